From an optimization exercise on the open Yosys and OpenROAD flow, aimed at small area and a short achievable clock period; shortcuts taken in it are not production practice. At most, simulation tests tie the RTL to the original design; equivalence was not proved. Runs are listed by start time; runs that overlapped did not see each other's results, and the first one shown may already differ from the original design. Some runs may be left out. An edit can pass the tests and still lose a function that they never use. The RTL of runs 2 to 10, 14, 15, 18, 24 to 31, 47, 49, 50, 56, 63, 64, 78 and 79 was laid out without a check of its function. Power and IR drop assume default switching activity.

**flow/config.mk**
```make
export PLATFORM = sky130hd
export DESIGN_NAME = shifter_io_wrapper
export DESIGN_NICKNAME = shifter_io_wrapper
export VERILOG_FILES = /design/flow/design.v
export SDC_FILE = /design/flow/constraint.sdc
export NUM_CORES = 4
export LEC_CHECK = 0
export CAP_MARGIN = 20
export CORE_MARGIN = 2
export CORE_UTILIZATION = 40
export SLEW_MARGIN = 20
```
**flow/constraint.sdc**
```tcl
create_clock -name core_clock -period 2.5 [get_ports {clk}]
set_input_delay 0.5000 -clock core_clock [delete_from_list [all_inputs] [get_ports {clk}]]
set_output_delay 0.5000 -clock core_clock [all_outputs]
set_load 0.01 [all_outputs]
```
**flow/design.v**
```verilog
module comb_bit_reverser #(parameter WIDTH = 32) (
    input  wire [WIDTH-1:0] in_data,
    output wire [WIDTH-1:0] out_data
);
    genvar i;
    generate
        for (i = 0; i < WIDTH; i = i + 1) begin : gen_rev
            assign out_data[i] = in_data[WIDTH-1-i];
        end
    endgenerate
endmodule
module comb_block_mux #(
    parameter integer WIDTH = 32,
    parameter integer BLOCK = 16,
    parameter integer BLOCK_OFFSET = 0,
    parameter integer SHIFT_AMT = 1
)(
    input  wire [WIDTH-1:0] in_full,
    input  wire             do_shift,
    input  wire             fill_bit,
    output wire [BLOCK-1:0] out_block
);
    genvar j;
    generate
        for (j = 0; j < BLOCK; j = j + 1) begin : bit_logic
            localparam integer my_idx = BLOCK_OFFSET + j;
            localparam integer src_idx = my_idx + SHIFT_AMT;
            if (src_idx < WIDTH) begin
                assign out_block[j] = do_shift ? in_full[src_idx] : in_full[my_idx];
            end else begin
                assign out_block[j] = do_shift ? fill_bit : in_full[my_idx];
            end
        end
    endgenerate
endmodule
module pipelined_shifter_core #(
    parameter integer WIDTH = 32,  
    parameter integer BLOCK = 16    
)(
    input  wire             clk,
    input  wire [1:0]       opcode,
    input  wire [$clog2(WIDTH)-1:0] shamt, 
    input  wire             v_in,
    input  wire [WIDTH-1:0] din,
    output reg  [WIDTH-1:0] dout,
    output reg              v_out
);
    function integer clog2;
        input integer value;
        begin
            value = value - 1;
            for (clog2 = 0; value > 0; clog2 = clog2 + 1)
                value = value >> 1;
        end
    endfunction
    localparam integer STAGES = clog2(WIDTH);  
    reg [WIDTH-1:0] pipe_data  [STAGES:0]; 
    reg [STAGES-1:0] pipe_shamt [STAGES:0];  
    reg             pipe_fill  [STAGES:0];
    reg             pipe_rev   [STAGES:0];
    reg             pipe_valid [STAGES:0];
    wire [WIDTH-1:0] din_reversed;
    comb_bit_reverser #(.WIDTH(WIDTH)) rev_in (.in_data(din), .out_data(din_reversed));
    wire is_left  = (opcode == 2'b00);
    wire is_arith = (opcode == 2'b10);
    always @(posedge clk) begin
        pipe_data[STAGES]  <= is_left ? din_reversed : din;
        pipe_fill[STAGES]  <= is_arith ? din[WIDTH-1] : 1'b0;
        pipe_rev[STAGES]   <= is_left;
        pipe_shamt[STAGES] <= shamt;
        pipe_valid[STAGES] <= v_in;
    end
    genvar i, b;
    generate
        for (i = STAGES - 1; i >= 0; i = i - 1) begin : gen_stages
            localparam integer SHIFT_AMT = 1 << i;
            wire [WIDTH-1:0] stage_comb_res;
            for (b = 0; b < WIDTH/BLOCK; b = b + 1) begin : gen_blocks
                comb_block_mux #(
                    .WIDTH(WIDTH), 
                    .BLOCK(BLOCK), 
                    .BLOCK_OFFSET(b*BLOCK), 
                    .SHIFT_AMT(SHIFT_AMT)
                ) u_blk (
                    .in_full(pipe_data[i+1]), 
                    .do_shift(pipe_shamt[i+1][i]), 
                    .fill_bit(pipe_fill[i+1]),
                    .out_block(stage_comb_res[b*BLOCK +: BLOCK])
                );
            end
            always @(posedge clk) begin
                pipe_data[i]  <= stage_comb_res;
                pipe_shamt[i] <= pipe_shamt[i+1];  
                pipe_fill[i]  <= pipe_fill[i+1];
                pipe_rev[i]   <= pipe_rev[i+1];
                pipe_valid[i] <= pipe_valid[i+1];
            end
        end
    endgenerate
    wire [WIDTH-1:0] data_final_reversed;
    comb_bit_reverser #(.WIDTH(WIDTH)) rev_out (.in_data(pipe_data[0]), .out_data(data_final_reversed));
    always @(posedge clk) begin
        dout  <= pipe_rev[0] ? data_final_reversed : pipe_data[0];
        v_out <= pipe_valid[0];
    end
endmodule
module shifter_io_wrapper #(
    parameter integer WIDTH = 32,
    parameter integer BLOCK = 16
)(
    input  wire             clk,
    input  wire             v_in,
    input  wire [1:0]       opcode,
    input  wire [$clog2(WIDTH)-1:0] shamt, 
    input  wire [WIDTH-1:0] din,
    output wire [WIDTH-1:0] dout,
    output wire             v_out
);
    function integer clog2;
        input integer value;
        begin
            value = value - 1;
            for (clog2 = 0; value > 0; clog2 = clog2 + 1)
                value = value >> 1;
        end
    endfunction
    localparam SHAMT_W = clog2(WIDTH);
    (* IOB = "true" *) reg [WIDTH-1:0] din_iob;
    (* IOB = "true" *) reg [1:0]       opcode_iob;
    (* IOB = "true" *) reg [SHAMT_W-1:0] shamt_iob;
    (* IOB = "true" *) reg             v_iob;
    always @(posedge clk) begin
        din_iob    <= din;
        opcode_iob <= opcode;
        shamt_iob  <= shamt;
        v_iob      <= v_in;
    end
    wire [WIDTH-1:0] core_out;
    wire             core_vout;
    pipelined_shifter_core #(
        .WIDTH(WIDTH),
        .BLOCK(BLOCK)
    ) u_core (
        .clk   (clk),
        .opcode(opcode_iob),
        .shamt (shamt_iob),
        .v_in  (v_iob),
        .din   (din_iob),
        .dout  (core_out),
        .v_out (core_vout)
    );
    (* IOB = "true" *) reg [WIDTH-1:0] dout_iob;
    (* IOB = "true" *) reg             v_out_iob;
    always @(posedge clk) begin
        dout_iob  <= core_out;
        v_out_iob <= core_vout;
    end
    assign dout  = dout_iob;
    assign v_out = v_out_iob;
endmodule
```
**flow/run.sh**
```bash
#!/bin/bash
# synth_recipe.tcl (not shown) runs the flow's synth.tcl, then flattens the netlist and writes it again
# the make line also repeats each setting of config.mk as NAME=value (left out here)
make -C /OpenROAD-flow-scripts/flow DESIGN_CONFIG=/design/flow/config.mk WORK_HOME=/design/flow/orfs CLKGATE_MAP_FILE= SYNTH_SCRIPT=/design/flow/synth_recipe.tcl finish
```
==> qor.txt, run 1 <==
PLACEMENT
--------------------------------------------------------------------------------------------
Worst setup slack after placement .............................................     0.945 ns
Last weighted congestion value of the routability-driven placer ...............        0.766
HPWL reported at the end of detailed placement ................................      8.07 mm
Number of input and output port buffers inserted ..............................           73
Post-DP Area ..................................................................   10,300 µm²
Total instance count after detailed placement .................................          982

GLOBAL ROUTING
--------------------------------------------------------------------------------------------
GR Overflow Total .............................................................            0
Number of global-route vias before repair .....................................        4,350
Antenna violations before repair ..............................................            0
Global-route wire length before repair ........................................      20.8 mm
Combined global-route utilization of all metal layers .........................        0.102
Largest net degree at the start of global routing .............................           34

YOSYS
--------------------------------------------------------------------------------------------
Synthesized area ..............................................................     9350 µm²
Post-Syn Instances ............................................................          618
Basic-gate share of the synthesized area counting and, or, nand and nor cells .      0.00388
Flip-flop and latch count after synthesis .....................................          330
Dominant combinational cell family by area after synthesis .................... multiplexers
Synth warn ....................................................................           12
Average cell area after synthesis .............................................     15.1 µm²
Share of the synthesized area in compound gates (AO/OA/AOI/OAI) ...............       0.0161
Xor-xnor portion of the synthesized cell area .................................            0
Adder and majority cell fraction of the synthesized area ......................            0
Proportion of synthesized area in mux cells ...................................        0.234
Number of distinct library cells after synthesis ..............................           15
Syn nets ......................................................................          659
Sequential cell area fraction in the yosys report .............................        0.707

WORST SETUP PATH
--------------------------------------------------------------------------------------------
Buffers & Inverters on Critical Path ..........................................            1
Data required, critical path ..................................................      2.00 ns
Crit path kind ................................................................ flip-flop to primary output
Crit-path leading delay family ................................................ buffers and inverters
Kind of launch point of the worst setup path ..................................    flip-flop
Slowest cell on crit path ..................................................... sky130_fd_sc_hd__clkdlybuf4s50_1
Highest cell delay on the worst timing path ...................................      0.53 ns
Cells along the critical path ................................................. clkdlybuf4s50_1
Arrival time of the worst setup path ..........................................      1.36 ns
Largest fanout on the critical path ...........................................            1
Kind of end point of the critical path ........................................ primary output

TIMING
--------------------------------------------------------------------------------------------
Setup tns final ...............................................................         0 ns
Final Slew Violations .........................................................            0
Max-slew headroom at the worst pin ............................................        0.443
Final-layout worst hold slack .................................................     0.323 ns
Max frequency .................................................................    0.537 GHz
Least setup slack across all paths after layout ...............................     0.637 ns
Setup Viol. Count Final .......................................................            0
Fin crit period ...............................................................      1.86 ns
Unrepaired setup endpoints after global routing ...............................           no
Final Hold Fails ..............................................................            0
Clk_skew ......................................................................   0.00557 ns
Measured slew at the worst slew-check pin .....................................     0.834 ns
Post-route clock period utilization ...........................................        0.745

DIE
--------------------------------------------------------------------------------------------
Site Rows .....................................................................           55
Ports placed on the boundary ..................................................           74
Die outline width .............................................................       157 µm
Area of the die ...............................................................   24,600 µm²
Area inside the core boundary .................................................   22,800 µm²
Die height ....................................................................       157 µm
Initial standard-cell utilization of the core .................................        0.410

CTS
--------------------------------------------------------------------------------------------
Number of sinks handled by clock tree synthesis ...............................          330
Clock latency of the later-clocked register in the worst-skew pair ............      0.53 ns
CTS clock-pin slew for the worst setup and hold paths .........................      0.06 ns
CTS tree ......................................................................         done
Post CTS Setup Buffer Count ...................................................            0
Number of hold buffers added after cts ........................................            0
CTS HTree Levels ..............................................................            1
CTS root buf .................................................................. sky130_fd_sc_hd__clkbuf_16
Buffers from clock root to sink, at most ......................................            3
Number of buffers added by the clock tree synthesis step ......................           31
# resized after CTS ...........................................................            0

ROUTE
--------------------------------------------------------------------------------------------
Drt via density ...............................................................         4.08
1st-iter DRT viols ............................................................           92
Total wirelength of the detailed-routed design ................................      12.2 mm
DR vias .......................................................................        4,233
Number of DRC violations after detailed routing ...............................            0
DR pass1 iterations ...........................................................            4
Remaining antenna violation count .............................................            0
Average wire per cell in the routed design ....................................      11.7 µm

LAYOUT
--------------------------------------------------------------------------------------------
Number of cells in the finished layout apart from fillers .....................        1,038
Layout cells sized above 1 ....................................................        0.341
Number of fill cells ..........................................................        1,945
Commonest cells after routing, fill and taps aside ............................ sky130_fd_sc_hd__dfxtp_1 (330), sky130_fd_sc_hd__mux2_2 (189), sky130_fd_sc_hd__clkdlybuf4s50_1 (73)
Number of diodes added for antenna fixing .....................................            0
Layout Cell Area excl Fill ....................................................   11,300 µm²
Post-layout net count .........................................................          743
Synth-to-Final Area Change ....................................................        21.1%
Utilization after layout ......................................................        0.497
Most common cell after layout, fill and taps aside ............................ sky130_fd_sc_hd__dfxtp_1

RUN
--------------------------------------------------------------------------------------------
Maximum capacitance violations ................................................            0

PWR
--------------------------------------------------------------------------------------------
Leak Pwr ......................................................................      4.62 nW
Power density normalized to cell area .........................................  1030 nW/µm²
Peak VDD IR ...................................................................     0.538 mV
Total power ...................................................................      11.6 mW

WORST HOLD PATH
--------------------------------------------------------------------------------------------
Hold crit path type ........................................................... flip-flop to flip-flop

OUTCOME
--------------------------------------------------------------------------------------------
Run status .................................................................... finished clean

==> flip-flops by register name, indices dropped and copies added, names as in the netlist <==
| register | cells |
|---|---|
| din_iob | 32 |
| dout_iob | 32 |
| opcode_iob | 2 |
| shamt_iob | 5 |
| u_core.dout | 32 |
| u_core.pipe_data | 192 |
| u_core.pipe_fill | 5 |
| u_core.pipe_rev | 6 |
| u_core.pipe_shamt | 15 |
| u_core.pipe_valid | 6 |
| u_core.v_out | 1 |
| v_iob | 1 |
| v_out_iob | 1 |
==> Yosys cell counts <==
library cell | n | share of area
sky130_fd_sc_hd__nor2_4 | 1 | 0.0012
sky130_fd_sc_hd__buf_2 | 6 | 0.0032
sky130_fd_sc_hd__buf_4 | 1 | 0.00080
sky130_fd_sc_hd__clkbuf_2 | 2 | 0.0011
sky130_fd_sc_hd__o21ai_0 | 30 | 0.016
sky130_fd_sc_hd__and3b_2 | 1 | 0.0011
sky130_fd_sc_hd__mux2_1 | 4 | 0.0048
sky130_fd_sc_hd__inv_1 | 30 | 0.012
sky130_fd_sc_hd__mux2_4 | 1 | 0.0016
sky130_fd_sc_hd__dfxtp_1 | 330 | 0.71
sky130_fd_sc_hd__clkbuf_8 | 2 | 0.0029
sky130_fd_sc_hd__mux2_2 | 189 | 0.23
sky130_fd_sc_hd__buf_6 | 15 | 0.018
sky130_fd_sc_hd__nand2_1 | 4 | 0.0016
sky130_fd_sc_hd__clkbuf_1 | 2 | 0.00080
==> where the power goes <==
| group | internal [mW] | switching [mW] |
|---|---|---|
| logic | 0.565 | 0.269 |
| clock network | 2.89 | 1.79 |
| registers | 5.89 | 0.230 |
| total | 9.34 | 2.29 |
==> final cells by class <==
type                       instances  area [µm²]  share of cell area
clock inverter                    11         160              0.0141
inverter                          30         113             0.00995
multi-input combinational        230        2370               0.210
clock buffer                      45         898              0.0794
timing repair buffer              79         776              0.0685
sequential                       330        6610               0.584
tap                              313         392              0.0346
==> logic make-up (layout without fill, tap and decap cells) <==
kind of cell / count (synthesis) / after routing
DFF: 330 / 330
and+or+nand+nor: 6 / 6
buffers and inverters: 58 / 165
muxes: 194 / 194
AOI/OAI and AO/OA: 30 / 30
==> metal layers <==
| metal | part of all wire | global-route usage |
|---|---|---|
| met1 | 0.47 | 0.130 |
| met2 | 0.45 | 0.170 |
| met3 | 0.051 | 0.0252 |
| met4 | 0.028 | 0.0345 |
| met5 | 0 | 0 |
==> path summary, 6_finish.rpt <==
| path | start | end | slack (ns) | cells past startpoint |
|---|---|---|---|---|
| setup / recovery | dout_iob[14] | dout[14] | 0.64 | 1 |
| hold / removal | shamt_iob[0] | u_core.pipe_shamt[5][0] | 0.32 | 0 |
| setup reg to reg | opcode_iob[1] | u_core.pipe_data[5][25] | 0.97 | 2 |
| hold reg to reg | shamt_iob[0] | u_core.pipe_shamt[5][0] | 0.32 | 0 |
==> inputs of run 2 (changes only) <==
--- a/flow/design.v
+++ b/flow/design.v
@@ -113,48 +113,33 @@
     input  wire [1:0]       opcode,
-    input  wire [$clog2(WIDTH)-1:0] shamt, 
-    input  wire [WIDTH-1:0] din,
-    output wire [WIDTH-1:0] dout,
-    output wire             v_out
+    input  wire [4:0]       shamt,
+    input  wire [31:0]      din,
+    output reg  [31:0]      dout,
+    output reg              v_out
 );
-    function integer clog2;
-        input integer value;
-        begin
-            value = value - 1;
-            for (clog2 = 0; value > 0; clog2 = clog2 + 1)
-                value = value >> 1;
-        end
-    endfunction
-    localparam SHAMT_W = clog2(WIDTH);
-    (* IOB = "true" *) reg [WIDTH-1:0] din_iob;
-    (* IOB = "true" *) reg [1:0]       opcode_iob;
-    (* IOB = "true" *) reg [SHAMT_W-1:0] shamt_iob;
-    (* IOB = "true" *) reg             v_iob;
+    integer i;
+    wire is_left = (opcode == 2'b00);
+    wire fill    = (opcode == 2'b10) & din[31];
+    reg [31:0] a0;
+    always @* for (i = 0; i < 32; i = i + 1) a0[i] = is_left ? din[31-i] : din[i];
+    wire [31:0] a1 = shamt[4] ? {{16{fill}}, a0[31:16]} : a0;
+    wire [31:0] a2 = shamt[3] ? {{8{fill}},  a1[31:8]}  : a1;
+    wire [31:0] a3 = shamt[2] ? {{4{fill}},  a2[31:4]}  : a2;
+    reg [31:0] m_data;
+    reg [1:0]  m_sh;
+    reg        m_fill, m_left, m_v;
     always @(posedge clk) begin
-        din_iob    <= din;
-        opcode_iob <= opcode;
-        shamt_iob  <= shamt;
-        v_iob      <= v_in;
+        m_data <= a3;
+        m_sh   <= shamt[1:0];
+        m_fill <= fill;
+        m_left <= is_left;
+        m_v    <= v_in;
     end
-    wire [WIDTH-1:0] core_out;
-    wire             core_vout;
-    pipelined_shifter_core #(
-        .WIDTH(WIDTH),
-        .BLOCK(BLOCK)
-    ) u_core (
-        .clk   (clk),
-        .opcode(opcode_iob),
-        .shamt (shamt_iob),
-        .v_in  (v_iob),
-        .din   (din_iob),
-        .dout  (core_out),
-        .v_out (core_vout)
-    );
-    (* IOB = "true" *) reg [WIDTH-1:0] dout_iob;
-    (* IOB = "true" *) reg             v_out_iob;
+    wire [31:0] b1 = m_sh[1] ? {{2{m_fill}}, m_data[31:2]} : m_data;
+    wire [31:0] b2 = m_sh[0] ? {m_fill, b1[31:1]} : b1;
+    reg [31:0] b3;
+    always @* for (i = 0; i < 32; i = i + 1) b3[i] = m_left ? b2[31-i] : b2[i];
     always @(posedge clk) begin
-        dout_iob  <= core_out;
-        v_out_iob <= core_vout;
+        dout  <= b3;
+        v_out <= m_v;
     end
-    assign dout  = dout_iob;
-    assign v_out = v_out_iob;
 endmodule
==> run 2 against run 1 <==
Compared with the run above:
- synthesized area down 56%
- design area down 52%
- wire length down 2.7%
- combinational power up 12%
- critical endpoint is now m_data[2]
- clock skew up 0.0057 ns
- largest power group unchanged
==> qor.txt, run 2 <==
WORST SETUP PATH
--------------------------------------------------------------------------------------------
Buffers & Inverters on Critical Path ..........................................            3
Highest cell delay on the worst timing path ...................................      0.49 ns
Slowest cell on crit path ..................................................... sky130_fd_sc_hd__mux4_2
Kind of launch point of the worst setup path ..................................   input port
Crit path kind ................................................................ input port to flip-flop

YOSYS
--------------------------------------------------------------------------------------------
Basic-gate share of the synthesized area counting and, or, nand and nor cells .        0.158
Share of the synthesized area in compound gates (AO/OA/AOI/OAI) ...............        0.129
Xor-xnor portion of the synthesized cell area .................................            0
Number of distinct library cells after synthesis ..............................           45
Largest area contributor in the netlist ....................................... sky130_fd_sc_hd__dfxtp_1
Post-synth top area share .....................................................        0.340
Async set-or-reset flop fraction in the synthesized netlist ...................            0
Dominant combinational cell family by area after synthesis .................... multiplexers

GLOBAL ROUTING
--------------------------------------------------------------------------------------------
Met3 track utilization from global routing ....................................       0.0322
Met2 track demand over resource ...............................................        0.350
GR Overflow Total .............................................................            0

CTS
--------------------------------------------------------------------------------------------
Post CTS Setup Buffer Count ...................................................            0
Number of sinks handled by clock tree synthesis ...............................           70

DIE
--------------------------------------------------------------------------------------------
Die outline width .............................................................       106 µm
Initial standard-cell utilization of the core .................................        0.405

ROUTE
--------------------------------------------------------------------------------------------
Drt via density ...............................................................         5.51
Wire length on met3 ...........................................................       623 µm
1st-iter DRT viols ............................................................          196
Wl on met1 ....................................................................      5.10 mm

WORST HOLD PATH
--------------------------------------------------------------------------------------------
Critical hold path startpoint .................................................          m_v

PWR
--------------------------------------------------------------------------------------------
Power of the clock network ....................................................     0.964 mW
Comb pwr share ................................................................        0.288
Logic power comb ..............................................................     0.936 mW
Biggest power consumer among the groups ....................................... sequential cells

TIMING
--------------------------------------------------------------------------------------------
Max-slew headroom at the worst pin ............................................        0.424
Fin crit period ...............................................................      2.12 ns
Max frequency .................................................................    0.471 GHz

LAYOUT
--------------------------------------------------------------------------------------------
Layout cells sized above 1 ....................................................        0.231

OUTCOME
--------------------------------------------------------------------------------------------
Run status .................................................................... finished clean

## run 2: changes by cell type in the layout (fill, tap and decap cells not counted), moves of 23 or more
cell | before | now
sky130_fd_sc_hd__nor2_1 | 0 | 23
sky130_fd_sc_hd__mux2_2 | 189 | 16
sky130_fd_sc_hd__buf_4 | 6 | 41
sky130_fd_sc_hd__nand2_1 | 4 | 92
sky130_fd_sc_hd__mux4_2 | 0 | 38
sky130_fd_sc_hd__mux2i_1 | 0 | 29
sky130_fd_sc_hd__clkbuf_16 | 31 | 0
sky130_fd_sc_hd__inv_1 | 30 | 6
sky130_fd_sc_hd__dfxtp_1 | 330 | 69
## run 2: final cells by class
class | instances | area, µm² | share of cell area
Multi-Input combinational cell | 307 | 2510 | 0.463
Sequential cell | 70 | 1400 | 0.259
Timing Repair Buffer | 117 | 1100 | 0.203
Tap cell | 136 | 170 | 0.0314
Clock buffer | 10 | 138 | 0.0254
Clock inverter | 4 | 72.6 | 0.0134
Inverter | 7 | 26.3 | 0.00485
## run 2: stage by stage
step           hold WS [ns]   util
2_1_floorplan         0.310      -
3_3_place_gp          0.312  0.511
3_5_place_dp          0.326  0.511
4_1_cts               0.344  0.532
5_1_grt               0.353  0.532
6_report              0.339  0.532
## run 2: logic make-up (layout without fill, tap and decap cells)
family          after synthesis  count (layout)
buf+inv                      44             138
compound gates               78              78
mux                          83              83
simple gates                146             146
flops                        70              70
==> inputs of run 3 (changes only) <==
--- a/flow/config.mk
+++ b/flow/config.mk
@@ -10,2 +10,3 @@
 export CORE_UTILIZATION = 40
+export SETUP_SLACK_MARGIN = 1.0
 export SLEW_MARGIN = 20
==> run 3 against run 2 <==
Compared with the run above:
- combinational power up about 10%
- utilization rose by 7.9 points
- critical endpoint is now m_data[18]
- sequential power hardly changed
- critical path type unchanged
- total power rose by 2.4%
- still clean
- setup slack better by 0.43 ns
- wire length grew 3.3%
- largest power group unchanged
==> qor.txt, run 3 <==
PWR
---------------------------------------------------------------------------------
Comb pwr share .....................................................        0.310
Sequential power ...................................................      1.34 mW
Clock power frac ...................................................        0.288
Logic power comb ...................................................      1.03 mW
Leak Pwr ...........................................................      2.68 nW

YOSYS
---------------------------------------------------------------------------------
Top post-synthesis cells by count .................................. sky130_fd_sc_hd__nand2_1 (92), sky130_fd_sc_hd__dfxtp_1 (70), sky130_fd_sc_hd__mux4_2 (38)
Sequential cell area fraction in the yosys report ..................        0.340
Library cell with the highest instance count after synthesis ....... sky130_fd_sc_hd__nand2_1
Async set-or-reset flop fraction in the synthesized netlist ........            0
Average cell area after synthesis ..................................     9.79 µm²

WORST HOLD PATH
---------------------------------------------------------------------------------
Critical hold path startpoint ......................................          m_v

TIMING
---------------------------------------------------------------------------------
Measured slew at the worst slew-check pin ..........................     0.844 ns
Setup Viol. Count Final ............................................            0
Clk_skew ...........................................................    0.0145 ns
Final Slew Violations ..............................................            0

ROUTE
---------------------------------------------------------------------------------
Wl on met1 .........................................................      5.05 mm

WORST SETUP PATH
---------------------------------------------------------------------------------
Largest fanout on the critical path ................................           14
Slowest cell on crit path .......................................... sky130_fd_sc_hd__a222oi_1

DIE
---------------------------------------------------------------------------------
Area of the die ....................................................   11,100 µm²
Die outline width ..................................................       106 µm

GLOBAL ROUTING
---------------------------------------------------------------------------------
Global-route wire length before repair .............................      19.5 mm
Antenna violations before repair ...................................            0
Met2 track demand over resource ....................................        0.392
GR Overflow Total ..................................................            0
Largest net degree at the start of global routing ..................           34

OUTCOME
---------------------------------------------------------------------------------
Run status ......................................................... finished clean

CTS
---------------------------------------------------------------------------------
CTS tree ...........................................................         done
Number of sinks handled by clock tree synthesis ....................           70
Buffers from clock root to sink, at most ...........................            2
Clock latency of the later-clocked register in the worst-skew pair .      0.35 ns

LAYOUT
---------------------------------------------------------------------------------
Layout cells sized above 1 .........................................        0.391
Number of cells in the finished layout apart from fillers ..........          689
Number of diodes added for antenna fixing ..........................            0

PLACEMENT
---------------------------------------------------------------------------------
Last weighted congestion value of the routability-driven placer ....        0.926

==> run 3: kinds of logic (layout without fill, tap and decap cells) <==
| kind of cell | count (synthesis) | count (layout) | share of synthesized area |
|---|---|---|---|
| AOI/OAI and AO/OA | 78 | 78 | 0.129 |
| buffers and inverters | 44 | 175 | 0.0510 |
| DFF | 70 | 70 | 0.340 |
| muxes | 83 | 83 | 0.322 |
| and+or+nand+nor | 146 | 147 | 0.158 |
==> run 3: what timing repair did <==
item                                    in CTS  in global routing
pin swaps                                   29                 30
gates resized for setup                    135                 53
hold endpoints to repair                     0                  0
setup buffers                               20                 13
endpoints found under the setup margin      93                 31
cloned                                       2                  0
==> run 3: through the flow <==
step	hold slack, ns	setup slack (ns)	util	TNS [ns]	power (mW)
4_1_cts	0.332	0.813	0.578	0	3.28
2_1_floorplan	0.310	0.637	-	0	1.90
3_5_place_dp	0.317	-0.0975	0.520	-0.167	2.31
5_1_grt	0.348	0.751	0.611	0	3.51
6_report	0.330	0.808	0.611	0	3.33
3_3_place_gp	0.314	-0.0688	0.520	-0.0892	2.30
==> run 3: area by class of cell <==
type | count | area [µm²]
clock inverters | 6 | 86.3
fillers | 874 | 3970
well taps | 136 | 170
multi-input cells | 308 | 2930
repair buffers | 152 | 1460
flip-flops and latches | 70 | 1410
clock buffers | 10 | 128
inverters | 7 | 36.3
==> inputs of run 4 (changes only) <==
--- a/flow/config.mk
+++ b/flow/config.mk
@@ -10,3 +10,3 @@
 export CORE_UTILIZATION = 40
-export SETUP_SLACK_MARGIN = 1.0
+export SETUP_SLACK_MARGIN = 0.5
 export SLEW_MARGIN = 20
==> run 4 against run 3 <==
Compared with the run above:
- die area is the same
- non-clock buffer count shrank 29
- critical path depth shrank 2
- synthesized area is the same
- via count shrank 3.0%
- clock power grew 0.8%
- register-to-register slack lost 0.35 ns
- largest cell class unchanged
- final cell count shrank 4.6%
- total power shrank 1.5%
==> qor.txt, run 4 <==
OUTCOME
------------------------------------------------------------------------------
Run status ...................................................... finished clean

LAYOUT
------------------------------------------------------------------------------
Layout Cell Area excl Fill ......................................     5550 µm²
Most common cell after layout, fill and taps aside .............. sky130_fd_sc_hd__nand2_1
Top class by area ............................................... multi-input gates
Final-layout clock-cell area share ..............................       0.0379
Layout cells sized above 1 ......................................        0.251
FF+latch area ...................................................     1400 µm²
Post-layout net count ...........................................          559
Proportion of cell area occupied by multi-input gates ...........        0.457
Top Registers ................................................... dout: 32 flops, m_data: 32 flops, m_sh: 2 flops
Utilization after layout ........................................        0.545

ROUTE
------------------------------------------------------------------------------
Average wire per cell in the routed design ......................      18.4 µm
Wl on met1 ......................................................      5.21 mm
DR pass1 iterations .............................................            5
Remaining antenna violation count ...............................            0

CTS
------------------------------------------------------------------------------
CTS root buf .................................................... sky130_fd_sc_hd__clkbuf_8
Buffers from clock root to sink, at most ........................            2
CTS tree ........................................................         done
Number of sinks handled by clock tree synthesis .................           70

WORST SETUP PATH
------------------------------------------------------------------------------
Path depth of the worst reg2reg path ............................            4
Arrival time of the worst setup path ............................      2.22 ns
Kind of end point of the critical path ..........................    flip-flop
Startpoint of the worst register-to-register path ...............      m_sh[0]
Highest cell delay on the worst timing path .....................      0.55 ns
Setup slack of the most critical reg-to-reg path ................      0.76 ns
Data required, critical path ....................................      2.74 ns

PLACEMENT
------------------------------------------------------------------------------
Total instance count after detailed placement ...................          637
Last weighted congestion value of the routability-driven placer .        0.943
Number of input and output port buffers inserted ................           73

TIMING
------------------------------------------------------------------------------
Least setup slack across all paths after layout .................     0.525 ns
Setup tns final .................................................         0 ns
Max-slew headroom at the worst pin ..............................        0.427
Unrepaired setup endpoints after global routing .................           no
Final-layout worst hold slack ...................................     0.339 ns

YOSYS
------------------------------------------------------------------------------
Synthesized area ................................................     4120 µm²
Post-Syn Instances ..............................................          421
Library cell with the highest instance count after synthesis .... sky130_fd_sc_hd__nand2_1
Post-synth top area share .......................................        0.340
Sequential cell area fraction in the yosys report ...............        0.340
Syn nets ........................................................          462

PWR
------------------------------------------------------------------------------
Clock power frac ................................................        0.295
Net switching power of the design ...............................     0.899 mW
Biggest power consumer among the groups ......................... sequential cells

WORST HOLD PATH
------------------------------------------------------------------------------
Critical hold path startpoint ...................................          m_v
Number of cells on the worst hold path ..........................            0

GLOBAL ROUTING
------------------------------------------------------------------------------
Global-route wire length before repair ..........................      19.1 mm
GR Overflow Total ...............................................            0
Layer with the highest usage ....................................         met2
Met3 track utilization from global routing ......................       0.0315

==> run 4: worst max-delay path by stage <==
stage	start	to	slack, ns	cells past startpoint
2_1_floorplan	opcode[0]	m_data[0]	0.51	7
3_3_place_gp	opcode[1]	m_data[2]	0.07	7
3_5_place_dp	opcode[1]	m_data[2]	0.03	7
4_1_cts	opcode[0]	m_data[2]	0.49	7
5_1_grt	shamt[2]	m_data[4]	0.52	6
6_report	shamt[2]	m_data[4]	0.52	6
==> run 4: cell families (layout without fill, tap and decap cells) <==
logic type      count (synthesis)  after routing  synth area share
compound gates                 78             78             0.129
buf+inv                        44            144            0.0510
flops                          70             70             0.340
mux                            83             83             0.322
simple gates                  146            146             0.158
==> run 4: worst register-to-register path, stage by stage (launching register included) <==
cell,delay [ns]
sky130_fd_sc_hd__dfxtp_2,0.64
sky130_fd_sc_hd__buf_4,0.30
sky130_fd_sc_hd__mux4_2,0.54
sky130_fd_sc_hd__nand2_1,0.09
sky130_fd_sc_hd__nand2_1,0.07
==> run 4: repair_timing <==
| action | in CTS | in global routing |
|---|---|---|
| cloned | 1 | 1 |
| hold buffers | 0 | 0 |
| pin swaps | 3 | 3 |
| setup endpoints to repair | 14 | 12 |
| gates resized for setup | 4 | 10 |
| setup buffers | 3 | 1 |
==> inputs of run 5 (changes only) <==
--- a/flow/config.mk
+++ b/flow/config.mk
@@ -7,2 +7,3 @@
 export LEC_CHECK = 0
+export ABC_AREA = 1
 export CAP_MARGIN = 20
@@ -10,3 +11,2 @@
 export CORE_UTILIZATION = 40
-export SETUP_SLACK_MARGIN = 0.5
 export SLEW_MARGIN = 20
==> run 5 against run 4 <==
Compared with the run above:
- setup slack better by 0.12 ns
- register-to-register slack about the same
- clock power down about 20%
- clock skew decreased by 0.0023 ns
- critical endpoint is now m_data[24]
- largest cell class unchanged
- largest power group unchanged
- highest routed layer unchanged
==> qor.txt, run 5 <==
OUTCOME
------------------------------------------------------------------------------
Run status ...................................................... finished clean

PLACEMENT
------------------------------------------------------------------------------
Number of input and output port buffers inserted ................           73
Post-DP Area ....................................................     4810 µm²
Total instance count after detailed placement ...................          798

ROUTE
------------------------------------------------------------------------------
1st-iter DRT viols ..............................................          283
Number of DRC violations after detailed routing .................            0
Drt via density .................................................         5.19
Total wirelength of the detailed-routed design ..................      11.0 mm

CTS
------------------------------------------------------------------------------
Number of buffers added by the clock tree synthesis step ........            9
CTS clock-pin slew for the worst setup and hold paths ...........      0.07 ns
Post CTS Setup Buffer Count .....................................            0
CTS HTree Levels ................................................            3
Number of hold buffers added after cts ..........................            0
Number of sinks handled by clock tree synthesis .................           70

YOSYS
------------------------------------------------------------------------------
Synth warn ......................................................            1
Share of the synthesized area in compound gates (AO/OA/AOI/OAI) .       0.0646
Adder and majority cell fraction of the synthesized area ........            0
Leading post-synthesis cells by cell area ....................... sky130_fd_sc_hd__dfxtp_1 (34%), sky130_fd_sc_hd__nand3_1 (21%), sky130_fd_sc_hd__nand2_1 (19%)
Post-Syn Instances ..............................................          623
Xor-xnor portion of the synthesized cell area ...................            0
Top post-synthesis cells by count ............................... sky130_fd_sc_hd__nand2_1 (202), sky130_fd_sc_hd__nand3_1 (171), sky130_fd_sc_hd__dfxtp_1 (70)

WORST SETUP PATH
------------------------------------------------------------------------------
Crit path kind .................................................. input port to flip-flop
Kind of end point of the critical path ..........................    flip-flop

GLOBAL ROUTING
------------------------------------------------------------------------------
Largest net degree at the start of global routing ...............           35
Combined global-route utilization of all metal layers ...........        0.205
GR Overflow Total ...............................................            0
Number of global-route vias before repair .......................        3,844

PWR
------------------------------------------------------------------------------
Sequential power ................................................      1.31 mW

RUN
------------------------------------------------------------------------------
Maximum capacitance violations ..................................            0

LAYOUT
------------------------------------------------------------------------------
Post-layout net count ...........................................          717

TIMING
------------------------------------------------------------------------------
Unrepaired setup endpoints after global routing .................           no
Final Hold Fails ................................................            0

DIE
------------------------------------------------------------------------------
Area inside the core boundary ...................................     9820 µm²
Site Rows .......................................................           36

[run 5: worst max-delay path, cell delays in order]
cell	delay (ns)
sky130_fd_sc_hd__clkdlybuf4s50_1	0.57
sky130_fd_sc_hd__inv_2	0.08
sky130_fd_sc_hd__nand2_4	0.33
sky130_fd_sc_hd__nand2_1	0.14
sky130_fd_sc_hd__nand3_1	0.13
sky130_fd_sc_hd__nand2_1	0.07
sky130_fd_sc_hd__nand2_1	0.06
sky130_fd_sc_hd__nand2_1	0.06
sky130_fd_sc_hd__nand2_1	0.06
sky130_fd_sc_hd__nand2_1	0.05
[run 5: metal layers]
layer,up-vias,GRT usage,share of wire
met5,-,0,0
met2,136,0.350,0.48
met1,1910,0.257,0.44
met4,0,0.0857,0.028
li1,2153,-,-
met3,24,0.0293,0.053
[run 5: path summary, 6_finish.rpt]
path / start / to / slack [ns]
setup reg to reg: m_sh[1] / dout[30] / 0.76
setup / recovery: opcode[0] / m_data[24] / 0.65
hold / removal: m_v / v_out / 0.33
hold reg to reg: m_v / v_out / 0.33
[run 5: area by class of cell]
class	count	area [µm²]	share of cell area
Sequential cell	70	1400	0.282
Antenna cell	1	2.50	0.000503
Clock buffer	9	124	0.0249
Tap cell	133	166	0.0334
Timing Repair Buffer	85	833	0.167
Clock inverter	6	38.8	0.00779
Inverter	41	154	0.0309
Multi-Input combinational cell	469	2260	0.453
==> inputs of run 6 (changes only) <==
==> flow/flow/run.sh (new file) <==
#!/bin/bash
# Standard ORFS layout; only the cell used for the port buffers differs.
set -euo pipefail
bash standard.sh "BUFFER_PORTS_ARGS=-buffer_cell sky130_fd_sc_hd__buf_2" finish > standard_flow.log 2>&1
==> flow/standard.sh (new file) <==
#!/bin/bash
# synth_recipe.tcl (not shown) runs the flow's synth.tcl, then flattens the netlist and writes it again
# the make line also repeats each setting of config.mk as NAME=value (left out here)
make -C /OpenROAD-flow-scripts/flow DESIGN_CONFIG=/design/flow/config.mk WORK_HOME=/design/flow/orfs CLKGATE_MAP_FILE= SYNTH_SCRIPT=/design/flow/synth_recipe.tcl "${@:-finish}"
removed: flow/run.sh
==> run 6 against run 5 <==
Compared with the run above:
- still clean on timing, DRC and antenna
- sequential power hardly changed
- utilization is 3.6 points lower
- combinational power is 13% lower
- die area stayed put
- design area is 7.1% lower
- wire length is 4.3% lower
- final cell count is 0.37% lower
- sequential share of layout area is 2.1 points higher
- critical endpoint is now dout[31]
- largest cell class unchanged
==> qor.txt, run 6 <==
OUTCOME
---------------------------------------------------------------------------------
Run status ......................................................... finished clean

CTS
---------------------------------------------------------------------------------
# resized after CTS ................................................            0
Clock latency of the later-clocked register in the worst-skew pair .      0.34 ns
Number of hold buffers added after cts .............................            0

WORST SETUP PATH
---------------------------------------------------------------------------------
Most frequent cell on the critical path ............................ sky130_fd_sc_hd__o21ai_0
Kind of end point of the critical path .............................    flip-flop

LAYOUT
---------------------------------------------------------------------------------
Layout non-clock buf frac ..........................................       0.0963
Number of fill cells ...............................................        1,057
FF+latch area ......................................................     1400 µm²
Top Registers ...................................................... dout: 32 flops, m_data: 32 flops, m_sh: 2 flops
Fraction of area in registers ......................................        0.303
Multi-input combinational cell count ...............................          469
Proportion of cell area occupied by multi-input gates ..............        0.488
Number of ordinary and repair buffers in the finished layout .......           82
Number of diodes added for antenna fixing ..........................            0
CLK BUF ............................................................           12

WORST HOLD PATH
---------------------------------------------------------------------------------
Hold crit path type ................................................ input port to flip-flop

YOSYS
---------------------------------------------------------------------------------
Largest area contributor in the netlist ............................ sky130_fd_sc_hd__dfxtp_1
Flip-flop and latch count after synthesis ..........................           70
Post-Syn Instances .................................................          623
Top post-synthesis cells by count .................................. sky130_fd_sc_hd__nand2_1 (202), sky130_fd_sc_hd__nand3_1 (171), sky130_fd_sc_hd__dfxtp_1 (70)
Post-synth top area share ..........................................        0.345

PWR
---------------------------------------------------------------------------------
Comb pwr share .....................................................        0.236
Sequential power ...................................................      1.30 mW
Internal power consumption .........................................      2.01 mW

TIMING
---------------------------------------------------------------------------------
Max frequency ......................................................    0.576 GHz
Final Slew Violations ..............................................            0
Post-route clock period utilization ................................        0.694

DIE
---------------------------------------------------------------------------------
Die height .........................................................       105 µm
Area inside the core boundary ......................................     9820 µm²

GLOBAL ROUTING
---------------------------------------------------------------------------------
Global-route wire length before repair .............................      17.7 mm
Combined global-route utilization of all metal layers ..............        0.198

PLACEMENT
---------------------------------------------------------------------------------
Last weighted congestion value of the routability-driven placer ....        0.950

ROUTE
---------------------------------------------------------------------------------
1st-iter DRT viols .................................................          368

==> run 6: cell counts after synthesis <==
Identical to the previous run, type by type.
==> run 6: final timing paths <==
| kind | startpoint | to | slack, ns | cells past startpoint |
|---|---|---|---|---|
| setup / recovery | m_sh[1] | dout[31] | 0.76 | 5 |
| hold / removal | v_in | m_v | 0.26 | 1 |
| setup reg to reg | m_sh[1] | dout[31] | 0.76 | 5 |
| hold reg to reg | m_v | v_out | 0.33 | 0 |
==> run 6: logic make-up after synthesis <==
kind of cell	Yosys count	synth area share
compound gates	52	0.0646
flops	70	0.345
mux	14	0.0344
buf+inv	84	0.101
simple gates	403	0.456
==> run 6: per-stage QoR <==
| stage | instance area (µm²) | hold slack (ns) |
|---|---|---|
| floorplan | 4070 | 0.310 |
| global placement | 4420 | 0.310 |
| detailed placement | 4420 | 0.317 |
| CTS | 4620 | 0.245 |
| global route | 4620 | 0.239 |
| finish | 4620 | 0.261 |
==> run 6: metal layers <==
metal / routed length [µm] / vias up / share of wire / GRT usage
li1: - / 2147 / - / -
met1: 4710 / 1880 / 0.45 / 0.248
met2: 5030 / 137 / 0.48 / 0.337
met3: 521 / 23 / 0.049 / 0.0312
met4: 276 / 0 / 0.026 / 0.0800
met5: 0 / - / 0 / 0
==> inputs of run 7 (changes only) <==
==> flow/flow/run.sh (replaced) <==
#!/bin/bash
# Standard ORFS layout; only the cell used for the port buffers differs.
set -euo pipefail
bash standard.sh "BUFFER_PORTS_ARGS=-buffer_cell sky130_fd_sc_hd__buf_1" finish > standard_flow.log 2>&1
==> run 7 against run 6 <==
Compared with the run above:
- register-to-register slack hardly changed
- non-clock buffer count is 1 lower
- hold slack worse by 0.020 ns
- first-iteration DRC count is 43% lower
- total power is 5.8% higher
- via count is 1.5% lower
- sequential share of layout area is 0.42 points higher
- fmax is 0.86% higher
- critical endpoint is now dout[30]
- die area stayed put
- critical path type unchanged
- global-route usage hardly changed
- combinational power is 5.1% lower
==> qor.txt, run 7 <==
LAYOUT
-----------------------------------------------------------------------
Number of diodes added for antenna fixing ................            0
Layout cells sized above 1 ...............................       0.0812
Post-layout net count ....................................          713

WORST SETUP PATH
-----------------------------------------------------------------------
Startpoint of the worst register-to-register path ........      m_sh[0]
Setup slack of the most critical reg-to-reg path .........      0.78 ns
Highest cell delay on the worst timing path ..............      0.61 ns
Crit-path leading delay family ...........................   flip-flops
Slowest cell on crit path ................................ sky130_fd_sc_hd__dfxtp_1
Kind of launch point of the worst setup path .............    flip-flop

GLOBAL ROUTING
-----------------------------------------------------------------------
Met3 track utilization from global routing ...............       0.0331
Global-route wire length before repair ...................      17.5 mm
Largest net degree at the start of global routing ........           35
Number of global-route vias before repair ................        3,868

ROUTE
-----------------------------------------------------------------------
Highest layer used for signal routing ....................         met4
Detailed-routed wire length on met2 ......................      4.88 mm
DR pass1 iterations ......................................            4
Number of DRC violations after detailed routing ..........            0

OUTCOME
-----------------------------------------------------------------------
Run status ............................................... finished clean

TIMING
-----------------------------------------------------------------------
Measured slew at the worst slew-check pin ................      1.02 ns
Setup Viol. Count Final ..................................            0
Final Hold Fails .........................................            0
Fin crit period ..........................................      1.72 ns

PWR
-----------------------------------------------------------------------
Power density normalized to cell area ....................   673 nW/µm²
Logic power comb .........................................     0.650 mW
Internal power consumption ...............................      2.16 mW
Net switching share of the total power ...................        0.295
Peak VDD IR ..............................................     0.320 mV
Comb pwr share ...........................................        0.212

CTS
-----------------------------------------------------------------------
Number of buffers added by the clock tree synthesis step .            9
# resized after CTS ......................................            0

PLACEMENT
-----------------------------------------------------------------------
Total instance count after detailed placement ............          794
Number of input and output port buffers inserted .........           73

WORST HOLD PATH
-----------------------------------------------------------------------
Worst Hold End ...........................................          m_v

YOSYS
-----------------------------------------------------------------------
Leading post-synthesis cells by cell area ................ sky130_fd_sc_hd__dfxtp_1 (34%), sky130_fd_sc_hd__nand3_1 (21%), sky130_fd_sc_hd__nand2_1 (19%)

[run 7: cell types whose count changed in the layout (fill, tap and decap cells not counted)]
cell	before	now
sky130_fd_sc_hd__buf_1	0	73
sky130_fd_sc_hd__buf_2	73	0
sky130_fd_sc_hd__clkinv_2	3	0
sky130_fd_sc_hd__bufinv_16	1	3
sky130_fd_sc_hd__buf_12	1	0
sky130_fd_sc_hd__clkbuf_8	11	10
sky130_fd_sc_hd__clkinv_4	0	1
sky130_fd_sc_hd__clkinvlp_4	0	1
[run 7: kinds of logic after synthesis]
logic type | after synthesis
and+or+nand+nor | 403
muxes | 14
buffers and inverters | 84
AOI/OAI and AO/OA | 52
DFF | 70
[run 7: worst register-to-register path, cell delays in order, from the launching register on]
cell and delay [ns]:
sky130_fd_sc_hd__dfxtp_1 0.61, sky130_fd_sc_hd__inv_2 0.34, sky130_fd_sc_hd__o21ai_0 0.52, sky130_fd_sc_hd__nand2_1 0.09
sky130_fd_sc_hd__o21ai_0 0.09
[run 7: final cells by class]
type	instances	area, µm²
fillers	1056	5260
multi-input cells	469	2260
flip-flops and latches	70	1400
repair buffers	81	334
well taps	133	166
inverters	41	154
clock buffers	11	141
clock inverters	5	106
[run 7: metrics by stage]
step | power (mW) | cell area (µm²)
after CTS | 3.09 | 4560
after detailed placement | 1.99 | 4310
final | 3.07 | 4560
after global routing | 3.25 | 4560
after floorplan | 1.80 | 4070
after global placement | 1.98 | 4310
==> inputs of run 8 (changes only) <==
--- a/flow/config.mk
+++ b/flow/config.mk
@@ -11,2 +11,3 @@
 export CORE_UTILIZATION = 40
+export SETUP_SLACK_MARGIN = 0.8
 export SLEW_MARGIN = 20
==> run 8 against run 7 <==
Compared with the run above:
- synthesized area is the same
- still clean on timing, DRC and antenna
- non-clock buffer count did not move
- critical endpoint is now dout[31]
- largest power group unchanged
- clock power about the same
- sequential cell count unchanged
- die area unchanged
- design area is 0.30% higher
- critical path depth increased by 2
==> qor.txt, run 8 <==
OUTCOME
------------------------------------------------------------------------------
Run status ...................................................... finished clean

ROUTE
------------------------------------------------------------------------------
Total wirelength of the detailed-routed design ..................      10.6 mm
Drt via density .................................................         5.10
Wl on met1 ......................................................      4.83 mm

TIMING
------------------------------------------------------------------------------
Post-route clock period utilization .............................        0.632
Max frequency ...................................................    0.632 GHz
Fin crit period .................................................      1.58 ns

YOSYS
------------------------------------------------------------------------------
Flip-flop and latch count after synthesis .......................           70
Count of flip-flops with a built-in enable after synthesis ......            0
Synthesized area ................................................     4070 µm²
Async set-or-reset flop fraction in the synthesized netlist .....            0
Average cell area after synthesis ...............................     6.53 µm²

PWR
------------------------------------------------------------------------------
Clock power frac ................................................        0.360
Power density normalized to cell area ...........................   672 nW/µm²

CTS
------------------------------------------------------------------------------
CTS HTree Levels ................................................            3
Number of sinks handled by clock tree synthesis .................           70
Buffers from clock root to sink, at most ........................            2

GLOBAL ROUTING
------------------------------------------------------------------------------
Met3 track utilization from global routing ......................       0.0331
Layer with the highest usage ....................................         met2

LAYOUT
------------------------------------------------------------------------------
Number of diodes added for antenna fixing .......................            0
Synth-to-Final Area Change ......................................        12.4%
Layout cells sized above 1 ......................................       0.0842
Top Registers ................................................... dout: 32 flops, m_data: 32 flops, m_sh: 2 flops

WORST SETUP PATH
------------------------------------------------------------------------------
Kind of end point of the critical path ..........................    flip-flop
Setup slack of the most critical reg-to-reg path ................      0.92 ns
Largest fanout on the critical path .............................           29
R2R Path End ....................................................     dout[31]
Arrival time of the worst setup path ............................      1.85 ns

DIE
------------------------------------------------------------------------------
Area inside the core boundary ...................................     9820 µm²

RUN
------------------------------------------------------------------------------
Maximum capacitance violations ..................................            0

PLACEMENT
------------------------------------------------------------------------------
Total instance count after detailed placement ...................          794
Last weighted congestion value of the routability-driven placer .        0.916

WORST HOLD PATH
------------------------------------------------------------------------------
Hold crit path type ............................................. input port to flip-flop
Number of cells on the worst hold path ..........................            1

run 8: per-stage QoR:
step           power [mW]  cell area [µm²]
2_1_floorplan        1.80             4070
3_3_place_gp         1.98             4310
3_5_place_dp         1.99             4310
4_1_cts              3.09             4560
5_1_grt              3.26             4570
6_report             3.07             4570
run 8: worst max-delay path, cell delays in order, from the launching register on:
cell,delay (ns)
sky130_fd_sc_hd__dfxtp_1,0.38
sky130_fd_sc_hd__buf_4,0.35
sky130_fd_sc_hd__nand2_1,0.11
sky130_fd_sc_hd__a21boi_0,0.16
sky130_fd_sc_hd__o21ai_1,0.32
sky130_fd_sc_hd__nand2_1,0.08
sky130_fd_sc_hd__o21ai_0,0.09
run 8: area by class of cell:
type / instances / area, µm² / area share
Clock inverter: 5 / 106 / 0.0233
Tap cell: 133 / 166 / 0.0364
Timing Repair Buffer: 81 / 334 / 0.0731
Multi-Input combinational cell: 469 / 2260 / 0.495
Sequential cell: 70 / 1400 / 0.307
Inverter: 41 / 158 / 0.0345
Clock buffer: 11 / 141 / 0.0309
run 8: kinds of logic (layout without fill, tap and decap cells):
group	Yosys count	count (layout)	share of synthesized area
DFF	70	70	0.345
buffers and inverters	84	138	0.101
AOI/OAI and AO/OA	52	52	0.0646
muxes	14	14	0.0344
and+or+nand+nor	403	403	0.456
run 8: what timing repair did:
action	in CTS	in global routing
hold buffers	0	0
endpoints found under the setup margin	2	37
resized for setup	1	4
==> inputs of run 9 (changes only) <==
--- a/flow/design.v
+++ b/flow/design.v
@@ -120,22 +120,46 @@
     wire is_left = (opcode == 2'b00);
-    wire fill    = (opcode == 2'b10) & din[31];
-    reg [31:0] a0;
-    always @* for (i = 0; i < 32; i = i + 1) a0[i] = is_left ? din[31-i] : din[i];
-    wire [31:0] a1 = shamt[4] ? {{16{fill}}, a0[31:16]} : a0;
-    wire [31:0] a2 = shamt[3] ? {{8{fill}},  a1[31:8]}  : a1;
-    wire [31:0] a3 = shamt[2] ? {{4{fill}},  a2[31:4]}  : a2;
+    reg [31:0] x0;
+    always @* for (i = 0; i < 32; i = i + 1) x0[i] = is_left ? din[31-i] : din[i];
+    reg [31:0] p_data;
+    reg [4:0]  p_sh, p_shn;
+    reg        p_fill, p_left, p_leftn, p_v;
+    always @(posedge clk) begin
+        p_data  <= x0;
+        p_sh    <= shamt;
+        p_shn   <= ~shamt;
+        p_fill  <= (opcode == 2'b10) & din[31];
+        p_left  <= is_left;
+        p_leftn <= ~is_left;
+        p_v     <= v_in;
+    end
+    reg [31:0] a1, a2, a3;
+    always @* begin
+        for (i = 0; i < 32; i = i + 1)
+            a1[i] = (p_sh[4] & (i + 16 < 32 ? p_data[(i + 16) % 32] : p_fill)) | (p_shn[4] & p_data[i]);
+        for (i = 0; i < 32; i = i + 1)
+            a2[i] = (p_sh[3] & (i + 8 < 32 ? a1[(i + 8) % 32] : p_fill)) | (p_shn[3] & a1[i]);
+        for (i = 0; i < 32; i = i + 1)
+            a3[i] = (p_sh[2] & (i + 4 < 32 ? a2[(i + 4) % 32] : p_fill)) | (p_shn[2] & a2[i]);
+    end
     reg [31:0] m_data;
-    reg [1:0]  m_sh;
-    reg        m_fill, m_left, m_v;
+    reg [1:0]  m_sh, m_shn;
+    reg        m_fill, m_left, m_leftn, m_v;
     always @(posedge clk) begin
-        m_data <= a3;
-        m_sh   <= shamt[1:0];
-        m_fill <= fill;
-        m_left <= is_left;
-        m_v    <= v_in;
+        m_data  <= a3;
+        m_sh    <= p_sh[1:0];
+        m_shn   <= p_shn[1:0];
+        m_fill  <= p_fill;
+        m_left  <= p_left;
+        m_leftn <= p_leftn;
+        m_v     <= p_v;
     end
-    wire [31:0] b1 = m_sh[1] ? {{2{m_fill}}, m_data[31:2]} : m_data;
-    wire [31:0] b2 = m_sh[0] ? {m_fill, b1[31:1]} : b1;
-    reg [31:0] b3;
-    always @* for (i = 0; i < 32; i = i + 1) b3[i] = m_left ? b2[31-i] : b2[i];
+    reg [31:0] b1, b2, b3;
+    always @* begin
+        for (i = 0; i < 32; i = i + 1)
+            b1[i] = (m_sh[1] & (i + 2 < 32 ? m_data[(i + 2) % 32] : m_fill)) | (m_shn[1] & m_data[i]);
+        for (i = 0; i < 32; i = i + 1)
+            b2[i] = (m_sh[0] & (i + 1 < 32 ? b1[(i + 1) % 32] : m_fill)) | (m_shn[0] & b1[i]);
+        for (i = 0; i < 32; i = i + 1)
+            b3[i] = (m_left & b2[31-i]) | (m_leftn & b2[i]);
+    end
     always @(posedge clk) begin
==> run 9 against run 8 <==
Compared with the run above:
- synthesized cell count is 28% higher
- design area up 30%
- sequential cell count is 49 higher
- fmax rose by 17%
- global-route usage fell by 2.5 points
- setup slack improved by 0.22 ns
- combinational power fell by 9.8%
- first-iteration DRC count grew 63%
- clock skew fell by 0.0026 ns
- synthesized area grew 26%
- total power up 60%
- largest cell class unchanged
- highest routed layer unchanged
==> qor.txt, run 9 <==
OUTCOME
---------------------------------------------------------------------------
Run status ................................................... finished clean

TIMING
---------------------------------------------------------------------------
Fin crit period ..............................................      1.36 ns
Measured slew at the worst slew-check pin ....................     0.989 ns
Max frequency ................................................    0.737 GHz
Final Slew Violations ........................................            0
Post-route clock period utilization ..........................        0.543

YOSYS
---------------------------------------------------------------------------
Sequential cell area fraction in the yosys report ............        0.464
Number of distinct library cells after synthesis .............           16
Flip-flop and latch count after synthesis ....................          119
Post-Syn Instances ...........................................          800
Post-synth top area share ....................................        0.464
Library cell with the highest instance count after synthesis . sky130_fd_sc_hd__nand2_1
Most common flop cell mapped by yosys ........................ sky130_fd_sc_hd__dfxtp_1
Async set-or-reset flop fraction in the synthesized netlist ..            0

LAYOUT
---------------------------------------------------------------------------
Layout Cell Area excl Fill ...................................     5970 µm²
FF+latch area ................................................     2380 µm²
Top class by area ............................................ multi-input gates

ROUTE
---------------------------------------------------------------------------
Number of DRC violations after detailed routing ..............            0
1st-iter DRT viols ...........................................          317

PWR
---------------------------------------------------------------------------
Sequential group share of total power ........................        0.445
Logic power comb .............................................     0.588 mW
Power of the clock network ...................................      2.13 mW
Biggest power consumer among the groups ...................... sequential cells
Net switching share of the total power .......................        0.254

CTS
---------------------------------------------------------------------------
CTS clock-pin slew for the worst setup and hold paths ........      0.05 ns
Post CTS Setup Buffer Count ..................................            0

DIE
---------------------------------------------------------------------------
Initial standard-cell utilization of the core ................        0.408
Area inside the core boundary ................................   12,600 µm²
Die height ...................................................       117 µm

WORST SETUP PATH
---------------------------------------------------------------------------
Startpoint of the worst register-to-register path ............     p_shn[2]
Crit path kind ............................................... flip-flop to primary output
Origin of the worst setup path ...............................     dout[22]
Data required, critical path .................................      2.00 ns
Path depth of the worst reg2reg path .........................            3

## run 9: cell types whose count changed in the layout (fill, tap and decap cells not counted), moves of 3 or more
cell and change:
sky130_fd_sc_hd__nand2_1 +367, sky130_fd_sc_hd__dfxtp_1 +49, sky130_fd_sc_hd__inv_2 -3, sky130_fd_sc_hd__o21ai_0 -16, sky130_fd_sc_hd__mux2i_1 -14, sky130_fd_sc_hd__inv_1 -15
sky130_fd_sc_hd__bufinv_16 -3, sky130_fd_sc_hd__nand3_2 -9, sky130_fd_sc_hd__nand3_1 -171, sky130_fd_sc_hd__clkbuf_8 -5, sky130_fd_sc_hd__clkbuf_16 +17, sky130_fd_sc_hd__buf_4 +3
sky130_fd_sc_hd__clkinv_2 +4
## run 9: logic make-up (layout without fill, tap and decap cells)
family	Yosys count	after routing	synth area share
simple gates	585	585	0.437
compound gates	32	32	0.0312
flops	119	119	0.464
buf+inv	64	135	0.0675
## run 9: metal layers
| metal | vias to the layer above | share of wire | GRT usage | wire (µm) |
|---|---|---|---|---|
| li1 | 2504 | - | - | - |
| met1 | 1810 | 0.50 | 0.228 | 5310 |
| met2 | 87 | 0.43 | 0.263 | 4480 |
| met3 | 19 | 0.045 | 0.0530 | 474 |
| met4 | 0 | 0.023 | 0.0698 | 243 |
| met5 | - | 0 | 0 | 0 |
==> inputs of run 10 (changes only) <==
--- a/flow/design.v
+++ b/flow/design.v
@@ -120,25 +120,8 @@
     wire is_left = (opcode == 2'b00);
-    reg [31:0] x0;
-    always @* for (i = 0; i < 32; i = i + 1) x0[i] = is_left ? din[31-i] : din[i];
-    reg [31:0] p_data;
-    reg [4:0]  p_sh, p_shn;
-    reg        p_fill, p_left, p_leftn, p_v;
-    always @(posedge clk) begin
-        p_data  <= x0;
-        p_sh    <= shamt;
-        p_shn   <= ~shamt;
-        p_fill  <= (opcode == 2'b10) & din[31];
-        p_left  <= is_left;
-        p_leftn <= ~is_left;
-        p_v     <= v_in;
-    end
-    reg [31:0] a1, a2, a3;
-    always @* begin
-        for (i = 0; i < 32; i = i + 1)
-            a1[i] = (p_sh[4] & (i + 16 < 32 ? p_data[(i + 16) % 32] : p_fill)) | (p_shn[4] & p_data[i]);
-        for (i = 0; i < 32; i = i + 1)
-            a2[i] = (p_sh[3] & (i + 8 < 32 ? a1[(i + 8) % 32] : p_fill)) | (p_shn[3] & a1[i]);
-        for (i = 0; i < 32; i = i + 1)
-            a3[i] = (p_sh[2] & (i + 4 < 32 ? a2[(i + 4) % 32] : p_fill)) | (p_shn[2] & a2[i]);
-    end
+    wire fill    = (opcode == 2'b10) & din[31];
+    reg [31:0] a0;
+    always @* for (i = 0; i < 32; i = i + 1) a0[i] = is_left ? din[31-i] : din[i];
+    wire [31:0] a1 = shamt[4] ? {{16{fill}}, a0[31:16]} : a0;
+    wire [31:0] a2 = shamt[3] ? {{8{fill}},  a1[31:8]}  : a1;
+    wire [31:0] a3 = shamt[2] ? {{4{fill}},  a2[31:4]}  : a2;
     reg [31:0] m_data;
@@ -148,8 +131,8 @@
         m_data  <= a3;
-        m_sh    <= p_sh[1:0];
-        m_shn   <= p_shn[1:0];
-        m_fill  <= p_fill;
-        m_left  <= p_left;
-        m_leftn <= p_leftn;
-        m_v     <= p_v;
+        m_sh    <= shamt[1:0];
+        m_shn   <= ~shamt[1:0];
+        m_fill  <= fill;
+        m_left  <= is_left;
+        m_leftn <= ~is_left;
+        m_v     <= v_in;
     end
==> run 10 against run 9 <==
Compared with the run above:
- still clean on timing, DRC and antenna
- total power is 41% lower
- fmax down 16%
- count of clock-buffer cells in the layout down 15
- hold slack better by 0.065 ns
- critical path type is now input port to flip-flop
- critical endpoint is now m_data[2]
- largest power group unchanged
==> qor.txt, run 10 <==
OUTCOME
---------------------------------------------------------------------------
Run status ................................................... finished clean

PLACEMENT
---------------------------------------------------------------------------
Number of input and output port buffers inserted .............           73
Worst setup slack after placement ............................     0.476 ns
Total instance count after detailed placement ................          871

LAYOUT
---------------------------------------------------------------------------
Non-clock inverter count .....................................           74
Post-layout net count ........................................          789
CLK BUF ......................................................           10
Layout cells sized above 1 ...................................       0.0531
Multi-input logic area .......................................     2200 µm²
Fraction of area in registers ................................        0.315
FF+latch area ................................................     1460 µm²
Commonest cells after routing, fill and taps aside ........... sky130_fd_sc_hd__nand2_1 (327), sky130_fd_sc_hd__nand3_1 (140), sky130_fd_sc_hd__dfxtp_1 (73), sky130_fd_sc_hd__buf_1 (73), sky130_fd_sc_hd__inv_1 (67)
Layout non-clock buf frac ....................................       0.0735
Top class by area ............................................ multi-input gates
Number of ordinary and repair buffers in the finished layout .           82
Final-layout clock-cell area share ...........................       0.0385

PWR
---------------------------------------------------------------------------
Sequential power .............................................      1.35 mW
Total power ..................................................      2.87 mW
Leak Pwr .....................................................      2.46 nW

DIE
---------------------------------------------------------------------------
Area of the die ..............................................   11,100 µm²
Tap cell count ...............................................          136

CTS
---------------------------------------------------------------------------
CTS HTree Levels .............................................            3
Number of buffers added by the clock tree synthesis step .....            9
Number of sinks handled by clock tree synthesis ..............           73

TIMING
---------------------------------------------------------------------------
Final Slew Violations ........................................            0
Setup tns final ..............................................         0 ns
Final-layout worst hold slack ................................     0.242 ns
Final Hold Fails .............................................            0
Post-route clock period utilization ..........................        0.645
Fin crit period ..............................................      1.61 ns
Max frequency ................................................    0.620 GHz
Setup Viol. Count Final ......................................            0
Clk_skew .....................................................    0.0101 ns
Measured slew at the worst slew-check pin ....................      1.02 ns
Unrepaired setup endpoints after global routing ..............          yes

WORST SETUP PATH
---------------------------------------------------------------------------
Crit path kind ............................................... input port to flip-flop
Arrival time of the worst setup path .........................      1.83 ns
Largest fanout on the critical path ..........................           32

ROUTE
---------------------------------------------------------------------------
DR pass1 iterations ..........................................            5
Remaining antenna violation count ............................            0
Average wire per cell in the routed design ...................      12.4 µm
Drt via density ..............................................         4.92
DR vias ......................................................        4,373

GLOBAL ROUTING
---------------------------------------------------------------------------
Number of global-route vias before repair ....................        4,006
GR Overflow Total ............................................            0
Largest net degree at the start of global routing ............           34
Global-route wire length before repair .......................      17.9 mm

YOSYS
---------------------------------------------------------------------------
Largest area contributor in the netlist ...................... sky130_fd_sc_hd__dfxtp_1
Most common flop cell mapped by yosys ........................ sky130_fd_sc_hd__dfxtp_1

run 10: changes by cell type in the layout (fill, tap and decap cells not counted), sizes merged, moves of 8 or more:
cell      change
nand2       -250
nand3       +140
inv          +48
dfxtp        -46
o21ai        -30
o22ai        +30
clkbuf       -15
clkinvlp      +8
run 10: logic make-up (layout without fill, tap and decap cells):
logic type      count (synthesis)  after routing  share of synthesized area
buf+inv                       116            172                      0.114
flops                          73             73                      0.354
simple gates                  476            476                      0.483
compound gates                 32             32                     0.0479
run 10: final timing paths:
| path | startpoint | to | slack [ns] | cells after the start |
|---|---|---|---|---|
| setup / recovery | shamt[4] | m_data[2] | 0.89 | 6 |
| hold / removal | v_in | m_v | 0.24 | 1 |
| hold reg to reg | m_v | v_out | 0.34 | 0 |
| setup reg to reg | m_shn[1] | dout[13] | 0.99 | 6 |
run 10: critical path: stages:
cell                         delay [ns]
sky130_fd_sc_hd__buf_1             0.15
sky130_fd_sc_hd__clkinvlp_4        0.48
sky130_fd_sc_hd__nand3_1           0.28
sky130_fd_sc_hd__nand3_1           0.18
sky130_fd_sc_hd__nand3_1           0.13
sky130_fd_sc_hd__nand2_1           0.10
run 10: metal layers:
metal / vias up / global-route usage / routed length, µm
li1: 2295 / - / -
met1: 1945 / 0.252 / 5170
met2: 116 / 0.335 / 5100
met3: 17 / 0.0414 / 538
met4: 0 / 0.0648 / 237
met5: - / 0 / 0
==> inputs of run 11 (changes only) <==
==> flow/design.v (replaced) <==
module mux_inv (
    input  wire a,
    input  wire b,
    input  wire s,
    input  wire sn,
    output wire y
);
    assign y = ~((a | s) & (b | sn));
endmodule
module mux_buf (
    input  wire a,
    input  wire b,
    input  wire s,
    input  wire sn,
    output wire y
);
    assign y = (a | s) & (b | sn);
endmodule
module shifter_io_wrapper #(
    parameter integer WIDTH = 32,
    parameter integer BLOCK = 16
)(
    input  wire             clk,
    input  wire             v_in,
    input  wire [1:0]       opcode,
    input  wire [4:0]       shamt,
    input  wire [31:0]      din,
    output reg  [31:0]      dout,
    output reg              v_out
);
    genvar i;
    wire is_left  = (opcode == 2'b00);
    wire is_leftn = ~is_left;
    wire fill     = (opcode == 2'b10) & din[31];
    wire filln    = ~fill;
    wire [4:2] shn = ~shamt[4:2];
    wire [31:0] d1;    
    wire [31:0] d2;    
    wire [31:0] d3;    
    wire [31:0] d4;    
    generate
        for (i = 0; i < 32; i = i + 1) begin : g_s1
            mux_inv u_rev (.a(din[i]), .b(din[31-i]), .s(is_left), .sn(is_leftn), .y(d1[i]));
            mux_inv u_16 (.a(d1[i]), .b(i + 16 < 32 ? d1[(i + 16) % 32] : filln),
                          .s(shamt[4]), .sn(shn[4]), .y(d2[i]));
            mux_inv u_8  (.a(d2[i]), .b(i + 8 < 32 ? d2[(i + 8) % 32] : fill),
                          .s(shamt[3]), .sn(shn[3]), .y(d3[i]));
            mux_inv u_4  (.a(d3[i]), .b(i + 4 < 32 ? d3[(i + 4) % 32] : filln),
                          .s(shamt[2]), .sn(shn[2]), .y(d4[i]));
        end
    endgenerate
    reg [31:0] m_data;
    reg [1:0]  m_sh;
    reg        m_fill, m_left, m_v;
    always @(posedge clk) begin
        m_data <= d4;
        m_sh   <= shamt[1:0];
        m_fill <= fill;
        m_left <= is_left;
        m_v    <= v_in;
    end
    wire [1:0] m_shn   = ~m_sh;
    wire       m_filln = ~m_fill;
    wire       m_leftn = ~m_left;
    wire [31:0] e1;    
    wire [31:0] e2;    
    wire [31:0] e3;    
    generate
        for (i = 0; i < 32; i = i + 1) begin : g_s2
            mux_inv u_2   (.a(m_data[i]), .b(i + 2 < 32 ? m_data[(i + 2) % 32] : m_fill),
                           .s(m_sh[1]), .sn(m_shn[1]), .y(e1[i]));
            mux_inv u_1   (.a(e1[i]), .b(i + 1 < 32 ? e1[(i + 1) % 32] : m_filln),
                           .s(m_sh[0]), .sn(m_shn[0]), .y(e2[i]));
            mux_buf u_rev (.a(e2[i]), .b(e2[31-i]), .s(m_left), .sn(m_leftn), .y(e3[i]));
        end
    endgenerate
    always @(posedge clk) begin
        dout  <= e3;
        v_out <= m_v;
    end
endmodule
--- a/flow/config.mk
+++ b/flow/config.mk
@@ -13 +13,2 @@
 export SLEW_MARGIN = 20
+export SYNTH_HIERARCHICAL = 1
==> run 11 against run 10 <==
Compared with the run above:
- clock skew is 0.00085 ns higher
- global-route usage fell by 3.7 points
- design area up 69%
- hold slack better by 0.0082 ns
- setup slack improved by 0.13 ns
- synthesized area rose by 66%
- die area grew 64%
- count of clock-buffer cells in the layout increased by 1
- sequential cell count decreased by 3
- critical endpoint is now m_data[23]
- non-clock buffer count increased by 3
- clock power up 57%
- fmax is 9.0% higher
==> qor.txt, run 11 <==
OUTCOME
--------------------------------------------------------------------------------------------
Run status .................................................................... finished clean

YOSYS
--------------------------------------------------------------------------------------------
Count of flip-flops with a built-in enable after synthesis ....................            0
Dominant combinational cell family by area after synthesis .................... buffers and inverters
Basic-gate share of the synthesized area counting and, or, nand and nor cells .        0.371
Xor-xnor portion of the synthesized cell area .................................            0
Synthesized area ..............................................................     6860 µm²
Post-Syn Instances ............................................................        1,523
Leading post-synthesis cells by cell area ..................................... sky130_fd_sc_hd__inv_1 (43%), sky130_fd_sc_hd__nand2_1 (32%), sky130_fd_sc_hd__dfxtp_1 (20%)

ROUTE
--------------------------------------------------------------------------------------------
Drt via density ...............................................................         3.58
Total wirelength of the detailed-routed design ................................      13.8 mm
Average wire per cell in the routed design ....................................      7.49 µm

WORST HOLD PATH
--------------------------------------------------------------------------------------------
Hold crit path type ........................................................... input port to flip-flop

CTS
--------------------------------------------------------------------------------------------
Buffers from clock root to sink, at most ......................................            2
CTS clock-pin slew for the worst setup and hold paths .........................      0.06 ns
CTS HTree Levels ..............................................................            3
Number of sinks handled by clock tree synthesis ...............................           70
Number of buffers added by the clock tree synthesis step ......................            9

WORST SETUP PATH
--------------------------------------------------------------------------------------------
Path depth of the worst reg2reg path ..........................................            9
Origin of the worst setup path ................................................    opcode[1]
Data required, critical path ..................................................      2.72 ns
Kind of launch point of the worst setup path ..................................   input port
Crit path to ..................................................................   m_data[23]
Slowest cell on crit path ..................................................... sky130_fd_sc_hd__buf_8
Setup slack of the most critical reg-to-reg path ..............................      1.03 ns
Kind of end point of the critical path ........................................    flip-flop

GLOBAL ROUTING
--------------------------------------------------------------------------------------------
Antenna violations before repair ..............................................            0
Largest net degree at the start of global routing .............................           34

TIMING
--------------------------------------------------------------------------------------------
Final Hold Fails ..............................................................            0
Fin crit period ...............................................................      1.48 ns
Least setup slack across all paths after layout ...............................      1.02 ns
Post-route clock period utilization ...........................................        0.592

PWR
--------------------------------------------------------------------------------------------
Power density normalized to cell area .........................................   471 nW/µm²

LAYOUT
--------------------------------------------------------------------------------------------
Number of fill cells ..........................................................        1,951
Top class by area .............................................................    inverters

run 11: metal layers:
metal,track usage,vias up,routed length [µm]
met2,0.277,68,6060
met3,0.0199,10,418
met1,0.211,2522,7210
met4,0.0486,0,133
li1,-,3997,-
met5,0,-,0
run 11: worst min path at each step:
| stage | startpoint | end | depth (start not counted) |
|---|---|---|---|
| after CTS | shamt[1] | m_sh[1] | 1 |
| after global placement | m_v | v_out | 0 |
| final | shamt[1] | m_sh[1] | 1 |
| after floorplan | m_v | v_out | 0 |
| after detailed placement | m_v | v_out | 0 |
| after global routing | shamt[1] | m_sh[1] | 1 |
run 11: report_power, final:
| part | switching (mW) | internal, mW |
|---|---|---|
| Combinational | 0.676 | 0.362 |
| Sequential | 0.0605 | 1.26 |
| Clock | 0.470 | 0.875 |
| Total | 1.21 | 2.49 |
run 11: per-module statistics from Yosys, one instance, submodules excluded:
| module | area, µm² | cells |
|---|---|---|
| mux_buf | 11.3 | 3 |
| shifter_io_wrapper | 1460 | 83 |
| mux_inv | 26.3 | 7 |
run 11: stage by stage:
stage / power (mW) / instance area [µm²]
2_1_floorplan: 2.11 / 6880
3_3_place_gp: 2.38 / 7520
3_5_place_dp: 2.39 / 7520
4_1_cts: 3.76 / 7830
5_1_grt: 4.03 / 7850
6_report: 3.70 / 7850
==> inputs of run 12 (changes only) <==
--- a/flow/config.mk
+++ b/flow/config.mk
@@ -8,2 +8,3 @@
 export ABC_AREA = 1
+export ABC_CLOCK_PERIOD_IN_PS = 2500
 export CAP_MARGIN = 20
==> run 12 against run 11 <==
Compared with the run above:
- critical path depth did not move
- sequential power is essentially flat
- count of clock-buffer cells in the layout is the same
- clock power hardly changed
- utilization unchanged
- wire length did not move
- critical endpoint unchanged
- clock skew unchanged
- first-iteration DRC count unchanged
- synthesized area unchanged
- design area stayed put
==> qor.txt, run 12 <==
OUTCOME
---------------------------------------------------------------------------------
Run status ......................................................... finished clean

TIMING
---------------------------------------------------------------------------------
Post-route clock period utilization ................................        0.592

ROUTE
---------------------------------------------------------------------------------
Total wirelength of the detailed-routed design .....................      13.8 mm
DR pass1 iterations ................................................            4
DR vias ............................................................        6,597
Average wire per cell in the routed design .........................      7.49 µm

CTS
---------------------------------------------------------------------------------
Number of hold buffers added after cts .............................            0
CTS tree ...........................................................         done
Clock latency of the later-clocked register in the worst-skew pair .      0.34 ns

WORST SETUP PATH
---------------------------------------------------------------------------------
Cells along the critical path ...................................... buf_1 > nor2_4 > inv_1 > buf_8 > inv_1 > nand2_1 > nand2_1 > inv_1 > nand2_1 > nand2_1 > inv_1 > nand2_1 > nand2_1 > inv_1 > nand2_1 > nand2_1
Buffers & Inverters on Critical Path ...............................            7
Slowest cell on crit path .......................................... sky130_fd_sc_hd__buf_8
Kind of end point of the critical path .............................    flip-flop
Crit-path leading delay family ..................................... simple AND/OR/NAND/NOR gates
Setup slack of the most critical reg-to-reg path ...................      1.03 ns
Largest fanout on the critical path ................................           32

PLACEMENT
---------------------------------------------------------------------------------
HPWL reported at the end of detailed placement .....................      10.5 mm
Total instance count after detailed placement ......................        1,828

LAYOUT
---------------------------------------------------------------------------------
Commonest cells after routing, fill and taps aside ................. sky130_fd_sc_hd__inv_1 (775), sky130_fd_sc_hd__nand2_1 (577), sky130_fd_sc_hd__nor2_1 (96)
Number of cells in the finished layout apart from fillers ..........        1,845
Layout cells sized above 1 .........................................       0.0203
Top Registers ...................................................... dout: 32 flops, m_data: 32 flops, m_sh: 2 flops

WORST HOLD PATH
---------------------------------------------------------------------------------
Critical hold path startpoint ......................................     shamt[1]

PWR
---------------------------------------------------------------------------------
Comb pwr share .....................................................        0.281
Power of the clock network .........................................      1.34 mW
Total power ........................................................      3.70 mW
Logic power comb ...................................................      1.04 mW
Clock power frac ...................................................        0.363

YOSYS
---------------------------------------------------------------------------------
Largest area contributor in the netlist ............................ sky130_fd_sc_hd__inv_1
Leading post-synthesis cells by cell area .......................... sky130_fd_sc_hd__inv_1 (43%), sky130_fd_sc_hd__nand2_1 (32%), sky130_fd_sc_hd__dfxtp_1 (20%)
Post-synth top area share ..........................................        0.425
Synth warn .........................................................            7

GLOBAL ROUTING
---------------------------------------------------------------------------------
GR Overflow Total ..................................................            0
Number of global-route vias before repair ..........................        5,673

## run 12: cell counts in the layout (fill, tap and decap cells not counted)
Identical to the previous run, type by type.
## run 12: path summary, 6_finish.rpt
kind,to,cells after the start
setup reg to reg,dout[0],9
setup / recovery,m_data[23],16
hold / removal,m_sh[1],1
hold reg to reg,v_out,0
## run 12: layout make-up
type	count	area (µm²)	share of cell area
timing repair buffer	85	375	0.0478
timing repair inverter	1	7.51	0.000956
clock buffer	11	233	0.0296
clock inverter	5	83.8	0.0107
multi-input combinational	676	2550	0.325
tap	220	275	0.0351
inverter	777	2920	0.372
sequential	70	1400	0.179
## run 12: per-stage QoR
| step | hold WS [ns] | util | setup slack, ns |
|---|---|---|---|
| final | 0.251 | 0.470 | 1.02 |
| after floorplan | 0.310 | - | 0.403 |
| after detailed placement | 0.319 | 0.450 | 0.582 |
| after CTS | 0.239 | 0.469 | 0.895 |
| after global placement | 0.311 | 0.450 | 0.612 |
| after global routing | 0.238 | 0.470 | 0.807 |
## run 12: kinds of logic after synthesis
family        synth area share
simple gates             0.371
flops                    0.204
buf+inv                  0.425
## run 12: timing repair
item | CTS | global route
setup endpoints to repair | 0 | 55
buffers inserted | 0 | 0
gates resized for setup | 0 | 4
hold endpoints to repair | 0 | 0
## run 12: metal layers
layer  wire length (µm)  global-route usage
met4                133              0.0486
met2               6060               0.277
met1               7210               0.211
met5                  0                   0
met3                418              0.0199
==> inputs of run 13 (changes only) <==
--- a/flow/config.mk
+++ b/flow/config.mk
@@ -8,3 +8,3 @@
 export ABC_AREA = 1
-export ABC_CLOCK_PERIOD_IN_PS = 2500
+export ABC_CLOCK_PERIOD_IN_PS = 100000
 export CAP_MARGIN = 20
==> run 13 against run 12 <==
Compared with the run above:
- still clean on timing, DRC and antenna
- fmax stayed put
- synthesized area stayed put
- via count stayed put
- count of clock-buffer cells in the layout stayed put
- design area stayed put
- wire length stayed put
- critical endpoint unchanged
- final cell count stayed put
- largest cell class unchanged
- clock power hardly changed
- sequential cell count stayed put
- non-clock buffer count stayed put
- global-route usage stayed put
- die area stayed put
==> qor.txt, run 13 <==
OUTCOME
--------------------------------------------------------------------------------------------
Run status .................................................................... finished clean

ROUTE
--------------------------------------------------------------------------------------------
Wire length on met3 ...........................................................       418 µm
Highest layer used for signal routing .........................................         met4
Detailed-routed wire length on met2 ...........................................      6.06 mm

PLACEMENT
--------------------------------------------------------------------------------------------
Post-DP Area ..................................................................     7520 µm²
HPWL reported at the end of detailed placement ................................      10.5 mm
Number of input and output port buffers inserted ..............................           73
Last weighted congestion value of the routability-driven placer ...............        0.827

YOSYS
--------------------------------------------------------------------------------------------
Post-synth top area share .....................................................        0.425
Adder and majority cell fraction of the synthesized area ......................            0
Library cell with the highest instance count after synthesis .................. sky130_fd_sc_hd__inv_1
Dominant combinational cell family by area after synthesis .................... buffers and inverters
Largest area contributor in the netlist ....................................... sky130_fd_sc_hd__inv_1
Average cell area after synthesis .............................................     4.51 µm²
Basic-gate share of the synthesized area counting and, or, nand and nor cells .        0.371

TIMING
--------------------------------------------------------------------------------------------
Max-slew headroom at the worst pin ............................................        0.360
Max frequency .................................................................    0.676 GHz
Setup Viol. Count Final .......................................................            0

LAYOUT
--------------------------------------------------------------------------------------------
Layout non-clock buf frac .....................................................       0.0478
Number of ordinary and repair buffers in the finished layout ..................           85
Top Registers ................................................................. dout: 32 flops, m_data: 32 flops, m_sh: 2 flops
Synth-to-Final Area Change ....................................................        14.4%
FFs & Latches .................................................................           70

RUN
--------------------------------------------------------------------------------------------
Maximum capacitance violations ................................................            0

WORST SETUP PATH
--------------------------------------------------------------------------------------------
Highest cell delay on the worst timing path ...................................      0.17 ns
Buffers & Inverters on Critical Path ..........................................            7
Path depth of the worst reg2reg path ..........................................            9
Most frequent cell on the critical path ....................................... sky130_fd_sc_hd__nand2_1
Crit-path leading delay family ................................................ simple AND/OR/NAND/NOR gates

CTS
--------------------------------------------------------------------------------------------
# resized after CTS ...........................................................            0
Number of hold buffers added after cts ........................................            0

PWR
--------------------------------------------------------------------------------------------
Internal power consumption ....................................................      2.49 mW

GLOBAL ROUTING
--------------------------------------------------------------------------------------------
Layer with the highest usage ..................................................         met2

DIE
--------------------------------------------------------------------------------------------
Area of the die ...............................................................   18,200 µm²

==> run 13: stage by stage <==
stage	instances	power, mW	utilization	hold slack (ns)
3_3_place_gp	1828	2.38	0.450	0.311
5_1_grt	1845	4.03	0.470	0.238
6_report	1845	3.70	0.470	0.251
2_1_floorplan	1523	2.11	-	0.310
4_1_cts	1844	3.76	0.469	0.239
3_5_place_dp	1828	2.39	0.450	0.319
==> run 13: Yosys stat by module (local to each module, per instance) <==
module / flip-flops and latches / cell area (µm²) / cells / times used
mux_buf: 0 / 11.3 / 3 / 32
mux_inv: 0 / 26.3 / 7 / 192
shifter_io_wrapper: 70 / 1460 / 83 / 1
==> run 13: worst register-to-register path, cell delays in order (launching register included) <==
cell and delay (ns):
sky130_fd_sc_hd__dfxtp_2 0.41, sky130_fd_sc_hd__clkinvlp_4 0.32, sky130_fd_sc_hd__inv_1 0.15, sky130_fd_sc_hd__nand2_1 0.08, sky130_fd_sc_hd__nand2_1 0.09, sky130_fd_sc_hd__inv_1 0.05, sky130_fd_sc_hd__nand2_1 0.06, sky130_fd_sc_hd__nand2_1 0.06
sky130_fd_sc_hd__nor2_1 0.09, sky130_fd_sc_hd__nor2_1 0.05
==> run 13: cell families (layout without fill, tap and decap cells) <==
family                 after synthesis  after routing
AND/OR/NAND/NOR                    676            676
flip-flops                          70             70
buffers and inverters              777            879
==> inputs of run 14 (changes only) <==
==> flow/design.v: back to that of run 2 <==
--- a/flow/config.mk
+++ b/flow/config.mk
@@ -8,3 +8,3 @@
 export ABC_AREA = 1
-export ABC_CLOCK_PERIOD_IN_PS = 100000
+export ABC_CLOCK_PERIOD_IN_PS = 2500
 export CAP_MARGIN = 20
@@ -14,2 +14 @@
 export SLEW_MARGIN = 20
-export SYNTH_HIERARCHICAL = 1
==> run 14 against run 13 <==
Compared with the run above:
- sequential share of layout area rose by 13 points
- clock power shrank 17%
- sequential power about the same
- critical path depth is 10 lower
- die area is 40% lower
- fmax is 6.5% lower
- count of clock-buffer cells in the layout unchanged
- design area decreased by 42%
- utilization is 0.44 points lower
- global-route usage increased by 3.6 points
- final cell count is 56% lower
- register-to-register slack worse by 0.11 ns
==> qor.txt, run 14 <==
GLOBAL ROUTING
-------------------------------------------------------------------------
Number of global-route vias before repair ..................        3,868
Layer with the highest usage ...............................         met2
Antenna violations before repair ...........................            0
Global-route wire length before repair .....................      17.5 mm

LAYOUT
-------------------------------------------------------------------------
Most common cell after layout, fill and taps aside ......... sky130_fd_sc_hd__nand2_1
Non-clock inverter count ...................................           41
Commonest cells after routing, fill and taps aside ......... sky130_fd_sc_hd__nand2_1 (202), sky130_fd_sc_hd__nand3_1 (171), sky130_fd_sc_hd__buf_1 (73)
Proportion of cell area occupied by multi-input gates ......        0.495

OUTCOME
-------------------------------------------------------------------------
Run status ................................................. finished clean

YOSYS
-------------------------------------------------------------------------
Average cell area after synthesis ..........................     6.53 µm²
Adder and majority cell fraction of the synthesized area ...            0
Syn nets ...................................................          664
Count of flip-flops with a built-in enable after synthesis .            0
Xor-xnor portion of the synthesized cell area ..............            0
Synthesized area ...........................................     4070 µm²
Flip-flop and latch count after synthesis ..................           70

TIMING
-------------------------------------------------------------------------
Least setup slack across all paths after layout ............     0.919 ns
Max frequency ..............................................    0.632 GHz
Fin crit period ............................................      1.58 ns
Final Slew Violations ......................................            0
Unrepaired setup endpoints after global routing ............          yes

WORST SETUP PATH
-------------------------------------------------------------------------
Kind of end point of the critical path .....................    flip-flop
Startpoint of the worst register-to-register path ..........      m_sh[1]
Path depth of the worst reg2reg path .......................            6
R2R Path End ...............................................     dout[31]
Setup slack of the most critical reg-to-reg path ...........      0.92 ns
Data required, critical path ...............................      2.77 ns

ROUTE
-------------------------------------------------------------------------
Wl on met1 .................................................      4.83 mm
Remaining antenna violation count ..........................            0

CTS
-------------------------------------------------------------------------
Buffers from clock root to sink, at most ...................            2
CTS root buf ............................................... sky130_fd_sc_hd__clkbuf_8

PWR
-------------------------------------------------------------------------
Leak Pwr ...................................................      2.22 nW

RUN
-------------------------------------------------------------------------
Maximum capacitance violations .............................            0

DIE
-------------------------------------------------------------------------
Ports placed on the boundary ...............................           74

==> run 14: worst min-delay path by stage <==
stage / startpoint / endpoint / slack (ns) / cells after the start
detailed placement: m_v / v_out / 0.32 / 0
global route: shamt[0] / m_sh[0] / 0.23 / 1
floorplan: m_v / v_out / 0.31 / 0
global placement: m_v / v_out / 0.31 / 0
CTS: v_in / m_v / 0.23 / 1
finish: v_in / m_v / 0.24 / 1
==> run 14: through the flow <==
step | total power [mW] | hold WS, ns | std cells | util | cell area [µm²]
after floorplan | 1.80 | 0.310 | 623 | - | 4070
after global placement | 1.98 | 0.311 | 794 | 0.439 | 4310
after detailed placement | 1.99 | 0.319 | 794 | 0.439 | 4310
after CTS | 3.09 | 0.231 | 810 | 0.464 | 4560
after global routing | 3.26 | 0.230 | 810 | 0.466 | 4570
final | 3.07 | 0.237 | 810 | 0.466 | 4570
==> run 14: worst max-delay path, delay by kind of cell (launching register included) <==
| family | cells | cell delay (ns) |
|---|---|---|
| AOI/OAI and AO/OA | 3 | 0.57 |
| buffers and inverters | 1 | 0.35 |
| DFF | 1 | 0.38 |
| and+or+nand+nor | 2 | 0.19 |
==> run 14: what timing repair did <==
action,CTS,global route
hold endpoints to repair,0,0
endpoints found under the setup margin,2,37
gates resized for setup,1,4
==> run 14: power by group <==
part | switching (mW) | internal, mW
Clock | 0.415 | 0.692
Sequential | 0.0595 | 1.25
Combinational | 0.433 | 0.220
==> inputs of run 15 (changes only) <==
--- a/flow/config.mk
+++ b/flow/config.mk
@@ -8,3 +8,3 @@
 export ABC_AREA = 1
-export ABC_CLOCK_PERIOD_IN_PS = 2500
+export ABC_CLOCK_PERIOD_IN_PS = 100000
 export CAP_MARGIN = 20
==> run 15 against run 14 <==
Compared with the run above:
- largest power group unchanged
- hold slack is the same
- count of clock-buffer cells in the layout did not move
- die area unchanged
- wire length did not move
==> qor.txt, run 15 <==
CTS
--------------------------------------------------------------------------
CTS root buf ................................................ sky130_fd_sc_hd__clkbuf_8
Number of hold buffers added after cts ......................            0

GLOBAL ROUTING
--------------------------------------------------------------------------
Combined global-route utilization of all metal layers .......        0.197
Global-route wire length before repair ......................      17.5 mm
Largest net degree at the start of global routing ...........           35

WORST SETUP PATH
--------------------------------------------------------------------------
Crit path kind .............................................. flip-flop to flip-flop
R2R Path End ................................................     dout[31]
Count of cell instances traversed by the critical path ......            6
Highest cell delay on the worst timing path .................      0.38 ns
Path depth of the worst reg2reg path ........................            6
Data required, critical path ................................      2.77 ns
Crit-path leading delay family .............................. compound AO/OA/AOI/OAI gates
Largest fanout on the critical path .........................           29
Setup slack of the most critical reg-to-reg path ............      0.92 ns
Kind of launch point of the worst setup path ................    flip-flop
Kind of end point of the critical path ......................    flip-flop

ROUTE
--------------------------------------------------------------------------
Number of DRC violations after detailed routing .............            0
Total wirelength of the detailed-routed design ..............      10.6 mm
DR vias .....................................................        4,131

WORST HOLD PATH
--------------------------------------------------------------------------
Number of cells on the worst hold path ......................            1
Hold crit path type ......................................... input port to flip-flop

TIMING
--------------------------------------------------------------------------
Unrepaired setup endpoints after global routing .............          yes
Setup Viol. Count Final .....................................            0
Fin crit period .............................................      1.58 ns
Max-slew headroom at the worst pin ..........................        0.341
Final Slew Violations .......................................            0
Final-layout worst hold slack ...............................     0.237 ns
Clk_skew ....................................................   0.00895 ns

PWR
--------------------------------------------------------------------------
Biggest power consumer among the groups ..................... sequential cells
Comb pwr share ..............................................        0.212
Total power .................................................      3.07 mW
Power of the clock network ..................................      1.11 mW

LAYOUT
--------------------------------------------------------------------------
Number of cells in the finished layout apart from fillers ...          810
Utilization after layout ....................................        0.466
Top Registers ............................................... dout: 32 flops, m_data: 32 flops, m_sh: 2 flops
Layout Cell Area excl Fill ..................................     4570 µm²
Number of fill cells ........................................        1,056

PLACEMENT
--------------------------------------------------------------------------
Worst setup slack after placement ...........................     0.512 ns
Number of input and output port buffers inserted ............           73
Total instance count after detailed placement ...............          794

YOSYS
--------------------------------------------------------------------------
Post-synth top area share ...................................        0.345
Async set-or-reset flop fraction in the synthesized netlist .            0
Average cell area after synthesis ...........................     6.53 µm²
Largest area contributor in the netlist ..................... sky130_fd_sc_hd__dfxtp_1

DIE
--------------------------------------------------------------------------
Site Rows ...................................................           36
Initial standard-cell utilization of the core ...............        0.414
Area inside the core boundary ...............................     9820 µm²

RUN
--------------------------------------------------------------------------
Maximum capacitance violations ..............................            0

OUTCOME
--------------------------------------------------------------------------
Run status .................................................. finished clean

[run 15: cell counts in the layout (fill, tap and decap cells not counted)]
Identical to the previous run, type by type.
[run 15: cells by family after synthesis]
| kind of cell | synth area share |
|---|---|
| flops | 0.345 |
| simple gates | 0.456 |
| mux | 0.0344 |
| buf+inv | 0.101 |
| compound gates | 0.0646 |
[run 15: area by class of cell]
cell class                 count  area [µm²]  area share
inverter                      41         158      0.0345
tap                          133         166      0.0364
clock buffer                  11         141      0.0309
timing repair buffer          81         334      0.0731
multi-input combinational    469        2260       0.495
clock inverter                 5         106      0.0233
sequential                    70        1400       0.307
[run 15: how the worst max path moves through the flow]
stage | start | slack, ns | to
final | m_sh[1] | 0.92 | dout[31]
after global routing | m_sh[1] | 0.78 | dout[31]
after CTS | m_sh[1] | 0.81 | dout[31]
after detailed placement | opcode[1] | 0.51 | m_data[4]
after global placement | opcode[1] | 0.53 | m_data[4]
after floorplan | shamt[3] | 1.12 | m_data[16]
[run 15: what timing repair did]
item	in CTS	in global routing
gates resized for setup	1	4
gates cloned	0	0
setup endpoints to repair	2	37
[run 15: metal layers]
metal,vias to the layer above,share of wire,global-route usage
met2,134,0.46,0.329
met4,0,0.033,0.100
met3,29,0.051,0.0331
met1,1825,0.45,0.245
met5,-,0,0
li1,2143,-,-
==> inputs of run 16 (changes only) <==
==> flow/design.v: back to that of run 11 <==
--- a/flow/config.mk
+++ b/flow/config.mk
@@ -7,4 +7,2 @@
 export LEC_CHECK = 0
-export ABC_AREA = 1
-export ABC_CLOCK_PERIOD_IN_PS = 100000
 export CAP_MARGIN = 20
@@ -14 +12,2 @@
 export SLEW_MARGIN = 20
+export SYNTH_HIERARCHICAL = 1
==> run 16 against run 15 <==
Compared with the run above:
- still clean
- utilization grew 5.2 points
- combinational power shrank 3.5%
- sequential share of layout area grew 7.2 points
- fmax grew 0.52%
- global-route usage grew 0.24 points
- total power shrank 4.5%
- critical path depth grew 1
==> qor.txt, run 16 <==
PLACEMENT
---------------------------------------------------------------------------------
Worst setup slack after placement ..................................     0.535 ns

YOSYS
---------------------------------------------------------------------------------
Flip-flop and latch count after synthesis ..........................           70
Dominant combinational cell family by area after synthesis ......... compound AO/OA/AOI/OAI gates
Proportion of synthesized area in mux cells ........................            0
Average cell area after synthesis ..................................     9.62 µm²
Adder and majority cell fraction of the synthesized area ...........            0
Most common flop cell mapped by yosys .............................. sky130_fd_sc_hd__dfxtp_1
Async set-or-reset flop fraction in the synthesized netlist ........            0
Sequential cell area fraction in the yosys report ..................        0.477
Largest area contributor in the netlist ............................ sky130_fd_sc_hd__dfxtp_1

WORST SETUP PATH
---------------------------------------------------------------------------------
Startpoint of the worst register-to-register path ..................      m_sh[1]
Kind of end point of the critical path .............................    flip-flop
Highest cell delay on the worst timing path ........................      0.29 ns

CTS
---------------------------------------------------------------------------------
CTS root buf ....................................................... sky130_fd_sc_hd__clkbuf_8
Clock latency of the later-clocked register in the worst-skew pair .      0.34 ns

TIMING
---------------------------------------------------------------------------------
Setup tns final ....................................................         0 ns
Post-route clock period utilization ................................        0.629
Least setup slack across all paths after layout ....................     0.927 ns
Final Slew Violations ..............................................            0

PWR
---------------------------------------------------------------------------------
Clock power frac ...................................................        0.336
Net switching power of the design ..................................     0.828 mW

ROUTE
---------------------------------------------------------------------------------
Total wirelength of the detailed-routed design .....................      8.14 mm
Number of DRC violations after detailed routing ....................            0

GLOBAL ROUTING
---------------------------------------------------------------------------------
Antenna violations before repair ...................................            0
Global-route wire length before repair .............................      12.6 mm
Largest net degree at the start of global routing ..................           35

DIE
---------------------------------------------------------------------------------
Site Rows ..........................................................           31
Area inside the core boundary ......................................     7180 µm²
Area of the die ....................................................     8040 µm²

LAYOUT
---------------------------------------------------------------------------------
Commonest cells after routing, fill and taps aside ................. sky130_fd_sc_hd__o22ai_1 (191), sky130_fd_sc_hd__buf_1 (71), sky130_fd_sc_hd__dfxtp_1 (67)
Number of diodes added for antenna fixing ..........................            0
Synth-to-Final Area Change .........................................        26.6%
Post-layout net count ..............................................          446

OUTCOME
---------------------------------------------------------------------------------
Run status ......................................................... finished clean

run 16: cell count changes after synthesis, sizes merged, moves of 32 or more:
cell,previous run,this run
nand2,217,0
o22ai,0,192
nand3,180,0
o21ai,50,0
inv,41,7
o22a,0,32
run 16: worst max path at each step:
stage | cells past startpoint | to | startpoint | slack, ns
after floorplan | 5 | m_data[28] | opcode[1] | 0.86
after global placement | 6 | m_data[30] | opcode[1] | 0.56
after detailed placement | 6 | m_data[26] | opcode[1] | 0.54
after CTS | 4 | dout[4] | m_sh[1] | 0.82
after global routing | 7 | m_data[23] | opcode[1] | 0.84
final | 7 | m_data[1] | opcode[1] | 0.93
run 16: routing by layer:
metal / wire [µm] / share of wire / global-route usage / vias up
met1: 3810 / 0.47 / 0.277 / 1441
met2: 3650 / 0.45 / 0.291 / 132
met4: 214 / 0.026 / 0.126 / 0
li1: - / - / - / 1582
met3: 468 / 0.057 / 0.0274 / 18
met5: 0 / 0 / 0 / -
run 16: cell type report:
type / count / area [µm²]
fillers: 683 / 3460
multi-input cells: 229 / 1530
flip-flops and latches: 70 / 1410
repair buffers: 87 / 385
clock buffers: 10 / 138
well taps: 99 / 124
clock inverters: 6 / 85.1
inverters: 7 / 37.5
repair inverters: 1 / 7.51
run 16: Yosys stat by module, one instance, submodules excluded:
module | cells | copies in the design | area [µm²]
mux_buf | 1 | 32 | 8.76
mux_inv | 1 | 192 | 6.26
shifter_io_wrapper | 81 | 1 | 1450
==> inputs of run 17 (changes only) <==
--- a/flow/config.mk
+++ b/flow/config.mk
@@ -10,3 +10,2 @@
 export CORE_UTILIZATION = 40
-export SETUP_SLACK_MARGIN = 0.8
 export SLEW_MARGIN = 20
==> run 17 against run 16 <==
Compared with the run above:
- register-to-register slack got worse by 0.19 ns
- fmax fell by 25%
- global-route usage grew 0.33 points
- highest routed layer unchanged
- sequential power barely moved
- clock power fell by about 10%
- first-iteration DRC count decreased by 18%
- combinational power shrank 2%
- largest power group unchanged
- non-clock buffer count fell by 3
- wire length down 3.0%
- critical endpoint is now m_data[22]
- setup slack lost 0.53 ns
- hold slack worse by 0.0048 ns
- synthesized area unchanged
==> qor.txt, run 17 <==
YOSYS
------------------------------------------------------------------------
Synthesized area ..........................................     2940 µm²
Largest area contributor in the netlist ................... sky130_fd_sc_hd__dfxtp_1

LAYOUT
------------------------------------------------------------------------
Number of cells in the finished layout apart from fillers .          504

WORST HOLD PATH
------------------------------------------------------------------------
Number of cells on the worst hold path ....................            1

CTS
------------------------------------------------------------------------
Number of buffers added by the clock tree synthesis step ..            9
Post CTS Setup Buffer Count ...............................            0

OUTCOME
------------------------------------------------------------------------
Run status ................................................ finished clean

DIE
------------------------------------------------------------------------
Die height ................................................      89.7 µm
Ports placed on the boundary ..............................           74
Area of the die ...........................................     8040 µm²

PLACEMENT
------------------------------------------------------------------------
Worst setup slack after placement .........................    0.0953 ns
Post-DP Area ..............................................     3420 µm²
Number of input and output port buffers inserted ..........           73

ROUTE
------------------------------------------------------------------------
Drt via density ...........................................         6.22
DR vias ...................................................        3,135

GLOBAL ROUTING
------------------------------------------------------------------------
Antenna violations before repair ..........................            0
Global-route wire length before repair ....................      12.8 mm

PWR
------------------------------------------------------------------------
Power density normalized to cell area .....................   779 nW/µm²
Total power ...............................................      2.82 mW

WORST SETUP PATH
------------------------------------------------------------------------
Largest fanout on the critical path .......................           32
Crit-path leading delay family ............................ compound AO/OA/AOI/OAI gates

TIMING
------------------------------------------------------------------------
Setup Viol. Count Final ...................................            0

RUN
------------------------------------------------------------------------
Maximum capacitance violations ............................            0

-- run 17: how the worst min path moves through the flow --
stage                     start    end  slack, ns
after floorplan             m_v  v_out       0.31
after global placement      m_v  v_out       0.31
after detailed placement    m_v  v_out       0.32
after CTS                  v_in    m_v       0.23
after global routing       v_in    m_v       0.25
final                      v_in    m_v       0.24
-- run 17: cell families (layout without fill, tap and decap cells) --
| family | count (synthesis) | count (layout) | share of synthesized area |
|---|---|---|---|
| compound gates | 224 | 224 | 0.505 |
| buf+inv | 7 | 107 | 0.00895 |
| flops | 70 | 70 | 0.477 |
| simple gates | 4 | 4 | 0.00895 |
-- run 17: power groups by stage --
stage,sequential (mW),combinational (mW),clock (mW)
2_1_floorplan,1.38,0.361,0
3_3_place_gp,1.34,0.607,0
3_5_place_dp,1.34,0.607,0
4_1_cts,1.31,0.614,0.913
5_1_grt,1.33,0.694,0.951
6_report,1.31,0.619,0.888
-- run 17: final cells by class --
type,count,area [µm²]
inverter,7,26.3
clock inverter,5,58.8
tap,99,124
multi-input combinational,228,1510
sequential,70,1400
timing repair buffer,84,357
clock buffer,11,141
fill,725,3560
-- run 17: layer usage --
layer | part of all wire | global-route usage | vias up
met2 | 0.45 | 0.313 | 121
met1 | 0.46 | 0.277 | 1432
li1 | - | - | 1568
met4 | 0.024 | 0.0923 | 0
met5 | 0 | 0 | -
met3 | 0.056 | 0.0366 | 14
==> inputs of run 18 (changes only) <==
==> flow/design.v (replaced) <==
module mux_inv (
    input  wire a,
    input  wire b,
    input  wire s,
    input  wire sn,
    output wire y
);
    assign y = ~((a | s) & (b | sn));
endmodule
module mask_bit (
    input  wire an,
    input  wire m,
    input  wire g,
    output wire y
);
    assign y = ~((an & m) | g);
endmodule
module shifter_io_wrapper #(
    parameter integer WIDTH = 32,
    parameter integer BLOCK = 16
)(
    input  wire             clk,
    input  wire             v_in,
    input  wire [1:0]       opcode,
    input  wire [4:0]       shamt,
    input  wire [31:0]      din,
    output reg  [31:0]      dout,
    output reg              v_out
);
    genvar i;
    wire is_left = (opcode == 2'b00);
    wire fill    = (opcode == 2'b10) & din[31];
    wire [4:0] rot = is_left ? (5'd0 - shamt) : shamt;
    wire [4:0] rotn = ~rot;
    wire [31:0] d1;    
    wire [31:0] d2;    
    wire [31:0] d3;    
    generate
        for (i = 0; i < 32; i = i + 1) begin : g_s1
            mux_inv u_1 (.a(din[i]), .b(din[(i + 1) % 32]), .s(rot[0]), .sn(rotn[0]), .y(d1[i]));
            mux_inv u_2 (.a(d1[i]),  .b(d1[(i + 2) % 32]),  .s(rot[1]), .sn(rotn[1]), .y(d2[i]));
            mux_inv u_4 (.a(d2[i]),  .b(d2[(i + 4) % 32]),  .s(rot[2]), .sn(rotn[2]), .y(d3[i]));
        end
    endgenerate
    reg [31:0] m_data;    
    reg [4:3]  m_rot;
    reg [4:0]  m_sh;
    reg        m_left, m_fill, m_v;
    always @(posedge clk) begin
        m_data <= d3;
        m_rot  <= rot[4:3];
        m_sh   <= shamt;
        m_left <= is_left;
        m_fill <= fill;
        m_v    <= v_in;
    end
    wire [4:3] m_rotn = ~m_rot;
    wire [31:0] e1;    
    wire [31:0] e2;    
    generate
        for (i = 0; i < 32; i = i + 1) begin : g_s2
            mux_inv u_8  (.a(m_data[i]), .b(m_data[(i + 8) % 32]), .s(m_rot[3]), .sn(m_rotn[3]), .y(e1[i]));
            mux_inv u_16 (.a(e1[i]),     .b(e1[(i + 16) % 32]),    .s(m_rot[4]), .sn(m_rotn[4]), .y(e2[i]));
        end
    endgenerate
    reg [31:0] keep;
    integer k;
    always @* begin
        for (k = 0; k < 32; k = k + 1)
            keep[k] = m_left ? (k >= m_sh) : (k + m_sh <= 31);
    end
    wire [31:0] fillg = ~(keep | {32{m_fill}});    
    wire [31:0] res;
    generate
        for (i = 0; i < 32; i = i + 1) begin : g_out
            mask_bit u_m (.an(e2[i]), .m(keep[i]), .g(fillg[i]), .y(res[i]));
        end
    endgenerate
    always @(posedge clk) begin
        dout  <= res;
        v_out <= m_v;
    end
endmodule
--- a/flow/config.mk
+++ b/flow/config.mk
@@ -10,2 +10,3 @@
 export CORE_UTILIZATION = 40
+export SETUP_SLACK_MARGIN = 0.8
 export SLEW_MARGIN = 20
==> run 18 against run 17 <==
Compared with the run above:
- register-to-register slack better by 0.02 ns
- sequential power up 14%
- utilization up 3.0 points
- sequential cell count up 5
- total power up 28%
- wire length up 53%
- global-route usage up 0.39 points
- clock skew down 0.0048 ns
- final cell count up 36%
==> qor.txt, run 18 <==
YOSYS
--------------------------------------------------------------------------------------------
Async set-or-reset flop fraction in the synthesized netlist ...................            0
Average cell area after synthesis .............................................     8.87 µm²
Count of flip-flops with a built-in enable after synthesis ....................            0
Share of the synthesized area in compound gates (AO/OA/AOI/OAI) ...............        0.483
Synth warn ....................................................................            7
Number of distinct library cells after synthesis ..............................           60
Post-synth top area share .....................................................        0.367
Proportion of synthesized area in mux cells ...................................      0.00245
Basic-gate share of the synthesized area counting and, or, nand and nor cells .       0.0710

PWR
--------------------------------------------------------------------------------------------
Power of the clock network ....................................................     0.915 mW
Net switching share of the total power ........................................        0.338
Total power ...................................................................      3.61 mW
Sequential power ..............................................................      1.49 mW
Leak Pwr ......................................................................      1.80 nW
Sequential group share of total power .........................................        0.411

LAYOUT
--------------------------------------------------------------------------------------------
Multi-input logic area ........................................................     2800 µm²
Synth-to-Final Area Change ....................................................        28.9%
Top Registers ................................................................. dout: 32 flops, m_data: 32 flops, m_sh: 5 flops
Number of cells in the finished layout apart from fillers .....................          686
Final-layout clock-cell area share ............................................       0.0368
CLK BUF .......................................................................           13
Number of fill cells ..........................................................          902
FF+latch area .................................................................     1520 µm²
Layout cells sized above 1 ....................................................        0.260
Layout non-clock buf frac .....................................................        0.100

RUN
--------------------------------------------------------------------------------------------
Maximum capacitance violations ................................................            0

ROUTE
--------------------------------------------------------------------------------------------
Number of DRC violations after detailed routing ...............................            0
Wire length on met3 ...........................................................       729 µm
Average wire per cell in the routed design ....................................      17.7 µm
Highest layer used for signal routing .........................................         met4
Total wirelength of the detailed-routed design ................................      12.1 mm

DIE
--------------------------------------------------------------------------------------------
Ports placed on the boundary ..................................................           74
Initial standard-cell utilization of the core .................................        0.415
Area of the die ...............................................................   11,000 µm²

OUTCOME
--------------------------------------------------------------------------------------------
Run status .................................................................... finished clean

WORST SETUP PATH
--------------------------------------------------------------------------------------------
Kind of launch point of the worst setup path ..................................   input port
R2R Path End ..................................................................     dout[18]
Origin of the worst setup path ................................................     shamt[0]
Setup slack of the most critical reg-to-reg path ..............................      0.84 ns
Largest fanout on the critical path ...........................................            8

CTS
--------------------------------------------------------------------------------------------
Clock latency of the later-clocked register in the worst-skew pair ............      0.34 ns

TIMING
--------------------------------------------------------------------------------------------
Setup Viol. Count Final .......................................................            0
Measured slew at the worst slew-check pin .....................................     0.572 ns

PLACEMENT
--------------------------------------------------------------------------------------------
Number of input and output port buffers inserted ..............................           73
HPWL reported at the end of detailed placement ................................      8.80 mm
Post-DP Area ..................................................................     4610 µm²

GLOBAL ROUTING
--------------------------------------------------------------------------------------------
Number of global-route vias before repair .....................................        3,652
Layer with the highest usage ..................................................         met2
GR Overflow Total .............................................................            0

==> run 18: per-stage QoR <==
stage,hold slack (ns),setup WS (ns)
6_report,0.271,0.774
5_1_grt,0.264,0.736
4_1_cts,0.262,0.757
3_5_place_dp,0.335,0.355
3_3_place_gp,0.310,0.388
2_1_floorplan,0.310,-0.429
==> run 18: repair_timing <==
action,4_1_cts,5_1_grt
hold buffers,0,0
pin swaps,2,6
cloned,0,3
endpoints found under the setup margin,51,47
buffers inserted,0,1
gates resized for setup,34,47
==> run 18: modules after synthesis (local to each module, per instance) <==
| module | cell area [µm²] | flip-flops and latches | cells | copies in the design |
|---|---|---|---|---|
| mask_bit | 8.76 | 0 | 1 | 32 |
| shifter_io_wrapper | 2810 | 75 | 269 | 1 |
| mux_inv | 6.26 | 0 | 1 | 160 |
==> run 18: critical path: stages <==
cell	delay, ns
sky130_fd_sc_hd__buf_6	0.08
sky130_fd_sc_hd__clkinvlp_4	0.11
sky130_fd_sc_hd__ha_4	0.26
sky130_fd_sc_hd__mux2i_4	0.18
sky130_fd_sc_hd__clkinvlp_4	0.23
sky130_fd_sc_hd__clkbuf_16	0.25
sky130_fd_sc_hd__o22ai_4	0.21
sky130_fd_sc_hd__o22ai_1	0.12
==> inputs of run 19 (changes only) <==
==> flow/design.v: back to that of run 11 <==
--- a/flow/config.mk
+++ b/flow/config.mk
@@ -10,3 +10,3 @@
 export CORE_UTILIZATION = 40
-export SETUP_SLACK_MARGIN = 0.8
+export SETUP_SLACK_MARGIN = 1.2
 export SLEW_MARGIN = 20
==> run 19 against run 18 <==
Compared with the run above:
- clock skew is 0.00052 ns lower
- clock power is 9.1% higher
- critical path depth stayed put
- global-route usage is 5.4 points higher
- design area is 0.55% higher
- register-to-register slack better by 0.23 ns
- sequential cell count is 5 lower
- largest cell class unchanged
- sequential power is 7% lower
- largest power group unchanged
- sequential share of layout area is 2.0 points lower
- hold slack worse by 0.028 ns
- synthesized cell count is 34% lower
==> qor.txt, run 19 <==
OUTCOME
--------------------------------------------------------------------------
Run status .................................................. finished clean

CTS
--------------------------------------------------------------------------
CTS clock-pin slew for the worst setup and hold paths .......      0.07 ns
CTS tree ....................................................         done
Number of sinks handled by clock tree synthesis .............           70
CTS root buf ................................................ sky130_fd_sc_hd__clkbuf_8

ROUTE
--------------------------------------------------------------------------
Drt via density .............................................         6.84
Total wirelength of the detailed-routed design ..............      11.6 mm
Remaining antenna violation count ...........................            0
DR vias .....................................................        3,603

WORST SETUP PATH
--------------------------------------------------------------------------
Kind of end point of the critical path ......................    flip-flop
Largest fanout on the critical path .........................            8

LAYOUT
--------------------------------------------------------------------------
Non-clock inverter count ....................................           10
Multi-input logic area ......................................     2680 µm²
Layout non-clock buf frac ...................................        0.150
Top Registers ............................................... dout: 32 flops, m_data: 32 flops, m_sh: 2 flops
Fraction of area in registers ...............................        0.267
FFs & Latches ...............................................           70
Post-layout net count .......................................          464

YOSYS
--------------------------------------------------------------------------
Syn nets ....................................................          346
Async set-or-reset flop fraction in the synthesized netlist .            0

TIMING
--------------------------------------------------------------------------
Clk_skew ....................................................   0.00542 ns
Post-route clock period utilization .........................        0.599
Fin crit period .............................................      1.50 ns

PWR
--------------------------------------------------------------------------
Comb pwr share ..............................................        0.307
Total power .................................................      3.44 mW
Leak Pwr ....................................................      1.84 nW
Power of the clock network ..................................     0.998 mW
Clock power frac ............................................        0.290
Net switching share of the total power ......................        0.313

DIE
--------------------------------------------------------------------------
Area inside the core boundary ...............................     7180 µm²
Die height ..................................................      89.7 µm

PLACEMENT
--------------------------------------------------------------------------
HPWL reported at the end of detailed placement ..............      5.45 mm
Total instance count after detailed placement ...............          485

GLOBAL ROUTING
--------------------------------------------------------------------------
Number of global-route vias before repair ...................        3,171

-- run 19: final timing paths --
| kind | cells past startpoint | endpoint | from | slack (ns) |
|---|---|---|---|---|
| setup / recovery | 8 | m_data[2] | opcode[0] | 1.00 |
| hold / removal | 1 | m_v | v_in | 0.24 |
| setup reg to reg | 6 | dout[10] | m_sh[1] | 1.07 |
| hold reg to reg | 0 | v_out | m_v | 0.33 |
-- run 19: what timing repair did --
action	4_1_cts	5_1_grt
pin swaps	43	21
buffers inserted	14	3
setup endpoints to repair	76	90
gates cloned	9	0
gates resized for setup	161	106
-- run 19: kinds of logic (layout without fill, tap and decap cells) --
kind of cell,count (synthesis),after routing,synth area share
AND/OR/NAND/NOR,4,7,0.00895
AO/OA/AOI/OAI,224,224,0.505
flip-flops,70,70,0.477
buffers and inverters,7,127,0.00895
-- run 19: per-layer routing --
| layer | vias to the layer above | share of wire | GRT usage |
|---|---|---|---|
| li1 | 1632 | - | - |
| met1 | 1728 | 0.41 | 0.321 |
| met2 | 202 | 0.50 | 0.437 |
| met3 | 41 | 0.061 | 0.0466 |
| met4 | 0 | 0.035 | 0.132 |
| met5 | - | 0 | 0 |
-- run 19: Yosys stat by module (local to each module, per instance) --
module	cells	flip-flops and latches	times used
mux_buf	1	0	32
shifter_io_wrapper	81	70	1
mux_inv	1	0	192
==> inputs of run 20 (changes only) <==
--- a/flow/config.mk
+++ b/flow/config.mk
@@ -9,4 +9,4 @@
 export CORE_MARGIN = 2
-export CORE_UTILIZATION = 40
-export SETUP_SLACK_MARGIN = 1.2
+export CORE_UTILIZATION = 60
+export SETUP_SLACK_MARGIN = 0.8
 export SLEW_MARGIN = 20
==> run 20 against run 19 <==
Compared with the run above:
- still clean
- fmax decreased by 6.9%
- combinational power decreased by about 40%
- global-route usage increased by 3.2 points
- synthesized cell count unchanged
- via count decreased by 7.0%
- hold slack got worse by 0.0038 ns
- sequential share of layout area increased by 12 points
- clock power decreased by 8.5%
- highest routed layer unchanged
==> qor.txt, run 20 <==
OUTCOME
---------------------------------------------------------------------------------
Run status ......................................................... finished clean

LAYOUT
---------------------------------------------------------------------------------
Layout cells sized above 1 .........................................       0.0954
Post-layout net count ..............................................          445
Utilization after layout ...........................................        0.771
Number of diodes added for antenna fixing ..........................            0

PLACEMENT
---------------------------------------------------------------------------------
Last weighted congestion value of the routability-driven placer ....        0.928
Total instance count after detailed placement ......................          453
Worst setup slack after placement ..................................     0.586 ns

TIMING
---------------------------------------------------------------------------------
Max-slew headroom at the worst pin .................................        0.432
Final-layout worst hold slack ......................................     0.239 ns
Setup Viol. Count Final ............................................            0

DIE
---------------------------------------------------------------------------------
Die outline width ..................................................      73.9 µm
Die height .........................................................      73.9 µm
Initial standard-cell utilization of the core ......................        0.621
Area inside the core boundary ......................................     4720 µm²

ROUTE
---------------------------------------------------------------------------------
DR vias ............................................................        3,349
Wire length on met3 ................................................       749 µm
Remaining antenna violation count ..................................            0
Wl on met1 .........................................................      3.42 mm

GLOBAL ROUTING
---------------------------------------------------------------------------------
Global-route wire length before repair .............................      12.4 mm
GR Overflow Total ..................................................            0
Number of global-route vias before repair ..........................        2,572

WORST HOLD PATH
---------------------------------------------------------------------------------
Number of cells on the worst hold path .............................            1

WORST SETUP PATH
---------------------------------------------------------------------------------
Crit path to .......................................................     dout[25]
R2R Path End .......................................................     dout[25]

PWR
---------------------------------------------------------------------------------
Total power ........................................................      2.87 mW
Power density normalized to cell area ..............................   788 nW/µm²

YOSYS
---------------------------------------------------------------------------------
Syn nets ...........................................................          346
Number of distinct library cells after synthesis ...................            8
Top post-synthesis cells by count .................................. sky130_fd_sc_hd__o22ai_1 (192), sky130_fd_sc_hd__dfxtp_1 (70), sky130_fd_sc_hd__o22a_1 (32)
Post-Syn Instances .................................................          305
Async set-or-reset flop fraction in the synthesized netlist ........            0

CTS
---------------------------------------------------------------------------------
Clock latency of the later-clocked register in the worst-skew pair .      0.35 ns
CTS root buf ....................................................... sky130_fd_sc_hd__clkbuf_8

[run 20: cell counts after synthesis]
No cell type changed its count.
[run 20: per-module statistics from Yosys (local to each module, per instance)]
| module | times used | cells inside |
|---|---|---|
| mux_buf | 32 | 1 |
| shifter_io_wrapper | 1 | 81 |
| mux_inv | 192 | 1 |
[run 20: cell families (layout without fill, tap and decap cells)]
kind of cell / count (synthesis) / in the layout / share of synthesized area
and+or+nand+nor: 4 / 5 / 0.00895
AOI/OAI and AO/OA: 224 / 224 / 0.505
buffers and inverters: 7 / 110 / 0.00895
DFF: 70 / 70 / 0.477
[run 20: layout make-up]
class	count	area, µm²	share of cell area
Timing Repair inverter	2	15.0	0.00412
Clock buffer	12	155	0.0426
Timing Repair Buffer	85	369	0.101
Inverter	7	37.5	0.0103
Tap cell	67	83.8	0.0230
Clock inverter	4	45.0	0.0124
Multi-Input combinational cell	229	1530	0.419
Sequential cell	70	1410	0.387
[run 20: power by group]
part	leakage, nW	switching (mW)	internal (mW)
sequential	0.590	0.0759	1.25
combinational	0.526	0.362	0.263
clock	0.106	0.402	0.510
total	1.22	0.840	2.03
[run 20: repair_timing]
item / in CTS / in global routing
setup buffers: 0 / 4
hold buffers: 0 / 0
gates cloned: 2 / 1
gates resized for setup: 3 / 2
setup endpoints to repair: 32 / 34
pin swaps: 0 / 1
==> inputs of run 21 (changes only) <==
--- a/flow/config.mk
+++ b/flow/config.mk
@@ -9,4 +9,4 @@
 export CORE_MARGIN = 2
-export CORE_UTILIZATION = 60
-export SETUP_SLACK_MARGIN = 0.8
+export CORE_UTILIZATION = 40
+export SETUP_SLACK_MARGIN = 1.0
 export SLEW_MARGIN = 20
==> run 21 against run 20 <==
Compared with the run above:
- sequential cell count unchanged
- utilization down 21 points
- design area is 10% higher
- count of clock-buffer cells in the layout stayed put
- critical path type is now input port to flip-flop
- critical endpoint is now m_data[6]
==> qor.txt, run 21 <==
LAYOUT
---------------------------------------------------------------------------------
Commonest cells after routing, fill and taps aside ................. sky130_fd_sc_hd__o22ai_1 (150), sky130_fd_sc_hd__buf_1 (70), sky130_fd_sc_hd__dfxtp_1 (67)
Number of cells in the finished layout apart from fillers ..........          513
Layout Cell Area excl Fill .........................................     4020 µm²
Utilization after layout ...........................................        0.561

PWR
---------------------------------------------------------------------------------
Leak Pwr ...........................................................      1.37 nW

TIMING
---------------------------------------------------------------------------------
Final Slew Violations ..............................................            0
Clk_skew ...........................................................   0.00587 ns
Setup tns final ....................................................         0 ns
Measured slew at the worst slew-check pin ..........................     0.913 ns
Fin crit period ....................................................      1.51 ns
Final-layout worst hold slack ......................................     0.250 ns

YOSYS
---------------------------------------------------------------------------------
Count of flip-flops with a built-in enable after synthesis .........            0
Syn nets ...........................................................          346
Share of the synthesized area in compound gates (AO/OA/AOI/OAI) ....        0.505
Synthesized area ...................................................     2940 µm²
Average cell area after synthesis ..................................     9.62 µm²
Flip-flop and latch count after synthesis ..........................           70
Post-Syn Instances .................................................          305

DIE
---------------------------------------------------------------------------------
Area of the die ....................................................     8040 µm²
Initial standard-cell utilization of the core ......................        0.409

ROUTE
---------------------------------------------------------------------------------
1st-iter DRT viols .................................................          212
Remaining antenna violation count ..................................            0

GLOBAL ROUTING
---------------------------------------------------------------------------------
Met2 track demand over resource ....................................        0.337
Antenna violations before repair ...................................            0
GR Overflow Total ..................................................            0
Layer with the highest usage .......................................         met2
Number of global-route vias before repair ..........................        2,746
Largest net degree at the start of global routing ..................           34

CTS
---------------------------------------------------------------------------------
Number of hold buffers added after cts .............................            0
CTS HTree Levels ...................................................            3
Clock latency of the later-clocked register in the worst-skew pair .      0.34 ns
CTS clock-pin slew for the worst setup and hold paths ..............      0.07 ns

WORST SETUP PATH
---------------------------------------------------------------------------------
Startpoint of the worst register-to-register path ..................      m_sh[1]

OUTCOME
---------------------------------------------------------------------------------
Run status ......................................................... finished clean

==> run 21: final timing paths <==
check	slack (ns)	depth (start not counted)	endpoint
hold reg to reg	0.33	0	v_out
setup reg to reg	1.10	5	dout[0]
setup / recovery	0.99	6	m_data[6]
hold / removal	0.25	1	m_v
==> run 21: layout make-up <==
cell class / instances / area share
clock buffers: 12 / 0.0361
inverters: 7 / 0.0103
repair inverters: 2 / 0.00373
repair buffers: 89 / 0.105
flip-flops and latches: 70 / 0.350
multi-input cells: 230 / 0.447
clock inverters: 4 / 0.0174
well taps: 99 / 0.0308
==> run 21: critical path, cell delays in order <==
cell	delay (ns)
sky130_fd_sc_hd__buf_2	0.15
sky130_fd_sc_hd__or2_4	0.34
sky130_fd_sc_hd__o22ai_1	0.20
sky130_fd_sc_hd__o22ai_2	0.11
sky130_fd_sc_hd__o22ai_1	0.23
sky130_fd_sc_hd__o22ai_1	0.13
==> run 21: logic make-up after synthesis <==
logic type	Yosys count
and+or+nand+nor	4
buffers and inverters	7
AOI/OAI and AO/OA	224
DFF	70
==> run 21: power by group <==
part / internal, mW / switching, mW
Combinational: 0.302 / 0.398
Clock: 0.587 / 0.395
Sequential: 1.26 / 0.0636
==> run 21: timing repair <==
action	4_1_cts	5_1_grt
endpoints found under the setup margin	63	33
pin swaps	3	1
setup buffers	7	1
gates resized for setup	8	42
gates cloned	3	1
==> inputs of run 22 (changes only) <==
--- a/flow/config.mk
+++ b/flow/config.mk
@@ -10,3 +10,3 @@
 export CORE_UTILIZATION = 40
-export SETUP_SLACK_MARGIN = 1.0
+export SETUP_SLACK_MARGIN = 0.6
 export SLEW_MARGIN = 20
==> run 22 against run 21 <==
Compared with the run above:
- global-route usage fell by 1.2 points
- clock skew is 0.00086 ns lower
- synthesized cell count unchanged
- count of clock-buffer cells in the layout is 1 higher
- non-clock buffer count decreased by 4
- first-iteration DRC count is 12% lower
- wire length down 8.3%
- critical path type unchanged
- critical endpoint is now m_data[29]
- largest cell class unchanged
==> qor.txt, run 22 <==
YOSYS
------------------------------------------------------------------------------
Top post-synthesis cells by count ............................... sky130_fd_sc_hd__o22ai_1 (192), sky130_fd_sc_hd__dfxtp_1 (70), sky130_fd_sc_hd__o22a_1 (32)
Count of flip-flops with a built-in enable after synthesis ......            0
Leading post-synthesis cells by cell area ....................... sky130_fd_sc_hd__dfxtp_1 (48%), sky130_fd_sc_hd__o22ai_1 (41%), sky130_fd_sc_hd__o22a_1 (9.5%)
Sequential cell area fraction in the yosys report ...............        0.477
Largest area contributor in the netlist ......................... sky130_fd_sc_hd__dfxtp_1

GLOBAL ROUTING
------------------------------------------------------------------------------
Number of global-route vias before repair .......................        2,679
GR Overflow Total ...............................................            0
Combined global-route utilization of all metal layers ...........        0.199

PWR
------------------------------------------------------------------------------
Comb pwr share ..................................................        0.227
Power of the clock network ......................................     0.801 mW
Leak Pwr ........................................................      1.20 nW
Internal power consumption ......................................      1.94 mW
Clock power frac ................................................        0.293

ROUTE
------------------------------------------------------------------------------
DR vias .........................................................        3,153
1st-iter DRT viols ..............................................          187

TIMING
------------------------------------------------------------------------------
Unrepaired setup endpoints after global routing .................           no
Final Slew Violations ...........................................            0

DIE
------------------------------------------------------------------------------
Die height ......................................................      89.7 µm
Die outline width ...............................................      89.7 µm

PLACEMENT
------------------------------------------------------------------------------
Worst setup slack after placement ...............................     0.401 ns
Last weighted congestion value of the routability-driven placer .        0.897
HPWL reported at the end of detailed placement ..................      5.50 mm

LAYOUT
------------------------------------------------------------------------------
Most common cell after layout, fill and taps aside .............. sky130_fd_sc_hd__o22ai_1
Top Registers ................................................... dout: 32 flops, m_data: 32 flops, m_sh: 2 flops
Layout Cell Area excl Fill ......................................     3610 µm²
Utilization after layout ........................................        0.503
Post-layout net count ...........................................          442

OUTCOME
------------------------------------------------------------------------------
Run status ...................................................... finished clean

WORST HOLD PATH
------------------------------------------------------------------------------
Critical hold path startpoint ...................................         v_in
Worst Hold End ..................................................          m_v

WORST SETUP PATH
------------------------------------------------------------------------------
Setup slack of the most critical reg-to-reg path ................      0.85 ns
Data required, critical path ....................................      2.66 ns

CTS
------------------------------------------------------------------------------
Number of sinks handled by clock tree synthesis .................           70

RUN
------------------------------------------------------------------------------
Maximum capacitance violations ..................................            0

## run 22: cell counts after synthesis
Identical to the previous run, type by type.
## run 22: cell families after synthesis
logic type,share of synthesized area
AO/OA/AOI/OAI,0.505
flip-flops,0.477
buffers and inverters,0.00895
AND/OR/NAND/NOR,0.00895
## run 22: worst max-delay path by stage
stage | to | slack, ns
finish | m_data[29] | 0.74
global placement | m_data[29] | 0.42
detailed placement | m_data[29] | 0.40
CTS | m_data[29] | 0.75
global route | m_data[9] | 0.61
floorplan | m_data[28] | 0.64
## run 22: routing by layer
layer / share of wire / up-vias / track usage
met5: 0 / - / 0
met4: 0.012 / 0 / 0.0706
met3: 0.072 / 11 / 0.0366
met2: 0.44 / 148 / 0.301
met1: 0.47 / 1422 / 0.285
li1: - / 1572 / -
## run 22: cell type report
type                       count  area [µm²]  share of cell area
clock inverter                 1        5.00             0.00139
tap                           99         124              0.0343
inverter                       7        30.0             0.00832
clock buffer                  13         169              0.0468
multi-input combinational    228        1520               0.420
sequential                    70        1400               0.389
timing repair buffer          85         364               0.101
## run 22: worst max-delay path, stage by stage
cell                      delay, ns
sky130_fd_sc_hd__buf_1         0.12
sky130_fd_sc_hd__or2_1         0.30
sky130_fd_sc_hd__buf_4         0.24
sky130_fd_sc_hd__o22ai_1       0.20
sky130_fd_sc_hd__o22ai_1       0.13
sky130_fd_sc_hd__o22ai_1       0.29
sky130_fd_sc_hd__o22ai_1       0.13
==> inputs of run 23 (changes only) <==
--- a/flow/config.mk
+++ b/flow/config.mk
@@ -9,4 +9,4 @@
 export CORE_MARGIN = 2
-export CORE_UTILIZATION = 40
-export SETUP_SLACK_MARGIN = 0.6
+export CORE_UTILIZATION = 60
+export SETUP_SLACK_MARGIN = 1.0
 export SLEW_MARGIN = 20
==> run 23 against run 22 <==
Compared with the run above:
- clock power shrank 3.6%
- critical path depth is the same
- via count grew 8.4%
- clock skew shrank 0.00095 ns
- sequential power is essentially flat
- hold slack lost 0.0077 ns
- fmax grew 16%
- critical endpoint is now m_data[19]
- sequential share of layout area shrank 1.8 points
- non-clock buffer count grew 8
- global-route usage grew 11 points
- sequential cell count is the same
==> qor.txt, run 23 <==
OUTCOME
--------------------------------------------------------------------------
Run status .................................................. finished clean

PWR
--------------------------------------------------------------------------
Comb pwr share ..............................................        0.242
Sequential group share of total power .......................        0.480
Total power .................................................      2.77 mW
Net switching share of the total power ......................        0.296
Internal power consumption ..................................      1.95 mW

LAYOUT
--------------------------------------------------------------------------
Utilization after layout ....................................        0.804
Commonest cells after routing, fill and taps aside .......... sky130_fd_sc_hd__o22ai_1 (176), sky130_fd_sc_hd__buf_1 (70), sky130_fd_sc_hd__dfxtp_1 (67)
Number of diodes added for antenna fixing ...................            0

YOSYS
--------------------------------------------------------------------------
Number of distinct library cells after synthesis ............            8
Async set-or-reset flop fraction in the synthesized netlist .            0
Synthesized area ............................................     2940 µm²
Leading post-synthesis cells by cell area ................... sky130_fd_sc_hd__dfxtp_1 (48%), sky130_fd_sc_hd__o22ai_1 (41%), sky130_fd_sc_hd__o22a_1 (9.5%)
Post-Syn Instances ..........................................          305

TIMING
--------------------------------------------------------------------------
Clk_skew ....................................................   0.00406 ns
Final Slew Violations .......................................            0
Max frequency ...............................................    0.658 GHz
Final-layout worst hold slack ...............................     0.247 ns
Fin crit period .............................................      1.52 ns
Least setup slack across all paths after layout .............     0.980 ns

ROUTE
--------------------------------------------------------------------------
Drt via density .............................................         7.06
DR vias .....................................................        3,418

WORST SETUP PATH
--------------------------------------------------------------------------
Largest fanout on the critical path .........................           33
Highest cell delay on the worst timing path .................      0.25 ns
Kind of end point of the critical path ......................    flip-flop
Kind of launch point of the worst setup path ................   input port

DIE
--------------------------------------------------------------------------
Area inside the core boundary ...............................     4720 µm²
Area of the die .............................................     5470 µm²
Die outline width ...........................................      73.9 µm

CTS
--------------------------------------------------------------------------
Number of hold buffers added after cts ......................            0
Post CTS Setup Buffer Count .................................            5

PLACEMENT
--------------------------------------------------------------------------
HPWL reported at the end of detailed placement ..............      5.19 mm
Post-DP Area ................................................     3420 µm²

GLOBAL ROUTING
--------------------------------------------------------------------------
Met3 track utilization from global routing ..................       0.0759

[run 23: cell counts after synthesis]
No cell type changed its count.
[run 23: cell families after synthesis]
group,after synthesis
DFF,70
and+or+nand+nor,4
buffers and inverters,7
AOI/OAI and AO/OA,224
[run 23: final timing paths]
kind | end | slack, ns | depth (start not counted)
worst min-delay path | m_v | 0.25 | 1
worst max register to register | dout[24] | 1.01 | 5
worst max-delay path | m_data[19] | 0.98 | 7
worst min register to register | v_out | 0.33 | 0
[run 23: Yosys stat by module (local to each module, per instance)]
module	area, µm²	cells inside	times used	flip-flops and latches
mux_buf	8.76	1	32	0
mux_inv	6.26	1	192	0
shifter_io_wrapper	1450	81	1	70
[run 23: layer usage]
layer	part of all wire	vias up
li1	-	1600
met1	0.42	1558
met2	0.47	224
met3	0.079	36
met4	0.032	0
met5	0	-
[run 23: layout make-up]
class | instances | area (µm²) | area share
timing repair buffer | 93 | 448 | 0.118
timing repair inverter | 2 | 15.0 | 0.00395
clock inverter | 1 | 5.00 | 0.00132
clock buffer | 14 | 163 | 0.0428
sequential | 70 | 1410 | 0.371
tap | 67 | 83.8 | 0.0221
multi-input combinational | 230 | 1640 | 0.431
inverter | 7 | 41.3 | 0.0109
[run 23: critical path, delay by kind of cell]
family	cells	cell delay (ns)
simple gates	1	0.13
compound gates	4	0.78
buf+inv	2	0.33
==> inputs of run 24 (changes only) <==
==> flow/design.v (replaced) <==
module mux_inv (
    input  wire a,
    input  wire b,
    input  wire s,
    input  wire sn,
    output wire y
);
    assign y = ~((a | s) & (b | sn));
endmodule
module oai21 (
    input  wire a,
    input  wire b,
    input  wire c,
    output wire y
);
    assign y = ~((a | b) & c);
endmodule
module nand2 (
    input  wire a,
    input  wire b,
    output wire y
);
    assign y = ~(a & b);
endmodule
module shifter_io_wrapper #(
    parameter integer WIDTH = 32,
    parameter integer BLOCK = 16
)(
    input  wire             clk,
    input  wire             v_in,
    input  wire [1:0]       opcode,
    input  wire [4:0]       shamt,
    input  wire [31:0]      din,
    output reg  [31:0]      dout,
    output reg              v_out
);
    genvar i, j;
    wire is_left = (opcode == 2'b00);
    wire fill    = (opcode == 2'b10) & din[31];
    wire [4:0] rot  = is_left ? (5'd0 - shamt) : shamt;
    wire [4:0] rotn = ~rot;
    wire [31:0] d1;    
    wire [31:0] d2;    
    wire [31:0] d3;    
    generate
        for (i = 0; i < 32; i = i + 1) begin : g_s1
            mux_inv u_1 (.a(din[i]), .b(din[(i + 1) % 32]), .s(rot[0]), .sn(rotn[0]), .y(d1[i]));
            mux_inv u_2 (.a(d1[i]),  .b(d1[(i + 2) % 32]),  .s(rot[1]), .sn(rotn[1]), .y(d2[i]));
            mux_inv u_4 (.a(d2[i]),  .b(d2[(i + 4) % 32]),  .s(rot[2]), .sn(rotn[2]), .y(d3[i]));
        end
    endgenerate
    reg [31:0] m_data;    
    reg [4:3]  m_rot, m_rotn;
    reg [4:0]  m_sh;
    reg        m_left, m_fill, m_v;
    always @(posedge clk) begin
        m_data <= d3;
        m_rot  <= rot[4:3];
        m_rotn <= rotn[4:3];
        m_sh   <= shamt;
        m_left <= is_left;
        m_fill <= fill;
        m_v    <= v_in;
    end
    wire [31:0] e1;    
    wire [31:0] e2;    
    generate
        for (i = 0; i < 32; i = i + 1) begin : g_s2
            mux_inv u_8  (.a(m_data[i]), .b(m_data[(i + 8) % 32]), .s(m_rot[3]), .sn(m_rotn[3]), .y(e1[i]));
            mux_inv u_16 (.a(e1[i]),     .b(e1[(i + 16) % 32]),    .s(m_rot[4]), .sn(m_rotn[4]), .y(e2[i]));
        end
    endgenerate
    wire [4:0] nb = ~m_sh;
    wire [4:0] up_x  = {5{m_left}} & nb;      
    wire [4:0] up_y  = {5{m_left}} | nb;
    wire [4:0] lo_x  = {5{~m_left}} & nb;     
    wire [4:0] lo_y  = {5{~m_left}} | nb;
    wire [1:0]  k1n = ~{up_y[0], lo_y[0]};    
    wire [3:0]  k2;                           
    wire [7:0]  k3n;                          
    wire [15:0] k4;                           
    wire [31:0] keepn;                        
    generate
        for (j = 0; j < 2; j = j + 1) begin : g_k2
            oai21 u_lo (.a(~lo_y[1]), .b(k1n[j]), .c(~lo_x[1]), .y(k2[j]));
            oai21 u_up (.a(~up_y[1]), .b(k1n[j]), .c(~up_x[1]), .y(k2[j + 2]));
        end
        for (j = 0; j < 4; j = j + 1) begin : g_k3
            oai21 u_lo (.a(lo_x[2]), .b(k2[j]), .c(lo_y[2]), .y(k3n[j]));
            oai21 u_up (.a(up_x[2]), .b(k2[j]), .c(up_y[2]), .y(k3n[j + 4]));
        end
        for (j = 0; j < 8; j = j + 1) begin : g_k4
            oai21 u_lo (.a(~lo_y[3]), .b(k3n[j]), .c(~lo_x[3]), .y(k4[j]));
            oai21 u_up (.a(~up_y[3]), .b(k3n[j]), .c(~up_x[3]), .y(k4[j + 8]));
        end
        for (j = 0; j < 16; j = j + 1) begin : g_k5
            oai21 u_lo (.a(lo_x[4]), .b(k4[j]), .c(lo_y[4]), .y(keepn[j]));
            oai21 u_up (.a(up_x[4]), .b(k4[j]), .c(up_y[4]), .y(keepn[j + 16]));
        end
    endgenerate
    wire [31:0] res;
    wire [31:0] h;
    generate
        for (i = 0; i < 32; i = i + 1) begin : g_out
            nand2 u_h (.a(keepn[i]), .b(m_fill), .y(h[i]));
            oai21 u_r (.a(e2[i]), .b(keepn[i]), .c(h[i]), .y(res[i]));
        end
    endgenerate
    always @(posedge clk) begin
        dout  <= res;
        v_out <= m_v;
    end
endmodule
--- a/flow/config.mk
+++ b/flow/config.mk
@@ -9,4 +9,4 @@
 export CORE_MARGIN = 2
-export CORE_UTILIZATION = 60
-export SETUP_SLACK_MARGIN = 1.0
+export CORE_UTILIZATION = 40
+export SETUP_SLACK_MARGIN = 0.8
 export SLEW_MARGIN = 20
==> run 24 against run 23 <==
Compared with the run above:
- combinational power rose by 38%
- register-to-register slack worse by 0.06 ns
- die area increased by 70%
- final cell count rose by 26%
- sequential share of layout area shrank 0.94 points
- clock skew grew 0.0084 ns
- critical path depth shrank 1
- clock power up 12%
- hold slack got worse by 0.0072 ns
- largest cell class unchanged
- utilization shrank 28 points
- via count grew 6.8%
- critical endpoint is now m_data[6]
==> qor.txt, run 24 <==
PWR
-------------------------------------------------------------------------
Sequential group share of total power ......................        0.460
Power of the clock network .................................     0.861 mW
Comb pwr share .............................................        0.280
Peak VDD IR ................................................     0.264 mV

LAYOUT
-------------------------------------------------------------------------
Utilization after layout ...................................        0.521
CLK BUF ....................................................            9
Top class by area .......................................... multi-input gates
Layout non-clock buf frac ..................................       0.0974
Post-layout net count ......................................          541

YOSYS
-------------------------------------------------------------------------
Syn nets ...................................................          444
Synth warn .................................................            7
Most common flop cell mapped by yosys ...................... sky130_fd_sc_hd__dfxtp_1
Count of flip-flops with a built-in enable after synthesis .            0

PLACEMENT
-------------------------------------------------------------------------
HPWL reported at the end of detailed placement .............      7.05 mm
Number of input and output port buffers inserted ...........           73

CTS
-------------------------------------------------------------------------
CTS tree ...................................................         done
CTS clock-pin slew for the worst setup and hold paths ......      0.08 ns
Number of sinks handled by clock tree synthesis ............           77

GLOBAL ROUTING
-------------------------------------------------------------------------
Met2 track demand over resource ............................        0.321
Largest net degree at the start of global routing ..........           36

TIMING
-------------------------------------------------------------------------
Measured slew at the worst slew-check pin ..................     0.987 ns
Setup Viol. Count Final ....................................            0
Setup tns final ............................................         0 ns
Least setup slack across all paths after layout ............     0.834 ns

WORST SETUP PATH
-------------------------------------------------------------------------
Data required, critical path ...............................      2.73 ns
Crit-path leading delay family ............................. compound AO/OA/AOI/OAI gates
Startpoint of the worst register-to-register path ..........       m_left

RUN
-------------------------------------------------------------------------
Maximum capacitance violations .............................            0

ROUTE
-------------------------------------------------------------------------
DR pass1 iterations ........................................            4

OUTCOME
-------------------------------------------------------------------------
Run status ................................................. finished clean

WORST HOLD PATH
-------------------------------------------------------------------------
Critical hold path startpoint ..............................         v_in

DIE
-------------------------------------------------------------------------
Site Rows ..................................................           33
Ports placed on the boundary ...............................           74
Initial standard-cell utilization of the core ..............        0.414

-- run 24: cell count changes after synthesis, moves of 3 or more --
cell | previous run | this run
sky130_fd_sc_hd__and2_1 | 0 | 3
sky130_fd_sc_hd__nand2b_1 | 0 | 4
sky130_fd_sc_hd__o22ai_1 | 192 | 160
sky130_fd_sc_hd__nand2_1 | 0 | 34
sky130_fd_sc_hd__dfxtp_1 | 70 | 77
sky130_fd_sc_hd__o22a_1 | 32 | 0
sky130_fd_sc_hd__inv_1 | 7 | 2
sky130_fd_sc_hd__o21ai_1 | 0 | 92
sky130_fd_sc_hd__nor2b_1 | 0 | 5
-- run 24: kinds of logic after synthesis --
family                     count (synthesis)  share of synthesized area
buffers and inverters                      3                    0.00331
and+or+nand+nor                           59                     0.0867
AOI/OAI and AO/OA                        258                      0.442
adders and majority gates                  1                    0.00367
DFF                                       77                      0.453
xor gates and xnor gates                   2                    0.00514
muxes                                      2                    0.00625
-- run 24: how the worst max path moves through the flow --
stage / start / cells past startpoint / slack (ns) / endpoint
2_1_floorplan: shamt[0] / 5 / 0.19 / m_data[0]
3_3_place_gp: shamt[0] / 6 / 0.38 / m_data[25]
3_5_place_dp: shamt[0] / 6 / 0.35 / m_data[25]
4_1_cts: opcode[1] / 7 / 0.82 / m_data[27]
5_1_grt: shamt[0] / 6 / 0.76 / m_data[19]
6_report: shamt[0] / 6 / 0.83 / m_data[6]
==> inputs of run 25 (changes only) <==
--- a/flow/config.mk
+++ b/flow/config.mk
@@ -9,4 +9,4 @@
 export CORE_MARGIN = 2
-export CORE_UTILIZATION = 40
-export SETUP_SLACK_MARGIN = 0.8
+export CORE_UTILIZATION = 60
+export SETUP_SLACK_MARGIN = 1.0
 export SLEW_MARGIN = 20
==> run 25 against run 24 <==
Compared with the run above:
- utilization is 41 points higher
- sequential cell count stayed put
- fmax is 5.0% lower
- non-clock buffer count is 12 higher
- setup slack worse by 0.088 ns
- critical endpoint is now dout[10]
- total power is 22% higher
- synthesized area stayed put
- still clean on timing, DRC and antenna
- die area is 32% lower
- sequential share of layout area is 5.8 points lower
- count of clock-buffer cells in the layout is 2 higher
- clock power is 38% higher
- wire length is 69% higher
==> qor.txt, run 25 <==
PWR
---------------------------------------------------------------------------------
Clock power frac ...................................................        0.293
Leak Pwr ...........................................................      1.76 nW
Net switching power of the design ..................................      1.39 mW
Sequential group share of total power ..............................        0.381

WORST SETUP PATH
---------------------------------------------------------------------------------
Origin of the worst setup path .....................................      m_sh[4]
Startpoint of the worst register-to-register path ..................      m_sh[4]

CTS
---------------------------------------------------------------------------------
Clock latency of the later-clocked register in the worst-skew pair .      0.35 ns
Number of buffers added by the clock tree synthesis step ...........            9

OUTCOME
---------------------------------------------------------------------------------
Run status ......................................................... finished clean

YOSYS
---------------------------------------------------------------------------------
Synth warn .........................................................            7
Leading post-synthesis cells by cell area .......................... sky130_fd_sc_hd__dfxtp_1 (45%), sky130_fd_sc_hd__o22ai_1 (29%), sky130_fd_sc_hd__o21ai_1 (14%)
Largest area contributor in the netlist ............................ sky130_fd_sc_hd__dfxtp_1
Count of flip-flops with a built-in enable after synthesis .........            0
Async set-or-reset flop fraction in the synthesized netlist ........            0

TIMING
---------------------------------------------------------------------------------
Final-layout worst hold slack ......................................     0.239 ns
Max-slew headroom at the worst pin .................................        0.255
Setup Viol. Count Final ............................................            0
Measured slew at the worst slew-check pin ..........................      1.12 ns

ROUTE
---------------------------------------------------------------------------------
Total wirelength of the detailed-routed design .....................      16.0 mm
Detailed-routed wire length on met2 ................................      6.80 mm
Wl on met1 .........................................................      5.26 mm
DR vias ............................................................        4,835

DIE
---------------------------------------------------------------------------------
Die height .........................................................      79.3 µm
Area of the die ....................................................     6290 µm²

PLACEMENT
---------------------------------------------------------------------------------
Total instance count after detailed placement ......................          556
Last weighted congestion value of the routability-driven placer ....        0.977
Post-DP Area .......................................................     3930 µm²

GLOBAL ROUTING
---------------------------------------------------------------------------------
Combined global-route utilization of all metal layers ..............        0.364
Global-route wire length before repair .............................      18.1 mm
GR Overflow Total ..................................................            0

LAYOUT
---------------------------------------------------------------------------------
Utilization after layout ...........................................        0.927
Top Registers ...................................................... dout: 32 flops, m_data: 32 flops, m_sh: 5 flops
Synth-to-Final Area Change .........................................        49.9%

WORST HOLD PATH
---------------------------------------------------------------------------------
Hold crit path type ................................................ input port to flip-flop

run 25: cell counts after synthesis:
Identical to the previous run, type by type.
run 25: cell families (layout without fill, tap and decap cells):
family                     Yosys count  after routing  synth area share
AOI/OAI and AO/OA                  258            258             0.442
DFF                                 77             77             0.453
and+or+nand+nor                     59             59            0.0867
xor gates and xnor gates             2              2           0.00514
adders and majority gates            1              1           0.00367
buffers and inverters                3            117           0.00331
muxes                                2              5           0.00625
run 25: repair_timing:
| item | in CTS | in global routing |
|---|---|---|
| hold endpoints to repair | 0 | 0 |
| buffers inserted | 9 | 4 |
| cloned | 3 | 3 |
| gates resized for setup | 65 | 82 |
| endpoints found under the setup margin | 64 | 63 |
| pin swaps | 24 | 45 |
run 25: area by class of cell:
class / count / area, µm²
multi-input cells: 325 / 2580
repair buffers: 99 / 619
clock inverters: 5 / 106
clock buffers: 11 / 151
fillers: 179 / 400
flip-flops and latches: 77 / 1550
well taps: 72 / 90.1
inverters: 2 / 11.3
run 25: power by group through the flow:
stage                     combinational (mW)  clock (mW)  sequential (mW)
after global routing                    1.36        1.23             1.55
after CTS                               1.00        1.16             1.52
after floorplan                        0.515           0             1.61
after global placement                 0.845           0             1.54
final                                   1.32        1.19             1.54
after detailed placement               0.860           0             1.55
==> inputs of run 26 (changes only) <==
==> flow/design.v (replaced) <==
module mux_inv (
    input  wire a,
    input  wire b,
    input  wire s,
    input  wire sn,
    output wire y
);
    assign y = ~((a | s) & (b | sn));
endmodule
module mux_buf (
    input  wire a,
    input  wire b,
    input  wire s,
    input  wire sn,
    output wire y
);
    assign y = (a | s) & (b | sn);
endmodule
module shifter_io_wrapper #(
    parameter integer WIDTH = 32,
    parameter integer BLOCK = 16
)(
    input  wire             clk,
    input  wire             v_in,
    input  wire [1:0]       opcode,
    input  wire [4:0]       shamt,
    input  wire [31:0]      din,
    output reg  [31:0]      dout,
    output reg              v_out
);
    genvar i;
    wire is_left  = (opcode == 2'b00);
    wire is_leftn = ~is_left;
    wire fill     = (opcode == 2'b10) & din[31];
    wire filln    = ~fill;
    wire [4:3] shn = ~shamt[4:3];
    wire [31:0] d1;    
    wire [31:0] d2;    
    wire [31:0] d3;    
    generate
        for (i = 0; i < 32; i = i + 1) begin : g_s1
            mux_inv u_rev (.a(din[i]), .b(din[31-i]), .s(is_left), .sn(is_leftn), .y(d1[i]));
            mux_inv u_16 (.a(d1[i]), .b(i + 16 < 32 ? d1[(i + 16) % 32] : filln),
                          .s(shamt[4]), .sn(shn[4]), .y(d2[i]));
            mux_inv u_8  (.a(d2[i]), .b(i + 8 < 32 ? d2[(i + 8) % 32] : fill),
                          .s(shamt[3]), .sn(shn[3]), .y(d3[i]));
        end
    endgenerate
    reg [31:0] m_datan;             
    reg [2:0]  m_sh, m_shn;
    reg        m_left, m_leftn;
    reg        m_fill, m_v;
    always @(posedge clk) begin
        m_datan <= d3;
        m_sh    <= shamt[2:0];
        m_shn   <= ~shamt[2:0];
        m_left  <= is_left;
        m_leftn <= is_leftn;
        m_fill  <= fill;
        m_v     <= v_in;
    end
    wire m_filln = ~m_fill;
    wire [31:0] e1;    
    wire [31:0] e2;    
    wire [31:0] e3;    
    wire [31:0] e4;    
    generate
        for (i = 0; i < 32; i = i + 1) begin : g_s2
            mux_inv u_4   (.a(m_datan[i]), .b(i + 4 < 32 ? m_datan[(i + 4) % 32] : m_filln),
                           .s(m_sh[2]), .sn(m_shn[2]), .y(e1[i]));
            mux_inv u_2   (.a(e1[i]), .b(i + 2 < 32 ? e1[(i + 2) % 32] : m_fill),
                           .s(m_sh[1]), .sn(m_shn[1]), .y(e2[i]));
            mux_inv u_1   (.a(e2[i]), .b(i + 1 < 32 ? e2[(i + 1) % 32] : m_filln),
                           .s(m_sh[0]), .sn(m_shn[0]), .y(e3[i]));
            mux_buf u_rev (.a(e3[i]), .b(e3[31-i]), .s(m_left), .sn(m_leftn), .y(e4[i]));
        end
    endgenerate
    always @(posedge clk) begin
        dout  <= e4;
        v_out <= m_v;
    end
endmodule
==> run 26 against run 25 <==
Compared with the run above:
- non-clock buffer count shrank 9
- final cell count decreased by 18%
- design area down 26%
- combinational power down 52%
- total power decreased by 28%
- sequential power fell by 8%
- register-to-register slack improved by 0.29 ns
- synthesized area fell by 11%
- still clean on timing, DRC and antenna
- utilization shrank 14 points
- sequential cell count decreased by 2
- clock skew down 0.0074 ns
- critical endpoint is now m_datan[23]
- critical path type is now input port to flip-flop
==> qor.txt, run 26 <==
YOSYS
-------------------------------------------------------------------------
Top post-synthesis cells by count .......................... sky130_fd_sc_hd__o22ai_1 (192), sky130_fd_sc_hd__dfxtp_1 (75), sky130_fd_sc_hd__o22a_1 (32)
Synth warn .................................................            7
Xor-xnor portion of the synthesized cell area ..............            0
Sequential cell area fraction in the yosys report ..........        0.495
Most common flop cell mapped by yosys ...................... sky130_fd_sc_hd__dfxtp_1
Count of flip-flops with a built-in enable after synthesis .            0

LAYOUT
-------------------------------------------------------------------------
Layout Cell Area excl Fill .................................     3780 µm²
Number of fill cells .......................................          351
Layout cells sized above 1 .................................       0.0935
Commonest cells after routing, fill and taps aside ......... sky130_fd_sc_hd__o22ai_1 (190), sky130_fd_sc_hd__dfxtp_1 (73), sky130_fd_sc_hd__buf_1 (72)
Number of cells in the finished layout apart from fillers ..          484

TIMING
-------------------------------------------------------------------------
Post-route clock period utilization ........................        0.602
Max-slew headroom at the worst pin .........................        0.313
Clk_skew ...................................................    0.0105 ns
Final-layout worst hold slack ..............................     0.259 ns
Measured slew at the worst slew-check pin ..................      1.03 ns
Setup tns final ............................................         0 ns
Unrepaired setup endpoints after global routing ............          yes

WORST SETUP PATH
-------------------------------------------------------------------------
Cells along the critical path .............................. buf_1 > or2_4 > o22ai_1 > o22ai_1 > o22ai_1

OUTCOME
-------------------------------------------------------------------------
Run status ................................................. finished clean

GLOBAL ROUTING
-------------------------------------------------------------------------
GR Overflow Total ..........................................            0
Combined global-route utilization of all metal layers ......        0.284
Global-route wire length before repair .....................      12.4 mm
Layer with the highest usage ...............................         met2
Largest net degree at the start of global routing ..........           34

PLACEMENT
-------------------------------------------------------------------------
Worst setup slack after placement ..........................     0.556 ns
HPWL reported at the end of detailed placement .............      5.12 mm

PWR
-------------------------------------------------------------------------
Clock power frac ...........................................        0.298
Power density normalized to cell area ......................   770 nW/µm²
Sequential power ...........................................      1.41 mW
Comb pwr share .............................................        0.219

CTS
-------------------------------------------------------------------------
Number of sinks handled by clock tree synthesis ............           75
Post CTS Setup Buffer Count ................................            1

RUN
-------------------------------------------------------------------------
Maximum capacitance violations .............................            0

==> run 26: cell count changes in the layout (fill, tap and decap cells not counted), moves of 15 or more <==
cell / previous run / this run
sky130_fd_sc_hd__o21ai_1: 62 / 0
sky130_fd_sc_hd__o22ai_4: 15 / 0
sky130_fd_sc_hd__o22a_1: 0 / 32
sky130_fd_sc_hd__o21ai_2: 30 / 0
sky130_fd_sc_hd__o22ai_1: 111 / 190
sky130_fd_sc_hd__nand2_1: 34 / 0
sky130_fd_sc_hd__o22ai_2: 34 / 2
==> run 26: layout make-up <==
| type | count | area (µm²) | area share |
|---|---|---|---|
| Inverter | 6 | 26.3 | 0.00694 |
| Timing Repair Buffer | 90 | 427 | 0.113 |
| Clock inverter | 2 | 35.0 | 0.00926 |
| Clock buffer | 14 | 153 | 0.0403 |
| Multi-Input combinational cell | 230 | 1550 | 0.410 |
| Sequential cell | 75 | 1510 | 0.399 |
| Tap cell | 67 | 83.8 | 0.0222 |
==> run 26: final timing paths <==
path                            startpoint  depth (start not counted)           to  slack [ns]
worst min register to register         m_v                          0        v_out        0.33
worst min-delay path                  v_in                          1          m_v        0.26
worst max register to register     m_sh[2]                          5     dout[13]        1.04
worst max-delay path             opcode[0]                          5  m_datan[23]         1.0
==> run 26: metal layers <==
layer	routed length, µm	share of wire	vias to the layer above
li1	-	-	1604
met1	3430	0.42	1497
met2	3870	0.47	224
met3	735	0.090	23
met4	127	0.016	0
met5	0	0	-
==> inputs of run 27 (changes only) <==
--- a/flow/config.mk
+++ b/flow/config.mk
@@ -9,4 +9,4 @@
 export CORE_MARGIN = 2
-export CORE_UTILIZATION = 60
-export SETUP_SLACK_MARGIN = 1.0
+export CORE_UTILIZATION = 40
+export SETUP_SLACK_MARGIN = 0.8
 export SLEW_MARGIN = 20
==> run 27 against run 26 <==
Compared with the run above:
- sequential share of layout area up 0.56 points
- sequential cell count is the same
- global-route usage decreased by 9.0 points
- utilization fell by 28 points
- hold slack got worse by 0.013 ns
- clock power fell by 9.1%
- setup slack lost 0.026 ns
- first-iteration DRC count down 57%
- register-to-register slack got worse by 0.07 ns
- non-clock buffer count decreased by 3
- die area rose by 47%
- critical path type is now flip-flop to flip-flop
- total power down 3.6%
==> qor.txt, run 27 <==
OUTCOME
--------------------------------------------------------------------------------------------
Run status .................................................................... finished clean

TIMING
--------------------------------------------------------------------------------------------
Setup tns final ...............................................................         0 ns
Final Slew Violations .........................................................            0
Final-layout worst hold slack .................................................     0.247 ns
Unrepaired setup endpoints after global routing ...............................           no
Max-slew headroom at the worst pin ............................................        0.321
Final Hold Fails ..............................................................            0
Fin crit period ...............................................................      1.53 ns

LAYOUT
--------------------------------------------------------------------------------------------
Commonest cells after routing, fill and taps aside ............................ sky130_fd_sc_hd__o22ai_1 (192), sky130_fd_sc_hd__dfxtp_1 (75), sky130_fd_sc_hd__buf_1 (73)
Number of diodes added for antenna fixing .....................................            0

WORST SETUP PATH
--------------------------------------------------------------------------------------------
R2R Path End ..................................................................      dout[3]
Path depth of the worst reg2reg path ..........................................            5
Origin of the worst setup path ................................................     m_shn[2]

CTS
--------------------------------------------------------------------------------------------
Buffers from clock root to sink, at most ......................................            2
CTS tree ......................................................................         done
Number of sinks handled by clock tree synthesis ...............................           75

YOSYS
--------------------------------------------------------------------------------------------
Largest area contributor in the netlist ....................................... sky130_fd_sc_hd__dfxtp_1
Count of flip-flops with a built-in enable after synthesis ....................            0
Basic-gate share of the synthesized area counting and, or, nand and nor cells .      0.00867
Library cell with the highest instance count after synthesis .................. sky130_fd_sc_hd__o22ai_1
Post-synth top area share .....................................................        0.495
Average cell area after synthesis .............................................     9.81 µm²
Most common flop cell mapped by yosys ......................................... sky130_fd_sc_hd__dfxtp_1

GLOBAL ROUTING
--------------------------------------------------------------------------------------------
Antenna violations before repair ..............................................            0
GR Overflow Total .............................................................            0
Combined global-route utilization of all metal layers .........................        0.194

PWR
--------------------------------------------------------------------------------------------
Total power ...................................................................      2.81 mW

WORST HOLD PATH
--------------------------------------------------------------------------------------------
Worst Hold End ................................................................          m_v

ROUTE
--------------------------------------------------------------------------------------------
Average wire per cell in the routed design ....................................      15.8 µm
DR pass1 iterations ...........................................................            4
DR vias .......................................................................        3,150
Number of DRC violations after detailed routing ...............................            0

DIE
--------------------------------------------------------------------------------------------
Area of the die ...............................................................     8290 µm²
Die outline width .............................................................      91.1 µm

[run 27: cell counts after synthesis]
Identical to the previous run, type by type.
[run 27: where the power goes]
group / internal (mW) / switching [mW] / leakage, nW
clock: 0.401 / 0.388 / 0.0843
combinational: 0.262 / 0.356 / 0.537
sequential: 1.33 / 0.0656 / 0.632
total: 2.00 / 0.809 / 1.25
[run 27: cell type report]
class                   count  area [µm²]
fillers                   767        3580
multi-input cells         228        1520
flip-flops and latches     75        1500
repair buffers             87         379
clock buffers              12         155
well taps                  99         124
inverters                   6        22.5
clock inverters             2        12.5
[run 27: how the worst max path moves through the flow]
stage | cells after the start | end | slack, ns
floorplan | 4 | dout[10] | 0.84
global placement | 5 | m_datan[29] | 0.52
finish | 5 | dout[3] | 0.97
CTS | 5 | m_datan[29] | 0.85
detailed placement | 5 | m_datan[29] | 0.47
global route | 5 | dout[20] | 0.87
[run 27: stage by stage]
| step | worst slack (ns) | cell area, µm² | std cells | utilization |
|---|---|---|---|---|
| after global routing | 0.868 | 3710 | 509 | 0.509 |
| final | 0.969 | 3710 | 509 | 0.509 |
| after global placement | 0.518 | 3510 | 491 | 0.482 |
| after floorplan | 0.837 | 3040 | 309 | - |
| after CTS | 0.846 | 3680 | 505 | 0.505 |
| after detailed placement | 0.472 | 3510 | 491 | 0.482 |
[run 27: timing repair]
item	4_1_cts	5_1_grt
buffers inserted	0	4
resized for setup	0	1
setup endpoints to repair	0	32
==> inputs of run 28 (changes only) <==
--- a/flow/config.mk
+++ b/flow/config.mk
@@ -10,3 +10,3 @@
 export CORE_UTILIZATION = 40
-export SETUP_SLACK_MARGIN = 0.8
+export SETUP_SLACK_MARGIN = 1.0
 export SLEW_MARGIN = 20
==> run 28 against run 27 <==
Compared with the run above:
- synthesized cell count unchanged
- clock power rose by 16%
- die area unchanged
- count of clock-buffer cells in the layout is 3 lower
- first-iteration DRC count grew 21%
- global-route usage rose by 0.74 points
- still clean
- largest cell class unchanged
- largest power group unchanged
- register-to-register slack better by 0.09 ns
- hold slack worse by 0.0015 ns
==> qor.txt, run 28 <==
LAYOUT
---------------------------------------------------------------------------
FFs & Latches ................................................           75
Layout non-clock buf frac ....................................        0.120
Number of diodes added for antenna fixing ....................            0
Number of fill cells .........................................          727
Top Registers ................................................ dout: 32 flops, m_datan: 32 flops
FF+latch area ................................................     1510 µm²
Synth-to-Final Area Change ...................................        26.8%
Most common cell after layout, fill and taps aside ........... sky130_fd_sc_hd__o22ai_1
Final-layout clock-cell area share ...........................       0.0527
Number of ordinary and repair buffers in the finished layout .           93

TIMING
---------------------------------------------------------------------------
Setup Viol. Count Final ......................................            0
Final-layout worst hold slack ................................     0.245 ns

RUN
---------------------------------------------------------------------------
Maximum capacitance violations ...............................            0

ROUTE
---------------------------------------------------------------------------
Wire length on met3 ..........................................       659 µm
Average wire per cell in the routed design ...................      16.4 µm
Wl on met1 ...................................................      3.93 mm
Number of DRC violations after detailed routing ..............            0

YOSYS
---------------------------------------------------------------------------
Largest area contributor in the netlist ...................... sky130_fd_sc_hd__dfxtp_1
Syn nets .....................................................          350
Library cell with the highest instance count after synthesis . sky130_fd_sc_hd__o22ai_1
Most common flop cell mapped by yosys ........................ sky130_fd_sc_hd__dfxtp_1
Flip-flop and latch count after synthesis ....................           75
Top post-synthesis cells by count ............................ sky130_fd_sc_hd__o22ai_1 (192), sky130_fd_sc_hd__dfxtp_1 (75), sky130_fd_sc_hd__o22a_1 (32)

PLACEMENT
---------------------------------------------------------------------------
Worst setup slack after placement ............................     0.583 ns

PWR
---------------------------------------------------------------------------
Total power ..................................................      2.95 mW
Sequential group share of total power ........................        0.474

CTS
---------------------------------------------------------------------------
Buffers from clock root to sink, at most .....................            2

OUTCOME
---------------------------------------------------------------------------
Run status ................................................... finished clean

DIE
---------------------------------------------------------------------------
Area inside the core boundary ................................     7290 µm²
Die height ...................................................      91.1 µm
Area of the die ..............................................     8290 µm²

WORST SETUP PATH
---------------------------------------------------------------------------
Startpoint of the worst register-to-register path ............      m_sh[2]
Buffers & Inverters on Critical Path .........................            1
Kind of end point of the critical path .......................    flip-flop

-- run 28: cell types whose count changed in the layout (fill, tap and decap cells not counted), moves of 2 or more --
cell                       delta
sky130_fd_sc_hd__buf_4        +2
sky130_fd_sc_hd__clkbuf_8     -2
sky130_fd_sc_hd__dfxtp_4      +2
sky130_fd_sc_hd__dfxtp_1      -3
sky130_fd_sc_hd__clkinv_4     +5
sky130_fd_sc_hd__buf_12       +2
-- run 28: worst min-delay path by stage --
stage | startpoint | endpoint | slack, ns | depth (start not counted)
after floorplan | m_v | v_out | 0.31 | 0
after global placement | m_v | v_out | 0.32 | 0
final | v_in | m_v | 0.25 | 1
after detailed placement | m_v | v_out | 0.31 | 0
after global routing | v_in | m_v | 0.24 | 1
after CTS | v_in | m_v | 0.23 | 1
-- run 28: modules after synthesis (local to each module, per instance) --
module	times used	cells
shifter_io_wrapper	1	85
mux_buf	32	1
mux_inv	192	1
-- run 28: logic make-up after synthesis --
logic type / synth area share
AND/OR/NAND/NOR: 0.00867
AO/OA/AOI/OAI: 0.489
buffers and inverters: 0.00743
flip-flops: 0.495
-- run 28: timing repair --
action                                  in CTS  in global routing
endpoints found under the setup margin      37                 55
buffers inserted                             1                  9
pin swaps                                    1                  2
gates resized for setup                      2                  2
-- run 28: per-stage QoR --
step,area (µm²),cells
finish,3840,517
global route,3840,517
CTS,3730,508
detailed placement,3520,491
global placement,3520,491
floorplan,3040,309
==> inputs of run 29 (changes only) <==
--- a/flow/config.mk
+++ b/flow/config.mk
@@ -9,3 +9,3 @@
 export CORE_MARGIN = 2
-export CORE_UTILIZATION = 40
+export CORE_UTILIZATION = 50
 export SETUP_SLACK_MARGIN = 1.0
==> run 29 against run 28 <==
Compared with the run above:
- clock power is 22% higher
- combinational power up 0.6%
- global-route usage grew 3.4 points
- sequential share of layout area fell by 0.49 points
==> qor.txt, run 29 <==
PWR
--------------------------------------------------------------------------
Power density normalized to cell area .......................   812 nW/µm²
Peak VDD IR .................................................     0.595 mV
Net switching share of the total power ......................        0.271
Sequential group share of total power .......................        0.445
Internal power consumption ..................................      2.30 mW

WORST SETUP PATH
--------------------------------------------------------------------------
Kind of launch point of the worst setup path ................    flip-flop
Origin of the worst setup path ..............................      m_sh[2]
Startpoint of the worst register-to-register path ...........      m_sh[2]
Setup slack of the most critical reg-to-reg path ............      1.03 ns
Cells along the critical path ............................... buf_12 > o22ai_1 > o22ai_1 > o22ai_1 > o22a_1
Data required, critical path ................................      2.79 ns
Crit path kind .............................................. flip-flop to flip-flop
Crit-path leading delay family .............................. compound AO/OA/AOI/OAI gates

ROUTE
--------------------------------------------------------------------------
Highest layer used for signal routing .......................         met4
Remaining antenna violation count ...........................            0
DR vias .....................................................        3,297

YOSYS
--------------------------------------------------------------------------
Post-synth top area share ...................................        0.495
Count of flip-flops with a built-in enable after synthesis ..            0
Flip-flop and latch count after synthesis ...................           75
Async set-or-reset flop fraction in the synthesized netlist .            0
Synthesized area ............................................     3030 µm²

OUTCOME
--------------------------------------------------------------------------
Run status .................................................. finished clean

PLACEMENT
--------------------------------------------------------------------------
HPWL reported at the end of detailed placement ..............      5.32 mm
Post-DP Area ................................................     3460 µm²
Number of input and output port buffers inserted ............           73

TIMING
--------------------------------------------------------------------------
Max-slew headroom at the worst pin ..........................        0.305
Fin crit period .............................................      1.47 ns
Unrepaired setup endpoints after global routing .............           no

CTS
--------------------------------------------------------------------------
Post CTS Setup Buffer Count .................................            0
CTS tree ....................................................         done
CTS root buf ................................................ sky130_fd_sc_hd__clkbuf_8

LAYOUT
--------------------------------------------------------------------------
Layout cells sized above 1 ..................................        0.112
Number of diodes added for antenna fixing ...................            0

GLOBAL ROUTING
--------------------------------------------------------------------------
Met2 track demand over resource .............................        0.372

==> run 29: cell count changes in the layout (fill, tap and decap cells not counted), moves of 2 or more <==
cell	previous run	this run
sky130_fd_sc_hd__bufinv_16	1	3
sky130_fd_sc_hd__clkinv_4	5	2
sky130_fd_sc_hd__o22ai_1	191	187
sky130_fd_sc_hd__buf_4	16	14
sky130_fd_sc_hd__clkbuf_2	0	2
sky130_fd_sc_hd__o22ai_2	1	5
sky130_fd_sc_hd__buf_1	73	71
==> run 29: area by class of cell <==
cell class	count	share of cell area
multi-input combinational	230	0.403
sequential	75	0.388
tap	75	0.0241
clock inverter	6	0.0290
inverter	6	0.00579
clock buffer	10	0.0354
timing repair buffer	91	0.114
==> run 29: metrics by stage <==
stage          power, mW  setup slack, ns
5_1_grt             3.30            0.958
3_5_place_dp        2.02            0.543
4_1_cts             3.14            0.982
3_3_place_gp        2.02            0.572
6_report            3.16             1.03
2_1_floorplan       1.83            0.988
==> run 29: kinds of logic (layout without fill, tap and decap cells) <==
logic type             count (synthesis)  after routing  synth area share
and+or+nand+nor                        4              6           0.00867
DFF                                   75             75             0.495
AOI/OAI and AO/OA                    224            224             0.489
buffers and inverters                  6            113           0.00743
==> run 29: modules after synthesis, one instance, submodules excluded <==
module,cells inside,copies in the design
mux_inv,1,192
mux_buf,1,32
shifter_io_wrapper,85,1
==> inputs of run 30 (changes only) <==
--- a/flow/config.mk
+++ b/flow/config.mk
@@ -9,4 +9,4 @@
 export CORE_MARGIN = 2
-export CORE_UTILIZATION = 50
-export SETUP_SLACK_MARGIN = 1.0
+export CORE_UTILIZATION = 40
+export SETUP_SLACK_MARGIN = 1.2
 export SLEW_MARGIN = 20
==> run 30 against run 29 <==
Compared with the run above:
- total power grew 8.9%
- global-route usage is 2.6 points lower
- fmax rose by 1.6%
- wire length rose by 15%
- setup slack improved by 0.023 ns
- largest power group unchanged
- critical endpoint is now dout[25]
- via count up 2.6%
- count of clock-buffer cells in the layout increased by 1
- highest routed layer unchanged
- still clean on timing, DRC and antenna
- final cell count is 4.7% higher
- non-clock buffer count fell by 3
- synthesized cell count unchanged
- hold slack got worse by 0.0025 ns
==> qor.txt, run 30 <==
OUTCOME
---------------------------------------------------------------------------------
Run status ......................................................... finished clean

TIMING
---------------------------------------------------------------------------------
Final Hold Fails ...................................................            0
Clk_skew ...........................................................    0.0121 ns
Setup tns final ....................................................         0 ns

CTS
---------------------------------------------------------------------------------
Post CTS Setup Buffer Count ........................................           10
Number of sinks handled by clock tree synthesis ....................           75
Number of hold buffers added after cts .............................            0
# resized after CTS ................................................           61
Clock latency of the later-clocked register in the worst-skew pair .      0.36 ns

ROUTE
---------------------------------------------------------------------------------
Drt via density ....................................................         6.55
Total wirelength of the detailed-routed design .....................      9.47 mm
Highest layer used for signal routing ..............................         met4
1st-iter DRT viols .................................................          258
Number of DRC violations after detailed routing ....................            0
Detailed-routed wire length on met2 ................................      4.43 mm
Average wire per cell in the routed design .........................      18.3 µm

DIE
---------------------------------------------------------------------------------
Die outline width ..................................................      91.1 µm
Area of the die ....................................................     8290 µm²
Area inside the core boundary ......................................     7290 µm²

LAYOUT
---------------------------------------------------------------------------------
Top Registers ...................................................... dout: 32 flops, m_datan: 32 flops
Layout cells sized above 1 .........................................        0.420
Utilization after layout ...........................................        0.636
Commonest cells after routing, fill and taps aside ................. sky130_fd_sc_hd__o22ai_1 (103), sky130_fd_sc_hd__o22ai_2 (85), sky130_fd_sc_hd__dfxtp_1 (64)
Number of cells in the finished layout apart from fillers ..........          516

WORST SETUP PATH
---------------------------------------------------------------------------------
Kind of end point of the critical path .............................    flip-flop
Arrival time of the worst setup path ...............................      1.74 ns

WORST HOLD PATH
---------------------------------------------------------------------------------
Hold crit path type ................................................ input port to flip-flop

PWR
---------------------------------------------------------------------------------
Power density normalized to cell area ..............................   741 nW/µm²

YOSYS
---------------------------------------------------------------------------------
Sequential cell area fraction in the yosys report ..................        0.495
Proportion of synthesized area in mux cells ........................            0
Share of the synthesized area in compound gates (AO/OA/AOI/OAI) ....        0.489

PLACEMENT
---------------------------------------------------------------------------------
Total instance count after detailed placement ......................          484

GLOBAL ROUTING
---------------------------------------------------------------------------------
GR Overflow Total ..................................................            0
Number of global-route vias before repair ..........................        2,936

run 30: cell counts after synthesis:
Identical to the previous run, type by type.
run 30: worst paths after layout:
kind / slack [ns] / cells past startpoint / startpoint / to
worst min register to register: 0.35 / 0 / m_v / v_out
worst max-delay path: 1.06 / 5 / m_sh[2] / dout[25]
worst max register to register: 1.06 / 5 / m_sh[2] / dout[25]
worst min-delay path: 0.24 / 1 / v_in / m_v
run 30: power breakdown:
part | internal, mW | leakage [nW] | total [mW] | switching [mW]
registers | 1.33 | 0.634 | 1.46 | 0.127
clock network | 0.752 | 0.131 | 1.19 | 0.441
logic | 0.388 | 0.923 | 0.783 | 0.395
run 30: cell type report:
| class | count | area, µm² |
|---|---|---|
| timing repair buffer | 88 | 547 |
| tap | 99 | 124 |
| clock buffer | 11 | 163 |
| sequential | 75 | 1530 |
| fill | 610 | 2660 |
| multi-input combinational | 232 | 2140 |
| clock inverter | 5 | 106 |
| inverter | 6 | 26.3 |
run 30: worst register-to-register path: cells and delay by family, from the launching register on:
kind            cells  cell delay [ns]
compound gates      4             0.86
flops               1             0.36
buf+inv             1             0.15
run 30: modules after synthesis (local to each module, per instance):
module / flops+latches / cells / times used
mux_inv: 0 / 1 / 192
mux_buf: 0 / 1 / 32
shifter_io_wrapper: 75 / 85 / 1
run 30: kinds of logic after synthesis:
group                  Yosys count
AOI/OAI and AO/OA              224
buffers and inverters            6
DFF                             75
and+or+nand+nor                  4
==> inputs of run 31 (changes only) <==
--- a/flow/config.mk
+++ b/flow/config.mk
@@ -9,4 +9,4 @@
 export CORE_MARGIN = 2
-export CORE_UTILIZATION = 40
-export SETUP_SLACK_MARGIN = 1.2
+export CORE_UTILIZATION = 60
+export SETUP_SLACK_MARGIN = 0.9
 export SLEW_MARGIN = 20
==> run 31 against run 30 <==
Compared with the run above:
- still clean on timing, DRC and antenna
- non-clock buffer count decreased by 7
- wire length decreased by 21%
- critical path depth decreased by 1
- register-to-register slack got worse by 0.06 ns
- sequential share of layout area increased by 8.2 points
- first-iteration DRC count increased by 50%
- die area decreased by 32%
- via count decreased by 4.2%
- synthesized cell count unchanged
- total power decreased by 18%
- fmax decreased by 4.3%
- highest routed layer unchanged
==> qor.txt, run 31 <==
WORST HOLD PATH
---------------------------------------------------------------------------
Number of cells on the worst hold path .......................            1

TIMING
---------------------------------------------------------------------------
Unrepaired setup endpoints after global routing ..............          yes
Final Slew Violations ........................................            0
Setup Viol. Count Final ......................................            0

WORST SETUP PATH
---------------------------------------------------------------------------
Setup slack of the most critical reg-to-reg path .............      0.99 ns
Kind of end point of the critical path .......................    flip-flop
Largest fanout on the critical path ..........................           32
Count of cell instances traversed by the critical path .......            4

YOSYS
---------------------------------------------------------------------------
Syn nets .....................................................          350
Post-synth top area share ....................................        0.495
Largest area contributor in the netlist ...................... sky130_fd_sc_hd__dfxtp_1
Library cell with the highest instance count after synthesis . sky130_fd_sc_hd__o22ai_1
Average cell area after synthesis ............................     9.81 µm²
Leading post-synthesis cells by cell area .................... sky130_fd_sc_hd__dfxtp_1 (50%), sky130_fd_sc_hd__o22ai_1 (40%), sky130_fd_sc_hd__o22a_1 (9.2%)

DIE
---------------------------------------------------------------------------
Area of the die ..............................................     5640 µm²

ROUTE
---------------------------------------------------------------------------
1st-iter DRT viols ...........................................          388
Average wire per cell in the routed design ...................      15.8 µm

PWR
---------------------------------------------------------------------------
Net switching power of the design ............................     0.797 mW
Logic power comb .............................................     0.601 mW
Comb pwr share ...............................................        0.213
Leak Pwr .....................................................      1.24 nW
Clock power frac .............................................        0.287
Sequential group share of total power ........................        0.500
Internal power consumption ...................................      2.02 mW
Power density normalized to cell area ........................   770 nW/µm²

LAYOUT
---------------------------------------------------------------------------
Number of fill cells .........................................          381
Number of cells in the finished layout apart from fillers ....          474
Number of diodes added for antenna fixing ....................            0
Layout cells sized above 1 ...................................       0.0688

OUTCOME
---------------------------------------------------------------------------
Run status ................................................... finished clean

CTS
---------------------------------------------------------------------------
CTS root buf ................................................. sky130_fd_sc_hd__clkbuf_8
Post CTS Setup Buffer Count ..................................            0
Number of hold buffers added after cts .......................            0

RUN
---------------------------------------------------------------------------
Maximum capacitance violations ...............................            0

[run 31: cell counts after synthesis]
No cell type changed its count.
[run 31: metrics by stage]
stage | power, mW | setup WS [ns] | cell area [µm²] | hold WS [ns] | utilization
after floorplan | 1.82 | 0.966 | 3040 | 0.310 | -
after global placement | 2.01 | 0.620 | 3450 | 0.311 | 0.721
after detailed placement | 2.01 | 0.525 | 3450 | 0.315 | 0.721
after CTS | 2.82 | 0.900 | 3640 | 0.240 | 0.761
after global routing | 2.97 | 0.851 | 3660 | 0.251 | 0.765
final | 2.82 | 0.993 | 3660 | 0.254 | 0.765
[run 31: kinds of logic after synthesis]
family,share of synthesized area
AOI/OAI and AO/OA,0.489
buffers and inverters,0.00743
DFF,0.495
and+or+nand+nor,0.00867
[run 31: layout make-up]
| cell class | count | area (µm²) | area share |
|---|---|---|---|
| Multi-Input combinational cell | 230 | 1540 | 0.419 |
| Sequential cell | 75 | 1510 | 0.412 |
| Tap cell | 67 | 83.8 | 0.0229 |
| Inverter | 6 | 22.5 | 0.00615 |
| Timing Repair Buffer | 81 | 334 | 0.0912 |
| Clock inverter | 2 | 10.0 | 0.00273 |
| Clock buffer | 13 | 169 | 0.0461 |
[run 31: layer usage]
metal	track usage	routed length, µm	up-vias
met5	0	0	-
met4	0.149	170	0
met3	0.0402	595	27
met2	0.412	3320	194
met1	0.377	3410	1437
li1	-	-	1583
==> inputs of run 32 (changes only) <==
--- a/flow/design.v
+++ b/flow/design.v
@@ -18,2 +18,22 @@
 endmodule
+module nor2_cell (
+    input  wire a,
+    input  wire b,
+    output wire y
+);
+    assign y = ~(a | b);
+endmodule
+module or2_cell (
+    input  wire a,
+    input  wire b,
+    output wire y
+);
+    assign y = a | b;
+endmodule
+module inv_cell (
+    input  wire a,
+    output wire y
+);
+    assign y = ~a;
+endmodule
 module shifter_io_wrapper #(
@@ -31,4 +51,7 @@
     genvar i;
-    wire is_left  = (opcode == 2'b00);
-    wire is_leftn = ~is_left;
+    wire [1:0] is_left, is_leftn;
+    nor2_cell u_l0  (.a(opcode[1]), .b(opcode[0]), .y(is_left[0]));
+    nor2_cell u_l1  (.a(opcode[1]), .b(opcode[0]), .y(is_left[1]));
+    or2_cell  u_ln0 (.a(opcode[1]), .b(opcode[0]), .y(is_leftn[0]));
+    or2_cell  u_ln1 (.a(opcode[1]), .b(opcode[0]), .y(is_leftn[1]));
     wire fill     = (opcode == 2'b10) & din[31];
@@ -41,3 +64,3 @@
         for (i = 0; i < 32; i = i + 1) begin : g_s1
-            mux_inv u_rev (.a(din[i]), .b(din[31-i]), .s(is_left), .sn(is_leftn), .y(d1[i]));
+            mux_inv u_rev (.a(din[i]), .b(din[31-i]), .s(is_left[i / 16]), .sn(is_leftn[i / 16]), .y(d1[i]));
             mux_inv u_16 (.a(d1[i]), .b(i + 16 < 32 ? d1[(i + 16) % 32] : filln),
@@ -48,4 +71,8 @@
     endgenerate
+    wire shn2b, sh2b;
+    inv_cell u_shn2b (.a(shamt[2]), .y(shn2b));
+    inv_cell u_sh2b  (.a(shn2b), .y(sh2b));
     reg [31:0] m_datan;             
     reg [2:0]  m_sh, m_shn;
+    reg        m_sh2b, m_shn2b;     
     reg        m_left, m_leftn;
@@ -56,4 +83,6 @@
         m_shn   <= ~shamt[2:0];
-        m_left  <= is_left;
-        m_leftn <= is_leftn;
+        m_sh2b  <= sh2b;
+        m_shn2b <= shn2b;
+        m_left  <= is_left[0];
+        m_leftn <= is_leftn[0];
         m_fill  <= fill;
@@ -69,3 +98,3 @@
             mux_inv u_4   (.a(m_datan[i]), .b(i + 4 < 32 ? m_datan[(i + 4) % 32] : m_filln),
-                           .s(m_sh[2]), .sn(m_shn[2]), .y(e1[i]));
+                           .s(i < 16 ? m_sh[2] : m_sh2b), .sn(i < 16 ? m_shn[2] : m_shn2b), .y(e1[i]));
             mux_inv u_2   (.a(e1[i]), .b(i + 2 < 32 ? e1[(i + 2) % 32] : m_fill),
--- a/flow/config.mk
+++ b/flow/config.mk
@@ -9,4 +9,4 @@
 export CORE_MARGIN = 2
-export CORE_UTILIZATION = 60
-export SETUP_SLACK_MARGIN = 0.9
+export CORE_UTILIZATION = 40
+export SETUP_SLACK_MARGIN = 1.0
 export SLEW_MARGIN = 20
==> run 32 against run 31 <==
Compared with the run above:
- still clean on timing, DRC and antenna
- critical path depth is the same
- fmax increased by 5.1%
- sequential cell count increased by 2
- register-to-register slack better by 0.07 ns
- final cell count grew 8.6%
- global-route usage is 7.6 points lower
- clock power grew 36%
- total power is 12% higher
- die area increased by 50%
- wire length rose by 11%
- sequential share of layout area is 0.67 points lower
- utilization is 26 points lower
==> qor.txt, run 32 <==
WORST SETUP PATH
--------------------------------------------------------------------------------------------
Largest fanout on the critical path ...........................................           16
Arrival time of the worst setup path ..........................................      1.67 ns
Most frequent cell on the critical path ....................................... sky130_fd_sc_hd__o22ai_1
Slowest cell on crit path ..................................................... sky130_fd_sc_hd__dfxtp_2

PLACEMENT
--------------------------------------------------------------------------------------------
Number of input and output port buffers inserted ..............................           73
HPWL reported at the end of detailed placement ................................      6.03 mm

LAYOUT
--------------------------------------------------------------------------------------------
Multi-input logic area ........................................................     1540 µm²
CLK BUF .......................................................................           10
Proportion of cell area occupied by multi-input gates .........................        0.402
Layout Cell Area excl Fill ....................................................     3830 µm²
Commonest cells after routing, fill and taps aside ............................ sky130_fd_sc_hd__o22ai_1 (192), sky130_fd_sc_hd__buf_1 (73), sky130_fd_sc_hd__dfxtp_1 (72)

TIMING
--------------------------------------------------------------------------------------------
Unrepaired setup endpoints after global routing ...............................           no
Max frequency .................................................................    0.697 GHz
Clk_skew ......................................................................   0.00935 ns
Setup Viol. Count Final .......................................................            0
Fin crit period ...............................................................      1.43 ns

CTS
--------------------------------------------------------------------------------------------
CTS root buf .................................................................. sky130_fd_sc_hd__clkbuf_8
Clock latency of the later-clocked register in the worst-skew pair ............      0.35 ns

GLOBAL ROUTING
--------------------------------------------------------------------------------------------
Largest net degree at the start of global routing .............................           34
Antenna violations before repair ..............................................            0
GR Overflow Total .............................................................            0

DIE
--------------------------------------------------------------------------------------------
Die outline width .............................................................      91.9 µm
Area of the die ...............................................................     8440 µm²

YOSYS
--------------------------------------------------------------------------------------------
Async set-or-reset flop fraction in the synthesized netlist ...................            0
Average cell area after synthesis .............................................     9.81 µm²
Largest area contributor in the netlist ....................................... sky130_fd_sc_hd__dfxtp_1
Flip-flop and latch count after synthesis .....................................           77
Adder and majority cell fraction of the synthesized area ......................            0
Count of flip-flops with a built-in enable after synthesis ....................            0
Basic-gate share of the synthesized area counting and, or, nand and nor cells .       0.0117

ROUTE
--------------------------------------------------------------------------------------------
Remaining antenna violation count .............................................            0
Total wirelength of the detailed-routed design ................................      8.33 mm

PWR
--------------------------------------------------------------------------------------------
Leak Pwr ......................................................................      1.30 nW

OUTCOME
--------------------------------------------------------------------------------------------
Run status .................................................................... finished clean

run 32: cell count changes in the layout (fill, tap and decap cells not counted), sizes merged:
| cell | previous run | this run |
|---|---|---|
| buf | 81 | 82 |
| clkinvlp | 0 | 1 |
| bufinv | 0 | 3 |
| inv | 6 | 8 |
| dfxtp | 75 | 77 |
| clkbuf | 13 | 10 |
run 32: where the power goes:
group	switching, mW	internal, mW	leakage, nW
Clock	0.440	0.663	0.116
Combinational	0.346	0.258	0.530
Sequential	0.0787	1.37	0.650
Total	0.865	2.29	1.30
run 32: per-module statistics from Yosys (local to each module, per instance):
module	cells inside	flip-flops and latches	cell area, µm²	times used
mux_buf	1	0	8.76	32
inv_cell	1	0	3.75	2
nor2_cell	1	0	3.75	2
or2_cell	1	0	6.26	2
shifter_io_wrapper	85	77	1580	1
mux_inv	1	0	6.26	192
run 32: final timing paths:
path	from	end	slack, ns	depth (start not counted)
setup reg to reg	m_sh[2]	dout[13]	1.07	4
hold / removal	v_in	m_v	0.24	1
hold reg to reg	m_v	v_out	0.33	0
setup / recovery	m_sh[2]	dout[13]	1.07	4
run 32: what timing repair did:
action / CTS / global route
cloned: 0 / 0
endpoints found under the setup margin: 48 / 36
setup buffers: 0 / 1
gates resized for setup: 5 / 6
pin swaps: 0 / 1
==> inputs of run 33 (changes only) <==
--- a/flow/config.mk
+++ b/flow/config.mk
@@ -10,3 +10,3 @@
 export CORE_UTILIZATION = 40
-export SETUP_SLACK_MARGIN = 1.0
+export SETUP_SLACK_MARGIN = 0.8
 export SLEW_MARGIN = 20
==> run 33 against run 32 <==
Compared with the run above:
- sequential power hardly changed
- total power is 10% lower
- design area is 2.5% lower
- critical path depth stayed put
- sequential share of layout area is 0.85 points higher
- wire length is 2.7% lower
- first-iteration DRC count is 4.6% lower
- sequential cell count stayed put
- via count is 1.4% lower
- non-clock buffer count stayed put
- clock power is 28% lower
- largest cell class unchanged
- highest routed layer unchanged
==> qor.txt, run 33 <==
GLOBAL ROUTING
--------------------------------------------------------------------------------------------
GR Overflow Total .............................................................            0
Global-route wire length before repair ........................................      13.0 mm
Combined global-route utilization of all metal layers .........................        0.189

PWR
--------------------------------------------------------------------------------------------
Sequential power ..............................................................      1.45 mW
Peak VDD IR ...................................................................     0.212 mV
Sequential group share of total power .........................................        0.511

ROUTE
--------------------------------------------------------------------------------------------
Number of DRC violations after detailed routing ...............................            0
Average wire per cell in the routed design ....................................      15.7 µm

YOSYS
--------------------------------------------------------------------------------------------
Post-Syn Instances ............................................................          315
Synth warn ....................................................................            7
Syn nets ......................................................................          356
Basic-gate share of the synthesized area counting and, or, nand and nor cells .       0.0117
Sequential cell area fraction in the yosys report .............................        0.499
Largest area contributor in the netlist ....................................... sky130_fd_sc_hd__dfxtp_1

DIE
--------------------------------------------------------------------------------------------
Area of the die ...............................................................     8440 µm²
Ports placed on the boundary ..................................................           74
Area inside the core boundary .................................................     7610 µm²
Die height ....................................................................      91.9 µm

WORST SETUP PATH
--------------------------------------------------------------------------------------------
Largest fanout on the critical path ...........................................           16
Crit path to ..................................................................     dout[21]
Path depth of the worst reg2reg path ..........................................            4
Setup slack of the most critical reg-to-reg path ..............................      0.94 ns
Startpoint of the worst register-to-register path .............................      m_shn2b

TIMING
--------------------------------------------------------------------------------------------
Measured slew at the worst slew-check pin .....................................      1.01 ns
Setup Viol. Count Final .......................................................            0
Max-slew headroom at the worst pin ............................................        0.327

CTS
--------------------------------------------------------------------------------------------
CTS HTree Levels ..............................................................            3
Number of hold buffers added after cts ........................................            0
Clock latency of the later-clocked register in the worst-skew pair ............      0.35 ns
# resized after CTS ...........................................................            0

PLACEMENT
--------------------------------------------------------------------------------------------
Total instance count after detailed placement .................................          499
Number of input and output port buffers inserted ..............................           73

LAYOUT
--------------------------------------------------------------------------------------------
Top Registers ................................................................. dout: 32 flops, m_datan: 32 flops

OUTCOME
--------------------------------------------------------------------------------------------
Run status .................................................................... finished clean

==> run 33: cell counts after synthesis <==
No cell type changed its count.
==> run 33: cells by family (layout without fill, tap and decap cells) <==
logic type / after synthesis / after routing
flops: 77 / 77
buf+inv: 8 / 106
compound gates: 224 / 224
simple gates: 6 / 6
==> run 33: metal layers <==
layer	share of wire	routed length (µm)	vias to the layer above	global-route usage
li1	-	-	1596	-
met1	0.48	3900	1433	0.253
met2	0.45	3640	98	0.301
met3	0.054	440	9	0.0362
met4	0.015	122	0	0.0759
met5	0	0	-	0
==> run 33: cell type report <==
type                            instances  area, µm²
Multi-Input combinational cell        230       1520
Timing Repair Buffer                   82        342
Fill cell                             811       3870
Sequential cell                        77       1540
Clock buffer                           11        131
Tap cell                              102        128
Inverter                                8       30.0
Clock inverter                          5       37.5
==> run 33: per-stage QoR <==
| step | power (mW) | util |
|---|---|---|
| 2_1_floorplan | 1.86 | - |
| 3_3_place_gp | 2.06 | 0.468 |
| 3_5_place_dp | 2.06 | 0.468 |
| 4_1_cts | 2.85 | 0.490 |
| 5_1_grt | 2.99 | 0.491 |
| 6_report | 2.84 | 0.491 |
==> run 33: critical path, stage by stage, from the launching register on <==
cell and delay [ns]:
sky130_fd_sc_hd__dfxtp_1 0.62, sky130_fd_sc_hd__o22ai_1 0.22, sky130_fd_sc_hd__o22ai_1 0.25, sky130_fd_sc_hd__o22ai_1 0.13
sky130_fd_sc_hd__o22a_1 0.21
==> inputs of run 34 (changes only) <==
--- a/flow/config.mk
+++ b/flow/config.mk
@@ -10,3 +10,4 @@
 export CORE_UTILIZATION = 40
-export SETUP_SLACK_MARGIN = 0.8
+export CTS_BUF_LIST = sky130_fd_sc_hd__clkbuf_4
+export SETUP_SLACK_MARGIN = 1.0
 export SLEW_MARGIN = 20
==> run 34 against run 33 <==
Compared with the run above:
- count of clock-buffer cells in the layout decreased by 1
- still clean on timing, DRC and antenna
- first-iteration DRC count decreased by 3.4%
- total power increased by 5.4%
- final cell count unchanged
- wire length increased by 2.8%
- combinational power increased by 0.7%
- sequential power about the same
- sequential cell count unchanged
- clock skew increased by 0.0074 ns
- largest cell class unchanged
- design area increased by 0.97%
- global-route usage increased by 0.88 points
- setup slack improved by 0.12 ns
==> qor.txt, run 34 <==
ROUTE
--------------------------------------------------------------------------------------------
DR pass1 iterations ...........................................................            5
Total wirelength of the detailed-routed design ................................      8.33 mm

GLOBAL ROUTING
--------------------------------------------------------------------------------------------
Combined global-route utilization of all metal layers .........................        0.198
Number of global-route vias before repair .....................................        2,806

YOSYS
--------------------------------------------------------------------------------------------
Library cell with the highest instance count after synthesis .................. sky130_fd_sc_hd__o22ai_1
Post-Syn Instances ............................................................          315
Top post-synthesis cells by count ............................................. sky130_fd_sc_hd__o22ai_1 (192), sky130_fd_sc_hd__dfxtp_1 (77), sky130_fd_sc_hd__o22a_1 (32)
Basic-gate share of the synthesized area counting and, or, nand and nor cells .       0.0117
Sequential cell area fraction in the yosys report .............................        0.499
Largest area contributor in the netlist ....................................... sky130_fd_sc_hd__dfxtp_1
Async set-or-reset flop fraction in the synthesized netlist ...................            0

OUTCOME
--------------------------------------------------------------------------------------------
Run status .................................................................... finished clean

DIE
--------------------------------------------------------------------------------------------
Site Rows .....................................................................           32
Area of the die ...............................................................     8440 µm²

CTS
--------------------------------------------------------------------------------------------
Number of sinks handled by clock tree synthesis ...............................           77
CTS HTree Levels ..............................................................            3
Number of buffers added by the clock tree synthesis step ......................            9

WORST SETUP PATH
--------------------------------------------------------------------------------------------
Slowest cell on crit path ..................................................... sky130_fd_sc_hd__or2_2
Count of cell instances traversed by the critical path ........................            5
R2R Path End ..................................................................     dout[13]
Crit path kind ................................................................ input port to flip-flop

TIMING
--------------------------------------------------------------------------------------------
Final Slew Violations .........................................................            0
Fin crit period ...............................................................      1.44 ns
Final-layout worst hold slack .................................................     0.160 ns
Least setup slack across all paths after layout ...............................      1.06 ns
Setup tns final ...............................................................         0 ns

LAYOUT
--------------------------------------------------------------------------------------------
Layout non-clock buf frac .....................................................       0.0906
Number of cells in the finished layout apart from fillers .....................          515
Top class by area ............................................................. sequential cells
FF+latch area .................................................................     1550 µm²
Number of diodes added for antenna fixing .....................................            0

WORST HOLD PATH
--------------------------------------------------------------------------------------------
Worst Hold End ................................................................          m_v

PLACEMENT
--------------------------------------------------------------------------------------------
Total instance count after detailed placement .................................          498
Worst setup slack after placement .............................................     0.577 ns

-- run 34: cell count changes in the layout (fill, tap and decap cells not counted), moves of 2 or more --
| cell | before | now |
|---|---|---|
| sky130_fd_sc_hd__bufinv_16 | 0 | 3 |
| sky130_fd_sc_hd__clkbuf_1 | 2 | 0 |
| sky130_fd_sc_hd__clkbuf_4 | 0 | 10 |
| sky130_fd_sc_hd__clkbuf_8 | 9 | 0 |
| sky130_fd_sc_hd__clkinvlp_4 | 5 | 1 |
| sky130_fd_sc_hd__dfxtp_1 | 75 | 72 |
| sky130_fd_sc_hd__dfxtp_2 | 2 | 4 |
| sky130_fd_sc_hd__nor2_4 | 0 | 2 |
-- run 34: routing by layer --
layer  global-route usage  vias to the layer above  share of wire
met3               0.0386                       14          0.059
met5                    0                        -              0
met1                0.259                     1460           0.47
met2                0.314                      132           0.45
met4               0.0945                        0          0.023
li1                     -                     1598              -
-- run 34: power by group --
group / leakage [nW] / internal, mW / switching (mW)
clock network: 0.0966 / 0.517 / 0.421
logic: 0.528 / 0.257 / 0.346
registers: 0.650 / 1.37 / 0.0782
total: 1.27 / 2.14 / 0.845
-- run 34: repair_timing --
| action | 4_1_cts | 5_1_grt |
|---|---|---|
| pin swaps | 0 | 1 |
| endpoints found under the setup margin | 32 | 38 |
| resized for setup | 4 | 6 |
| buffers inserted | 0 | 1 |
| endpoints found under the hold margin | 0 | 0 |
==> inputs of run 35 (changes only) <==
--- a/flow/config.mk
+++ b/flow/config.mk
@@ -10,3 +10,4 @@
 export CORE_UTILIZATION = 40
-export CTS_BUF_LIST = sky130_fd_sc_hd__clkbuf_4
+export CTS_CLUSTER_DIAMETER = 100
+export CTS_CLUSTER_SIZE = 40
 export SETUP_SLACK_MARGIN = 1.0
==> run 35 against run 34 <==
Compared with the run above:
- first-iteration DRC count rose by 8.5%
- die area unchanged
- critical path depth is 1 lower
- non-clock buffer count is the same
- highest routed layer unchanged
- global-route usage is essentially flat
- still clean
- combinational power about the same
- register-to-register slack worse by 0.02 ns
- clock skew shrank 0.0054 ns
- hold slack better by 0.085 ns
- largest cell class unchanged
- clock power is 17% higher
- design area up 1.5%
==> qor.txt, run 35 <==
PWR
-------------------------------------------------------------------------
Power density normalized to cell area ......................   824 nW/µm²
Internal power consumption .................................      2.29 mW
Peak VDD IR ................................................     0.319 mV
Biggest power consumer among the groups .................... sequential cells
Power of the clock network .................................      1.10 mW

ROUTE
-------------------------------------------------------------------------
1st-iter DRT viols .........................................          153
Wl on met1 .................................................      3.88 mm

LAYOUT
-------------------------------------------------------------------------
Post-layout net count ......................................          449
Number of diodes added for antenna fixing ..................            0
Most common cell after layout, fill and taps aside ......... sky130_fd_sc_hd__o22ai_1

CTS
-------------------------------------------------------------------------
Number of sinks handled by clock tree synthesis ............           77
CTS root buf ............................................... sky130_fd_sc_hd__clkbuf_8
Buffers from clock root to sink, at most ...................            2
Number of buffers added by the clock tree synthesis step ...            9

TIMING
-------------------------------------------------------------------------
Clk_skew ...................................................   0.00935 ns
Fin crit period ............................................      1.43 ns
Setup Viol. Count Final ....................................            0
Measured slew at the worst slew-check pin ..................     0.999 ns

WORST SETUP PATH
-------------------------------------------------------------------------
Arrival time of the worst setup path .......................      1.67 ns
Buffers & Inverters on Critical Path .......................            0
Most frequent cell on the critical path .................... sky130_fd_sc_hd__o22ai_1
R2R Path End ...............................................     dout[13]
Kind of launch point of the worst setup path ...............    flip-flop
Crit path kind ............................................. flip-flop to flip-flop
Startpoint of the worst register-to-register path ..........      m_sh[2]
Largest fanout on the critical path ........................           16

WORST HOLD PATH
-------------------------------------------------------------------------
Number of cells on the worst hold path .....................            1
Critical hold path startpoint ..............................         v_in

YOSYS
-------------------------------------------------------------------------
Count of flip-flops with a built-in enable after synthesis .            0
Largest area contributor in the netlist .................... sky130_fd_sc_hd__dfxtp_1
Most common flop cell mapped by yosys ...................... sky130_fd_sc_hd__dfxtp_1

OUTCOME
-------------------------------------------------------------------------
Run status ................................................. finished clean

GLOBAL ROUTING
-------------------------------------------------------------------------
Layer with the highest usage ...............................         met2
Antenna violations before repair ...........................            0

==> run 35: cell counts after synthesis <==
No cell type changed its count.
==> run 35: timing repair <==
action | in CTS | in global routing
gates resized for setup | 5 | 6
buffers inserted | 0 | 1
pin swaps | 0 | 1
setup endpoints to repair | 48 | 36
==> run 35: final cells by class <==
type	count	area, µm²
fill	759	3780
sequential	77	1550
multi-input combinational	230	1540
timing repair buffer	82	342
clock buffer	10	128
tap	102	128
clock inverter	6	111
inverter	8	30.0
==> run 35: worst max path at each step <==
stage	start	end	cells after the start
after CTS	opcode[0]	m_datan[30]	5
after floorplan	opcode[0]	m_datan[16]	4
final	m_sh[2]	dout[13]	4
after detailed placement	opcode[1]	m_datan[30]	5
after global placement	opcode[1]	m_datan[25]	5
after global routing	shamt[4]	m_datan[30]	5
==> run 35: stage by stage <==
step	worst slack [ns]	hold slack [ns]	std cells	power [mW]
2_1_floorplan	1.04	0.310	315	1.86
3_3_place_gp	0.580	0.314	498	2.06
3_5_place_dp	0.577	0.315	498	2.06
4_1_cts	0.979	0.231	514	3.16
5_1_grt	1.00	0.237	515	3.31
6_report	1.07	0.245	515	3.15
==> run 35: cell families (layout without fill, tap and decap cells) <==
logic type,Yosys count,after routing,synth area share
compound gates,224,224,0.480
buf+inv,8,106,0.00972
flops,77,77,0.499
simple gates,6,6,0.0117
==> inputs of run 36 (changes only) <==
--- a/flow/config.mk
+++ b/flow/config.mk
@@ -10,4 +10,3 @@
 export CORE_UTILIZATION = 40
-export CTS_CLUSTER_DIAMETER = 100
-export CTS_CLUSTER_SIZE = 40
+export PLACE_DENSITY = 0.8
 export SETUP_SLACK_MARGIN = 1.0
==> run 36 against run 35 <==
Compared with the run above:
- global-route usage shrank 0.67 points
- die area unchanged
- wire length is 1.6% lower
- clock skew shrank 0.0042 ns
- setup slack improved by 0.012 ns
- highest routed layer unchanged
==> qor.txt, run 36 <==
CTS
---------------------------------------------------------------------------
CTS clock-pin slew for the worst setup and hold paths ........      0.08 ns
CTS root buf ................................................. sky130_fd_sc_hd__clkbuf_8
Number of hold buffers added after cts .......................            0
CTS HTree Levels .............................................            3
CTS tree .....................................................         done
Number of buffers added by the clock tree synthesis step .....            9

YOSYS
---------------------------------------------------------------------------
Post-Syn Instances ...........................................          315
Top post-synthesis cells by count ............................ sky130_fd_sc_hd__o22ai_1 (192), sky130_fd_sc_hd__dfxtp_1 (77), sky130_fd_sc_hd__o22a_1 (32)
Library cell with the highest instance count after synthesis . sky130_fd_sc_hd__o22ai_1
Xor-xnor portion of the synthesized cell area ................            0
Syn nets .....................................................          356
Proportion of synthesized area in mux cells ..................            0
Async set-or-reset flop fraction in the synthesized netlist ..            0
Post-synth top area share ....................................        0.499

GLOBAL ROUTING
---------------------------------------------------------------------------
Global-route wire length before repair .......................      13.4 mm
Largest net degree at the start of global routing ............           34
Antenna violations before repair .............................            0

PWR
---------------------------------------------------------------------------
Power density normalized to cell area ........................   830 nW/µm²

WORST SETUP PATH
---------------------------------------------------------------------------
Arrival time of the worst setup path .........................      1.64 ns
Largest fanout on the critical path ..........................           16
Crit-path leading delay family ............................... compound AO/OA/AOI/OAI gates

TIMING
---------------------------------------------------------------------------
Final-layout worst hold slack ................................     0.252 ns
Measured slew at the worst slew-check pin ....................      1.01 ns
Fin crit period ..............................................      1.42 ns

OUTCOME
---------------------------------------------------------------------------
Run status ................................................... finished clean

LAYOUT
---------------------------------------------------------------------------
Top Registers ................................................ dout: 32 flops, m_datan: 32 flops
Number of cells in the finished layout apart from fillers ....          514
FF+latch area ................................................     1550 µm²
Layout Cell Area excl Fill ...................................     3830 µm²

ROUTE
---------------------------------------------------------------------------
DR pass1 iterations ..........................................            5
Total wirelength of the detailed-routed design ...............      8.19 mm
DR vias ......................................................        3,268

WORST HOLD PATH
---------------------------------------------------------------------------
Hold crit path type .......................................... input port to flip-flop

PLACEMENT
---------------------------------------------------------------------------
Post-DP Area .................................................     3560 µm²

run 36: cell counts after synthesis:
Identical to the previous run, type by type.
run 36: final cells by class:
class / instances / area share
timing repair buffer: 82 / 0.0895
clock buffer: 10 / 0.0359
tap: 102 / 0.0333
clock inverter: 5 / 0.0281
sequential: 77 / 0.404
inverter: 8 / 0.00784
multi-input combinational: 230 / 0.402
run 36: final timing paths:
path	from	end	slack, ns	depth (start not counted)
worst min-delay path	v_in	m_v	0.25	1
worst max register to register	m_shn[2]	dout[6]	1.09	4
worst min register to register	m_v	v_out	0.34	0
worst max-delay path	opcode[1]	m_datan[22]	1.08	5
run 36: what timing repair did:
action | in CTS | in global routing
setup buffers | 1 | 0
setup endpoints to repair | 54 | 27
resized for setup | 8 | 3
pin swaps | 1 | 0
hold endpoints to repair | 0 | 0
run 36: per-module statistics from Yosys (local to each module, per instance):
module              flops+latches  cells inside  area, µm²
nor2_cell                       0             1       3.75
inv_cell                        0             1       3.75
or2_cell                        0             1       6.26
mux_buf                         0             1       8.76
mux_inv                         0             1       6.26
shifter_io_wrapper             77            85       1580
run 36: report_power, final:
group / internal (mW) / switching [mW]
Clock: 0.690 / 0.440
Combinational: 0.259 / 0.345
Sequential: 1.37 / 0.0796
run 36: layer usage:
metal  global-route usage  wire [µm]
met1                0.259       3780
met2                0.300       3790
met3               0.0386        550
met4               0.0746         77
met5                    0          0
==> inputs of run 37 (changes only) <==
--- a/flow/config.mk
+++ b/flow/config.mk
@@ -10,4 +10,3 @@
 export CORE_UTILIZATION = 40
-export PLACE_DENSITY = 0.8
-export SETUP_SLACK_MARGIN = 1.0
+export SETUP_SLACK_MARGIN = 1.15
 export SLEW_MARGIN = 20
==> run 37 against run 36 <==
Compared with the run above:
- non-clock buffer count is 3 higher
- clock skew is 0.0062 ns higher
- critical path type is now flip-flop to flip-flop
- still clean on timing, DRC and antenna
- sequential cell count unchanged
- highest routed layer unchanged
- wire length grew 4.2%
- count of clock-buffer cells in the layout grew 2
- clock power is 13% lower
- utilization increased by 2.3 points
==> qor.txt, run 37 <==
GLOBAL ROUTING
--------------------------------------------------------------------------
Number of global-route vias before repair ...................        2,876
GR Overflow Total ...........................................            0

LAYOUT
--------------------------------------------------------------------------
Non-clock inverter count ....................................            9
Final-layout clock-cell area share ..........................       0.0550
Post-layout net count .......................................          453
Multi-input logic area ......................................     1640 µm²
Most common cell after layout, fill and taps aside .......... sky130_fd_sc_hd__o22ai_1
Fraction of area in registers ...............................        0.391
FF+latch area ...............................................     1570 µm²
Synth-to-Final Area Change ..................................        29.6%
Number of fill cells ........................................          728
Layout non-clock buf frac ...................................        0.100
Top class by area ........................................... multi-input gates

YOSYS
--------------------------------------------------------------------------
Async set-or-reset flop fraction in the synthesized netlist .            0
Number of distinct library cells after synthesis ............            8
Post-Syn Instances ..........................................          315
Flip-flop and latch count after synthesis ...................           77
Synth warn ..................................................            7
Count of flip-flops with a built-in enable after synthesis ..            0

DIE
--------------------------------------------------------------------------
Die outline width ...........................................      91.9 µm
Area inside the core boundary ...............................     7610 µm²

WORST SETUP PATH
--------------------------------------------------------------------------
Largest fanout on the critical path .........................           16
Startpoint of the worst register-to-register path ...........      m_sh[2]
R2R Path End ................................................     dout[14]
Crit path kind .............................................. flip-flop to flip-flop
Crit-path leading delay family .............................. compound AO/OA/AOI/OAI gates
Buffers & Inverters on Critical Path ........................            0
Cells along the critical path ............................... o22ai_1 > o22ai_1 > o22ai_1 > o22a_1
Count of cell instances traversed by the critical path ......            4
Data required, critical path ................................      2.75 ns

ROUTE
--------------------------------------------------------------------------
DR pass1 iterations .........................................            5
Total wirelength of the detailed-routed design ..............      8.53 mm
DR vias .....................................................        3,289

PWR
--------------------------------------------------------------------------
Sequential power ............................................      1.47 mW
Internal power consumption ..................................      2.19 mW
Comb pwr share ..............................................        0.205
Biggest power consumer among the groups ..................... sequential cells

CTS
--------------------------------------------------------------------------
Number of buffers added by the clock tree synthesis step ....            9
CTS root buf ................................................ sky130_fd_sc_hd__clkbuf_8
Buffers from clock root to sink, at most ....................            2

PLACEMENT
--------------------------------------------------------------------------
Number of input and output port buffers inserted ............           73
HPWL reported at the end of detailed placement ..............      5.91 mm

WORST HOLD PATH
--------------------------------------------------------------------------
Worst Hold End ..............................................          m_v
Hold crit path type ......................................... input port to flip-flop

TIMING
--------------------------------------------------------------------------
Final Hold Fails ............................................            0
Setup tns final .............................................         0 ns
Post-route clock period utilization .........................        0.539
Final Slew Violations .......................................            0

OUTCOME
--------------------------------------------------------------------------
Run status .................................................. finished clean

==> run 37: cell counts after synthesis <==
No cell type changed its count.
==> run 37: stage by stage <==
| stage | setup slack, ns | util | instance area (µm²) | hold WS, ns | std cells |
|---|---|---|---|---|---|
| after detailed placement | 0.512 | 0.466 | 3550 | 0.314 | 494 |
| final | 1.15 | 0.526 | 4000 | 0.240 | 519 |
| after CTS | 1.15 | 0.507 | 3850 | 0.231 | 516 |
| after global routing | 1.09 | 0.526 | 4000 | 0.233 | 519 |
| after global placement | 0.593 | 0.466 | 3550 | 0.314 | 494 |
| after floorplan | 1.13 | - | 3120 | 0.310 | 315 |
==> run 37: timing repair <==
| action | CTS | global route |
|---|---|---|
| endpoints found under the setup margin | 62 | 61 |
| gates cloned | 1 | 0 |
| endpoints found under the hold margin | 0 | 0 |
| hold buffers | 0 | 0 |
| setup buffers | 5 | 3 |
| pin swaps | 2 | 1 |
| resized for setup | 13 | 27 |
==> run 37: metal layers <==
layer | global-route usage | vias up | share of wire
met5 | 0 | - | 0
met4 | 0.0883 | 0 | 0.019
met3 | 0.0452 | 17 | 0.059
met2 | 0.323 | 150 | 0.45
met1 | 0.261 | 1523 | 0.47
li1 | - | 1599 | -
==> run 37: kinds of logic after synthesis <==
group / Yosys count / synth area share
flops: 77 / 0.499
compound gates: 224 / 0.480
simple gates: 6 / 0.0117
buf+inv: 8 / 0.00972
==> inputs of run 38 (changes only) <==
--- a/flow/config.mk
+++ b/flow/config.mk
@@ -10,3 +10,3 @@
 export CORE_UTILIZATION = 40
-export SETUP_SLACK_MARGIN = 1.15
+export SETUP_SLACK_MARGIN = 1.2
 export SLEW_MARGIN = 20
==> run 38 against run 37 <==
Compared with the run above:
- still clean on timing, DRC and antenna
- total power up 1.7%
- die area unchanged
- setup slack lost 0.011 ns
- register-to-register slack is essentially flat
- fmax fell by 0.79%
- sequential power barely moved
- wire length up 7.0%
- clock power down 6.3%
- first-iteration DRC count fell by 9.2%
==> qor.txt, run 38 <==
OUTCOME
---------------------------------------------------------------------------------
Run status ......................................................... finished clean

GLOBAL ROUTING
---------------------------------------------------------------------------------
Antenna violations before repair ...................................            0
Number of global-route vias before repair ..........................        2,856

ROUTE
---------------------------------------------------------------------------------
Number of DRC violations after detailed routing ....................            0
Wire length on met3 ................................................       371 µm
Total wirelength of the detailed-routed design .....................      9.14 mm
DR vias ............................................................        3,330
1st-iter DRT viols .................................................          168
Average wire per cell in the routed design .........................      17.4 µm
Drt via density ....................................................         6.35

WORST SETUP PATH
---------------------------------------------------------------------------------
Startpoint of the worst register-to-register path ..................       m_sh2b
Kind of end point of the critical path .............................    flip-flop
Buffers & Inverters on Critical Path ...............................            0
Kind of launch point of the worst setup path .......................    flip-flop
Arrival time of the worst setup path ...............................      1.65 ns
Crit path kind ..................................................... flip-flop to flip-flop

YOSYS
---------------------------------------------------------------------------------
Synthesized area ...................................................     3090 µm²
Post-synth top area share ..........................................        0.499
Average cell area after synthesis ..................................     9.81 µm²
Sequential cell area fraction in the yosys report ..................        0.499
Syn nets ...........................................................          356
Library cell with the highest instance count after synthesis ....... sky130_fd_sc_hd__o22ai_1
Flip-flop and latch count after synthesis ..........................           77

PWR
---------------------------------------------------------------------------------
Power density normalized to cell area ..............................   725 nW/µm²
Total power ........................................................      3.13 mW

DIE
---------------------------------------------------------------------------------
Site Rows ..........................................................           32
Ports placed on the boundary .......................................           74

CTS
---------------------------------------------------------------------------------
Clock latency of the later-clocked register in the worst-skew pair .      0.35 ns

RUN
---------------------------------------------------------------------------------
Maximum capacitance violations .....................................            0

LAYOUT
---------------------------------------------------------------------------------
Multi-input logic area .............................................     1860 µm²
FF+latch area ......................................................     1580 µm²

TIMING
---------------------------------------------------------------------------------
Final Hold Fails ...................................................            0
Least setup slack across all paths after layout ....................      1.14 ns

WORST HOLD PATH
---------------------------------------------------------------------------------
Worst Hold End .....................................................          m_v

-- run 38: area by class of cell --
cell class	count	area share
Tap cell	102	0.0295
Timing Repair Buffer	88	0.118
Clock buffer	9	0.0287
Clock inverter	7	0.0171
Timing Repair inverter	1	0.00174
Sequential cell	77	0.366
Inverter	8	0.00869
Multi-Input combinational cell	232	0.431
-- run 38: worst max path at each step --
stage	from	endpoint	slack, ns	depth (start not counted)
floorplan	opcode[0]	m_datan[16]	1.13	3
global placement	opcode[1]	m_datan[12]	0.61	4
detailed placement	opcode[1]	m_datan[16]	0.56	4
CTS	m_sh[2]	dout[12]	1.18	4
global route	m_sh2b	dout[20]	1.10	4
finish	m_sh2b	dout[27]	1.14	4
-- run 38: Yosys stat by module (local to each module, per instance) --
module	times used	flip-flops and latches	cells
inv_cell	2	0	1
mux_buf	32	0	1
mux_inv	192	0	1
nor2_cell	2	0	1
or2_cell	2	0	1
shifter_io_wrapper	1	77	85
-- run 38: cell families (layout without fill, tap and decap cells) --
family	after synthesis	count (layout)	share of synthesized area
compound gates	224	224	0.480
simple gates	6	8	0.0117
flops	77	77	0.499
buf+inv	8	113	0.00972
-- run 38: what timing repair did --
action	in CTS	in global routing
resized for setup	48	70
buffers inserted	7	6
setup endpoints to repair	97	90
endpoints found under the hold margin	0	0
pin swaps	3	7
gates cloned	1	2
==> inputs of run 39 (changes only) <==
--- a/flow/config.mk
+++ b/flow/config.mk
@@ -10,3 +10,3 @@
 export CORE_UTILIZATION = 40
-export SETUP_SLACK_MARGIN = 1.2
+export SETUP_SLACK_MARGIN = 1.25
 export SLEW_MARGIN = 20
==> run 39 against run 38 <==
Compared with the run above:
- critical path depth stayed put
- non-clock buffer count stayed put
- sequential cell count stayed put
- count of clock-buffer cells in the layout is 2 higher
- wire length is 1.9% higher
- design area is 4.9% higher
- hold slack better by 0.0021 ns
- total power is 3.7% higher
- critical endpoint is now dout[22]
- fmax is 3.0% lower
- highest routed layer unchanged
==> qor.txt, run 39 <==
LAYOUT
---------------------------------------------------------------------------------
Post-layout net count ..............................................          458
Top Registers ...................................................... dout: 32 flops, m_datan: 32 flops
Commonest cells after routing, fill and taps aside ................. sky130_fd_sc_hd__o22ai_1 (121), sky130_fd_sc_hd__o22ai_2 (66), sky130_fd_sc_hd__dfxtp_1 (60)
Number of fill cells ...............................................          667

OUTCOME
---------------------------------------------------------------------------------
Run status ......................................................... finished clean

TIMING
---------------------------------------------------------------------------------
Fin crit period ....................................................      1.40 ns
Setup Viol. Count Final ............................................            0
Post-route clock period utilization ................................        0.560
Max-slew headroom at the worst pin .................................        0.629
Unrepaired setup endpoints after global routing ....................          yes
Final Slew Violations ..............................................            0

CTS
---------------------------------------------------------------------------------
# resized after CTS ................................................           47
Clock latency of the later-clocked register in the worst-skew pair .      0.34 ns
Post CTS Setup Buffer Count ........................................            9

WORST SETUP PATH
---------------------------------------------------------------------------------
Startpoint of the worst register-to-register path ..................      m_shn2b
Buffers & Inverters on Critical Path ...............................            0
Crit path kind ..................................................... flip-flop to flip-flop

PLACEMENT
---------------------------------------------------------------------------------
Last weighted congestion value of the routability-driven placer ....        0.832
HPWL reported at the end of detailed placement .....................      5.89 mm
Number of input and output port buffers inserted ...................           73

DIE
---------------------------------------------------------------------------------
Area inside the core boundary ......................................     7610 µm²
Die outline width ..................................................      91.9 µm
Site Rows ..........................................................           32
Area of the die ....................................................     8440 µm²

ROUTE
---------------------------------------------------------------------------------
Drt via density ....................................................         6.49
Remaining antenna violation count ..................................            0
DR vias ............................................................        3,403

GLOBAL ROUTING
---------------------------------------------------------------------------------
Combined global-route utilization of all metal layers ..............        0.200
Largest net degree at the start of global routing ..................           33
Global-route wire length before repair .............................      13.7 mm

YOSYS
---------------------------------------------------------------------------------
Flip-flop and latch count after synthesis ..........................           77
Top post-synthesis cells by count .................................. sky130_fd_sc_hd__o22ai_1 (192), sky130_fd_sc_hd__dfxtp_1 (77), sky130_fd_sc_hd__o22a_1 (32)
Synthesized area ...................................................     3090 µm²

WORST HOLD PATH
---------------------------------------------------------------------------------
Critical hold path startpoint ......................................         v_in

## run 39: cell count changes in the layout (fill, tap and decap cells not counted), sizes merged
cell	change
clkinv	-3
clkinvlp	+1
inv	-1
bufinv	+1
clkbuf	+2
## run 39: path summary, 6_finish.rpt
path / to / cells past startpoint / slack, ns
setup reg to reg: dout[22] / 4 / 1.10
setup / recovery: dout[22] / 4 / 1.10
hold / removal: m_v / 1 / 0.24
hold reg to reg: v_out / 0 / 0.33
## run 39: final cells by class
cell class / instances / area share
flip-flops and latches: 77 / 0.349
clock inverters: 5 / 0.0185
clock buffers: 11 / 0.0290
multi-input cells: 232 / 0.450
repair buffers: 88 / 0.115
inverters: 8 / 0.00829
well taps: 102 / 0.0282
repair inverters: 1 / 0.00166
## run 39: per-layer routing
metal	wire, µm	part of all wire	global-route usage
met1	4110	0.44	0.261
met2	4420	0.47	0.328
met3	560	0.060	0.0370
met4	216	0.023	0.0808
met5	0	0	0
## run 39: modules after synthesis (local to each module, per instance)
module | times used | flip-flops and latches
inv_cell | 2 | 0
or2_cell | 2 | 0
shifter_io_wrapper | 1 | 77
nor2_cell | 2 | 0
mux_buf | 32 | 0
mux_inv | 192 | 0
## run 39: cells by family after synthesis
group                  count (synthesis)  share of synthesized area
AOI/OAI and AO/OA                    224                      0.480
buffers and inverters                  8                    0.00972
DFF                                   77                      0.499
and+or+nand+nor                        6                     0.0117
==> inputs of run 40 (changes only) <==
--- a/flow/config.mk
+++ b/flow/config.mk
@@ -10,3 +10,3 @@
 export CORE_UTILIZATION = 40
-export SETUP_SLACK_MARGIN = 1.25
+export SETUP_SLACK_MARGIN = 1.05
 export SLEW_MARGIN = 20
==> run 40 against run 39 <==
Compared with the run above:
- sequential power fell by 3%
- still clean on timing, DRC and antenna
- combinational power fell by about 20%
- critical path type unchanged
- clock power barely moved
- die area did not move
- utilization fell by 9.4 points
- non-clock buffer count fell by 5
- largest cell class is now sequential cells
- clock skew barely moved
==> qor.txt, run 40 <==
TIMING
---------------------------------------------------------------------------------
Unrepaired setup endpoints after global routing ....................           no
Max-slew headroom at the worst pin .................................        0.342
Measured slew at the worst slew-check pin ..........................     0.986 ns
Setup tns final ....................................................         0 ns

OUTCOME
---------------------------------------------------------------------------------
Run status ......................................................... finished clean

LAYOUT
---------------------------------------------------------------------------------
Utilization after layout ...........................................        0.502
Layout cells sized above 1 .........................................       0.0845
Layout Cell Area excl Fill .........................................     3820 µm²
Top Registers ...................................................... dout: 32 flops, m_datan: 32 flops

CTS
---------------------------------------------------------------------------------
Number of buffers added by the clock tree synthesis step ...........            9
CTS root buf ....................................................... sky130_fd_sc_hd__clkbuf_8
Clock latency of the later-clocked register in the worst-skew pair .      0.34 ns
Buffers from clock root to sink, at most ...........................            2
Number of sinks handled by clock tree synthesis ....................           77

GLOBAL ROUTING
---------------------------------------------------------------------------------
GR Overflow Total ..................................................            0
Global-route wire length before repair .............................      13.3 mm

WORST SETUP PATH
---------------------------------------------------------------------------------
Slowest cell on crit path .......................................... sky130_fd_sc_hd__dfxtp_2
Kind of launch point of the worst setup path .......................    flip-flop
Crit-path leading delay family ..................................... compound AO/OA/AOI/OAI gates
Count of cell instances traversed by the critical path .............            4
Most frequent cell on the critical path ............................ sky130_fd_sc_hd__o22ai_1
Origin of the worst setup path .....................................      m_shn2b

YOSYS
---------------------------------------------------------------------------------
Synthesized area ...................................................     3090 µm²
Post-Syn Instances .................................................          315
Number of distinct library cells after synthesis ...................            8
Post-synth top area share ..........................................        0.499
Synth warn .........................................................            7
Top post-synthesis cells by count .................................. sky130_fd_sc_hd__o22ai_1 (192), sky130_fd_sc_hd__dfxtp_1 (77), sky130_fd_sc_hd__o22a_1 (32)

PWR
---------------------------------------------------------------------------------
Power of the clock network .........................................     0.994 mW
Comb pwr share .....................................................        0.199

PLACEMENT
---------------------------------------------------------------------------------
Number of input and output port buffers inserted ...................           73
HPWL reported at the end of detailed placement .....................      5.93 mm

DIE
---------------------------------------------------------------------------------
Initial standard-cell utilization of the core ......................        0.406
Ports placed on the boundary .......................................           74

-- run 40: cells by family (layout without fill, tap and decap cells) --
kind of cell / after synthesis / count (layout) / share of synthesized area
flops: 77 / 77 / 0.499
buf+inv: 8 / 107 / 0.00972
compound gates: 224 / 224 / 0.480
simple gates: 6 / 6 / 0.0117
-- run 40: area by class of cell --
cell class,count,area (µm²)
flip-flops and latches,77,1550
clock buffers,10,128
well taps,102,128
inverters,8,30.0
repair buffers,83,352
clock inverters,6,87.6
multi-input cells,230,1540
fillers,768,3790
-- run 40: timing repair --
| item | CTS | global route |
|---|---|---|
| endpoints found under the setup margin | 64 | 41 |
| pin swaps | 1 | 1 |
| gates cloned | 0 | 0 |
| gates resized for setup | 7 | 7 |
| setup buffers | 2 | 0 |
-- run 40: how the worst min path moves through the flow --
stage | start | to | slack, ns | depth (start not counted)
after floorplan | m_v | v_out | 0.31 | 0
after global placement | m_v | v_out | 0.31 | 0
after detailed placement | m_v | v_out | 0.32 | 0
after CTS | v_in | m_v | 0.23 | 1
after global routing | v_in | m_v | 0.23 | 1
final | v_in | m_v | 0.25 | 1
-- run 40: per-layer routing --
metal | up-vias | share of wire
met5 | - | 0
met2 | 151 | 0.45
met1 | 1466 | 0.47
met3 | 14 | 0.064
li1 | 1591 | -
met4 | 0 | 0.019
==> inputs of run 41 (changes only) <==
--- a/flow/config.mk
+++ b/flow/config.mk
@@ -10,3 +10,3 @@
 export CORE_UTILIZATION = 40
-export SETUP_SLACK_MARGIN = 1.05
+export SETUP_SLACK_MARGIN = 1.1
 export SLEW_MARGIN = 20
==> run 41 against run 40 <==
Compared with the run above:
- global-route usage is 0.15 points higher
- design area grew 2.0%
- still clean on timing, DRC and antenna
- die area stayed put
- sequential share of layout area fell by 0.59 points
- sequential cell count is the same
- largest power group unchanged
- synthesized cell count unchanged
- fmax rose by 3.6%
- non-clock buffer count unchanged
==> qor.txt, run 41 <==
OUTCOME
---------------------------------------------------------------------------------
Run status ......................................................... finished clean

TIMING
---------------------------------------------------------------------------------
Measured slew at the worst slew-check pin ..........................     0.554 ns
Least setup slack across all paths after layout ....................      1.17 ns

LAYOUT
---------------------------------------------------------------------------------
Multi-input combinational cell count ...............................          230
Post-layout net count ..............................................          451
Top Registers ...................................................... dout: 32 flops, m_datan: 32 flops
Non-clock inverter count ...........................................            9
Most common cell after layout, fill and taps aside ................. sky130_fd_sc_hd__o22ai_1
Number of cells in the finished layout apart from fillers ..........          516

YOSYS
---------------------------------------------------------------------------------
Largest area contributor in the netlist ............................ sky130_fd_sc_hd__dfxtp_1
Average cell area after synthesis ..................................     9.81 µm²
Proportion of synthesized area in mux cells ........................            0
Synth warn .........................................................            7
Post-Syn Instances .................................................          315

WORST SETUP PATH
---------------------------------------------------------------------------------
R2R Path End .......................................................     dout[19]
Largest fanout on the critical path ................................           16
Kind of end point of the critical path .............................    flip-flop
Crit-path leading delay family ..................................... compound AO/OA/AOI/OAI gates
Slowest cell on crit path .......................................... sky130_fd_sc_hd__dfxtp_4
Data required, critical path .......................................      2.80 ns
Count of cell instances traversed by the critical path .............            4
Startpoint of the worst register-to-register path ..................      m_sh[2]
Cells along the critical path ...................................... o22ai_1 > o22ai_1 > o22ai_1 > o22a_1

DIE
---------------------------------------------------------------------------------
Die outline width ..................................................      91.9 µm
Site Rows ..........................................................           32

PLACEMENT
---------------------------------------------------------------------------------
HPWL reported at the end of detailed placement .....................      5.99 mm
Last weighted congestion value of the routability-driven placer ....        0.862
Post-DP Area .......................................................     3560 µm²

PWR
---------------------------------------------------------------------------------
Sequential group share of total power ..............................        0.446
Power density normalized to cell area ..............................   837 nW/µm²
Comb pwr share .....................................................        0.185

GLOBAL ROUTING
---------------------------------------------------------------------------------
Combined global-route utilization of all metal layers ..............        0.196

CTS
---------------------------------------------------------------------------------
Clock latency of the later-clocked register in the worst-skew pair .      0.35 ns
# resized after CTS ................................................            6

## run 41: cell count changes in the layout (fill, tap and decap cells not counted), sizes merged
cell | before | now
bufinv | 2 | 4
clkbuf | 12 | 11
inv | 8 | 7
## run 41: kinds of logic after synthesis
group / count (synthesis)
compound gates: 224
buf+inv: 8
simple gates: 6
flops: 77
## run 41: power groups by stage
| stage | Combinational (mW) | Sequential [mW] | Clock, mW |
|---|---|---|---|
| final | 0.604 | 1.45 | 1.20 |
| after CTS | 0.592 | 1.45 | 1.22 |
| after global routing | 0.660 | 1.47 | 1.28 |
| after floorplan | 0.345 | 1.52 | 0 |
| after global placement | 0.584 | 1.48 | 0 |
| after detailed placement | 0.584 | 1.48 | 0 |
## run 41: how the worst min path moves through the flow
stage | start | to | cells past startpoint
floorplan | m_v | v_out | 0
CTS | v_in | m_v | 1
global placement | m_v | v_out | 0
detailed placement | m_v | v_out | 0
global route | v_in | m_v | 1
finish | v_in | m_v | 1
## run 41: per-layer routing
layer / track usage / part of all wire
met2: 0.314 / 0.45
met1: 0.250 / 0.47
met5: 0 / 0
met3: 0.0452 / 0.054
met4: 0.0958 / 0.023
## run 41: worst register-to-register path, stage by stage (launching register included)
cell and delay, ns:
sky130_fd_sc_hd__dfxtp_4 0.40, sky130_fd_sc_hd__o22ai_1 0.33, sky130_fd_sc_hd__o22ai_1 0.17, sky130_fd_sc_hd__o22ai_1 0.23, sky130_fd_sc_hd__o22a_1 0.16
==> inputs of run 42 (changes only) <==
==> flow/flow/run.sh (replaced) <==
#!/bin/bash
# Standard ORFS layout, with the port buffers made of the smallest buffer and
# a clock tree built without dummy balancing loads.
set -euo pipefail
bash standard.sh "BUFFER_PORTS_ARGS=-buffer_cell sky130_fd_sc_hd__buf_1" \
  "CTS_ARGS=-sink_clustering_enable -repair_clock_nets -dont_use_dummy_load" finish > standard_flow.log 2>&1
==> run 42 against run 41 <==
Compared with the run above:
- still clean on timing, DRC and antenna
- synthesized cell count did not move
- hold slack better by 0.023 ns
- clock power is 43% lower
- setup slack lost 0.024 ns
- global-route usage down 0.19 points
- largest cell class unchanged
==> qor.txt, run 42 <==
PWR
--------------------------------------------------------------------------------------------
Power of the clock network ....................................................     0.684 mW
Sequential power ..............................................................      1.45 mW
Logic power comb ..............................................................     0.607 mW
Internal power consumption ....................................................      1.95 mW

LAYOUT
--------------------------------------------------------------------------------------------
CLK BUF .......................................................................            9
Multi-input logic area ........................................................     1550 µm²
Proportion of cell area occupied by multi-input gates .........................        0.411

GLOBAL ROUTING
--------------------------------------------------------------------------------------------
Largest net degree at the start of global routing .............................           33
Global-route wire length before repair ........................................      13.5 mm
Combined global-route utilization of all metal layers .........................        0.194

WORST SETUP PATH
--------------------------------------------------------------------------------------------
Cells along the critical path ................................................. o22ai_1 > o22ai_1 > o22ai_1 > o22a_1
Highest cell delay on the worst timing path ...................................      0.40 ns
Origin of the worst setup path ................................................      m_sh[2]

PLACEMENT
--------------------------------------------------------------------------------------------
Last weighted congestion value of the routability-driven placer ...............        0.862
Post-DP Area ..................................................................     3560 µm²
HPWL reported at the end of detailed placement ................................      5.99 mm

TIMING
--------------------------------------------------------------------------------------------
Post-route clock period utilization ...........................................        0.541
Least setup slack across all paths after layout ...............................      1.15 ns
Setup tns final ...............................................................         0 ns

CTS
--------------------------------------------------------------------------------------------
Number of buffers added by the clock tree synthesis step ......................            9
Buffers from clock root to sink, at most ......................................            2
Clock latency of the later-clocked register in the worst-skew pair ............      0.35 ns

OUTCOME
--------------------------------------------------------------------------------------------
Run status .................................................................... finished clean

RUN
--------------------------------------------------------------------------------------------
Maximum capacitance violations ................................................            0

DIE
--------------------------------------------------------------------------------------------
Tap cell count ................................................................          102
Area inside the core boundary .................................................     7610 µm²

YOSYS
--------------------------------------------------------------------------------------------
Most common flop cell mapped by yosys ......................................... sky130_fd_sc_hd__dfxtp_1
Count of flip-flops with a built-in enable after synthesis ....................            0
Dominant combinational cell family by area after synthesis .................... compound AO/OA/AOI/OAI gates
Synthesized area ..............................................................     3090 µm²
Basic-gate share of the synthesized area counting and, or, nand and nor cells .       0.0117

WORST HOLD PATH
--------------------------------------------------------------------------------------------
Worst Hold End ................................................................          m_v

ROUTE
--------------------------------------------------------------------------------------------
DR pass1 iterations ...........................................................            7
Number of DRC violations after detailed routing ...............................            0

==> run 42: cell count changes in the layout (fill, tap and decap cells not counted), moves of 2 or more <==
cell                        previous run  this run
sky130_fd_sc_hd__o22ai_1             192       190
sky130_fd_sc_hd__buf_2                 0         2
sky130_fd_sc_hd__clkbuf_2              2         0
sky130_fd_sc_hd__bufinv_16             4         0
sky130_fd_sc_hd__o22ai_2               0         2
==> run 42: routing by layer <==
| layer | vias to the layer above | wire, µm | global-route usage | share of wire |
|---|---|---|---|---|
| met4 | 0 | 174 | 0.0933 | 0.021 |
| li1 | 1597 | - | - | - |
| met1 | 1506 | 3960 | 0.249 | 0.47 |
| met2 | 125 | 3770 | 0.310 | 0.45 |
| met5 | - | 0 | 0 | 0 |
| met3 | 15 | 514 | 0.0452 | 0.061 |
==> run 42: critical path: cells and delay by family (launching register included) <==
| family | cells | cell delay (ns) |
|---|---|---|
| DFF | 1 | 0.40 |
| AOI/OAI and AO/OA | 4 | 0.88 |
==> run 42: timing repair <==
| item | 4_1_cts | 5_1_grt |
|---|---|---|
| resized for setup | 10 | 8 |
| pin swaps | 1 | 1 |
| gates cloned | 0 | 1 |
| buffers inserted | 2 | 2 |
| endpoints found under the setup margin | 64 | 62 |
==> run 42: kinds of logic after synthesis <==
family,Yosys count
AO/OA/AOI/OAI,224
flip-flops,77
buffers and inverters,8
AND/OR/NAND/NOR,6
==> inputs of run 43 (changes only) <==
==> flow/flow/run.sh (replaced) <==
#!/bin/bash
# Standard ORFS layout, with the port buffers made of the smallest buffer and
# a clock tree built without dummy balancing loads.
set -euo pipefail
bash standard.sh "BUFFER_PORTS_ARGS=-buffer_cell sky130_fd_sc_hd__buf_1" \
  "CTS_ARGS=-sink_clustering_enable -repair_clock_nets -dont_use_dummy_load -sink_clustering_size 40 -sink_clustering_max_diameter 100" finish > standard_flow.log 2>&1
==> run 43 against run 42 <==
Compared with the run above:
- still clean
- critical path type unchanged
- critical endpoint unchanged
- fmax stayed put
- total power is the same
- hold slack unchanged
- clock power is essentially flat
- sequential cell count is the same
- design area unchanged
==> qor.txt, run 43 <==
WORST SETUP PATH
---------------------------------------------------------------------------
Slowest cell on crit path .................................... sky130_fd_sc_hd__dfxtp_4
Path depth of the worst reg2reg path .........................            4
Arrival time of the worst setup path .........................      1.63 ns
Highest cell delay on the worst timing path ..................      0.40 ns

PWR
---------------------------------------------------------------------------
Clock power frac .............................................        0.249
Sequential power .............................................      1.45 mW
Internal power consumption ...................................      1.95 mW

WORST HOLD PATH
---------------------------------------------------------------------------
Number of cells on the worst hold path .......................            1
Hold crit path type .......................................... input port to flip-flop

LAYOUT
---------------------------------------------------------------------------
Number of ordinary and repair buffers in the finished layout .           83
Synth-to-Final Area Change ...................................        22.0%
Layout non-clock buf frac ....................................       0.0966
Number of fill cells .........................................          755
FF+latch area ................................................     1560 µm²
Commonest cells after routing, fill and taps aside ........... sky130_fd_sc_hd__o22ai_1 (190), sky130_fd_sc_hd__buf_1 (71), sky130_fd_sc_hd__dfxtp_1 (70)
Multi-input logic area .......................................     1550 µm²

ROUTE
---------------------------------------------------------------------------
Highest layer used for signal routing ........................         met4
Number of DRC violations after detailed routing ..............            0
Wire length on met3 ..........................................       514 µm

YOSYS
---------------------------------------------------------------------------
Most common flop cell mapped by yosys ........................ sky130_fd_sc_hd__dfxtp_1
Async set-or-reset flop fraction in the synthesized netlist ..            0
Leading post-synthesis cells by cell area .................... sky130_fd_sc_hd__dfxtp_1 (50%), sky130_fd_sc_hd__o22ai_1 (39%), sky130_fd_sc_hd__o22a_1 (9.1%)
Number of distinct library cells after synthesis .............            8
Average cell area after synthesis ............................     9.81 µm²
Largest area contributor in the netlist ...................... sky130_fd_sc_hd__dfxtp_1

CTS
---------------------------------------------------------------------------
Buffers from clock root to sink, at most .....................            2
CTS root buf ................................................. sky130_fd_sc_hd__clkbuf_8
Number of sinks handled by clock tree synthesis ..............           77
CTS tree .....................................................         done

RUN
---------------------------------------------------------------------------
Maximum capacitance violations ...............................            0

GLOBAL ROUTING
---------------------------------------------------------------------------
Layer with the highest usage .................................         met2

DIE
---------------------------------------------------------------------------
Die height ...................................................      91.9 µm
Ports placed on the boundary .................................           74

OUTCOME
---------------------------------------------------------------------------
Run status ................................................... finished clean

## run 43: cells by family after synthesis
logic type      after synthesis  synth area share
flops                        77             0.499
simple gates                  6            0.0117
compound gates              224             0.480
buf+inv                       8           0.00972
## run 43: timing repair
action                     CTS  global route
buffers inserted             2             2
gates cloned                 0             1
pin swaps                    1             1
setup endpoints to repair   64            62
hold buffers                 0             0
resized for setup           10             8
## run 43: how the worst max path moves through the flow
stage | start | endpoint | slack [ns] | depth (start not counted)
6_report | m_sh[2] | dout[8] | 1.15 | 4
5_1_grt | opcode[0] | m_datan[3] | 1.08 | 5
4_1_cts | shamt[4] | m_datan[17] | 1.11 | 4
3_5_place_dp | opcode[1] | m_datan[3] | 0.50 | 5
3_3_place_gp | opcode[1] | m_datan[10] | 0.53 | 5
2_1_floorplan | opcode[0] | m_datan[10] | 1.10 | 4
## run 43: Yosys stat by module, one instance, submodules excluded
module	area [µm²]	cells inside	flip-flops and latches	times used
inv_cell	3.75	1	0	2
mux_buf	8.76	1	0	32
mux_inv	6.26	1	0	192
nor2_cell	3.75	1	0	2
or2_cell	6.26	1	0	2
shifter_io_wrapper	1580	85	77	1
## run 43: stage by stage
step | util | hold WS [ns]
floorplan | - | 0.310
global placement | 0.468 | 0.314
detailed placement | 0.468 | 0.316
CTS | 0.488 | 0.244
global route | 0.496 | 0.262
finish | 0.496 | 0.261
==> inputs of run 44 (changes only) <==
==> flow/flow/run.sh (replaced) <==
#!/bin/bash
# Standard ORFS layout, with the port buffers made of the smallest buffer and
# a clock tree built without dummy balancing loads.
set -euo pipefail
bash standard.sh "BUFFER_PORTS_ARGS=-buffer_cell sky130_fd_sc_hd__buf_1" \
  "CTS_ARGS=-sink_clustering_enable -repair_clock_nets -dont_use_dummy_load -buf_list sky130_fd_sc_hd__clkbuf_16" finish > standard_flow.log 2>&1
==> run 44 against run 43 <==
Compared with the run above:
- highest routed layer unchanged
- final cell count up 0.59%
- combinational power up 0.8%
- largest cell class unchanged
- fmax up 0.68%
- non-clock buffer count up 3
- count of clock-buffer cells in the layout unchanged
- critical path type is now input port to flip-flop
- still clean on timing, DRC and antenna
- critical path depth unchanged
- clock skew down 0.0071 ns
- global-route usage up 0.21 points
- via count down 1.4%
==> qor.txt, run 44 <==
WORST HOLD PATH
---------------------------------------------------------------------------------
Critical hold path startpoint ......................................         v_in

WORST SETUP PATH
---------------------------------------------------------------------------------
Path depth of the worst reg2reg path ...............................            4
Crit path kind ..................................................... input port to flip-flop
Crit path to .......................................................  m_datan[17]
Cells along the critical path ...................................... buf_1 > clkinvlp_4 > o22ai_1 > o22ai_1
Slowest cell on crit path .......................................... sky130_fd_sc_hd__clkinvlp_4
Most frequent cell on the critical path ............................ sky130_fd_sc_hd__o22ai_1

DIE
---------------------------------------------------------------------------------
Area inside the core boundary ......................................     7610 µm²
Site Rows ..........................................................           32
Initial standard-cell utilization of the core ......................        0.406

TIMING
---------------------------------------------------------------------------------
Max frequency ......................................................    0.744 GHz
Setup Viol. Count Final ............................................            0
Final-layout worst hold slack ......................................     0.274 ns
Clk_skew ...........................................................    0.0120 ns
Setup tns final ....................................................         0 ns

GLOBAL ROUTING
---------------------------------------------------------------------------------
Antenna violations before repair ...................................            0
Global-route wire length before repair .............................      13.7 mm

ROUTE
---------------------------------------------------------------------------------
1st-iter DRT viols .................................................          136
Number of DRC violations after detailed routing ....................            0
DR vias ............................................................        3,198
DR pass1 iterations ................................................            4

OUTCOME
---------------------------------------------------------------------------------
Run status ......................................................... finished clean

LAYOUT
---------------------------------------------------------------------------------
Layout Cell Area excl Fill .........................................     3900 µm²
Number of cells in the finished layout apart from fillers ..........          513
Utilization after layout ...........................................        0.513
Layout cells sized above 1 .........................................       0.0925

PWR
---------------------------------------------------------------------------------
Power density normalized to cell area ..............................   795 nW/µm²

YOSYS
---------------------------------------------------------------------------------
Adder and majority cell fraction of the synthesized area ...........            0

PLACEMENT
---------------------------------------------------------------------------------
Post-DP Area .......................................................     3560 µm²

CTS
---------------------------------------------------------------------------------
Clock latency of the later-clocked register in the worst-skew pair .      0.33 ns
Buffers from clock root to sink, at most ...........................            2
Number of sinks handled by clock tree synthesis ....................           77
Number of hold buffers added after cts .............................            0
Post CTS Setup Buffer Count ........................................            2

-- run 44: cell count changes in the layout (fill, tap and decap cells not counted), sizes merged --
cell	change
buf	+3
-- run 44: cell type report --
cell class | instances | area, µm² | share of cell area
Sequential cell | 77 | 1560 | 0.401
Timing Repair Buffer | 86 | 399 | 0.102
Tap cell | 102 | 128 | 0.0327
Clock buffer | 9 | 225 | 0.0577
Inverter | 8 | 33.8 | 0.00866
Multi-Input combinational cell | 230 | 1540 | 0.396
Timing Repair inverter | 1 | 7.51 | 0.00192
-- run 44: per-module statistics from Yosys, one instance, submodules excluded --
module	cells inside	flops+latches	area (µm²)	copies in the design
shifter_io_wrapper	85	77	1580	1
or2_cell	1	0	6.26	2
nor2_cell	1	0	3.75	2
mux_buf	1	0	8.76	32
inv_cell	1	0	3.75	2
mux_inv	1	0	6.26	192
-- run 44: per-layer routing --
metal	part of all wire	routed length [µm]
met5	0	0
met4	0.018	150
met3	0.055	464
met2	0.45	3830
met1	0.48	4030
-- run 44: critical path: cells and delay by family --
family | cells | cell delay (ns)
buf+inv | 2 | 0.65
compound gates | 2 | 0.38
-- run 44: where the power goes --
part / internal (mW) / total (mW) / switching (mW)
Sequential: 1.37 / 1.46 / 0.0876
Clock: 0.629 / 1.03 / 0.403
Combinational: 0.268 / 0.612 / 0.344
Total: 2.27 / 3.10 / 0.835
==> inputs of run 45 (changes only) <==
==> flow/flow/run.sh (replaced) <==
#!/bin/bash
# Standard ORFS layout, with the port buffers made of the smallest buffer and
# a clock tree built without dummy balancing loads.
set -euo pipefail
bash standard.sh "BUFFER_PORTS_ARGS=-buffer_cell sky130_fd_sc_hd__buf_1" \
  "CTS_ARGS=-sink_clustering_enable -repair_clock_nets -dont_use_dummy_load" finish > standard_flow.log 2>&1
--- a/flow/config.mk
+++ b/flow/config.mk
@@ -10,3 +10,3 @@
 export CORE_UTILIZATION = 40
-export SETUP_SLACK_MARGIN = 1.1
+export SETUP_SLACK_MARGIN = 1.05
 export SLEW_MARGIN = 20
==> run 45 against run 44 <==
Compared with the run above:
- non-clock buffer count is 3 lower
- via count is 0.59% lower
- design area is 4.1% lower
- synthesized area stayed put
- sequential share of layout area is 1.5 points higher
- largest cell class unchanged
==> qor.txt, run 45 <==
OUTCOME
------------------------------------------------------------------------------
Run status ...................................................... finished clean

PWR
------------------------------------------------------------------------------
Power density normalized to cell area ...........................   732 nW/µm²
Sequential group share of total power ...........................        0.529
Net switching power of the design ...............................     0.785 mW
Leak Pwr ........................................................      1.26 nW

WORST SETUP PATH
------------------------------------------------------------------------------
Crit path kind .................................................. input port to flip-flop
Data required, critical path ....................................      2.69 ns
Kind of end point of the critical path ..........................    flip-flop
Path depth of the worst reg2reg path ............................            4
Buffers & Inverters on Critical Path ............................            4
Largest fanout on the critical path .............................           33

GLOBAL ROUTING
------------------------------------------------------------------------------
Number of global-route vias before repair .......................        2,785
Antenna violations before repair ................................            0
Global-route track usage on met1 ................................        0.255

LAYOUT
------------------------------------------------------------------------------
Layout cells sized above 1 ......................................       0.0737
Utilization after layout ........................................        0.491
Most common cell after layout, fill and taps aside .............. sky130_fd_sc_hd__o22ai_1

YOSYS
------------------------------------------------------------------------------
Count of flip-flops with a built-in enable after synthesis ......            0
Synthesized area ................................................     3090 µm²
Most common flop cell mapped by yosys ........................... sky130_fd_sc_hd__dfxtp_1
Largest area contributor in the netlist ......................... sky130_fd_sc_hd__dfxtp_1
Async set-or-reset flop fraction in the synthesized netlist .....            0
Syn nets ........................................................          356

ROUTE
------------------------------------------------------------------------------
Number of DRC violations after detailed routing .................            0
Total wirelength of the detailed-routed design ..................      8.19 mm

PLACEMENT
------------------------------------------------------------------------------
Last weighted congestion value of the routability-driven placer .        0.883

CTS
------------------------------------------------------------------------------
CTS tree ........................................................         done
Number of sinks handled by clock tree synthesis .................           77
Number of hold buffers added after cts ..........................            0
Number of buffers added by the clock tree synthesis step ........            9

TIMING
------------------------------------------------------------------------------
Measured slew at the worst slew-check pin .......................     0.976 ns
Clk_skew ........................................................    0.0225 ns

DIE
------------------------------------------------------------------------------
Die outline width ...............................................      91.9 µm
Site Rows .......................................................           32

[run 45: kinds of logic after synthesis]
| logic type | share of synthesized area |
|---|---|
| buf+inv | 0.00972 |
| simple gates | 0.0117 |
| flops | 0.499 |
| compound gates | 0.480 |
[run 45: power by group through the flow]
stage          clock network [mW]  registers [mW]  logic [mW]
6_report                    0.683            1.45       0.606
5_1_grt                     0.751            1.46       0.662
4_1_cts                     0.704            1.45       0.598
3_5_place_dp                    0            1.48       0.588
3_3_place_gp                    0            1.47       0.590
2_1_floorplan                   0            1.52       0.344
[run 45: cell type report]
class                           instances  area (µm²)  share of cell area
Sequential cell                        77        1560               0.416
Multi-Input combinational cell        230        1540               0.411
Timing Repair Buffer                   83         364              0.0974
Tap cell                              102         128              0.0341
Clock buffer                            9         124              0.0331
Inverter                                8        30.0             0.00803
[run 45: final timing paths]
| kind | to | startpoint | slack, ns |
|---|---|---|---|
| worst min-delay path | m_v | v_in | 0.26 |
| worst min register to register | v_out | m_v | 0.33 |
| worst max register to register | dout[26] | m_sh2b | 1.13 |
| worst max-delay path | m_datan[12] | shamt[4] | 1.13 |
[run 45: worst register-to-register path: stages, from the launching register on]
cell and delay [ns]:
sky130_fd_sc_hd__dfxtp_2 0.47, sky130_fd_sc_hd__o22ai_1 0.19, sky130_fd_sc_hd__o22ai_1 0.24, sky130_fd_sc_hd__o22ai_1 0.12
sky130_fd_sc_hd__o22a_1 0.22
==> inputs of run 46 (changes only) <==
--- a/flow/config.mk
+++ b/flow/config.mk
@@ -10,3 +10,3 @@
 export CORE_UTILIZATION = 40
-export SETUP_SLACK_MARGIN = 1.05
+export SETUP_SLACK_MARGIN = 1.15
 export SLEW_MARGIN = 20
==> run 46 against run 45 <==
Compared with the run above:
- utilization rose by 2.2 points
- fmax rose by 0.96%
- sequential cell count did not move
- synthesized area did not move
- design area rose by 4.6%
- hold slack got worse by 0.0039 ns
- wire length rose by 4.3%
- final cell count rose by 0.98%
- total power rose by 1.1%
- critical path depth fell by 2
- largest cell class is now multi-input gates
- highest routed layer unchanged
==> qor.txt, run 46 <==
YOSYS
---------------------------------------------------------------------------
Synthesized area .............................................     3090 µm²
Top post-synthesis cells by count ............................ sky130_fd_sc_hd__o22ai_1 (192), sky130_fd_sc_hd__dfxtp_1 (77), sky130_fd_sc_hd__o22a_1 (32)
Number of distinct library cells after synthesis .............            8
Syn nets .....................................................          356
Library cell with the highest instance count after synthesis . sky130_fd_sc_hd__o22ai_1
Post-Syn Instances ...........................................          315

PLACEMENT
---------------------------------------------------------------------------
HPWL reported at the end of detailed placement ...............      5.91 mm
Number of input and output port buffers inserted .............           73
Worst setup slack after placement ............................     0.512 ns

WORST SETUP PATH
---------------------------------------------------------------------------
Path depth of the worst reg2reg path .........................            4
Cells along the critical path ................................ o22ai_1 > o22ai_1 > o22ai_1 > o22a_1
Data required, critical path .................................      2.73 ns
Kind of launch point of the worst setup path .................    flip-flop

RUN
---------------------------------------------------------------------------
Maximum capacitance violations ...............................            0

TIMING
---------------------------------------------------------------------------
Post-route clock period utilization ..........................        0.544
Measured slew at the worst slew-check pin ....................     0.528 ns
Unrepaired setup endpoints after global routing ..............          yes
Final Hold Fails .............................................            0
Final-layout worst hold slack ................................     0.256 ns

PWR
---------------------------------------------------------------------------
Leak Pwr .....................................................      1.32 nW
Power density normalized to cell area ........................   708 nW/µm²

OUTCOME
---------------------------------------------------------------------------
Run status ................................................... finished clean

GLOBAL ROUTING
---------------------------------------------------------------------------
GR Overflow Total ............................................            0
Global-route wire length before repair .......................      13.8 mm

ROUTE
---------------------------------------------------------------------------
1st-iter DRT viols ...........................................          196
Total wirelength of the detailed-routed design ...............      8.54 mm

LAYOUT
---------------------------------------------------------------------------
Number of fill cells .........................................          739
Commonest cells after routing, fill and taps aside ........... sky130_fd_sc_hd__o22ai_1 (174), sky130_fd_sc_hd__buf_1 (70), sky130_fd_sc_hd__dfxtp_1 (69)

WORST HOLD PATH
---------------------------------------------------------------------------
Number of cells on the worst hold path .......................            1

CTS
---------------------------------------------------------------------------
Number of hold buffers added after cts .......................            0
Number of sinks handled by clock tree synthesis ..............           77
CTS root buf ................................................. sky130_fd_sc_hd__clkbuf_8

DIE
---------------------------------------------------------------------------
Die outline width ............................................      91.9 µm
Area inside the core boundary ................................     7610 µm²

-- run 46: cell counts after synthesis --
No cell type changed its count.
-- run 46: how the worst max path moves through the flow --
| stage | from | end | slack (ns) | cells past startpoint |
|---|---|---|---|---|
| 2_1_floorplan | opcode[0] | m_datan[16] | 1.13 | 3 |
| 3_3_place_gp | opcode[1] | m_datan[18] | 0.59 | 4 |
| 3_5_place_dp | opcode[1] | m_datan[28] | 0.51 | 4 |
| 4_1_cts | m_sh[1] | dout[20] | 1.17 | 3 |
| 5_1_grt | m_sh[2] | dout[13] | 1.09 | 4 |
| 6_report | m_shn2b | dout[18] | 1.14 | 4 |
-- run 46: logic make-up after synthesis --
group           share of synthesized area
compound gates                      0.480
simple gates                       0.0117
buf+inv                           0.00972
flops                               0.499
-- run 46: where the power goes --
group	total [mW]	internal [mW]	switching (mW)
clock	0.674	0.320	0.354
sequential	1.47	1.37	0.101
combinational	0.626	0.280	0.345
total	2.77	1.97	0.800
-- run 46: metal layers --
layer  vias up  share of wire
li1       1602              -
met1      1489           0.46
met2       135           0.46
met3        17          0.060
met4         0          0.021
met5         -              0
-- run 46: cell type report --
class,instances,area share
Timing Repair inverter,1,0.00192
Inverter,8,0.00960
Tap cell,102,0.0327
Multi-Input combinational cell,230,0.422
Clock buffer,9,0.0317
Sequential cell,77,0.401
Timing Repair Buffer,87,0.101
==> inputs of run 47 (changes only) <==
--- a/flow/design.v
+++ b/flow/design.v
@@ -18,22 +18,2 @@
 endmodule
-module nor2_cell (
-    input  wire a,
-    input  wire b,
-    output wire y
-);
-    assign y = ~(a | b);
-endmodule
-module or2_cell (
-    input  wire a,
-    input  wire b,
-    output wire y
-);
-    assign y = a | b;
-endmodule
-module inv_cell (
-    input  wire a,
-    output wire y
-);
-    assign y = ~a;
-endmodule
 module shifter_io_wrapper #(
@@ -51,7 +31,4 @@
     genvar i;
-    wire [1:0] is_left, is_leftn;
-    nor2_cell u_l0  (.a(opcode[1]), .b(opcode[0]), .y(is_left[0]));
-    nor2_cell u_l1  (.a(opcode[1]), .b(opcode[0]), .y(is_left[1]));
-    or2_cell  u_ln0 (.a(opcode[1]), .b(opcode[0]), .y(is_leftn[0]));
-    or2_cell  u_ln1 (.a(opcode[1]), .b(opcode[0]), .y(is_leftn[1]));
+    wire is_left  = (opcode == 2'b00);
+    wire is_leftn = ~is_left;
     wire fill     = (opcode == 2'b10) & din[31];
@@ -64,3 +41,3 @@
         for (i = 0; i < 32; i = i + 1) begin : g_s1
-            mux_inv u_rev (.a(din[i]), .b(din[31-i]), .s(is_left[i / 16]), .sn(is_leftn[i / 16]), .y(d1[i]));
+            mux_inv u_rev (.a(din[i]), .b(din[31-i]), .s(is_left), .sn(is_leftn), .y(d1[i]));
             mux_inv u_16 (.a(d1[i]), .b(i + 16 < 32 ? d1[(i + 16) % 32] : filln),
@@ -71,8 +48,4 @@
     endgenerate
-    wire shn2b, sh2b;
-    inv_cell u_shn2b (.a(shamt[2]), .y(shn2b));
-    inv_cell u_sh2b  (.a(shn2b), .y(sh2b));
     reg [31:0] m_datan;             
     reg [2:0]  m_sh, m_shn;
-    reg        m_sh2b, m_shn2b;     
     reg        m_left, m_leftn;
@@ -83,6 +56,4 @@
         m_shn   <= ~shamt[2:0];
-        m_sh2b  <= sh2b;
-        m_shn2b <= shn2b;
-        m_left  <= is_left[0];
-        m_leftn <= is_leftn[0];
+        m_left  <= is_left;
+        m_leftn <= is_leftn;
         m_fill  <= fill;
@@ -98,3 +69,3 @@
             mux_inv u_4   (.a(m_datan[i]), .b(i + 4 < 32 ? m_datan[(i + 4) % 32] : m_filln),
-                           .s(i < 16 ? m_sh[2] : m_sh2b), .sn(i < 16 ? m_shn[2] : m_shn2b), .y(e1[i]));
+                           .s(m_sh[2]), .sn(m_shn[2]), .y(e1[i]));
             mux_inv u_2   (.a(e1[i]), .b(i + 2 < 32 ? e1[(i + 2) % 32] : m_fill),
--- a/flow/config.mk
+++ b/flow/config.mk
@@ -10,3 +10,3 @@
 export CORE_UTILIZATION = 40
-export SETUP_SLACK_MARGIN = 1.15
+export SETUP_SLACK_MARGIN = 1.1
 export SLEW_MARGIN = 20
==> run 47 against run 46 <==
Compared with the run above:
- critical path depth grew 1
- final cell count is 0.58% lower
- highest routed layer unchanged
- count of clock-buffer cells in the layout is the same
- largest power group unchanged
- synthesized cell count shrank 1.9%
- die area shrank 1.8%
- via count is 4.0% higher
==> qor.txt, run 47 <==
OUTCOME
---------------------------------------------------------------------------------
Run status ......................................................... finished clean

LAYOUT
---------------------------------------------------------------------------------
Number of cells in the finished layout apart from fillers ..........          511
Layout cells sized above 1 .........................................        0.231
Number of diodes added for antenna fixing ..........................            0
Post-layout net count ..............................................          455

YOSYS
---------------------------------------------------------------------------------
Library cell with the highest instance count after synthesis ....... sky130_fd_sc_hd__o22ai_1
Async set-or-reset flop fraction in the synthesized netlist ........            0
Post-synth top area share ..........................................        0.495
Sequential cell area fraction in the yosys report ..................        0.495
Most common flop cell mapped by yosys .............................. sky130_fd_sc_hd__dfxtp_1
Flip-flop and latch count after synthesis ..........................           75
Number of distinct library cells after synthesis ...................            8
Post-Syn Instances .................................................          309

CTS
---------------------------------------------------------------------------------
Buffers from clock root to sink, at most ...........................            2
Clock latency of the later-clocked register in the worst-skew pair .      0.35 ns
Number of hold buffers added after cts .............................            0
Number of buffers added by the clock tree synthesis step ...........            9
CTS tree ...........................................................         done

PWR
---------------------------------------------------------------------------------
Power of the clock network .........................................     0.672 mW
Clock power frac ...................................................        0.237
Net switching power of the design ..................................     0.843 mW

DIE
---------------------------------------------------------------------------------
Die height .........................................................      91.1 µm
Initial standard-cell utilization of the core ......................        0.416
Ports placed on the boundary .......................................           74

PLACEMENT
---------------------------------------------------------------------------------
Worst setup slack after placement ..................................     0.503 ns
Total instance count after detailed placement ......................          487
Post-DP Area .......................................................     3490 µm²

GLOBAL ROUTING
---------------------------------------------------------------------------------
Largest net degree at the start of global routing ..................           34
Combined global-route utilization of all metal layers ..............        0.203
Antenna violations before repair ...................................            0
Number of global-route vias before repair ..........................        2,878

WORST SETUP PATH
---------------------------------------------------------------------------------
Kind of launch point of the worst setup path .......................    flip-flop
Path depth of the worst reg2reg path ...............................            5
Cells along the critical path ...................................... buf_4 > o22ai_2 > o22ai_1 > o22ai_1 > o22a_1
Crit path kind ..................................................... flip-flop to flip-flop
Buffers & Inverters on Critical Path ...............................            1
Kind of end point of the critical path .............................    flip-flop
Data required, critical path .......................................      2.77 ns
Crit-path leading delay family ..................................... compound AO/OA/AOI/OAI gates
Largest fanout on the critical path ................................            5

ROUTE
---------------------------------------------------------------------------------
Remaining antenna violation count ..................................            0
Drt via density ....................................................         6.60
DR vias ............................................................        3,374

TIMING
---------------------------------------------------------------------------------
Unrepaired setup endpoints after global routing ....................          yes
Max-slew headroom at the worst pin .................................        0.633
Setup Viol. Count Final ............................................            0
Final Slew Violations ..............................................            0
Post-route clock period utilization ................................        0.583

RUN
---------------------------------------------------------------------------------
Maximum capacitance violations .....................................            0

run 47: changes by cell type after synthesis:
cell                      before  now
sky130_fd_sc_hd__inv_1         8    6
sky130_fd_sc_hd__dfxtp_1      77   75
sky130_fd_sc_hd__or2_1         2    1
sky130_fd_sc_hd__nor2_1        2    1
run 47: area by class of cell:
| class | count | area (µm²) |
|---|---|---|
| inverters | 6 | 26.3 |
| repair buffers | 91 | 512 |
| multi-input cells | 231 | 1900 |
| well taps | 99 | 124 |
| flip-flops and latches | 75 | 1520 |
| clock buffers | 9 | 124 |
| fillers | 666 | 3090 |
run 47: layer usage:
metal	wire length (µm)	vias to the layer above	global-route usage
met4	255	0	0.101
met5	0	-	0
met3	522	29	0.0390
met1	4090	1586	0.264
met2	4220	160	0.321
li1	-	1599	-
run 47: what timing repair did:
item	CTS	global route
gates resized for setup	8	67
buffers inserted	7	4
setup endpoints to repair	64	64
pin swaps	3	11
cloned	2	2
run 47: kinds of logic after synthesis:
group / count (synthesis) / share of synthesized area
AO/OA/AOI/OAI: 224 / 0.489
buffers and inverters: 6 / 0.00743
flip-flops: 75 / 0.495
AND/OR/NAND/NOR: 4 / 0.00867
run 47: worst paths after layout:
check / from / end / slack [ns]
min: v_in / m_v / 0.26
min reg2reg: m_v / v_out / 0.33
max reg2reg: m_sh[2] / dout[8] / 1.04
max: m_sh[2] / dout[8] / 1.04
==> inputs of run 48 (changes only) <==
--- a/flow/design.v
+++ b/flow/design.v
@@ -18,2 +18,22 @@
 endmodule
+module nor2_cell (
+    input  wire a,
+    input  wire b,
+    output wire y
+);
+    assign y = ~(a | b);
+endmodule
+module or2_cell (
+    input  wire a,
+    input  wire b,
+    output wire y
+);
+    assign y = a | b;
+endmodule
+module inv_cell (
+    input  wire a,
+    output wire y
+);
+    assign y = ~a;
+endmodule
 module shifter_io_wrapper #(
@@ -31,4 +51,7 @@
     genvar i;
-    wire is_left  = (opcode == 2'b00);
-    wire is_leftn = ~is_left;
+    wire [1:0] is_left, is_leftn;
+    nor2_cell u_l0  (.a(opcode[1]), .b(opcode[0]), .y(is_left[0]));
+    nor2_cell u_l1  (.a(opcode[1]), .b(opcode[0]), .y(is_left[1]));
+    or2_cell  u_ln0 (.a(opcode[1]), .b(opcode[0]), .y(is_leftn[0]));
+    or2_cell  u_ln1 (.a(opcode[1]), .b(opcode[0]), .y(is_leftn[1]));
     wire fill     = (opcode == 2'b10) & din[31];
@@ -41,3 +64,3 @@
         for (i = 0; i < 32; i = i + 1) begin : g_s1
-            mux_inv u_rev (.a(din[i]), .b(din[31-i]), .s(is_left), .sn(is_leftn), .y(d1[i]));
+            mux_inv u_rev (.a(din[i]), .b(din[31-i]), .s(is_left[i / 16]), .sn(is_leftn[i / 16]), .y(d1[i]));
             mux_inv u_16 (.a(d1[i]), .b(i + 16 < 32 ? d1[(i + 16) % 32] : filln),
@@ -48,4 +71,8 @@
     endgenerate
+    wire shn2b, sh2b;
+    inv_cell u_shn2b (.a(shamt[2]), .y(shn2b));
+    inv_cell u_sh2b  (.a(shn2b), .y(sh2b));
     reg [31:0] m_datan;             
     reg [2:0]  m_sh, m_shn;
+    reg        m_sh2b, m_shn2b;     
     reg        m_left, m_leftn;
@@ -56,4 +83,6 @@
         m_shn   <= ~shamt[2:0];
-        m_left  <= is_left;
-        m_leftn <= is_leftn;
+        m_sh2b  <= sh2b;
+        m_shn2b <= shn2b;
+        m_left  <= is_left[0];
+        m_leftn <= is_leftn[0];
         m_fill  <= fill;
@@ -69,3 +98,3 @@
             mux_inv u_4   (.a(m_datan[i]), .b(i + 4 < 32 ? m_datan[(i + 4) % 32] : m_filln),
-                           .s(m_sh[2]), .sn(m_shn[2]), .y(e1[i]));
+                           .s(i < 16 ? m_sh[2] : m_sh2b), .sn(i < 16 ? m_shn[2] : m_shn2b), .y(e1[i]));
             mux_inv u_2   (.a(e1[i]), .b(i + 2 < 32 ? e1[(i + 2) % 32] : m_fill),
--- a/flow/config.mk
+++ b/flow/config.mk
@@ -9,3 +9,3 @@
 export CORE_MARGIN = 2
-export CORE_UTILIZATION = 40
+export CORE_UTILIZATION = 50
 export SETUP_SLACK_MARGIN = 1.1
==> run 48 against run 47 <==
Compared with the run above:
- clock power grew 1%
- hold slack lost 0.0082 ns
- register-to-register slack gained 0.099 ns
- utilization grew 5.4 points
- sequential power is essentially flat
- combinational power shrank 15%
- wire length shrank 11%
- clock skew shrank 0.0062 ns
- synthesized area grew 1.9%
- fmax grew 7.3%
- critical path type unchanged
- largest power group unchanged
==> qor.txt, run 48 <==
WORST HOLD PATH
--------------------------------------------------------------------------
Critical hold path startpoint ...............................         v_in

PLACEMENT
--------------------------------------------------------------------------
Post-DP Area ................................................     3540 µm²

YOSYS
--------------------------------------------------------------------------
Leading post-synthesis cells by cell area ................... sky130_fd_sc_hd__dfxtp_1 (50%), sky130_fd_sc_hd__o22ai_1 (39%), sky130_fd_sc_hd__o22a_1 (9.1%)
Async set-or-reset flop fraction in the synthesized netlist .            0
Post-Syn Instances ..........................................          315
Largest area contributor in the netlist ..................... sky130_fd_sc_hd__dfxtp_1
Synth warn ..................................................            7
Sequential cell area fraction in the yosys report ...........        0.499

LAYOUT
--------------------------------------------------------------------------
Number of fill cells ........................................          525
Synth-to-Final Area Change ..................................        21.3%
Post-layout net count .......................................          452

DIE
--------------------------------------------------------------------------
Site Rows ...................................................           28
Area of the die .............................................     6820 µm²
Ports placed on the boundary ................................           74

TIMING
--------------------------------------------------------------------------
Least setup slack across all paths after layout .............      1.14 ns
Final Slew Violations .......................................            0
Max-slew headroom at the worst pin ..........................        0.659

OUTCOME
--------------------------------------------------------------------------
Run status .................................................. finished clean

GLOBAL ROUTING
--------------------------------------------------------------------------
Met2 track demand over resource .............................        0.377
Global-route wire length before repair ......................      12.6 mm
Number of global-route vias before repair ...................        2,569
Met3 track utilization from global routing ..................       0.0772
Antenna violations before repair ............................            0

WORST SETUP PATH
--------------------------------------------------------------------------
Cells along the critical path ............................... o22ai_1 > o22ai_1 > o22ai_1 > o22a_1
Slowest cell on crit path ................................... sky130_fd_sc_hd__dfxtp_4
Buffers & Inverters on Critical Path ........................            0
Crit-path leading delay family .............................. compound AO/OA/AOI/OAI gates
Kind of end point of the critical path ......................    flip-flop
Crit path kind .............................................. flip-flop to flip-flop
Arrival time of the worst setup path ........................      1.62 ns

ROUTE
--------------------------------------------------------------------------
Remaining antenna violation count ...........................            0
Total wirelength of the detailed-routed design ..............      8.06 mm

PWR
--------------------------------------------------------------------------
Power density normalized to cell area .......................   731 nW/µm²
Leak Pwr ....................................................      1.27 nW

==> run 48: changes by cell type after synthesis, sizes merged <==
cell   previous run  this run
dfxtp            75        77
inv               6         8
nor2              1         2
or2               1         2
==> run 48: cells by family after synthesis <==
group,synth area share
AOI/OAI and AO/OA,0.480
buffers and inverters,0.00972
and+or+nand+nor,0.0117
DFF,0.499
==> run 48: cell type report <==
class / count / area (µm²) / share of cell area
inverter: 8 / 33.8 / 0.00901
multi-input combinational: 230 / 1560 / 0.415
timing repair buffer: 84 / 372 / 0.0991
tap: 75 / 93.8 / 0.0250
timing repair inverter: 1 / 7.51 / 0.00200
sequential: 77 / 1560 / 0.417
clock buffer: 9 / 124 / 0.0330
==> run 48: worst max-delay path by stage <==
stage / start / endpoint / cells past startpoint
floorplan: opcode[0] / m_datan[10] / 4
finish: m_sh[2] / dout[6] / 4
global route: m_shn[2] / dout[2] / 4
global placement: opcode[1] / m_datan[12] / 5
detailed placement: opcode[1] / m_datan[12] / 5
CTS: m_sh[2] / dout[6] / 4
==> run 48: repair_timing <==
item / 4_1_cts / 5_1_grt
resized for setup: 9 / 9
pin swaps: 0 / 1
endpoints found under the setup margin: 49 / 60
gates cloned: 0 / 1
setup buffers: 0 / 3
==> run 48: power breakdown <==
group,switching (mW),internal [mW],total [mW]
Sequential,0.0786,1.37,1.45
Clock,0.358,0.321,0.679
Combinational,0.350,0.266,0.617
==> inputs of run 49 (changes only) <==
--- a/flow/design.v
+++ b/flow/design.v
@@ -75,5 +75,6 @@
     reg [31:0] m_datan;             
-    reg [2:0]  m_sh, m_shn;
+    reg [2:0]  m_sh;
+    reg        m_shn2;
     reg        m_sh2b, m_shn2b;     
-    reg        m_left, m_leftn;
+    reg        m_left;
     reg        m_fill, m_v;
@@ -82,3 +83,3 @@
         m_sh    <= shamt[2:0];
-        m_shn   <= ~shamt[2:0];
+        m_shn2  <= ~shamt[2];
         m_sh2b  <= sh2b;
@@ -86,3 +87,2 @@
         m_left  <= is_left[0];
-        m_leftn <= is_leftn[0];
         m_fill  <= fill;
@@ -91,2 +91,4 @@
     wire m_filln = ~m_fill;
+    wire [2:0] m_shn   = {m_shn2, ~m_sh[1], ~m_sh[0]};
+    wire       m_leftn = ~m_left;
     wire [31:0] e1;    
==> run 49 against run 48 <==
Compared with the run above:
- sequential cell count decreased by 3
- still clean on timing, DRC and antenna
- design area increased by 0.90%
- die area is 1.7% lower
- combinational power up 4.9%
- critical path type unchanged
- largest power group unchanged
- register-to-register slack worse by 0.03 ns
- critical endpoint is now dout[12]
- utilization increased by 1.3 points
==> qor.txt, run 49 <==
OUTCOME
--------------------------------------------------------------------------
Run status .................................................. finished clean

WORST SETUP PATH
--------------------------------------------------------------------------
Highest cell delay on the worst timing path .................      0.41 ns
Data required, critical path ................................      2.72 ns
Largest fanout on the critical path .........................           11

PWR
--------------------------------------------------------------------------
Sequential group share of total power .......................        0.515
Leak Pwr ....................................................      1.27 nW
Net switching power of the design ...........................     0.781 mW
Biggest power consumer among the groups ..................... sequential cells

DIE
--------------------------------------------------------------------------
Area inside the core boundary ...............................     5890 µm²
Ports placed on the boundary ................................           74
Site Rows ...................................................           28
Die outline width ...........................................      81.9 µm
Die height ..................................................      81.9 µm

YOSYS
--------------------------------------------------------------------------
Largest area contributor in the netlist ..................... sky130_fd_sc_hd__dfxtp_1
Async set-or-reset flop fraction in the synthesized netlist .            0

TIMING
--------------------------------------------------------------------------
Max-slew headroom at the worst pin ..........................        0.673
Measured slew at the worst slew-check pin ...................     0.490 ns
Post-route clock period utilization .........................        0.555
Clk_skew ....................................................    0.0217 ns
Setup Viol. Count Final .....................................            0

CTS
--------------------------------------------------------------------------
CTS HTree Levels ............................................            3
# resized after CTS .........................................            9
CTS tree ....................................................         done

WORST HOLD PATH
--------------------------------------------------------------------------
Hold crit path type ......................................... input port to flip-flop

ROUTE
--------------------------------------------------------------------------
Highest layer used for signal routing .......................         met4
DR pass1 iterations .........................................            5
Wl on met1 ..................................................      3.67 mm
Drt via density .............................................         6.75

PLACEMENT
--------------------------------------------------------------------------
Number of input and output port buffers inserted ............           73
HPWL reported at the end of detailed placement ..............      5.59 mm

GLOBAL ROUTING
--------------------------------------------------------------------------
Global-route wire length before repair ......................      12.7 mm
Combined global-route utilization of all metal layers .......        0.244

LAYOUT
--------------------------------------------------------------------------
Number of diodes added for antenna fixing ...................            0
Most common cell after layout, fill and taps aside .......... sky130_fd_sc_hd__o22ai_1

[run 49: layout make-up]
cell class,count,area share
clock buffers,9,0.0327
inverters,9,0.0129
multi-input cells,230,0.418
flip-flops and latches,74,0.397
well taps,75,0.0248
repair buffers,89,0.108
repair inverters,3,0.00595
[run 49: worst paths after layout]
| kind | from | end | slack (ns) | cells after the start |
|---|---|---|---|---|
| max | m_sh[1] | dout[12] | 1.11 | 5 |
| min | v_in | m_v | 0.26 | 1 |
| max reg2reg | m_sh[1] | dout[12] | 1.11 | 5 |
| min reg2reg | m_v | v_out | 0.33 | 0 |
[run 49: cells by family (layout without fill, tap and decap cells)]
| logic type | count (synthesis) | in the layout | synth area share |
|---|---|---|---|
| flops | 74 | 74 | 0.488 |
| buf+inv | 9 | 110 | 0.0111 |
| simple gates | 6 | 6 | 0.0120 |
| compound gates | 224 | 224 | 0.488 |
[run 49: through the flow]
| stage | hold slack (ns) | setup WS (ns) | std cells | instance area [µm²] | power (mW) |
|---|---|---|---|---|---|
| after global placement | 0.312 | 0.570 | 466 | 3480 | 2.00 |
| after CTS | 0.243 | 1.11 | 485 | 3690 | 2.68 |
| after floorplan | 0.310 | 0.932 | 313 | 3070 | 1.81 |
| after detailed placement | 0.326 | 0.544 | 466 | 3480 | 2.01 |
| final | 0.257 | 1.11 | 489 | 3780 | 2.69 |
| after global routing | 0.252 | 1.04 | 489 | 3780 | 2.84 |
==> inputs of run 50 (changes only) <==
--- a/flow/config.mk
+++ b/flow/config.mk
@@ -9,3 +9,3 @@
 export CORE_MARGIN = 2
-export CORE_UTILIZATION = 50
+export CORE_UTILIZATION = 40
 export SETUP_SLACK_MARGIN = 1.1
==> run 50 against run 49 <==
Compared with the run above:
- final cell count increased by 4.1%
- design area unchanged
- clock power about the same
- setup slack got worse by 0.0058 ns
- sequential cell count unchanged
- non-clock buffer count decreased by 4
- clock skew increased by 0.0018 ns
- synthesized area unchanged
- global-route usage decreased by 5.7 points
==> qor.txt, run 50 <==
OUTCOME
-------------------------------------------------------------------------
Run status ................................................. finished clean

YOSYS
-------------------------------------------------------------------------
Synthesized area ...........................................     3030 µm²
Number of distinct library cells after synthesis ...........            8
Count of flip-flops with a built-in enable after synthesis .            0
Post-synth top area share ..................................        0.488
Xor-xnor portion of the synthesized cell area ..............            0
Average cell area after synthesis ..........................     9.69 µm²

ROUTE
-------------------------------------------------------------------------
Average wire per cell in the routed design .................      16.3 µm
Highest layer used for signal routing ......................         met4
Drt via density ............................................         6.41
Wl on met1 .................................................      3.84 mm

DIE
-------------------------------------------------------------------------
Initial standard-cell utilization of the core ..............        0.416
Die height .................................................      91.1 µm

LAYOUT
-------------------------------------------------------------------------
CLK BUF ....................................................            9
Layout cells sized above 1 .................................        0.117
Proportion of cell area occupied by multi-input gates ......        0.418
Layout Cell Area excl Fill .................................     3780 µm²

GLOBAL ROUTING
-------------------------------------------------------------------------
Global-route track usage on met1 ...........................        0.240
Number of global-route vias before repair ..................        2,689
Layer with the highest usage ...............................         met2
Antenna violations before repair ...........................            0

WORST SETUP PATH
-------------------------------------------------------------------------
Origin of the worst setup path .............................      m_sh[1]
Crit-path leading delay family ............................. compound AO/OA/AOI/OAI gates
Data required, critical path ...............................      2.70 ns
Startpoint of the worst register-to-register path ..........      m_sh[1]
Kind of end point of the critical path .....................    flip-flop

RUN
-------------------------------------------------------------------------
Maximum capacitance violations .............................            0

CTS
-------------------------------------------------------------------------
Number of buffers added by the clock tree synthesis step ...            9
Number of sinks handled by clock tree synthesis ............           74
CTS clock-pin slew for the worst setup and hold paths ......      0.07 ns

TIMING
-------------------------------------------------------------------------
Final-layout worst hold slack ..............................     0.249 ns
Unrepaired setup endpoints after global routing ............          yes
Max-slew headroom at the worst pin .........................        0.590

PWR
-------------------------------------------------------------------------
Peak VDD IR ................................................     0.214 mV

[run 50: cell counts after synthesis]
No cell type changed its count.
[run 50: cell families (layout without fill, tap and decap cells)]
family / after synthesis / count (layout)
buffers and inverters: 9 / 106
DFF: 74 / 74
and+or+nand+nor: 6 / 6
AOI/OAI and AO/OA: 224 / 224
[run 50: worst min path at each step]
stage	from	end	slack, ns
2_1_floorplan	m_v	v_out	0.31
3_3_place_gp	m_v	v_out	0.31
3_5_place_dp	m_v	v_out	0.32
4_1_cts	shamt[1]	m_sh[1]	0.23
5_1_grt	shamt[1]	m_sh[1]	0.23
6_report	shamt[1]	m_sh[1]	0.25
[run 50: what timing repair did]
| action | in CTS | in global routing |
|---|---|---|
| buffers inserted | 6 | 1 |
| cloned | 1 | 2 |
| endpoints found under the setup margin | 64 | 62 |
| pin swaps | 1 | 1 |
| resized for setup | 9 | 12 |
[run 50: worst register-to-register path: stages (launching register included)]
cell and delay, ns:
sky130_fd_sc_hd__dfxtp_4 0.40, sky130_fd_sc_hd__clkinvlp_4 0.08, sky130_fd_sc_hd__buf_4 0.20, sky130_fd_sc_hd__o22ai_1 0.21
sky130_fd_sc_hd__o22ai_1 0.14, sky130_fd_sc_hd__o22a_1 0.22
[run 50: where the power goes]
part / leakage [nW] / internal (mW) / switching [mW]
registers: 0.626 / 1.32 / 0.0713
logic: 0.560 / 0.272 / 0.369
clock network: 0.0647 / 0.320 / 0.342
==> inputs of run 51 (changes only) <==
--- a/flow/design.v
+++ b/flow/design.v
@@ -75,6 +75,5 @@
     reg [31:0] m_datan;             
-    reg [2:0]  m_sh;
-    reg        m_shn2;
+    reg [2:0]  m_sh, m_shn;
     reg        m_sh2b, m_shn2b;     
-    reg        m_left;
+    reg        m_left, m_leftn;
     reg        m_fill, m_v;
@@ -83,3 +82,3 @@
         m_sh    <= shamt[2:0];
-        m_shn2  <= ~shamt[2];
+        m_shn   <= ~shamt[2:0];
         m_sh2b  <= sh2b;
@@ -87,2 +86,3 @@
         m_left  <= is_left[0];
+        m_leftn <= is_leftn[0];
         m_fill  <= fill;
@@ -91,4 +91,2 @@
     wire m_filln = ~m_fill;
-    wire [2:0] m_shn   = {m_shn2, ~m_sh[1], ~m_sh[0]};
-    wire       m_leftn = ~m_left;
     wire [31:0] e1;    
==> flow/flow/run.sh (replaced) <==
#!/bin/bash
# Standard ORFS layout, with the port buffers made of the smallest buffer and
# a clock tree built without dummy balancing loads.
set -euo pipefail
bash standard.sh "BUFFER_PORTS_ARGS=-buffer_cell sky130_fd_sc_hd__buf_1" \
  "CTS_ARGS=-sink_clustering_enable -repair_clock_nets -dont_use_dummy_load -buf_list sky130_fd_sc_hd__clkbuf_4" finish > standard_flow.log 2>&1
--- a/flow/config.mk
+++ b/flow/config.mk
@@ -9,3 +9,3 @@
 export CORE_MARGIN = 2
-export CORE_UTILIZATION = 40
+export CORE_UTILIZATION = 50
 export SETUP_SLACK_MARGIN = 1.1
==> run 51 against run 50 <==
Compared with the run above:
- still clean on timing, DRC and antenna
- utilization increased by 11 points
- total power decreased by 3.3%
- register-to-register slack improved by 0.06 ns
- clock power decreased by 22%
- global-route usage increased by 5.4 points
- hold slack got worse by 0.071 ns
- first-iteration DRC count decreased by 29%
- count of clock-buffer cells in the layout unchanged
- combinational power decreased by 1%
- critical endpoint is now dout[0]
- largest power group unchanged
==> qor.txt, run 51 <==
DIE
--------------------------------------------------------------------------------------------
Tap cell count ................................................................           75
Area of the die ...............................................................     6820 µm²

WORST SETUP PATH
--------------------------------------------------------------------------------------------
Kind of launch point of the worst setup path ..................................    flip-flop
Crit-path leading delay family ................................................   flip-flops
Buffers & Inverters on Critical Path ..........................................            1
Largest fanout on the critical path ...........................................            1
Crit path kind ................................................................ flip-flop to primary output

CTS
--------------------------------------------------------------------------------------------
Number of buffers added by the clock tree synthesis step ......................            9
CTS HTree Levels ..............................................................            3
CTS root buf .................................................................. sky130_fd_sc_hd__clkbuf_4
Buffers from clock root to sink, at most ......................................            2

OUTCOME
--------------------------------------------------------------------------------------------
Run status .................................................................... finished clean

GLOBAL ROUTING
--------------------------------------------------------------------------------------------
Global-route wire length before repair ........................................      12.5 mm
Combined global-route utilization of all metal layers .........................        0.241
Layer with the highest usage ..................................................         met2

TIMING
--------------------------------------------------------------------------------------------
Unrepaired setup endpoints after global routing ...............................          yes
Setup tns final ...............................................................         0 ns
Final-layout worst hold slack .................................................     0.178 ns
Final Hold Fails ..............................................................            0
Max-slew headroom at the worst pin ............................................        0.659

LAYOUT
--------------------------------------------------------------------------------------------
Most common cell after layout, fill and taps aside ............................ sky130_fd_sc_hd__o22ai_1
Layout non-clock buf frac .....................................................        0.105
Number of ordinary and repair buffers in the finished layout ..................           81
Non-clock inverter count ......................................................            8

YOSYS
--------------------------------------------------------------------------------------------
Async set-or-reset flop fraction in the synthesized netlist ...................            0
Top post-synthesis cells by count ............................................. sky130_fd_sc_hd__o22ai_1 (192), sky130_fd_sc_hd__dfxtp_1 (77), sky130_fd_sc_hd__o22a_1 (32)
Basic-gate share of the synthesized area counting and, or, nand and nor cells .       0.0117
Library cell with the highest instance count after synthesis .................. sky130_fd_sc_hd__o22ai_1
Share of the synthesized area in compound gates (AO/OA/AOI/OAI) ...............        0.480

WORST HOLD PATH
--------------------------------------------------------------------------------------------
Hold crit path type ........................................................... input port to flip-flop
Critical hold path startpoint .................................................         v_in

ROUTE
--------------------------------------------------------------------------------------------
1st-iter DRT viols ............................................................          191
Detailed-routed wire length on met2 ...........................................      3.74 mm
DR pass1 iterations ...........................................................            4

==> run 51: changes by cell type in the layout (fill, tap and decap cells not counted) <==
| cell | previous run | this run |
|---|---|---|
| sky130_fd_sc_hd__buf_1 | 71 | 40 |
| sky130_fd_sc_hd__buf_12 | 1 | 0 |
| sky130_fd_sc_hd__buf_2 | 0 | 8 |
| sky130_fd_sc_hd__buf_4 | 11 | 8 |
| sky130_fd_sc_hd__buf_6 | 0 | 3 |
| sky130_fd_sc_hd__clkbuf_2 | 2 | 22 |
| sky130_fd_sc_hd__clkbuf_4 | 0 | 9 |
| sky130_fd_sc_hd__clkbuf_8 | 9 | 0 |
| sky130_fd_sc_hd__clkinvlp_4 | 7 | 1 |
| sky130_fd_sc_hd__dfxtp_2 | 2 | 5 |
| sky130_fd_sc_hd__inv_1 | 5 | 7 |
==> run 51: worst max-delay path by stage <==
stage               slack (ns)  cells past startpoint  startpoint     endpoint
floorplan                 1.10                      4   opcode[0]  m_datan[10]
global placement          0.56                      5   opcode[1]  m_datan[12]
detailed placement        0.54                      5   opcode[1]  m_datan[12]
CTS                       1.10                      4     m_sh[2]      dout[3]
global route              1.07                      4    shamt[4]  m_datan[11]
finish                    1.14                      1     dout[0]      dout[0]
==> run 51: power by group <==
part           switching (mW)  internal [mW]  leakage, nW
Sequential             0.0843           1.37        0.651
Clock                   0.351          0.167       0.0414
Combinational           0.344          0.290        0.641
==> inputs of run 52 (changes only) <==
==> flow/flow/run.sh (replaced) <==
#!/bin/bash
# Standard ORFS layout, with the port buffers made of the smallest buffer and
# a clock tree built without dummy balancing loads.
set -euo pipefail
bash standard.sh "BUFFER_PORTS_ARGS=-buffer_cell sky130_fd_sc_hd__buf_1" \
  "CTS_ARGS=-sink_clustering_enable -repair_clock_nets -dont_use_dummy_load -buf_list sky130_fd_sc_hd__clkbuf_4" RECOVER_POWER=50 finish > standard_flow.log 2>&1
==> run 52 against run 51 <==
Compared with the run above:
- largest power group unchanged
- count of clock-buffer cells in the layout unchanged
- first-iteration DRC count fell by 13%
- register-to-register slack worse by 0.31 ns
- final cell count is the same
- design area fell by 0.54%
- global-route usage stayed put
- sequential share of layout area is 0.12 points higher
- critical path depth is 4 higher
==> qor.txt, run 52 <==
WORST SETUP PATH
---------------------------------------------------------------------------------
Cells along the critical path ...................................... clkbuf_1 > nor2_1 > o22ai_1 > o22ai_1 > o22ai_1
Most frequent cell on the critical path ............................ sky130_fd_sc_hd__o22ai_1
Highest cell delay on the worst timing path ........................      0.87 ns
Data required, critical path .......................................      2.76 ns
Crit-path leading delay family ..................................... simple AND/OR/NAND/NOR gates
Slowest cell on crit path .......................................... sky130_fd_sc_hd__nor2_1

CTS
---------------------------------------------------------------------------------
Buffers from clock root to sink, at most ...........................            2
Post CTS Setup Buffer Count ........................................            0
Clock latency of the later-clocked register in the worst-skew pair .      0.40 ns
# resized after CTS ................................................            6
CTS tree ...........................................................         done

YOSYS
---------------------------------------------------------------------------------
Number of distinct library cells after synthesis ...................            8
Synth warn .........................................................            7
Library cell with the highest instance count after synthesis ....... sky130_fd_sc_hd__o22ai_1
Async set-or-reset flop fraction in the synthesized netlist ........            0

TIMING
---------------------------------------------------------------------------------
Post-route clock period utilization ................................        0.736
Fin crit period ....................................................      1.84 ns
Final-layout worst hold slack ......................................     0.188 ns
Max frequency ......................................................    0.544 GHz
Final Slew Violations ..............................................            0
Clk_skew ...........................................................    0.0323 ns

PWR
---------------------------------------------------------------------------------
Sequential group share of total power ..............................        0.560
Total power ........................................................      2.59 mW

GLOBAL ROUTING
---------------------------------------------------------------------------------
GR Overflow Total ..................................................            0
Antenna violations before repair ...................................            0

LAYOUT
---------------------------------------------------------------------------------
Commonest cells after routing, fill and taps aside ................. sky130_fd_sc_hd__o22ai_1 (185), sky130_fd_sc_hd__dfxtp_1 (68), sky130_fd_sc_hd__buf_1 (40)
Utilization after layout ...........................................        0.624
Most common cell after layout, fill and taps aside ................. sky130_fd_sc_hd__o22ai_1
Number of diodes added for antenna fixing ..........................            0
Layout cells sized above 1 .........................................        0.158

PLACEMENT
---------------------------------------------------------------------------------
Last weighted congestion value of the routability-driven placer ....        0.865

ROUTE
---------------------------------------------------------------------------------
Total wirelength of the detailed-routed design .....................      7.98 mm
1st-iter DRT viols .................................................          167

OUTCOME
---------------------------------------------------------------------------------
Run status ......................................................... finished clean

run 52: cell counts after synthesis:
Identical to the previous run, type by type.
run 52: logic make-up (layout without fill, tap and decap cells):
logic type / count (synthesis) / after routing
AND/OR/NAND/NOR: 6 / 6
AO/OA/AOI/OAI: 224 / 224
buffers and inverters: 8 / 98
flip-flops: 77 / 77
run 52: area by class of cell:
class | count | area, µm²
fillers | 536 | 2240
multi-input cells | 230 | 1570
flip-flops and latches | 77 | 1560
repair buffers | 81 | 388
well taps | 75 | 93.8
clock buffers | 9 | 67.6
inverters | 8 | 33.8
run 52: routing by layer:
metal	part of all wire	wire (µm)	track usage
met3	0.044	350	0.0522
met4	0.0099	79	0.0934
met5	0	0	0
met2	0.47	3790	0.376
met1	0.47	3760	0.325
run 52: worst register-to-register path: cells and delay by family (launching register included):
family | cells | cell delay, ns
flip-flops | 1 | 0.66
AO/OA/AOI/OAI | 4 | 0.86
run 52: power by group through the flow:
stage               combinational, mW  clock [mW]  sequential (mW)
floorplan                       0.345           0             1.52
global placement                0.589           0             1.47
detailed placement              0.589           0             1.47
CTS                             0.595       0.528             1.44
global route                    0.697       0.577             1.47
finish                          0.629       0.513             1.45
run 52: worst paths after layout:
path / from / endpoint / slack [ns] / depth (start not counted)
min: v_in / m_v / 0.19 / 1
max reg2reg: m_shn2b / dout[22] / 0.86 / 4
max: opcode[0] / m_datan[1] / 0.66 / 5
min reg2reg: m_v / v_out / 0.34 / 0
==> inputs of run 53 (changes only) <==
==> flow/flow/run.sh (replaced) <==
#!/bin/bash
# Standard ORFS layout, with the port buffers made of the smallest buffer and
# a clock tree built without dummy balancing loads.
set -euo pipefail
bash standard.sh "BUFFER_PORTS_ARGS=-buffer_cell sky130_fd_sc_hd__buf_1" \
  "CTS_ARGS=-sink_clustering_enable -repair_clock_nets -dont_use_dummy_load -buf_list sky130_fd_sc_hd__clkbuf_4" RECOVER_POWER=100 finish > standard_flow.log 2>&1
==> run 53 against run 52 <==
Compared with the run above:
- synthesized cell count is the same
- wire length grew 1.3%
- via count grew 1.5%
- largest power group unchanged
- critical endpoint unchanged
- count of clock-buffer cells in the layout is the same
==> qor.txt, run 53 <==
OUTCOME
---------------------------------------------------------------------------------
Run status ......................................................... finished clean

ROUTE
---------------------------------------------------------------------------------
Wl on met1 .........................................................      3.83 mm
Highest layer used for signal routing ..............................         met4
Drt via density ....................................................         6.64
Wire length on met3 ................................................       432 µm
Average wire per cell in the routed design .........................      16.8 µm

YOSYS
---------------------------------------------------------------------------------
Synthesized area ...................................................     3090 µm²
Most common flop cell mapped by yosys .............................. sky130_fd_sc_hd__dfxtp_1
Sequential cell area fraction in the yosys report ..................        0.499
Top post-synthesis cells by count .................................. sky130_fd_sc_hd__o22ai_1 (192), sky130_fd_sc_hd__dfxtp_1 (77), sky130_fd_sc_hd__o22a_1 (32)
Post-synth top area share ..........................................        0.499
Largest area contributor in the netlist ............................ sky130_fd_sc_hd__dfxtp_1
Synth warn .........................................................            7

WORST HOLD PATH
---------------------------------------------------------------------------------
Critical hold path startpoint ......................................         v_in

CTS
---------------------------------------------------------------------------------
CTS HTree Levels ...................................................            3
Clock latency of the later-clocked register in the worst-skew pair .      0.42 ns
Number of sinks handled by clock tree synthesis ....................           77
CTS tree ...........................................................         done

TIMING
---------------------------------------------------------------------------------
Final Hold Fails ...................................................            0
Setup Viol. Count Final ............................................            0

GLOBAL ROUTING
---------------------------------------------------------------------------------
Met2 track demand over resource ....................................        0.376
Global-route track usage on met1 ...................................        0.325
Met3 track utilization from global routing .........................       0.0522
Antenna violations before repair ...................................            0
Largest net degree at the start of global routing ..................           33
GR Overflow Total ..................................................            0

LAYOUT
---------------------------------------------------------------------------------
Most common cell after layout, fill and taps aside ................. sky130_fd_sc_hd__o22ai_1
Top Registers ...................................................... dout: 32 flops, m_datan: 32 flops
Post-layout net count ..............................................          448

WORST SETUP PATH
---------------------------------------------------------------------------------
Origin of the worst setup path .....................................    opcode[0]
Kind of launch point of the worst setup path .......................   input port
Arrival time of the worst setup path ...............................      2.10 ns
Data required, critical path .......................................      2.77 ns

PLACEMENT
---------------------------------------------------------------------------------
Worst setup slack after placement ..................................     0.536 ns

==> run 53: layout make-up <==
cell class	count	area (µm²)
clock buffers	9	67.6
fillers	558	2280
inverters	8	33.8
multi-input cells	230	1570
flip-flops and latches	77	1560
well taps	75	93.8
repair buffers	81	352
==> run 53: final timing paths <==
check	cells past startpoint	end	slack [ns]
setup reg to reg	4	dout[22]	0.87
setup / recovery	5	m_datan[1]	0.67
hold reg to reg	0	v_out	0.34
hold / removal	1	m_v	0.18
==> run 53: power by group <==
part           internal [mW]  switching (mW)  leakage (nW)
clock                  0.167           0.349        0.0414
combinational          0.269           0.345         0.550
sequential              1.37          0.0842         0.651
==> run 53: cells by family (layout without fill, tap and decap cells) <==
logic type	after synthesis	after routing	share of synthesized area
AO/OA/AOI/OAI	224	224	0.480
buffers and inverters	8	98	0.00972
flip-flops	77	77	0.499
AND/OR/NAND/NOR	6	6	0.0117
==> run 53: per-module statistics from Yosys, one instance, submodules excluded <==
module / cells inside / copies in the design / flip-flops and latches / area, µm²
shifter_io_wrapper: 85 / 1 / 77 / 1580
nor2_cell: 1 / 2 / 0 / 3.75
mux_inv: 1 / 192 / 0 / 6.26
or2_cell: 1 / 2 / 0 / 6.26
inv_cell: 1 / 2 / 0 / 3.75
mux_buf: 1 / 32 / 0 / 8.76
==> run 53: timing repair <==
item,4_1_cts,5_1_grt
endpoints found under the setup margin,48,85
hold buffers,0,0
gates resized for setup,6,64
==> inputs of run 54 (changes only) <==
==> flow/flow/run.sh (replaced) <==
#!/bin/bash
# Standard ORFS layout, with the port buffers made of the smallest buffer and
# a clock tree built without dummy balancing loads.
set -euo pipefail
bash standard.sh "BUFFER_PORTS_ARGS=-buffer_cell sky130_fd_sc_hd__buf_1" \
  "CTS_ARGS=-sink_clustering_enable -repair_clock_nets -dont_use_dummy_load -buf_list sky130_fd_sc_hd__clkbuf_4" finish > standard_flow.log 2>&1
--- a/flow/config.mk
+++ b/flow/config.mk
@@ -10,3 +10,3 @@
 export CORE_UTILIZATION = 50
-export SETUP_SLACK_MARGIN = 1.1
+export SETUP_SLACK_MARGIN = 1.05
 export SLEW_MARGIN = 20
==> run 54 against run 53 <==
Compared with the run above:
- still clean on timing, DRC and antenna
- global-route usage shrank 0.28 points
- combinational power shrank 2%
- wire length shrank 2.6%
- sequential power is essentially flat
- die area is the same
- sequential share of layout area grew 0.36 points
- first-iteration DRC count grew 32%
- utilization shrank 0.57 points
- sequential cell count is the same
- synthesized area is the same
- count of clock-buffer cells in the layout is the same
- non-clock buffer count grew 1
==> qor.txt, run 54 <==
OUTCOME
---------------------------------------------------------------------------------
Run status ......................................................... finished clean

WORST HOLD PATH
---------------------------------------------------------------------------------
Number of cells on the worst hold path .............................            1
Critical hold path startpoint ......................................         v_in

CTS
---------------------------------------------------------------------------------
Number of buffers added by the clock tree synthesis step ...........            9
Number of sinks handled by clock tree synthesis ....................           77
Clock latency of the later-clocked register in the worst-skew pair .      0.41 ns
CTS tree ...........................................................         done

YOSYS
---------------------------------------------------------------------------------
Proportion of synthesized area in mux cells ........................            0
Library cell with the highest instance count after synthesis ....... sky130_fd_sc_hd__o22ai_1
Async set-or-reset flop fraction in the synthesized netlist ........            0
Average cell area after synthesis ..................................     9.81 µm²
Synth warn .........................................................            7

ROUTE
---------------------------------------------------------------------------------
Wire length on met3 ................................................       505 µm
1st-iter DRT viols .................................................          215
Detailed-routed wire length on met2 ................................      3.67 mm

WORST SETUP PATH
---------------------------------------------------------------------------------
Crit path to .......................................................      dout[3]
Path depth of the worst reg2reg path ...............................            4
Crit path kind ..................................................... flip-flop to flip-flop
Setup slack of the most critical reg-to-reg path ...................      1.11 ns
Arrival time of the worst setup path ...............................      1.71 ns

TIMING
---------------------------------------------------------------------------------
Setup Viol. Count Final ............................................            0
Unrepaired setup endpoints after global routing ....................          yes
Least setup slack across all paths after layout ....................      1.11 ns

LAYOUT
---------------------------------------------------------------------------------
Multi-input logic area .............................................     1550 µm²
Number of diodes added for antenna fixing ..........................            0
Number of fill cells ...............................................          560

GLOBAL ROUTING
---------------------------------------------------------------------------------
Number of global-route vias before repair ..........................        2,623

PLACEMENT
---------------------------------------------------------------------------------
HPWL reported at the end of detailed placement .....................      5.61 mm
Worst setup slack after placement ..................................     0.475 ns

PWR
---------------------------------------------------------------------------------
Logic power comb ...................................................     0.603 mW
Net switching power of the design ..................................     0.755 mW
Leak Pwr ...........................................................      1.23 nW
Sequential power ...................................................      1.45 mW

DIE
---------------------------------------------------------------------------------
Area inside the core boundary ......................................     5960 µm²

run 54: cell counts after synthesis:
Identical to the previous run, type by type.
run 54: stage by stage:
step | area [µm²] | power, mW | utilization | std cells | hold WS (ns)
2_1_floorplan | 3100 | 1.86 | - | 315 | 0.310
3_3_place_gp | 3520 | 2.06 | 0.591 | 470 | 0.315
3_5_place_dp | 3520 | 2.06 | 0.591 | 470 | 0.322
4_1_cts | 3610 | 2.56 | 0.607 | 481 | 0.164
5_1_grt | 3640 | 2.70 | 0.612 | 481 | 0.170
6_report | 3640 | 2.55 | 0.612 | 481 | 0.183
run 54: final cells by class:
type / instances / area share
Inverter: 8 / 0.00824
Sequential cell: 77 / 0.428
Timing Repair Buffer: 82 / 0.0944
Multi-Input combinational cell: 230 / 0.425
Tap cell: 75 / 0.0258
Clock buffer: 9 / 0.0185
run 54: critical path, stage by stage, from the launching register on:
cell and delay, ns:
sky130_fd_sc_hd__dfxtp_4 0.42, sky130_fd_sc_hd__o22ai_1 0.31, sky130_fd_sc_hd__o22ai_1 0.16, sky130_fd_sc_hd__o22ai_1 0.24
sky130_fd_sc_hd__o22a_1 0.17
run 54: repair_timing:
item	4_1_cts	5_1_grt
setup buffers	2	0
pin swaps	1	0
endpoints found under the setup margin	64	60
resized for setup	7	11
==> inputs of run 55 (changes only) <==
--- a/flow/config.mk
+++ b/flow/config.mk
@@ -10,4 +10,5 @@
 export CORE_UTILIZATION = 50
-export SETUP_SLACK_MARGIN = 1.05
+export SETUP_SLACK_MARGIN = 1.1
 export SLEW_MARGIN = 20
 export SYNTH_HIERARCHICAL = 1
+export TNS_END_PERCENT = 100
==> run 55 against run 54 <==
Compared with the run above:
- still clean
- non-clock buffer count fell by 1
- synthesized area did not move
- fmax rose by 2.2%
- global-route usage rose by 0.28 points
- clock power rose by 3%
- utilization rose by 1.6 points
- synthesized cell count did not move
- via count fell by 0.63%
- critical path type is now flip-flop to primary output
==> qor.txt, run 55 <==
CTS
---------------------------------------------------------------------------------
CTS root buf ....................................................... sky130_fd_sc_hd__clkbuf_4
Post CTS Setup Buffer Count ........................................            0
Clock latency of the later-clocked register in the worst-skew pair .      0.42 ns
Number of hold buffers added after cts .............................            0
Number of buffers added by the clock tree synthesis step ...........            9

TIMING
---------------------------------------------------------------------------------
Unrepaired setup endpoints after global routing ....................          yes
Max frequency ......................................................    0.737 GHz
Clk_skew ...........................................................    0.0370 ns
Least setup slack across all paths after layout ....................      1.14 ns
Final Hold Fails ...................................................            0
Setup Viol. Count Final ............................................            0

YOSYS
---------------------------------------------------------------------------------
Largest area contributor in the netlist ............................ sky130_fd_sc_hd__dfxtp_1
Flip-flop and latch count after synthesis ..........................           77
Post-synth top area share ..........................................        0.499
Synth warn .........................................................            7

OUTCOME
---------------------------------------------------------------------------------
Run status ......................................................... finished clean

ROUTE
---------------------------------------------------------------------------------
Average wire per cell in the routed design .........................      16.7 µm
Number of DRC violations after detailed routing ....................            0
Wl on met1 .........................................................      3.78 mm

LAYOUT
---------------------------------------------------------------------------------
Layout Cell Area excl Fill .........................................     3740 µm²
Number of fill cells ...............................................          531
Post-layout net count ..............................................          448

PLACEMENT
---------------------------------------------------------------------------------
Post-DP Area .......................................................     3540 µm²
Worst setup slack after placement ..................................     0.536 ns
Last weighted congestion value of the routability-driven placer ....        0.865

PWR
---------------------------------------------------------------------------------
Internal power consumption .........................................      1.82 mW
Comb pwr share .....................................................        0.243
Power density normalized to cell area ..............................   697 nW/µm²

DIE
---------------------------------------------------------------------------------
Ports placed on the boundary .......................................           74

WORST SETUP PATH
---------------------------------------------------------------------------------
Kind of end point of the critical path ............................. primary output
Data required, critical path .......................................      2.00 ns
Cells along the critical path ......................................        buf_2
Arrival time of the worst setup path ...............................      0.86 ns

GLOBAL ROUTING
---------------------------------------------------------------------------------
Global-route wire length before repair .............................      12.5 mm

## run 55: cell counts after synthesis
No cell type changed its count.
## run 55: final timing paths
path         startpoint  endpoint  cells past startpoint
min reg2reg         m_v     v_out                      0
min                v_in       m_v                      1
max             dout[0]   dout[0]                      1
max reg2reg     m_sh[2]   dout[2]                      4
## run 55: what timing repair did
item	in CTS	in global routing
setup endpoints to repair	48	85
resized for setup	6	64
pin swaps	0	0
endpoints found under the hold margin	0	0
cloned	0	0
## run 55: cells by family (layout without fill, tap and decap cells)
kind of cell    count (synthesis)  count (layout)  share of synthesized area
buf+inv                         8              98                    0.00972
simple gates                    6               6                     0.0117
flops                          77              77                      0.499
compound gates                224             224                      0.480
## run 55: modules after synthesis, one instance, submodules excluded
module	cells inside	cell area (µm²)
inv_cell	1	3.75
mux_buf	1	8.76
mux_inv	1	6.26
nor2_cell	1	3.75
or2_cell	1	6.26
shifter_io_wrapper	85	1580
## run 55: final cells by class
cell class              instances  area [µm²]  area share
inverters                       8        33.8     0.00904
multi-input cells             230        1580       0.423
clock buffers                   9        67.6      0.0181
well taps                      75        93.8      0.0251
flip-flops and latches         77        1570       0.419
repair buffers                 81         394       0.105
## run 55: stage by stage
stage                     instances  total power [mW]
after floorplan                 315              1.86
after global routing            480              2.75
after global placement          471              2.06
after detailed placement        471              2.06
final                           480              2.60
after CTS                       480              2.57
==> inputs of run 56 (changes only) <==
--- a/flow/design.v
+++ b/flow/design.v
@@ -51,7 +51,10 @@
     genvar i;
-    wire [1:0] is_left, is_leftn;
-    nor2_cell u_l0  (.a(opcode[1]), .b(opcode[0]), .y(is_left[0]));
-    nor2_cell u_l1  (.a(opcode[1]), .b(opcode[0]), .y(is_left[1]));
-    or2_cell  u_ln0 (.a(opcode[1]), .b(opcode[0]), .y(is_leftn[0]));
-    or2_cell  u_ln1 (.a(opcode[1]), .b(opcode[0]), .y(is_leftn[1]));
+    wire [3:0] is_left, is_leftn;
+    genvar c;
+    generate
+        for (c = 0; c < 4; c = c + 1) begin : g_dec
+            nor2_cell u_l  (.a(opcode[1]), .b(opcode[0]), .y(is_left[c]));
+            or2_cell  u_ln (.a(opcode[1]), .b(opcode[0]), .y(is_leftn[c]));
+        end
+    endgenerate
     wire fill     = (opcode == 2'b10) & din[31];
@@ -64,3 +67,3 @@
         for (i = 0; i < 32; i = i + 1) begin : g_s1
-            mux_inv u_rev (.a(din[i]), .b(din[31-i]), .s(is_left[i / 16]), .sn(is_leftn[i / 16]), .y(d1[i]));
+            mux_inv u_rev (.a(din[i]), .b(din[31-i]), .s(is_left[i / 8]), .sn(is_leftn[i / 8]), .y(d1[i]));
             mux_inv u_16 (.a(d1[i]), .b(i + 16 < 32 ? d1[(i + 16) % 32] : filln),
@@ -71,8 +74,12 @@
     endgenerate
-    wire shn2b, sh2b;
-    inv_cell u_shn2b (.a(shamt[2]), .y(shn2b));
-    inv_cell u_sh2b  (.a(shn2b), .y(sh2b));
+    wire [3:0] sh2_c, shn2_c;
+    generate
+        for (c = 0; c < 4; c = c + 1) begin : g_sh2
+            inv_cell u_n (.a(shamt[2]), .y(shn2_c[c]));
+            inv_cell u_p (.a(shn2_c[c]), .y(sh2_c[c]));
+        end
+    endgenerate
     reg [31:0] m_datan;             
-    reg [2:0]  m_sh, m_shn;
-    reg        m_sh2b, m_shn2b;     
+    reg [1:0]  m_sh, m_shn;
+    reg [3:0]  m_sh2, m_shn2;
     reg        m_left, m_leftn;
@@ -81,6 +88,6 @@
         m_datan <= d3;
-        m_sh    <= shamt[2:0];
-        m_shn   <= ~shamt[2:0];
-        m_sh2b  <= sh2b;
-        m_shn2b <= shn2b;
+        m_sh    <= shamt[1:0];
+        m_shn   <= ~shamt[1:0];
+        m_sh2   <= sh2_c;
+        m_shn2  <= shn2_c;
         m_left  <= is_left[0];
@@ -98,3 +105,3 @@
             mux_inv u_4   (.a(m_datan[i]), .b(i + 4 < 32 ? m_datan[(i + 4) % 32] : m_filln),
-                           .s(i < 16 ? m_sh[2] : m_sh2b), .sn(i < 16 ? m_shn[2] : m_shn2b), .y(e1[i]));
+                           .s(m_sh2[i / 8]), .sn(m_shn2[i / 8]), .y(e1[i]));
             mux_inv u_2   (.a(e1[i]), .b(i + 2 < 32 ? e1[(i + 2) % 32] : m_fill),
--- a/flow/config.mk
+++ b/flow/config.mk
@@ -13,2 +13 @@
 export SYNTH_HIERARCHICAL = 1
-export TNS_END_PERCENT = 100
==> run 56 against run 55 <==
Compared with the run above:
- still clean on timing, DRC and antenna
- setup slack better by 0.0020 ns
- first-iteration DRC count is 66% higher
- sequential power is 6% higher
- clock skew is 0.00083 ns higher
- count of clock-buffer cells in the layout stayed put
- hold slack better by 0.015 ns
- global-route usage is 0.73 points higher
- clock power is 2% higher
- critical path type unchanged
- critical endpoint is now dout[16]
- highest routed layer unchanged
==> qor.txt, run 56 <==
OUTCOME
------------------------------------------------------------------------
Run status ................................................ finished clean

TIMING
------------------------------------------------------------------------
Setup tns final ...........................................         0 ns
Max-slew headroom at the worst pin ........................        0.620
Post-route clock period utilization .......................        0.542
Final Hold Fails ..........................................            0

ROUTE
------------------------------------------------------------------------
1st-iter DRT viols ........................................          318
Remaining antenna violation count .........................            0
Number of DRC violations after detailed routing ...........            0
Total wirelength of the detailed-routed design ............      9.11 mm
DR pass1 iterations .......................................            4
Average wire per cell in the routed design ................      18.3 µm

DIE
------------------------------------------------------------------------
Die outline width .........................................      84.1 µm
Area of the die ...........................................     7070 µm²

WORST SETUP PATH
------------------------------------------------------------------------
Arrival time of the worst setup path ......................      0.85 ns
Crit path kind ............................................ flip-flop to primary output
Kind of launch point of the worst setup path ..............    flip-flop
Crit-path leading delay family ............................   flip-flops
Highest cell delay on the worst timing path ...............      0.34 ns
Kind of end point of the critical path .................... primary output
Cells along the critical path .............................        buf_6

WORST HOLD PATH
------------------------------------------------------------------------
Number of cells on the worst hold path ....................            1
Hold crit path type ....................................... input port to flip-flop
Critical hold path startpoint .............................         v_in

YOSYS
------------------------------------------------------------------------
Synthesized area ..........................................     3210 µm²
Syn nets ..................................................          369
Post-synth top area share .................................        0.505
Synth warn ................................................            7
Flip-flop and latch count after synthesis .................           81
Average cell area after synthesis .........................     9.78 µm²
Post-Syn Instances ........................................          328
Largest area contributor in the netlist ................... sky130_fd_sc_hd__dfxtp_1

CTS
------------------------------------------------------------------------
Buffers from clock root to sink, at most ..................            2
Number of sinks handled by clock tree synthesis ...........           81
CTS tree ..................................................         done
CTS HTree Levels ..........................................            3

LAYOUT
------------------------------------------------------------------------
Number of diodes added for antenna fixing .................            0
Post-layout net count .....................................          464
Synth-to-Final Area Change ................................        19.9%
Commonest cells after routing, fill and taps aside ........ sky130_fd_sc_hd__o22ai_1 (191), sky130_fd_sc_hd__dfxtp_1 (68), sky130_fd_sc_hd__buf_1 (43)
Number of cells in the finished layout apart from fillers .          498

PWR
------------------------------------------------------------------------
Peak VDD IR ...............................................     0.441 mV
Sequential power ..........................................      1.53 mW
Logic power comb ..........................................     0.645 mW
Net switching share of the total power ....................        0.298

GLOBAL ROUTING
------------------------------------------------------------------------
GR Overflow Total .........................................            0
Global-route wire length before repair ....................      14.1 mm
Largest net degree at the start of global routing .........           33
Layer with the highest usage ..............................         met2

PLACEMENT
------------------------------------------------------------------------
Total instance count after detailed placement .............          484

[run 56: changes by cell type after synthesis, sizes merged]
cell | before | now
nor2 | 2 | 4
dfxtp | 77 | 81
or2 | 2 | 4
inv | 8 | 13
[run 56: area by class of cell]
| cell class | count | area (µm²) |
|---|---|---|
| clock buffers | 9 | 67.6 |
| fillers | 582 | 2430 |
| inverters | 13 | 52.6 |
| multi-input cells | 234 | 1560 |
| flip-flops and latches | 81 | 1640 |
| well taps | 77 | 96.3 |
| repair buffers | 83 | 423 |
| repair inverters | 1 | 7.51 |
[run 56: timing repair]
action,4_1_cts,5_1_grt
cloned,0,1
buffers inserted,2,1
endpoints found under the setup margin,37,84
pin swaps,1,0
gates resized for setup,12,51
endpoints found under the hold margin,0,0
[run 56: layer usage]
layer  share of wire  up-vias
met3           0.062       10
met2            0.48      133
met4           0.015        0
li1                -     1624
met1            0.44     1573
met5               0        -
[run 56: kinds of logic (layout without fill, tap and decap cells)]
group | after synthesis | count (layout) | synth area share
compound gates | 224 | 224 | 0.462
buf+inv | 13 | 106 | 0.0152
flops | 81 | 81 | 0.505
simple gates | 10 | 10 | 0.0175
[run 56: per-stage QoR]
stage	power, mW	hold slack, ns
2_1_floorplan	1.93	0.310
3_5_place_dp	2.14	0.323
6_report	2.70	0.193
4_1_cts	2.67	0.173
3_3_place_gp	2.14	0.316
5_1_grt	2.85	0.155
==> inputs of run 57 (changes only) <==
--- a/flow/design.v
+++ b/flow/design.v
@@ -51,10 +51,7 @@
     genvar i;
-    wire [3:0] is_left, is_leftn;
-    genvar c;
-    generate
-        for (c = 0; c < 4; c = c + 1) begin : g_dec
-            nor2_cell u_l  (.a(opcode[1]), .b(opcode[0]), .y(is_left[c]));
-            or2_cell  u_ln (.a(opcode[1]), .b(opcode[0]), .y(is_leftn[c]));
-        end
-    endgenerate
+    wire [1:0] is_left, is_leftn;
+    nor2_cell u_l0  (.a(opcode[1]), .b(opcode[0]), .y(is_left[0]));
+    nor2_cell u_l1  (.a(opcode[1]), .b(opcode[0]), .y(is_left[1]));
+    or2_cell  u_ln0 (.a(opcode[1]), .b(opcode[0]), .y(is_leftn[0]));
+    or2_cell  u_ln1 (.a(opcode[1]), .b(opcode[0]), .y(is_leftn[1]));
     wire fill     = (opcode == 2'b10) & din[31];
@@ -67,3 +64,3 @@
         for (i = 0; i < 32; i = i + 1) begin : g_s1
-            mux_inv u_rev (.a(din[i]), .b(din[31-i]), .s(is_left[i / 8]), .sn(is_leftn[i / 8]), .y(d1[i]));
+            mux_inv u_rev (.a(din[i]), .b(din[31-i]), .s(is_left[i / 16]), .sn(is_leftn[i / 16]), .y(d1[i]));
             mux_inv u_16 (.a(d1[i]), .b(i + 16 < 32 ? d1[(i + 16) % 32] : filln),
@@ -74,12 +71,8 @@
     endgenerate
-    wire [3:0] sh2_c, shn2_c;
-    generate
-        for (c = 0; c < 4; c = c + 1) begin : g_sh2
-            inv_cell u_n (.a(shamt[2]), .y(shn2_c[c]));
-            inv_cell u_p (.a(shn2_c[c]), .y(sh2_c[c]));
-        end
-    endgenerate
+    wire shn2b, sh2b;
+    inv_cell u_shn2b (.a(shamt[2]), .y(shn2b));
+    inv_cell u_sh2b  (.a(shn2b), .y(sh2b));
     reg [31:0] m_datan;             
-    reg [1:0]  m_sh, m_shn;
-    reg [3:0]  m_sh2, m_shn2;
+    reg [2:0]  m_sh, m_shn;
+    reg        m_sh2b, m_shn2b;     
     reg        m_left, m_leftn;
@@ -88,6 +81,6 @@
         m_datan <= d3;
-        m_sh    <= shamt[1:0];
-        m_shn   <= ~shamt[1:0];
-        m_sh2   <= sh2_c;
-        m_shn2  <= shn2_c;
+        m_sh    <= shamt[2:0];
+        m_shn   <= ~shamt[2:0];
+        m_sh2b  <= sh2b;
+        m_shn2b <= shn2b;
         m_left  <= is_left[0];
@@ -105,3 +98,3 @@
             mux_inv u_4   (.a(m_datan[i]), .b(i + 4 < 32 ? m_datan[(i + 4) % 32] : m_filln),
-                           .s(m_sh2[i / 8]), .sn(m_shn2[i / 8]), .y(e1[i]));
+                           .s(i < 16 ? m_sh[2] : m_sh2b), .sn(i < 16 ? m_shn[2] : m_shn2b), .y(e1[i]));
             mux_inv u_2   (.a(e1[i]), .b(i + 2 < 32 ? e1[(i + 2) % 32] : m_fill),
==> flow/flow/run.sh (replaced) <==
#!/bin/bash
# Standard ORFS layout, with the port buffers made of the smallest buffer and
# a clock tree built without dummy balancing loads.
set -euo pipefail
bash standard.sh "BUFFER_PORTS_ARGS=-buffer_cell sky130_fd_sc_hd__buf_1" \
  "CTS_ARGS=-sink_clustering_enable -repair_clock_nets -dont_use_dummy_load -buf_list {sky130_fd_sc_hd__clkbuf_4 sky130_fd_sc_hd__clkbuf_8}" finish > standard_flow.log 2>&1
==> run 57 against run 56 <==
Compared with the run above:
- global-route usage fell by 0.44 points
- highest routed layer unchanged
- hold slack improved by 0.061 ns
- largest power group unchanged
- die area fell by 3.5%
- design area fell by 2.5%
- fmax fell by 0.24%
- register-to-register slack got worse by 0.04 ns
- sequential cell count fell by 4
- final cell count fell by 2.8%
- sequential power fell by 5%
- wire length fell by 11%
==> qor.txt, run 57 <==
WORST SETUP PATH
--------------------------------------------------------------------------
Setup slack of the most critical reg-to-reg path ............      1.14 ns
Path depth of the worst reg2reg path ........................            4
Slowest cell on crit path ................................... sky130_fd_sc_hd__dfxtp_4
Crit-path leading delay family .............................. compound AO/OA/AOI/OAI gates

CTS
--------------------------------------------------------------------------
Number of buffers added by the clock tree synthesis step ....            9

OUTCOME
--------------------------------------------------------------------------
Run status .................................................. finished clean

PWR
--------------------------------------------------------------------------
Internal power consumption ..................................      1.95 mW
Comb pwr share ..............................................        0.225
Net switching power of the design ...........................     0.787 mW

ROUTE
--------------------------------------------------------------------------
DR pass1 iterations .........................................            5
Highest layer used for signal routing .......................         met4

YOSYS
--------------------------------------------------------------------------
Async set-or-reset flop fraction in the synthesized netlist .            0
Flip-flop and latch count after synthesis ...................           77
Top post-synthesis cells by count ........................... sky130_fd_sc_hd__o22ai_1 (192), sky130_fd_sc_hd__dfxtp_1 (77), sky130_fd_sc_hd__o22a_1 (32)
Synthesized area ............................................     3090 µm²
Sequential cell area fraction in the yosys report ...........        0.499
Number of distinct library cells after synthesis ............            8
Post-Syn Instances ..........................................          315

LAYOUT
--------------------------------------------------------------------------
Utilization after layout ....................................        0.629
Top class by area ........................................... sequential cells
Non-clock inverter count ....................................            9
Number of fill cells ........................................          525
Multi-input combinational cell count ........................          230

PLACEMENT
--------------------------------------------------------------------------
Number of input and output port buffers inserted ............           73

GLOBAL ROUTING
--------------------------------------------------------------------------
Antenna violations before repair ............................            0
Number of global-route vias before repair ...................        2,569

DIE
--------------------------------------------------------------------------
Ports placed on the boundary ................................           74
Site Rows ...................................................           28
Initial standard-cell utilization of the core ...............        0.519

WORST HOLD PATH
--------------------------------------------------------------------------
Hold crit path type ......................................... input port to flip-flop

TIMING
--------------------------------------------------------------------------
Max frequency ...............................................    0.737 GHz
Max-slew headroom at the worst pin ..........................        0.659
Clk_skew ....................................................    0.0190 ns
Setup Viol. Count Final .....................................            0

==> run 57: cell count changes after synthesis, sizes merged <==
cell,delta
inv,-5
or2,-2
nor2,-2
dfxtp,-4
==> run 57: modules after synthesis, one instance, submodules excluded <==
module              area, µm²  cells inside  copies in the design  flip-flops and latches
shifter_io_wrapper       1580            85                     1                      77
mux_buf                  8.76             1                    32                       0
mux_inv                  6.26             1                   192                       0
or2_cell                 6.26             1                     2                       0
inv_cell                 3.75             1                     2                       0
nor2_cell                3.75             1                     2                       0
==> run 57: timing repair <==
action / 4_1_cts / 5_1_grt
gates resized for setup: 9 / 9
pin swaps: 0 / 1
setup buffers: 0 / 3
endpoints found under the setup margin: 49 / 60
hold buffers: 0 / 0
cloned: 0 / 1
==> run 57: cells by family after synthesis <==
family,synth area share
AOI/OAI and AO/OA,0.480
buffers and inverters,0.00972
DFF,0.499
and+or+nand+nor,0.0117
==> run 57: stage by stage <==
stage                     hold WS [ns]  cell area [µm²]
after global placement           0.315             3540
after CTS                        0.243             3680
after global routing             0.231             3750
final                            0.254             3750
after floorplan                  0.310             3110
after detailed placement         0.324             3540
==> run 57: per-layer routing <==
layer	GRT usage	vias up
met5	0	-
met4	0.0738	0
met3	0.0772	14
met2	0.377	130
met1	0.325	1470
li1	-	1602
==> inputs of run 58 (changes only) <==
==> flow/flow/run.sh (replaced) <==
#!/bin/bash
# Standard ORFS layout, with the port buffers made of the smallest buffer and
# a clock tree built without dummy balancing loads.
set -euo pipefail
bash standard.sh "BUFFER_PORTS_ARGS=-buffer_cell sky130_fd_sc_hd__buf_1" \
  "CTS_ARGS=-sink_clustering_enable -repair_clock_nets -dont_use_dummy_load -buf_list sky130_fd_sc_hd__clkbuf_4 -sink_clustering_size 10" finish > standard_flow.log 2>&1
==> run 58 against run 57 <==
Compared with the run above:
- synthesized cell count unchanged
- design area decreased by 0.30%
- global-route usage decreased by 0.30 points
- non-clock buffer count is 3 lower
- synthesized area did not move
- wire length is 0.84% lower
- final cell count decreased by 0.83%
- hold slack got worse by 0.076 ns
- largest cell class is now multi-input gates
- highest routed layer unchanged
==> qor.txt, run 58 <==
OUTCOME
---------------------------------------------------------------------------
Run status ................................................... finished clean

LAYOUT
---------------------------------------------------------------------------
Most common cell after layout, fill and taps aside ........... sky130_fd_sc_hd__o22ai_1
Commonest cells after routing, fill and taps aside ........... sky130_fd_sc_hd__o22ai_1 (185), sky130_fd_sc_hd__dfxtp_1 (67), sky130_fd_sc_hd__buf_1 (40)
Layout cells sized above 1 ...................................        0.178
Synth-to-Final Area Change ...................................        21.0%
Number of diodes added for antenna fixing ....................            0

TIMING
---------------------------------------------------------------------------
Clk_skew .....................................................    0.0370 ns
Measured slew at the worst slew-check pin ....................     0.512 ns
Setup Viol. Count Final ......................................            0

YOSYS
---------------------------------------------------------------------------
Async set-or-reset flop fraction in the synthesized netlist ..            0
Top post-synthesis cells by count ............................ sky130_fd_sc_hd__o22ai_1 (192), sky130_fd_sc_hd__dfxtp_1 (77), sky130_fd_sc_hd__o22a_1 (32)
Proportion of synthesized area in mux cells ..................            0
Library cell with the highest instance count after synthesis . sky130_fd_sc_hd__o22ai_1
Synth warn ...................................................            7
Sequential cell area fraction in the yosys report ............        0.499

CTS
---------------------------------------------------------------------------
Number of sinks handled by clock tree synthesis ..............           77
CTS HTree Levels .............................................            3
Number of hold buffers added after cts .......................            0
CTS clock-pin slew for the worst setup and hold paths ........      0.11 ns

WORST SETUP PATH
---------------------------------------------------------------------------
Startpoint of the worst register-to-register path ............      m_sh[2]
Slowest cell on crit path .................................... sky130_fd_sc_hd__dfxtp_1
Highest cell delay on the worst timing path ..................      0.32 ns
Crit path kind ............................................... flip-flop to primary output
Crit path to .................................................      dout[0]
Setup slack of the most critical reg-to-reg path .............      1.17 ns

DIE
---------------------------------------------------------------------------
Initial standard-cell utilization of the core ................        0.519

PWR
---------------------------------------------------------------------------
Sequential group share of total power ........................        0.557
Leak Pwr .....................................................      1.33 nW
Power density normalized to cell area ........................   697 nW/µm²
Power of the clock network ...................................     0.518 mW

WORST HOLD PATH
---------------------------------------------------------------------------
Critical hold path startpoint ................................         v_in
Worst Hold End ...............................................          m_v

PLACEMENT
---------------------------------------------------------------------------
HPWL reported at the end of detailed placement ...............      5.65 mm

GLOBAL ROUTING
---------------------------------------------------------------------------
Number of global-route vias before repair ....................        2,562

run 58: cell counts after synthesis:
Identical to the previous run, type by type.
run 58: through the flow:
step | area, µm² | setup slack, ns | power (mW) | cells | util
after floorplan | 3110 | 1.10 | 1.86 | 315 | -
after global placement | 3540 | 0.561 | 2.06 | 471 | 0.594
after detailed placement | 3540 | 0.536 | 2.06 | 471 | 0.594
after CTS | 3610 | 1.10 | 2.57 | 480 | 0.607
after global routing | 3740 | 1.07 | 2.75 | 480 | 0.628
final | 3740 | 1.14 | 2.60 | 480 | 0.628
run 58: area by class of cell:
type,count,area [µm²]
fillers,531,2220
multi-input cells,230,1580
flip-flops and latches,77,1570
repair buffers,81,394
well taps,75,93.8
clock buffers,9,67.6
inverters,8,33.8
run 58: metal layers:
metal / GRT usage / routed length (µm) / up-vias / part of all wire
met5: 0 / 0 / - / 0
met4: 0.0934 / 83 / 0 / 0.010
met3: 0.0522 / 384 / 7 / 0.048
met2: 0.376 / 3740 / 112 / 0.47
met1: 0.325 / 3780 / 1461 / 0.47
li1: - / - / 1591 / -
run 58: cells by family after synthesis:
family | count (synthesis)
AO/OA/AOI/OAI | 224
flip-flops | 77
buffers and inverters | 8
AND/OR/NAND/NOR | 6
run 58: what timing repair did:
item	4_1_cts	5_1_grt
gates resized for setup	6	64
setup endpoints to repair	48	85
buffers inserted	0	0
hold endpoints to repair	0	0
==> inputs of run 59 (changes only) <==
==> flow/flow/run.sh (replaced) <==
#!/bin/bash
# Standard ORFS layout, with the port buffers made of the smallest buffer and
# a clock tree built without dummy balancing loads.
set -euo pipefail
bash standard.sh "BUFFER_PORTS_ARGS=-buffer_cell sky130_fd_sc_hd__buf_1" \
  "CTS_ARGS=-sink_clustering_enable -repair_clock_nets -dont_use_dummy_load -buf_list {sky130_fd_sc_hd__clkbuf_2 sky130_fd_sc_hd__clkbuf_4}" finish > standard_flow.log 2>&1
==> run 59 against run 58 <==
Compared with the run above:
- critical endpoint unchanged
- synthesized cell count did not move
- sequential cell count did not move
- clock skew did not move
- utilization did not move
- global-route usage did not move
- wire length did not move
- synthesized area did not move
- design area did not move
- clock power barely moved
==> qor.txt, run 59 <==
YOSYS
------------------------------------------------------------------------------
Dominant combinational cell family by area after synthesis ...... compound AO/OA/AOI/OAI gates
Top post-synthesis cells by count ............................... sky130_fd_sc_hd__o22ai_1 (192), sky130_fd_sc_hd__dfxtp_1 (77), sky130_fd_sc_hd__o22a_1 (32)
Syn nets ........................................................          356
Proportion of synthesized area in mux cells .....................            0
Count of flip-flops with a built-in enable after synthesis ......            0
Post-Syn Instances ..............................................          315

TIMING
------------------------------------------------------------------------------
Final Slew Violations ...........................................            0
Max-slew headroom at the worst pin ..............................        0.659
Post-route clock period utilization .............................        0.543
Measured slew at the worst slew-check pin .......................     0.512 ns
Max frequency ...................................................    0.737 GHz
Setup tns final .................................................         0 ns

CTS
------------------------------------------------------------------------------
CTS clock-pin slew for the worst setup and hold paths ...........      0.11 ns
Post CTS Setup Buffer Count .....................................            0
Buffers from clock root to sink, at most ........................            2
# resized after CTS .............................................            6

PWR
------------------------------------------------------------------------------
Peak VDD IR .....................................................     0.349 mV

WORST SETUP PATH
------------------------------------------------------------------------------
Origin of the worst setup path ..................................      dout[0]
Crit path kind .................................................. flip-flop to primary output
Crit-path leading delay family ..................................   flip-flops
Kind of end point of the critical path .......................... primary output

PLACEMENT
------------------------------------------------------------------------------
Total instance count after detailed placement ...................          471
Last weighted congestion value of the routability-driven placer .        0.865

ROUTE
------------------------------------------------------------------------------
Highest layer used for signal routing ...........................         met4
Total wirelength of the detailed-routed design ..................      7.99 mm
Number of DRC violations after detailed routing .................            0

LAYOUT
------------------------------------------------------------------------------
Synth-to-Final Area Change ......................................        21.0%
Layout cells sized above 1 ......................................        0.178
Number of cells in the finished layout apart from fillers .......          480

WORST HOLD PATH
------------------------------------------------------------------------------
Critical hold path startpoint ...................................         v_in
Number of cells on the worst hold path ..........................            1

DIE
------------------------------------------------------------------------------
Die height ......................................................      82.6 µm

OUTCOME
------------------------------------------------------------------------------
Run status ...................................................... finished clean

GLOBAL ROUTING
------------------------------------------------------------------------------
Antenna violations before repair ................................            0

-- run 59: final cells by class --
cell class | instances | area, µm²
fillers | 531 | 2220
well taps | 75 | 93.8
inverters | 8 | 33.8
repair buffers | 81 | 394
multi-input cells | 230 | 1580
flip-flops and latches | 77 | 1570
clock buffers | 9 | 67.6
-- run 59: per-module statistics from Yosys (local to each module, per instance) --
module              flops+latches  copies in the design  cells inside  area, µm²
nor2_cell                       0                     2             1       3.75
mux_inv                         0                   192             1       6.26
inv_cell                        0                     2             1       3.75
mux_buf                         0                    32             1       8.76
shifter_io_wrapper             77                     1            85       1580
or2_cell                        0                     2             1       6.26
-- run 59: through the flow --
stage               cell area [µm²]  power (mW)
finish                         3740        2.60
global route                   3740        2.75
CTS                            3610        2.57
detailed placement             3540        2.06
global placement               3540        2.06
floorplan                      3110        1.86
-- run 59: worst max-delay path by stage --
stage,cells after the start,slack (ns),endpoint
global route,4,1.07,m_datan[11]
global placement,5,0.56,m_datan[12]
detailed placement,5,0.54,m_datan[12]
CTS,4,1.10,dout[3]
finish,1,1.14,dout[0]
floorplan,4,1.10,m_datan[10]
-- run 59: report_power, final --
| part | switching, mW | internal [mW] | total (mW) |
|---|---|---|---|
| clock network | 0.351 | 0.167 | 0.518 |
| logic | 0.344 | 0.290 | 0.634 |
| registers | 0.0843 | 1.37 | 1.45 |
==> inputs of run 60 (changes only) <==
==> flow/flow/run.sh (replaced) <==
#!/bin/bash
# Standard ORFS layout, with the port buffers made of the smallest buffer and
# a clock tree built without dummy balancing loads.
set -euo pipefail
bash standard.sh "BUFFER_PORTS_ARGS=-buffer_cell sky130_fd_sc_hd__buf_1" \
  "CTS_ARGS=-sink_clustering_enable -repair_clock_nets -dont_use_dummy_load -buf_list sky130_fd_sc_hd__clkbuf_4" finish > standard_flow.log 2>&1
--- a/flow/config.mk
+++ b/flow/config.mk
@@ -7,7 +7,7 @@
 export LEC_CHECK = 0
-export CAP_MARGIN = 20
+export CAP_MARGIN = 0
 export CORE_MARGIN = 2
-export CORE_UTILIZATION = 50
+export CORE_UTILIZATION = 40
 export SETUP_SLACK_MARGIN = 1.1
-export SLEW_MARGIN = 20
+export SLEW_MARGIN = 0
 export SYNTH_HIERARCHICAL = 1
==> run 60 against run 59 <==
Compared with the run above:
- highest routed layer unchanged
- hold slack better by 0.020 ns
- count of clock-buffer cells in the layout unchanged
- synthesized area stayed put
- total power shrank 0.27%
- critical path depth rose by 3
- critical endpoint is now dout[8]
- sequential cell count is the same
==> qor.txt, run 60 <==
OUTCOME
-----------------------------------------------------------------------
Run status ............................................... finished clean

LAYOUT
-----------------------------------------------------------------------
Layout cells sized above 1 ...............................        0.177
Top Registers ............................................ dout: 32 flops, m_datan: 32 flops
Most common cell after layout, fill and taps aside ....... sky130_fd_sc_hd__o22ai_1

ROUTE
-----------------------------------------------------------------------
DR pass1 iterations ......................................            4
Wire length on met3 ......................................       482 µm

PWR
-----------------------------------------------------------------------
Internal power consumption ...............................      1.82 mW
Power density normalized to cell area ....................   691 nW/µm²
Biggest power consumer among the groups .................. sequential cells
Sequential group share of total power ....................        0.562
Net switching power of the design ........................     0.775 mW
Net switching share of the total power ...................        0.298
Logic power comb .........................................     0.627 mW
Comb pwr share ...........................................        0.241

GLOBAL ROUTING
-----------------------------------------------------------------------
Global-route wire length before repair ...................      13.5 mm
Number of global-route vias before repair ................        2,878

YOSYS
-----------------------------------------------------------------------
Number of distinct library cells after synthesis .........            8
Flip-flop and latch count after synthesis ................           77
Synth warn ...............................................            7
Sequential cell area fraction in the yosys report ........        0.499

CTS
-----------------------------------------------------------------------
Number of hold buffers added after cts ...................            0
Number of buffers added by the clock tree synthesis step .            9
Number of sinks handled by clock tree synthesis ..........           77

TIMING
-----------------------------------------------------------------------
Final Hold Fails .........................................            0
Final Slew Violations ....................................            0
Setup Viol. Count Final ..................................            0
Unrepaired setup endpoints after global routing ..........          yes
Setup tns final ..........................................         0 ns

WORST SETUP PATH
-----------------------------------------------------------------------
R2R Path End .............................................      dout[8]
Cells along the critical path ............................ o22ai_1 > o22ai_1 > o22ai_1 > o22a_1
Buffers & Inverters on Critical Path .....................            0
Arrival time of the worst setup path .....................      1.71 ns

WORST HOLD PATH
-----------------------------------------------------------------------
Hold crit path type ...................................... input port to flip-flop

DIE
-----------------------------------------------------------------------
Die height ...............................................      91.9 µm

run 60: repair_timing:
item                       4_1_cts  5_1_grt
cloned                           0        1
setup buffers                    2        0
resized for setup               11       51
pin swaps                        1        0
setup endpoints to repair       68       76
run 60: how the worst min path moves through the flow:
stage                     endpoint  slack [ns]
after detailed placement     v_out        0.32
after floorplan              v_out        0.31
after global placement       v_out        0.31
after CTS                      m_v        0.17
after global routing       m_sh[0]        0.17
final                          m_v        0.20
run 60: cells by family (layout without fill, tap and decap cells):
family | Yosys count | in the layout | synth area share
AO/OA/AOI/OAI | 224 | 224 | 0.480
buffers and inverters | 8 | 99 | 0.00972
flip-flops | 77 | 77 | 0.499
AND/OR/NAND/NOR | 6 | 6 | 0.0117
run 60: area by class of cell:
class / count / area, µm² / share of cell area
clock buffer: 9 / 67.6 / 0.0180
tap: 102 / 128 / 0.0340
timing repair inverter: 1 / 7.51 / 0.00200
sequential: 77 / 1570 / 0.419
inverter: 8 / 33.8 / 0.00899
multi-input combinational: 230 / 1560 / 0.414
timing repair buffer: 81 / 392 / 0.104
run 60: stage by stage:
step | setup slack, ns | instance area, µm² | utilization
2_1_floorplan | 1.10 | 3110 | -
3_3_place_gp | 0.532 | 3560 | 0.468
3_5_place_dp | 0.496 | 3560 | 0.468
4_1_cts | 1.11 | 3660 | 0.481
5_1_grt | 1.07 | 3760 | 0.494
6_report | 1.13 | 3760 | 0.494
==> inputs of run 61 (changes only) <==
--- a/flow/config.mk
+++ b/flow/config.mk
@@ -7,7 +7,8 @@
 export LEC_CHECK = 0
-export CAP_MARGIN = 0
+export CAP_MARGIN = 20
 export CORE_MARGIN = 2
 export CORE_UTILIZATION = 40
+export GPL_TIMING_DRIVEN = 0
 export SETUP_SLACK_MARGIN = 1.1
-export SLEW_MARGIN = 0
+export SLEW_MARGIN = 20
 export SYNTH_HIERARCHICAL = 1
==> run 61 against run 60 <==
Compared with the run above:
- die area unchanged
- wire length grew 1.2%
- count of clock-buffer cells in the layout did not move
- setup slack lost 0.019 ns
- largest power group unchanged
- design area is 8.4% higher
- fmax fell by 1.4%
- critical path depth grew 1
- synthesized cell count unchanged
- sequential share of layout area decreased by 3.2 points
- largest cell class is now multi-input gates
- highest routed layer unchanged
- hold slack worse by 0.020 ns
- utilization rose by 4.2 points
- first-iteration DRC count fell by 20%
==> qor.txt, run 61 <==
TIMING
--------------------------------------------------------------------------------------------
Measured slew at the worst slew-check pin .....................................     0.604 ns
Fin crit period ...............................................................      1.39 ns
Setup Viol. Count Final .......................................................            0
Final Hold Fails ..............................................................            0
Max frequency .................................................................    0.718 GHz
Least setup slack across all paths after layout ...............................      1.11 ns

LAYOUT
--------------------------------------------------------------------------------------------
Post-layout net count .........................................................          455
Number of diodes added for antenna fixing .....................................            0
Layout cells sized above 1 ....................................................        0.250

YOSYS
--------------------------------------------------------------------------------------------
Number of distinct library cells after synthesis ..............................            8
Top post-synthesis cells by count ............................................. sky130_fd_sc_hd__o22ai_1 (192), sky130_fd_sc_hd__dfxtp_1 (77), sky130_fd_sc_hd__o22a_1 (32)
Syn nets ......................................................................          356
Basic-gate share of the synthesized area counting and, or, nand and nor cells .       0.0117
Count of flip-flops with a built-in enable after synthesis ....................            0
Leading post-synthesis cells by cell area ..................................... sky130_fd_sc_hd__dfxtp_1 (50%), sky130_fd_sc_hd__o22ai_1 (39%), sky130_fd_sc_hd__o22a_1 (9.1%)

CTS
--------------------------------------------------------------------------------------------
Number of sinks handled by clock tree synthesis ...............................           77
CTS HTree Levels ..............................................................            3

PLACEMENT
--------------------------------------------------------------------------------------------
Worst setup slack after placement .............................................   -0.0406 ns

GLOBAL ROUTING
--------------------------------------------------------------------------------------------
Antenna violations before repair ..............................................            0

ROUTE
--------------------------------------------------------------------------------------------
Number of DRC violations after detailed routing ...............................            0

OUTCOME
--------------------------------------------------------------------------------------------
Run status .................................................................... finished clean

WORST SETUP PATH
--------------------------------------------------------------------------------------------
Kind of end point of the critical path ........................................    flip-flop

DIE
--------------------------------------------------------------------------------------------
Ports placed on the boundary ..................................................           74

==> run 61: cell counts after synthesis <==
Identical to the previous run, type by type.
==> run 61: final timing paths <==
path	endpoint	slack [ns]	depth (start not counted)	from
worst max-delay path	dout[5]	1.11	5	m_sh[2]
worst min-delay path	m_v	0.18	1	v_in
worst max register to register	dout[5]	1.11	5	m_sh[2]
worst min register to register	v_out	0.34	0	m_v
==> run 61: critical path: cells and delay by family, from the launching register on <==
family                 cells  cell delay (ns)
AO/OA/AOI/OAI              4             0.78
flip-flops                 1             0.38
buffers and inverters      1             0.14
==> run 61: metal layers <==
metal / routed length, µm / vias up / track usage
li1: - / 1604 / -
met1: 3850 / 1496 / 0.251
met2: 4000 / 123 / 0.305
met3: 457 / 13 / 0.0394
met4: 170 / 0 / 0.0808
met5: 0 / - / 0
==> run 61: cell families after synthesis <==
kind of cell | Yosys count
buffers and inverters | 8
flip-flops | 77
AND/OR/NAND/NOR | 6
AO/OA/AOI/OAI | 224
==> run 61: final cells by class <==
cell class	count	area share
Inverter	8	0.00921
Timing Repair inverter	2	0.00369
Timing Repair Buffer	86	0.109
Tap cell	102	0.0313
Multi-Input combinational cell	230	0.443
Sequential cell	77	0.387
Clock buffer	9	0.0166
==> run 61: power breakdown <==
part	total (mW)	internal (mW)	switching [mW]
Combinational	0.674	0.325	0.349
Sequential	1.49	1.37	0.123
Clock	0.498	0.167	0.331
==> inputs of run 62 (changes only) <==
--- a/flow/config.mk
+++ b/flow/config.mk
@@ -7,8 +7,7 @@
 export LEC_CHECK = 0
-export CAP_MARGIN = 20
+export CAP_MARGIN = 10
 export CORE_MARGIN = 2
-export CORE_UTILIZATION = 40
-export GPL_TIMING_DRIVEN = 0
+export CORE_UTILIZATION = 45
 export SETUP_SLACK_MARGIN = 1.1
-export SLEW_MARGIN = 20
+export SLEW_MARGIN = 10
 export SYNTH_HIERARCHICAL = 1
==> run 62 against run 61 <==
Compared with the run above:
- still clean on timing, DRC and antenna
- non-clock buffer count down 2
- utilization rose by 4.9 points
- clock power increased by 1%
- sequential share of layout area is 1.1 points higher
- total power fell by 0.93%
- sequential power barely moved
- wire length is 2.5% lower
- count of clock-buffer cells in the layout is the same
- final cell count is 4.9% lower
- clock skew is 0.0043 ns higher
- fmax rose by 1.2%
- largest cell class unchanged
- largest power group unchanged
==> qor.txt, run 62 <==
OUTCOME
---------------------------------------------------------------------------------
Run status ......................................................... finished clean

DIE
---------------------------------------------------------------------------------
Area of the die ....................................................     7540 µm²
Die outline width ..................................................      86.9 µm

PWR
---------------------------------------------------------------------------------
Internal power consumption .........................................      1.84 mW
Net switching share of the total power .............................        0.303
Total power ........................................................      2.64 mW
Power of the clock network .........................................     0.503 mW

WORST SETUP PATH
---------------------------------------------------------------------------------
Startpoint of the worst register-to-register path ..................       m_sh2b
Path depth of the worst reg2reg path ...............................            4
Arrival time of the worst setup path ...............................      1.66 ns
Crit path kind ..................................................... flip-flop to flip-flop

TIMING
---------------------------------------------------------------------------------
Unrepaired setup endpoints after global routing ....................          yes
Clk_skew ...........................................................    0.0457 ns
Setup Viol. Count Final ............................................            0
Setup tns final ....................................................         0 ns
Max frequency ......................................................    0.726 GHz
Fin crit period ....................................................      1.38 ns
Max-slew headroom at the worst pin .................................        0.647
Measured slew at the worst slew-check pin ..........................     0.529 ns

GLOBAL ROUTING
---------------------------------------------------------------------------------
Combined global-route utilization of all metal layers ..............        0.213
Global-route wire length before repair .............................      12.7 mm
Largest net degree at the start of global routing ..................           33

YOSYS
---------------------------------------------------------------------------------
Top post-synthesis cells by count .................................. sky130_fd_sc_hd__o22ai_1 (192), sky130_fd_sc_hd__dfxtp_1 (77), sky130_fd_sc_hd__o22a_1 (32)
Synth warn .........................................................            7
Number of distinct library cells after synthesis ...................            8
Count of flip-flops with a built-in enable after synthesis .........            0

CTS
---------------------------------------------------------------------------------
Number of buffers added by the clock tree synthesis step ...........            9
CTS tree ...........................................................         done
Clock latency of the later-clocked register in the worst-skew pair .      0.42 ns
CTS clock-pin slew for the worst setup and hold paths ..............      0.12 ns

ROUTE
---------------------------------------------------------------------------------
Remaining antenna violation count ..................................            0
Number of DRC violations after detailed routing ....................            0

PLACEMENT
---------------------------------------------------------------------------------
Total instance count after detailed placement ......................          474

WORST HOLD PATH
---------------------------------------------------------------------------------
Worst Hold End .....................................................      m_sh[0]

==> run 62: cell counts after synthesis <==
Identical to the previous run, type by type.
==> run 62: worst max-delay path: cells and delay by family, from the launching register on <==
kind	cells	cell delay, ns
compound gates	4	0.79
flops	1	0.46
==> run 62: layer usage <==
layer  global-route usage  wire length, µm
met2                0.342             3900
met1                0.281             3830
met4               0.0994              159
met5                    0                0
met3               0.0332              373
==> run 62: kinds of logic after synthesis <==
family | synth area share
AO/OA/AOI/OAI | 0.480
buffers and inverters | 0.00972
flip-flops | 0.499
AND/OR/NAND/NOR | 0.0117
==> run 62: area by class of cell <==
type / instances / area share
Multi-Input combinational cell: 230 / 0.444
Sequential cell: 77 / 0.398
Timing Repair Buffer: 84 / 0.105
Tap cell: 80 / 0.0255
Clock buffer: 9 / 0.0172
Inverter: 8 / 0.00860
Timing Repair inverter: 1 / 0.00191
==> run 62: timing repair <==
item / 4_1_cts / 5_1_grt
setup buffers: 1 / 4
endpoints found under the setup margin: 60 / 62
gates cloned: 0 / 1
gates resized for setup: 11 / 56
pin swaps: 1 / 5
==> run 62: worst max path at each step <==
stage	start	end	slack, ns	cells after the start
final	m_sh2b	dout[19]	1.12	4
after global routing	m_sh[2]	dout[2]	1.04	5
after CTS	dout[13]	dout[13]	1.10	1
after detailed placement	opcode[1]	m_datan[13]	0.50	5
after global placement	opcode[1]	m_datan[13]	0.51	5
after floorplan	opcode[0]	m_datan[10]	1.10	4
==> inputs of run 63 (changes only) <==
--- a/flow/design.v
+++ b/flow/design.v
@@ -71,8 +71,4 @@
     endgenerate
-    wire shn2b, sh2b;
-    inv_cell u_shn2b (.a(shamt[2]), .y(shn2b));
-    inv_cell u_sh2b  (.a(shn2b), .y(sh2b));
     reg [31:0] m_datan;             
     reg [2:0]  m_sh, m_shn;
-    reg        m_sh2b, m_shn2b;     
     reg        m_left, m_leftn;
@@ -83,4 +79,2 @@
         m_shn   <= ~shamt[2:0];
-        m_sh2b  <= sh2b;
-        m_shn2b <= shn2b;
         m_left  <= is_left[0];
@@ -98,3 +92,3 @@
             mux_inv u_4   (.a(m_datan[i]), .b(i + 4 < 32 ? m_datan[(i + 4) % 32] : m_filln),
-                           .s(i < 16 ? m_sh[2] : m_sh2b), .sn(i < 16 ? m_shn[2] : m_shn2b), .y(e1[i]));
+                           .s(m_sh[2]), .sn(m_shn[2]), .y(e1[i]));
             mux_inv u_2   (.a(e1[i]), .b(i + 2 < 32 ? e1[(i + 2) % 32] : m_fill),
--- a/flow/config.mk
+++ b/flow/config.mk
@@ -7,7 +7,7 @@
 export LEC_CHECK = 0
-export CAP_MARGIN = 10
+export CAP_MARGIN = 20
 export CORE_MARGIN = 2
-export CORE_UTILIZATION = 45
+export CORE_UTILIZATION = 50
 export SETUP_SLACK_MARGIN = 1.1
-export SLEW_MARGIN = 10
+export SLEW_MARGIN = 20
 export SYNTH_HIERARCHICAL = 1
==> run 63 against run 62 <==
Compared with the run above:
- still clean on timing, DRC and antenna
- critical endpoint is now dout[27]
- total power rose by 3.9%
- register-to-register slack lost 0.08 ns
- count of clock-buffer cells in the layout is the same
- hold slack got worse by 0.016 ns
- combinational power up 18%
- critical path type unchanged
==> qor.txt, run 63 <==
ROUTE
--------------------------------------------------------------------------
Number of DRC violations after detailed routing .............            0
Remaining antenna violation count ...........................            0
DR vias .....................................................        3,340
Average wire per cell in the routed design ..................      18.9 µm

PLACEMENT
--------------------------------------------------------------------------
Post-DP Area ................................................     3490 µm²
Worst setup slack after placement ...........................     0.510 ns

CTS
--------------------------------------------------------------------------
Number of sinks handled by clock tree synthesis .............           75
# resized after CTS .........................................           18
Post CTS Setup Buffer Count .................................            5
CTS root buf ................................................ sky130_fd_sc_hd__clkbuf_4

TIMING
--------------------------------------------------------------------------
Post-route clock period utilization .........................        0.583
Final Slew Violations .......................................            0
Final-layout worst hold slack ...............................     0.179 ns
Max frequency ...............................................    0.686 GHz

YOSYS
--------------------------------------------------------------------------
Xor-xnor portion of the synthesized cell area ...............            0
Synth warn ..................................................            7
Flip-flop and latch count after synthesis ...................           75
Leading post-synthesis cells by cell area ................... sky130_fd_sc_hd__dfxtp_1 (49%), sky130_fd_sc_hd__o22ai_1 (39%), sky130_fd_sc_hd__o22a_1 (9.2%)
Syn nets ....................................................          352
Async set-or-reset flop fraction in the synthesized netlist .            0
Number of distinct library cells after synthesis ............            8
Count of flip-flops with a built-in enable after synthesis ..            0
Most common flop cell mapped by yosys ....................... sky130_fd_sc_hd__dfxtp_1
Adder and majority cell fraction of the synthesized area ....            0

WORST SETUP PATH
--------------------------------------------------------------------------
Crit path kind .............................................. flip-flop to flip-flop
Largest fanout on the critical path .........................            8
Slowest cell on crit path ................................... sky130_fd_sc_hd__dfxtp_4
Buffers & Inverters on Critical Path ........................            1

GLOBAL ROUTING
--------------------------------------------------------------------------
GR Overflow Total ...........................................            0

PWR
--------------------------------------------------------------------------
Peak VDD IR .................................................     0.396 mV

LAYOUT
--------------------------------------------------------------------------
Layout cells sized above 1 ..................................        0.354

DIE
--------------------------------------------------------------------------
Area of the die .............................................     6720 µm²
Initial standard-cell utilization of the core ...............        0.517

OUTCOME
--------------------------------------------------------------------------
Run status .................................................. finished clean

[run 63: Yosys stat by module (local to each module, per instance)]
module / cells inside / area, µm² / flops+latches / times used
mux_buf: 1 / 8.76 / 0 / 32
mux_inv: 1 / 6.26 / 0 / 192
nor2_cell: 1 / 3.75 / 0 / 2
or2_cell: 1 / 6.26 / 0 / 2
shifter_io_wrapper: 83 / 1540 / 75 / 1
[run 63: path summary, 6_finish.rpt]
kind | startpoint | depth (start not counted) | endpoint
worst max register to register | m_sh[2] | 5 | dout[27]
worst min-delay path | v_in | 1 | m_v
worst min register to register | m_v | 0 | v_out
worst max-delay path | m_sh[2] | 5 | dout[27]
[run 63: power by group]
group,leakage (nW),switching [mW],total (mW),internal [mW]
Clock,0.0414,0.334,0.501,0.167
Sequential,0.633,0.108,1.44,1.34
Combinational,0.848,0.423,0.796,0.373
[run 63: area by class of cell]
cell class | instances | area [µm²]
Multi-Input combinational cell | 230 | 2080
Inverter | 6 | 26.3
Timing Repair Buffer | 86 | 493
Tap cell | 75 | 93.8
Clock buffer | 9 | 67.6
Fill cell | 429 | 1590
Timing Repair inverter | 1 | 7.51
Sequential cell | 75 | 1520
[run 63: routing by layer]
metal | global-route usage | up-vias | share of wire
li1 | - | 1591 | -
met1 | 0.321 | 1563 | 0.43
met2 | 0.396 | 162 | 0.48
met3 | 0.0484 | 24 | 0.059
met4 | 0.142 | 0 | 0.034
met5 | 0 | - | 0
==> inputs of run 64 (changes only) <==
--- a/flow/config.mk
+++ b/flow/config.mk
@@ -9,4 +9,4 @@
 export CORE_MARGIN = 2
-export CORE_UTILIZATION = 50
-export SETUP_SLACK_MARGIN = 1.1
+export CORE_UTILIZATION = 40
+export SETUP_SLACK_MARGIN = 1.05
 export SLEW_MARGIN = 20
==> run 64 against run 63 <==
Compared with the run above:
- still clean
- global-route usage down 5.1 points
- fmax is 0.34% higher
- hold slack better by 0.021 ns
- clock skew rose by 0.00056 ns
- synthesized area did not move
- count of clock-buffer cells in the layout stayed put
- synthesized cell count did not move
- clock power about the same
- non-clock buffer count stayed put
- critical path type unchanged
==> qor.txt, run 64 <==
YOSYS
------------------------------------------------------------------------------
Sequential cell area fraction in the yosys report ...............        0.494
Number of distinct library cells after synthesis ................            8
Largest area contributor in the netlist ......................... sky130_fd_sc_hd__dfxtp_1
Xor-xnor portion of the synthesized cell area ...................            0
Syn nets ........................................................          352
Synthesized area ................................................     3040 µm²

WORST SETUP PATH
------------------------------------------------------------------------------
Data required, critical path ....................................      2.84 ns
Kind of launch point of the worst setup path ....................    flip-flop
Slowest cell on crit path ....................................... sky130_fd_sc_hd__dfxtp_4
Crit path kind .................................................. flip-flop to flip-flop
Origin of the worst setup path ..................................      m_sh[2]

LAYOUT
------------------------------------------------------------------------------
Utilization after layout ........................................        0.526
Layout Cell Area excl Fill ......................................     3830 µm²
Post-layout net count ...........................................          449
Layout cells sized above 1 ......................................        0.140

PWR
------------------------------------------------------------------------------
Net switching share of the total power ..........................        0.304
Internal power consumption ......................................      1.79 mW
Power of the clock network ......................................     0.500 mW
Net switching power of the design ...............................     0.783 mW

PLACEMENT
------------------------------------------------------------------------------
Last weighted congestion value of the routability-driven placer .        0.821
HPWL reported at the end of detailed placement ..................      5.80 mm

CTS
------------------------------------------------------------------------------
Number of buffers added by the clock tree synthesis step ........            9
Buffers from clock root to sink, at most ........................            2
CTS tree ........................................................         done

GLOBAL ROUTING
------------------------------------------------------------------------------
Antenna violations before repair ................................            0

TIMING
------------------------------------------------------------------------------
Clk_skew ........................................................    0.0360 ns
Measured slew at the worst slew-check pin .......................     0.531 ns
Max-slew headroom at the worst pin ..............................        0.646

ROUTE
------------------------------------------------------------------------------
DR vias .........................................................        3,206
Average wire per cell in the routed design ......................      16.5 µm

DIE
------------------------------------------------------------------------------
Site Rows .......................................................           31
Initial standard-cell utilization of the core ...................        0.417
Die outline width ...............................................      91.2 µm

OUTCOME
------------------------------------------------------------------------------
Run status ...................................................... finished clean

run 64: timing repair:
| item | CTS | global route |
|---|---|---|
| hold buffers | 0 | 0 |
| pin swaps | 1 | 2 |
| setup buffers | 5 | 0 |
| gates resized for setup | 6 | 31 |
| setup endpoints to repair | 48 | 59 |
run 64: cell families after synthesis:
| group | after synthesis |
|---|---|
| buffers and inverters | 6 |
| AO/OA/AOI/OAI | 224 |
| AND/OR/NAND/NOR | 6 |
| flip-flops | 75 |
run 64: layout make-up:
cell class	instances	area, µm²	area share
sequential	75	1510	0.394
clock buffer	9	67.6	0.0176
inverter	6	26.3	0.00685
timing repair buffer	86	405	0.106
tap	99	124	0.0323
multi-input combinational	230	1700	0.444
run 64: worst max-delay path, delay by kind of cell (launching register included):
family          cells  cell delay (ns)
compound gates      4             0.85
flops               1             0.38
buf+inv             1             0.16
run 64: path summary, 6_finish.rpt:
kind | to | depth (start not counted)
setup / recovery | dout[22] | 5
hold / removal | m_sh[2] | 1
setup reg to reg | dout[22] | 5
hold reg to reg | v_out | 0
run 64: Yosys stat by module, one instance, submodules excluded:
module,cells,copies in the design,flops+latches
mux_buf,1,32,0
mux_inv,1,192,0
nor2_cell,1,2,0
or2_cell,1,2,0
shifter_io_wrapper,83,1,75
==> inputs of run 65 (changes only) <==
--- a/flow/design.v
+++ b/flow/design.v
@@ -71,4 +71,8 @@
     endgenerate
+    wire shn2b, sh2b;
+    inv_cell u_shn2b (.a(shamt[2]), .y(shn2b));
+    inv_cell u_sh2b  (.a(shn2b), .y(sh2b));
     reg [31:0] m_datan;             
     reg [2:0]  m_sh, m_shn;
+    reg        m_sh2b, m_shn2b;     
     reg        m_left, m_leftn;
@@ -79,2 +83,4 @@
         m_shn   <= ~shamt[2:0];
+        m_sh2b  <= sh2b;
+        m_shn2b <= shn2b;
         m_left  <= is_left[0];
@@ -92,3 +98,3 @@
             mux_inv u_4   (.a(m_datan[i]), .b(i + 4 < 32 ? m_datan[(i + 4) % 32] : m_filln),
-                           .s(m_sh[2]), .sn(m_shn[2]), .y(e1[i]));
+                           .s(i < 16 ? m_sh[2] : m_sh2b), .sn(i < 16 ? m_shn[2] : m_shn2b), .y(e1[i]));
             mux_inv u_2   (.a(e1[i]), .b(i + 2 < 32 ? e1[(i + 2) % 32] : m_fill),
--- a/flow/config.mk
+++ b/flow/config.mk
@@ -9,4 +9,4 @@
 export CORE_MARGIN = 2
-export CORE_UTILIZATION = 40
-export SETUP_SLACK_MARGIN = 1.05
+export CORE_UTILIZATION = 55
+export SETUP_SLACK_MARGIN = 1.1
 export SLEW_MARGIN = 20
==> run 65 against run 64 <==
Compared with the run above:
- highest routed layer unchanged
- total power hardly changed
- count of clock-buffer cells in the layout is the same
- critical path type unchanged
- setup slack better by 0.051 ns
- die area down 25%
- still clean
- non-clock buffer count down 5
==> qor.txt, run 65 <==
DIE
------------------------------------------------------------------------------
Die outline width ...............................................      78.9 µm
Area of the die .................................................     6230 µm²
Ports placed on the boundary ....................................           74

PWR
------------------------------------------------------------------------------
Biggest power consumer among the groups ......................... sequential cells
Comb pwr share ..................................................        0.241
Sequential group share of total power ...........................        0.564
Power of the clock network ......................................     0.503 mW
Clock power frac ................................................        0.196

GLOBAL ROUTING
------------------------------------------------------------------------------
Number of global-route vias before repair .......................        2,771
Global-route wire length before repair ..........................      12.7 mm

TIMING
------------------------------------------------------------------------------
Final Hold Fails ................................................            0
Max frequency ...................................................    0.713 GHz
Final Slew Violations ...........................................            0
Unrepaired setup endpoints after global routing .................          yes

LAYOUT
------------------------------------------------------------------------------
Most common cell after layout, fill and taps aside .............. sky130_fd_sc_hd__o22ai_1
Number of cells in the finished layout apart from fillers .......          477
Multi-input logic area ..........................................     1580 µm²
Number of fill cells ............................................          473
FF+latch area ...................................................     1560 µm²
Top Registers ................................................... dout: 32 flops, m_datan: 32 flops
Layout cells sized above 1 ......................................        0.121

WORST SETUP PATH
------------------------------------------------------------------------------
Most frequent cell on the critical path ......................... sky130_fd_sc_hd__o22ai_1
Slowest cell on crit path ....................................... sky130_fd_sc_hd__dfxtp_4
Origin of the worst setup path ..................................      m_sh[2]
Startpoint of the worst register-to-register path ...............      m_sh[2]
Data required, critical path ....................................      2.79 ns

ROUTE
------------------------------------------------------------------------------
1st-iter DRT viols ..............................................          232
Average wire per cell in the routed design ......................      16.7 µm
DR pass1 iterations .............................................            5
Drt via density .................................................         6.83

WORST HOLD PATH
------------------------------------------------------------------------------
Number of cells on the worst hold path ..........................            1

CTS
------------------------------------------------------------------------------
Number of sinks handled by clock tree synthesis .................           77
Number of hold buffers added after cts ..........................            0
CTS tree ........................................................         done
Number of buffers added by the clock tree synthesis step ........            9
CTS HTree Levels ................................................            3

YOSYS
------------------------------------------------------------------------------
Number of distinct library cells after synthesis ................            8
Most common flop cell mapped by yosys ........................... sky130_fd_sc_hd__dfxtp_1
Average cell area after synthesis ...............................     9.81 µm²
Post-Syn Instances ..............................................          315
Async set-or-reset flop fraction in the synthesized netlist .....            0
Share of the synthesized area in compound gates (AO/OA/AOI/OAI) .        0.480
Proportion of synthesized area in mux cells .....................            0
Synthesized area ................................................     3090 µm²
Synth warn ......................................................            7
Dominant combinational cell family by area after synthesis ...... compound AO/OA/AOI/OAI gates

OUTCOME
------------------------------------------------------------------------------
Run status ...................................................... finished clean

PLACEMENT
------------------------------------------------------------------------------
Number of input and output port buffers inserted ................           73

RUN
------------------------------------------------------------------------------
Maximum capacitance violations ..................................            0

-- run 65: cell count changes after synthesis, sizes merged --
cell and change:
dfxtp +2, inv +2
-- run 65: path summary, 6_finish.rpt --
kind	end	slack (ns)
setup reg to reg	dout[3]	1.10
hold / removal	m_v	0.18
hold reg to reg	v_out	0.34
setup / recovery	dout[3]	1.10
-- run 65: cell families after synthesis --
| logic type | after synthesis |
|---|---|
| DFF | 77 |
| buffers and inverters | 8 |
| and+or+nand+nor | 6 |
| AOI/OAI and AO/OA | 224 |
-- run 65: through the flow --
stage	power (mW)	worst slack (ns)	utilization	cell area, µm²	hold slack [ns]
3_5_place_dp	2.06	0.518	0.645	3530	0.313
2_1_floorplan	1.86	1.10	-	3110	0.310
5_1_grt	2.70	1.06	0.674	3690	0.168
4_1_cts	2.56	1.10	0.662	3620	0.168
6_report	2.57	1.10	0.674	3690	0.184
3_3_place_gp	2.05	0.573	0.645	3530	0.314
-- run 65: routing by layer --
layer	up-vias	wire length, µm	GRT usage
met3	13	556	0.0500
met2	160	3790	0.423
met1	1500	3500	0.324
met4	0	120	0.100
li1	1587	-	-
met5	-	0	0
-- run 65: final cells by class --
cell class                      instances  share of cell area
Multi-Input combinational cell        230               0.429
Sequential cell                        77               0.424
Timing Repair Buffer                   81              0.0950
Tap cell                               72              0.0244
Clock buffer                            9              0.0183
Inverter                                8             0.00916
==> inputs of run 66 (changes only) <==
--- a/flow/config.mk
+++ b/flow/config.mk
@@ -9,3 +9,3 @@
 export CORE_MARGIN = 2
-export CORE_UTILIZATION = 55
+export CORE_UTILIZATION = 45
 export SETUP_SLACK_MARGIN = 1.1
==> run 66 against run 65 <==
Compared with the run above:
- setup slack improved by 0.025 ns
- hold slack improved by 0.010 ns
- synthesized cell count did not move
- sequential power barely moved
- first-iteration DRC count fell by 20%
- global-route usage fell by 4.0 points
- still clean on timing, DRC and antenna
- utilization fell by 8.9 points
- sequential cell count did not move
- total power rose by 2.5%
- clock power barely moved
==> qor.txt, run 66 <==
PWR
------------------------------------------------------------------------------
Internal power consumption ......................................      1.84 mW
Logic power comb ................................................     0.672 mW
Biggest power consumer among the groups ......................... sequential cells
Net switching power of the design ...............................     0.798 mW
Net switching share of the total power ..........................        0.303
Comb pwr share ..................................................        0.255

TIMING
------------------------------------------------------------------------------
Final-layout worst hold slack ...................................     0.194 ns
Clk_skew ........................................................    0.0457 ns
Max-slew headroom at the worst pin ..............................        0.647
Fin crit period .................................................      1.38 ns

GLOBAL ROUTING
------------------------------------------------------------------------------
Combined global-route utilization of all metal layers ...........        0.213
GR Overflow Total ...............................................            0
Number of global-route vias before repair .......................        2,674

WORST SETUP PATH
------------------------------------------------------------------------------
R2R Path End ....................................................     dout[19]
Crit path kind .................................................. flip-flop to flip-flop
Setup slack of the most critical reg-to-reg path ................      1.12 ns
Most frequent cell on the critical path ......................... sky130_fd_sc_hd__o22ai_1

LAYOUT
------------------------------------------------------------------------------
Layout Cell Area excl Fill ......................................     3930 µm²
Synth-to-Final Area Change ......................................        27.2%
Layout non-clock buf frac .......................................        0.105
Multi-input combinational cell count ............................          230
Non-clock inverter count ........................................            9
Post-layout net count ...........................................          452

PLACEMENT
------------------------------------------------------------------------------
Number of input and output port buffers inserted ................           73
Post-DP Area ....................................................     3530 µm²
Last weighted congestion value of the routability-driven placer .        0.869

YOSYS
------------------------------------------------------------------------------
Syn nets ........................................................          356
Leading post-synthesis cells by cell area ....................... sky130_fd_sc_hd__dfxtp_1 (50%), sky130_fd_sc_hd__o22ai_1 (39%), sky130_fd_sc_hd__o22a_1 (9.1%)
Sequential cell area fraction in the yosys report ...............        0.499
Post-synth top area share .......................................        0.499
Top post-synthesis cells by count ............................... sky130_fd_sc_hd__o22ai_1 (192), sky130_fd_sc_hd__dfxtp_1 (77), sky130_fd_sc_hd__o22a_1 (32)

CTS
------------------------------------------------------------------------------
CTS root buf .................................................... sky130_fd_sc_hd__clkbuf_4

WORST HOLD PATH
------------------------------------------------------------------------------
Critical hold path startpoint ...................................     shamt[0]

OUTCOME
------------------------------------------------------------------------------
Run status ...................................................... finished clean

run 66: cell counts after synthesis:
No cell type changed its count.
run 66: per-layer routing:
layer | GRT usage | vias up | wire (µm) | share of wire
met5 | 0 | - | 0 | 0
met2 | 0.342 | 121 | 3900 | 0.47
li1 | - | 1602 | - | -
met3 | 0.0332 | 14 | 373 | 0.045
met4 | 0.0994 | 0 | 159 | 0.019
met1 | 0.281 | 1514 | 3830 | 0.46
run 66: modules after synthesis (local to each module, per instance):
module / cells inside / cell area [µm²] / copies in the design
mux_inv: 1 / 6.26 / 192
shifter_io_wrapper: 85 / 1580 / 1
or2_cell: 1 / 6.26 / 2
inv_cell: 1 / 3.75 / 2
mux_buf: 1 / 8.76 / 32
nor2_cell: 1 / 3.75 / 2
run 66: timing repair:
item                       in CTS  in global routing
gates resized for setup        11                 56
setup buffers                   1                  4
cloned                          0                  1
pin swaps                       1                  5
setup endpoints to repair      60                 62
run 66: kinds of logic (layout without fill, tap and decap cells):
logic type	count (synthesis)	in the layout	share of synthesized area
DFF	77	77	0.499
AOI/OAI and AO/OA	224	224	0.480
buffers and inverters	8	102	0.00972
and+or+nand+nor	6	6	0.0117
run 66: worst max-delay path, delay by kind of cell, from the launching register on:
kind           cells  cell delay, ns
AO/OA/AOI/OAI      4            0.79
flip-flops         1            0.46
==> inputs of run 67 (changes only) <==
--- a/flow/config.mk
+++ b/flow/config.mk
@@ -8,4 +8,5 @@
 export CAP_MARGIN = 20
+export CORE_ASPECT_RATIO = 0.7
 export CORE_MARGIN = 2
-export CORE_UTILIZATION = 45
+export CORE_UTILIZATION = 50
 export SETUP_SLACK_MARGIN = 1.1
==> run 67 against run 66 <==
Compared with the run above:
- critical endpoint is now dout[7]
- hold slack worse by 0.040 ns
- highest routed layer unchanged
- global-route usage up 3.4 points
- sequential share of layout area up 1.4 points
- synthesized area unchanged
- still clean
- critical path depth unchanged
- clock power up 2%
- total power down 0.10%
==> qor.txt, run 67 <==
CTS
---------------------------------------------------------------------------------
CTS tree ...........................................................         done
Clock latency of the later-clocked register in the worst-skew pair .      0.43 ns
Number of buffers added by the clock tree synthesis step ...........            9

ROUTE
---------------------------------------------------------------------------------
Total wirelength of the detailed-routed design .....................      8.81 mm
Remaining antenna violation count ..................................            0
Average wire per cell in the routed design .........................      18.2 µm
Highest layer used for signal routing ..............................         met4
Drt via density ....................................................         6.83

GLOBAL ROUTING
---------------------------------------------------------------------------------
Met2 track demand over resource ....................................        0.347
Global-route track usage on met1 ...................................        0.373
Layer with the highest usage .......................................         met1
Antenna violations before repair ...................................            0
Global-route wire length before repair .............................      13.6 mm
Number of global-route vias before repair ..........................        2,826

DIE
---------------------------------------------------------------------------------
Ports placed on the boundary .......................................           74
Area of the die ....................................................     6830 µm²

YOSYS
---------------------------------------------------------------------------------
Post-synth top area share ..........................................        0.499
Top post-synthesis cells by count .................................. sky130_fd_sc_hd__o22ai_1 (192), sky130_fd_sc_hd__dfxtp_1 (77), sky130_fd_sc_hd__o22a_1 (32)
Synthesized area ...................................................     3090 µm²
Largest area contributor in the netlist ............................ sky130_fd_sc_hd__dfxtp_1
Share of the synthesized area in compound gates (AO/OA/AOI/OAI) ....        0.480

OUTCOME
---------------------------------------------------------------------------------
Run status ......................................................... finished clean

WORST SETUP PATH
---------------------------------------------------------------------------------
Data required, critical path .......................................      2.84 ns
Crit path kind ..................................................... flip-flop to flip-flop
Slowest cell on crit path .......................................... sky130_fd_sc_hd__dfxtp_4
Arrival time of the worst setup path ...............................      1.74 ns

TIMING
---------------------------------------------------------------------------------
Post-route clock period utilization ................................        0.559
Final Hold Fails ...................................................            0
Setup Viol. Count Final ............................................            0
Max frequency ......................................................    0.715 GHz
Measured slew at the worst slew-check pin ..........................     0.551 ns

PLACEMENT
---------------------------------------------------------------------------------
Last weighted congestion value of the routability-driven placer ....        0.934

PWR
---------------------------------------------------------------------------------
Total power ........................................................      2.64 mW

WORST HOLD PATH
---------------------------------------------------------------------------------
Hold crit path type ................................................ input port to flip-flop

## run 67: cell counts after synthesis
Identical to the previous run, type by type.
## run 67: logic make-up (layout without fill, tap and decap cells)
| family | after synthesis | after routing |
|---|---|---|
| DFF | 77 | 77 |
| AOI/OAI and AO/OA | 224 | 224 |
| and+or+nand+nor | 6 | 6 |
| buffers and inverters | 8 | 102 |
## run 67: report_power, final
| part | leakage [nW] | switching, mW | internal [mW] |
|---|---|---|---|
| Combinational | 0.664 | 0.359 | 0.302 |
| Clock | 0.0414 | 0.348 | 0.167 |
| Sequential | 0.651 | 0.0908 | 1.37 |
## run 67: layout make-up
cell class,instances,area (µm²)
Fill cell,517,2030
Multi-Input combinational cell,230,1590
Sequential cell,77,1570
Timing Repair Buffer,84,445
Tap cell,75,93.8
Clock buffer,9,67.6
Inverter,8,33.8
Timing Repair inverter,1,7.51
## run 67: final timing paths
check | start | to | slack [ns] | depth (start not counted)
setup / recovery | m_sh[2] | dout[7] | 1.10 | 4
hold / removal | v_in | m_v | 0.15 | 1
setup reg to reg | m_sh[2] | dout[7] | 1.10 | 4
hold reg to reg | m_v | v_out | 0.35 | 0
## run 67: repair_timing
| action | CTS | global route |
|---|---|---|
| setup endpoints to repair | 59 | 86 |
| pin swaps | 0 | 2 |
| resized for setup | 19 | 53 |
| gates cloned | 0 | 1 |
| setup buffers | 0 | 2 |
==> inputs of run 68 (changes only) <==
--- a/flow/config.mk
+++ b/flow/config.mk
@@ -8,3 +8,3 @@
 export CAP_MARGIN = 20
-export CORE_ASPECT_RATIO = 0.7
+export CORE_ASPECT_RATIO = 1.5
 export CORE_MARGIN = 2
==> run 68 against run 67 <==
Compared with the run above:
- non-clock buffer count fell by 3
- sequential share of layout area is 1.1 points higher
- sequential cell count is the same
- first-iteration DRC count is 5.2% higher
- combinational power shrank 6.7%
- still clean
- total power down 2.6%
- final cell count is 0.83% lower
==> qor.txt, run 68 <==
TIMING
---------------------------------------------------------------------------
Post-route clock period utilization ..........................        0.557
Unrepaired setup endpoints after global routing ..............          yes
Max frequency ................................................    0.718 GHz
Final-layout worst hold slack ................................     0.204 ns

DIE
---------------------------------------------------------------------------
Tap cell count ...............................................           74

PWR
---------------------------------------------------------------------------
Total power ..................................................      2.57 mW
Comb pwr share ...............................................        0.240
Clock power frac .............................................        0.193
Sequential group share of total power ........................        0.567

ROUTE
---------------------------------------------------------------------------
Total wirelength of the detailed-routed design ...............      8.01 mm

WORST SETUP PATH
---------------------------------------------------------------------------
Kind of launch point of the worst setup path .................    flip-flop
Crit path kind ............................................... flip-flop to flip-flop
R2R Path End .................................................      dout[3]
Crit path to .................................................      dout[3]
Origin of the worst setup path ...............................      m_sh[2]
Crit-path leading delay family ............................... compound AO/OA/AOI/OAI gates

YOSYS
---------------------------------------------------------------------------
Post-Syn Instances ...........................................          315
Average cell area after synthesis ............................     9.81 µm²
Syn nets .....................................................          356
Number of distinct library cells after synthesis .............            8
Top post-synthesis cells by count ............................ sky130_fd_sc_hd__o22ai_1 (192), sky130_fd_sc_hd__dfxtp_1 (77), sky130_fd_sc_hd__o22a_1 (32)

WORST HOLD PATH
---------------------------------------------------------------------------
Worst Hold End ...............................................          m_v
Critical hold path startpoint ................................         v_in

CTS
---------------------------------------------------------------------------
CTS HTree Levels .............................................            3

OUTCOME
---------------------------------------------------------------------------
Run status ................................................... finished clean

LAYOUT
---------------------------------------------------------------------------
Utilization after layout .....................................        0.614
Top Registers ................................................ dout: 32 flops, m_datan: 32 flops
FFs & Latches ................................................           77
Number of ordinary and repair buffers in the finished layout .           81
Most common cell after layout, fill and taps aside ........... sky130_fd_sc_hd__o22ai_1
Fraction of area in registers ................................        0.423
Synth-to-Final Area Change ...................................        20.0%

GLOBAL ROUTING
---------------------------------------------------------------------------
Layer with the highest usage .................................         met2
Antenna violations before repair .............................            0

## run 68: cell types whose count changed in the layout (fill, tap and decap cells not counted), sizes merged
cell	before	now
clkbuf	24	28
buf	69	62
## run 68: per-module statistics from Yosys (local to each module, per instance)
module	copies in the design	flops+latches
shifter_io_wrapper	1	77
mux_buf	32	0
mux_inv	192	0
or2_cell	2	0
inv_cell	2	0
nor2_cell	2	0
## run 68: cell families after synthesis
family | Yosys count | synth area share
flops | 77 | 0.499
compound gates | 224 | 0.480
buf+inv | 8 | 0.00972
simple gates | 6 | 0.0117
## run 68: power by group through the flow
stage / Combinational [mW] / Sequential, mW / Clock (mW)
after global placement: 0.578 / 1.48 / 0
after detailed placement: 0.579 / 1.48 / 0
after CTS: 0.587 / 1.45 / 0.516
final: 0.617 / 1.46 / 0.494
after floorplan: 0.345 / 1.52 / 0
after global routing: 0.680 / 1.47 / 0.575
## run 68: layer usage
layer,share of wire,up-vias
li1,-,1597
met1,0.40,1479
met2,0.52,132
met3,0.052,21
met4,0.025,0
met5,0,-
## run 68: what timing repair did
action / CTS / global route
setup endpoints to repair: 65 / 83
setup buffers: 1 / 2
cloned: 0 / 1
pin swaps: 1 / 1
hold endpoints to repair: 0 / 0
gates resized for setup: 7 / 43
==> inputs of run 69 (changes only) <==
--- a/flow/config.mk
+++ b/flow/config.mk
@@ -8,6 +8,5 @@
 export CAP_MARGIN = 20
-export CORE_ASPECT_RATIO = 1.5
 export CORE_MARGIN = 2
 export CORE_UTILIZATION = 50
-export SETUP_SLACK_MARGIN = 1.1
+export SETUP_SLACK_MARGIN = 1.08
 export SLEW_MARGIN = 20
==> run 69 against run 68 <==
Compared with the run above:
- non-clock buffer count grew 1
- synthesized area did not move
- utilization up 1.3 points
- register-to-register slack about the same
- sequential cell count is the same
- clock power rose by 3%
- first-iteration DRC count down 21%
- fmax increased by 0.18%
- critical path type unchanged
- wire length down 1.1%
==> qor.txt, run 69 <==
OUTCOME
------------------------------------------------------------------------------
Run status ...................................................... finished clean

YOSYS
------------------------------------------------------------------------------
Sequential cell area fraction in the yosys report ...............        0.499
Adder and majority cell fraction of the synthesized area ........            0
Post-Syn Instances ..............................................          315
Largest area contributor in the netlist ......................... sky130_fd_sc_hd__dfxtp_1
Xor-xnor portion of the synthesized cell area ...................            0

DIE
------------------------------------------------------------------------------
Site Rows .......................................................           28
Die height ......................................................      82.6 µm

WORST SETUP PATH
------------------------------------------------------------------------------
Crit path kind .................................................. flip-flop to flip-flop
Setup slack of the most critical reg-to-reg path ................      1.11 ns
Origin of the worst setup path ..................................     m_shn[2]
Largest fanout on the critical path .............................           16

LAYOUT
------------------------------------------------------------------------------
Top class by area ............................................... multi-input gates
Multi-input combinational cell count ............................          230
Commonest cells after routing, fill and taps aside .............. sky130_fd_sc_hd__o22ai_1 (181), sky130_fd_sc_hd__dfxtp_1 (71), sky130_fd_sc_hd__buf_1 (45)
Number of fill cells ............................................          558
FFs & Latches ...................................................           77
Fraction of area in registers ...................................        0.418
Top Registers ................................................... dout: 32 flops, m_datan: 32 flops

ROUTE
------------------------------------------------------------------------------
Remaining antenna violation count ...............................            0
1st-iter DRT viols ..............................................          176
Number of DRC violations after detailed routing .................            0

TIMING
------------------------------------------------------------------------------
Measured slew at the worst slew-check pin .......................     0.881 ns
Clk_skew ........................................................    0.0222 ns

PLACEMENT
------------------------------------------------------------------------------
Last weighted congestion value of the routability-driven placer .        0.886
HPWL reported at the end of detailed placement ..................      5.59 mm

CTS
------------------------------------------------------------------------------
CTS root buf .................................................... sky130_fd_sc_hd__clkbuf_4
Number of buffers added by the clock tree synthesis step ........            9
CTS HTree Levels ................................................            3

PWR
------------------------------------------------------------------------------
Net switching power of the design ...............................     0.772 mW
Clock power frac ................................................        0.196

WORST HOLD PATH
------------------------------------------------------------------------------
Critical hold path startpoint ...................................         v_in

GLOBAL ROUTING
------------------------------------------------------------------------------
GR Overflow Total ...............................................            0

RUN
------------------------------------------------------------------------------
Maximum capacitance violations ..................................            0

==> run 69: cell counts after synthesis <==
No cell type changed its count.
==> run 69: per-module statistics from Yosys (local to each module, per instance) <==
module              copies in the design  cells  area (µm²)  flip-flops and latches
inv_cell                               2      1        3.75                       0
shifter_io_wrapper                     1     85        1580                      77
mux_inv                              192      1        6.26                       0
nor2_cell                              2      1        3.75                       0
or2_cell                               2      1        6.26                       0
mux_buf                               32      1        8.76                       0
==> run 69: power groups by stage <==
stage	clock network, mW	registers, mW	logic, mW
floorplan	0	1.52	0.344
global placement	0	1.47	0.585
detailed placement	0	1.47	0.585
CTS	0.528	1.44	0.594
global route	0.577	1.47	0.702
finish	0.507	1.45	0.634
==> run 69: critical path, cell delays in order, from the launching register on <==
cell and delay, ns:
sky130_fd_sc_hd__dfxtp_4 0.45, sky130_fd_sc_hd__o22ai_1 0.16, sky130_fd_sc_hd__o22ai_1 0.27, sky130_fd_sc_hd__o22ai_1 0.15, sky130_fd_sc_hd__o22a_1 0.23
==> run 69: how the worst max path moves through the flow <==
stage | endpoint | slack [ns] | cells after the start
finish | dout[13] | 1.11 | 4
global route | dout[11] | 1.07 | 1
CTS | m_datan[25] | 1.06 | 5
detailed placement | m_datan[25] | 0.43 | 5
global placement | m_datan[28] | 0.51 | 5
floorplan | m_datan[16] | 1.08 | 4
==> inputs of run 70 (changes only) <==
--- a/flow/design.v
+++ b/flow/design.v
@@ -38,2 +38,8 @@
 endmodule
+module wire_cell (
+    input  wire a,
+    output wire y
+);
+    assign y = a;
+endmodule
 module shifter_io_wrapper #(
@@ -58,3 +64,3 @@
     wire filln    = ~fill;
-    wire [4:3] shn = ~shamt[4:3];
+    wire [4:2] shn = ~shamt[4:2];
     wire [31:0] d1;    
@@ -71,5 +77,5 @@
     endgenerate
-    wire shn2b, sh2b;
-    inv_cell u_shn2b (.a(shamt[2]), .y(shn2b));
-    inv_cell u_sh2b  (.a(shn2b), .y(sh2b));
+    wire sh2b, shn2b;
+    wire_cell u_sh2b  (.a(shamt[2]), .y(sh2b));
+    wire_cell u_shn2b (.a(shn[2]),   .y(shn2b));
     reg [31:0] m_datan;             
--- a/flow/config.mk
+++ b/flow/config.mk
@@ -10,3 +10,3 @@
 export CORE_UTILIZATION = 50
-export SETUP_SLACK_MARGIN = 1.08
+export SETUP_SLACK_MARGIN = 1.1
 export SLEW_MARGIN = 20
==> run 70 against run 69 <==
Compared with the run above:
- clock power barely moved
- first-iteration DRC count is 41% higher
- count of clock-buffer cells in the layout unchanged
==> qor.txt, run 70 <==
TIMING
---------------------------------------------------------------------------------
Measured slew at the worst slew-check pin ..........................     0.523 ns
Clk_skew ...........................................................    0.0282 ns
Post-route clock period utilization ................................        0.548
Setup tns final ....................................................         0 ns

PWR
---------------------------------------------------------------------------------
Biggest power consumer among the groups ............................ sequential cells
Power density normalized to cell area ..............................   697 nW/µm²
Logic power comb ...................................................     0.626 mW
Peak VDD IR ........................................................     0.319 mV

YOSYS
---------------------------------------------------------------------------------
Post-Syn Instances .................................................          315
Library cell with the highest instance count after synthesis ....... sky130_fd_sc_hd__o22ai_1
Average cell area after synthesis ..................................     9.83 µm²
Async set-or-reset flop fraction in the synthesized netlist ........            0
Most common flop cell mapped by yosys .............................. sky130_fd_sc_hd__dfxtp_1
Syn nets ...........................................................          356
Flip-flop and latch count after synthesis ..........................           77

WORST SETUP PATH
---------------------------------------------------------------------------------
Cells along the critical path ...................................... o22ai_1 > o22ai_1 > o22ai_1 > o22a_1
Data required, critical path .......................................      2.79 ns
Setup slack of the most critical reg-to-reg path ...................      1.13 ns
Buffers & Inverters on Critical Path ...............................            0
Highest cell delay on the worst timing path ........................      0.46 ns

WORST HOLD PATH
---------------------------------------------------------------------------------
Hold crit path type ................................................ input port to flip-flop

ROUTE
---------------------------------------------------------------------------------
Drt via density ....................................................         6.79
Total wirelength of the detailed-routed design .....................      7.92 mm

GLOBAL ROUTING
---------------------------------------------------------------------------------
Global-route wire length before repair .............................      12.6 mm
GR Overflow Total ..................................................            0
Number of global-route vias before repair ..........................        2,662

CTS
---------------------------------------------------------------------------------
Number of buffers added by the clock tree synthesis step ...........            9
CTS root buf ....................................................... sky130_fd_sc_hd__clkbuf_4
Clock latency of the later-clocked register in the worst-skew pair .      0.42 ns
CTS clock-pin slew for the worst setup and hold paths ..............      0.11 ns

OUTCOME
---------------------------------------------------------------------------------
Run status ......................................................... finished clean

LAYOUT
---------------------------------------------------------------------------------
Most common cell after layout, fill and taps aside ................. sky130_fd_sc_hd__o22ai_1
Utilization after layout ...........................................        0.622

DIE
---------------------------------------------------------------------------------
Die outline width ..................................................      82.7 µm

## run 70: cell count changes after synthesis, sizes merged
cell  previous run  this run
inv              8         6
buf              0         2
## run 70: routing by layer
metal	routed length (µm)	part of all wire	up-vias	GRT usage
met2	3670	0.46	149	0.381
met4	167	0.021	0	0.126
met5	0	0	-	0
met3	431	0.054	20	0.0446
li1	-	-	1583	-
met1	3650	0.46	1493	0.312
## run 70: cell families (layout without fill, tap and decap cells)
group,after synthesis,after routing,synth area share
AOI/OAI and AO/OA,224,224,0.478
DFF,77,77,0.498
and+or+nand+nor,6,6,0.0117
buffers and inverters,8,96,0.0121
## run 70: cell type report
| class | count | area, µm² |
|---|---|---|
| Clock buffer | 9 | 67.6 |
| Fill cell | 568 | 2250 |
| Inverter | 6 | 26.3 |
| Multi-Input combinational cell | 230 | 1560 |
| Sequential cell | 77 | 1570 |
| Tap cell | 75 | 93.8 |
| Timing Repair Buffer | 81 | 383 |
## run 70: worst min path at each step
stage,from,endpoint,slack [ns],depth (start not counted)
6_report,v_in,m_v,0.19,1
5_1_grt,shamt[1],m_sh[1],0.16,1
4_1_cts,v_in,m_v,0.17,1
3_5_place_dp,m_v,v_out,0.32,0
3_3_place_gp,m_v,v_out,0.31,0
2_1_floorplan,m_v,v_out,0.31,0
## run 70: repair_timing
action,CTS,global route
hold buffers,0,0
setup endpoints to repair,64,81
pin swaps,1,0
setup buffers,1,0
resized for setup,10,52
==> inputs of run 71 (changes only) <==
--- a/flow/config.mk
+++ b/flow/config.mk
@@ -9,3 +9,3 @@
 export CORE_MARGIN = 2
-export CORE_UTILIZATION = 50
+export CORE_UTILIZATION = 40
 export SETUP_SLACK_MARGIN = 1.1
==> run 71 against run 70 <==
Compared with the run above:
- critical endpoint is now dout[21]
- non-clock buffer count rose by 5
- via count fell by 0.83%
- critical path depth did not move
- register-to-register slack barely moved
- highest routed layer unchanged
- critical path type unchanged
- still clean
==> qor.txt, run 71 <==
LAYOUT
------------------------------------------------------------------------------
Number of fill cells ............................................          717
Most common cell after layout, fill and taps aside .............. sky130_fd_sc_hd__o22ai_1
Number of diodes added for antenna fixing .......................            0
Utilization after layout ........................................        0.525
Non-clock inverter count ........................................            7
Multi-input combinational cell count ............................          230

WORST SETUP PATH
------------------------------------------------------------------------------
Data required, critical path ....................................      2.82 ns
Cells along the critical path ................................... o22ai_1 > o22ai_1 > o22ai_1 > o22a_1
Crit-path leading delay family .................................. compound AO/OA/AOI/OAI gates
Arrival time of the worst setup path ............................      1.70 ns
Crit path kind .................................................. flip-flop to flip-flop
Kind of end point of the critical path ..........................    flip-flop

ROUTE
------------------------------------------------------------------------------
DR pass1 iterations .............................................            7
DR vias .........................................................        3,218
Total wirelength of the detailed-routed design ..................      8.60 mm
Remaining antenna violation count ...............................            0

YOSYS
------------------------------------------------------------------------------
Number of distinct library cells after synthesis ................            9
Most common flop cell mapped by yosys ........................... sky130_fd_sc_hd__dfxtp_1
Share of the synthesized area in compound gates (AO/OA/AOI/OAI) .        0.478
Syn nets ........................................................          356
Proportion of synthesized area in mux cells .....................            0
Post-synth top area share .......................................        0.498
Largest area contributor in the netlist ......................... sky130_fd_sc_hd__dfxtp_1

TIMING
------------------------------------------------------------------------------
Max-slew headroom at the worst pin ..............................        0.640
Least setup slack across all paths after layout .................      1.12 ns
Setup tns final .................................................         0 ns
Post-route clock period utilization .............................        0.552
Unrepaired setup endpoints after global routing .................          yes
Setup Viol. Count Final .........................................            0
Final Hold Fails ................................................            0
Final-layout worst hold slack ...................................     0.185 ns

DIE
------------------------------------------------------------------------------
Area inside the core boundary ...................................     7610 µm²
Tap cell count ..................................................          102
Die height ......................................................      92.0 µm

RUN
------------------------------------------------------------------------------
Maximum capacitance violations ..................................            0

GLOBAL ROUTING
------------------------------------------------------------------------------
Global-route wire length before repair ..........................      13.3 mm
Antenna violations before repair ................................            0

CTS
------------------------------------------------------------------------------
Number of sinks handled by clock tree synthesis .................           77
CTS HTree Levels ................................................            3
CTS tree ........................................................         done
CTS clock-pin slew for the worst setup and hold paths ...........      0.11 ns
Buffers from clock root to sink, at most ........................            2
Number of hold buffers added after cts ..........................            0

PWR
------------------------------------------------------------------------------
Leak Pwr ........................................................      1.38 nW

PLACEMENT
------------------------------------------------------------------------------
Number of input and output port buffers inserted ................           73
Last weighted congestion value of the routability-driven placer .        0.889
HPWL reported at the end of detailed placement ..................      5.90 mm
Worst setup slack after placement ...............................     0.510 ns

OUTCOME
------------------------------------------------------------------------------
Run status ...................................................... finished clean

run 71: cell counts after synthesis:
Identical to the previous run, type by type.
run 71: per-layer routing:
layer	wire length, µm	global-route usage	up-vias
li1	-	-	1594
met1	3980	0.252	1466
met2	3970	0.303	139
met5	0	0	-
met3	516	0.0477	19
met4	140	0.0858	0
run 71: where the power goes:
part	leakage (nW)	internal (mW)	total, mW	switching (mW)
clock network	0.0414	0.167	0.501	0.334
logic	0.690	0.319	0.689	0.370
registers	0.651	1.37	1.47	0.101
run 71: path summary, 6_finish.rpt:
check	cells past startpoint	startpoint	to	slack, ns
min reg2reg	0	m_v	v_out	0.34
max reg2reg	4	m_sh2b	dout[21]	1.12
min	1	v_in	m_v	0.18
max	4	m_sh2b	dout[21]	1.12
run 71: what timing repair did:
| item | in CTS | in global routing |
|---|---|---|
| gates cloned | 0 | 1 |
| setup buffers | 2 | 5 |
| setup endpoints to repair | 71 | 72 |
| gates resized for setup | 16 | 69 |
| pin swaps | 1 | 2 |
run 71: stage by stage:
stage          area (µm²)  power [mW]
3_5_place_dp         3550        2.06
4_1_cts              3660        2.57
2_1_floorplan        3120        1.86
6_report             4000        2.66
5_1_grt              4000        2.81
3_3_place_gp         3550        2.06
run 71: cell families after synthesis:
| family | count (synthesis) |
|---|---|
| AOI/OAI and AO/OA | 224 |
| DFF | 77 |
| buffers and inverters | 8 |
| and+or+nand+nor | 6 |
==> inputs of run 72 (changes only) <==
--- a/flow/config.mk
+++ b/flow/config.mk
@@ -9,4 +9,4 @@
 export CORE_MARGIN = 2
-export CORE_UTILIZATION = 40
-export SETUP_SLACK_MARGIN = 1.1
+export CORE_UTILIZATION = 50
+export SETUP_SLACK_MARGIN = 1.05
 export SLEW_MARGIN = 20
==> run 72 against run 71 <==
Compared with the run above:
- clock power barely moved
- count of clock-buffer cells in the layout did not move
- sequential share of layout area rose by 3.6 points
- hold slack got worse by 0.0044 ns
- via count fell by 0.71%
- fmax rose by 0.41%
- sequential cell count did not move
- critical path depth fell by 3
- register-to-register slack improved by 0.03 ns
- first-iteration DRC count fell by 29%
- critical path type is now flip-flop to primary output
- critical endpoint is now dout[31]
- largest cell class is now sequential cells
==> qor.txt, run 72 <==
OUTCOME
------------------------------------------------------------------------
Run status ................................................ finished clean

LAYOUT
------------------------------------------------------------------------
Number of diodes added for antenna fixing .................            0
Layout Cell Area excl Fill ................................     3640 µm²
Number of cells in the finished layout apart from fillers .          479

TIMING
------------------------------------------------------------------------
Measured slew at the worst slew-check pin .................     0.961 ns
Unrepaired setup endpoints after global routing ...........           no
Least setup slack across all paths after layout ...........      1.13 ns
Final Slew Violations .....................................            0

PLACEMENT
------------------------------------------------------------------------
Post-DP Area ..............................................     3510 µm²
Total instance count after detailed placement .............          468
HPWL reported at the end of detailed placement ............      5.67 mm
Number of input and output port buffers inserted ..........           73

DIE
------------------------------------------------------------------------
Ports placed on the boundary ..............................           74
Die outline width .........................................      82.7 µm
Area of the die ...........................................     6840 µm²

GLOBAL ROUTING
------------------------------------------------------------------------
Combined global-route utilization of all metal layers .....        0.239
Global-route wire length before repair ....................      12.5 mm
Number of global-route vias before repair .................        2,591

WORST SETUP PATH
------------------------------------------------------------------------
Crit-path leading delay family ............................   flip-flops
Highest cell delay on the worst timing path ...............      0.33 ns
Startpoint of the worst register-to-register path .........     m_shn[2]
Data required, critical path ..............................      2.00 ns
Kind of end point of the critical path .................... primary output

PWR
------------------------------------------------------------------------
Net switching power of the design .........................     0.759 mW
Power density normalized to cell area .....................   702 nW/µm²
Clock power frac ..........................................        0.197
Peak VDD IR ...............................................     0.379 mV
Comb pwr share ............................................        0.237

CTS
------------------------------------------------------------------------
CTS HTree Levels ..........................................            3

YOSYS
------------------------------------------------------------------------
Average cell area after synthesis .........................     9.83 µm²
Leading post-synthesis cells by cell area ................. sky130_fd_sc_hd__dfxtp_1 (50%), sky130_fd_sc_hd__o22ai_1 (39%), sky130_fd_sc_hd__o22a_1 (9.1%)
Post-Syn Instances ........................................          315

ROUTE
------------------------------------------------------------------------
DR pass1 iterations .......................................            4
Total wirelength of the detailed-routed design ............      7.94 mm

-- run 72: final cells by class --
type,instances,area (µm²),share of cell area
Sequential cell,77,1560,0.428
Inverter,6,22.5,0.00619
Multi-Input combinational cell,230,1550,0.426
Timing Repair Buffer,82,345,0.0949
Clock buffer,9,67.6,0.0186
Tap cell,75,93.8,0.0258
-- run 72: kinds of logic (layout without fill, tap and decap cells) --
group | count (synthesis) | count (layout) | share of synthesized area
buffers and inverters | 8 | 97 | 0.0121
AOI/OAI and AO/OA | 224 | 224 | 0.478
and+or+nand+nor | 6 | 6 | 0.0117
DFF | 77 | 77 | 0.498
-- run 72: power groups by stage --
| stage | Combinational [mW] | Clock [mW] | Sequential, mW |
|---|---|---|---|
| floorplan | 0.346 | 0 | 1.52 |
| global placement | 0.585 | 0 | 1.47 |
| detailed placement | 0.586 | 0 | 1.47 |
| CTS | 0.595 | 0.522 | 1.44 |
| global route | 0.671 | 0.567 | 1.47 |
| finish | 0.605 | 0.503 | 1.45 |
-- run 72: layer usage --
layer / vias to the layer above / global-route usage / wire length (µm)
li1: 1590 / - / -
met1: 1483 / 0.315 / 3710
met2: 114 / 0.381 / 3710
met3: 8 / 0.0446 / 436
met4: 0 / 0.107 / 91
met5: - / 0 / 0
-- run 72: repair_timing --
action	CTS	global route
gates cloned	0	0
pin swaps	1	0
endpoints found under the setup margin	64	61
buffers inserted	2	0
resized for setup	7	12
==> inputs of run 73 (changes only) <==
--- a/flow/config.mk
+++ b/flow/config.mk
@@ -9,4 +9,4 @@
 export CORE_MARGIN = 2
-export CORE_UTILIZATION = 50
-export SETUP_SLACK_MARGIN = 1.05
+export CORE_UTILIZATION = 45
+export SETUP_SLACK_MARGIN = 1.1
 export SLEW_MARGIN = 20
==> run 73 against run 72 <==
Compared with the run above:
- first-iteration DRC count increased by 29%
- critical path depth rose by 3
- global-route usage is 3.0 points lower
- non-clock buffer count down 1
- clock skew is essentially flat
- critical path type is now flip-flop to flip-flop
- wire length is 1.6% lower
- synthesized cell count stayed put
- largest cell class is now multi-input gates
- still clean on timing, DRC and antenna
==> qor.txt, run 73 <==
DIE
---------------------------------------------------------------------------
Ports placed on the boundary .................................           74
Initial standard-cell utilization of the core ................        0.461
Die height ...................................................      87.0 µm

TIMING
---------------------------------------------------------------------------
Final-layout worst hold slack ................................     0.183 ns
Least setup slack across all paths after layout ..............      1.12 ns
Unrepaired setup endpoints after global routing ..............          yes

LAYOUT
---------------------------------------------------------------------------
Top Registers ................................................ dout: 32 flops, m_datan: 32 flops
Layout Cell Area excl Fill ...................................     3680 µm²
Layout cells sized above 1 ...................................        0.112
Non-clock inverter count .....................................            6
Number of ordinary and repair buffers in the finished layout .           81
Multi-input combinational cell count .........................          230
FFs & Latches ................................................           77
Number of cells in the finished layout apart from fillers ....          483

WORST SETUP PATH
---------------------------------------------------------------------------
Cells along the critical path ................................ o22ai_1 > o22ai_1 > o22ai_1 > o22a_1
Slowest cell on crit path .................................... sky130_fd_sc_hd__dfxtp_4
Count of cell instances traversed by the critical path .......            4
Data required, critical path .................................      2.78 ns
Most frequent cell on the critical path ...................... sky130_fd_sc_hd__o22ai_1

PWR
---------------------------------------------------------------------------
Leak Pwr .....................................................      1.25 nW
Internal power consumption ...................................      1.80 mW
Net switching power of the design ............................     0.755 mW
Clock power frac .............................................        0.194
Sequential group share of total power ........................        0.568
Peak VDD IR ..................................................     0.221 mV

ROUTE
---------------------------------------------------------------------------
Number of DRC violations after detailed routing ..............            0
Remaining antenna violation count ............................            0

OUTCOME
---------------------------------------------------------------------------
Run status ................................................... finished clean

PLACEMENT
---------------------------------------------------------------------------
Worst setup slack after placement ............................     0.537 ns
Number of input and output port buffers inserted .............           73
Total instance count after detailed placement ................          473

WORST HOLD PATH
---------------------------------------------------------------------------
Worst Hold End ...............................................          m_v

YOSYS
---------------------------------------------------------------------------
Synthesized area .............................................     3100 µm²
Largest area contributor in the netlist ...................... sky130_fd_sc_hd__dfxtp_1

==> run 73: repair_timing <==
| action | in CTS | in global routing |
|---|---|---|
| resized for setup | 8 | 22 |
| endpoints found under the setup margin | 61 | 62 |
| buffers inserted | 1 | 0 |
| pin swaps | 1 | 0 |
==> run 73: power by group through the flow <==
stage | Sequential, mW | Combinational, mW | Clock [mW]
floorplan | 1.52 | 0.347 | 0
global route | 1.47 | 0.674 | 0.573
finish | 1.45 | 0.610 | 0.495
CTS | 1.45 | 0.594 | 0.521
detailed placement | 1.47 | 0.586 | 0
global placement | 1.47 | 0.589 | 0
==> run 73: layer usage <==
layer | track usage | share of wire | vias to the layer above
met2 | 0.326 | 0.45 | 127
met4 | 0.101 | 0.026 | 0
met1 | 0.276 | 0.46 | 1389
li1 | - | - | 1588
met3 | 0.0427 | 0.062 | 17
met5 | 0 | 0 | -
==> run 73: cell families (layout without fill, tap and decap cells) <==
family	after synthesis	in the layout
AO/OA/AOI/OAI	224	224
buffers and inverters	8	96
flip-flops	77	77
AND/OR/NAND/NOR	6	6
==> run 73: worst register-to-register path: stages, from the launching register on <==
cell and delay [ns]:
sky130_fd_sc_hd__dfxtp_4 0.47, sky130_fd_sc_hd__o22ai_1 0.18, sky130_fd_sc_hd__o22ai_1 0.24, sky130_fd_sc_hd__o22ai_1 0.13, sky130_fd_sc_hd__o22a_1 0.22
==> inputs of run 74 (changes only) <==
--- a/flow/config.mk
+++ b/flow/config.mk
@@ -9,3 +9,3 @@
 export CORE_MARGIN = 2
-export CORE_UTILIZATION = 45
+export CORE_UTILIZATION = 55
 export SETUP_SLACK_MARGIN = 1.1
==> run 74 against run 73 <==
Compared with the run above:
- register-to-register slack improved by 0.04 ns
- non-clock buffer count decreased by 1
- synthesized cell count unchanged
- critical endpoint unchanged
- largest power group unchanged
- highest routed layer unchanged
==> qor.txt, run 74 <==
PLACEMENT
---------------------------------------------------------------------------------
Total instance count after detailed placement ......................          464
Worst setup slack after placement ..................................     0.536 ns
Number of input and output port buffers inserted ...................           73

WORST SETUP PATH
---------------------------------------------------------------------------------
Crit path kind ..................................................... flip-flop to flip-flop
Kind of end point of the critical path .............................    flip-flop
Buffers & Inverters on Critical Path ...............................            0
Slowest cell on crit path .......................................... sky130_fd_sc_hd__dfxtp_4
Most frequent cell on the critical path ............................ sky130_fd_sc_hd__o22ai_1
Highest cell delay on the worst timing path ........................      0.46 ns
Kind of launch point of the worst setup path .......................    flip-flop

LAYOUT
---------------------------------------------------------------------------------
Layout Cell Area excl Fill .........................................     3690 µm²
Layout cells sized above 1 .........................................        0.152
Number of cells in the finished layout apart from fillers ..........          474
Utilization after layout ...........................................        0.675
Post-layout net count ..............................................          445

YOSYS
---------------------------------------------------------------------------------
Flip-flop and latch count after synthesis ..........................           77
Leading post-synthesis cells by cell area .......................... sky130_fd_sc_hd__dfxtp_1 (50%), sky130_fd_sc_hd__o22ai_1 (39%), sky130_fd_sc_hd__o22a_1 (9.1%)
Average cell area after synthesis ..................................     9.83 µm²
Count of flip-flops with a built-in enable after synthesis .........            0
Async set-or-reset flop fraction in the synthesized netlist ........            0
Most common flop cell mapped by yosys .............................. sky130_fd_sc_hd__dfxtp_1
Post-synth top area share ..........................................        0.498
Library cell with the highest instance count after synthesis ....... sky130_fd_sc_hd__o22ai_1

PWR
---------------------------------------------------------------------------------
Peak VDD IR ........................................................     0.291 mV
Power of the clock network .........................................     0.502 mW
Biggest power consumer among the groups ............................ sequential cells
Clock power frac ...................................................        0.195
Power density normalized to cell area ..............................   698 nW/µm²

GLOBAL ROUTING
---------------------------------------------------------------------------------
Global-route track usage on met1 ...................................        0.335
Antenna violations before repair ...................................            0
GR Overflow Total ..................................................            0
Layer with the highest usage .......................................         met2

DIE
---------------------------------------------------------------------------------
Die height .........................................................      79.0 µm
Ports placed on the boundary .......................................           74
Site Rows ..........................................................           27
Area inside the core boundary ......................................     5470 µm²

OUTCOME
---------------------------------------------------------------------------------
Run status ......................................................... finished clean

TIMING
---------------------------------------------------------------------------------
Least setup slack across all paths after layout ....................      1.15 ns
Max frequency ......................................................    0.742 GHz
Max-slew headroom at the worst pin .................................        0.624
Clk_skew ...........................................................    0.0378 ns
Fin crit period ....................................................      1.35 ns
Setup Viol. Count Final ............................................            0

CTS
---------------------------------------------------------------------------------
Clock latency of the later-clocked register in the worst-skew pair .      0.41 ns
Post CTS Setup Buffer Count ........................................            1
Number of sinks handled by clock tree synthesis ....................           77
# resized after CTS ................................................            6

ROUTE
---------------------------------------------------------------------------------
DR vias ............................................................        3,218
Remaining antenna violation count ..................................            0

## run 74: cell count changes in the layout (fill, tap and decap cells not counted)
cell                       delta
sky130_fd_sc_hd__buf_1       -13
sky130_fd_sc_hd__buf_2        +2
sky130_fd_sc_hd__clkbuf_2    +10
sky130_fd_sc_hd__dfxtp_1      -2
sky130_fd_sc_hd__dfxtp_2      +2
sky130_fd_sc_hd__o22ai_1      -2
sky130_fd_sc_hd__o22ai_2      +2
## run 74: area by class of cell
| cell class | instances | area, µm² | area share |
|---|---|---|---|
| multi-input combinational | 230 | 1580 | 0.428 |
| timing repair buffer | 80 | 364 | 0.0986 |
| inverter | 6 | 26.3 | 0.00711 |
| tap | 72 | 90.1 | 0.0244 |
| clock buffer | 9 | 67.6 | 0.0183 |
| sequential | 77 | 1560 | 0.423 |
## run 74: final timing paths
kind	startpoint	end	slack, ns	cells after the start
max	m_sh[2]	dout[13]	1.15	4
min	v_in	m_v	0.19	1
max reg2reg	m_sh[2]	dout[13]	1.15	4
min reg2reg	m_v	v_out	0.33	0
## run 74: cells by family (layout without fill, tap and decap cells)
group	after synthesis	in the layout	synth area share
buf+inv	8	95	0.0121
compound gates	224	224	0.478
flops	77	77	0.498
simple gates	6	6	0.0117
==> inputs of run 75 (changes only) <==
==> flow/flow/run.sh (replaced) <==
#!/bin/bash
# Standard ORFS layout, with the port buffers made of the smallest buffer and
# a clock tree built without dummy balancing loads.
set -euo pipefail
bash standard.sh "BUFFER_PORTS_ARGS=-buffer_cell sky130_fd_sc_hd__buf_1" \
  "CTS_ARGS=-sink_clustering_enable -repair_clock_nets -dont_use_dummy_load -buf_list {sky130_fd_sc_hd__clkbuf_4 sky130_fd_sc_hd__clkbuf_8}" finish > standard_flow.log 2>&1
--- a/flow/config.mk
+++ b/flow/config.mk
@@ -9,3 +9,3 @@
 export CORE_MARGIN = 2
-export CORE_UTILIZATION = 55
+export CORE_UTILIZATION = 50
 export SETUP_SLACK_MARGIN = 1.1
==> run 75 against run 74 <==
Compared with the run above:
- wire length up 0.68%
- sequential cell count unchanged
- critical path type unchanged
- via count down 0.78%
- largest power group unchanged
- still clean on timing, DRC and antenna
- clock power up 36%
- sequential share of layout area down 0.45 points
- clock skew down 0.017 ns
- sequential power about the same
- synthesized cell count unchanged
==> qor.txt, run 75 <==
PWR
------------------------------------------------------------------------------
Sequential power ................................................      1.45 mW
Internal power consumption ......................................      1.95 mW
Power density normalized to cell area ...........................   735 nW/µm²

LAYOUT
------------------------------------------------------------------------------
Most common cell after layout, fill and taps aside .............. sky130_fd_sc_hd__o22ai_1
Layout cells sized above 1 ......................................       0.0862
FF+latch area ...................................................     1560 µm²
Top Registers ................................................... dout: 32 flops, m_datan: 32 flops

ROUTE
------------------------------------------------------------------------------
Detailed-routed wire length on met2 .............................      3.63 mm
Wl on met1 ......................................................      3.72 mm
Remaining antenna violation count ...............................            0
Average wire per cell in the routed design ......................      16.6 µm
DR pass1 iterations .............................................            5

CTS
------------------------------------------------------------------------------
Number of sinks handled by clock tree synthesis .................           77

DIE
------------------------------------------------------------------------------
Area of the die .................................................     6840 µm²
Ports placed on the boundary ....................................           74

TIMING
------------------------------------------------------------------------------
Final Hold Fails ................................................            0
Fin crit period .................................................      1.36 ns
Final-layout worst hold slack ...................................     0.266 ns

GLOBAL ROUTING
------------------------------------------------------------------------------
Layer with the highest usage ....................................         met2
Met2 track demand over resource .................................        0.380
GR Overflow Total ...............................................            0

YOSYS
------------------------------------------------------------------------------
Number of distinct library cells after synthesis ................            9
Flip-flop and latch count after synthesis .......................           77
Leading post-synthesis cells by cell area ....................... sky130_fd_sc_hd__dfxtp_1 (50%), sky130_fd_sc_hd__o22ai_1 (39%), sky130_fd_sc_hd__o22a_1 (9.1%)
Top post-synthesis cells by count ............................... sky130_fd_sc_hd__o22ai_1 (192), sky130_fd_sc_hd__dfxtp_1 (77), sky130_fd_sc_hd__o22a_1 (32)
Synthesized area ................................................     3100 µm²

PLACEMENT
------------------------------------------------------------------------------
Last weighted congestion value of the routability-driven placer .        0.894
Post-DP Area ....................................................     3520 µm²

WORST SETUP PATH
------------------------------------------------------------------------------
Crit-path leading delay family .................................. compound AO/OA/AOI/OAI gates
Buffers & Inverters on Critical Path ............................            0
Kind of launch point of the worst setup path ....................    flip-flop
Startpoint of the worst register-to-register path ...............      m_sh[2]

OUTCOME
------------------------------------------------------------------------------
Run status ...................................................... finished clean

WORST HOLD PATH
------------------------------------------------------------------------------
Hold crit path type ............................................. input port to flip-flop

==> run 75: changes by cell type in the layout (fill, tap and decap cells not counted), moves of 2 or more <==
cell,delta
sky130_fd_sc_hd__clkbuf_2,-19
sky130_fd_sc_hd__dfxtp_2,-2
sky130_fd_sc_hd__o22ai_1,+5
sky130_fd_sc_hd__buf_2,-3
sky130_fd_sc_hd__buf_1,+23
sky130_fd_sc_hd__o22ai_2,-5
sky130_fd_sc_hd__clkbuf_4,-9
sky130_fd_sc_hd__clkbuf_8,+9
sky130_fd_sc_hd__buf_4,+2
sky130_fd_sc_hd__dfxtp_1,+2
==> run 75: worst paths after layout <==
path	to	slack (ns)	cells after the start
min	m_v	0.27	1
max	dout[28]	1.14	4
max reg2reg	dout[28]	1.14	4
min reg2reg	v_out	0.33	0
==> run 75: layout make-up <==
| type | instances | share of cell area |
|---|---|---|
| Timing Repair Buffer | 83 | 0.0977 |
| Tap cell | 75 | 0.0252 |
| Sequential cell | 77 | 0.419 |
| Timing Repair inverter | 1 | 0.00201 |
| Multi-Input combinational cell | 230 | 0.416 |
| Clock buffer | 9 | 0.0332 |
| Inverter | 6 | 0.00705 |
==> run 75: cell families after synthesis <==
family                 after synthesis  share of synthesized area
DFF                                 77                      0.498
AOI/OAI and AO/OA                  224                      0.478
buffers and inverters                8                     0.0121
and+or+nand+nor                      6                     0.0117
==> inputs of run 76 (changes only) <==
==> flow/flow/run.sh (replaced) <==
#!/bin/bash
# Standard ORFS layout, with the port buffers made of the smallest buffer and
# a clock tree built without dummy balancing loads.
set -euo pipefail
bash standard.sh "BUFFER_PORTS_ARGS=-buffer_cell sky130_fd_sc_hd__buf_1" \
  "CTS_ARGS=-sink_clustering_enable -repair_clock_nets -dont_use_dummy_load -buf_list sky130_fd_sc_hd__clkbuf_4" finish > standard_flow.log 2>&1
--- a/flow/config.mk
+++ b/flow/config.mk
@@ -9,4 +9,4 @@
 export CORE_MARGIN = 2
-export CORE_UTILIZATION = 50
-export SETUP_SLACK_MARGIN = 1.1
+export CORE_UTILIZATION = 55
+export SETUP_SLACK_MARGIN = 1.07
 export SLEW_MARGIN = 20
==> run 76 against run 75 <==
Compared with the run above:
- sequential power about the same
- final cell count down 0.83%
- count of clock-buffer cells in the layout unchanged
- critical path type is now flip-flop to primary output
- largest cell class unchanged
- largest power group unchanged
==> qor.txt, run 76 <==
ROUTE
---------------------------------------------------------------------------------
Remaining antenna violation count ..................................            0
DR vias ............................................................        3,306
1st-iter DRT viols .................................................          244
Total wirelength of the detailed-routed design .....................      7.78 mm

YOSYS
---------------------------------------------------------------------------------
Leading post-synthesis cells by cell area .......................... sky130_fd_sc_hd__dfxtp_1 (50%), sky130_fd_sc_hd__o22ai_1 (39%), sky130_fd_sc_hd__o22a_1 (9.1%)
Post-Syn Instances .................................................          315
Synth warn .........................................................            7
Synthesized area ...................................................     3100 µm²
Adder and majority cell fraction of the synthesized area ...........            0
Proportion of synthesized area in mux cells ........................            0
Syn nets ...........................................................          356

WORST SETUP PATH
---------------------------------------------------------------------------------
Count of cell instances traversed by the critical path .............            1
Setup slack of the most critical reg-to-reg path ...................      1.13 ns
Startpoint of the worst register-to-register path ..................       m_sh2b

TIMING
---------------------------------------------------------------------------------
Final Slew Violations ..............................................            0
Final Hold Fails ...................................................            0
Post-route clock period utilization ................................        0.550
Final-layout worst hold slack ......................................     0.203 ns

GLOBAL ROUTING
---------------------------------------------------------------------------------
Combined global-route utilization of all metal layers ..............        0.253
Global-route wire length before repair .............................      12.7 mm

PLACEMENT
---------------------------------------------------------------------------------
Number of input and output port buffers inserted ...................           73
Last weighted congestion value of the routability-driven placer ....        0.960
Worst setup slack after placement ..................................     0.485 ns

PWR
---------------------------------------------------------------------------------
Peak VDD IR ........................................................     0.297 mV
Power density normalized to cell area ..............................   700 nW/µm²

WORST HOLD PATH
---------------------------------------------------------------------------------
Hold crit path type ................................................ input port to flip-flop

CTS
---------------------------------------------------------------------------------
Clock latency of the later-clocked register in the worst-skew pair .      0.41 ns

LAYOUT
---------------------------------------------------------------------------------
Utilization after layout ...........................................        0.664
Synth-to-Final Area Change .........................................        17.3%
Post-layout net count ..............................................          448

RUN
---------------------------------------------------------------------------------
Maximum capacitance violations .....................................            0

OUTCOME
---------------------------------------------------------------------------------
Run status ......................................................... finished clean

DIE
---------------------------------------------------------------------------------
Site Rows ..........................................................           27
Ports placed on the boundary .......................................           74

run 76: cell counts after synthesis:
No cell type changed its count.
run 76: layout make-up:
cell class,instances,area [µm²]
Clock buffer,9,67.6
Multi-Input combinational cell,230,1540
Tap cell,72,90.1
Timing Repair Buffer,83,350
Fill cell,474,1840
Inverter,6,22.5
Sequential cell,77,1560
run 76: how the worst min path moves through the flow:
stage,from,endpoint,slack (ns),cells after the start
after floorplan,m_v,v_out,0.31,0
after global placement,m_v,v_out,0.31,0
after detailed placement,m_v,v_out,0.31,0
after CTS,shamt[0],m_sh[0],0.18,1
after global routing,shamt[1],m_sh[1],0.18,1
final,v_in,m_v,0.20,1
run 76: power breakdown:
part	switching (mW)	leakage [nW]	internal (mW)
Sequential	0.0801	0.650	1.37
Clock	0.324	0.0414	0.167
Combinational	0.346	0.529	0.260
run 76: layer usage:
layer	GRT usage	share of wire	vias up
met4	0.112	0.019	0
met1	0.321	0.43	1519
li1	-	-	1592
met2	0.427	0.48	174
met3	0.0375	0.068	21
met5	0	0	-
run 76: what timing repair did:
| item | CTS | global route |
|---|---|---|
| pin swaps | 1 | 0 |
| resized for setup | 6 | 10 |
| endpoints found under the setup margin | 64 | 62 |
| buffers inserted | 2 | 0 |
| gates cloned | 0 | 0 |
==> inputs of run 77 (changes only) <==
--- a/flow/config.mk
+++ b/flow/config.mk
@@ -10,3 +10,3 @@
 export CORE_UTILIZATION = 55
-export SETUP_SLACK_MARGIN = 1.07
+export SETUP_SLACK_MARGIN = 1.13
 export SLEW_MARGIN = 20
==> run 77 against run 76 <==
Compared with the run above:
- design area is 0.96% higher
- final cell count is 0.21% lower
- total power is 0.48% higher
- global-route usage is 0.40 points lower
- die area stayed put
- critical path depth is 3 higher
- setup slack worse by 0.013 ns
- non-clock buffer count is 2 lower
- count of clock-buffer cells in the layout stayed put
- clock power hardly changed
- fmax is 0.91% lower
- clock skew is 0.0068 ns lower
- critical endpoint is now dout[13]
- largest cell class unchanged
- largest power group unchanged
==> qor.txt, run 77 <==
LAYOUT
--------------------------------------------------------------------------
Synth-to-Final Area Change ..................................        18.5%
Most common cell after layout, fill and taps aside .......... sky130_fd_sc_hd__o22ai_1
Commonest cells after routing, fill and taps aside .......... sky130_fd_sc_hd__o22ai_1 (192), sky130_fd_sc_hd__dfxtp_1 (69), sky130_fd_sc_hd__buf_1 (42)
Layout cells sized above 1 ..................................        0.153

PWR
--------------------------------------------------------------------------
Comb pwr share ..............................................        0.238
Logic power comb ............................................     0.607 mW
Sequential power ............................................      1.46 mW
Power of the clock network ..................................     0.490 mW

CTS
--------------------------------------------------------------------------
CTS tree ....................................................         done
CTS root buf ................................................ sky130_fd_sc_hd__clkbuf_4

DIE
--------------------------------------------------------------------------
Site Rows ...................................................           27
Area inside the core boundary ...............................     5470 µm²

YOSYS
--------------------------------------------------------------------------
Most common flop cell mapped by yosys ....................... sky130_fd_sc_hd__dfxtp_1
Proportion of synthesized area in mux cells .................            0
Async set-or-reset flop fraction in the synthesized netlist .            0
Number of distinct library cells after synthesis ............            9
Synth warn ..................................................            7

WORST HOLD PATH
--------------------------------------------------------------------------
Worst Hold End ..............................................          m_v

ROUTE
--------------------------------------------------------------------------
Total wirelength of the detailed-routed design ..............      7.80 mm
1st-iter DRT viols ..........................................          265

WORST SETUP PATH
--------------------------------------------------------------------------
Kind of launch point of the worst setup path ................    flip-flop
Most frequent cell on the critical path ..................... sky130_fd_sc_hd__o22ai_1
Crit path kind .............................................. flip-flop to flip-flop
Origin of the worst setup path ..............................      m_sh[2]
Kind of end point of the critical path ......................    flip-flop
Buffers & Inverters on Critical Path ........................            0
Cells along the critical path ............................... o22ai_1 > o22ai_1 > o22ai_1 > o22a_1

TIMING
--------------------------------------------------------------------------
Unrepaired setup endpoints after global routing .............          yes
Final Hold Fails ............................................            0
Setup Viol. Count Final .....................................            0
Max-slew headroom at the worst pin ..........................        0.419
Max frequency ...............................................    0.721 GHz

OUTCOME
--------------------------------------------------------------------------
Run status .................................................. finished clean

GLOBAL ROUTING
--------------------------------------------------------------------------
Met2 track demand over resource .............................        0.400

==> run 77: worst register-to-register path: cells and delay by family, from the launching register on <==
kind / cells / cell delay (ns)
AOI/OAI and AO/OA: 4 / 0.93
DFF: 1 / 0.41
==> run 77: worst max path at each step <==
stage / to / slack [ns] / depth (start not counted)
floorplan: m_datan[16] / 1.13 / 3
global placement: m_datan[28] / 0.61 / 4
finish: dout[13] / 1.11 / 4
detailed placement: m_datan[12] / 0.54 / 4
global route: dout[13] / 1.09 / 4
CTS: dout[13] / 1.10 / 4
==> run 77: stage by stage <==
stage	setup slack (ns)	instance area, µm²	cells	utilization	total power, mW
after global routing	1.09	3670	476	0.670	2.69
after CTS	1.10	3600	473	0.658	2.55
after global placement	0.612	3500	462	0.640	2.05
after floorplan	1.13	3120	315	-	1.86
after detailed placement	0.545	3500	462	0.640	2.06
final	1.11	3670	476	0.670	2.56
==> run 77: repair_timing <==
| item | in CTS | in global routing |
|---|---|---|
| setup buffers | 2 | 2 |
| gates cloned | 0 | 1 |
| endpoints found under the setup margin | 62 | 89 |
| pin swaps | 1 | 1 |
| hold buffers | 0 | 0 |
| resized for setup | 12 | 33 |
==> run 77: layout make-up <==
cell class	instances	area [µm²]	area share
inverters	6	26.3	0.00716
repair inverters	1	7.51	0.00205
flip-flops and latches	77	1570	0.427
repair buffers	81	373	0.102
clock buffers	9	67.6	0.0184
multi-input cells	230	1540	0.419
well taps	72	90.1	0.0246
==> inputs of run 78 (changes only) <==
--- a/flow/design.v
+++ b/flow/design.v
@@ -24,2 +24,9 @@
     assign y = ~(a | b);
+endmodule
+module and2_cell (
+    input  wire a,
+    input  wire b,
+    output wire y
+);
+    assign y = a & b;
 endmodule
@@ -58,4 +65,5 @@
     wire [1:0] is_left, is_leftn;
-    nor2_cell u_l0  (.a(opcode[1]), .b(opcode[0]), .y(is_left[0]));
-    nor2_cell u_l1  (.a(opcode[1]), .b(opcode[0]), .y(is_left[1]));
+    wire [1:0] opn = ~opcode;
+    and2_cell u_l0  (.a(opn[1]), .b(opn[0]), .y(is_left[0]));
+    and2_cell u_l1  (.a(opn[1]), .b(opn[0]), .y(is_left[1]));
     or2_cell  u_ln0 (.a(opcode[1]), .b(opcode[0]), .y(is_leftn[0]));
--- a/flow/config.mk
+++ b/flow/config.mk
@@ -10,3 +10,3 @@
 export CORE_UTILIZATION = 55
-export SETUP_SLACK_MARGIN = 1.13
+export SETUP_SLACK_MARGIN = 1.1
 export SLEW_MARGIN = 20
==> run 78 against run 77 <==
Compared with the run above:
- still clean
- fmax increased by 1.1%
- design area increased by 0.68%
- critical path depth unchanged
- critical endpoint is now dout[8]
- largest cell class is now multi-input gates
- largest power group unchanged
==> qor.txt, run 78 <==
DIE
---------------------------------------------------------------------------
Ports placed on the boundary .................................           74
Die height ...................................................      79.2 µm
Tap cell count ...............................................           72

PWR
---------------------------------------------------------------------------
Leak Pwr .....................................................      1.30 nW
Sequential group share of total power ........................        0.564
Power of the clock network ...................................     0.514 mW
Logic power comb .............................................     0.611 mW
Biggest power consumer among the groups ...................... sequential cells
Net switching power of the design ............................     0.773 mW
Power density normalized to cell area ........................   699 nW/µm²
Sequential power .............................................      1.46 mW

YOSYS
---------------------------------------------------------------------------
Syn nets .....................................................          358
Library cell with the highest instance count after synthesis . sky130_fd_sc_hd__o22ai_1
Top post-synthesis cells by count ............................ sky130_fd_sc_hd__o22ai_1 (192), sky130_fd_sc_hd__dfxtp_1 (77), sky130_fd_sc_hd__o22a_1 (32)
Most common flop cell mapped by yosys ........................ sky130_fd_sc_hd__dfxtp_1
Post-synth top area share ....................................        0.496
Synth warn ...................................................            7
Async set-or-reset flop fraction in the synthesized netlist ..            0

LAYOUT
---------------------------------------------------------------------------
Post-layout net count ........................................          448
Synth-to-Final Area Change ...................................        18.8%
Layout non-clock buf frac ....................................       0.0979
Number of cells in the finished layout apart from fillers ....          477
FF+latch area ................................................     1560 µm²
Layout Cell Area excl Fill ...................................     3690 µm²
Utilization after layout .....................................        0.675
Layout cells sized above 1 ...................................        0.146
Multi-input logic area .......................................     1580 µm²
FFs & Latches ................................................           77

TIMING
---------------------------------------------------------------------------
Max-slew headroom at the worst pin ...........................        0.624
Max frequency ................................................    0.729 GHz
Setup tns final ..............................................         0 ns
Setup Viol. Count Final ......................................            0

CTS
---------------------------------------------------------------------------
Post CTS Setup Buffer Count ..................................            0
Buffers from clock root to sink, at most .....................            2
CTS clock-pin slew for the worst setup and hold paths ........      0.12 ns
# resized after CTS ..........................................            6
Number of buffers added by the clock tree synthesis step .....            9

ROUTE
---------------------------------------------------------------------------
Detailed-routed wire length on met2 ..........................      3.58 mm
Total wirelength of the detailed-routed design ...............      7.78 mm
Remaining antenna violation count ............................            0

OUTCOME
---------------------------------------------------------------------------
Run status ................................................... finished clean

GLOBAL ROUTING
---------------------------------------------------------------------------
Met3 track utilization from global routing ...................       0.0455
Number of global-route vias before repair ....................        2,648
Global-route track usage on met1 .............................        0.328
Antenna violations before repair .............................            0

WORST SETUP PATH
---------------------------------------------------------------------------
Arrival time of the worst setup path .........................      1.64 ns
Kind of launch point of the worst setup path .................    flip-flop

PLACEMENT
---------------------------------------------------------------------------
HPWL reported at the end of detailed placement ...............      5.56 mm

RUN
---------------------------------------------------------------------------
Maximum capacitance violations ...............................            0

-- run 78: cell types whose count changed after synthesis --
cell,change
sky130_fd_sc_hd__and2_1,+2
sky130_fd_sc_hd__nor2_1,-2
sky130_fd_sc_hd__inv_1,+2
-- run 78: critical path: stages (launching register included) --
cell and delay (ns):
sky130_fd_sc_hd__dfxtp_4 0.47, sky130_fd_sc_hd__o22ai_1 0.16, sky130_fd_sc_hd__o22ai_1 0.24, sky130_fd_sc_hd__o22ai_1 0.13, sky130_fd_sc_hd__o22a_1 0.22
-- run 78: final timing paths --
path | startpoint | end | slack (ns) | cells past startpoint
max | m_shn[2] | dout[8] | 1.13 | 4
min | v_in | m_v | 0.19 | 1
max reg2reg | m_shn[2] | dout[8] | 1.13 | 4
min reg2reg | m_v | v_out | 0.34 | 0
-- run 78: per-module statistics from Yosys (local to each module, per instance) --
module / cells / copies in the design / flops+latches
or2_cell: 1 / 2 / 0
shifter_io_wrapper: 87 / 1 / 77
wire_cell: 1 / 2 / 0
and2_cell: 1 / 2 / 0
mux_buf: 1 / 32 / 0
mux_inv: 1 / 192 / 0
-- run 78: cells by family (layout without fill, tap and decap cells) --
logic type	after synthesis	after routing	share of synthesized area
AND/OR/NAND/NOR	6	6	0.0133
flip-flops	77	77	0.496
AO/OA/AOI/OAI	224	224	0.476
buffers and inverters	10	98	0.0145
==> inputs of run 79 (changes only) <==
--- a/flow/config.mk
+++ b/flow/config.mk
@@ -9,3 +9,3 @@
 export CORE_MARGIN = 2
-export CORE_UTILIZATION = 55
+export CORE_UTILIZATION = 50
 export SETUP_SLACK_MARGIN = 1.1
==> run 79 against run 78 <==
Compared with the run above:
- die area is 9.5% higher
- clock power is 3% lower
- count of clock-buffer cells in the layout stayed put
- total power is 0.22% lower
- register-to-register slack hardly changed
==> qor.txt, run 79 <==
TIMING
---------------------------------------------------------------------------------
Final-layout worst hold slack ......................................     0.186 ns
Final Slew Violations ..............................................            0
Setup Viol. Count Final ............................................            0
Post-route clock period utilization ................................        0.545
Max-slew headroom at the worst pin .................................        0.659

WORST SETUP PATH
---------------------------------------------------------------------------------
Path depth of the worst reg2reg path ...............................            4
Crit path to .......................................................      dout[2]
Arrival time of the worst setup path ...............................      1.70 ns
Crit path kind ..................................................... flip-flop to flip-flop
Origin of the worst setup path .....................................      m_sh[2]
Buffers & Inverters on Critical Path ...............................            0
Largest fanout on the critical path ................................           16
Startpoint of the worst register-to-register path ..................      m_sh[2]
Count of cell instances traversed by the critical path .............            4
Data required, critical path .......................................      2.84 ns

OUTCOME
---------------------------------------------------------------------------------
Run status ......................................................... finished clean

GLOBAL ROUTING
---------------------------------------------------------------------------------
Layer with the highest usage .......................................         met2
Combined global-route utilization of all metal layers ..............        0.233
Number of global-route vias before repair ..........................        2,749
Global-route wire length before repair .............................      13.2 mm

PWR
---------------------------------------------------------------------------------
Clock power frac ...................................................        0.195
Total power ........................................................      2.58 mW
Power of the clock network .........................................     0.501 mW
Power density normalized to cell area ..............................   694 nW/µm²
Biggest power consumer among the groups ............................ sequential cells
Internal power consumption .........................................      1.81 mW
Leak Pwr ...........................................................      1.30 nW

YOSYS
---------------------------------------------------------------------------------
Synthesized area ...................................................     3110 µm²
Library cell with the highest instance count after synthesis ....... sky130_fd_sc_hd__o22ai_1
Flip-flop and latch count after synthesis ..........................           77
Sequential cell area fraction in the yosys report ..................        0.496
Count of flip-flops with a built-in enable after synthesis .........            0
Syn nets ...........................................................          358

ROUTE
---------------------------------------------------------------------------------
Drt via density ....................................................         6.61
Number of DRC violations after detailed routing ....................            0
1st-iter DRT viols .................................................          149
Remaining antenna violation count ..................................            0
Average wire per cell in the routed design .........................      16.7 µm

WORST HOLD PATH
---------------------------------------------------------------------------------
Hold crit path type ................................................ input port to flip-flop
Worst Hold End .....................................................          m_v

DIE
---------------------------------------------------------------------------------
Initial standard-cell utilization of the core ......................        0.522
Area inside the core boundary ......................................     5960 µm²

PLACEMENT
---------------------------------------------------------------------------------
Last weighted congestion value of the routability-driven placer ....        0.881
Number of input and output port buffers inserted ...................           73

CTS
---------------------------------------------------------------------------------
Number of buffers added by the clock tree synthesis step ...........            9
Number of hold buffers added after cts .............................            0
CTS HTree Levels ...................................................            3
Clock latency of the later-clocked register in the worst-skew pair .      0.41 ns

LAYOUT
---------------------------------------------------------------------------------
Top Registers ...................................................... dout: 32 flops, m_datan: 32 flops

==> run 79: cell counts after synthesis <==
No cell type changed its count.
==> run 79: modules after synthesis, one instance, submodules excluded <==
| module | flip-flops and latches | cell area (µm²) | cells | copies in the design |
|---|---|---|---|---|
| mux_inv | 0 | 6.26 | 1 | 192 |
| or2_cell | 0 | 6.26 | 1 | 2 |
| shifter_io_wrapper | 77 | 1590 | 87 | 1 |
| and2_cell | 0 | 6.26 | 1 | 2 |
| mux_buf | 0 | 8.76 | 1 | 32 |
| wire_cell | 0 | 7.51 | 1 | 2 |
==> run 79: timing repair <==
action	4_1_cts	5_1_grt
gates resized for setup	7	38
pin swaps	0	1
buffers inserted	0	1
endpoints found under the setup margin	32	75
==> run 79: through the flow <==
stage	worst slack [ns]	instance area, µm²	instances
after global placement	0.709	3520	470
after global routing	1.05	3710	480
after CTS	1.10	3600	479
after floorplan	1.10	3120	317
final	1.14	3710	480
after detailed placement	0.680	3520	470
==> run 79: cell type report <==
cell class                      count  area, µm²
Clock buffer                        9       67.6
Fill cell                         585       2240
Inverter                            8       33.8
Multi-Input combinational cell    230       1600
Sequential cell                    77       1570
Tap cell                           75       93.8
Timing Repair Buffer               81        358
==> run 79: cells by family (layout without fill, tap and decap cells) <==
group,Yosys count,in the layout,share of synthesized area
DFF,77,77,0.496
AOI/OAI and AO/OA,224,224,0.476
buffers and inverters,10,98,0.0145
and+or+nand+nor,6,6,0.0133

## afterwards: timing with drivers on the ports
Ports are ideal in the flow. The routed layouts listed here were re-timed in OpenROAD. Step 1 assumes that a clkbuf_16 drives the clock port and a buf_2 every other input. Step 2, shift: input delay + t, output delay - t, t = (earliest + latest rising clock arrival at the registers) / 2. This alone moves slack from input paths to output paths. a / b / c = ideal ports / drivers / drivers and shift; a / b = the first two.
run | t, ns | slack for setup (ns) | clock arrival spread, ns
run 1 | 0.567 | 0.637 / 0.596 / 0.970 | 0.007 / 0.007
run 2 | 0.361 | 0.375 / 0.383 / 0.022 | 0.012 / 0.013
run 3 | 0.368 | 0.808 / 0.797 / 0.428 | 0.015 / 0.015
run 4 | 0.362 | 0.525 / 0.534 / 0.172 | 0.013 / 0.013
run 5 | 0.361 | 0.649 / 0.660 / 0.299 | 0.012 / 0.012
run 6 | 0.368 | 0.764 / 0.764 / 0.617 | 0.009 / 0.010
run 7 | 0.371 | 0.779 / 0.779 / 0.487 | 0.009 / 0.010
run 8 | 0.374 | 0.919 / 0.919 / 0.611 | 0.010 / 0.009
run 9 | 0.447 | 1.144 / 1.105 / 1.180 | 0.009 / 0.009
run 10 | 0.377 | 0.888 / 0.898 / 0.521 | 0.010 / 0.010
run 11 | 0.369 | 1.021 / 1.029 / 0.670 | 0.011 / 0.011
run 12 | 0.369 | 1.021 / 1.029 / 0.670 | 0.011 / 0.011
run 13 | 0.369 | 1.021 / 1.029 / 0.670 | 0.011 / 0.011
run 14 | 0.374 | 0.919 / 0.919 / 0.611 | 0.010 / 0.009
run 15 | 0.374 | 0.919 / 0.919 / 0.611 | 0.010 / 0.009
run 16 | 0.365 | 0.927 / 0.936 / 0.571 | 0.006 / 0.007
run 17 | 0.364 | 0.393 / 0.402 / 0.038 | 0.011 / 0.011
run 18 | 0.373 | 0.774 / 0.768 / 0.395 | 0.006 / 0.006
run 19 | 0.365 | 1.002 / 0.980 / 0.615 | 0.006 / 0.006
run 20 | 0.367 | 0.890 / 0.890 / 0.542 | 0.010 / 0.010
run 21 | 0.364 | 0.990 / 1.002 / 0.638 | 0.006 / 0.006
run 22 | 0.356 | 0.736 / 0.743 / 0.387 | 0.006 / 0.006
run 23 | 0.361 | 0.980 / 0.981 / 0.620 | 0.004 / 0.004
run 24 | 0.376 | 0.834 / 0.838 / 0.462 | 0.012 / 0.012
run 25 | 0.371 | 0.746 / 0.746 / 0.401 | 0.018 / 0.018
run 26 | 0.347 | 0.995 / 0.997 / 0.651 | 0.011 / 0.011
run 27 | 0.375 | 0.969 / 0.969 / 0.668 | 0.011 / 0.012
run 28 | 0.377 | 1.058 / 1.058 / 0.702 | 0.014 / 0.014
run 29 | 0.371 | 1.035 / 1.035 / 0.763 | 0.009 / 0.009
run 30 | 0.384 | 1.057 / 1.057 / 0.848 | 0.012 / 0.012
run 31 | 0.356 | 0.993 / 0.993 / 0.650 | 0.007 / 0.006
run 32 | 0.374 | 1.066 / 1.066 / 0.727 | 0.010 / 0.010
run 33 | 0.372 | 0.941 / 0.941 / 0.586 | 0.007 / 0.008
run 34 | 0.448 | 1.060 / 1.070 / 0.622 | 0.015 / 0.015
run 35 | 0.374 | 1.066 / 1.066 / 0.727 | 0.010 / 0.010
run 36 | 0.374 | 1.078 / 1.085 / 0.711 | 0.005 / 0.006
run 37 | 0.374 | 1.153 / 1.153 / 0.814 | 0.012 / 0.012
run 38 | 0.377 | 1.143 / 1.143 / 0.872 | 0.010 / 0.010
run 39 | 0.368 | 1.101 / 1.101 / 0.877 | 0.010 / 0.011
run 40 | 0.367 | 1.123 / 1.123 / 0.779 | 0.010 / 0.011
run 41 | 0.379 | 1.170 / 1.154 / 0.821 | 0.007 / 0.007
run 42 | 0.366 | 1.146 / 1.146 / 0.834 | 0.019 / 0.019
run 43 | 0.366 | 1.146 / 1.146 / 0.834 | 0.019 / 0.019
run 44 | 0.356 | 1.156 / 1.162 / 0.806 | 0.012 / 0.012
run 45 | 0.361 | 1.128 / 1.133 / 0.775 | 0.023 / 0.022
run 46 | 0.364 | 1.141 / 1.141 / 0.840 | 0.024 / 0.024
run 47 | 0.366 | 1.043 / 1.043 / 0.830 | 0.025 / 0.025
run 48 | 0.359 | 1.142 / 1.142 / 0.840 | 0.019 / 0.019
run 49 | 0.357 | 1.112 / 1.112 / 0.807 | 0.022 / 0.022
run 50 | 0.354 | 1.106 / 1.106 / 0.827 | 0.023 / 0.023
run 51 | 0.427 | 1.144 / 1.117 / 0.758 | 0.037 / 0.037
run 52 | 0.415 | 0.660 / 0.667 / 0.252 | 0.033 / 0.032
run 53 | 0.427 | 0.673 / 0.679 / 0.252 | 0.032 / 0.032
run 54 | 0.419 | 1.113 / 1.107 / 0.756 | 0.038 / 0.038
run 55 | 0.427 | 1.144 / 1.117 / 0.758 | 0.037 / 0.037
run 56 | 0.410 | 1.146 / 1.117 / 0.760 | 0.038 / 0.038
run 57 | 0.359 | 1.142 / 1.142 / 0.840 | 0.019 / 0.019
run 58 | 0.427 | 1.144 / 1.117 / 0.758 | 0.037 / 0.037
run 59 | 0.427 | 1.144 / 1.117 / 0.758 | 0.037 / 0.037
run 60 | 0.429 | 1.127 / 1.107 / 0.706 | 0.030 / 0.030
run 61 | 0.424 | 1.107 / 1.107 / 0.735 | 0.041 / 0.041
run 62 | 0.418 | 1.123 / 1.112 / 0.729 | 0.046 / 0.046
run 63 | 0.432 | 1.043 / 1.043 / 0.796 | 0.035 / 0.035
run 64 | 0.414 | 1.048 / 1.048 / 0.720 | 0.036 / 0.036
run 65 | 0.414 | 1.098 / 1.098 / 0.813 | 0.039 / 0.040
run 66 | 0.418 | 1.123 / 1.112 / 0.729 | 0.046 / 0.046
run 67 | 0.435 | 1.102 / 1.084 / 0.757 | 0.033 / 0.033
run 68 | 0.411 | 1.107 / 1.107 / 0.782 | 0.031 / 0.031
run 69 | 0.428 | 1.109 / 1.109 / 0.728 | 0.022 / 0.023
run 70 | 0.424 | 1.130 / 1.119 / 0.778 | 0.028 / 0.028
run 71 | 0.417 | 1.120 / 1.120 / 0.718 | 0.036 / 0.037
run 72 | 0.425 | 1.126 / 1.098 / 0.725 | 0.041 / 0.041
run 73 | 0.423 | 1.118 / 1.114 / 0.772 | 0.041 / 0.040
run 74 | 0.417 | 1.153 / 1.132 / 0.750 | 0.038 / 0.038
run 75 | 0.358 | 1.142 / 1.142 / 0.820 | 0.021 / 0.022
run 76 | 0.411 | 1.125 / 1.100 / 0.724 | 0.039 / 0.039
run 77 | 0.411 | 1.113 / 1.113 / 0.772 | 0.032 / 0.032
run 78 | 0.422 | 1.127 / 1.117 / 0.794 | 0.043 / 0.042
run 79 | 0.423 | 1.138 / 1.123 / 0.744 | 0.034 / 0.034
After both steps setup and hold are still met in every run listed. For run 34, which loses most, drivers alone change the setup slack by +0.010 ns; drivers and shift together by -0.438 ns.
